From an optimization exercise on the open Yosys and OpenROAD flow, aimed at small area and a short achievable clock period; shortcuts taken in it are not production practice. Where RTL was checked, it was by simulation tests only, not by an equivalence proof against the original. The runs stand in the order in which they began. Some may have run side by side, so a run need not build on the results above it, and the first need not be the original design. The series may have gaps, and a smaller design here may also do less where the tests do not look. The RTL of runs 1 to 9, 12, 14, 15, 19, 23, 28, 35, 36 and 39 was laid out without a check of its function.

File: flow/design.v
`timescale 1ns / 1ps
module folding_2(Xn,Yn,a,b,clk,switch,rst);
parameter n=16;
input [n-1:0]Xn,a,b;
input clk,switch,rst;
output reg [n-1:0]Yn;
wire signed [n-1:0]w[1:15];
mult_16X16 M(w[14],w[9],w[10]);       
ripplemod add( w[1],w[15], 1'b0, w[2], );  
mux u1(w[12],Xn,w[1],switch);
mux u2(w[13],w[3],w[15],switch);
mux u3(w[5],w[8],w[9],switch);
mux u4(a,b,w[14],switch);
delay d1(w[2],w[3],clk,rst);
delay d2(w[3],w[4],clk,rst);
delay d3(w[4],w[5],clk,rst);
delay d4(w[5],w[6],clk,rst);
delay d5(w[6],w[7],clk,rst);
delay d6(w[7],w[8],clk,rst);
delay d7(w[10],w[11],clk,rst);
delay d8(w[11],w[12],clk,rst); 
delay d9(w[12],w[13],clk,rst);
always@(posedge clk)
if(switch==0)
 Yn<=w[3];
endmodule
module fulladd(a, b, cin, sum, cout);
input a,b,cin;
output sum,cout;
assign sum=(a^b^cin);
assign cout=((a&b)|(b&cin)|(a&cin));
endmodule
module ripplemod(a, b, cin, sum, cout);
input [15:0] a;
input [15:0] b;
input cin;
output [15:0]sum;
output cout;
wire[14:0] c;
fulladd a1(a[0],b[0],cin,sum[0],c[0]);
fulladd aa[15:2](a[14:1],b[14:1],c[13:0],sum[14:1],c[14:1]);
fulladd a16(a[15],b[15],c[14],sum[15],cout);
endmodule
module mux(i0,i1,out,s);
parameter n=16;
input [n-1:0]i0,i1;
input s;
output reg [n-1:0]out;
always@(*)
begin
	out=s?i1:i0;
end
endmodule
module delay(in,out,clk,rst);
parameter n=16;
input [n-1:0]in;
output reg [n-1:0]out;
input clk,rst;
always@(posedge clk)
begin
	out<=rst?0:in;
end
endmodule
module mult_16X16(a,b,y
    );
    input [15:0] a, b;
    output  [15:0] y;
    wire    [15:0] ab0 = a & {16{b[0]}};
    wire    [15:0] ab1 = a & {16{b[1]}};
    wire    [15:0] ab2 = a & {16{b[2]}};
    wire    [15:0] ab3 = a & {16{b[3]}};
    wire    [15:0] ab4 = a & {16{b[4]}};
    wire    [15:0] ab5 = a & {16{b[5]}};
    wire    [15:0] ab6 = a & {16{b[6]}};
    wire    [15:0] ab7 = a & {16{b[7]}};
    wire    [15:0] ab8 = a & {16{b[8]}};
    wire    [15:0] ab9 = a & {16{b[9]}};
    wire    [15:0] ab10 = a & {16{b[10]}};
    wire    [15:0] ab11 = a & {16{b[11]}};
    wire    [15:0] ab12 = a & {16{b[12]}};
    wire    [15:0] ab13 = a & {16{b[13]}};
    wire    [15:0] ab14 = a & {16{b[14]}};
    wire    [15:0] ab15 = a & {16{b[15]}};
    assign y = {~ab0[15], ab0[14:0]}
               + {ab1[14:0], 1'b0}
               + {ab2[13:0], 2'b0}
               + {ab3[12:0], 3'b0}
               + {ab4[11:0], 4'b0}
               + {ab5[10:0], 5'b0}
               + {ab6[9:0], 6'b0}
               + {ab7[8:0], 7'b0}
               + {ab8[7:0], 8'b0}
               + {ab9[6:0], 9'b0}
               + {ab10[5:0], 10'b0}
               + {ab11[4:0], 11'b0}
               + {ab12[3:0], 12'b0}
               + {ab13[2:0], 13'b0}
               + {ab14[1:0], 14'b0}
               + {~ab15[0], 15'b0};
endmodule
File: flow/run.sh
#!/bin/bash
# synth_recipe.tcl (not shown) runs the flow's synth.tcl, then flattens the netlist and writes it again
# the make line also repeats each setting of config.mk as NAME=value (left out here)
make -C /OpenROAD-flow-scripts/flow DESIGN_CONFIG=/design/flow/config.mk WORK_HOME=/design/flow/orfs CLKGATE_MAP_FILE= SYNTH_SCRIPT=/design/flow/synth_recipe.tcl finish
File: flow/config.mk
export PLATFORM = sky130hd
export DESIGN_NAME = folding_2
export DESIGN_NICKNAME = folding_2
export VERILOG_FILES = /design/flow/design.v
export SDC_FILE = /design/flow/constraint.sdc
export NUM_CORES = 4
export LEC_CHECK = 0
export CAP_MARGIN = 20
export CORE_MARGIN = 2
export CORE_UTILIZATION = 40
export SLEW_MARGIN = 20
File: flow/constraint.sdc
create_clock -name core_clock -period 8.0 [get_ports {clk}]
set_input_delay 1.6000 -clock core_clock [delete_from_list [all_inputs] [get_ports {clk}]]
set_output_delay 1.6000 -clock core_clock [all_outputs]
set_load 0.01 [all_outputs]
==> flow_summary.ini, run 1 <==
[status]
status = no timing/DRC/antenna violations

[synthesis]
synth_ff_type = dfxtp_1
synth_commonest_cells = dfxtp_1 (144), nor2b_1 (142), fa_1 (98), nor2_1 (84), inv_1 (76)
avgSynthCellArea_um2 = 11.0
synth_top_cell_area_share = 0.318
synth_cell_types = 34
ys_ff_latch = 160
yosysMostFrequentCell = dfxtp_1
yosysSeqAreaShare = 0.371
synth_cells = 827
async_flop_share = 0
synth_edf_count = 16
yosys-top-cells-area = dfxtp_1 (32%), fa_1 (22%), nor2b_1 (9.8%), ha_1 (5.7%), edfxtp_1 (5.3%)
yosys_warnings = 3
synth_area_um2 = 9060
synth_area_leader_cell = dfxtp_1

[sta]
post-route-period-util = 0.908
max_freq_ghz = 0.138
setup_viol = 0
maxSlewViolCount = 0
worst_pin_slew_ns = 1.02
maxSlewHeadroom = 0.321
fin_crit_ns = 7.26
finalHoldViolCount = 0
fin_skew_ns = 0.0111
rsz0062_at_grt = false
tns_ns = 0

[worst_hold_path]
min-delay-start = d4.out[2]$_SDFF_PP0_
hold_end = d5.out[2]$_SDFF_PP0_
whs_path_depth = 1
min_path_type = register to register

[critical_path]
rrSetupSlack_ns = 2.03
max_stage_delay_ns = 0.55
path_delay_family = adder cells
path_max_fanout = 23
crit_top_cell = fa_1
crit_path_cell_trace = buf_4 -> buf_4 -> mux2i_1 -> nor2_1 -> fa_1 -> inv_1 -> fa_1 -> inv_1 -> fa_1 -> inv_1 -> fa_1 -> fa_1 -> inv_1 -> ha_1 -> xnor2_1 -> xnor2_1 -> xnor2_1 -> xnor2_2 -> xnor3_1 -> xnor2_1 -> xor2_1 -> nor2_1
cp_num_buf_inv = 6
crit_type = primary input to register
start_kind = primary input
r2r_end = d1.out[14]$_SDFF_PP0_
path_depth = 22
arrival_ns = 7.52
critical_path.endpoint_type = register
crit_slowest_cell = fa_1
timing.rr.start = d8.out[0]$_SDFF_PP0_
required_ns = 8.26
r2r_cells = 17

[job]
cap_violations = 0

[placed_design]
port_buffers = 66
dp.final_hpwl_mm = 15.2
place_area_um2 = 10100
gp_congestion = 0.884

[die]
core_um2 = 22400
die_area_um2 = 23900
io_pins = 67
die_x_um = 155
rows = 55
die_h_um = 155
start_util = 0.404

[routing]
wl_per_cell_um = 16.3
drtIter0Drc = 311
route.detailed.drc = 0
routed_wl_mm = 19.6
vias_per_cell = 4.70
ant_nets = 0
dr.pass1.iters = 4
vias = 5640

[cts]
numCtsBuffers = 17
cts_root_buf = clkbuf_16
tritoncts = done
htree_levels = 4
clk_latency_ns = 0.41
clockBufferDepth = 2
ctsResizeCount = 0
cts_hold_buf = 0
cts.sinks = 160
path_clk_slew_ns = 0.07
postCtsSetupBuffers = 0

[grt]
grt_use_total = 0.177
grt_max_degree = 104
grt_pass1_vias = 6022
antenna_found_initial = 0
grt-ovfl-total = 0
grt_pass1_wl_mm = 32.5

[final_layout]
layout.nets = 1092
final_area_um2 = 10800
antennaDiodeCount = 0
syn_to_final_growth_pct = 18.8
drive_above_1_share = 0.144
register_area_um2 = 3360
multi_input_area_um2 = 5290
fillers = 2064
[stage by stage]
step	setup slack, ns	hold WS, ns	std cells	utilization
6_report	0.740	0.434	1200	0.480
5_1_grt	0.435	0.452	1200	0.480
4_1_cts	0.746	0.435	1200	0.480
3_5_place_dp	0.305	0.420	1168	0.451
3_3_place_gp	0.369	0.416	1168	0.451
2_1_floorplan	0.00105	0.414	827	-
[area by class of cell]
type,count,area share
repair buffers,87,0.0767
flip-flops and latches,160,0.312
well taps,285,0.0331
clock inverters,13,0.0156
multi-input cells,560,0.492
clock buffers,19,0.0442
inverters,76,0.0265
[worst max path at each step]
stage,start,end,slack [ns]
after floorplan,switch,d1.out[14]$_SDFF_PP0_,0.001
after global placement,Xn[0],d1.out[15]$_SDFF_PP0_,0.37
after detailed placement,Xn[0],d1.out[14]$_SDFF_PP0_,0.30
after CTS,Xn[0],d1.out[14]$_SDFF_PP0_,0.75
after global routing,switch,d7.out[15]$_SDFF_PP0_,0.43
final,switch,d7.out[15]$_SDFF_PP0_,0.74
[cell usage in the layout (no fill, tap or decap), types with 6 or more instances in the layout]
master             n
mux2_2            40
xnor2_1           28
clkbuf_16         19
xor2_1             7
nand2_1           40
or2_2             13
clkdlybuf4s50_1   64
a21oi_1           12
fa_2              14
buf_4             22
nor2b_1          142
inv_1             76
a21o_1             6
fa_1              84
dfxtp_1          144
mux2i_1           18
ha_1              40
edfxtp_1          16
nor2_1            84
[state kept, by name, summed over array words and instances (netlist names)]
name	cells
d5.out	16
d2.out	16
d3.out	16
d6.out	16
d7.out	16
d8.out	16
Yn	16
d9.out	16
d1.out	16
d4.out	16
[kinds of logic (layout without fill, tap and decap cells)]
logic type	count (synthesis)	in the layout	share of synthesized area
flops	160	160	0.371
buf+inv	107	195	0.0493
compound gates	33	33	0.0258
xor+xnor	37	37	0.0381
simple gates	288	288	0.164
mux	63	63	0.0791
fa+ha+maj	139	139	0.273
[routing by layer]
layer  share of wire  GRT usage
met1            0.47      0.246
met2            0.47      0.282
met3           0.048     0.0350
met4           0.020     0.0511
met5               0          0
Power of run 1 is not shown: the default activity estimate is doubtful for this run.
==> run 2, diff against run 1 <==
==> flow/design.v (replaced) <==
module folding_2(Xn,Yn,a,b,clk,switch,rst);
input [15:0] Xn,a,b;
input clk,switch,rst;
output reg [15:0] Yn;
reg ph;                   
reg rq;                   
reg [15:0] c;             
reg [15:0] h2, h3, h4;    
reg [15:0] as_, ac;       
wire [15:0] y = ph ? h3 : h4;
wire [15:0] as_g = as_ & {16{ph}};
wire [15:0] ac_g = ac & {16{ph}};
wire [15:0] x_g = Xn & {16{ph}};
wire [15:0] ns, nc, ysum;
wire sh = ~ph | rq;        
  wire pp0_0;
  wire pp0_1;
  wire pp0_2;
  wire pp0_3;
  wire pp0_4;
  wire pp0_5;
  wire pp0_6;
  wire pp0_7;
  wire pp0_8;
  wire pp0_9;
  wire pp0_10;
  wire pp0_11;
  wire pp0_12;
  wire pp0_13;
  wire pp0_14;
  wire pp0_15;
  wire pp1_0;
  wire pp1_1;
  wire pp1_2;
  wire pp1_3;
  wire pp1_4;
  wire pp1_5;
  wire pp1_6;
  wire pp1_7;
  wire pp1_8;
  wire pp1_9;
  wire pp1_10;
  wire pp1_11;
  wire pp1_12;
  wire pp1_13;
  wire pp1_14;
  wire pp2_0;
  wire pp2_1;
  wire pp2_2;
  wire pp2_3;
  wire pp2_4;
  wire pp2_5;
  wire pp2_6;
  wire pp2_7;
  wire pp2_8;
  wire pp2_9;
  wire pp2_10;
  wire pp2_11;
  wire pp2_12;
  wire pp2_13;
  wire pp3_0;
  wire pp3_1;
  wire pp3_2;
  wire pp3_3;
  wire pp3_4;
  wire pp3_5;
  wire pp3_6;
  wire pp3_7;
  wire pp3_8;
  wire pp3_9;
  wire pp3_10;
  wire pp3_11;
  wire pp3_12;
  wire pp4_0;
  wire pp4_1;
  wire pp4_2;
  wire pp4_3;
  wire pp4_4;
  wire pp4_5;
  wire pp4_6;
  wire pp4_7;
  wire pp4_8;
  wire pp4_9;
  wire pp4_10;
  wire pp4_11;
  wire pp5_0;
  wire pp5_1;
  wire pp5_2;
  wire pp5_3;
  wire pp5_4;
  wire pp5_5;
  wire pp5_6;
  wire pp5_7;
  wire pp5_8;
  wire pp5_9;
  wire pp5_10;
  wire pp6_0;
  wire pp6_1;
  wire pp6_2;
  wire pp6_3;
  wire pp6_4;
  wire pp6_5;
  wire pp6_6;
  wire pp6_7;
  wire pp6_8;
  wire pp6_9;
  wire pp7_0;
  wire pp7_1;
  wire pp7_2;
  wire pp7_3;
  wire pp7_4;
  wire pp7_5;
  wire pp7_6;
  wire pp7_7;
  wire pp7_8;
  wire pp8_0;
  wire pp8_1;
  wire pp8_2;
  wire pp8_3;
  wire pp8_4;
  wire pp8_5;
  wire pp8_6;
  wire pp8_7;
  wire pp9_0;
  wire pp9_1;
  wire pp9_2;
  wire pp9_3;
  wire pp9_4;
  wire pp9_5;
  wire pp9_6;
  wire pp10_0;
  wire pp10_1;
  wire pp10_2;
  wire pp10_3;
  wire pp10_4;
  wire pp10_5;
  wire pp11_0;
  wire pp11_1;
  wire pp11_2;
  wire pp11_3;
  wire pp11_4;
  wire pp12_0;
  wire pp12_1;
  wire pp12_2;
  wire pp12_3;
  wire pp13_0;
  wire pp13_1;
  wire pp13_2;
  wire pp14_0;
  wire pp14_1;
  wire pp15_0;
  wire s1;
  wire k2;
  wire s3;
  wire k4;
  wire s5;
  wire k6;
  wire s7;
  wire k8;
  wire s9;
  wire k10;
  wire s11;
  wire k12;
  wire s13;
  wire k14;
  wire s15;
  wire k16;
  wire s17;
  wire k18;
  wire s19;
  wire k20;
  wire s21;
  wire k22;
  wire s23;
  wire k24;
  wire s25;
  wire k26;
  wire s27;
  wire k28;
  wire s29;
  wire k30;
  wire s31;
  wire k32;
  wire s33;
  wire k34;
  wire s35;
  wire k36;
  wire s37;
  wire k38;
  wire s39;
  wire k40;
  wire s41;
  wire k42;
  wire s43;
  wire k44;
  wire s45;
  wire k46;
  wire s47;
  wire k48;
  wire s49;
  wire k50;
  wire s51;
  wire k52;
  wire s53;
  wire k54;
  wire s55;
  wire k56;
  wire s57;
  wire k58;
  wire s59;
  wire k60;
  wire s61;
  wire k62;
  wire s63;
  wire k64;
  wire s65;
  wire k66;
  wire s67;
  wire k68;
  wire s69;
  wire k70;
  wire s71;
  wire k72;
  wire s73;
  wire k74;
  wire s75;
  wire k76;
  wire s77;
  wire k78;
  wire s79;
  wire k80;
  wire s81;
  wire k82;
  wire s83;
  wire k84;
  wire s85;
  wire k86;
  wire s87;
  wire k88;
  wire s89;
  wire k90;
  wire s91;
  wire k92;
  wire s93;
  wire k94;
  wire s95;
  wire k96;
  wire s97;
  wire k98;
  wire s99;
  wire k100;
  wire s101;
  wire k102;
  wire s103;
  wire k104;
  wire s105;
  wire k106;
  wire s107;
  wire k108;
  wire s109;
  wire k110;
  wire s111;
  wire k112;
  wire s113;
  wire k114;
  wire s115;
  wire k116;
  wire s117;
  wire k118;
  wire s119;
  wire k120;
  wire s121;
  wire k122;
  wire s123;
  wire k124;
  wire s125;
  wire k126;
  wire s127;
  wire k128;
  wire s129;
  wire k130;
  wire s131;
  wire k132;
  wire s133;
  wire k134;
  wire s135;
  wire k136;
  wire s137;
  wire k138;
  wire s139;
  wire k140;
  wire s141;
  wire k142;
  wire s143;
  wire k144;
  wire s145;
  wire k146;
  wire s147;
  wire k148;
  wire s149;
  wire k150;
  wire s151;
  wire k152;
  wire s153;
  wire k154;
  wire s155;
  wire k156;
  wire s157;
  wire k158;
  wire s159;
  wire k160;
  wire s161;
  wire k162;
  wire s163;
  wire k164;
  wire s165;
  wire k166;
  wire s167;
  wire k168;
  wire s169;
  wire k170;
  wire s171;
  wire k172;
  wire s173;
  wire k174;
  wire s175;
  wire k176;
  wire s177;
  wire k178;
  wire s179;
  wire k180;
  wire s181;
  wire k182;
  wire s183;
  wire k184;
  wire s185;
  wire k186;
  wire s187;
  wire k188;
  wire s189;
  wire k190;
  wire s191;
  wire k192;
  wire s193;
  wire k194;
  wire s195;
  wire k196;
  wire s197;
  wire k198;
  wire s199;
  wire k200;
  wire s201;
  wire k202;
  wire s203;
  wire k204;
  wire s205;
  wire k206;
  wire s207;
  wire k208;
  wire s209;
  wire k210;
  wire s211;
  wire k212;
  wire s213;
  wire k214;
  wire s215;
  wire k216;
  wire s217;
  wire k218;
  wire s219;
  wire k220;
  wire s221;
  wire k222;
  wire s223;
  wire k224;
  wire s225;
  wire k226;
  wire s227;
  wire k228;
  wire s229;
  wire k230;
  wire s231;
  wire k232;
  wire s233;
  wire k234;
  wire s235;
  wire k236;
  wire s237;
  wire k238;
  wire s239;
  wire k240;
  wire s241;
  wire s242;
  wire s243;
  wire s244;
  wire s245;
  wire s246;
  wire s247;
  wire s248;
  wire s249;
  wire s250;
  wire s251;
  wire s252;
  wire s253;
  wire s254;
  wire s255;
  wire s256;
  assign pp0_0 = c[0] & y[0];
  assign pp0_1 = c[0] & y[1];
  assign pp0_2 = c[0] & y[2];
  assign pp0_3 = c[0] & y[3];
  assign pp0_4 = c[0] & y[4];
  assign pp0_5 = c[0] & y[5];
  assign pp0_6 = c[0] & y[6];
  assign pp0_7 = c[0] & y[7];
  assign pp0_8 = c[0] & y[8];
  assign pp0_9 = c[0] & y[9];
  assign pp0_10 = c[0] & y[10];
  assign pp0_11 = c[0] & y[11];
  assign pp0_12 = c[0] & y[12];
  assign pp0_13 = c[0] & y[13];
  assign pp0_14 = c[0] & y[14];
  assign pp0_15 = c[0] & y[15];
  assign pp1_0 = c[1] & y[0];
  assign pp1_1 = c[1] & y[1];
  assign pp1_2 = c[1] & y[2];
  assign pp1_3 = c[1] & y[3];
  assign pp1_4 = c[1] & y[4];
  assign pp1_5 = c[1] & y[5];
  assign pp1_6 = c[1] & y[6];
  assign pp1_7 = c[1] & y[7];
  assign pp1_8 = c[1] & y[8];
  assign pp1_9 = c[1] & y[9];
  assign pp1_10 = c[1] & y[10];
  assign pp1_11 = c[1] & y[11];
  assign pp1_12 = c[1] & y[12];
  assign pp1_13 = c[1] & y[13];
  assign pp1_14 = c[1] & y[14];
  assign pp2_0 = c[2] & y[0];
  assign pp2_1 = c[2] & y[1];
  assign pp2_2 = c[2] & y[2];
  assign pp2_3 = c[2] & y[3];
  assign pp2_4 = c[2] & y[4];
  assign pp2_5 = c[2] & y[5];
  assign pp2_6 = c[2] & y[6];
  assign pp2_7 = c[2] & y[7];
  assign pp2_8 = c[2] & y[8];
  assign pp2_9 = c[2] & y[9];
  assign pp2_10 = c[2] & y[10];
  assign pp2_11 = c[2] & y[11];
  assign pp2_12 = c[2] & y[12];
  assign pp2_13 = c[2] & y[13];
  assign pp3_0 = c[3] & y[0];
  assign pp3_1 = c[3] & y[1];
  assign pp3_2 = c[3] & y[2];
  assign pp3_3 = c[3] & y[3];
  assign pp3_4 = c[3] & y[4];
  assign pp3_5 = c[3] & y[5];
  assign pp3_6 = c[3] & y[6];
  assign pp3_7 = c[3] & y[7];
  assign pp3_8 = c[3] & y[8];
  assign pp3_9 = c[3] & y[9];
  assign pp3_10 = c[3] & y[10];
  assign pp3_11 = c[3] & y[11];
  assign pp3_12 = c[3] & y[12];
  assign pp4_0 = c[4] & y[0];
  assign pp4_1 = c[4] & y[1];
  assign pp4_2 = c[4] & y[2];
  assign pp4_3 = c[4] & y[3];
  assign pp4_4 = c[4] & y[4];
  assign pp4_5 = c[4] & y[5];
  assign pp4_6 = c[4] & y[6];
  assign pp4_7 = c[4] & y[7];
  assign pp4_8 = c[4] & y[8];
  assign pp4_9 = c[4] & y[9];
  assign pp4_10 = c[4] & y[10];
  assign pp4_11 = c[4] & y[11];
  assign pp5_0 = c[5] & y[0];
  assign pp5_1 = c[5] & y[1];
  assign pp5_2 = c[5] & y[2];
  assign pp5_3 = c[5] & y[3];
  assign pp5_4 = c[5] & y[4];
  assign pp5_5 = c[5] & y[5];
  assign pp5_6 = c[5] & y[6];
  assign pp5_7 = c[5] & y[7];
  assign pp5_8 = c[5] & y[8];
  assign pp5_9 = c[5] & y[9];
  assign pp5_10 = c[5] & y[10];
  assign pp6_0 = c[6] & y[0];
  assign pp6_1 = c[6] & y[1];
  assign pp6_2 = c[6] & y[2];
  assign pp6_3 = c[6] & y[3];
  assign pp6_4 = c[6] & y[4];
  assign pp6_5 = c[6] & y[5];
  assign pp6_6 = c[6] & y[6];
  assign pp6_7 = c[6] & y[7];
  assign pp6_8 = c[6] & y[8];
  assign pp6_9 = c[6] & y[9];
  assign pp7_0 = c[7] & y[0];
  assign pp7_1 = c[7] & y[1];
  assign pp7_2 = c[7] & y[2];
  assign pp7_3 = c[7] & y[3];
  assign pp7_4 = c[7] & y[4];
  assign pp7_5 = c[7] & y[5];
  assign pp7_6 = c[7] & y[6];
  assign pp7_7 = c[7] & y[7];
  assign pp7_8 = c[7] & y[8];
  assign pp8_0 = c[8] & y[0];
  assign pp8_1 = c[8] & y[1];
  assign pp8_2 = c[8] & y[2];
  assign pp8_3 = c[8] & y[3];
  assign pp8_4 = c[8] & y[4];
  assign pp8_5 = c[8] & y[5];
  assign pp8_6 = c[8] & y[6];
  assign pp8_7 = c[8] & y[7];
  assign pp9_0 = c[9] & y[0];
  assign pp9_1 = c[9] & y[1];
  assign pp9_2 = c[9] & y[2];
  assign pp9_3 = c[9] & y[3];
  assign pp9_4 = c[9] & y[4];
  assign pp9_5 = c[9] & y[5];
  assign pp9_6 = c[9] & y[6];
  assign pp10_0 = c[10] & y[0];
  assign pp10_1 = c[10] & y[1];
  assign pp10_2 = c[10] & y[2];
  assign pp10_3 = c[10] & y[3];
  assign pp10_4 = c[10] & y[4];
  assign pp10_5 = c[10] & y[5];
  assign pp11_0 = c[11] & y[0];
  assign pp11_1 = c[11] & y[1];
  assign pp11_2 = c[11] & y[2];
  assign pp11_3 = c[11] & y[3];
  assign pp11_4 = c[11] & y[4];
  assign pp12_0 = c[12] & y[0];
  assign pp12_1 = c[12] & y[1];
  assign pp12_2 = c[12] & y[2];
  assign pp12_3 = c[12] & y[3];
  assign pp13_0 = c[13] & y[0];
  assign pp13_1 = c[13] & y[1];
  assign pp13_2 = c[13] & y[2];
  assign pp14_0 = c[14] & y[0];
  assign pp14_1 = c[14] & y[1];
  assign pp15_0 = c[15] & y[0];
  assign s1 = pp0_0 ^ as_g[0] ^ ac_g[0];
  assign k2 = (pp0_0 & as_g[0]) | (pp0_0 & ac_g[0]) | (as_g[0] & ac_g[0]);
  assign s3 = pp0_1 ^ pp1_0 ^ as_g[1];
  assign k4 = (pp0_1 & pp1_0) | (pp0_1 & as_g[1]) | (pp1_0 & as_g[1]);
  assign s5 = ac_g[1] ^ k2 ^ s3;
  assign k6 = (ac_g[1] & k2) | (ac_g[1] & s3) | (k2 & s3);
  assign s7 = pp0_2 ^ pp1_1 ^ pp2_0;
  assign k8 = (pp0_2 & pp1_1) | (pp0_2 & pp2_0) | (pp1_1 & pp2_0);
  assign s9 = as_g[2] ^ ac_g[2] ^ k4;
  assign k10 = (as_g[2] & ac_g[2]) | (as_g[2] & k4) | (ac_g[2] & k4);
  assign s11 = s7 ^ s9 ^ k6;
  assign k12 = (s7 & s9) | (s7 & k6) | (s9 & k6);
  assign s13 = pp0_3 ^ pp1_2 ^ pp2_1;
  assign k14 = (pp0_3 & pp1_2) | (pp0_3 & pp2_1) | (pp1_2 & pp2_1);
  assign s15 = pp3_0 ^ as_g[3] ^ ac_g[3];
  assign k16 = (pp3_0 & as_g[3]) | (pp3_0 & ac_g[3]) | (as_g[3] & ac_g[3]);
  assign s17 = k8 ^ s13 ^ s15;
  assign k18 = (k8 & s13) | (k8 & s15) | (s13 & s15);
  assign s19 = k10 ^ s17 ^ k12;
  assign k20 = (k10 & s17) | (k10 & k12) | (s17 & k12);
  assign s21 = pp0_4 ^ pp1_3 ^ pp2_2;
  assign k22 = (pp0_4 & pp1_3) | (pp0_4 & pp2_2) | (pp1_3 & pp2_2);
  assign s23 = pp3_1 ^ pp4_0 ^ as_g[4];
  assign k24 = (pp3_1 & pp4_0) | (pp3_1 & as_g[4]) | (pp4_0 & as_g[4]);
  assign s25 = ac_g[4] ^ k14 ^ k16;
  assign k26 = (ac_g[4] & k14) | (ac_g[4] & k16) | (k14 & k16);
  assign s27 = s21 ^ s23 ^ s25;
  assign k28 = (s21 & s23) | (s21 & s25) | (s23 & s25);
  assign s29 = k18 ^ x_g[4] ^ s27;
  assign k30 = (k18 & x_g[4]) | (k18 & s27) | (x_g[4] & s27);
  assign s31 = pp0_5 ^ pp1_4 ^ pp2_3;
  assign k32 = (pp0_5 & pp1_4) | (pp0_5 & pp2_3) | (pp1_4 & pp2_3);
  assign s33 = pp3_2 ^ pp4_1 ^ pp5_0;
  assign k34 = (pp3_2 & pp4_1) | (pp3_2 & pp5_0) | (pp4_1 & pp5_0);
  assign s35 = as_g[5] ^ ac_g[5] ^ k22;
  assign k36 = (as_g[5] & ac_g[5]) | (as_g[5] & k22) | (ac_g[5] & k22);
  assign s37 = k24 ^ s31 ^ s33;
  assign k38 = (k24 & s31) | (k24 & s33) | (s31 & s33);
  assign s39 = k26 ^ s35 ^ s37;
  assign k40 = (k26 & s35) | (k26 & s37) | (s35 & s37);
  assign s41 = k28 ^ x_g[5] ^ s39;
  assign k42 = (k28 & x_g[5]) | (k28 & s39) | (x_g[5] & s39);
  assign s43 = pp0_6 ^ pp1_5 ^ pp2_4;
  assign k44 = (pp0_6 & pp1_5) | (pp0_6 & pp2_4) | (pp1_5 & pp2_4);
  assign s45 = pp3_3 ^ pp4_2 ^ pp5_1;
  assign k46 = (pp3_3 & pp4_2) | (pp3_3 & pp5_1) | (pp4_2 & pp5_1);
  assign s47 = pp6_0 ^ as_g[6] ^ ac_g[6];
  assign k48 = (pp6_0 & as_g[6]) | (pp6_0 & ac_g[6]) | (as_g[6] & ac_g[6]);
  assign s49 = k32 ^ k34 ^ s43;
  assign k50 = (k32 & k34) | (k32 & s43) | (k34 & s43);
  assign s51 = s45 ^ s47 ^ k36;
  assign k52 = (s45 & s47) | (s45 & k36) | (s47 & k36);
  assign s53 = k38 ^ s49 ^ s51;
  assign k54 = (k38 & s49) | (k38 & s51) | (s49 & s51);
  assign s55 = x_g[6] ^ k40 ^ s53;
  assign k56 = (x_g[6] & k40) | (x_g[6] & s53) | (k40 & s53);
  assign s57 = pp0_7 ^ pp1_6 ^ pp2_5;
  assign k58 = (pp0_7 & pp1_6) | (pp0_7 & pp2_5) | (pp1_6 & pp2_5);
  assign s59 = pp3_4 ^ pp4_3 ^ pp5_2;
  assign k60 = (pp3_4 & pp4_3) | (pp3_4 & pp5_2) | (pp4_3 & pp5_2);
  assign s61 = pp6_1 ^ pp7_0 ^ as_g[7];
  assign k62 = (pp6_1 & pp7_0) | (pp6_1 & as_g[7]) | (pp7_0 & as_g[7]);
  assign s63 = ac_g[7] ^ k44 ^ k46;
  assign k64 = (ac_g[7] & k44) | (ac_g[7] & k46) | (k44 & k46);
  assign s65 = k48 ^ s57 ^ s59;
  assign k66 = (k48 & s57) | (k48 & s59) | (s57 & s59);
  assign s67 = s61 ^ s63 ^ k50;
  assign k68 = (s61 & s63) | (s61 & k50) | (s63 & k50);
  assign s69 = s65 ^ k52 ^ x_g[7];
  assign k70 = (s65 & k52) | (s65 & x_g[7]) | (k52 & x_g[7]);
  assign s71 = s67 ^ k54 ^ s69;
  assign k72 = (s67 & k54) | (s67 & s69) | (k54 & s69);
  assign s73 = pp0_8 ^ pp1_7 ^ pp2_6;
  assign k74 = (pp0_8 & pp1_7) | (pp0_8 & pp2_6) | (pp1_7 & pp2_6);
  assign s75 = pp3_5 ^ pp4_4 ^ pp5_3;
  assign k76 = (pp3_5 & pp4_4) | (pp3_5 & pp5_3) | (pp4_4 & pp5_3);
  assign s77 = pp6_2 ^ pp7_1 ^ pp8_0;
  assign k78 = (pp6_2 & pp7_1) | (pp6_2 & pp8_0) | (pp7_1 & pp8_0);
  assign s79 = as_g[8] ^ ac_g[8] ^ k58;
  assign k80 = (as_g[8] & ac_g[8]) | (as_g[8] & k58) | (ac_g[8] & k58);
  assign s81 = k60 ^ k62 ^ s73;
  assign k82 = (k60 & k62) | (k60 & s73) | (k62 & s73);
  assign s83 = s75 ^ s77 ^ k64;
  assign k84 = (s75 & s77) | (s75 & k64) | (s77 & k64);
  assign s85 = s79 ^ k66 ^ s81;
  assign k86 = (s79 & k66) | (s79 & s81) | (k66 & s81);
  assign s87 = s83 ^ k68 ^ x_g[8];
  assign k88 = (s83 & k68) | (s83 & x_g[8]) | (k68 & x_g[8]);
  assign s89 = s85 ^ k70 ^ s87;
  assign k90 = (s85 & k70) | (s85 & s87) | (k70 & s87);
  assign s91 = pp0_9 ^ pp1_8 ^ pp2_7;
  assign k92 = (pp0_9 & pp1_8) | (pp0_9 & pp2_7) | (pp1_8 & pp2_7);
  assign s93 = pp3_6 ^ pp4_5 ^ pp5_4;
  assign k94 = (pp3_6 & pp4_5) | (pp3_6 & pp5_4) | (pp4_5 & pp5_4);
  assign s95 = pp6_3 ^ pp7_2 ^ pp8_1;
  assign k96 = (pp6_3 & pp7_2) | (pp6_3 & pp8_1) | (pp7_2 & pp8_1);
  assign s97 = pp9_0 ^ as_g[9] ^ ac_g[9];
  assign k98 = (pp9_0 & as_g[9]) | (pp9_0 & ac_g[9]) | (as_g[9] & ac_g[9]);
  assign s99 = k74 ^ k76 ^ k78;
  assign k100 = (k74 & k76) | (k74 & k78) | (k76 & k78);
  assign s101 = s91 ^ s93 ^ s95;
  assign k102 = (s91 & s93) | (s91 & s95) | (s93 & s95);
  assign s103 = s97 ^ k80 ^ s99;
  assign k104 = (s97 & k80) | (s97 & s99) | (k80 & s99);
  assign s105 = k82 ^ s101 ^ k84;
  assign k106 = (k82 & s101) | (k82 & k84) | (s101 & k84);
  assign s107 = x_g[9] ^ k86 ^ s103;
  assign k108 = (x_g[9] & k86) | (x_g[9] & s103) | (k86 & s103);
  assign s109 = s105 ^ k88 ^ s107;
  assign k110 = (s105 & k88) | (s105 & s107) | (k88 & s107);
  assign s111 = pp0_10 ^ pp1_9 ^ pp2_8;
  assign k112 = (pp0_10 & pp1_9) | (pp0_10 & pp2_8) | (pp1_9 & pp2_8);
  assign s113 = pp3_7 ^ pp4_6 ^ pp5_5;
  assign k114 = (pp3_7 & pp4_6) | (pp3_7 & pp5_5) | (pp4_6 & pp5_5);
  assign s115 = pp6_4 ^ pp7_3 ^ pp8_2;
  assign k116 = (pp6_4 & pp7_3) | (pp6_4 & pp8_2) | (pp7_3 & pp8_2);
  assign s117 = pp9_1 ^ pp10_0 ^ as_g[10];
  assign k118 = (pp9_1 & pp10_0) | (pp9_1 & as_g[10]) | (pp10_0 & as_g[10]);
  assign s119 = ac_g[10] ^ k92 ^ k94;
  assign k120 = (ac_g[10] & k92) | (ac_g[10] & k94) | (k92 & k94);
  assign s121 = k96 ^ k98 ^ s111;
  assign k122 = (k96 & k98) | (k96 & s111) | (k98 & s111);
  assign s123 = s113 ^ s115 ^ s117;
  assign k124 = (s113 & s115) | (s113 & s117) | (s115 & s117);
  assign s125 = k100 ^ s119 ^ k102;
  assign k126 = (k100 & s119) | (k100 & k102) | (s119 & k102);
  assign s127 = s121 ^ s123 ^ k104;
  assign k128 = (s121 & s123) | (s121 & k104) | (s123 & k104);
  assign s129 = x_g[10] ^ s125 ^ k106;
  assign k130 = (x_g[10] & s125) | (x_g[10] & k106) | (s125 & k106);
  assign s131 = k108 ^ s127 ^ s129;
  assign k132 = (k108 & s127) | (k108 & s129) | (s127 & s129);
  assign s133 = pp0_11 ^ pp1_10 ^ pp2_9;
  assign k134 = (pp0_11 & pp1_10) | (pp0_11 & pp2_9) | (pp1_10 & pp2_9);
  assign s135 = pp3_8 ^ pp4_7 ^ pp5_6;
  assign k136 = (pp3_8 & pp4_7) | (pp3_8 & pp5_6) | (pp4_7 & pp5_6);
  assign s137 = pp6_5 ^ pp7_4 ^ pp8_3;
  assign k138 = (pp6_5 & pp7_4) | (pp6_5 & pp8_3) | (pp7_4 & pp8_3);
  assign s139 = pp9_2 ^ pp10_1 ^ pp11_0;
  assign k140 = (pp9_2 & pp10_1) | (pp9_2 & pp11_0) | (pp10_1 & pp11_0);
  assign s141 = as_g[11] ^ ac_g[11] ^ k112;
  assign k142 = (as_g[11] & ac_g[11]) | (as_g[11] & k112) | (ac_g[11] & k112);
  assign s143 = k114 ^ k116 ^ k118;
  assign k144 = (k114 & k116) | (k114 & k118) | (k116 & k118);
  assign s145 = s133 ^ s135 ^ s137;
  assign k146 = (s133 & s135) | (s133 & s137) | (s135 & s137);
  assign s147 = s139 ^ k120 ^ s141;
  assign k148 = (s139 & k120) | (s139 & s141) | (k120 & s141);
  assign s149 = s143 ^ k122 ^ k124;
  assign k150 = (s143 & k122) | (s143 & k124) | (k122 & k124);
  assign s151 = s145 ^ k126 ^ x_g[11];
  assign k152 = (s145 & k126) | (s145 & x_g[11]) | (k126 & x_g[11]);
  assign s153 = s147 ^ s149 ^ k128;
  assign k154 = (s147 & s149) | (s147 & k128) | (s149 & k128);
  assign s155 = s151 ^ k130 ^ s153;
  assign k156 = (s151 & k130) | (s151 & s153) | (k130 & s153);
  assign s157 = pp0_12 ^ pp1_11 ^ pp2_10;
  assign k158 = (pp0_12 & pp1_11) | (pp0_12 & pp2_10) | (pp1_11 & pp2_10);
  assign s159 = pp3_9 ^ pp4_8 ^ pp5_7;
  assign k160 = (pp3_9 & pp4_8) | (pp3_9 & pp5_7) | (pp4_8 & pp5_7);
  assign s161 = pp6_6 ^ pp7_5 ^ pp8_4;
  assign k162 = (pp6_6 & pp7_5) | (pp6_6 & pp8_4) | (pp7_5 & pp8_4);
  assign s163 = pp9_3 ^ pp10_2 ^ pp11_1;
  assign k164 = (pp9_3 & pp10_2) | (pp9_3 & pp11_1) | (pp10_2 & pp11_1);
  assign s165 = pp12_0 ^ as_g[12] ^ ac_g[12];
  assign k166 = (pp12_0 & as_g[12]) | (pp12_0 & ac_g[12]) | (as_g[12] & ac_g[12]);
  assign s167 = k134 ^ k136 ^ k138;
  assign k168 = (k134 & k136) | (k134 & k138) | (k136 & k138);
  assign s169 = k140 ^ s157 ^ s159;
  assign k170 = (k140 & s157) | (k140 & s159) | (s157 & s159);
  assign s171 = s161 ^ s163 ^ s165;
  assign k172 = (s161 & s163) | (s161 & s165) | (s163 & s165);
  assign s173 = k142 ^ k144 ^ s167;
  assign k174 = (k142 & k144) | (k142 & s167) | (k144 & s167);
  assign s175 = k146 ^ s169 ^ s171;
  assign k176 = (k146 & s169) | (k146 & s171) | (s169 & s171);
  assign s177 = k148 ^ k150 ^ x_g[12];
  assign k178 = (k148 & k150) | (k148 & x_g[12]) | (k150 & x_g[12]);
  assign s179 = s173 ^ s175 ^ k152;
  assign k180 = (s173 & s175) | (s173 & k152) | (s175 & k152);
  assign s181 = s177 ^ k154 ^ s179;
  assign k182 = (s177 & k154) | (s177 & s179) | (k154 & s179);
  assign s183 = pp0_13 ^ pp1_12 ^ pp2_11;
  assign k184 = (pp0_13 & pp1_12) | (pp0_13 & pp2_11) | (pp1_12 & pp2_11);
  assign s185 = pp3_10 ^ pp4_9 ^ pp5_8;
  assign k186 = (pp3_10 & pp4_9) | (pp3_10 & pp5_8) | (pp4_9 & pp5_8);
  assign s187 = pp6_7 ^ pp7_6 ^ pp8_5;
  assign k188 = (pp6_7 & pp7_6) | (pp6_7 & pp8_5) | (pp7_6 & pp8_5);
  assign s189 = pp9_4 ^ pp10_3 ^ pp11_2;
  assign k190 = (pp9_4 & pp10_3) | (pp9_4 & pp11_2) | (pp10_3 & pp11_2);
  assign s191 = pp12_1 ^ pp13_0 ^ as_g[13];
  assign k192 = (pp12_1 & pp13_0) | (pp12_1 & as_g[13]) | (pp13_0 & as_g[13]);
  assign s193 = ac_g[13] ^ k158 ^ k160;
  assign k194 = (ac_g[13] & k158) | (ac_g[13] & k160) | (k158 & k160);
  assign s195 = k162 ^ k164 ^ k166;
  assign k196 = (k162 & k164) | (k162 & k166) | (k164 & k166);
  assign s197 = s183 ^ s185 ^ s187;
  assign k198 = (s183 & s185) | (s183 & s187) | (s185 & s187);
  assign s199 = s189 ^ s191 ^ k168;
  assign k200 = (s189 & s191) | (s189 & k168) | (s191 & k168);
  assign s201 = s193 ^ s195 ^ k170;
  assign k202 = (s193 & s195) | (s193 & k170) | (s195 & k170);
  assign s203 = k172 ^ s197 ^ s199;
  assign k204 = (k172 & s197) | (k172 & s199) | (s197 & s199);
  assign s205 = k174 ^ x_g[13] ^ k176;
  assign k206 = (k174 & x_g[13]) | (k174 & k176) | (x_g[13] & k176);
  assign s207 = s201 ^ k178 ^ s203;
  assign k208 = (s201 & k178) | (s201 & s203) | (k178 & s203);
  assign s209 = s205 ^ k180 ^ s207;
  assign k210 = (s205 & k180) | (s205 & s207) | (k180 & s207);
  assign s211 = pp0_14 ^ pp1_13 ^ pp2_12;
  assign k212 = (pp0_14 & pp1_13) | (pp0_14 & pp2_12) | (pp1_13 & pp2_12);
  assign s213 = pp3_11 ^ pp4_10 ^ pp5_9;
  assign k214 = (pp3_11 & pp4_10) | (pp3_11 & pp5_9) | (pp4_10 & pp5_9);
  assign s215 = pp6_8 ^ pp7_7 ^ pp8_6;
  assign k216 = (pp6_8 & pp7_7) | (pp6_8 & pp8_6) | (pp7_7 & pp8_6);
  assign s217 = pp9_5 ^ pp10_4 ^ pp11_3;
  assign k218 = (pp9_5 & pp10_4) | (pp9_5 & pp11_3) | (pp10_4 & pp11_3);
  assign s219 = pp12_2 ^ pp13_1 ^ pp14_0;
  assign k220 = (pp12_2 & pp13_1) | (pp12_2 & pp14_0) | (pp13_1 & pp14_0);
  assign s221 = as_g[14] ^ ac_g[14] ^ k184;
  assign k222 = (as_g[14] & ac_g[14]) | (as_g[14] & k184) | (ac_g[14] & k184);
  assign s223 = k186 ^ k188 ^ k190;
  assign k224 = (k186 & k188) | (k186 & k190) | (k188 & k190);
  assign s225 = k192 ^ s211 ^ s213;
  assign k226 = (k192 & s211) | (k192 & s213) | (s211 & s213);
  assign s227 = s215 ^ s217 ^ s219;
  assign k228 = (s215 & s217) | (s215 & s219) | (s217 & s219);
  assign s229 = k194 ^ k196 ^ s221;
  assign k230 = (k194 & k196) | (k194 & s221) | (k196 & s221);
  assign s231 = s223 ^ k198 ^ s225;
  assign k232 = (s223 & k198) | (s223 & s225) | (k198 & s225);
  assign s233 = s227 ^ k200 ^ k202;
  assign k234 = (s227 & k200) | (s227 & k202) | (k200 & k202);
  assign s235 = x_g[14] ^ s229 ^ s231;
  assign k236 = (x_g[14] & s229) | (x_g[14] & s231) | (s229 & s231);
  assign s237 = k204 ^ k206 ^ s233;
  assign k238 = (k204 & k206) | (k204 & s233) | (k206 & s233);
  assign s239 = s235 ^ k208 ^ s237;
  assign k240 = (s235 & k208) | (s235 & s237) | (k208 & s237);
  assign s241 = pp0_15 ^ pp1_14 ^ pp2_13;
  assign s242 = pp3_12 ^ pp4_11 ^ pp5_10;
  assign s243 = pp6_9 ^ pp7_8 ^ pp8_7;
  assign s244 = pp9_6 ^ pp10_5 ^ pp11_4;
  assign s245 = pp12_3 ^ pp13_2 ^ pp14_1;
  assign s246 = pp15_0 ^ as_g[15] ^ ac_g[15];
  assign s247 = k212 ^ k214 ^ k216;
  assign s248 = k218 ^ k220 ^ s241;
  assign s249 = s242 ^ s243 ^ s244;
  assign s250 = s245 ^ s246 ^ k222;
  assign s251 = k224 ^ s247 ^ k226;
  assign s252 = k228 ^ s248 ^ s249;
  assign s253 = s250 ^ k230 ^ x_g[15];
  assign s254 = k232 ^ s251 ^ s252;
  assign s255 = k234 ^ s253 ^ k236;
  assign s256 = s254 ^ k238 ^ s255;
  assign ns = {k240, k210, k182, k156, k132, k110, k90, k72, k56, k42, k30, k20, x_g[3], x_g[2], x_g[1], x_g[0]};
  assign nc = {s256, s239, s209, s181, s155, s131, s109, s89, s71, s55, s41, s29, s19, s11, s5, s1};
  assign ysum = as_ + ac;
always @(posedge clk) begin
  ph <= ~switch;
  rq <= rst;
  c <= rst ? 16'd0 : (switch ? b : a);
  as_ <= ns;
  ac <= nc;
  if (sh) begin
    Yn <= (rst | rq) ? 16'd0 : ysum;
    h2 <= Yn;
    h3 <= h2;
    h4 <= h3;
  end
end
endmodule
==> flow_summary.ini, run 2 <==
[status]
status = no timing/DRC/antenna violations

[synthesis]
synth_commonest_cells = inv_1 (124), fa_1 (121), and2_1 (93), nand2_1 (83), edfxtp_1 (64)
synth_area_leader_cell = fa_1
yosys_warnings = 1
synth_top_cell_area_share = 0.291
ys_ff_latch = 114
yosys-top-cells-area = fa_1 (29%), edfxtp_1 (23%), dfxtp_1 (12%), and2_1 (7.0%), inv_1 (5.6%)
yosysSeqAreaShare = 0.351
synth_area_um2 = 8320
synth_cell_types = 41
yosysMostFrequentCell = inv_1
synth_ff_type = edfxtp_1
avgSynthCellArea_um2 = 11.1
synth_edf_count = 64
synth_cells = 749
async_flop_share = 0

[placed_design]
place_area_um2 = 9220
gp_congestion = 0.830
dp.final_hpwl_mm = 14.4
port_buffers = 66

[die]
rows = 52
die_h_um = 148
io_pins = 67
core_um2 = 20300
die_area_um2 = 22000
start_util = 0.410
die_x_um = 148

[sta]
rsz0062_at_grt = false
finalHoldViolCount = 0
max_freq_ghz = 0.203
setup_viol = 0
post-route-period-util = 0.614
maxSlewViolCount = 0
fin_skew_ns = 0.00942
worst_pin_slew_ns = 0.987
maxSlewHeadroom = 0.340
tns_ns = 0
fin_crit_ns = 4.91

[critical_path]
crit_type = register to register
startpoint = ph$_DFF_P_
start_kind = register
timing.rr.start = ph$_DFF_P_
path_max_fanout = 65
required_ns = 8.32
r2r_end = ac[15]$_DFF_P_
r2r_cells = 15
rrSetupSlack_ns = 3.09
endpoint = ac[15]$_DFF_P_
arrival_ns = 5.23
critical_path.endpoint_type = register

[cts]
cts_hold_buf = 0
htree_levels = 4
path_clk_slew_ns = 0.06
tritoncts = done
numCtsBuffers = 17
postCtsSetupBuffers = 0
clockBufferDepth = 2
ctsResizeCount = 0
clk_latency_ns = 0.43
cts_root_buf = clkbuf_16
cts.sinks = 114

[final_layout]
final_cell_mix = inv_1 (124), fa_1 (121), and2_1 (93)
syn_to_final_growth_pct = 17.8
final_util = 0.483
layout.nets = 997
antennaDiodeCount = 0
fillers = 1913
final_area_um2 = 9810
layout_commonest_cell = inv_1
drive_above_1_share = 0.0668

[job]
cap_violations = 0

[routing]
wl_per_cell_um = 17.3
met3WireLength_um = 671
dr.max_layer_used = met4
route.detailed.drc = 0
vias_per_cell = 4.70
wl_met1_mm = 8.78
drtIter0Drc = 286
dr_wl_met2_mm = 9.14
ant_nets = 0
routed_wl_mm = 18.9
dr.pass1.iters = 5
vias = 5135

[grt]
grt_pass1_vias = 5724
grt_max_degree = 66
grt_use_total = 0.187
grt-ovfl-total = 0
grt_pass1_wl_mm = 30.9
antenna_found_initial = 0

[worst_hold_path]
min_path_type = register to register
-- run 2: cell count changes after synthesis, moves of 7 or more --
cell	change
fa_1	+23
or2_2	-11
ha_1	-26
and2_1	+92
xnor2_1	+7
mux2_2	-34
edfxtp_1	+48
dfxtp_1	-94
nand2_1	+43
nor2b_1	-131
nor2_1	-56
inv_1	+48
-- run 2: worst min-delay path by stage --
stage / start / to / slack (ns) / cells after the start
2_1_floorplan: h2[0]$_DFFE_PP_ / h3[0]$_DFFE_PP_ / 0.40 / 0
3_3_place_gp: h2[11]$_DFFE_PP_ / h3[11]$_DFFE_PP_ / 0.40 / 0
3_5_place_dp: h2[2]$_DFFE_PP_ / h3[2]$_DFFE_PP_ / 0.40 / 0
4_1_cts: h2[13]$_DFFE_PP_ / h3[13]$_DFFE_PP_ / 0.42 / 0
5_1_grt: h2[10]$_DFFE_PP_ / h3[10]$_DFFE_PP_ / 0.42 / 0
6_report: h2[13]$_DFFE_PP_ / h3[13]$_DFFE_PP_ / 0.41 / 0
-- run 2: logic make-up (layout without fill, tap and decap cells) --
family | count (synthesis) | after routing | synth area share
xor+xnor | 39 | 39 | 0.0410
fa+ha+maj | 136 | 136 | 0.314
mux | 33 | 33 | 0.0440
buf+inv | 150 | 224 | 0.0704
compound gates | 36 | 36 | 0.0293
flops | 114 | 114 | 0.351
simple gates | 241 | 241 | 0.150
-- run 2: metrics by stage --
stage	hold WS [ns]	setup WS [ns]	std cells
final	0.415	3.09	1093
after global routing	0.422	2.81	1093
after CTS	0.416	3.04	1093
after detailed placement	0.405	3.05	1061
after global placement	0.401	3.10	1061
after floorplan	0.400	3.67	749
-- run 2: per-layer routing --
layer | vias to the layer above | GRT usage
met5 | - | 0
met1 | 2599 | 0.252
li1 | 2428 | -
met2 | 88 | 0.310
met4 | 0 | 0.0505
met3 | 20 | 0.0374
-- run 2: worst max-delay path: stages (launching register included) --
cell and delay [ns]:
dfxtp_2 0.31, buf_4 0.55, mux2_2 0.53, and2_1 0.22
fa_1 0.45, fa_1 0.50, fa_1 0.39, inv_1 0.08
fa_1 0.42, fa_1 0.40, xnor2_1 0.20, xnor2_1 0.15
xnor2_1 0.15, xnor2_1 0.15, xnor2_1 0.16, xnor2_1 0.09
-- run 2: area by class of cell --
class	instances	area, um^2	share of cell area
Clock inverter	15	161	0.0165
Multi-Input combinational cell	485	4820	0.491
Clock buffer	17	425	0.0434
Tap cell	270	338	0.0344
Timing Repair Buffer	68	676	0.0689
Inverter	124	465	0.0475
Sequential cell	114	2920	0.298
Power of run 2 is not shown: the default activity estimate is doubtful for this run.
## Run 3: large edit since run 2, in outline
flow/design.v: 816 -> 542 lines; modules unchanged: 0
  folding_2: edited, 816 -> 542 lines, shown in part
==> module folding_2, changes in run 3, first 109 of 893 lines <==
@@ -13,6 +13,7 @@
 wire [15:0] x_g = Xn & {16{ph}};
 wire [15:0] ns, nc, ysum;
 wire sh = ~ph | rq;        
+  wire bo0, bt0, bn0;
   wire pp0_0;
   wire pp0_1;
   wire pp0_2;
@@ -29,6 +30,7 @@
   wire pp0_13;
   wire pp0_14;
   wire pp0_15;
+  wire bo1, bt1, bn1;
   wire pp1_0;
   wire pp1_1;
   wire pp1_2;
@@ -43,7 +45,7 @@
   wire pp1_11;
   wire pp1_12;
   wire pp1_13;
-  wire pp1_14;
+  wire bo2, bt2, bn2;
   wire pp2_0;
   wire pp2_1;
   wire pp2_2;
@@ -56,8 +58,7 @@
   wire pp2_9;
   wire pp2_10;
   wire pp2_11;
-  wire pp2_12;
-  wire pp2_13;
+  wire bo3, bt3, bn3;
   wire pp3_0;
   wire pp3_1;
   wire pp3_2;
@@ -68,9 +69,7 @@
   wire pp3_7;
   wire pp3_8;
   wire pp3_9;
-  wire pp3_10;
-  wire pp3_11;
-  wire pp3_12;
+  wire bo4, bt4, bn4;
   wire pp4_0;
   wire pp4_1;
   wire pp4_2;
@@ -79,76 +78,21 @@
   wire pp4_5;
   wire pp4_6;
   wire pp4_7;
-  wire pp4_8;
-  wire pp4_9;
-  wire pp4_10;
-  wire pp4_11;
+  wire bo5, bt5, bn5;
   wire pp5_0;
   wire pp5_1;
   wire pp5_2;
   wire pp5_3;
   wire pp5_4;
   wire pp5_5;
-  wire pp5_6;
-  wire pp5_7;
-  wire pp5_8;
-  wire pp5_9;
-  wire pp5_10;
+  wire bo6, bt6, bn6;
   wire pp6_0;
   wire pp6_1;
   wire pp6_2;
   wire pp6_3;
-  wire pp6_4;
-  wire pp6_5;
-  wire pp6_6;
-  wire pp6_7;
-  wire pp6_8;
-  wire pp6_9;
+  wire bo7, bt7, bn7;
   wire pp7_0;
   wire pp7_1;
-  wire pp7_2;
-  wire pp7_3;
-  wire pp7_4;
-  wire pp7_5;
-  wire pp7_6;
-  wire pp7_7;
-  wire pp7_8;
-  wire pp8_0;
-  wire pp8_1;
-  wire pp8_2;
-  wire pp8_3;
-  wire pp8_4;
-  wire pp8_5;
-  wire pp8_6;
-  wire pp8_7;
-  wire pp9_0;
-  wire pp9_1;
-  wire pp9_2;
-  wire pp9_3;
-  wire pp9_4;
-  wire pp9_5;
-  wire pp9_6;
-  wire pp10_0;
-  wire pp10_1;
-  wire pp10_2;
-  wire pp10_3;
-  wire pp10_4;
-  wire pp10_5;
-  wire pp11_0;
==> flow_summary.ini, run 3 <==
[status]
status = no timing/DRC/antenna violations

[grt]
grt_pass1_vias = 6622
grt_pass1_wl_mm = 38.3
antenna_found_initial = 2
grt_max_degree = 65
grt_use_total = 0.211
grt-ovfl-total = 0

[routing]
route.detailed.drc = 0
dr.pass1.iters = 8
vias_per_cell = 5.67
wl_per_cell_um = 19.8
vias = 6869
drtIter0Drc = 846
routed_wl_mm = 24.0
ant_nets = 0

[die]
start_util = 0.405
die_area_um2 = 23200
rows = 54
die_h_um = 152
io_pins = 67
core_um2 = 21800
die_x_um = 152

[cts]
postCtsSetupBuffers = 0
numCtsBuffers = 17
ctsResizeCount = 0
htree_levels = 4
cts_hold_buf = 0
path_clk_slew_ns = 0.06
clockBufferDepth = 2
clk_latency_ns = 0.43
cts_root_buf = clkbuf_16
tritoncts = done
cts.sinks = 113

[final_layout]
final_cell_mix = fa_1 (79), nand2_1 (78), clkdlybuf4s50_1 (66)
antennaDiodeCount = 0
drive_above_1_share = 0.0827
layout_commonest_cell = fa_1
layout.nets = 1063
stdcell_count = 1211
syn_to_final_growth_pct = 15.9

[placed_design]
dp.final_hpwl_mm = 17.4
port_buffers = 66
place_inst = 1179
gp_congestion = 0.923

[synthesis]
synth_edf_count = 64
yosys-top-cells-area = edfxtp_1 (22%), fa_1 (18%), dfxtp_1 (11%), mux2i_1 (3.5%), xnor2_1 (3.5%)
avgSynthCellArea_um2 = 9.85
synth_area_um2 = 8810
yosys_warnings = 1
async_flop_share = 0
synth_ff_type = edfxtp_1
synth_cells = 895
synth_area_leader_cell = edfxtp_1
synth_top_cell_area_share = 0.218
yosysMostFrequentCell = fa_1
synth_commonest_cells = fa_1 (79), nand2_1 (78), clkbuf_1 (64), edfxtp_1 (64), inv_1 (62)
yosysSeqAreaShare = 0.329
synth_cell_types = 55
ys_ff_latch = 113

[sta]
max_freq_ghz = 0.189
fin_crit_ns = 5.29
maxSlewHeadroom = 0.319
rsz0062_at_grt = false
maxSlewViolCount = 0
worst_pin_slew_ns = 0.996
finalHoldViolCount = 0
hold-worst-slack_ns = 0.421
setup_viol = 0
fin_skew_ns = 0.0186
tns_ns = 0
post-route-period-util = 0.661

[critical_path]
cp_num_buf_inv = 2
path_max_fanout = 64
arrival_ns = 5.60
crit_type = register to register
crit_slowest_cell = mux2i_1
max_stage_delay_ns = 0.69
r2r_end = ac[15]$_DFF_P_
r2r_cells = 14
critical_path.endpoint_type = register
crit_top_cell = xnor2_1
timing.rr.start = ph$_DFF_P_
path_delay_family = adder cells
required_ns = 8.31
start_kind = register
rrSetupSlack_ns = 2.71
crit_path_cell_trace = buf_4 -> mux2i_1 -> o221ai_1 -> fa_1 -> inv_1 -> fa_1 -> fa_1 -> fa_1 -> xnor2_1 -> xnor2_1 -> xnor2_1 -> xnor2_1 -> xnor2_1 -> xnor3_1

[worst_hold_path]
min_path_type = register to register
min-delay-start = h2[9]$_DFFE_PP_
hold_end = h3[9]$_DFFE_PP_
whs_path_depth = 0

[job]
cap_violations = 0
-- run 3: area by class of cell --
class / instances / area [um^2]
clock buffer: 17 / 425
clock inverter: 15 / 166
fill: 2037 / 11500
inverter: 62 / 233
multi-input combinational: 643 / 5360
sequential: 113 / 2900
tap: 280 / 350
timing repair buffer: 81 / 773
-- run 3: routing by layer --
metal | up-vias | GRT usage | wire [um]
met4 | 0 | 0.0454 | 323
met5 | - | 0 | 0
met3 | 27 | 0.0455 | 1760
met1 | 3359 | 0.312 | 11100
li1 | 3199 | - | -
met2 | 284 | 0.319 | 10800
-- run 3: stage by stage --
stage	utilization	worst slack [ns]	area, um^2
final	0.470	2.71	10200
after global routing	0.470	2.37	10200
after CTS	0.470	2.70	10200
after detailed placement	0.442	2.72	9620
after global placement	0.442	2.83	9620
after floorplan	-	3.47	8810
-- run 3: cell families after synthesis --
kind of cell,count (synthesis),share of synthesized area
buffers and inverters,139,0.0626
xor gates and xnor gates,44,0.0453
adders and majority gates,106,0.214
AOI/OAI and AO/OA,243,0.183
and+or+nand+nor,203,0.106
muxes,47,0.0595
DFF,113,0.329
-- run 3: worst max-delay path by stage --
stage | startpoint | endpoint | slack [ns] | cells after the start
global route | ph$_DFF_P_ | ac[15]$_DFF_P_ | 2.37 | 14
detailed placement | ph$_DFF_P_ | ac[15]$_DFF_P_ | 2.72 | 14
global placement | ph$_DFF_P_ | ac[15]$_DFF_P_ | 2.83 | 14
floorplan | ph$_DFF_P_ | ac[15]$_DFF_P_ | 3.47 | 17
CTS | ph$_DFF_P_ | ac[15]$_DFF_P_ | 2.70 | 14
finish | ph$_DFF_P_ | ac[15]$_DFF_P_ | 2.71 | 14
Power of run 3 is not shown: the default activity estimate is doubtful for this run.
==> run 4, diff against run 3 <==
==> flow/design.v: back to that of run 2 <==
--- a/flow/config.mk
+++ b/flow/config.mk
@@ -5,7 +5,9 @@
 export SDC_FILE = /design/flow/constraint.sdc
 export NUM_CORES = 4
 export LEC_CHECK = 0
+export ABC_CLOCK_PERIOD_IN_PS = 3000
 export CAP_MARGIN = 20
 export CORE_MARGIN = 2
 export CORE_UTILIZATION = 40
+export SETUP_SLACK_MARGIN = 4.5
 export SLEW_MARGIN = 20
==> flow_summary.ini, run 4 <==
[status]
status = no timing/DRC/antenna violations

[placed_design]
dp.final_hpwl_mm = 14.3
gp_congestion = 0.834
post-place-ws_ns = 3.20
place_area_um2 = 9270
port_buffers = 66

[sta]
fin_crit_ns = 4.15
worst_pin_slew_ns = 0.995
maxSlewViolCount = 0
maxSlewHeadroom = 0.335
tns_ns = 0
setup_viol = 0
fin_skew_ns = 0.0135
finalHoldViolCount = 0
setup_ws_ns = 3.85
post-route-period-util = 0.519
max_freq_ghz = 0.241
rsz0062_at_grt = true

[synthesis]
synth_cell_types = 41
yosys-top-cells-area = fa_1 (29%), edfxtp_1 (23%), dfxtp_1 (12%), and2_1 (7.0%), inv_1 (5.6%)
synth_area_leader_cell = fa_1
synth_edf_count = 64
synth_ff_type = edfxtp_1
avgSynthCellArea_um2 = 11.1
synth_area_um2 = 8320
synth_commonest_cells = inv_1 (124), fa_1 (121), and2_1 (93), nand2_1 (83), edfxtp_1 (64)
ys_ff_latch = 114
yosys_warnings = 1
yosysMostFrequentCell = inv_1
async_flop_share = 0
synth_cells = 749
synth_top_cell_area_share = 0.291
yosysSeqAreaShare = 0.351

[critical_path]
crit_type = register to register
path_max_fanout = 8
r2r_cells = 14
arrival_ns = 4.51
rrSetupSlack_ns = 3.85
required_ns = 8.35
start_kind = register
critical_path.endpoint_type = register

[cts]
clockBufferDepth = 2
cts_root_buf = clkbuf_16
tritoncts = done
path_clk_slew_ns = 0.06
clk_latency_ns = 0.43
htree_levels = 4
cts.sinks = 114
numCtsBuffers = 17

[worst_hold_path]
min_path_type = register to register
whs_path_depth = 0

[die]
start_util = 0.410
die_area_um2 = 22000
die_x_um = 148
core_um2 = 20300
die_h_um = 148
rows = 52
io_pins = 67

[routing]
vias_per_cell = 4.71
routed_wl_mm = 20.4
ant_nets = 0
wl_per_cell_um = 18.0
dr.pass1.iters = 4
drtIter0Drc = 311
vias = 5318
route.detailed.drc = 0

[final_layout]
multi_input_area_um2 = 5040
layout.nets = 1032
drive_above_1_share = 0.216
final_area_um2 = 10400
final_cell_mix = inv_1 (93), and2_1 (83), nand2_1 (81)
register_area_um2 = 2930
syn_to_final_growth_pct = 25.3
fillers = 1854
antennaDiodeCount = 0
layout_commonest_cell = inv_1

[grt]
grt_use_total = 0.199
grt_max_degree = 41
grt_pass1_vias = 5952
grt-ovfl-total = 0
antenna_found_initial = 0
grt_pass1_wl_mm = 32.8

[job]
cap_violations = 0
-- run 4: cell families (layout without fill, tap and decap cells) --
| group | count (synthesis) | count (layout) | share of synthesized area |
|---|---|---|---|
| xor gates and xnor gates | 39 | 39 | 0.0410 |
| adders and majority gates | 136 | 136 | 0.314 |
| muxes | 33 | 34 | 0.0440 |
| AOI/OAI and AO/OA | 36 | 36 | 0.0293 |
| DFF | 114 | 114 | 0.351 |
| buffers and inverters | 150 | 258 | 0.0704 |
| and+or+nand+nor | 241 | 241 | 0.150 |
-- run 4: area by class of cell --
cell class                 count  share of cell area
clock buffer                  17              0.0408
clock inverter                15              0.0156
inverter                     124              0.0446
multi-input combinational    486               0.484
sequential                   114               0.281
tap                          270              0.0324
timing repair buffer         102               0.102
-- run 4: per-layer routing --
layer	track usage	vias up	share of wire
li1	-	2495	-
met1	0.268	2674	0.45
met2	0.334	130	0.49
met3	0.0402	19	0.046
met4	0.0462	0	0.0092
met5	0	-	0
-- run 4: timing repair --
| action | 4_1_cts | 5_1_grt |
|---|---|---|
| resized for setup | 62 | 35 |
| pin swaps | 36 | 28 |
| hold buffers | 0 | 0 |
| setup buffers | 25 | 6 |
| cloned | 3 | 1 |
| endpoints found under the setup margin | 25 | 23 |
-- run 4: worst max-delay path: stages, from the launching register on --
cell and delay (ns):
dfxtp_4 0.38, buf_12 0.15, mux2_4 0.28, nand2_1 0.10
fa_1 0.47, fa_1 0.45, fa_1 0.41, fa_1 0.52
fa_2 0.40, xnor2_2 0.15, xnor2_1 0.18, xnor2_1 0.15
xnor2_1 0.15, xnor2_1 0.15, xnor2_1 0.13
-- run 4: worst paths after layout --
check	from	end
max	ph$_DFF_P_	ac[15]$_DFF_P_
min	h2[11]$_DFFE_PP_	h3[11]$_DFFE_PP_
max reg2reg	ph$_DFF_P_	ac[15]$_DFF_P_
min reg2reg	h2[11]$_DFFE_PP_	h3[11]$_DFFE_PP_
-- run 4: stage by stage --
step	util	hold slack (ns)	std cells
5_1_grt	0.514	0.423	1128
3_3_place_gp	0.457	0.403	1061
2_1_floorplan	-	0.400	749
3_5_place_dp	0.457	0.405	1061
6_report	0.514	0.417	1128
4_1_cts	0.508	0.411	1121
Power of run 4 is not shown: the default activity estimate is doubtful for this run.
==> run 5, diff against run 4 <==
==> flow/config.mk (replaced) <==
export PLATFORM = sky130hd
export DESIGN_NAME = folding_2
export DESIGN_NICKNAME = folding_2
export VERILOG_FILES = /design/flow/design.v
export SDC_FILE = /design/flow/constraint.sdc
export NUM_CORES = 4
export LEC_CHECK = 0
export ABC_CLOCK_PERIOD_IN_PS = 2500
export CAP_MARGIN = 20
export CORE_MARGIN = 2
export CORE_UTILIZATION = 40
export SETUP_SLACK_MARGIN = 5
export SLEW_MARGIN = 20
==> flow_summary.ini, run 5 <==
[status]
status = no timing/DRC/antenna violations

[die]
die_area_um2 = 22000
io_pins = 67
start_util = 0.410
rows = 52
core_um2 = 20300
die_h_um = 148
die_x_um = 148

[cts]
clockBufferDepth = 2
numCtsBuffers = 17
cts_hold_buf = 0
htree_levels = 4
cts_root_buf = clkbuf_16
path_clk_slew_ns = 0.06
clk_latency_ns = 0.42
cts.sinks = 114
tritoncts = done

[synthesis]
yosys_warnings = 1
yosysSeqAreaShare = 0.351
synth_edf_count = 64
synth_top_cell_area_share = 0.291
synth_ff_type = edfxtp_1
synth_area_um2 = 8320
synth_cell_types = 41
ys_ff_latch = 114
avgSynthCellArea_um2 = 11.1
yosys-top-cells-area = fa_1 (29%), edfxtp_1 (23%), dfxtp_1 (12%), and2_1 (7.0%), inv_1 (5.6%)
synth_commonest_cells = inv_1 (124), fa_1 (121), and2_1 (93), nand2_1 (83), edfxtp_1 (64)
synth_cells = 749
async_flop_share = 0
yosysMostFrequentCell = inv_1
synth_area_leader_cell = fa_1

[critical_path]
cp_num_buf_inv = 8
rrSetupSlack_ns = 3.80
path_max_fanout = 8
required_ns = 8.36
start_kind = register
max_stage_delay_ns = 0.57
crit_type = register to register
critical_path.endpoint_type = register
arrival_ns = 4.56
crit_slowest_cell = fa_2
path_delay_family = adder cells
crit_top_cell = fa_2
crit_path_cell_trace = buf_12 -> buf_12 -> mux2_4 -> buf_6 -> buf_6 -> and2_4 -> fa_2 -> inv_2 -> fa_2 -> inv_2 -> fa_2 -> inv_2 -> fa_2 -> fa_2 -> inv_2 -> fa_2

[grt]
grt_use_total = 0.196
grt_pass1_vias = 5812
grt-ovfl-total = 0
grt_max_degree = 48
grt_pass1_wl_mm = 32.4
antenna_found_initial = 0

[sta]
fin_skew_ns = 0.00841
setup_viol = 0
fin_crit_ns = 4.20
maxSlewViolCount = 0
post-route-period-util = 0.525
max_freq_ghz = 0.238
rsz0062_at_grt = true
maxSlewHeadroom = 0.348
finalHoldViolCount = 0
worst_pin_slew_ns = 0.975
tns_ns = 0

[routing]
ant_nets = 0
wl_per_cell_um = 17.9
routed_wl_mm = 20.1
dr.pass1.iters = 4
route.detailed.drc = 0
vias = 5352
drtIter0Drc = 254
vias_per_cell = 4.76

[final_layout]
final_cell_mix = inv_1 (84), nand2_1 (79), and2_1 (76)
antennaDiodeCount = 0
syn_to_final_growth_pct = 25.6
drive_above_1_share = 0.247
layout.nets = 1028
layout_commonest_cell = inv_1

[worst_hold_path]
min_path_type = register to register

[job]
cap_violations = 0

[placed_design]
gp_congestion = 0.847
port_buffers = 66
dp.final_hpwl_mm = 14.3
-- run 5: cell counts after synthesis --
No cell type changed its count.
-- run 5: cells by family (layout without fill, tap and decap cells) --
family	after synthesis	after routing	share of synthesized area
adders and majority gates	136	136	0.314
xor gates and xnor gates	39	39	0.0410
DFF	114	114	0.351
AOI/OAI and AO/OA	36	36	0.0293
and+or+nand+nor	241	241	0.150
muxes	33	34	0.0440
buffers and inverters	150	254	0.0704
-- run 5: area by class of cell --
cell class	instances	area (um^2)
multi-input cells	486	5100
fillers	1811	9850
inverters	124	465
well taps	270	338
flip-flops and latches	114	2930
repair buffers	98	1020
clock buffers	17	425
clock inverters	15	175
-- run 5: path summary, 6_finish.rpt --
check | start | to | depth (start not counted)
setup / recovery | ph$_DFF_P_ | ac[13]$_DFF_P_ | 16
hold / removal | h2[10]$_DFFE_PP_ | h3[10]$_DFFE_PP_ | 0
setup reg to reg | ph$_DFF_P_ | ac[13]$_DFF_P_ | 16
hold reg to reg | h2[10]$_DFFE_PP_ | h3[10]$_DFFE_PP_ | 0
-- run 5: worst reg2reg max path, stage by stage, from the launching register on --
cell and delay [ns]:
dfxtp_4 0.37, buf_12 0.14, buf_12 0.15, mux2_4 0.39, buf_6 0.15, buf_6 0.11, and2_4 0.15, fa_2 0.57
inv_2 0.04, fa_2 0.32, inv_2 0.06, fa_2 0.19, inv_2 0.04, fa_2 0.36, fa_2 0.54, inv_2 0.04
fa_2 0.53
-- run 5: layer usage --
| metal | GRT usage | routed length [um] |
|---|---|---|
| met4 | 0.0638 | 525 |
| met5 | 0 | 0 |
| met2 | 0.321 | 9820 |
| met3 | 0.0439 | 980 |
| met1 | 0.262 | 8810 |
-- run 5: metrics by stage --
step | cells | hold WS (ns) | utilization | instance area, um^2 | setup WS, ns
final | 1124 | 0.412 | 0.515 | 10500 | 3.80
after global routing | 1124 | 0.432 | 0.515 | 10500 | 3.63
after CTS | 1120 | 0.413 | 0.510 | 10400 | 3.83
after detailed placement | 1062 | 0.405 | 0.457 | 9280 | 3.45
after global placement | 1062 | 0.401 | 0.457 | 9280 | 3.50
after floorplan | 749 | 0.400 | - | 8440 | 3.96
-- run 5: timing repair --
action / in CTS / in global routing
buffers inserted: 24 / 4
resized for setup: 110 / 26
endpoints found under the hold margin: 0 / 0
endpoints found under the setup margin: 32 / 27
cloned: 2 / 0
pin swaps: 55 / 20
Power of run 5 is not shown: the default activity estimate is doubtful for this run.
==> run 6, diff against run 5 <==
==> flow/design.v (replaced) <==
module folding_2(Xn,Yn,a,b,clk,switch,rst);
input [15:0] Xn,a,b;
input clk,switch,rst;
output reg [15:0] Yn;
reg ph;                   
reg phn;                  
reg rq;                   
reg [15:0] c;             
reg [15:0] yo;            
reg [15:0] h2, h3, h4;    
reg [15:0] asn, acn;      
wire sh = phn | rq;       
wire [255:0] ppn;
genvar gk, gi;
generate for (gk = 0; gk < 16; gk = gk + 1) begin : g_pp
  for (gi = 0; gi < 16 - gk; gi = gi + 1) begin : g_ppi
    assign ppn[gk*16 + gi] = ~(c[gk] & yo[gi]);
  end
end endgenerate
wire [15:0] asg = asn | {16{phn}};
wire [15:0] acg = acn | {16{phn}};
wire [15:0] xg = ~(Xn & {16{ph}});
wire [15:0] tsn, tcn, ysum;
wire s1, k2;
wire s3, k4;
wire s5, k6;
wire s7, k8;
wire s9, k10;
wire s11, k12;
wire s13, k14;
wire s15, k16;
wire s17, k18;
wire s19, k20;
wire s21, k22;
wire s23, k24;
wire s25, k26;
wire s27, k28;
wire s29, k30;
wire s31, k32;
wire s33, k34;
wire s35, k36;
wire s37, k38;
wire s39, k40;
wire s41, k42;
wire s43, k44;
wire s45, k46;
wire s47, k48;
wire s49, k50;
wire s51, k52;
wire s53, k54;
wire s55, k56;
wire s57, k58;
wire s59, k60;
wire s61, k62;
wire s63, k64;
wire s65, k66;
wire s67, k68;
wire s69, k70;
wire s71, k72;
wire s73, k74;
wire s75, k76;
wire s77, k78;
wire s79, k80;
wire s81, k82;
wire s83, k84;
wire s85, k86;
wire s87, k88;
wire s89, k90;
wire s91, k92;
wire s93, k94;
wire s95, k96;
wire s97, k98;
wire s99, k100;
wire s101, k102;
wire s103, k104;
wire s105, k106;
wire s107, k108;
wire s109, k110;
wire s111, k112;
wire s113, k114;
wire s115, k116;
wire s117, k118;
wire s119, k120;
wire s121, k122;
wire s123, k124;
wire s125, k126;
wire s127, k128;
wire s129, k130;
wire s131, k132;
wire s133, k134;
wire s135, k136;
wire s137, k138;
wire s139, k140;
wire s141, k142;
wire s143, k144;
wire s145, k146;
wire s147, k148;
wire s149, k150;
wire s151, k152;
wire s153, k154;
wire s155, k156;
wire s157, k158;
wire s159, k160;
wire s161, k162;
wire s163, k164;
wire s165, k166;
wire s167, k168;
wire s169, k170;
wire s171, k172;
wire s173, k174;
wire s175, k176;
wire s177, k178;
wire s179, k180;
wire s181, k182;
wire s183, k184;
wire s185, k186;
wire s187, k188;
wire s189, k190;
wire s191, k192;
wire s193, k194;
wire s195, k196;
wire s197, k198;
wire s199, k200;
wire s201, k202;
wire s203, k204;
wire s205, k206;
wire s207, k208;
wire s209, k210;
wire s211, k212;
wire s213, k214;
wire s215, k216;
wire s217, k218;
wire s219, k220;
wire s221, k222;
wire s223, k224;
wire s225, k226;
wire s227, k228;
wire s229, k230;
wire s231, k232;
wire s233, k234;
wire s235, k236;
wire s237, k238;
wire s239, k240;
wire s241;
wire s242;
wire s243;
wire s244;
wire s245;
wire s246;
wire s247;
wire s248;
wire s249;
wire s250;
wire s251;
wire s252;
wire s253;
wire s254;
wire s255;
wire s256;
fa u0 (ppn[0], asg[0], acg[0], s1, k2);
fa u1 (ppn[1], ppn[16], asg[1], s3, k4);
fa u2 (acg[1], k2, s3, s5, k6);
fa u3 (ppn[2], ppn[17], ppn[32], s7, k8);
fa u4 (asg[2], acg[2], k4, s9, k10);
fa u5 (s7, s9, k6, s11, k12);
fa u6 (ppn[3], ppn[18], ppn[33], s13, k14);
fa u7 (ppn[48], asg[3], acg[3], s15, k16);
fa u8 (k8, s13, s15, s17, k18);
fa u9 (k10, s17, k12, s19, k20);
fa u10 (ppn[4], ppn[19], ppn[34], s21, k22);
fa u11 (ppn[49], ppn[64], asg[4], s23, k24);
fa u12 (acg[4], k14, k16, s25, k26);
fa u13 (s21, s23, s25, s27, k28);
fa u14 (k18, xg[4], s27, s29, k30);
fa u15 (ppn[5], ppn[20], ppn[35], s31, k32);
fa u16 (ppn[50], ppn[65], ppn[80], s33, k34);
fa u17 (asg[5], acg[5], k22, s35, k36);
fa u18 (k24, s31, s33, s37, k38);
fa u19 (k26, s35, s37, s39, k40);
fa u20 (k28, xg[5], s39, s41, k42);
fa u21 (ppn[6], ppn[21], ppn[36], s43, k44);
fa u22 (ppn[51], ppn[66], ppn[81], s45, k46);
fa u23 (ppn[96], asg[6], acg[6], s47, k48);
fa u24 (k32, k34, s43, s49, k50);
fa u25 (s45, s47, k36, s51, k52);
fa u26 (k38, s49, s51, s53, k54);
fa u27 (xg[6], k40, s53, s55, k56);
fa u28 (ppn[7], ppn[22], ppn[37], s57, k58);
fa u29 (ppn[52], ppn[67], ppn[82], s59, k60);
fa u30 (ppn[97], ppn[112], asg[7], s61, k62);
fa u31 (acg[7], k44, k46, s63, k64);
fa u32 (k48, s57, s59, s65, k66);
fa u33 (s61, s63, k50, s67, k68);
fa u34 (s65, k52, xg[7], s69, k70);
fa u35 (s67, k54, s69, s71, k72);
fa u36 (ppn[8], ppn[23], ppn[38], s73, k74);
fa u37 (ppn[53], ppn[68], ppn[83], s75, k76);
fa u38 (ppn[98], ppn[113], ppn[128], s77, k78);
fa u39 (asg[8], acg[8], k58, s79, k80);
fa u40 (k60, k62, s73, s81, k82);
fa u41 (s75, s77, k64, s83, k84);
fa u42 (s79, k66, s81, s85, k86);
fa u43 (s83, k68, xg[8], s87, k88);
fa u44 (s85, k70, s87, s89, k90);
fa u45 (ppn[9], ppn[24], ppn[39], s91, k92);
fa u46 (ppn[54], ppn[69], ppn[84], s93, k94);
fa u47 (ppn[99], ppn[114], ppn[129], s95, k96);
fa u48 (ppn[144], asg[9], acg[9], s97, k98);
fa u49 (k74, k76, k78, s99, k100);
fa u50 (s91, s93, s95, s101, k102);
fa u51 (s97, k80, s99, s103, k104);
fa u52 (k82, s101, k84, s105, k106);
fa u53 (xg[9], k86, s103, s107, k108);
fa u54 (s105, k88, s107, s109, k110);
fa u55 (ppn[10], ppn[25], ppn[40], s111, k112);
fa u56 (ppn[55], ppn[70], ppn[85], s113, k114);
fa u57 (ppn[100], ppn[115], ppn[130], s115, k116);
fa u58 (ppn[145], ppn[160], asg[10], s117, k118);
fa u59 (acg[10], k92, k94, s119, k120);
fa u60 (k96, k98, s111, s121, k122);
fa u61 (s113, s115, s117, s123, k124);
fa u62 (k100, s119, k102, s125, k126);
fa u63 (s121, s123, k104, s127, k128);
fa u64 (xg[10], s125, k106, s129, k130);
fa u65 (k108, s127, s129, s131, k132);
fa u66 (ppn[11], ppn[26], ppn[41], s133, k134);
fa u67 (ppn[56], ppn[71], ppn[86], s135, k136);
fa u68 (ppn[101], ppn[116], ppn[131], s137, k138);
fa u69 (ppn[146], ppn[161], ppn[176], s139, k140);
fa u70 (asg[11], acg[11], k112, s141, k142);
fa u71 (k114, k116, k118, s143, k144);
fa u72 (s133, s135, s137, s145, k146);
fa u73 (s139, k120, s141, s147, k148);
fa u74 (s143, k122, k124, s149, k150);
fa u75 (s145, k126, xg[11], s151, k152);
fa u76 (s147, s149, k128, s153, k154);
fa u77 (s151, k130, s153, s155, k156);
fa u78 (ppn[12], ppn[27], ppn[42], s157, k158);
fa u79 (ppn[57], ppn[72], ppn[87], s159, k160);
fa u80 (ppn[102], ppn[117], ppn[132], s161, k162);
fa u81 (ppn[147], ppn[162], ppn[177], s163, k164);
fa u82 (ppn[192], asg[12], acg[12], s165, k166);
fa u83 (k134, k136, k138, s167, k168);
fa u84 (k140, s157, s159, s169, k170);
fa u85 (s161, s163, s165, s171, k172);
fa u86 (k142, k144, s167, s173, k174);
fa u87 (k146, s169, s171, s175, k176);
fa u88 (k148, k150, xg[12], s177, k178);
fa u89 (s173, s175, k152, s179, k180);
fa u90 (s177, k154, s179, s181, k182);
fa u91 (ppn[13], ppn[28], ppn[43], s183, k184);
fa u92 (ppn[58], ppn[73], ppn[88], s185, k186);
fa u93 (ppn[103], ppn[118], ppn[133], s187, k188);
fa u94 (ppn[148], ppn[163], ppn[178], s189, k190);
fa u95 (ppn[193], ppn[208], asg[13], s191, k192);
fa u96 (acg[13], k158, k160, s193, k194);
fa u97 (k162, k164, k166, s195, k196);
fa u98 (s183, s185, s187, s197, k198);
fa u99 (s189, s191, k168, s199, k200);
fa u100 (s193, s195, k170, s201, k202);
fa u101 (k172, s197, s199, s203, k204);
fa u102 (k174, xg[13], k176, s205, k206);
fa u103 (s201, k178, s203, s207, k208);
fa u104 (s205, k180, s207, s209, k210);
fa u105 (ppn[14], ppn[29], ppn[44], s211, k212);
fa u106 (ppn[59], ppn[74], ppn[89], s213, k214);
fa u107 (ppn[104], ppn[119], ppn[134], s215, k216);
fa u108 (ppn[149], ppn[164], ppn[179], s217, k218);
fa u109 (ppn[194], ppn[209], ppn[224], s219, k220);
fa u110 (asg[14], acg[14], k184, s221, k222);
fa u111 (k186, k188, k190, s223, k224);
fa u112 (k192, s211, s213, s225, k226);
fa u113 (s215, s217, s219, s227, k228);
fa u114 (k194, k196, s221, s229, k230);
fa u115 (s223, k198, s225, s231, k232);
fa u116 (s227, k200, k202, s233, k234);
fa u117 (xg[14], s229, s231, s235, k236);
fa u118 (k204, k206, s233, s237, k238);
fa u119 (s235, k208, s237, s239, k240);
fa u120 (ppn[15], ppn[30], ppn[45], s241, );
fa u121 (ppn[60], ppn[75], ppn[90], s242, );
fa u122 (ppn[105], ppn[120], ppn[135], s243, );
fa u123 (ppn[150], ppn[165], ppn[180], s244, );
fa u124 (ppn[195], ppn[210], ppn[225], s245, );
fa u125 (ppn[240], asg[15], acg[15], s246, );
fa u126 (k212, k214, k216, s247, );
fa u127 (k218, k220, s241, s248, );
fa u128 (s242, s243, s244, s249, );
fa u129 (s245, s246, k222, s250, );
fa u130 (k224, s247, k226, s251, );
fa u131 (k228, s248, s249, s252, );
fa u132 (s250, k230, xg[15], s253, );
fa u133 (k232, s251, s252, s254, );
fa u134 (k234, s253, k236, s255, );
fa u135 (s254, k238, s255, s256, );
assign tsn = {k240, k210, k182, k156, k132, k110, k90, k72, k56, k42, k30, k20, xg[3], xg[2], xg[1], xg[0]};
assign tcn = {s256, s239, s209, s181, s155, s131, s109, s89, s71, s55, s41, s29, s19, s11, s5, s1};
cpa u_cpa (asn, acn, ysum);
always @(posedge clk) begin
  ph <= ~switch;
  phn <= switch;
  rq <= rst;
  c <= rst ? 16'd0 : (switch ? b : a);
  yo <= sh ? h2 : h4;
  asn <= tsn;
  acn <= tcn;
  if (sh) begin
    Yn <= (rst | rq) ? 16'd0 : ysum;
    h2 <= Yn;
    h3 <= h2;
    h4 <= h3;
  end
end
endmodule
module fa (a, b, c, s, co);
input a, b, c;
output s, co;
assign s = a ^ b ^ c;
assign co = (a & b) | (a & c) | (b & c);
endmodule
module cpa (sn, cn, y);
input [15:0] sn, cn;
output [15:0] y;
wire [15:0] g = ~(sn | cn);
wire [15:0] p = sn ^ cn;
wire G0_1 = g[1] | (p[1] & g[0]);
wire G0_3 = g[3] | (p[3] & g[2]);
wire P0_3 = p[3] & p[2];
wire G0_5 = g[5] | (p[5] & g[4]);
wire P0_5 = p[5] & p[4];
wire G0_7 = g[7] | (p[7] & g[6]);
wire P0_7 = p[7] & p[6];
wire G0_9 = g[9] | (p[9] & g[8]);
wire P0_9 = p[9] & p[8];
wire G0_11 = g[11] | (p[11] & g[10]);
wire P0_11 = p[11] & p[10];
wire G0_13 = g[13] | (p[13] & g[12]);
wire P0_13 = p[13] & p[12];
wire G0_15 = g[15] | (p[15] & g[14]);
wire P0_15 = p[15] & p[14];
wire G1_2 = g[2] | (p[2] & G0_1);
wire G1_3 = G0_3 | (P0_3 & G0_1);
wire G1_6 = g[6] | (p[6] & G0_5);
wire P1_6 = p[6] & P0_5;
wire G1_7 = G0_7 | (P0_7 & G0_5);
wire P1_7 = P0_7 & P0_5;
wire G1_10 = g[10] | (p[10] & G0_9);
wire P1_10 = p[10] & P0_9;
wire G1_11 = G0_11 | (P0_11 & G0_9);
wire P1_11 = P0_11 & P0_9;
wire G1_14 = g[14] | (p[14] & G0_13);
wire P1_14 = p[14] & P0_13;
wire G1_15 = G0_15 | (P0_15 & G0_13);
wire P1_15 = P0_15 & P0_13;
wire G2_4 = g[4] | (p[4] & G1_3);
wire G2_5 = G0_5 | (P0_5 & G1_3);
wire G2_6 = G1_6 | (P1_6 & G1_3);
wire G2_7 = G1_7 | (P1_7 & G1_3);
wire G2_12 = g[12] | (p[12] & G1_11);
wire P2_12 = p[12] & P1_11;
wire G2_13 = G0_13 | (P0_13 & G1_11);
wire P2_13 = P0_13 & P1_11;
wire G2_14 = G1_14 | (P1_14 & G1_11);
wire P2_14 = P1_14 & P1_11;
wire G2_15 = G1_15 | (P1_15 & G1_11);
wire P2_15 = P1_15 & P1_11;
wire G3_8 = g[8] | (p[8] & G2_7);
wire G3_9 = G0_9 | (P0_9 & G2_7);
wire G3_10 = G1_10 | (P1_10 & G2_7);
wire G3_11 = G1_11 | (P1_11 & G2_7);
wire G3_12 = G2_12 | (P2_12 & G2_7);
wire G3_13 = G2_13 | (P2_13 & G2_7);
wire G3_14 = G2_14 | (P2_14 & G2_7);
wire G3_15 = G2_15 | (P2_15 & G2_7);
assign y = p ^ {G3_14, G3_13, G3_12, G3_11, G3_10, G3_9, G3_8, G2_7, G2_6, G2_5, G2_4, G1_3, G1_2, G0_1, g[0], 1'b0};
endmodule
==> flow/config.mk (replaced) <==
export PLATFORM = sky130hd
export DESIGN_NAME = folding_2
export DESIGN_NICKNAME = folding_2
export VERILOG_FILES = /design/flow/design.v
export SDC_FILE = /design/flow/constraint.sdc
export NUM_CORES = 4
export LEC_CHECK = 0
export ABC_CLOCK_PERIOD_IN_PS = 3000
export CAP_MARGIN = 20
export CORE_MARGIN = 2
export CORE_UTILIZATION = 40
export SETUP_SLACK_MARGIN = 4.5
export SLEW_MARGIN = 20
export SYNTH_HIERARCHICAL = 1
export SYNTH_MINIMUM_KEEP_SIZE = 0
==> flow_summary.ini, run 6 <==
[sta]
max_freq_ghz = 0.287
rsz0062_at_grt = true
maxSlewHeadroom = 0.386
setup_ws_ns = 4.52
hold-worst-slack_ns = 0.421
setup_viol = 0
finalHoldViolCount = 0
fin_crit_ns = 3.48
maxSlewViolCount = 0
post-route-period-util = 0.435
tns_ns = 0
fin_skew_ns = 0.0140
worst_pin_slew_ns = 0.918

[synthesis]
yosysSeqAreaShare = 0.398
yosys-top-cells-area = fa_1 (34%), edfxtp_1 (23%), dfxtp_1 (16%), nand2_1 (7.1%), or2_2 (2.4%)
async_flop_share = 0
synth_edf_count = 64
synth_cell_types = 37
synth_top_cell_area_share = 0.342
avgSynthCellArea_um2 = 12.5
synth_commonest_cells = nand2_1 (156), fa_1 (140), dfxtp_1 (67), edfxtp_1 (64), inv_1 (40)
synth_area_leader_cell = fa_1
yosysMostFrequentCell = nand2_1
synth_area_um2 = 8200
ys_ff_latch = 131
synth_ff_type = dfxtp_1
synth_cells = 655
yosys_warnings = 7

[worst_hold_path]
min_path_type = register to register

[grt]
grt_pass1_wl_mm = 29.7
antenna_found_initial = 0
grt_max_degree = 65
grt_use_total = 0.181
grt_pass1_vias = 5538
grt-ovfl-total = 0

[routing]
wl_per_cell_um = 18.2
dr.pass1.iters = 5
drtIter0Drc = 344
ant_nets = 0
vias_per_cell = 4.85
route.detailed.drc = 0
vias = 4891
routed_wl_mm = 18.3

[placed_design]
post-place-ws_ns = 3.99
dp.final_hpwl_mm = 13.3
gp_congestion = 0.833
port_buffers = 66

[critical_path]
crit_path_cell_trace = or2_2 -> fa_2 -> fa_1 -> fa_2 -> fa_2 -> fa_1 -> fa_1
critical_path.endpoint_type = register
start_kind = register
rrSetupSlack_ns = 4.52
required_ns = 8.29
crit_type = register to register
path_max_fanout = 10
path_delay_family = adder cells
max_stage_delay_ns = 0.54
arrival_ns = 3.77
cp_num_buf_inv = 0
crit_slowest_cell = fa_2

[cts]
tritoncts = done
numCtsBuffers = 17
clk_latency_ns = 0.42
path_clk_slew_ns = 0.06
cts.sinks = 131
cts_root_buf = clkbuf_16
clockBufferDepth = 2
htree_levels = 4

[die]
die_h_um = 147
rows = 52
die_area_um2 = 21700
die_x_um = 147
start_util = 0.407
core_um2 = 20200
io_pins = 67

[final_layout]
layout.nets = 930
final_cell_mix = nand2_1 (156), fa_1 (122), clkdlybuf4s50_1 (66)
antennaDiodeCount = 0
layout_commonest_cell = nand2_1
syn_to_final_growth_pct = 20.8
drive_above_1_share = 0.192

[status]
status = no timing/DRC/antenna violations

[job]
cap_violations = 0
## run 6: changes by cell type after synthesis, moves of 6 or more
cell,previous run,this run
and2_1,93,17
and2b_1,6,0
dfxtp_1,50,67
fa_1,121,140
inv_1,124,40
nand2_1,83,156
nor2_1,28,21
nor2b_1,11,1
o21ai_0,9,2
or2_2,2,32
xnor2_1,35,6
## run 6: metrics by stage
stage               utilization  area [um^2]  std cells
detailed placement        0.451         9090        962
finish                    0.491         9910       1008
floorplan                     -         8240        655
global placement          0.451         9090        962
global route              0.491         9910       1008
CTS                       0.486         9810       1002
## run 6: kinds of logic after synthesis
| group | Yosys count | share of synthesized area |
|---|---|---|
| simple gates | 234 | 0.126 |
| fa+ha+maj | 154 | 0.363 |
| flops | 131 | 0.398 |
| buf+inv | 71 | 0.0360 |
| mux | 33 | 0.0468 |
| compound gates | 23 | 0.0209 |
| xor+xnor | 9 | 0.00961 |
## run 6: layout make-up
cell class                      count  area [um^2]
Sequential cell                   131         3340
Timing Repair Buffer               82          797
Inverter                           40          150
Fill cell                        1790        10300
Clock inverter                      9          104
Tap cell                          270          338
Clock buffer                       23          489
Multi-Input combinational cell    453         4690
## run 6: modules after synthesis (local to each module, per instance)
module / area [um^2] / flip-flops and latches / times used / cells
cpa: 738 / 0 / 1 / 105
fa: 20.0 / 0 / 136 / 1
folding_2: 4740 / 131 / 1 / 414
## run 6: repair_timing
action                                  CTS  global route
pin swaps                                 0             2
hold buffers                              0             0
setup buffers                             8             6
gates resized for setup                  38            21
endpoints found under the setup margin   13             7
## run 6: worst paths after layout
kind	cells after the start	to	from
setup / recovery	7	acn[14]$_DFF_P_	phn$_DFF_P_
hold / removal	0	h4[0]$_DFFE_PP_	h3[0]$_DFFE_PP_
setup reg to reg	7	acn[14]$_DFF_P_	phn$_DFF_P_
hold reg to reg	0	h4[0]$_DFFE_PP_	h3[0]$_DFFE_PP_
## run 6: routing by layer
layer | wire length [um] | GRT usage | vias to the layer above
met5 | 0 | 0 | -
met4 | 379 | 0.0620 | 0
met3 | 1010 | 0.0335 | 33
met2 | 8970 | 0.295 | 191
met1 | 7990 | 0.247 | 2476
li1 | - | - | 2191
Power of run 6 is not shown: the default activity estimate is doubtful for this run.
==> run 7, diff against run 6 <==
--- a/flow/config.mk
+++ b/flow/config.mk
@@ -9,7 +9,7 @@
 export CAP_MARGIN = 20
 export CORE_MARGIN = 2
 export CORE_UTILIZATION = 40
-export SETUP_SLACK_MARGIN = 4.5
+export SETUP_SLACK_MARGIN = 5
 export SLEW_MARGIN = 20
 export SYNTH_HIERARCHICAL = 1
 export SYNTH_MINIMUM_KEEP_SIZE = 0
==> flow_summary.ini, run 7 <==
[cts]
cts.sinks = 131
tritoncts = done
clk_latency_ns = 0.44
cts_hold_buf = 0
htree_levels = 4
cts_root_buf = clkbuf_16
path_clk_slew_ns = 0.07
numCtsBuffers = 17
clockBufferDepth = 2

[final_layout]
antennaDiodeCount = 0
layout_commonest_cell = nand2_1
multi_input_area_um2 = 4870
layout.nets = 973
register_area_um2 = 3350
final_cell_mix = nand2_1 (144), fa_1 (76), edfxtp_1 (64), fa_2 (64), clkdlybuf4s50_1 (64)
drive_above_1_share = 0.318
fillers = 1739
syn_to_final_growth_pct = 27.6

[routing]
vias = 5128
drtIter0Drc = 321
route.detailed.drc = 0
vias_per_cell = 4.88
routed_wl_mm = 19.3
ant_nets = 0
wl_per_cell_um = 18.4
dr.pass1.iters = 5

[die]
die_x_um = 147
core_um2 = 20200
io_pins = 67
die_h_um = 147
rows = 52
start_util = 0.407
die_area_um2 = 21700

[synthesis]
synth-simple-area-share = 0.126
synth_cell_types = 37
yosys.area_share.adder = 0.363
synth_xor_area_frac = 0.00961
synth_commonest_cells = nand2_1 (156), fa_1 (140), dfxtp_1 (67), edfxtp_1 (64), inv_1 (40)
synth_top_family_by_area = adder cells
synth_cells = 655
synth_edf_count = 64
synth_mux_area_frac = 0.0468
yosysMostFrequentCell = nand2_1
ys_ff_latch = 131
async_flop_share = 0
synth_area_um2 = 8200
synth_area_leader_cell = fa_1
yosys-top-cells-area = fa_1 (34%), edfxtp_1 (23%), dfxtp_1 (16%), nand2_1 (7.1%), or2_2 (2.4%)
synth_top_cell_area_share = 0.342
yosys_warnings = 7
synth_ff_type = dfxtp_1
synth_compound_area_frac = 0.0209
yosysSeqAreaShare = 0.398
avgSynthCellArea_um2 = 12.5

[worst_hold_path]
whs_path_depth = 0
min_path_type = register to register

[placed_design]
gp_congestion = 0.883
post-place-ws_ns = 4.14
dp.final_hpwl_mm = 13.4
port_buffers = 66

[critical_path]
crit_top_cell = fa_1
critical_path.endpoint_type = register
crit_slowest_cell = fa_1
start_kind = register
cp_num_buf_inv = 0
path_delay_family = adder cells
startpoint = yo[7]$_DFF_P_
endpoint = acn[15]$_DFF_P_
arrival_ns = 3.75
path_max_fanout = 6
crit_path_cell_trace = nand2_1 -> fa_1 -> fa_1 -> fa_1 -> fa_2 -> fa_1 -> fa_1
rrSetupSlack_ns = 4.55
r2r_cells = 7
max_stage_delay_ns = 0.53
path_depth = 7
required_ns = 8.31
r2r_end = acn[15]$_DFF_P_
timing.rr.start = yo[7]$_DFF_P_
crit_type = register to register

[sta]
setup_viol = 0
setup_ws_ns = 4.55
fin_crit_ns = 3.45
maxSlewViolCount = 0
tns_ns = 0
post-route-period-util = 0.431
finalHoldViolCount = 0
worst_pin_slew_ns = 0.889
maxSlewHeadroom = 0.406
fin_skew_ns = 0.0157
max_freq_ghz = 0.290
rsz0062_at_grt = true

[grt]
top_usage_layer = met2
grtUsageMet2 = 0.304
grt_use_total = 0.189
grt_pass1_wl_mm = 30.6
grt_pass1_vias = 5585
antenna_found_initial = 0
gr-usage-met3 = 0.0388
grt-ovfl-total = 0
grt_max_degree = 65
grt_use_met1 = 0.259

[status]
status = no timing/DRC/antenna violations

[job]
cap_violations = 0
[run 7: cell counts after synthesis]
Identical to the previous run, type by type.
[run 7: cell families after synthesis]
logic type | count (synthesis)
xor+xnor | 9
buf+inv | 71
compound gates | 23
fa+ha+maj | 154
simple gates | 234
flops | 131
mux | 33
[run 7: worst reg2reg max path, cell delays in order, from the launching register on]
cell	delay [ns]
dfxtp_4	0.41
nand2_1	0.11
fa_1	0.47
fa_1	0.52
fa_1	0.53
fa_2	0.35
fa_1	0.51
fa_1	0.42
[run 7: through the flow]
step	util	area, um^2	hold slack, ns	cells
final	0.519	10500	0.419	1051
after floorplan	-	8440	0.400	655
after detailed placement	0.455	9170	0.405	961
after CTS	0.508	10300	0.420	1035
after global placement	0.455	9170	0.404	961
after global routing	0.519	10500	0.428	1051
[run 7: layout make-up]
type | count | share of cell area
Clock buffer | 17 | 0.0406
Clock inverter | 15 | 0.0134
Inverter | 40 | 0.0143
Multi-Input combinational cell | 453 | 0.465
Sequential cell | 131 | 0.320
Tap cell | 270 | 0.0323
Timing Repair Buffer | 125 | 0.114
[run 7: worst min-delay path by stage]
stage	from	to	slack (ns)
final	h3[6]$_DFFE_PP_	h4[6]$_DFFE_PP_	0.42
after global routing	h3[2]$_DFFE_PP_	h4[2]$_DFFE_PP_	0.43
after CTS	h3[6]$_DFFE_PP_	h4[6]$_DFFE_PP_	0.42
after detailed placement	h3[6]$_DFFE_PP_	h4[6]$_DFFE_PP_	0.40
after global placement	h3[0]$_DFFE_PP_	h4[0]$_DFFE_PP_	0.40
after floorplan	h3[0]$_DFFE_PP_	h4[0]$_DFFE_PP_	0.40
[run 7: per-module statistics from Yosys, one instance, submodules excluded]
module     cells  copies in the design  area (um^2)
fa             1                   136         20.0
cpa          105                     1          738
folding_2    414                     1         4740
[run 7: repair_timing]
action,4_1_cts,5_1_grt
buffers inserted,42,16
gates resized for setup,72,32
endpoints found under the setup margin,21,24
pin swaps,12,13
[run 7: metal layers]
| layer | routed length (um) | vias up |
|---|---|---|
| li1 | - | 2278 |
| met1 | 8390 | 2628 |
| met2 | 9340 | 192 |
| met3 | 1180 | 30 |
| met4 | 420 | 0 |
| met5 | 0 | - |
Power of run 7 is not shown: the default activity estimate is doubtful for this run.
==> run 8, diff against run 7 <==
==> flow/design.v (replaced) <==
module folding_2(Xn,Yn,a,b,clk,switch,rst);
input [15:0] Xn,a,b;
input clk,switch,rst;
output reg [15:0] Yn;
reg ph;                   
reg phn;                  
reg rq;                   
reg [15:0] c;             
reg [15:0] yo;            
reg [15:0] h2, h3, h4;    
reg [15:0] asn, acn;      
reg [15:0] xrn;           
wire sh = phn | rq;       
genvar gk, gi;
wire [16:0] ce = {c, 1'b0};
wire [7:0] bone, btwo, bneg;
wire [255:0] bpn;         
wire [7:0] negn = ~bneg;
generate for (gk = 0; gk < 8; gk = gk + 1) begin : g_bo
  assign bone[gk] = ce[2*gk+1] ^ ce[2*gk];
  assign btwo[gk] = (ce[2*gk+2] & ~ce[2*gk+1] & ~ce[2*gk]) | (~ce[2*gk+2] & ce[2*gk+1] & ce[2*gk]);
  assign bneg[gk] = ce[2*gk+2];
  bpp0 q0 (yo[0], bone[gk], bneg[gk], bpn[gk*16]);
  for (gi = 1; gi < 16 - 2*gk; gi = gi + 1) begin : g_bpi
    bpp q (yo[gi], yo[gi-1], bone[gk], btwo[gk], bneg[gk], bpn[gk*16 + gi]);
  end
end endgenerate
wire [15:0] asg = asn | {16{phn}};
wire [15:0] acg = acn | {16{phn}};
wire [15:0] tsn, tcn, ysum;
wire s1, k2;
wire s3, k4;
wire s5, k6;
wire s7, k8;
wire s9, k10;
wire s11, k12;
wire s13, k14;
wire s15, k16;
wire s17, k18;
wire s19, k20;
wire s21, k22;
wire s23, k24;
wire s25, k26;
wire s27, k28;
wire s29, k30;
wire s31, k32;
wire s33, k34;
wire s35, k36;
wire s37, k38;
wire s39, k40;
wire s41, k42;
wire s43, k44;
wire s45, k46;
wire s47, k48;
wire s49, k50;
wire s51, k52;
wire s53, k54;
wire s55, k56;
wire s57, k58;
wire s59, k60;
wire s61, k62;
wire s63, k64;
wire s65, k66;
wire s67, k68;
wire s69, k70;
wire s71, k72;
wire s73, k74;
wire s75, k76;
wire s77, k78;
wire s79, k80;
wire s81, k82;
wire s83, k84;
wire s85, k86;
wire s87, k88;
wire s89, k90;
wire s91, k92;
wire s93, k94;
wire s95, k96;
wire s97, k98;
wire s99, k100;
wire s101, k102;
wire s103, k104;
wire s105, k106;
wire s107, k108;
wire s109, k110;
wire s111, k112;
wire s113, k114;
wire s115, k116;
wire s117, k118;
wire s119, k120;
wire s121, k122;
wire s123, k124;
wire s125, k126;
wire s127, k128;
wire s129;
wire s130;
wire s131;
wire s132;
wire s133;
wire s134;
wire s135;
wire s136;
fa u0 (negn[0], asg[0], acg[0], s1, k2);
fa u1 (asg[1], acg[1], bpn[1], s3, k4);
fa u2 (negn[1], asg[2], acg[2], s5, k6);
fa u3 (bpn[2], bpn[16], s5, s7, k8);
fa u4 (asg[3], acg[3], bpn[3], s9, k10);
fa u5 (bpn[17], k6, s9, s11, k12);
fa u6 (negn[2], asg[4], acg[4], s13, k14);
fa u7 (bpn[4], bpn[18], bpn[32], s15, k16);
fa u8 (s13, k10, s15, s17, k18);
fa u9 (asg[5], acg[5], bpn[5], s19, k20);
fa u10 (bpn[19], bpn[33], k14, s21, k22);
fa u11 (k16, s19, s21, s23, k24);
fa u12 (negn[3], asg[6], acg[6], s25, k26);
fa u13 (bpn[6], bpn[20], bpn[34], s27, k28);
fa u14 (bpn[48], s25, k20, s29, k30);
fa u15 (s27, k22, s29, s31, k32);
fa u16 (asg[7], acg[7], bpn[7], s33, k34);
fa u17 (bpn[21], bpn[35], bpn[49], s35, k36);
fa u18 (k26, k28, s33, s37, k38);
fa u19 (s35, k30, s37, s39, k40);
fa u20 (negn[4], asg[8], acg[8], s41, k42);
fa u21 (bpn[8], bpn[22], bpn[36], s43, k44);
fa u22 (bpn[50], bpn[64], s41, s45, k46);
fa u23 (k34, k36, s43, s47, k48);
fa u24 (s45, k38, s47, s49, k50);
fa u25 (asg[9], acg[9], bpn[9], s51, k52);
fa u26 (bpn[23], bpn[37], bpn[51], s53, k54);
fa u27 (bpn[65], k42, k44, s55, k56);
fa u28 (s51, s53, k46, s57, k58);
fa u29 (k48, s55, s57, s59, k60);
fa u30 (negn[5], asg[10], acg[10], s61, k62);
fa u31 (bpn[10], bpn[24], bpn[38], s63, k64);
fa u32 (bpn[52], bpn[66], bpn[80], s65, k66);
fa u33 (s61, k52, k54, s67, k68);
fa u34 (s63, s65, k56, s69, k70);
fa u35 (s67, k58, s69, s71, k72);
fa u36 (asg[11], acg[11], bpn[11], s73, k74);
fa u37 (bpn[25], bpn[39], bpn[53], s75, k76);
fa u38 (bpn[67], bpn[81], k62, s77, k78);
fa u39 (k64, k66, s73, s79, k80);
fa u40 (s75, s77, k68, s81, k82);
fa u41 (s79, k70, s81, s83, k84);
fa u42 (negn[6], asg[12], acg[12], s85, k86);
fa u43 (bpn[12], bpn[26], bpn[40], s87, k88);
fa u44 (bpn[54], bpn[68], bpn[82], s89, k90);
fa u45 (bpn[96], s85, k74, s91, k92);
fa u46 (k76, s87, s89, s93, k94);
fa u47 (k78, k80, s91, s95, k96);
fa u48 (s93, k82, s95, s97, k98);
fa u49 (asg[13], acg[13], bpn[13], s99, k100);
fa u50 (bpn[27], bpn[41], bpn[55], s101, k102);
fa u51 (bpn[69], bpn[83], bpn[97], s103, k104);
fa u52 (k86, k88, k90, s105, k106);
fa u53 (s99, s101, s103, s107, k108);
fa u54 (k92, k94, s105, s109, k110);
fa u55 (s107, k96, s109, s111, k112);
fa u56 (negn[7], asg[14], acg[14], s113, k114);
fa u57 (bpn[14], bpn[28], bpn[42], s115, k116);
fa u58 (bpn[56], bpn[70], bpn[84], s117, k118);
fa u59 (bpn[98], bpn[112], s113, s119, k120);
fa u60 (k100, k102, k104, s121, k122);
fa u61 (s115, s117, s119, s123, k124);
fa u62 (k106, k108, s121, s125, k126);
fa u63 (s123, k110, s125, s127, k128);
fa u64 (asg[15], acg[15], bpn[15], s129, );
fa u65 (bpn[29], bpn[43], bpn[57], s130, );
fa u66 (bpn[71], bpn[85], bpn[99], s131, );
fa u67 (bpn[113], k114, k116, s132, );
fa u68 (k118, s129, s130, s133, );
fa u69 (s131, k120, k122, s134, );
fa u70 (s132, s133, k124, s135, );
fa u71 (k126, s134, s135, s136, );
assign tsn = {k128, k112, k98, k84, k72, k60, k50, k40, k32, k24, k18, k12, k8, k4, k2, bpn[0]};
assign tcn = {s136, s127, s111, s97, s83, s71, s59, s49, s39, s31, s23, s17, s11, s7, s3, s1};
cpa u_cpa (asn, acn, xrn, ysum);
always @(posedge clk) begin
  ph <= ~switch;
  phn <= switch;
  rq <= rst;
  c <= rst ? 16'd0 : (switch ? b : a);
  yo <= sh ? h2 : h4;
  asn <= tsn;
  acn <= tcn;
  xrn <= ~Xn;
  if (sh) begin
    Yn <= (rst | rq) ? 16'd0 : ysum;
    h2 <= Yn;
    h3 <= h2;
    h4 <= h3;
  end
end
endmodule
module fa (a, b, c, s, co);
input a, b, c;
output s, co;
assign s = a ^ b ^ c;
assign co = (a & b) | (a & c) | (b & c);
endmodule
module bpp (y1, y0, one, two, neg, pn);
input y1, y0, one, two, neg;
output pn;
assign pn = ~(((y1 & one) | (y0 & two)) ^ neg);
endmodule
module bpp0 (y1, one, neg, pn);
input y1, one, neg;
output pn;
assign pn = ~((y1 & one) ^ neg);
endmodule
module cpa (sn, cn, xn, y);
input [15:0] sn, cn, xn;
output [15:0] y;
wire [15:0] rs, rc;
fa v0 (sn[0], cn[0], xn[0], rs[0], rc[0]);
fa v1 (sn[1], cn[1], xn[1], rs[1], rc[1]);
fa v2 (sn[2], cn[2], xn[2], rs[2], rc[2]);
fa v3 (sn[3], cn[3], xn[3], rs[3], rc[3]);
fa v4 (sn[4], cn[4], xn[4], rs[4], rc[4]);
fa v5 (sn[5], cn[5], xn[5], rs[5], rc[5]);
fa v6 (sn[6], cn[6], xn[6], rs[6], rc[6]);
fa v7 (sn[7], cn[7], xn[7], rs[7], rc[7]);
fa v8 (sn[8], cn[8], xn[8], rs[8], rc[8]);
fa v9 (sn[9], cn[9], xn[9], rs[9], rc[9]);
fa v10 (sn[10], cn[10], xn[10], rs[10], rc[10]);
fa v11 (sn[11], cn[11], xn[11], rs[11], rc[11]);
fa v12 (sn[12], cn[12], xn[12], rs[12], rc[12]);
fa v13 (sn[13], cn[13], xn[13], rs[13], rc[13]);
fa v14 (sn[14], cn[14], xn[14], rs[14], rc[14]);
fa v15 (sn[15], cn[15], xn[15], rs[15], );
assign rc[15] = 1'b1;
wire g0 = ~(rs[0] | 1'b1);
wire p0 = rs[0] ^ 1'b1;
wire g1 = ~(rs[1] | rc[0]);
wire p1 = rs[1] ^ rc[0];
wire g2 = ~(rs[2] | rc[1]);
wire p2 = rs[2] ^ rc[1];
wire g3 = ~(rs[3] | rc[2]);
wire p3 = rs[3] ^ rc[2];
wire g4 = ~(rs[4] | rc[3]);
wire p4 = rs[4] ^ rc[3];
wire g5 = ~(rs[5] | rc[4]);
wire p5 = rs[5] ^ rc[4];
wire g6 = ~(rs[6] | rc[5]);
wire p6 = rs[6] ^ rc[5];
wire g7 = ~(rs[7] | rc[6]);
wire p7 = rs[7] ^ rc[6];
wire g8 = ~(rs[8] | rc[7]);
wire p8 = rs[8] ^ rc[7];
wire g9 = ~(rs[9] | rc[8]);
wire p9 = rs[9] ^ rc[8];
wire g10 = ~(rs[10] | rc[9]);
wire p10 = rs[10] ^ rc[9];
wire g11 = ~(rs[11] | rc[10]);
wire p11 = rs[11] ^ rc[10];
wire g12 = ~(rs[12] | rc[11]);
wire p12 = rs[12] ^ rc[11];
wire g13 = ~(rs[13] | rc[12]);
wire p13 = rs[13] ^ rc[12];
wire g14 = ~(rs[14] | rc[13]);
wire p14 = rs[14] ^ rc[13];
wire g15 = ~(rs[15] | rc[14]);
wire p15 = rs[15] ^ rc[14];
wire G0_1 = g1 | (p1 & g0);
wire G0_3 = g3 | (p3 & g2);
wire P0_3 = p3 & p2;
wire G0_5 = g5 | (p5 & g4);
wire P0_5 = p5 & p4;
wire G0_7 = g7 | (p7 & g6);
wire P0_7 = p7 & p6;
wire G0_9 = g9 | (p9 & g8);
wire P0_9 = p9 & p8;
wire G0_11 = g11 | (p11 & g10);
wire P0_11 = p11 & p10;
wire G0_13 = g13 | (p13 & g12);
wire P0_13 = p13 & p12;
wire G0_15 = g15 | (p15 & g14);
wire P0_15 = p15 & p14;
wire G1_2 = g2 | (p2 & G0_1);
wire G1_3 = G0_3 | (P0_3 & G0_1);
wire G1_6 = g6 | (p6 & G0_5);
wire P1_6 = p6 & P0_5;
wire G1_7 = G0_7 | (P0_7 & G0_5);
wire P1_7 = P0_7 & P0_5;
wire G1_10 = g10 | (p10 & G0_9);
wire P1_10 = p10 & P0_9;
wire G1_11 = G0_11 | (P0_11 & G0_9);
wire P1_11 = P0_11 & P0_9;
wire G1_14 = g14 | (p14 & G0_13);
wire P1_14 = p14 & P0_13;
wire G1_15 = G0_15 | (P0_15 & G0_13);
wire P1_15 = P0_15 & P0_13;
wire G2_4 = g4 | (p4 & G1_3);
wire G2_5 = G0_5 | (P0_5 & G1_3);
wire G2_6 = G1_6 | (P1_6 & G1_3);
wire G2_7 = G1_7 | (P1_7 & G1_3);
wire G2_12 = g12 | (p12 & G1_11);
wire P2_12 = p12 & P1_11;
wire G2_13 = G0_13 | (P0_13 & G1_11);
wire P2_13 = P0_13 & P1_11;
wire G2_14 = G1_14 | (P1_14 & G1_11);
wire P2_14 = P1_14 & P1_11;
wire G2_15 = G1_15 | (P1_15 & G1_11);
wire P2_15 = P1_15 & P1_11;
wire G3_8 = g8 | (p8 & G2_7);
wire G3_9 = G0_9 | (P0_9 & G2_7);
wire G3_10 = G1_10 | (P1_10 & G2_7);
wire G3_11 = G1_11 | (P1_11 & G2_7);
wire G3_12 = G2_12 | (P2_12 & G2_7);
wire G3_13 = G2_13 | (P2_13 & G2_7);
wire G3_14 = G2_14 | (P2_14 & G2_7);
wire G3_15 = G2_15 | (P2_15 & G2_7);
assign y = {p15, p14, p13, p12, p11, p10, p9, p8, p7, p6, p5, p4, p3, p2, p1, p0} ^ {G3_14, G3_13, G3_12, G3_11, G3_10, G3_9, G3_8, G2_7, G2_6, G2_5, G2_4, G1_3, G1_2, G0_1, g0, 1'b0};
endmodule
==> flow_summary.ini, run 8 <==
[sta]
tns_ns = 0
maxSlewViolCount = 0
worst_pin_slew_ns = 0.997
fin_crit_ns = 3.17
finalHoldViolCount = 0
fin_skew_ns = 0.00887
max_freq_ghz = 0.316
rsz0062_at_grt = true
setup_viol = 0
maxSlewHeadroom = 0.333
post-route-period-util = 0.396

[routing]
wl_per_cell_um = 17.6
routed_wl_mm = 18.9
drtIter0Drc = 179
ant_nets = 0
dr.pass1.iters = 4
route.detailed.drc = 0
vias = 5252
vias_per_cell = 4.89

[grt]
grt_pass1_vias = 5631
antenna_found_initial = 0
grt_max_degree = 65
grt-ovfl-total = 0
grt_pass1_wl_mm = 30.1
grt_use_total = 0.178

[die]
core_um2 = 21100
die_area_um2 = 22700
die_h_um = 151
rows = 53
io_pins = 67
die_x_um = 151
start_util = 0.408

[final_layout]
syn_to_final_growth_pct = 30.8
final_cell_mix = xor2_1 (68), fa_1 (68), clkdlybuf4s50_1 (66)
antennaDiodeCount = 0
drive_above_1_share = 0.378
fillers = 1747
layout.nets = 942

[critical_path]
arrival_ns = 3.47
critical_path.endpoint_type = register
cp_num_buf_inv = 2
required_ns = 8.31
path_delay_family = adder cells
start_kind = register
crit_path_cell_trace = buf_12 -> xor2_4 -> buf_6 -> a22oi_2 -> xor2_2 -> fa_2 -> fa_1 -> fa_1 -> fa_2
crit_slowest_cell = fa_1
path_max_fanout = 7
crit_type = register to register
max_stage_delay_ns = 0.54

[worst_hold_path]
min_path_type = register to register

[placed_design]
port_buffers = 66
dp.final_hpwl_mm = 13.3
gp_congestion = 0.884

[cts]
tritoncts = done
cts.sinks = 146
clk_latency_ns = 0.43
htree_levels = 4
cts_root_buf = clkbuf_16
path_clk_slew_ns = 0.07
numCtsBuffers = 17
clockBufferDepth = 2

[synthesis]
yosys-top-cells-area = edfxtp_1 (22%), fa_1 (21%), dfxtp_1 (19%), a22oi_2 (9.3%), xor2_1 (8.3%)
yosysMostFrequentCell = fa_1
async_flop_share = 0
synth_ff_type = dfxtp_1
synth_area_leader_cell = edfxtp_1
ys_ff_latch = 146
synth_cell_types = 42
synth_edf_count = 64
synth_area_um2 = 8600
yosys_warnings = 7
synth_commonest_cells = fa_1 (91), dfxtp_1 (82), xor2_1 (82), a22oi_2 (64), edfxtp_1 (64)
synth_top_cell_area_share = 0.223
avgSynthCellArea_um2 = 13.4
synth_cells = 644
yosysSeqAreaShare = 0.414

[job]
cap_violations = 0

[status]
status = no timing/DRC/antenna violations
[run 8: changes by cell type in the layout (fill, tap and decap cells not counted), sizes merged, moves of 6 or more]
cell / change
a22oi: +64
buf: +10
dfxtp: +15
fa: -49
inv: +20
nand2: -138
nand2b: +7
o22ai: +6
xor2: +79
[run 8: layer usage]
layer | vias up | share of wire | global-route usage
met5 | - | 0 | 0
met4 | 0 | 0.027 | 0.0780
met3 | 32 | 0.030 | 0.0327
met2 | 104 | 0.50 | 0.295
met1 | 2669 | 0.44 | 0.229
li1 | 2447 | - | -
[run 8: cells by family (layout without fill, tap and decap cells)]
logic type	Yosys count	count (layout)	synth area share
xor+xnor	88	88	0.0896
mux	32	32	0.0435
buf+inv	73	228	0.0358
flops	146	146	0.414
fa+ha+maj	105	105	0.232
compound gates	96	96	0.119
simple gates	104	104	0.0657
[run 8: path summary, 6_finish.rpt]
kind | startpoint | endpoint | slack [ns] | cells after the start
hold / removal | h3[13]$_DFFE_PP_ | h4[13]$_DFFE_PP_ | 0.42 | 0
setup reg to reg | c[5]$_SDFF_PP0_ | acn[14]$_DFF_P_ | 4.83 | 9
setup / recovery | c[5]$_SDFF_PP0_ | acn[14]$_DFF_P_ | 4.83 | 9
hold reg to reg | h3[13]$_DFFE_PP_ | h4[13]$_DFFE_PP_ | 0.42 | 0
[run 8: timing repair]
item,in CTS,in global routing
setup buffers,53,11
pin swaps,34,15
endpoints found under the setup margin,17,14
hold buffers,0,0
resized for setup,49,26
[run 8: modules after synthesis, one instance, submodules excluded]
module | area (um^2) | cells | flops+latches
fa | 20.0 | 1 | 0
folding_2 | 4660 | 307 | 146
bpp | 21.3 | 2 | 0
cpa | 724 | 105 | 0
bpp0 | 12.5 | 2 | 0
[run 8: final cells by class]
cell class | count | area (um^2) | share of cell area
multi-input cells | 425 | 5150 | 0.458
flip-flops and latches | 146 | 3610 | 0.321
repair buffers | 134 | 1340 | 0.119
clock buffers | 17 | 425 | 0.0378
well taps | 275 | 344 | 0.0306
inverters | 62 | 233 | 0.0207
clock inverters | 15 | 148 | 0.0131
[run 8: through the flow]
stage | utilization | instance area, um^2 | worst slack (ns) | hold WS (ns) | instances
final | 0.534 | 11300 | 4.83 | 0.422 | 1074
after global routing | 0.534 | 11300 | 4.77 | 0.427 | 1074
after CTS | 0.525 | 11100 | 4.85 | 0.421 | 1063
after detailed placement | 0.463 | 9760 | 4.50 | 0.405 | 978
after global placement | 0.463 | 9760 | 4.56 | 0.403 | 978
after floorplan | - | 8800 | 4.76 | 0.400 | 644
Power of run 8 is not shown: the default activity estimate is doubtful for this run.
==> run 9, diff against run 8 <==
--- a/flow/config.mk
+++ b/flow/config.mk
@@ -9,7 +9,6 @@
 export CAP_MARGIN = 20
 export CORE_MARGIN = 2
 export CORE_UTILIZATION = 40
-export SETUP_SLACK_MARGIN = 5
 export SLEW_MARGIN = 20
 export SYNTH_HIERARCHICAL = 1
 export SYNTH_MINIMUM_KEEP_SIZE = 0
==> flow_summary.ini, run 9 <==
[status]
status = no timing/DRC/antenna violations

[synthesis]
synth_commonest_cells = fa_1 (91), dfxtp_1 (82), xor2_1 (82), a22oi_2 (64), edfxtp_1 (64)
yosys-top-cells-area = edfxtp_1 (22%), fa_1 (21%), dfxtp_1 (19%), a22oi_2 (9.3%), xor2_1 (8.3%)
synth_area_leader_cell = edfxtp_1
avgSynthCellArea_um2 = 13.4
async_flop_share = 0
synth_area_um2 = 8600
synth_ff_type = dfxtp_1
synth_cell_types = 42
yosysMostFrequentCell = fa_1
synth_edf_count = 64
ys_ff_latch = 146
synth_top_cell_area_share = 0.223
yosysSeqAreaShare = 0.414
synth_cells = 644
yosys_warnings = 7

[die]
start_util = 0.408
core_um2 = 21100
die_area_um2 = 22700
die_h_um = 151
die_x_um = 151
io_pins = 67
rows = 53

[final_layout]
antennaDiodeCount = 0
layout_commonest_cell = fa_1
syn_to_final_growth_pct = 18.6
final_cell_mix = fa_1 (91), xor2_1 (81), dfxtp_1 (81)
drive_above_1_share = 0.218
layout.nets = 882

[sta]
rsz0062_at_grt = false
max_freq_ghz = 0.237
fin_crit_ns = 4.23
fin_skew_ns = 0.0103
setup_viol = 0
tns_ns = 0
maxSlewHeadroom = 0.341
maxSlewViolCount = 0
finalHoldViolCount = 0
worst_pin_slew_ns = 0.989
post-route-period-util = 0.528

[routing]
route.detailed.drc = 0
vias_per_cell = 4.89
wl_per_cell_um = 17.4
ant_nets = 0
routed_wl_mm = 17.7
dr.pass1.iters = 4
drtIter0Drc = 175
vias = 4963

[grt]
grt-ovfl-total = 0
grt_max_degree = 65
grt_use_total = 0.167
grt_pass1_vias = 5424
grt_pass1_wl_mm = 28.7
antenna_found_initial = 0

[cts]
clk_latency_ns = 0.43
ctsResizeCount = 0
cts_root_buf = clkbuf_16
cts.sinks = 146
cts_hold_buf = 0
numCtsBuffers = 17
tritoncts = done
htree_levels = 4
path_clk_slew_ns = 0.06
clockBufferDepth = 2
postCtsSetupBuffers = 0

[critical_path]
endpoint = acn[15]$_DFF_P_
arrival_ns = 4.53
path_max_fanout = 18
timing.rr.start = c[5]$_SDFF_PP0_
rrSetupSlack_ns = 3.77
r2r_end = acn[15]$_DFF_P_
crit_type = register to register
startpoint = c[5]$_SDFF_PP0_
required_ns = 8.30
critical_path.endpoint_type = register
r2r_cells = 7
start_kind = register

[job]
cap_violations = 0

[placed_design]
gp_congestion = 0.843
dp.final_hpwl_mm = 13.0
port_buffers = 66

[worst_hold_path]
min_path_type = register to register
## run 9: cell count changes in the layout (fill, tap and decap cells not counted), sizes merged
cell / before / now
inv: 69 / 70
clkinvlp: 4 / 2
buf: 68 / 8
bufinv: 1 / 2
## run 9: cell type report
cell class / count / area, um^2
clock buffers: 17 / 425
clock inverters: 15 / 169
fillers: 1886 / 10900
inverters: 62 / 233
multi-input cells: 425 / 4750
flip-flops and latches: 146 / 3560
well taps: 275 / 344
repair buffers: 74 / 721
## run 9: worst min path at each step
| stage | from | endpoint | depth (start not counted) |
|---|---|---|---|
| finish | h3[14]$_DFFE_PP_ | h4[14]$_DFFE_PP_ | 0 |
| global route | h3[14]$_DFFE_PP_ | h4[14]$_DFFE_PP_ | 0 |
| CTS | h3[14]$_DFFE_PP_ | h4[14]$_DFFE_PP_ | 0 |
| detailed placement | h3[13]$_DFFE_PP_ | h4[13]$_DFFE_PP_ | 0 |
| global placement | h3[1]$_DFFE_PP_ | h4[1]$_DFFE_PP_ | 0 |
| floorplan | h3[0]$_DFFE_PP_ | h4[0]$_DFFE_PP_ | 0 |
## run 9: worst max-delay path, stage by stage (launching register included)
cell and delay [ns]:
dfxtp_1 0.91, xor2_1 0.83, a22oi_2 0.18, xor2_1 0.22
fa_1 0.49, fa_1 0.51, fa_1 0.54, fa_1 0.42
## run 9: logic make-up after synthesis
| group | Yosys count | share of synthesized area |
|---|---|---|
| AND/OR/NAND/NOR | 104 | 0.0657 |
| flip-flops | 146 | 0.414 |
| adder cells (fa/ha/maj) | 105 | 0.232 |
| XOR/XNOR | 88 | 0.0896 |
| AO/OA/AOI/OAI | 96 | 0.119 |
| buffers and inverters | 73 | 0.0358 |
| multiplexers | 32 | 0.0435 |
## run 9: metrics by stage
stage / setup slack (ns) / cell area, um^2 / std cells / hold WS [ns] / util
floorplan: 3.78 / 8600 / 644 / 0.400 / -
global placement: 3.66 / 9590 / 982 / 0.405 / 0.455
detailed placement: 3.75 / 9610 / 982 / 0.410 / 0.456
CTS: 3.74 / 10200 / 1014 / 0.420 / 0.484
global route: 3.57 / 10200 / 1014 / 0.435 / 0.484
finish: 3.77 / 10200 / 1014 / 0.418 / 0.484
## run 9: per-module statistics from Yosys (local to each module, per instance)
module | copies in the design | area [um^2] | cells
bpp0 | 8 | 12.5 | 2
folding_2 | 1 | 4660 | 307
bpp | 64 | 21.3 | 2
fa | 88 | 20.0 | 1
cpa | 1 | 724 | 105
## run 9: routing by layer
metal	routed length [um]	share of wire	global-route usage	vias to the layer above
met4	288	0.016	0.0537	0
li1	-	-	-	2330
met1	7880	0.45	0.217	2530
met2	8960	0.51	0.279	79
met5	0	0	0	-
met3	522	0.030	0.0361	24
Power of run 9 is not shown: the default activity estimate is doubtful for this run.
==> run 10, diff against run 9 <==
--- a/flow/design.v
+++ b/flow/design.v
@@ -5,21 +5,22 @@
 reg ph;                   
 reg phn;                  
 reg rq;                   
-reg [15:0] c;             
+reg [7:0] bone, btwo, bneg;    
 reg [15:0] yo;            
 reg [15:0] h2, h3, h4;    
 reg [15:0] asn, acn;      
 reg [15:0] xrn;           
 wire sh = phn | rq;       
 genvar gk, gi;
-wire [16:0] ce = {c, 1'b0};
-wire [7:0] bone, btwo, bneg;
 wire [255:0] bpn;         
 wire [7:0] negn = ~bneg;
+wire [15:0] cn = rst ? 16'd0 : (switch ? b : a);    
+wire [16:0] ce = {cn, 1'b0};
+wire [7:0] eone, etwo, eneg;
 generate for (gk = 0; gk < 8; gk = gk + 1) begin : g_bo
-  assign bone[gk] = ce[2*gk+1] ^ ce[2*gk];
-  assign btwo[gk] = (ce[2*gk+2] & ~ce[2*gk+1] & ~ce[2*gk]) | (~ce[2*gk+2] & ce[2*gk+1] & ce[2*gk]);
-  assign bneg[gk] = ce[2*gk+2];
+  assign eone[gk] = ce[2*gk+1] ^ ce[2*gk];
+  assign etwo[gk] = (ce[2*gk+2] & ~ce[2*gk+1] & ~ce[2*gk]) | (~ce[2*gk+2] & ce[2*gk+1] & ce[2*gk]);
+  assign eneg[gk] = ce[2*gk+2];
   bpp0 q0 (yo[0], bone[gk], bneg[gk], bpn[gk*16]);
   for (gi = 1; gi < 16 - 2*gk; gi = gi + 1) begin : g_bpi
     bpp q (yo[gi], yo[gi-1], bone[gk], btwo[gk], bneg[gk], bpn[gk*16 + gi]);
@@ -179,7 +180,9 @@
   ph <= ~switch;
   phn <= switch;
   rq <= rst;
-  c <= rst ? 16'd0 : (switch ? b : a);
+  bone <= eone;
+  btwo <= etwo;
+  bneg <= eneg;
   yo <= sh ? h2 : h4;
   asn <= tsn;
   acn <= tcn;
@@ -229,86 +232,86 @@
 fa v14 (sn[14], cn[14], xn[14], rs[14], rc[14]);
 fa v15 (sn[15], cn[15], xn[15], rs[15], );
 assign rc[15] = 1'b1;
-wire g0 = ~(rs[0] | 1'b1);
 wire p0 = rs[0] ^ 1'b1;
-wire g1 = ~(rs[1] | rc[0]);
+wire k0 = rs[0] | 1'b1;
 wire p1 = rs[1] ^ rc[0];
-wire g2 = ~(rs[2] | rc[1]);
+wire k1 = rs[1] & rc[0];
 wire p2 = rs[2] ^ rc[1];
-wire g3 = ~(rs[3] | rc[2]);
+wire k2 = rs[2] & rc[1];
 wire p3 = rs[3] ^ rc[2];
-wire g4 = ~(rs[4] | rc[3]);
+wire k3 = rs[3] & rc[2];
 wire p4 = rs[4] ^ rc[3];
-wire g5 = ~(rs[5] | rc[4]);
+wire k4 = rs[4] & rc[3];
 wire p5 = rs[5] ^ rc[4];
-wire g6 = ~(rs[6] | rc[5]);
+wire k5 = rs[5] & rc[4];
 wire p6 = rs[6] ^ rc[5];
-wire g7 = ~(rs[7] | rc[6]);
+wire k6 = rs[6] & rc[5];
 wire p7 = rs[7] ^ rc[6];
-wire g8 = ~(rs[8] | rc[7]);
+wire k7 = rs[7] & rc[6];
 wire p8 = rs[8] ^ rc[7];
-wire g9 = ~(rs[9] | rc[8]);
+wire k8 = rs[8] & rc[7];
 wire p9 = rs[9] ^ rc[8];
-wire g10 = ~(rs[10] | rc[9]);
+wire k9 = rs[9] & rc[8];
 wire p10 = rs[10] ^ rc[9];
-wire g11 = ~(rs[11] | rc[10]);
+wire k10 = rs[10] & rc[9];
 wire p11 = rs[11] ^ rc[10];
-wire g12 = ~(rs[12] | rc[11]);
+wire k11 = rs[11] & rc[10];
 wire p12 = rs[12] ^ rc[11];
-wire g13 = ~(rs[13] | rc[12]);
+wire k12 = rs[12] & rc[11];
 wire p13 = rs[13] ^ rc[12];
-wire g14 = ~(rs[14] | rc[13]);
+wire k13 = rs[13] & rc[12];
 wire p14 = rs[14] ^ rc[13];
-wire g15 = ~(rs[15] | rc[14]);
+wire k14 = rs[14] & rc[13];
 wire p15 = rs[15] ^ rc[14];
-wire G0_1 = g1 | (p1 & g0);
-wire G0_3 = g3 | (p3 & g2);
+wire k15 = rs[15] & rc[14];
+wire K0_1 = k1 | (p1 & k0);
+wire K0_3 = k3 | (p3 & k2);
 wire P0_3 = p3 & p2;
-wire G0_5 = g5 | (p5 & g4);
+wire K0_5 = k5 | (p5 & k4);
 wire P0_5 = p5 & p4;
-wire G0_7 = g7 | (p7 & g6);
+wire K0_7 = k7 | (p7 & k6);
 wire P0_7 = p7 & p6;
-wire G0_9 = g9 | (p9 & g8);
+wire K0_9 = k9 | (p9 & k8);
 wire P0_9 = p9 & p8;
-wire G0_11 = g11 | (p11 & g10);
+wire K0_11 = k11 | (p11 & k10);
 wire P0_11 = p11 & p10;
-wire G0_13 = g13 | (p13 & g12);
+wire K0_13 = k13 | (p13 & k12);
 wire P0_13 = p13 & p12;
-wire G0_15 = g15 | (p15 & g14);
+wire K0_15 = k15 | (p15 & k14);
 wire P0_15 = p15 & p14;
-wire G1_2 = g2 | (p2 & G0_1);
-wire G1_3 = G0_3 | (P0_3 & G0_1);
-wire G1_6 = g6 | (p6 & G0_5);
+wire K1_2 = k2 | (p2 & K0_1);
+wire K1_3 = K0_3 | (P0_3 & K0_1);
+wire K1_6 = k6 | (p6 & K0_5);
 wire P1_6 = p6 & P0_5;
-wire G1_7 = G0_7 | (P0_7 & G0_5);
+wire K1_7 = K0_7 | (P0_7 & K0_5);
 wire P1_7 = P0_7 & P0_5;
-wire G1_10 = g10 | (p10 & G0_9);
+wire K1_10 = k10 | (p10 & K0_9);
 wire P1_10 = p10 & P0_9;
-wire G1_11 = G0_11 | (P0_11 & G0_9);
+wire K1_11 = K0_11 | (P0_11 & K0_9);
 wire P1_11 = P0_11 & P0_9;
-wire G1_14 = g14 | (p14 & G0_13);
+wire K1_14 = k14 | (p14 & K0_13);
 wire P1_14 = p14 & P0_13;
-wire G1_15 = G0_15 | (P0_15 & G0_13);
+wire K1_15 = K0_15 | (P0_15 & K0_13);
 wire P1_15 = P0_15 & P0_13;
-wire G2_4 = g4 | (p4 & G1_3);
-wire G2_5 = G0_5 | (P0_5 & G1_3);
-wire G2_6 = G1_6 | (P1_6 & G1_3);
-wire G2_7 = G1_7 | (P1_7 & G1_3);
-wire G2_12 = g12 | (p12 & G1_11);
+wire K2_4 = k4 | (p4 & K1_3);
+wire K2_5 = K0_5 | (P0_5 & K1_3);
+wire K2_6 = K1_6 | (P1_6 & K1_3);
+wire K2_7 = K1_7 | (P1_7 & K1_3);
+wire K2_12 = k12 | (p12 & K1_11);
 wire P2_12 = p12 & P1_11;
-wire G2_13 = G0_13 | (P0_13 & G1_11);
+wire K2_13 = K0_13 | (P0_13 & K1_11);
 wire P2_13 = P0_13 & P1_11;
-wire G2_14 = G1_14 | (P1_14 & G1_11);
+wire K2_14 = K1_14 | (P1_14 & K1_11);
 wire P2_14 = P1_14 & P1_11;
-wire G2_15 = G1_15 | (P1_15 & G1_11);
+wire K2_15 = K1_15 | (P1_15 & K1_11);
 wire P2_15 = P1_15 & P1_11;
-wire G3_8 = g8 | (p8 & G2_7);
-wire G3_9 = G0_9 | (P0_9 & G2_7);
-wire G3_10 = G1_10 | (P1_10 & G2_7);
-wire G3_11 = G1_11 | (P1_11 & G2_7);
-wire G3_12 = G2_12 | (P2_12 & G2_7);
-wire G3_13 = G2_13 | (P2_13 & G2_7);
-wire G3_14 = G2_14 | (P2_14 & G2_7);
-wire G3_15 = G2_15 | (P2_15 & G2_7);
-assign y = {p15, p14, p13, p12, p11, p10, p9, p8, p7, p6, p5, p4, p3, p2, p1, p0} ^ {G3_14, G3_13, G3_12, G3_11, G3_10, G3_9, G3_8, G2_7, G2_6, G2_5, G2_4, G1_3, G1_2, G0_1, g0, 1'b0};
+wire K3_8 = k8 | (p8 & K2_7);
+wire K3_9 = K0_9 | (P0_9 & K2_7);
+wire K3_10 = K1_10 | (P1_10 & K2_7);
+wire K3_11 = K1_11 | (P1_11 & K2_7);
+wire K3_12 = K2_12 | (P2_12 & K2_7);
+wire K3_13 = K2_13 | (P2_13 & K2_7);
+wire K3_14 = K2_14 | (P2_14 & K2_7);
+wire K3_15 = K2_15 | (P2_15 & K2_7);
+assign y = ~({p15, p14, p13, p12, p11, p10, p9, p8, p7, p6, p5, p4, p3, p2, p1, p0} ^ {K3_14, K3_13, K3_12, K3_11, K3_10, K3_9, K3_8, K2_7, K2_6, K2_5, K2_4, K1_3, K1_2, K0_1, k0, 1'b1});
 endmodule
--- a/flow/config.mk
+++ b/flow/config.mk
@@ -9,6 +9,8 @@
 export CAP_MARGIN = 20
 export CORE_MARGIN = 2
 export CORE_UTILIZATION = 40
+export CTS_BUF_LIST = sky130_fd_sc_hd__clkbuf_4 sky130_fd_sc_hd__clkbuf_8
+export SETUP_SLACK_MARGIN = 5
 export SLEW_MARGIN = 20
 export SYNTH_HIERARCHICAL = 1
 export SYNTH_MINIMUM_KEEP_SIZE = 0
==> flow_summary.ini, run 10 <==
[placed_design]
dp.final_hpwl_mm = 13.1
port_buffers = 66
place_area_um2 = 9790
post-place-ws_ns = 4.70
gp_congestion = 0.800

[synthesis]
avgSynthCellArea_um2 = 13.6
synth_top_cell_area_share = 0.218
synth_commonest_cells = fa_1 (91), dfxtp_1 (90), xor2_1 (83), a22oi_2 (64), edfxtp_1 (64)
async_flop_share = 0
synth_cell_types = 43
yosys_warnings = 7
yosys-top-cells-area = edfxtp_1 (22%), fa_1 (21%), dfxtp_1 (20%), a22oi_2 (9.1%), xor2_1 (8.2%)
synth_edf_count = 64
synth_ff_type = dfxtp_1
ys_ff_latch = 154
yosysSeqAreaShare = 0.423
yosysMostFrequentCell = fa_1
synth_area_um2 = 8810
synth_cells = 649
synth_area_leader_cell = edfxtp_1

[final_layout]
final_util = 0.475
layout.nets = 883
syn_to_final_growth_pct = 17.3
final_cell_mix = fa_1 (90), xor2_1 (83), dfxtp_1 (66)
final_area_um2 = 10300
drive_above_1_share = 0.261
antennaDiodeCount = 0
layout_commonest_cell = fa_1

[critical_path]
crit_path_cell_trace = buf_12 -> or2_2 -> fa_1 -> fa_1 -> fa_2 -> fa_1 -> fa_1
rrSetupSlack_ns = 4.82
r2r_end = acn[15]$_DFF_P_
critical_path.endpoint_type = register
path_delay_family = adder cells
r2r_cells = 7
timing.rr.start = phn$_DFF_P_
arrival_ns = 3.51
crit_top_cell = fa_1
crit_type = register to register
path_max_fanout = 33
max_stage_delay_ns = 0.53
required_ns = 8.33
cp_num_buf_inv = 1
start_kind = register
crit_slowest_cell = fa_1

[routing]
wl_met1_mm = 8.57
vias = 5074
dr.pass1.iters = 4
dr_wl_met2_mm = 7.91
wl_per_cell_um = 17.0
dr.max_layer_used = met4
ant_nets = 0
met3WireLength_um = 606
drtIter0Drc = 204
vias_per_cell = 4.97
route.detailed.drc = 0
routed_wl_mm = 17.4

[sta]
fin_skew_ns = 0.0114
setup_viol = 0
post-route-period-util = 0.398
maxSlewHeadroom = 0.394
tns_ns = 0
fin_crit_ns = 3.18
finalHoldViolCount = 0
max_freq_ghz = 0.314
setup_ws_ns = 4.82
rsz0062_at_grt = true
worst_pin_slew_ns = 0.907
maxSlewViolCount = 0

[cts]
clk_latency_ns = 0.45
numCtsBuffers = 17
clockBufferDepth = 2
cts_hold_buf = 0
path_clk_slew_ns = 0.09
cts.sinks = 154
cts_root_buf = clkbuf_8
tritoncts = done
htree_levels = 4

[worst_hold_path]
whs_path_depth = 0
hold_end = h4[4]$_DFFE_PN_
min-delay-start = h3[4]$_DFFE_PN_
min_path_type = register to register

[status]
status = no timing/DRC/antenna violations

[die]
rows = 54
io_pins = 67
die_h_um = 152
start_util = 0.405
die_x_um = 152
core_um2 = 21800
die_area_um2 = 23200

[grt]
grt_use_total = 0.159
grt_pass1_wl_mm = 29.2
grt_pass1_vias = 5467
antenna_found_initial = 0
grt_max_degree = 34
grt-ovfl-total = 0

[job]
cap_violations = 0
## run 10: what timing repair did
| action | in CTS | in global routing |
|---|---|---|
| pin swaps | 0 | 2 |
| setup buffers | 0 | 0 |
| hold endpoints to repair | 0 | 0 |
| endpoints found under the setup margin | 12 | 17 |
| gates resized for setup | 24 | 25 |
## run 10: logic make-up after synthesis
family          Yosys count  share of synthesized area
buf+inv                  49                     0.0237
mux                      39                     0.0473
flops                   154                      0.423
fa+ha+maj               105                      0.227
compound gates           98                      0.120
xor+xnor                 87                     0.0865
simple gates            117                     0.0730
## run 10: worst max-delay path by stage
stage,startpoint,endpoint,slack [ns],cells after the start
floorplan,phn$_DFF_P_,acn[15]$_DFF_P_,4.93,7
global placement,yo[1]$_DFF_P_,acn[14]$_DFF_P_,4.76,6
detailed placement,btwo[0]$_DFF_P_,acn[15]$_DFF_P_,4.70,6
CTS,phn$_DFF_P_,acn[15]$_DFF_P_,4.82,7
global route,phn$_DFF_P_,acn[15]$_DFF_P_,4.73,7
finish,phn$_DFF_P_,acn[15]$_DFF_P_,4.82,7
## run 10: final cells by class
class | count | area (um^2)
Timing Repair Buffer | 71 | 739
Clock buffer | 22 | 272
Sequential cell | 154 | 3780
Tap cell | 280 | 350
Fill cell | 1943 | 11400
Inverter | 37 | 139
Multi-Input combinational cell | 446 | 4890
Clock inverter | 10 | 168
## run 10: layer usage
metal | up-vias | global-route usage
met1 | 2533 | 0.233
met3 | 21 | 0.0273
met2 | 122 | 0.242
met5 | - | 0
li1 | 2398 | -
met4 | 0 | 0.0507
## run 10: Yosys stat by module, one instance, submodules excluded
module     cells inside  copies in the design  flip-flops and latches
folding_2           337                     1                     154
fa                    1                    88                       0
bpp                   2                    64                       0
bpp0                  2                     8                       0
cpa                  80                     1                       0
## run 10: through the flow
step | hold WS (ns) | std cells
final | 0.422 | 1020
after CTS | 0.425 | 1020
after global placement | 0.404 | 988
after global routing | 0.433 | 1020
after floorplan | 0.400 | 649
after detailed placement | 0.406 | 988
Power of run 10 is not shown: the default activity estimate is doubtful for this run.
==> run 11, diff against run 10 <==
--- a/flow/config.mk
+++ b/flow/config.mk
@@ -5,6 +5,7 @@
 export SDC_FILE = /design/flow/constraint.sdc
 export NUM_CORES = 4
 export LEC_CHECK = 0
+export ABC_AREA = 1
 export ABC_CLOCK_PERIOD_IN_PS = 3000
 export CAP_MARGIN = 20
 export CORE_MARGIN = 2
==> flow_summary.ini, run 11 <==
[cts]
cts_hold_buf = 0
cts_root_buf = clkbuf_8
clockBufferDepth = 2
cts.sinks = 154
path_clk_slew_ns = 0.09
numCtsBuffers = 17
clk_latency_ns = 0.48
htree_levels = 4
tritoncts = done

[synthesis]
avgSynthCellArea_um2 = 8.13
synth_top_family_by_area = simple AND/OR/NAND/NOR gates
synth_commonest_cells = nand2_1 (526), inv_1 (160), nand3_1 (94), fa_1 (91), dfxtp_1 (90)
synth_area_um2 = 9450
yosysMostFrequentCell = nand2_1
synth_cells = 1162
yosys.area_share.adder = 0.211
yosys-top-cells-area = nand2_1 (21%), edfxtp_1 (20%), fa_1 (19%), dfxtp_1 (19%), inv_1 (6.4%)
synth_mux_area_frac = 0
synth_ff_type = dfxtp_1
yosys_warnings = 7
synth_compound_area_frac = 0.00463
synth_xor_area_frac = 0.00463
yosysSeqAreaShare = 0.394
synth-simple-area-share = 0.310
ys_ff_latch = 154
async_flop_share = 0
synth_edf_count = 64
synth_area_leader_cell = nand2_1
synth_cell_types = 25
synth_top_cell_area_share = 0.209

[die]
io_pins = 67
start_util = 0.405
die_x_um = 158
die_h_um = 158
rows = 56
core_um2 = 23300
die_area_um2 = 24900

[final_layout]
drive_above_1_share = 0.0893
syn_to_final_growth_pct = 15.2
fillers = 2344
final_cell_mix = nand2_1 (526), inv_1 (160), nand3_1 (94)
layout_commonest_cell = nand2_1
antennaDiodeCount = 0
layout.nets = 1397

[critical_path]
crit_path_cell_trace = or2_2 -> fa_1 -> fa_1 -> fa_2 -> fa_1 -> fa_1
critical_path.endpoint_type = register
crit_slowest_cell = fa_1
crit_top_cell = fa_1
path_max_fanout = 3
rrSetupSlack_ns = 4.99
arrival_ns = 3.37
start_kind = register
max_stage_delay_ns = 0.52
required_ns = 8.36
crit_type = register to register

[status]
status = no timing/DRC/antenna violations

[sta]
setup_viol = 0
post-route-period-util = 0.376
hold-worst-slack_ns = 0.421
fin_crit_ns = 3.01
tns_ns = 0
finalHoldViolCount = 0
rsz0062_at_grt = true
fin_skew_ns = 0.0163
maxSlewHeadroom = 0.453
maxSlewViolCount = 0
max_freq_ghz = 0.332
worst_pin_slew_ns = 0.821

[grt]
grt_use_total = 0.182
grt_pass1_vias = 6949
grt-ovfl-total = 0
grt_pass1_wl_mm = 34.7
grt_max_degree = 71
antenna_found_initial = 0

[routing]
routed_wl_mm = 21.0
vias_per_cell = 4.56
dr.pass1.iters = 5
vias = 7177
ant_nets = 0
route.detailed.drc = 0
drtIter0Drc = 438
wl_per_cell_um = 13.3

[job]
cap_violations = 0

[placed_design]
dp.final_hpwl_mm = 15.2
port_buffers = 66
gp_congestion = 0.787

[worst_hold_path]
min_path_type = register to register
==> run 11: cell types whose count changed after synthesis, sizes merged, moves of 10 or more <==
cell   before  now
mux2       18    0
and2       22    0
nand2      11  536
xor2       83    4
a22oi      64    0
nor2       30   40
mux2i      21    0
nand3       2   94
inv        37  163
==> run 11: per-module statistics from Yosys, one instance, submodules excluded <==
module | area (um^2) | copies in the design
bpp | 27.5 | 64
folding_2 | 5040 | 1
fa | 20.0 | 88
cpa | 724 | 1
bpp0 | 20.0 | 8
==> run 11: worst max-delay path, delay by kind of cell, from the launching register on <==
kind	cells	cell delay (ns)
adders and majority gates	5	2.21
DFF	1	0.37
and+or+nand+nor	1	0.31
==> run 11: what timing repair did <==
item | CTS | global route
gates cloned | 0 | 0
resized for setup | 25 | 24
setup buffers | 3 | 0
hold endpoints to repair | 0 | 0
endpoints found under the setup margin | 39 | 13
==> run 11: layout make-up <==
class	count	area [um^2]	share of cell area
multi-input combinational	829	5010	0.461
sequential	154	3770	0.346
timing repair buffer	75	741	0.0681
inverter	164	617	0.0567
tap	319	399	0.0367
clock buffer	17	234	0.0215
clock inverter	15	115	0.0106
==> run 11: cell families (layout without fill, tap and decap cells) <==
| logic type | after synthesis | after routing |
|---|---|---|
| flops | 154 | 154 |
| fa+ha+maj | 105 | 105 |
| simple gates | 711 | 711 |
| buf+inv | 179 | 271 |
| xor+xnor | 5 | 5 |
| compound gates | 8 | 8 |
==> run 11: routing by layer <==
metal  vias up  wire length [um]  global-route usage  part of all wire
met5         -                 0                   0                 0
met4         0               274              0.0463             0.013
met3        21               812              0.0348             0.039
met2       112             10300               0.304              0.49
met1      3356              9590               0.244              0.46
li1       3688                 -                   -                 -
==> run 11: worst paths after layout <==
kind	startpoint	to	depth (start not counted)
min	h3[1]$_DFFE_PN_	h4[1]$_DFFE_PN_	0
max	phn$_DFF_P_	acn[15]$_DFF_P_	6
min reg2reg	h3[1]$_DFFE_PN_	h4[1]$_DFFE_PN_	0
max reg2reg	phn$_DFF_P_	acn[15]$_DFF_P_	6
==> run 11: stage by stage <==
step | cells | setup slack [ns] | util | instance area, um^2
2_1_floorplan | 1162 | 4.93 | - | 9460
3_3_place_gp | 1538 | 4.27 | 0.448 | 10500
3_5_place_dp | 1538 | 4.23 | 0.448 | 10500
4_1_cts | 1573 | 4.95 | 0.464 | 10800
5_1_grt | 1573 | 4.90 | 0.466 | 10900
6_report | 1573 | 4.99 | 0.466 | 10900
Power of run 11 is not shown: the default activity estimate is doubtful for this run.
==> run 12, diff against run 11 <==
--- a/flow/design.v
+++ b/flow/design.v
@@ -8,8 +8,8 @@
 reg [7:0] bone, btwo, bneg;    
 reg [15:0] yo;            
 reg [15:0] h2, h3, h4;    
-reg [15:0] asn, acn;      
-reg [15:0] xrn;           
+reg [15:0] as_, ac;       
+reg [15:0] xr;            
 wire sh = phn | rq;       
 genvar gk, gi;
 wire [255:0] bpn;         
@@ -26,8 +26,8 @@
     bpp q (yo[gi], yo[gi-1], bone[gk], btwo[gk], bneg[gk], bpn[gk*16 + gi]);
   end
 end endgenerate
-wire [15:0] asg = asn | {16{phn}};
-wire [15:0] acg = acn | {16{phn}};
+wire [15:0] asg = ~(as_ & {16{ph}});    
+wire [15:0] acg = ~(ac & {16{ph}});
 wire [15:0] tsn, tcn, ysum;
 wire s1, k2;
 wire s3, k4;
@@ -175,7 +175,7 @@
 fa u71 (k126, s134, s135, s136, );
 assign tsn = {k128, k112, k98, k84, k72, k60, k50, k40, k32, k24, k18, k12, k8, k4, k2, bpn[0]};
 assign tcn = {s136, s127, s111, s97, s83, s71, s59, s49, s39, s31, s23, s17, s11, s7, s3, s1};
-cpa u_cpa (asn, acn, xrn, ysum);
+cpa u_cpa (as_, ac, xr, ysum);
 always @(posedge clk) begin
   ph <= ~switch;
   phn <= switch;
@@ -184,9 +184,9 @@
   btwo <= etwo;
   bneg <= eneg;
   yo <= sh ? h2 : h4;
-  asn <= tsn;
-  acn <= tcn;
-  xrn <= ~Xn;
+  as_ <= ~tsn;
+  ac <= ~tcn;
+  xr <= Xn;
   if (sh) begin
     Yn <= (rst | rq) ? 16'd0 : ysum;
     h2 <= Yn;
@@ -211,107 +211,107 @@
 output pn;
 assign pn = ~((y1 & one) ^ neg);
 endmodule
-module cpa (sn, cn, xn, y);
-input [15:0] sn, cn, xn;
+module cpa (s, c, x, y);
+input [15:0] s, c, x;
 output [15:0] y;
 wire [15:0] rs, rc;
-fa v0 (sn[0], cn[0], xn[0], rs[0], rc[0]);
-fa v1 (sn[1], cn[1], xn[1], rs[1], rc[1]);
-fa v2 (sn[2], cn[2], xn[2], rs[2], rc[2]);
-fa v3 (sn[3], cn[3], xn[3], rs[3], rc[3]);
-fa v4 (sn[4], cn[4], xn[4], rs[4], rc[4]);
-fa v5 (sn[5], cn[5], xn[5], rs[5], rc[5]);
-fa v6 (sn[6], cn[6], xn[6], rs[6], rc[6]);
-fa v7 (sn[7], cn[7], xn[7], rs[7], rc[7]);
-fa v8 (sn[8], cn[8], xn[8], rs[8], rc[8]);
-fa v9 (sn[9], cn[9], xn[9], rs[9], rc[9]);
-fa v10 (sn[10], cn[10], xn[10], rs[10], rc[10]);
-fa v11 (sn[11], cn[11], xn[11], rs[11], rc[11]);
-fa v12 (sn[12], cn[12], xn[12], rs[12], rc[12]);
-fa v13 (sn[13], cn[13], xn[13], rs[13], rc[13]);
-fa v14 (sn[14], cn[14], xn[14], rs[14], rc[14]);
-fa v15 (sn[15], cn[15], xn[15], rs[15], );
-assign rc[15] = 1'b1;
-wire p0 = rs[0] ^ 1'b1;
-wire k0 = rs[0] | 1'b1;
+fa v0 (s[0], c[0], x[0], rs[0], rc[0]);
+fa v1 (s[1], c[1], x[1], rs[1], rc[1]);
+fa v2 (s[2], c[2], x[2], rs[2], rc[2]);
+fa v3 (s[3], c[3], x[3], rs[3], rc[3]);
+fa v4 (s[4], c[4], x[4], rs[4], rc[4]);
+fa v5 (s[5], c[5], x[5], rs[5], rc[5]);
+fa v6 (s[6], c[6], x[6], rs[6], rc[6]);
+fa v7 (s[7], c[7], x[7], rs[7], rc[7]);
+fa v8 (s[8], c[8], x[8], rs[8], rc[8]);
+fa v9 (s[9], c[9], x[9], rs[9], rc[9]);
+fa v10 (s[10], c[10], x[10], rs[10], rc[10]);
+fa v11 (s[11], c[11], x[11], rs[11], rc[11]);
+fa v12 (s[12], c[12], x[12], rs[12], rc[12]);
+fa v13 (s[13], c[13], x[13], rs[13], rc[13]);
+fa v14 (s[14], c[14], x[14], rs[14], rc[14]);
+fa v15 (s[15], c[15], x[15], rs[15], );
+assign rc[15] = 1'b0;
+wire p0 = rs[0] ^ 1'b0;
+wire g0 = rs[0] & 1'b0;
 wire p1 = rs[1] ^ rc[0];
-wire k1 = rs[1] & rc[0];
+wire g1 = rs[1] & rc[0];
 wire p2 = rs[2] ^ rc[1];
-wire k2 = rs[2] & rc[1];
+wire g2 = rs[2] & rc[1];
 wire p3 = rs[3] ^ rc[2];
-wire k3 = rs[3] & rc[2];
+wire g3 = rs[3] & rc[2];
 wire p4 = rs[4] ^ rc[3];
-wire k4 = rs[4] & rc[3];
+wire g4 = rs[4] & rc[3];
 wire p5 = rs[5] ^ rc[4];
-wire k5 = rs[5] & rc[4];
+wire g5 = rs[5] & rc[4];
 wire p6 = rs[6] ^ rc[5];
-wire k6 = rs[6] & rc[5];
+wire g6 = rs[6] & rc[5];
 wire p7 = rs[7] ^ rc[6];
-wire k7 = rs[7] & rc[6];
+wire g7 = rs[7] & rc[6];
 wire p8 = rs[8] ^ rc[7];
-wire k8 = rs[8] & rc[7];
+wire g8 = rs[8] & rc[7];
 wire p9 = rs[9] ^ rc[8];
-wire k9 = rs[9] & rc[8];
+wire g9 = rs[9] & rc[8];
 wire p10 = rs[10] ^ rc[9];
-wire k10 = rs[10] & rc[9];
+wire g10 = rs[10] & rc[9];
 wire p11 = rs[11] ^ rc[10];
-wire k11 = rs[11] & rc[10];
+wire g11 = rs[11] & rc[10];
 wire p12 = rs[12] ^ rc[11];
-wire k12 = rs[12] & rc[11];
+wire g12 = rs[12] & rc[11];
 wire p13 = rs[13] ^ rc[12];
-wire k13 = rs[13] & rc[12];
+wire g13 = rs[13] & rc[12];
 wire p14 = rs[14] ^ rc[13];
-wire k14 = rs[14] & rc[13];
+wire g14 = rs[14] & rc[13];
 wire p15 = rs[15] ^ rc[14];
-wire k15 = rs[15] & rc[14];
-wire K0_1 = k1 | (p1 & k0);
-wire K0_3 = k3 | (p3 & k2);
+wire g15 = rs[15] & rc[14];
+wire G0_1 = g1 | (p1 & g0);
+wire G0_3 = g3 | (p3 & g2);
 wire P0_3 = p3 & p2;
-wire K0_5 = k5 | (p5 & k4);
+wire G0_5 = g5 | (p5 & g4);
 wire P0_5 = p5 & p4;
-wire K0_7 = k7 | (p7 & k6);
+wire G0_7 = g7 | (p7 & g6);
 wire P0_7 = p7 & p6;
-wire K0_9 = k9 | (p9 & k8);
+wire G0_9 = g9 | (p9 & g8);
 wire P0_9 = p9 & p8;
-wire K0_11 = k11 | (p11 & k10);
+wire G0_11 = g11 | (p11 & g10);
 wire P0_11 = p11 & p10;
-wire K0_13 = k13 | (p13 & k12);
+wire G0_13 = g13 | (p13 & g12);
 wire P0_13 = p13 & p12;
-wire K0_15 = k15 | (p15 & k14);
+wire G0_15 = g15 | (p15 & g14);
 wire P0_15 = p15 & p14;
-wire K1_2 = k2 | (p2 & K0_1);
-wire K1_3 = K0_3 | (P0_3 & K0_1);
-wire K1_6 = k6 | (p6 & K0_5);
+wire G1_2 = g2 | (p2 & G0_1);
+wire G1_3 = G0_3 | (P0_3 & G0_1);
+wire G1_6 = g6 | (p6 & G0_5);
 wire P1_6 = p6 & P0_5;
-wire K1_7 = K0_7 | (P0_7 & K0_5);
+wire G1_7 = G0_7 | (P0_7 & G0_5);
 wire P1_7 = P0_7 & P0_5;
-wire K1_10 = k10 | (p10 & K0_9);
+wire G1_10 = g10 | (p10 & G0_9);
 wire P1_10 = p10 & P0_9;
-wire K1_11 = K0_11 | (P0_11 & K0_9);
+wire G1_11 = G0_11 | (P0_11 & G0_9);
 wire P1_11 = P0_11 & P0_9;
-wire K1_14 = k14 | (p14 & K0_13);
+wire G1_14 = g14 | (p14 & G0_13);
 wire P1_14 = p14 & P0_13;
-wire K1_15 = K0_15 | (P0_15 & K0_13);
+wire G1_15 = G0_15 | (P0_15 & G0_13);
 wire P1_15 = P0_15 & P0_13;
-wire K2_4 = k4 | (p4 & K1_3);
-wire K2_5 = K0_5 | (P0_5 & K1_3);
-wire K2_6 = K1_6 | (P1_6 & K1_3);
-wire K2_7 = K1_7 | (P1_7 & K1_3);
-wire K2_12 = k12 | (p12 & K1_11);
+wire G2_4 = g4 | (p4 & G1_3);
+wire G2_5 = G0_5 | (P0_5 & G1_3);
+wire G2_6 = G1_6 | (P1_6 & G1_3);
+wire G2_7 = G1_7 | (P1_7 & G1_3);
+wire G2_12 = g12 | (p12 & G1_11);
 wire P2_12 = p12 & P1_11;
-wire K2_13 = K0_13 | (P0_13 & K1_11);
+wire G2_13 = G0_13 | (P0_13 & G1_11);
 wire P2_13 = P0_13 & P1_11;
-wire K2_14 = K1_14 | (P1_14 & K1_11);
+wire G2_14 = G1_14 | (P1_14 & G1_11);
 wire P2_14 = P1_14 & P1_11;
-wire K2_15 = K1_15 | (P1_15 & K1_11);
+wire G2_15 = G1_15 | (P1_15 & G1_11);
 wire P2_15 = P1_15 & P1_11;
-wire K3_8 = k8 | (p8 & K2_7);
-wire K3_9 = K0_9 | (P0_9 & K2_7);
-wire K3_10 = K1_10 | (P1_10 & K2_7);
-wire K3_11 = K1_11 | (P1_11 & K2_7);
-wire K3_12 = K2_12 | (P2_12 & K2_7);
-wire K3_13 = K2_13 | (P2_13 & K2_7);
-wire K3_14 = K2_14 | (P2_14 & K2_7);
-wire K3_15 = K2_15 | (P2_15 & K2_7);
-assign y = ~({p15, p14, p13, p12, p11, p10, p9, p8, p7, p6, p5, p4, p3, p2, p1, p0} ^ {K3_14, K3_13, K3_12, K3_11, K3_10, K3_9, K3_8, K2_7, K2_6, K2_5, K2_4, K1_3, K1_2, K0_1, k0, 1'b1});
+wire G3_8 = g8 | (p8 & G2_7);
+wire G3_9 = G0_9 | (P0_9 & G2_7);
+wire G3_10 = G1_10 | (P1_10 & G2_7);
+wire G3_11 = G1_11 | (P1_11 & G2_7);
+wire G3_12 = G2_12 | (P2_12 & G2_7);
+wire G3_13 = G2_13 | (P2_13 & G2_7);
+wire G3_14 = G2_14 | (P2_14 & G2_7);
+wire G3_15 = G2_15 | (P2_15 & G2_7);
+assign y = {p15, p14, p13, p12, p11, p10, p9, p8, p7, p6, p5, p4, p3, p2, p1, p0} ^ {G3_14, G3_13, G3_12, G3_11, G3_10, G3_9, G3_8, G2_7, G2_6, G2_5, G2_4, G1_3, G1_2, G0_1, g0, 1'b0};
 endmodule
==> flow/flow/run.sh (new file) <==
#!/bin/bash
# Own flow: the standard ORFS flow (standard.sh) with two changes:
#  - ports are buffered with sky130_fd_sc_hd__buf_1 (the resizer upsizes them where timing needs it)
#  - CTS uses clkbuf_4/clkbuf_8 and inserts no dummy loads
# Every tool's output goes to standard.log in the work folder (ORFS also keeps its own logs in orfs/logs).
set -euo pipefail
export BUFFER_PORTS_ARGS="-buffer_cell sky130_fd_sc_hd__buf_1"
export CTS_ARGS="-sink_clustering_enable -repair_clock_nets -dont_use_dummy_load -buf_list {sky130_fd_sc_hd__clkbuf_4 sky130_fd_sc_hd__clkbuf_8}"
bash standard.sh > standard.log 2>&1
==> flow/standard.sh (new file) <==
#!/bin/bash
# synth_recipe.tcl (not shown) runs the flow's synth.tcl, then flattens the netlist and writes it again
# the make line also repeats each setting of config.mk as NAME=value (left out here)
make -C /OpenROAD-flow-scripts/flow DESIGN_CONFIG=/design/flow/config.mk WORK_HOME=/design/flow/orfs CLKGATE_MAP_FILE= SYNTH_SCRIPT=/design/flow/synth_recipe.tcl "${@:-finish}"
--- a/flow/config.mk
+++ b/flow/config.mk
@@ -5,7 +5,6 @@
 export SDC_FILE = /design/flow/constraint.sdc
 export NUM_CORES = 4
 export LEC_CHECK = 0
-export ABC_AREA = 1
 export ABC_CLOCK_PERIOD_IN_PS = 3000
 export CAP_MARGIN = 20
 export CORE_MARGIN = 2
removed: flow/run.sh
==> flow_summary.ini, run 12 <==
[status]
status = no timing/DRC/antenna violations

[die]
die_h_um = 152
start_util = 0.405
io_pins = 67
die_area_um2 = 23200
die_x_um = 152
core_um2 = 21700
rows = 54

[critical_path]
r2r_cells = 8
path_max_fanout = 6
required_ns = 8.32
critical_path.endpoint_type = register
timing.rr.start = bone[0]$_DFF_P_
r2r_end = ac[13]$_DFF_P_
start_kind = register
crit_type = register to register
rrSetupSlack_ns = 5.03
arrival_ns = 3.29

[routing]
vias_per_cell = 4.98
dr.pass1.iters = 4
route.detailed.drc = 0
wl_per_cell_um = 17.0
ant_nets = 0
routed_wl_mm = 18.0
drtIter0Drc = 204
vias = 5248

[grt]
grt_use_total = 0.160
grt_max_degree = 63
grt-ovfl-total = 0
antenna_found_initial = 0
grt_pass1_vias = 5636
grt_pass1_wl_mm = 29.3

[cts]
cts.sinks = 155
path_clk_slew_ns = 0.09
clockBufferDepth = 2
clk_latency_ns = 0.46
cts_root_buf = clkbuf_8
tritoncts = done
numCtsBuffers = 17
htree_levels = 4

[synthesis]
synth_edf_count = 64
async_flop_share = 0
synth_top_cell_area_share = 0.219
ys_ff_latch = 155
synth_commonest_cells = dfxtp_1 (91), fa_1 (91), xor2_1 (81), a22oi_2 (64), edfxtp_1 (64)
synth_area_um2 = 8780
synth_cells = 667
synth_cell_types = 41
yosys.area_share.adder = 0.227
yosysSeqAreaShare = 0.426
synth_mux_area_frac = 0.0449
synth_xor_area_frac = 0.0877
yosys-top-cells-area = edfxtp_1 (22%), dfxtp_1 (21%), fa_1 (21%), a22oi_2 (9.1%), xor2_1 (8.1%)
synth-simple-area-share = 0.0620
yosys_warnings = 7
synth_compound_area_frac = 0.121
avgSynthCellArea_um2 = 13.2
synth_ff_type = dfxtp_1
synth_top_family_by_area = adder cells
synth_area_leader_cell = edfxtp_1

[job]
cap_violations = 0

[placed_design]
place_inst = 1003
place_area_um2 = 9340
port_buffers = 66
gp_congestion = 0.813
dp.final_hpwl_mm = 12.9

[final_layout]
drive_above_1_share = 0.246
final_cell_mix = fa_1 (88), xor2_1 (76), buf_1 (65)
layout_commonest_cell = fa_1
final_area_um2 = 10000
syn_to_final_growth_pct = 14.1
antennaDiodeCount = 0
stdcell_count = 1053
layout.nets = 931

[sta]
maxSlewHeadroom = 0.473
post-route-period-util = 0.371
tns_ns = 0
max_freq_ghz = 0.337
worst_pin_slew_ns = 0.790
rsz0062_at_grt = true
setup_viol = 0
fin_crit_ns = 2.97
hold-worst-slack_ns = 0.417
finalHoldViolCount = 0
fin_skew_ns = 0.0363
maxSlewViolCount = 0

[worst_hold_path]
min-delay-start = h3[10]$_DFFE_PN_
hold_end = h4[10]$_DFFE_PN_
whs_path_depth = 0
min_path_type = register to register
run 12: worst max path at each step:
| stage | startpoint | endpoint | slack (ns) |
|---|---|---|---|
| 2_1_floorplan | ph$_DFF_P_ | ac[15]$_DFF_P_ | 5.01 |
| 3_3_place_gp | ph$_DFF_P_ | ac[15]$_DFF_P_ | 4.36 |
| 3_5_place_dp | ph$_DFF_P_ | ac[15]$_DFF_P_ | 4.15 |
| 4_1_cts | bone[4]$_DFF_P_ | ac[15]$_DFF_P_ | 4.99 |
| 5_1_grt | bone[0]$_DFF_P_ | ac[13]$_DFF_P_ | 4.96 |
| 6_report | bone[0]$_DFF_P_ | ac[13]$_DFF_P_ | 5.03 |
run 12: Yosys stat by module (local to each module, per instance):
module | cells | flops+latches
folding_2 | 355 | 155
cpa | 80 | 0
bpp0 | 2 | 0
fa | 1 | 0
bpp | 2 | 0
run 12: metal layers:
metal / track usage / vias up / routed length (um)
met5: 0 / - / 0
li1: - / 2469 / -
met3: 0.0381 / 19 / 699
met2: 0.252 / 107 / 8310
met4: 0.0534 / 0 / 313
met1: 0.219 / 2653 / 8630
run 12: repair_timing:
item	4_1_cts	5_1_grt
hold buffers	0	0
pin swaps	1	11
buffers inserted	10	23
gates resized for setup	33	29
setup endpoints to repair	14	6
run 12: worst max-delay path, stage by stage, from the launching register on:
cell,delay [ns]
dfxtp_4,0.39
buf_12,0.15
a22oi_2,0.22
xor2_2,0.12
fa_1,0.46
fa_1,0.53
fa_1,0.44
fa_1,0.50
inv_1,0.04
run 12: final cells by class:
type	count	area, um^2
sequential	155	3830
clock buffer	17	234
fill	1990	11700
tap	280	350
timing repair buffer	102	548
multi-input combinational	447	4860
inverter	52	195
run 12: cell families (layout without fill, tap and decap cells):
logic type | Yosys count | after routing
XOR/XNOR | 88 | 88
flip-flops | 155 | 155
buffers and inverters | 65 | 171
AND/OR/NAND/NOR | 116 | 116
adder cells (fa/ha/maj) | 105 | 105
multiplexers | 37 | 37
AO/OA/AOI/OAI | 101 | 101
run 12: through the flow:
| step | setup WS [ns] | util |
|---|---|---|
| 3_5_place_dp | 4.15 | 0.430 |
| 2_1_floorplan | 5.01 | - |
| 6_report | 5.03 | 0.462 |
| 4_1_cts | 4.99 | 0.449 |
| 3_3_place_gp | 4.36 | 0.430 |
| 5_1_grt | 4.96 | 0.462 |
Power of run 12 is not shown: the default activity estimate is doubtful for this run.
==> run 13, diff against run 12 <==
==> flow/design.v: back to that of run 10 <==
==> flow_summary.ini, run 13 <==
[status]
status = no timing/DRC/antenna violations

[sta]
fin_skew_ns = 0.0401
fin_crit_ns = 3.16
maxSlewViolCount = 0
worst_pin_slew_ns = 0.983
tns_ns = 0
max_freq_ghz = 0.316
setup_viol = 0
maxSlewHeadroom = 0.344
finalHoldViolCount = 0
post-route-period-util = 0.395
rsz0062_at_grt = true
setup_ws_ns = 4.84

[placed_design]
port_buffers = 66
dp.final_hpwl_mm = 13.4
gp_congestion = 0.841
place_inst = 986
post-place-ws_ns = 4.69

[job]
cap_violations = 0

[cts]
cts_root_buf = clkbuf_8
cts_hold_buf = 0
path_clk_slew_ns = 0.10
tritoncts = done
cts.sinks = 154
numCtsBuffers = 17
htree_levels = 4
clockBufferDepth = 2
clk_latency_ns = 0.46

[final_layout]
layout_commonest_cell = fa_1
final_cell_mix = fa_1 (90), xor2_1 (83), buf_1 (65)
syn_to_final_growth_pct = 9.54
stdcell_count = 1003
layout.nets = 881
final_util = 0.444
register_area_um2 = 3770
fillers = 2019
multi_input_area_um2 = 4880
drive_above_1_share = 0.246
antennaDiodeCount = 0

[synthesis]
yosysSeqAreaShare = 0.423
synth_area_leader_cell = edfxtp_1
ys_ff_latch = 154
yosys-top-cells-area = edfxtp_1 (22%), fa_1 (21%), dfxtp_1 (20%), a22oi_2 (9.1%), xor2_1 (8.2%)
synth_area_um2 = 8810
avgSynthCellArea_um2 = 13.6
synth_ff_type = dfxtp_1
synth_top_cell_area_share = 0.218
synth_cells = 649
async_flop_share = 0
synth_commonest_cells = fa_1 (91), dfxtp_1 (90), xor2_1 (83), a22oi_2 (64), edfxtp_1 (64)
synth_cell_types = 43
synth_edf_count = 64
yosysMostFrequentCell = fa_1
yosys_warnings = 7

[die]
io_pins = 67
die_h_um = 152
start_util = 0.405
core_um2 = 21800
die_area_um2 = 23200
die_x_um = 152
rows = 54

[grt]
grt_pass1_vias = 5314
antenna_found_initial = 0
grt_use_total = 0.155
grt_pass1_wl_mm = 28.4
grt-ovfl-total = 0
grt_max_degree = 38

[critical_path]
crit_slowest_cell = fa_1
required_ns = 8.31
crit_path_cell_trace = buf_8 -> or2_2 -> fa_1 -> fa_1 -> fa_2 -> fa_1 -> fa_1
start_kind = register
arrival_ns = 3.47
cp_num_buf_inv = 1
crit_type = register to register
max_stage_delay_ns = 0.53
critical_path.endpoint_type = register
path_max_fanout = 33
path_delay_family = adder cells
crit_top_cell = fa_1

[routing]
route.detailed.drc = 0
wl_per_cell_um = 17.3
dr.pass1.iters = 6
routed_wl_mm = 17.4
vias = 4995
ant_nets = 0
drtIter0Drc = 194
vias_per_cell = 4.98

[worst_hold_path]
min_path_type = register to register
==> run 13: changes by cell type in the layout (fill, tap and decap cells not counted), moves of 3 or more <==
cell	change
dfxtp_1	+5
inv_1	-15
or2_2	+34
xor2_2	-5
xnor2_1	-3
nand2_1	-33
a21o_1	-4
dfxtp_2	+9
a211o_1	-3
xor2_1	+7
buf_4	-31
dfxtp_4	-15
==> run 13: what timing repair did <==
action                     CTS  global route
setup endpoints to repair   11             6
setup buffers                0             0
pin swaps                    0             0
resized for setup           22            10
==> run 13: Yosys stat by module, one instance, submodules excluded <==
module | times used | cells | flip-flops and latches | area, um^2
bpp | 64 | 2 | 0 | 21.3
cpa | 1 | 80 | 0 | 653
folding_2 | 1 | 337 | 154 | 4940
fa | 88 | 1 | 0 | 20.0
bpp0 | 8 | 2 | 0 | 12.5
==> run 13: path summary, 6_finish.rpt <==
kind,from,endpoint,slack (ns),depth (start not counted)
hold / removal,h3[15]$_DFFE_PN_,h4[15]$_DFFE_PN_,0.39,0
hold reg to reg,h3[15]$_DFFE_PN_,h4[15]$_DFFE_PN_,0.39,0
setup reg to reg,phn$_DFF_P_,acn[15]$_DFF_P_,4.84,7
setup / recovery,phn$_DFF_P_,acn[15]$_DFF_P_,4.84,7
==> run 13: logic make-up after synthesis <==
family	Yosys count	share of synthesized area
DFF	154	0.423
xor gates and xnor gates	87	0.0865
buffers and inverters	49	0.0237
muxes	39	0.0473
and+or+nand+nor	117	0.0730
adders and majority gates	105	0.227
AOI/OAI and AO/OA	98	0.120
==> run 13: final cells by class <==
type / instances / area share
repair buffers: 69 / 0.0289
well taps: 280 / 0.0363
flip-flops and latches: 154 / 0.390
clock buffers: 17 / 0.0242
multi-input cells: 446 / 0.506
inverters: 37 / 0.0144
==> run 13: per-layer routing <==
metal  up-vias  GRT usage  wire length [um]
met3         9     0.0347               738
met2       100      0.234              7800
met1      2514      0.228              8690
met5         -          0                 0
li1       2372          -                 -
met4         0     0.0370               125
==> run 13: stage by stage <==
stage | instance area (um^2) | hold slack (ns)
final | 9650 | 0.392
after global routing | 9650 | 0.403
after global placement | 9370 | 0.406
after detailed placement | 9370 | 0.406
after floorplan | 8820 | 0.400
after CTS | 9630 | 0.390
Power of run 13 is not shown: the default activity estimate is doubtful for this run.
==> run 14, diff against run 13 <==
--- a/flow/design.v
+++ b/flow/design.v
@@ -8,8 +8,8 @@
 reg [7:0] bone, btwo, bneg;    
 reg [15:0] yo;            
 reg [15:0] h2, h3, h4;    
-reg [15:0] asn, acn;      
-reg [15:0] xrn;           
+reg [15:0] as_, ac;       
+reg [15:0] xr;            
 wire sh = phn | rq;       
 genvar gk, gi;
 wire [255:0] bpn;         
@@ -26,8 +26,8 @@
     bpp q (yo[gi], yo[gi-1], bone[gk], btwo[gk], bneg[gk], bpn[gk*16 + gi]);
   end
 end endgenerate
-wire [15:0] asg = asn | {16{phn}};
-wire [15:0] acg = acn | {16{phn}};
+wire [15:0] asg = ~(as_ & {16{ph}});    
+wire [15:0] acg = ~(ac & {16{ph}});
 wire [15:0] tsn, tcn, ysum;
 wire s1, k2;
 wire s3, k4;
@@ -93,14 +93,23 @@
 wire s123, k124;
 wire s125, k126;
 wire s127, k128;
-wire s129;
-wire s130;
-wire s131;
-wire s132;
-wire s133;
-wire s134;
-wire s135;
-wire s136;
+wire x129 = ~(asg[15] ^ acg[15]);
+wire x130 = ~(x129 ^ bpn[15]);
+wire x131 = ~(bpn[29] ^ bpn[43]);
+wire x132 = ~(bpn[57] ^ bpn[71]);
+wire x133 = ~(bpn[85] ^ bpn[99]);
+wire x134 = ~(bpn[113] ^ k114);
+wire x135 = ~(x130 ^ x131);
+wire x136 = ~(x132 ^ x133);
+wire x137 = ~(x134 ^ k116);
+wire x138 = ~(k118 ^ x135);
+wire x139 = ~(x136 ^ x137);
+wire x140 = ~(k120 ^ x138);
+wire x141 = ~(k122 ^ x139);
+wire x142 = ~(x140 ^ x141);
+wire x143 = ~(k124 ^ x142);
+wire x144 = ~(k126 ^ x143);
+wire x145 = ~(x144 ^ k128);
 fa u0 (negn[0], asg[0], acg[0], s1, k2);
 fa u1 (asg[1], acg[1], bpn[1], s3, k4);
 fa u2 (negn[1], asg[2], acg[2], s5, k6);
@@ -165,17 +174,9 @@
 fa u61 (s115, s117, s119, s123, k124);
 fa u62 (k106, k108, s121, s125, k126);
 fa u63 (s123, k110, s125, s127, k128);
-fa u64 (asg[15], acg[15], bpn[15], s129, );
-fa u65 (bpn[29], bpn[43], bpn[57], s130, );
-fa u66 (bpn[71], bpn[85], bpn[99], s131, );
-fa u67 (bpn[113], k114, k116, s132, );
-fa u68 (k118, s129, s130, s133, );
-fa u69 (s131, k120, k122, s134, );
-fa u70 (s132, s133, k124, s135, );
-fa u71 (k126, s134, s135, s136, );
-assign tsn = {k128, k112, k98, k84, k72, k60, k50, k40, k32, k24, k18, k12, k8, k4, k2, bpn[0]};
-assign tcn = {s136, s127, s111, s97, s83, s71, s59, s49, s39, s31, s23, s17, s11, s7, s3, s1};
-cpa u_cpa (asn, acn, xrn, ysum);
+assign tsn = {x145, k112, k98, k84, k72, k60, k50, k40, k32, k24, k18, k12, k8, k4, k2, bpn[0]};
+assign tcn = {1'b1, s127, s111, s97, s83, s71, s59, s49, s39, s31, s23, s17, s11, s7, s3, s1};
+cpa u_cpa (as_, ac, xr, ysum);
 always @(posedge clk) begin
   ph <= ~switch;
   phn <= switch;
@@ -184,9 +185,9 @@
   btwo <= etwo;
   bneg <= eneg;
   yo <= sh ? h2 : h4;
-  asn <= tsn;
-  acn <= tcn;
-  xrn <= ~Xn;
+  as_ <= ~tsn;
+  ac <= ~tcn;
+  xr <= Xn;
   if (sh) begin
     Yn <= (rst | rq) ? 16'd0 : ysum;
     h2 <= Yn;
@@ -211,107 +212,107 @@
 output pn;
 assign pn = ~((y1 & one) ^ neg);
 endmodule
-module cpa (sn, cn, xn, y);
-input [15:0] sn, cn, xn;
+module cpa (s, c, x, y);
+input [15:0] s, c, x;
 output [15:0] y;
 wire [15:0] rs, rc;
-fa v0 (sn[0], cn[0], xn[0], rs[0], rc[0]);
-fa v1 (sn[1], cn[1], xn[1], rs[1], rc[1]);
-fa v2 (sn[2], cn[2], xn[2], rs[2], rc[2]);
-fa v3 (sn[3], cn[3], xn[3], rs[3], rc[3]);
-fa v4 (sn[4], cn[4], xn[4], rs[4], rc[4]);
-fa v5 (sn[5], cn[5], xn[5], rs[5], rc[5]);
-fa v6 (sn[6], cn[6], xn[6], rs[6], rc[6]);
-fa v7 (sn[7], cn[7], xn[7], rs[7], rc[7]);
-fa v8 (sn[8], cn[8], xn[8], rs[8], rc[8]);
-fa v9 (sn[9], cn[9], xn[9], rs[9], rc[9]);
-fa v10 (sn[10], cn[10], xn[10], rs[10], rc[10]);
-fa v11 (sn[11], cn[11], xn[11], rs[11], rc[11]);
-fa v12 (sn[12], cn[12], xn[12], rs[12], rc[12]);
-fa v13 (sn[13], cn[13], xn[13], rs[13], rc[13]);
-fa v14 (sn[14], cn[14], xn[14], rs[14], rc[14]);
-fa v15 (sn[15], cn[15], xn[15], rs[15], );
-assign rc[15] = 1'b1;
-wire p0 = rs[0] ^ 1'b1;
-wire k0 = rs[0] | 1'b1;
+fa v0 (s[0], c[0], x[0], rs[0], rc[0]);
+fa v1 (s[1], c[1], x[1], rs[1], rc[1]);
+fa v2 (s[2], c[2], x[2], rs[2], rc[2]);
+fa v3 (s[3], c[3], x[3], rs[3], rc[3]);
+fa v4 (s[4], c[4], x[4], rs[4], rc[4]);
+fa v5 (s[5], c[5], x[5], rs[5], rc[5]);
+fa v6 (s[6], c[6], x[6], rs[6], rc[6]);
+fa v7 (s[7], c[7], x[7], rs[7], rc[7]);
+fa v8 (s[8], c[8], x[8], rs[8], rc[8]);
+fa v9 (s[9], c[9], x[9], rs[9], rc[9]);
+fa v10 (s[10], c[10], x[10], rs[10], rc[10]);
+fa v11 (s[11], c[11], x[11], rs[11], rc[11]);
+fa v12 (s[12], c[12], x[12], rs[12], rc[12]);
+fa v13 (s[13], c[13], x[13], rs[13], rc[13]);
+fa v14 (s[14], c[14], x[14], rs[14], rc[14]);
+fa v15 (s[15], c[15], x[15], rs[15], );
+assign rc[15] = 1'b0;
+wire p0 = rs[0] ^ 1'b0;
+wire g0 = rs[0] & 1'b0;
 wire p1 = rs[1] ^ rc[0];
-wire k1 = rs[1] & rc[0];
+wire g1 = rs[1] & rc[0];
 wire p2 = rs[2] ^ rc[1];
-wire k2 = rs[2] & rc[1];
+wire g2 = rs[2] & rc[1];
 wire p3 = rs[3] ^ rc[2];
-wire k3 = rs[3] & rc[2];
+wire g3 = rs[3] & rc[2];
 wire p4 = rs[4] ^ rc[3];
-wire k4 = rs[4] & rc[3];
+wire g4 = rs[4] & rc[3];
 wire p5 = rs[5] ^ rc[4];
-wire k5 = rs[5] & rc[4];
+wire g5 = rs[5] & rc[4];
 wire p6 = rs[6] ^ rc[5];
-wire k6 = rs[6] & rc[5];
+wire g6 = rs[6] & rc[5];
 wire p7 = rs[7] ^ rc[6];
-wire k7 = rs[7] & rc[6];
+wire g7 = rs[7] & rc[6];
 wire p8 = rs[8] ^ rc[7];
-wire k8 = rs[8] & rc[7];
+wire g8 = rs[8] & rc[7];
 wire p9 = rs[9] ^ rc[8];
-wire k9 = rs[9] & rc[8];
+wire g9 = rs[9] & rc[8];
 wire p10 = rs[10] ^ rc[9];
-wire k10 = rs[10] & rc[9];
+wire g10 = rs[10] & rc[9];
 wire p11 = rs[11] ^ rc[10];
-wire k11 = rs[11] & rc[10];
+wire g11 = rs[11] & rc[10];
 wire p12 = rs[12] ^ rc[11];
-wire k12 = rs[12] & rc[11];
+wire g12 = rs[12] & rc[11];
 wire p13 = rs[13] ^ rc[12];
-wire k13 = rs[13] & rc[12];
+wire g13 = rs[13] & rc[12];
 wire p14 = rs[14] ^ rc[13];
-wire k14 = rs[14] & rc[13];
+wire g14 = rs[14] & rc[13];
 wire p15 = rs[15] ^ rc[14];
-wire k15 = rs[15] & rc[14];
-wire K0_1 = k1 | (p1 & k0);
-wire K0_3 = k3 | (p3 & k2);
+wire g15 = rs[15] & rc[14];
+wire G0_1 = g1 | (p1 & g0);
+wire G0_3 = g3 | (p3 & g2);
 wire P0_3 = p3 & p2;
-wire K0_5 = k5 | (p5 & k4);
+wire G0_5 = g5 | (p5 & g4);
 wire P0_5 = p5 & p4;
-wire K0_7 = k7 | (p7 & k6);
+wire G0_7 = g7 | (p7 & g6);
 wire P0_7 = p7 & p6;
-wire K0_9 = k9 | (p9 & k8);
+wire G0_9 = g9 | (p9 & g8);
 wire P0_9 = p9 & p8;
-wire K0_11 = k11 | (p11 & k10);
+wire G0_11 = g11 | (p11 & g10);
 wire P0_11 = p11 & p10;
-wire K0_13 = k13 | (p13 & k12);
+wire G0_13 = g13 | (p13 & g12);
 wire P0_13 = p13 & p12;
-wire K0_15 = k15 | (p15 & k14);
+wire G0_15 = g15 | (p15 & g14);
 wire P0_15 = p15 & p14;
-wire K1_2 = k2 | (p2 & K0_1);
-wire K1_3 = K0_3 | (P0_3 & K0_1);
-wire K1_6 = k6 | (p6 & K0_5);
+wire G1_2 = g2 | (p2 & G0_1);
+wire G1_3 = G0_3 | (P0_3 & G0_1);
+wire G1_6 = g6 | (p6 & G0_5);
 wire P1_6 = p6 & P0_5;
-wire K1_7 = K0_7 | (P0_7 & K0_5);
+wire G1_7 = G0_7 | (P0_7 & G0_5);
 wire P1_7 = P0_7 & P0_5;
-wire K1_10 = k10 | (p10 & K0_9);
+wire G1_10 = g10 | (p10 & G0_9);
 wire P1_10 = p10 & P0_9;
-wire K1_11 = K0_11 | (P0_11 & K0_9);
+wire G1_11 = G0_11 | (P0_11 & G0_9);
 wire P1_11 = P0_11 & P0_9;
-wire K1_14 = k14 | (p14 & K0_13);
+wire G1_14 = g14 | (p14 & G0_13);
 wire P1_14 = p14 & P0_13;
-wire K1_15 = K0_15 | (P0_15 & K0_13);
+wire G1_15 = G0_15 | (P0_15 & G0_13);
 wire P1_15 = P0_15 & P0_13;
-wire K2_4 = k4 | (p4 & K1_3);
-wire K2_5 = K0_5 | (P0_5 & K1_3);
-wire K2_6 = K1_6 | (P1_6 & K1_3);
-wire K2_7 = K1_7 | (P1_7 & K1_3);
-wire K2_12 = k12 | (p12 & K1_11);
+wire G2_4 = g4 | (p4 & G1_3);
+wire G2_5 = G0_5 | (P0_5 & G1_3);
+wire G2_6 = G1_6 | (P1_6 & G1_3);
+wire G2_7 = G1_7 | (P1_7 & G1_3);
+wire G2_12 = g12 | (p12 & G1_11);
 wire P2_12 = p12 & P1_11;
-wire K2_13 = K0_13 | (P0_13 & K1_11);
+wire G2_13 = G0_13 | (P0_13 & G1_11);
 wire P2_13 = P0_13 & P1_11;
-wire K2_14 = K1_14 | (P1_14 & K1_11);
+wire G2_14 = G1_14 | (P1_14 & G1_11);
 wire P2_14 = P1_14 & P1_11;
-wire K2_15 = K1_15 | (P1_15 & K1_11);
+wire G2_15 = G1_15 | (P1_15 & G1_11);
 wire P2_15 = P1_15 & P1_11;
-wire K3_8 = k8 | (p8 & K2_7);
-wire K3_9 = K0_9 | (P0_9 & K2_7);
-wire K3_10 = K1_10 | (P1_10 & K2_7);
-wire K3_11 = K1_11 | (P1_11 & K2_7);
-wire K3_12 = K2_12 | (P2_12 & K2_7);
-wire K3_13 = K2_13 | (P2_13 & K2_7);
-wire K3_14 = K2_14 | (P2_14 & K2_7);
-wire K3_15 = K2_15 | (P2_15 & K2_7);
-assign y = ~({p15, p14, p13, p12, p11, p10, p9, p8, p7, p6, p5, p4, p3, p2, p1, p0} ^ {K3_14, K3_13, K3_12, K3_11, K3_10, K3_9, K3_8, K2_7, K2_6, K2_5, K2_4, K1_3, K1_2, K0_1, k0, 1'b1});
+wire G3_8 = g8 | (p8 & G2_7);
+wire G3_9 = G0_9 | (P0_9 & G2_7);
+wire G3_10 = G1_10 | (P1_10 & G2_7);
+wire G3_11 = G1_11 | (P1_11 & G2_7);
+wire G3_12 = G2_12 | (P2_12 & G2_7);
+wire G3_13 = G2_13 | (P2_13 & G2_7);
+wire G3_14 = G2_14 | (P2_14 & G2_7);
+wire G3_15 = G2_15 | (P2_15 & G2_7);
+assign y = {p15, p14, p13, p12, p11, p10, p9, p8, p7, p6, p5, p4, p3, p2, p1, p0} ^ {G3_14, G3_13, G3_12, G3_11, G3_10, G3_9, G3_8, G2_7, G2_6, G2_5, G2_4, G1_3, G1_2, G0_1, g0, 1'b0};
 endmodule
--- a/flow/flow/run.sh
+++ b/flow/flow/run.sh
@@ -5,5 +5,5 @@
 # Every tool's output goes to standard.log in the work folder (ORFS also keeps its own logs in orfs/logs).
 set -euo pipefail
 export BUFFER_PORTS_ARGS="-buffer_cell sky130_fd_sc_hd__buf_1"
-export CTS_ARGS="-sink_clustering_enable -repair_clock_nets -dont_use_dummy_load -buf_list {sky130_fd_sc_hd__clkbuf_4 sky130_fd_sc_hd__clkbuf_8}"
+export CTS_ARGS="-sink_clustering_enable -sink_clustering_size 25 -repair_clock_nets -dont_use_dummy_load -buf_list {sky130_fd_sc_hd__clkbuf_4 sky130_fd_sc_hd__clkbuf_8}"
 bash standard.sh > standard.log 2>&1
--- a/flow/config.mk
+++ b/flow/config.mk
@@ -8,8 +8,7 @@
 export ABC_CLOCK_PERIOD_IN_PS = 3000
 export CAP_MARGIN = 20
 export CORE_MARGIN = 2
-export CORE_UTILIZATION = 40
-export CTS_BUF_LIST = sky130_fd_sc_hd__clkbuf_4 sky130_fd_sc_hd__clkbuf_8
+export CORE_UTILIZATION = 65
 export SETUP_SLACK_MARGIN = 5
 export SLEW_MARGIN = 20
 export SYNTH_HIERARCHICAL = 1
==> flow_summary.ini, run 14 <==
[status]
status = no timing/DRC/antenna violations

[sta]
worst_pin_slew_ns = 0.644
post-route-period-util = 0.423
finalHoldViolCount = 0
maxSlewViolCount = 0
maxSlewHeadroom = 0.570
fin_skew_ns = 0.0295
setup_viol = 0
setup_ws_ns = 4.61
rsz0062_at_grt = true
tns_ns = 0
fin_crit_ns = 3.39
max_freq_ghz = 0.295

[synthesis]
ys_ff_latch = 154
synth_cell_types = 43
async_flop_share = 0
synth_commonest_cells = dfxtp_1 (90), fa_1 (83), xor2_1 (75), a22oi_2 (64), edfxtp_1 (64)
yosys_warnings = 7
synth_cells = 653
yosysMostFrequentCell = dfxtp_1
synth_top_cell_area_share = 0.222
synth_area_leader_cell = edfxtp_1
yosys-top-cells-area = edfxtp_1 (22%), dfxtp_1 (21%), fa_1 (19%), a22oi_2 (9.3%), xor2_1 (7.6%)
synth_edf_count = 64
avgSynthCellArea_um2 = 13.2
yosysSeqAreaShare = 0.431
synth_area_um2 = 8640
synth_ff_type = dfxtp_1

[final_layout]
drive_above_1_share = 0.270
fillers = 915
layout_commonest_cell = fa_1
final_cell_mix = fa_1 (72), xor2_1 (69), buf_1 (66)
register_area_um2 = 3830
layout.nets = 912
antennaDiodeCount = 0
multi_input_area_um2 = 4810
syn_to_final_growth_pct = 13.6

[grt]
antenna_found_initial = 0
grt_pass1_wl_mm = 28.4
grt_use_met1 = 0.348
grt_pass1_vias = 5503
grt-ovfl-total = 0
grtUsageMet2 = 0.439
grt_use_total = 0.267
grt_max_degree = 49
gr-usage-met3 = 0.0642
top_usage_layer = met2

[critical_path]
crit_slowest_cell = fa_1
critical_path.endpoint_type = register
start_kind = register
crit_path_cell_trace = a22oi_2 -> xor2_1 -> fa_2 -> fa_1 -> fa_1 -> fa_2 -> xnor2_2 -> xnor2_1 -> xnor3_1 -> xnor2_1
path_delay_family = adder cells
path_max_fanout = 10
cp_num_buf_inv = 0
max_stage_delay_ns = 0.57
required_ns = 8.31
crit_type = register to register
arrival_ns = 3.70

[die]
rows = 42
die_h_um = 119
core_um2 = 13100
io_pins = 67
die_area_um2 = 14200
die_x_um = 119
start_util = 0.658

[cts]
cts.sinks = 154
clockBufferDepth = 2
path_clk_slew_ns = 0.08
htree_levels = 4
cts_root_buf = clkbuf_8
cts_hold_buf = 0
clk_latency_ns = 0.45
numCtsBuffers = 17
tritoncts = done

[routing]
dr.pass1.iters = 4
route.detailed.drc = 0
wl_per_cell_um = 19.1
vias = 5181
ant_nets = 0
routed_wl_mm = 17.9
vias_per_cell = 5.52
drtIter0Drc = 309

[placed_design]
gp_congestion = 0.898
dp.final_hpwl_mm = 12.4
post-place-ws_ns = 3.96
port_buffers = 66

[job]
cap_violations = 0

[worst_hold_path]
min_path_type = register to register
-- run 14: path summary, 6_finish.rpt --
kind | depth (start not counted) | start | slack [ns] | endpoint
worst min-delay path | 0 | h3[8]$_DFFE_PN_ | 0.42 | h4[8]$_DFFE_PN_
worst max-delay path | 10 | bone[3]$_DFF_P_ | 4.61 | as_[15]$_DFF_P_
worst min register to register | 0 | h3[8]$_DFFE_PN_ | 0.42 | h4[8]$_DFFE_PN_
worst max register to register | 10 | bone[3]$_DFF_P_ | 4.61 | as_[15]$_DFF_P_
-- run 14: metrics by stage --
step / hold slack, ns / cell area (um^2) / util / cells
after floorplan: 0.400 / 8730 / - / 653
after detailed placement: 0.406 / 9150 / 0.697 / 887
final: 0.416 / 9820 / 0.748 / 938
after global placement: 0.401 / 9150 / 0.697 / 887
after CTS: 0.421 / 9690 / 0.738 / 935
after global routing: 0.427 / 9820 / 0.748 / 938
-- run 14: modules after synthesis (local to each module, per instance) --
module     flops+latches  cells inside
fa                     0             1
cpa                    0            80
bpp                    0             2
folding_2            154           349
bpp0                   0             2
-- run 14: cell type report --
cell class                      instances  share of cell area
Clock buffer                           17              0.0238
Inverter                               50              0.0191
Multi-Input combinational cell        437               0.489
Sequential cell                       154               0.390
Tap cell                              176              0.0224
Timing Repair Buffer                  104              0.0554
-- run 14: cell families (layout without fill, tap and decap cells) --
logic type / after synthesis / count (layout) / synth area share
DFF: 154 / 154 / 0.431
and+or+nand+nor: 108 / 108 / 0.0592
xor gates and xnor gates: 103 / 103 / 0.106
adders and majority gates: 97 / 97 / 0.212
AOI/OAI and AO/OA: 95 / 95 / 0.117
buffers and inverters: 62 / 171 / 0.0307
muxes: 33 / 33 / 0.0439
other: 1 / 1 / 0.000434
-- run 14: what timing repair did --
item                       4_1_cts  5_1_grt
setup buffers                   31        3
gates cloned                     0        0
resized for setup               23       23
pin swaps                       11       11
setup endpoints to repair       15        8
-- run 14: metal layers --
| metal | share of wire | vias up |
|---|---|---|
| met1 | 0.43 | 2606 |
| met5 | 0 | - |
| met4 | 0.028 | 0 |
| met3 | 0.047 | 36 |
| met2 | 0.50 | 116 |
| li1 | - | 2423 |
Power of run 14 is not shown: the default activity estimate is doubtful for this run.
==> run 15, diff against run 14 <==
==> flow/flow/run.sh (replaced) <==
#!/bin/bash
# Own flow: the standard ORFS flow (standard.sh) with two changes:
#  - ports are buffered with sky130_fd_sc_hd__buf_1 (the resizer upsizes them where timing needs it)
#  - CTS uses clkbuf_4/clkbuf_8 and inserts no dummy loads
# Every tool's output goes to standard.log in the work folder (ORFS also keeps its own logs in orfs/logs).
set -euo pipefail
export BUFFER_PORTS_ARGS="-buffer_cell sky130_fd_sc_hd__buf_1"
export CTS_ARGS="-sink_clustering_enable -repair_clock_nets -dont_use_dummy_load -buf_list {sky130_fd_sc_hd__clkbuf_4 sky130_fd_sc_hd__clkbuf_8}"
bash standard.sh > standard.log 2>&1
--- a/flow/config.mk
+++ b/flow/config.mk
@@ -8,7 +8,8 @@
 export ABC_CLOCK_PERIOD_IN_PS = 3000
 export CAP_MARGIN = 20
 export CORE_MARGIN = 2
-export CORE_UTILIZATION = 65
+export CORE_UTILIZATION = 40
+export CTS_BUF_LIST = sky130_fd_sc_hd__clkbuf_4 sky130_fd_sc_hd__clkbuf_8
 export SETUP_SLACK_MARGIN = 5
 export SLEW_MARGIN = 20
 export SYNTH_HIERARCHICAL = 1
==> flow_summary.ini, run 15 <==
[synthesis]
yosysSeqAreaShare = 0.431
synth_area_leader_cell = edfxtp_1
avgSynthCellArea_um2 = 13.2
async_flop_share = 0
synth_commonest_cells = dfxtp_1 (90), fa_1 (83), xor2_1 (75), a22oi_2 (64), edfxtp_1 (64)
ys_ff_latch = 154
synth_top_cell_area_share = 0.222
yosysMostFrequentCell = dfxtp_1
synth_cell_types = 43
synth_cells = 653
synth_area_um2 = 8640
yosys-top-cells-area = edfxtp_1 (22%), dfxtp_1 (21%), fa_1 (19%), a22oi_2 (9.3%), xor2_1 (7.6%)
synth_edf_count = 64
synth_ff_type = dfxtp_1
yosys_warnings = 7

[routing]
vias = 5177
ant_nets = 0
routed_wl_mm = 18.4
dr.pass1.iters = 4
route.detailed.drc = 0
drtIter0Drc = 214
vias_per_cell = 4.96
wl_per_cell_um = 17.6

[die]
core_um2 = 21100
rows = 53
io_pins = 67
start_util = 0.410
die_h_um = 151
die_area_um2 = 22800
die_x_um = 151

[critical_path]
max_stage_delay_ns = 0.59
crit_path_cell_trace = a22oi_2 -> xor2_1 -> fa_2 -> fa_1 -> fa_1 -> fa_2 -> xnor2_2 -> xnor2_1 -> xnor3_1 -> xnor2_1
r2r_cells = 10
required_ns = 8.33
start_kind = register
crit_slowest_cell = fa_1
crit_type = register to register
arrival_ns = 3.73
critical_path.endpoint_type = register
path_max_fanout = 12

[final_layout]
layout.nets = 918
syn_to_final_growth_pct = 14.8
final_cell_mix = fa_1 (74), xor2_1 (72), buf_1 (65)
layout_commonest_cell = fa_1
register_area_um2 = 3820
antennaDiodeCount = 0
drive_above_1_share = 0.259
fillers = 1917
multi_input_area_um2 = 4750

[cts]
clockBufferDepth = 2
tritoncts = done
path_clk_slew_ns = 0.10
cts.sinks = 154
htree_levels = 4
numCtsBuffers = 17
cts_root_buf = clkbuf_8
clk_latency_ns = 0.47

[job]
cap_violations = 0

[sta]
tns_ns = 0
fin_skew_ns = 0.0428
fin_crit_ns = 3.40
rsz0062_at_grt = true
finalHoldViolCount = 0
maxSlewHeadroom = 0.668
max_freq_ghz = 0.294
maxSlewViolCount = 0
post-route-period-util = 0.425
worst_pin_slew_ns = 0.484
setup_viol = 0

[grt]
grtUsageMet2 = 0.270
grt-ovfl-total = 0
top_usage_layer = met2
grt_pass1_vias = 5533
grt_use_met1 = 0.236
gr-usage-met3 = 0.0419
grt_use_total = 0.172
antenna_found_initial = 0
grt_max_degree = 41
grt_pass1_wl_mm = 29.4

[status]
status = no timing/DRC/antenna violations

[worst_hold_path]
min_path_type = register to register
whs_path_depth = 0

[placed_design]
gp_congestion = 0.818
port_buffers = 66
dp.final_hpwl_mm = 12.8
[run 15: worst paths after layout]
| check | from | to | slack, ns |
|---|---|---|---|
| worst max register to register | bone[2]$_DFF_P_ | as_[15]$_DFF_P_ | 4.60 |
| worst min-delay path | h3[3]$_DFFE_PN_ | h4[3]$_DFFE_PN_ | 0.41 |
| worst min register to register | h3[3]$_DFFE_PN_ | h4[3]$_DFFE_PN_ | 0.41 |
| worst max-delay path | bone[2]$_DFF_P_ | as_[15]$_DFF_P_ | 4.60 |
[run 15: cells by family (layout without fill, tap and decap cells)]
kind of cell,after synthesis,in the layout,share of synthesized area
compound gates,95,95,0.117
flops,154,154,0.431
xor+xnor,103,103,0.106
simple gates,108,108,0.0592
other cells,1,1,0.000434
mux,33,33,0.0439
buf+inv,62,177,0.0307
fa+ha+maj,97,97,0.212
[run 15: cell type report]
type                       instances  share of cell area
sequential                       154               0.385
timing repair buffer             110              0.0588
tap                              275              0.0347
clock buffer                      17              0.0236
multi-input combinational        437               0.479
inverter                          50              0.0189
[run 15: critical path: cells and delay by family, from the launching register on]
| kind | cells | cell delay, ns |
|---|---|---|
| DFF | 1 | 0.48 |
| AOI/OAI and AO/OA | 1 | 0.11 |
| xor gates and xnor gates | 5 | 0.88 |
| adders and majority gates | 4 | 1.80 |
[run 15: timing repair]
action	CTS	global route
gates resized for setup	19	11
gates cloned	0	0
pin swaps	1	7
hold endpoints to repair	0	0
endpoints found under the setup margin	15	8
hold buffers	0	0
buffers inserted	24	15
[run 15: layer usage]
metal	vias to the layer above	wire length (um)
met5	-	0
met4	0	377
met3	23	712
met2	115	8770
met1	2600	8530
li1	2439	-
[run 15: modules after synthesis, one instance, submodules excluded]
module / copies in the design / flops+latches / cells
cpa: 1 / 0 / 80
fa: 80 / 0 / 1
bpp: 64 / 0 / 2
bpp0: 8 / 0 / 2
folding_2: 1 / 154 / 349
[run 15: stage by stage]
| step | util | setup slack (ns) | cell area, um^2 | hold WS, ns | std cells |
|---|---|---|---|---|---|
| 5_1_grt | 0.470 | 4.46 | 9920 | 0.411 | 1043 |
| 2_1_floorplan | - | 4.75 | 8730 | 0.400 | 653 |
| 3_5_place_dp | 0.440 | 3.93 | 9280 | 0.405 | 987 |
| 6_report | 0.470 | 4.60 | 9920 | 0.406 | 1043 |
| 3_3_place_gp | 0.440 | 4.10 | 9280 | 0.407 | 986 |
| 4_1_cts | 0.462 | 4.55 | 9750 | 0.409 | 1028 |
Power of run 15 is not shown: the default activity estimate is doubtful for this run.
==> run 16, diff against run 15 <==
--- a/flow/design.v
+++ b/flow/design.v
@@ -93,23 +93,23 @@
 wire s123, k124;
 wire s125, k126;
 wire s127, k128;
-wire x129 = ~(asg[15] ^ acg[15]);
-wire x130 = ~(x129 ^ bpn[15]);
-wire x131 = ~(bpn[29] ^ bpn[43]);
-wire x132 = ~(bpn[57] ^ bpn[71]);
-wire x133 = ~(bpn[85] ^ bpn[99]);
-wire x134 = ~(bpn[113] ^ k114);
-wire x135 = ~(x130 ^ x131);
-wire x136 = ~(x132 ^ x133);
-wire x137 = ~(x134 ^ k116);
-wire x138 = ~(k118 ^ x135);
-wire x139 = ~(x136 ^ x137);
-wire x140 = ~(k120 ^ x138);
-wire x141 = ~(k122 ^ x139);
-wire x142 = ~(x140 ^ x141);
-wire x143 = ~(k124 ^ x142);
-wire x144 = ~(k126 ^ x143);
-wire x145 = ~(x144 ^ k128);
+wire x129;
+wire x130;
+wire x131;
+wire x132;
+wire x133;
+wire x134;
+wire x135;
+wire x136;
+wire x137;
+wire x138;
+wire x139;
+wire x140;
+wire x141;
+wire x142;
+wire x143;
+wire x144;
+wire x145;
 fa u0 (negn[0], asg[0], acg[0], s1, k2);
 fa u1 (asg[1], acg[1], bpn[1], s3, k4);
 fa u2 (negn[1], asg[2], acg[2], s5, k6);
@@ -174,6 +174,23 @@
 fa u61 (s115, s117, s119, s123, k124);
 fa u62 (k106, k108, s121, s125, k126);
 fa u63 (s123, k110, s125, s127, k128);
+xnr z0 (asg[15], acg[15], x129);
+xnr z1 (x129, bpn[15], x130);
+xnr z2 (bpn[29], bpn[43], x131);
+xnr z3 (bpn[57], bpn[71], x132);
+xnr z4 (bpn[85], bpn[99], x133);
+xnr z5 (bpn[113], k114, x134);
+xnr z6 (x130, x131, x135);
+xnr z7 (x132, x133, x136);
+xnr z8 (x134, k116, x137);
+xnr z9 (k118, x135, x138);
+xnr z10 (x136, x137, x139);
+xnr z11 (k120, x138, x140);
+xnr z12 (k122, x139, x141);
+xnr z13 (x140, x141, x142);
+xnr z14 (k124, x142, x143);
+xnr z15 (k126, x143, x144);
+xnr z16 (x144, k128, x145);
 assign tsn = {x145, k112, k98, k84, k72, k60, k50, k40, k32, k24, k18, k12, k8, k4, k2, bpn[0]};
 assign tcn = {1'b1, s127, s111, s97, s83, s71, s59, s49, s39, s31, s23, s17, s11, s7, s3, s1};
 cpa u_cpa (as_, ac, xr, ysum);
@@ -202,6 +219,11 @@
 assign s = a ^ b ^ c;
 assign co = (a & b) | (a & c) | (b & c);
 endmodule
+module xnr (an, bn, sn);
+input an, bn;
+output sn;
+assign sn = ~(an ^ bn);
+endmodule
 module bpp (y1, y0, one, two, neg, pn);
 input y1, y0, one, two, neg;
 output pn;
==> flow/flow/run.sh (replaced) <==
#!/bin/bash
# Own flow: the standard ORFS flow (standard.sh) with two changes:
#  - ports are buffered with sky130_fd_sc_hd__buf_1 (the resizer upsizes them where timing needs it)
#  - timing repair aims at 5.3 ns of setup slack (a 2.7 ns period)
#  - CTS uses clkbuf_4/clkbuf_8 and inserts no dummy loads
# Every tool's output goes to standard.log in the work folder (ORFS also keeps its own logs in orfs/logs).
set -euo pipefail
export BUFFER_PORTS_ARGS="-buffer_cell sky130_fd_sc_hd__buf_1"
export SETUP_SLACK_MARGIN=5.3
export CTS_ARGS="-sink_clustering_enable -repair_clock_nets -dont_use_dummy_load -buf_list {sky130_fd_sc_hd__clkbuf_4 sky130_fd_sc_hd__clkbuf_8}"
bash standard.sh > standard.log 2>&1
--- a/flow/config.mk
+++ b/flow/config.mk
@@ -9,8 +9,6 @@
 export CAP_MARGIN = 20
 export CORE_MARGIN = 2
 export CORE_UTILIZATION = 40
-export CTS_BUF_LIST = sky130_fd_sc_hd__clkbuf_4 sky130_fd_sc_hd__clkbuf_8
-export SETUP_SLACK_MARGIN = 5
 export SLEW_MARGIN = 20
 export SYNTH_HIERARCHICAL = 1
 export SYNTH_MINIMUM_KEEP_SIZE = 0
==> flow_summary.ini, run 16 <==
[sta]
setup_viol = 0
worst_pin_slew_ns = 0.818
maxSlewViolCount = 0
rsz0062_at_grt = true
fin_skew_ns = 0.0248
max_freq_ghz = 0.346
finalHoldViolCount = 0
fin_crit_ns = 2.89
post-route-period-util = 0.361
maxSlewHeadroom = 0.455
tns_ns = 0

[synthesis]
synth_top_cell_area_share = 0.220
synth_mux_area_frac = 0.0450
yosys-top-cells-area = edfxtp_1 (22%), dfxtp_1 (21%), fa_1 (19%), a22oi_2 (9.1%), xor2_1 (8.1%)
synth_area_leader_cell = edfxtp_1
yosysSeqAreaShare = 0.425
synth_cell_types = 42
synth_commonest_cells = dfxtp_1 (90), fa_1 (83), xor2_1 (81), a22oi_2 (64), edfxtp_1 (64)
synth_top_family_by_area = adder cells
synth_cells = 675
synth_edf_count = 64
yosysMostFrequentCell = dfxtp_1
synth_area_um2 = 8750
synth-simple-area-share = 0.0618
synth_xor_area_frac = 0.105
async_flop_share = 0
synth_compound_area_frac = 0.122
avgSynthCellArea_um2 = 13.0
yosys_warnings = 7
ys_ff_latch = 154
yosys.area_share.adder = 0.210
synth_ff_type = dfxtp_1

[cts]
numCtsBuffers = 17
clk_latency_ns = 0.45
path_clk_slew_ns = 0.08
cts_root_buf = clkbuf_8
cts_hold_buf = 0
cts.sinks = 154
htree_levels = 4
clockBufferDepth = 2
tritoncts = done

[routing]
dr.pass1.iters = 5
vias = 5620
wl_per_cell_um = 18.3
vias_per_cell = 5.10
route.detailed.drc = 0
drtIter0Drc = 258
routed_wl_mm = 20.1
ant_nets = 0

[critical_path]
crit_top_cell = fa_2
arrival_ns = 3.22
endpoint = ac[14]$_DFF_P_
r2r_end = ac[14]$_DFF_P_
path_depth = 7
crit_slowest_cell = fa_2
timing.rr.start = bone[0]$_DFF_P_
path_max_fanout = 6
path_delay_family = adder cells
rrSetupSlack_ns = 5.11
cp_num_buf_inv = 1
startpoint = bone[0]$_DFF_P_
max_stage_delay_ns = 0.55
critical_path.endpoint_type = register
r2r_cells = 7
start_kind = register
crit_type = register to register
required_ns = 8.33
crit_path_cell_trace = a22oi_2 -> xor2_2 -> fa_2 -> fa_2 -> fa_1 -> fa_2 -> inv_2

[placed_design]
place_inst = 1011
port_buffers = 66
gp_congestion = 0.806
dp.final_hpwl_mm = 13.3

[final_layout]
layout.nets = 973
final_cell_mix = xor2_1 (71), buf_4 (70), buf_1 (65)
fillers = 1945
syn_to_final_growth_pct = 20.3
layout_commonest_cell = xor2_1
stdcell_count = 1103
antennaDiodeCount = 0
drive_above_1_share = 0.339

[die]
die_area_um2 = 23100
io_pins = 67
start_util = 0.405
die_x_um = 152
core_um2 = 21600
die_h_um = 152
rows = 54

[grt]
top_usage_layer = met2
antenna_found_initial = 0
grt-ovfl-total = 0
grt_pass1_wl_mm = 31.8
grtUsageMet2 = 0.299
grt_pass1_vias = 5992
grt_use_met1 = 0.229
gr-usage-met3 = 0.0436
grt_use_total = 0.179
grt_max_degree = 65

[worst_hold_path]
min_path_type = register to register

[status]
status = no timing/DRC/antenna violations

[job]
cap_violations = 0
run 16: cell count changes after synthesis, moves of 3 or more:
| cell | before | now |
|---|---|---|
| xnor2_1 | 27 | 24 |
| xor2_1 | 75 | 81 |
| nand3b_1 | 6 | 1 |
| nor3_1 | 3 | 9 |
| and2_1 | 17 | 22 |
| or3b_1 | 4 | 1 |
| a32oi_1 | 0 | 5 |
| mux2i_1 | 12 | 20 |
| nor2_2 | 0 | 6 |
run 16: worst min-delay path by stage:
| stage | startpoint | to | slack, ns | cells past startpoint |
|---|---|---|---|---|
| 6_report | h3[2]$_DFFE_PN_ | h4[2]$_DFFE_PN_ | 0.43 | 0 |
| 5_1_grt | h3[2]$_DFFE_PN_ | h4[2]$_DFFE_PN_ | 0.44 | 0 |
| 4_1_cts | h3[13]$_DFFE_PN_ | h4[13]$_DFFE_PN_ | 0.42 | 0 |
| 3_5_place_dp | h3[10]$_DFFE_PN_ | h4[10]$_DFFE_PN_ | 0.41 | 0 |
| 3_3_place_gp | h3[13]$_DFFE_PN_ | h4[13]$_DFFE_PN_ | 0.41 | 0 |
| 2_1_floorplan | h3[0]$_DFFE_PN_ | h4[0]$_DFFE_PN_ | 0.40 | 0 |
run 16: cell type report:
class,instances,area (um^2),share of cell area
sequential,154,3840,0.364
timing repair buffer,144,902,0.0857
inverter,51,191,0.0182
clock buffer,17,234,0.0222
tap,280,350,0.0333
multi-input combinational,457,5010,0.476
run 16: layer usage:
| layer | share of wire | up-vias |
|---|---|---|
| met3 | 0.055 | 35 |
| met4 | 0.023 | 0 |
| met1 | 0.43 | 2831 |
| li1 | - | 2582 |
| met2 | 0.50 | 172 |
| met5 | 0 | - |
run 16: what timing repair did:
action | 4_1_cts | 5_1_grt
hold endpoints to repair | 0 | 0
pin swaps | 32 | 23
gates resized for setup | 49 | 24
buffers inserted | 64 | 11
gates cloned | 0 | 0
endpoints found under the setup margin | 26 | 18
run 16: stage by stage:
step	instance area, um^2	utilization	worst slack (ns)	hold slack (ns)
2_1_floorplan	8850	-	5.26	0.400
3_3_place_gp	9400	0.435	4.59	0.406
3_5_place_dp	9400	0.435	4.51	0.407
4_1_cts	10400	0.480	5.11	0.424
5_1_grt	10500	0.487	5.05	0.436
6_report	10500	0.487	5.11	0.425
run 16: cells by family after synthesis:
logic type / after synthesis
XOR/XNOR: 105
AO/OA/AOI/OAI: 101
other: 2
adder cells (fa/ha/maj): 97
flip-flops: 154
buffers and inverters: 64
AND/OR/NAND/NOR: 115
multiplexers: 37
run 16: modules after synthesis, one instance, submodules excluded:
module	flops+latches	cell area [um^2]
fa	0	20.0
bpp	0	21.3
cpa	0	626
xnr	0	8.76
folding_2	154	4910
bpp0	0	12.5
Power of run 16 is not shown: the default activity estimate is doubtful for this run.
==> run 17, diff against run 16 <==
==> flow/flow/run.sh (replaced) <==
#!/bin/bash
# Own flow: the standard ORFS flow (standard.sh) with two changes:
#  - ports are buffered with sky130_fd_sc_hd__buf_1 (the resizer upsizes them where timing needs it)
#  - CTS uses clkbuf_4/clkbuf_8 and inserts no dummy loads
# Every tool's output goes to standard.log in the work folder (ORFS also keeps its own logs in orfs/logs).
set -euo pipefail
export BUFFER_PORTS_ARGS="-buffer_cell sky130_fd_sc_hd__buf_1"
export CTS_ARGS="-sink_clustering_enable -repair_clock_nets -dont_use_dummy_load -buf_list {sky130_fd_sc_hd__clkbuf_4 sky130_fd_sc_hd__clkbuf_8}"
bash standard.sh > standard.log 2>&1
--- a/flow/config.mk
+++ b/flow/config.mk
@@ -9,6 +9,8 @@
 export CAP_MARGIN = 20
 export CORE_MARGIN = 2
 export CORE_UTILIZATION = 40
+export CTS_BUF_LIST = sky130_fd_sc_hd__clkbuf_4 sky130_fd_sc_hd__clkbuf_8
+export SETUP_SLACK_MARGIN = 5
 export SLEW_MARGIN = 20
 export SYNTH_HIERARCHICAL = 1
 export SYNTH_MINIMUM_KEEP_SIZE = 0
==> flow_summary.ini, run 17 <==
[cts]
cts.sinks = 154
path_clk_slew_ns = 0.08
tritoncts = done
cts_hold_buf = 0
clockBufferDepth = 2
clk_latency_ns = 0.45
cts_root_buf = clkbuf_8
htree_levels = 4
numCtsBuffers = 17

[final_layout]
layout_commonest_cell = fa_1
drive_above_1_share = 0.217
final_cell_mix = fa_1 (81), xor2_1 (78), buf_1 (65)
layout.nets = 916
antennaDiodeCount = 0
syn_to_final_growth_pct = 12.1

[synthesis]
synth_area_um2 = 8750
synth-simple-area-share = 0.0618
synth_compound_area_frac = 0.122
yosys.area_share.adder = 0.210
yosys-top-cells-area = edfxtp_1 (22%), dfxtp_1 (21%), fa_1 (19%), a22oi_2 (9.1%), xor2_1 (8.1%)
synth_top_cell_area_share = 0.220
yosysSeqAreaShare = 0.425
synth_commonest_cells = dfxtp_1 (90), fa_1 (83), xor2_1 (81), a22oi_2 (64), edfxtp_1 (64)
synth_cell_types = 42
yosysMostFrequentCell = dfxtp_1
yosys_warnings = 7
synth_edf_count = 64
synth_cells = 675
synth_top_family_by_area = adder cells
synth_mux_area_frac = 0.0450
avgSynthCellArea_um2 = 13.0
synth_ff_type = dfxtp_1
synth_xor_area_frac = 0.105
async_flop_share = 0
synth_area_leader_cell = edfxtp_1
ys_ff_latch = 154

[critical_path]
crit_path_cell_trace = a22oi_2 -> xor2_1 -> fa_1 -> fa_1 -> fa_1 -> fa_1 -> xnor2_1 -> inv_1
critical_path.endpoint_type = register
crit_type = register to register
required_ns = 8.33
arrival_ns = 3.30
path_max_fanout = 15
start_kind = register
crit_slowest_cell = dfxtp_4
rrSetupSlack_ns = 5.03
crit_top_cell = fa_1
max_stage_delay_ns = 0.56

[routing]
ant_nets = 0
routed_wl_mm = 18.3
vias = 5214
vias_per_cell = 4.98
drtIter0Drc = 241
route.detailed.drc = 0
wl_per_cell_um = 17.5
dr.pass1.iters = 4

[sta]
fin_skew_ns = 0.0268
finalHoldViolCount = 0
max_freq_ghz = 0.336
maxSlewViolCount = 0
post-route-period-util = 0.372
setup_viol = 0
rsz0062_at_grt = true
fin_crit_ns = 2.97
worst_pin_slew_ns = 0.788
tns_ns = 0
maxSlewHeadroom = 0.475

[die]
die_area_um2 = 23100
die_x_um = 152
die_h_um = 152
io_pins = 67
rows = 54
start_util = 0.405
core_um2 = 21600

[grt]
grt_use_total = 0.162
grt-ovfl-total = 0
grt_max_degree = 65
grt_pass1_vias = 5634
antenna_found_initial = 0
grt_pass1_wl_mm = 29.2

[job]
cap_violations = 0

[placed_design]
port_buffers = 66
gp_congestion = 0.826
dp.final_hpwl_mm = 13.5

[worst_hold_path]
min_path_type = register to register

[status]
status = no timing/DRC/antenna violations
[run 17: cell counts after synthesis]
Identical to the previous run, type by type.
[run 17: area by class of cell]
cell class | instances | area [um^2]
Sequential cell | 154 | 3800
Timing Repair Buffer | 87 | 414
Multi-Input combinational cell | 457 | 4820
Fill cell | 1997 | 11800
Inverter | 51 | 191
Clock buffer | 17 | 234
Tap cell | 280 | 350
[run 17: metrics by stage]
stage	hold slack [ns]	setup WS (ns)	cells	util	instance area [um^2]
2_1_floorplan	0.400	5.00	675	-	8760
3_3_place_gp	0.406	4.53	1013	0.431	9320
3_5_place_dp	0.407	4.49	1013	0.431	9330
4_1_cts	0.415	5.00	1040	0.449	9720
5_1_grt	0.436	4.96	1046	0.454	9810
6_report	0.413	5.03	1046	0.454	9810
[run 17: cell families after synthesis]
| family | Yosys count |
|---|---|
| flip-flops | 154 |
| AND/OR/NAND/NOR | 115 |
| XOR/XNOR | 105 |
| AO/OA/AOI/OAI | 101 |
| adder cells (fa/ha/maj) | 97 |
| buffers and inverters | 64 |
| multiplexers | 37 |
| other | 2 |
[run 17: per-module statistics from Yosys, one instance, submodules excluded]
module | copies in the design | flip-flops and latches
bpp | 64 | 0
bpp0 | 8 | 0
cpa | 1 | 0
fa | 80 | 0
folding_2 | 1 | 154
xnr | 17 | 0
[run 17: worst max-delay path, delay by kind of cell, from the launching register on]
| kind | cells | cell delay (ns) |
|---|---|---|
| compound gates | 1 | 0.14 |
| xor+xnor | 2 | 0.32 |
| flops | 1 | 0.56 |
| buf+inv | 1 | 0.05 |
| fa+ha+maj | 4 | 1.76 |
[run 17: timing repair]
action,4_1_cts,5_1_grt
endpoints found under the setup margin,15,4
resized for setup,37,14
pin swaps,1,4
endpoints found under the hold margin,0,0
setup buffers,10,6
[run 17: routing by layer]
metal	vias up	global-route usage	share of wire
met1	2606	0.219	0.45
met4	0	0.0436	0.011
met5	-	0	0
met2	127	0.264	0.49
li1	2471	-	-
met3	10	0.0359	0.048
[run 17: worst paths after layout]
kind	from	endpoint	depth (start not counted)
worst max-delay path	yo[1]$_DFF_P_	as_[15]$_DFF_P_	8
worst min-delay path	h3[14]$_DFFE_PN_	h4[14]$_DFFE_PN_	0
worst max register to register	yo[1]$_DFF_P_	as_[15]$_DFF_P_	8
worst min register to register	h3[14]$_DFFE_PN_	h4[14]$_DFFE_PN_	0
Power of run 17 is not shown: the default activity estimate is doubtful for this run.
==> run 18, diff against run 17 <==
--- a/flow/flow/run.sh
+++ b/flow/flow/run.sh
@@ -5,5 +5,5 @@
 # Every tool's output goes to standard.log in the work folder (ORFS also keeps its own logs in orfs/logs).
 set -euo pipefail
 export BUFFER_PORTS_ARGS="-buffer_cell sky130_fd_sc_hd__buf_1"
-export CTS_ARGS="-sink_clustering_enable -repair_clock_nets -dont_use_dummy_load -buf_list {sky130_fd_sc_hd__clkbuf_4 sky130_fd_sc_hd__clkbuf_8}"
+export CTS_ARGS="-sink_clustering_enable -sink_clustering_size 40 -sink_clustering_max_diameter 150 -repair_clock_nets -dont_use_dummy_load -buf_list {sky130_fd_sc_hd__clkbuf_4 sky130_fd_sc_hd__clkbuf_8}"
 bash standard.sh > standard.log 2>&1
==> flow_summary.ini, run 18 <==
[synthesis]
yosysSeqAreaShare = 0.425
synth_top_cell_area_share = 0.220
synth_area_um2 = 8750
synth_ff_type = dfxtp_1
yosys-top-cells-area = edfxtp_1 (22%), dfxtp_1 (21%), fa_1 (19%), a22oi_2 (9.1%), xor2_1 (8.1%)
synth_area_leader_cell = edfxtp_1
synth_commonest_cells = dfxtp_1 (90), fa_1 (83), xor2_1 (81), a22oi_2 (64), edfxtp_1 (64)
async_flop_share = 0
ys_ff_latch = 154
synth_cell_types = 42
synth_edf_count = 64
avgSynthCellArea_um2 = 13.0
yosysMostFrequentCell = dfxtp_1
synth_cells = 675
yosys_warnings = 7

[final_layout]
final_cell_mix = fa_1 (81), xor2_1 (78), buf_1 (65)
stdcell_count = 1046
fillers = 1997
layout.nets = 916
layout_commonest_cell = fa_1
syn_to_final_growth_pct = 12.1
antennaDiodeCount = 0
drive_above_1_share = 0.217
final_area_um2 = 9810

[critical_path]
r2r_cells = 8
r2r_end = as_[15]$_DFF_P_
timing.rr.start = yo[1]$_DFF_P_
path_max_fanout = 15
endpoint = as_[15]$_DFF_P_
crit_type = register to register
required_ns = 8.33
startpoint = yo[1]$_DFF_P_
critical_path.endpoint_type = register
rrSetupSlack_ns = 5.03
start_kind = register
arrival_ns = 3.30

[grt]
grt_use_total = 0.162
grt_pass1_vias = 5634
grt_max_degree = 65
grt_pass1_wl_mm = 29.2
grt-ovfl-total = 0
antenna_found_initial = 0

[routing]
vias_per_cell = 4.98
dr.pass1.iters = 4
drtIter0Drc = 241
routed_wl_mm = 18.3
vias = 5214
route.detailed.drc = 0
ant_nets = 0
wl_per_cell_um = 17.5

[job]
cap_violations = 0

[sta]
post-route-period-util = 0.372
fin_crit_ns = 2.97
rsz0062_at_grt = true
fin_skew_ns = 0.0268
worst_pin_slew_ns = 0.788
finalHoldViolCount = 0
tns_ns = 0
setup_viol = 0
maxSlewHeadroom = 0.475
maxSlewViolCount = 0
max_freq_ghz = 0.336

[placed_design]
port_buffers = 66
place_area_um2 = 9330
place_inst = 1013
dp.final_hpwl_mm = 13.5
gp_congestion = 0.826

[status]
status = no timing/DRC/antenna violations

[cts]
clockBufferDepth = 2
cts_hold_buf = 0
htree_levels = 4
cts_root_buf = clkbuf_8
clk_latency_ns = 0.45
cts.sinks = 154
path_clk_slew_ns = 0.08
numCtsBuffers = 17
tritoncts = done

[worst_hold_path]
min_path_type = register to register

[die]
die_h_um = 152
start_util = 0.405
core_um2 = 21600
die_x_um = 152
die_area_um2 = 23100
rows = 54
io_pins = 67
==> run 18: per-layer routing <==
layer / share of wire / global-route usage / up-vias
met4: 0.011 / 0.0436 / 0
met2: 0.49 / 0.264 / 127
met5: 0 / 0 / -
li1: - / - / 2471
met3: 0.048 / 0.0359 / 10
met1: 0.45 / 0.219 / 2606
==> run 18: how the worst min path moves through the flow <==
stage | from | endpoint | slack, ns | depth (start not counted)
3_3_place_gp | h3[11]$_DFFE_PN_ | h4[11]$_DFFE_PN_ | 0.41 | 0
2_1_floorplan | h3[0]$_DFFE_PN_ | h4[0]$_DFFE_PN_ | 0.40 | 0
5_1_grt | h3[14]$_DFFE_PN_ | h4[14]$_DFFE_PN_ | 0.44 | 0
3_5_place_dp | h3[4]$_DFFE_PN_ | h4[4]$_DFFE_PN_ | 0.41 | 0
4_1_cts | h3[14]$_DFFE_PN_ | h4[14]$_DFFE_PN_ | 0.42 | 0
6_report | h3[14]$_DFFE_PN_ | h4[14]$_DFFE_PN_ | 0.41 | 0
==> run 18: final cells by class <==
class / instances / area, um^2 / area share
inverter: 51 / 191 / 0.0195
multi-input combinational: 457 / 4820 / 0.491
timing repair buffer: 87 / 414 / 0.0422
clock buffer: 17 / 234 / 0.0238
sequential: 154 / 3800 / 0.388
tap: 280 / 350 / 0.0357
==> run 18: cell families (layout without fill, tap and decap cells) <==
| logic type | Yosys count | count (layout) | synth area share |
|---|---|---|---|
| buffers and inverters | 64 | 155 | 0.0304 |
| other | 2 | 2 | 0.000858 |
| DFF | 154 | 154 | 0.425 |
| muxes | 37 | 37 | 0.0450 |
| xor gates and xnor gates | 105 | 105 | 0.105 |
| AOI/OAI and AO/OA | 101 | 101 | 0.122 |
| and+or+nand+nor | 115 | 115 | 0.0618 |
| adders and majority gates | 97 | 97 | 0.210 |
==> run 18: repair_timing <==
action                     4_1_cts  5_1_grt
setup endpoints to repair       15        4
pin swaps                        1        4
resized for setup               37       14
buffers inserted                10        6
==> run 18: critical path: stages, from the launching register on <==
cell and delay [ns]:
dfxtp_4 0.56, a22oi_2 0.14, xor2_1 0.16, fa_1 0.41, fa_1 0.52, fa_1 0.44
fa_1 0.39, xnor2_1 0.16, inv_1 0.05
==> run 18: per-stage QoR <==
step | utilization | hold slack (ns) | worst slack, ns
finish | 0.454 | 0.413 | 5.03
global route | 0.454 | 0.436 | 4.96
CTS | 0.449 | 0.415 | 5.00
detailed placement | 0.431 | 0.407 | 4.49
global placement | 0.431 | 0.406 | 4.53
floorplan | - | 0.400 | 5.00
==> run 18: per-module statistics from Yosys (local to each module, per instance) <==
module	flip-flops and latches	copies in the design	area [um^2]	cells
folding_2	154	1	4910	354
xnr	0	17	8.76	1
cpa	0	1	626	80
bpp0	0	8	12.5	2
fa	0	80	20.0	1
bpp	0	64	21.3	2
Power of run 18 is not shown: the default activity estimate is doubtful for this run.
==> run 19, diff against run 18 <==
--- a/flow/design.v
+++ b/flow/design.v
@@ -7,9 +7,9 @@
 reg rq;                   
 reg [7:0] bone, btwo, bneg;    
 reg [15:0] yo;            
-reg [15:0] h2, h3, h4;    
+reg [15:0] h2, h3;        
+reg [15:0] h4;            
 reg [15:0] as_, ac;       
-reg [15:0] xr;            
 wire sh = phn | rq;       
 genvar gk, gi;
 wire [255:0] bpn;         
@@ -193,7 +193,7 @@
 xnr z16 (x144, k128, x145);
 assign tsn = {x145, k112, k98, k84, k72, k60, k50, k40, k32, k24, k18, k12, k8, k4, k2, bpn[0]};
 assign tcn = {1'b1, s127, s111, s97, s83, s71, s59, s49, s39, s31, s23, s17, s11, s7, s3, s1};
-cpa u_cpa (as_, ac, xr, ysum);
+cpa u_cpa (as_, ac, h4, ysum);
 always @(posedge clk) begin
   ph <= ~switch;
   phn <= switch;
@@ -204,12 +204,11 @@
   yo <= sh ? h2 : h4;
   as_ <= ~tsn;
   ac <= ~tcn;
-  xr <= Xn;
+  h4 <= phn ? h3 : Xn;
   if (sh) begin
     Yn <= (rst | rq) ? 16'd0 : ysum;
     h2 <= Yn;
     h3 <= h2;
-    h4 <= h3;
   end
 end
 endmodule
==> flow/flow/run.sh (replaced) <==
#!/bin/bash
# Own flow: the standard ORFS flow (standard.sh) with two changes:
#  - ports are buffered with sky130_fd_sc_hd__buf_1 (the resizer upsizes them where timing needs it)
#  - CTS uses clkbuf_4/clkbuf_8 and inserts no dummy loads
# Every tool's output goes to standard.log in the work folder (ORFS also keeps its own logs in orfs/logs).
set -euo pipefail
export BUFFER_PORTS_ARGS="-buffer_cell sky130_fd_sc_hd__buf_1"
export CTS_ARGS="-sink_clustering_enable -repair_clock_nets -dont_use_dummy_load -buf_list {sky130_fd_sc_hd__clkbuf_4 sky130_fd_sc_hd__clkbuf_8}"
bash standard.sh > standard.log 2>&1
==> flow_summary.ini, run 19 <==
[status]
status = no timing/DRC/antenna violations

[sta]
finalHoldViolCount = 0
setup_viol = 0
worst_pin_slew_ns = 1.00
max_freq_ghz = 0.342
rsz0062_at_grt = true
post-route-period-util = 0.365
maxSlewViolCount = 0
tns_ns = 0
fin_skew_ns = 0.0301
maxSlewHeadroom = 0.333
fin_crit_ns = 2.92

[critical_path]
max_stage_delay_ns = 0.49
critical_path.endpoint_type = register
crit_slowest_cell = fa_1
crit_top_cell = fa_1
crit_type = register to register
rrSetupSlack_ns = 5.08
crit_path_cell_trace = buf_4 -> a22oi_2 -> xor2_1 -> fa_1 -> fa_1 -> fa_1 -> fa_1 -> inv_1
cp_num_buf_inv = 2
arrival_ns = 3.26
path_max_fanout = 10
path_delay_family = adder cells
required_ns = 8.34
start_kind = register

[synthesis]
avgSynthCellArea_um2 = 12.5
yosysSeqAreaShare = 0.383
synth_cell_types = 43
synth_edf_count = 48
synth_top_cell_area_share = 0.213
synth_ff_type = dfxtp_1
synth_commonest_cells = dfxtp_1 (90), fa_1 (83), xor2_1 (81), a22oi_2 (64), inv_1 (51)
ys_ff_latch = 138
synth_area_leader_cell = dfxtp_1
synth_area_um2 = 8470
yosys-top-cells-area = dfxtp_1 (21%), fa_1 (20%), edfxtp_1 (17%), a22oi_2 (9.5%), xor2_1 (8.4%)
yosysMostFrequentCell = dfxtp_1
synth_cells = 677
async_flop_share = 0
yosys_warnings = 7

[grt]
grt-ovfl-total = 0
grt_use_total = 0.174
grt_pass1_wl_mm = 29.7
grt_max_degree = 34
antenna_found_initial = 0
grt_pass1_vias = 5645

[placed_design]
gp_congestion = 0.833
dp.final_hpwl_mm = 13.6
place_inst = 1006
port_buffers = 66

[cts]
htree_levels = 4
clockBufferDepth = 2
numCtsBuffers = 17
cts_hold_buf = 0
clk_latency_ns = 0.45
cts_root_buf = clkbuf_8
path_clk_slew_ns = 0.08
tritoncts = done
cts.sinks = 138

[final_layout]
fillers = 1896
final_cell_mix = fa_1 (79), xor2_1 (74), buf_4 (72)
antennaDiodeCount = 0
drive_above_1_share = 0.303
syn_to_final_growth_pct = 17.9
layout.nets = 969
layout_commonest_cell = fa_1
register_area_um2 = 3330
multi_input_area_um2 = 5060
stdcell_count = 1094

[die]
rows = 53
die_h_um = 150
die_x_um = 150
die_area_um2 = 22400
start_util = 0.405
core_um2 = 20900
io_pins = 67

[worst_hold_path]
min_path_type = register to register

[routing]
drtIter0Drc = 225
wl_per_cell_um = 17.3
vias_per_cell = 4.96
route.detailed.drc = 0
ant_nets = 0
routed_wl_mm = 19.0
dr.pass1.iters = 4
vias = 5422

[job]
cap_violations = 0
## run 19: cell types whose count changed after synthesis, sizes merged
| cell | delta |
|---|---|
| edfxtp | -16 |
| mux2 | +16 |
| buf | +2 |
## run 19: area by class of cell
| cell class | count | share of cell area |
|---|---|---|
| clock buffer | 17 | 0.0234 |
| tap | 275 | 0.0345 |
| sequential | 138 | 0.334 |
| timing repair buffer | 140 | 0.0824 |
| inverter | 51 | 0.0193 |
| multi-input combinational | 473 | 0.507 |
## run 19: kinds of logic after synthesis
logic type	synth area share
other cells	0.000887
compound gates	0.126
fa+ha+maj	0.217
flops	0.383
simple gates	0.0644
buf+inv	0.0329
mux	0.0678
xor+xnor	0.109
## run 19: routing by layer
metal | vias to the layer above | share of wire | track usage
li1 | 2571 | - | -
met3 | 25 | 0.040 | 0.0415
met2 | 108 | 0.50 | 0.289
met1 | 2718 | 0.44 | 0.227
met4 | 0 | 0.016 | 0.0481
met5 | - | 0 | 0
## run 19: worst paths after layout
check                                          from         endpoint  cells after the start
worst max register to register      bone[0]$_DFF_P_   ac[12]$_DFF_P_                      8
worst min-delay path            Yn[3]$_SDFFCE_PP0N_  h2[3]$_DFFE_PN_                      0
worst max-delay path                bone[0]$_DFF_P_   ac[12]$_DFF_P_                      8
worst min register to register  Yn[3]$_SDFFCE_PP0N_  h2[3]$_DFFE_PN_                      0
## run 19: per-module statistics from Yosys, one instance, submodules excluded
module	cells inside	flip-flops and latches
fa	1	0
cpa	80	0
folding_2	356	138
xnr	1	0
bpp	2	0
bpp0	2	0
## run 19: repair_timing
action	in CTS	in global routing
gates resized for setup	30	36
buffers inserted	0	71
gates cloned	0	0
pin swaps	1	14
setup endpoints to repair	41	6
## run 19: metrics by stage
stage | setup WS, ns | area (um^2) | utilization | hold WS, ns
4_1_cts | 4.94 | 9300 | 0.445 | 0.435
6_report | 5.08 | 9980 | 0.478 | 0.437
5_1_grt | 4.97 | 9980 | 0.478 | 0.457
3_5_place_dp | 4.48 | 9010 | 0.431 | 0.441
3_3_place_gp | 4.61 | 9010 | 0.431 | 0.435
2_1_floorplan | 5.00 | 8480 | - | 0.422
Power of run 19 is not shown: the default activity estimate is doubtful for this run.
==> run 20, diff against run 19 <==
--- a/flow/design.v
+++ b/flow/design.v
@@ -13,7 +13,6 @@
 wire sh = phn | rq;       
 genvar gk, gi;
 wire [255:0] bpn;         
-wire [7:0] negn = ~bneg;
 wire [15:0] cn = rst ? 16'd0 : (switch ? b : a);    
 wire [16:0] ce = {cn, 1'b0};
 wire [7:0] eone, etwo, eneg;
@@ -26,9 +25,9 @@
     bpp q (yo[gi], yo[gi-1], bone[gk], btwo[gk], bneg[gk], bpn[gk*16 + gi]);
   end
 end endgenerate
-wire [15:0] asg = ~(as_ & {16{ph}});    
-wire [15:0] acg = ~(ac & {16{ph}});
-wire [15:0] tsn, tcn, ysum;
+wire [15:0] asg = as_ & {16{ph}};       
+wire [15:0] acg = ac & {16{ph}};
+wire [15:0] tsn, tcn, ysum;    
 wire s1, k2;
 wire s3, k4;
 wire s5, k6;
@@ -110,19 +109,19 @@
 wire x143;
 wire x144;
 wire x145;
-fa u0 (negn[0], asg[0], acg[0], s1, k2);
+fa u0 (bneg[0], asg[0], acg[0], s1, k2);
 fa u1 (asg[1], acg[1], bpn[1], s3, k4);
-fa u2 (negn[1], asg[2], acg[2], s5, k6);
+fa u2 (bneg[1], asg[2], acg[2], s5, k6);
 fa u3 (bpn[2], bpn[16], s5, s7, k8);
 fa u4 (asg[3], acg[3], bpn[3], s9, k10);
 fa u5 (bpn[17], k6, s9, s11, k12);
-fa u6 (negn[2], asg[4], acg[4], s13, k14);
+fa u6 (bneg[2], asg[4], acg[4], s13, k14);
 fa u7 (bpn[4], bpn[18], bpn[32], s15, k16);
 fa u8 (s13, k10, s15, s17, k18);
 fa u9 (asg[5], acg[5], bpn[5], s19, k20);
 fa u10 (bpn[19], bpn[33], k14, s21, k22);
 fa u11 (k16, s19, s21, s23, k24);
-fa u12 (negn[3], asg[6], acg[6], s25, k26);
+fa u12 (bneg[3], asg[6], acg[6], s25, k26);
 fa u13 (bpn[6], bpn[20], bpn[34], s27, k28);
 fa u14 (bpn[48], s25, k20, s29, k30);
 fa u15 (s27, k22, s29, s31, k32);
@@ -130,7 +129,7 @@
 fa u17 (bpn[21], bpn[35], bpn[49], s35, k36);
 fa u18 (k26, k28, s33, s37, k38);
 fa u19 (s35, k30, s37, s39, k40);
-fa u20 (negn[4], asg[8], acg[8], s41, k42);
+fa u20 (bneg[4], asg[8], acg[8], s41, k42);
 fa u21 (bpn[8], bpn[22], bpn[36], s43, k44);
 fa u22 (bpn[50], bpn[64], s41, s45, k46);
 fa u23 (k34, k36, s43, s47, k48);
@@ -140,7 +139,7 @@
 fa u27 (bpn[65], k42, k44, s55, k56);
 fa u28 (s51, s53, k46, s57, k58);
 fa u29 (k48, s55, s57, s59, k60);
-fa u30 (negn[5], asg[10], acg[10], s61, k62);
+fa u30 (bneg[5], asg[10], acg[10], s61, k62);
 fa u31 (bpn[10], bpn[24], bpn[38], s63, k64);
 fa u32 (bpn[52], bpn[66], bpn[80], s65, k66);
 fa u33 (s61, k52, k54, s67, k68);
@@ -152,7 +151,7 @@
 fa u39 (k64, k66, s73, s79, k80);
 fa u40 (s75, s77, k68, s81, k82);
 fa u41 (s79, k70, s81, s83, k84);
-fa u42 (negn[6], asg[12], acg[12], s85, k86);
+fa u42 (bneg[6], asg[12], acg[12], s85, k86);
 fa u43 (bpn[12], bpn[26], bpn[40], s87, k88);
 fa u44 (bpn[54], bpn[68], bpn[82], s89, k90);
 fa u45 (bpn[96], s85, k74, s91, k92);
@@ -166,7 +165,7 @@
 fa u53 (s99, s101, s103, s107, k108);
 fa u54 (k92, k94, s105, s109, k110);
 fa u55 (s107, k96, s109, s111, k112);
-fa u56 (negn[7], asg[14], acg[14], s113, k114);
+fa u56 (bneg[7], asg[14], acg[14], s113, k114);
 fa u57 (bpn[14], bpn[28], bpn[42], s115, k116);
 fa u58 (bpn[56], bpn[70], bpn[84], s117, k118);
 fa u59 (bpn[98], bpn[112], s113, s119, k120);
@@ -192,7 +191,7 @@
 xnr z15 (k126, x143, x144);
 xnr z16 (x144, k128, x145);
 assign tsn = {x145, k112, k98, k84, k72, k60, k50, k40, k32, k24, k18, k12, k8, k4, k2, bpn[0]};
-assign tcn = {1'b1, s127, s111, s97, s83, s71, s59, s49, s39, s31, s23, s17, s11, s7, s3, s1};
+assign tcn = {1'b0, s127, s111, s97, s83, s71, s59, s49, s39, s31, s23, s17, s11, s7, s3, s1};
 cpa u_cpa (as_, ac, h4, ysum);
 always @(posedge clk) begin
   ph <= ~switch;
@@ -202,8 +201,8 @@
   btwo <= etwo;
   bneg <= eneg;
   yo <= sh ? h2 : h4;
-  as_ <= ~tsn;
-  ac <= ~tcn;
+  as_ <= tsn;
+  ac <= tcn;
   h4 <= phn ? h3 : Xn;
   if (sh) begin
     Yn <= (rst | rq) ? 16'd0 : ysum;
@@ -221,17 +220,17 @@
 module xnr (an, bn, sn);
 input an, bn;
 output sn;
-assign sn = ~(an ^ bn);
+assign sn = an ^ bn;
 endmodule
 module bpp (y1, y0, one, two, neg, pn);
 input y1, y0, one, two, neg;
 output pn;
-assign pn = ~(((y1 & one) | (y0 & two)) ^ neg);
+assign pn = ((y1 & one) | (y0 & two)) ^ neg;
 endmodule
 module bpp0 (y1, one, neg, pn);
 input y1, one, neg;
 output pn;
-assign pn = ~((y1 & one) ^ neg);
+assign pn = (y1 & one) ^ neg;
 endmodule
 module cpa (s, c, x, y);
 input [15:0] s, c, x;
--- a/flow/config.mk
+++ b/flow/config.mk
@@ -9,8 +9,8 @@
 export CAP_MARGIN = 20
 export CORE_MARGIN = 2
 export CORE_UTILIZATION = 40
-export CTS_BUF_LIST = sky130_fd_sc_hd__clkbuf_4 sky130_fd_sc_hd__clkbuf_8
 export SETUP_SLACK_MARGIN = 5
 export SLEW_MARGIN = 20
 export SYNTH_HIERARCHICAL = 1
 export SYNTH_MINIMUM_KEEP_SIZE = 0
+export TNS_END_PERCENT = 0
==> flow_summary.ini, run 20 <==
[placed_design]
port_buffers = 66
dp.final_hpwl_mm = 12.9
gp_congestion = 0.866
place_inst = 971

[critical_path]
start_kind = register
r2r_cells = 7
crit_type = register to register
required_ns = 8.32
arrival_ns = 3.22
critical_path.endpoint_type = register
path_max_fanout = 9

[synthesis]
ys_ff_latch = 138
yosysMostFrequentCell = dfxtp_1
yosys-top-cells-area = dfxtp_1 (21%), fa_1 (20%), edfxtp_1 (17%), a22oi_2 (9.5%), xnor2_1 (7.8%)
synth_top_cell_area_share = 0.214
yosysSeqAreaShare = 0.385
avgSynthCellArea_um2 = 13.1
yosys_warnings = 7
synth_cells = 641
synth_commonest_cells = dfxtp_1 (90), fa_1 (83), xnor2_1 (75), a22oi_2 (64), and2_1 (52)
async_flop_share = 0
synth_area_leader_cell = dfxtp_1
synth_ff_type = dfxtp_1
synth_cell_types = 44
synth_area_um2 = 8430
synth_edf_count = 48

[grt]
grt_use_met1 = 0.226
grt_pass1_vias = 5309
gr-usage-met3 = 0.0385
antenna_found_initial = 0
grtUsageMet2 = 0.253
grt_max_degree = 49
grt_pass1_wl_mm = 28.0
grt_use_total = 0.164
top_usage_layer = met2
grt-ovfl-total = 0

[die]
core_um2 = 20800
io_pins = 67
die_area_um2 = 22200
rows = 53
die_h_um = 149
die_x_um = 149
start_util = 0.405

[final_layout]
layout_commonest_cell = fa_1
final_cell_mix = fa_1 (83), xnor2_1 (75), buf_1 (65)
layout.nets = 884
antennaDiodeCount = 0
fillers = 1921
drive_above_1_share = 0.247
syn_to_final_growth_pct = 12.1
stdcell_count = 1009

[cts]
numCtsBuffers = 17
htree_levels = 4
cts_root_buf = clkbuf_8
clk_latency_ns = 0.44
path_clk_slew_ns = 0.07
tritoncts = done
cts.sinks = 138
clockBufferDepth = 2

[status]
status = no timing/DRC/antenna violations

[sta]
maxSlewHeadroom = 0.312
finalHoldViolCount = 0
post-route-period-util = 0.364
fin_skew_ns = 0.0298
rsz0062_at_grt = true
setup_viol = 0
maxSlewViolCount = 0
fin_crit_ns = 2.91
max_freq_ghz = 0.344
worst_pin_slew_ns = 1.03
tns_ns = 0

[routing]
vias = 5039
vias_per_cell = 4.99
ant_nets = 0
dr.pass1.iters = 4
route.detailed.drc = 0
routed_wl_mm = 17.2
drtIter0Drc = 308
wl_per_cell_um = 17.0

[worst_hold_path]
whs_path_depth = 0
min_path_type = register to register

[job]
cap_violations = 0
## run 20: cell types whose count changed in the layout (fill, tap and decap cells not counted), moves of 5 or more
cell,previous run,this run
and2_1,22,52
buf_4,72,25
o21ai_0,1,6
xnor2_1,24,75
xor2_2,7,0
xor2_1,74,30
inv_1,50,7
nand2_1,43,12
## run 20: repair_timing
| action | CTS | global route |
|---|---|---|
| gates resized for setup | 25 | 19 |
| hold buffers | 0 | 0 |
| buffers inserted | 0 | 21 |
| endpoints found under the setup margin | 12 | 7 |
| pin swaps | 0 | 3 |
## run 20: logic make-up (layout without fill, tap and decap cells)
kind of cell,after synthesis,in the layout,share of synthesized area
buffers and inverters,24,116,0.0146
and+or+nand+nor,117,117,0.0760
DFF,138,138,0.385
muxes,53,53,0.0682
AOI/OAI and AO/OA,106,106,0.129
other,1,2,0.000445
xor gates and xnor gates,105,105,0.109
adders and majority gates,97,97,0.218
## run 20: area by class of cell
| type | instances | area, um^2 | area share |
|---|---|---|---|
| timing repair buffer | 91 | 437 | 0.0462 |
| multi-input combinational | 480 | 5070 | 0.537 |
| sequential | 138 | 3330 | 0.352 |
| tap | 275 | 344 | 0.0364 |
| inverter | 8 | 30.0 | 0.00318 |
| clock buffer | 17 | 234 | 0.0248 |
## run 20: final timing paths
path / startpoint / endpoint / slack, ns
max: btwo[3]$_DFF_P_ / as_[15]$_DFF_P_ / 5.09
min: Yn[9]$_SDFFCE_PP0N_ / h2[9]$_DFFE_PN_ / 0.45
max reg2reg: btwo[3]$_DFF_P_ / as_[15]$_DFF_P_ / 5.09
min reg2reg: Yn[9]$_SDFFCE_PP0N_ / h2[9]$_DFFE_PN_ / 0.45
## run 20: per-layer routing
metal / up-vias / wire [um]
met5: - / 0
met2: 99 / 7850
met4: 0 / 346
met3: 18 / 708
li1: 2415 / -
met1: 2507 / 8270
## run 20: worst max-delay path: stages (launching register included)
cell     delay (ns)
dfxtp_2        0.51
a22oi_2        0.09
xnor2_1        0.24
fa_1           0.48
fa_1           0.42
fa_1           0.48
fa_1           0.38
xor2_1         0.17
## run 20: through the flow
| stage | hold WS, ns | worst slack (ns) | util | area [um^2] |
|---|---|---|---|---|
| 2_1_floorplan | 0.422 | 5.00 | - | 8440 |
| 3_3_place_gp | 0.426 | 4.75 | 0.431 | 8970 |
| 3_5_place_dp | 0.434 | 4.64 | 0.431 | 8970 |
| 4_1_cts | 0.450 | 4.99 | 0.444 | 9250 |
| 5_1_grt | 0.461 | 4.99 | 0.453 | 9440 |
| 6_report | 0.451 | 5.09 | 0.453 | 9440 |
## run 20: modules after synthesis, one instance, submodules excluded
module	cells	times used	area, um^2	flops+latches
folding_2	316	1	4560	138
cpa	84	1	656	0
bpp	2	64	21.3	0
fa	1	80	20.0	0
bpp0	2	8	12.5	0
xnr	1	17	8.76	0
Power of run 20 is not shown: the default activity estimate is doubtful for this run.
==> run 21, diff against run 20 <==
--- a/flow/config.mk
+++ b/flow/config.mk
@@ -5,6 +5,7 @@
 export SDC_FILE = /design/flow/constraint.sdc
 export NUM_CORES = 4
 export LEC_CHECK = 0
+export ABC_AREA = 1
 export ABC_CLOCK_PERIOD_IN_PS = 3000
 export CAP_MARGIN = 20
 export CORE_MARGIN = 2
@@ -13,4 +14,3 @@
 export SLEW_MARGIN = 20
 export SYNTH_HIERARCHICAL = 1
 export SYNTH_MINIMUM_KEEP_SIZE = 0
-export TNS_END_PERCENT = 0
==> flow_summary.ini, run 21 <==
[cts]
path_clk_slew_ns = 0.07
htree_levels = 4
numCtsBuffers = 17
cts_root_buf = clkbuf_8
postCtsSetupBuffers = 0
cts.sinks = 138
ctsResizeCount = 16
clockBufferDepth = 2
cts_hold_buf = 0
clk_latency_ns = 0.45
tritoncts = done

[routing]
wl_per_cell_um = 12.9
drtIter0Drc = 370
dr.pass1.iters = 5
route.detailed.drc = 0
vias = 7498
routed_wl_mm = 21.1
ant_nets = 0
vias_per_cell = 4.59

[critical_path]
arrival_ns = 3.25
critical_path.endpoint_type = register
start_kind = register
r2r_end = as_[15]$_DFF_P_
rrSetupSlack_ns = 5.10
r2r_cells = 9
timing.rr.start = ph$_DFF_P_
required_ns = 8.34
path_max_fanout = 31
crit_type = register to register

[synthesis]
synth_cells = 1276
async_flop_share = 0
yosysSeqAreaShare = 0.350
synth_mux_area_frac = 0
avgSynthCellArea_um2 = 7.26
yosys-top-cells-area = nand2_1 (27%), dfxtp_1 (19%), fa_1 (18%), edfxtp_1 (16%), inv_1 (7.8%)
synth_ff_type = dfxtp_1
synth_xor_area_frac = 0.00473
synth-simple-area-share = 0.349
synth_cell_types = 30
yosysMostFrequentCell = nand2_1
synth_area_leader_cell = nand2_1
synth_edf_count = 48
synth_compound_area_frac = 0.00757
synth_top_cell_area_share = 0.265
synth_area_um2 = 9260
yosys_warnings = 7
yosys.area_share.adder = 0.198
synth_top_family_by_area = simple AND/OR/NAND/NOR gates
ys_ff_latch = 138
synth_commonest_cells = nand2_1 (654), inv_1 (192), nand3_1 (92), dfxtp_1 (90), fa_1 (83)

[sta]
fin_crit_ns = 2.90
tns_ns = 0
maxSlewViolCount = 0
fin_skew_ns = 0.0371
maxSlewHeadroom = 0.475
worst_pin_slew_ns = 0.782
hold-worst-slack_ns = 0.428
post-route-period-util = 0.363
finalHoldViolCount = 0
rsz0062_at_grt = true
max_freq_ghz = 0.344
setup_viol = 0
setup_ws_ns = 5.10

[grt]
grt_pass1_vias = 7044
grt_use_met1 = 0.240
grt_use_total = 0.182
grtUsageMet2 = 0.315
grt-ovfl-total = 0
grt_max_degree = 52
gr-usage-met3 = 0.0300
grt_pass1_wl_mm = 34.5
antenna_found_initial = 0
top_usage_layer = met2

[worst_hold_path]
min_path_type = register to register
hold_end = h4[13]$_DFF_P_
min-delay-start = h3[13]$_DFFE_PN_
whs_path_depth = 2

[final_layout]
final_util = 0.445
layout.nets = 1497
drive_above_1_share = 0.0475
antennaDiodeCount = 0
final_cell_mix = nand2_1 (654), inv_1 (192), nand3_1 (92)
syn_to_final_growth_pct = 9.01
layout_commonest_cell = nand2_1

[die]
die_h_um = 156
rows = 55
core_um2 = 22700
die_area_um2 = 24400
io_pins = 67
die_x_um = 156
start_util = 0.408

[placed_design]
dp.final_hpwl_mm = 15.9
gp_congestion = 0.827
port_buffers = 66
post-place-ws_ns = 4.67

[job]
cap_violations = 0

[status]
status = no timing/DRC/antenna violations
[run 21: layout make-up]
type | instances | area, um^2
tap | 285 | 357
inverter | 196 | 736
clock buffer | 17 | 234
timing repair buffer | 71 | 293
sequential | 138 | 3280
multi-input combinational | 925 | 5190
fill | 2302 | 12600
[run 21: modules after synthesis (local to each module, per instance)]
module     times used  cells
fa                 80      1
xnr                17      5
bpp0                8      5
folding_2           1    501
cpa                 1    122
bpp                64      7
[run 21: logic make-up after synthesis]
logic type / Yosys count
AO/OA/AOI/OAI: 11
XOR/XNOR: 5
adder cells (fa/ha/maj): 97
buffers and inverters: 215
flip-flops: 138
other: 1
AND/OR/NAND/NOR: 809
[run 21: metrics by stage]
step                      cells  cell area [um^2]
after floorplan            1278              9270
after global placement     1615              9810
after detailed placement   1615              9810
after CTS                  1632             10100
after global routing       1632             10100
final                      1632             10100
[run 21: how the worst max path moves through the flow]
| stage | depth (start not counted) | slack [ns] | startpoint | to |
|---|---|---|---|---|
| 3_5_place_dp | 9 | 4.67 | bneg[1]$_DFF_P_ | as_[15]$_DFF_P_ |
| 2_1_floorplan | 9 | 5.03 | bneg[1]$_DFF_P_ | as_[15]$_DFF_P_ |
| 6_report | 9 | 5.10 | ph$_DFF_P_ | as_[15]$_DFF_P_ |
| 5_1_grt | 11 | 5.00 | yo[0]$_DFF_P_ | as_[15]$_DFF_P_ |
| 4_1_cts | 7 | 5.02 | yo[6]$_DFF_P_ | ac[13]$_DFF_P_ |
| 3_3_place_gp | 9 | 4.75 | bneg[1]$_DFF_P_ | as_[15]$_DFF_P_ |
[run 21: layer usage]
metal | vias up | share of wire | wire length (um)
li1 | 3950 | - | -
met1 | 3397 | 0.48 | 10000
met2 | 131 | 0.48 | 10000
met3 | 20 | 0.031 | 660
met4 | 0 | 0.015 | 320
met5 | - | 0 | 0
[run 21: critical path, stage by stage, from the launching register on]
cell	delay [ns]
dfxtp_1	0.35
buf_8	0.24
nand2_1	0.12
inv_1	0.10
fa_1	0.44
fa_1	0.51
fa_1	0.45
fa_1	0.45
nand2_1	0.08
nand2_1	0.05
Power of run 21 is not shown: the default activity estimate is doubtful for this run.
==> run 22, diff against run 21 <==
--- a/flow/config.mk
+++ b/flow/config.mk
@@ -5,11 +5,11 @@
 export SDC_FILE = /design/flow/constraint.sdc
 export NUM_CORES = 4
 export LEC_CHECK = 0
-export ABC_AREA = 1
 export ABC_CLOCK_PERIOD_IN_PS = 3000
 export CAP_MARGIN = 20
 export CORE_MARGIN = 2
 export CORE_UTILIZATION = 40
+export CTS_BUF_LIST = sky130_fd_sc_hd__clkbuf_4 sky130_fd_sc_hd__clkbuf_8
 export SETUP_SLACK_MARGIN = 5
 export SLEW_MARGIN = 20
 export SYNTH_HIERARCHICAL = 1
==> flow_summary.ini, run 22 <==
[die]
rows = 53
die_x_um = 149
start_util = 0.405
core_um2 = 20800
die_h_um = 149
die_area_um2 = 22200
io_pins = 67

[critical_path]
path_delay_family = adder cells
crit_top_cell = fa_1
path_max_fanout = 9
crit_slowest_cell = dfxtp_2
arrival_ns = 3.22
critical_path.endpoint_type = register
required_ns = 8.32
crit_path_cell_trace = a22oi_2 -> xnor2_1 -> fa_1 -> fa_1 -> fa_1 -> fa_1 -> xor2_1
max_stage_delay_ns = 0.51
crit_type = register to register
cp_num_buf_inv = 0
start_kind = register

[synthesis]
async_flop_share = 0
yosys_warnings = 7
yosysSeqAreaShare = 0.385
avgSynthCellArea_um2 = 13.1
synth_top_cell_area_share = 0.214
synth_commonest_cells = dfxtp_1 (90), fa_1 (83), xnor2_1 (75), a22oi_2 (64), and2_1 (52)
synth_cell_types = 44
yosysMostFrequentCell = dfxtp_1
synth_edf_count = 48
ys_ff_latch = 138
synth_ff_type = dfxtp_1
yosys-top-cells-area = dfxtp_1 (21%), fa_1 (20%), edfxtp_1 (17%), a22oi_2 (9.5%), xnor2_1 (7.8%)
synth_area_leader_cell = dfxtp_1
synth_cells = 641
synth_area_um2 = 8430

[cts]
cts.sinks = 138
path_clk_slew_ns = 0.07
numCtsBuffers = 17
htree_levels = 4
clockBufferDepth = 2
tritoncts = done
clk_latency_ns = 0.44
cts_root_buf = clkbuf_8
cts_hold_buf = 0

[sta]
maxSlewViolCount = 0
finalHoldViolCount = 0
setup_viol = 0
rsz0062_at_grt = true
post-route-period-util = 0.364
tns_ns = 0
maxSlewHeadroom = 0.312
fin_skew_ns = 0.0298
fin_crit_ns = 2.91
worst_pin_slew_ns = 1.03
hold-worst-slack_ns = 0.451
max_freq_ghz = 0.344

[grt]
grt_use_total = 0.164
grt_max_degree = 49
grt_pass1_wl_mm = 28.0
grt-ovfl-total = 0
grt_pass1_vias = 5309
antenna_found_initial = 0

[routing]
dr.pass1.iters = 4
vias = 5039
routed_wl_mm = 17.2
route.detailed.drc = 0
drtIter0Drc = 308
wl_per_cell_um = 17.0
vias_per_cell = 4.99
ant_nets = 0

[final_layout]
antennaDiodeCount = 0
fillers = 1921
layout_commonest_cell = fa_1
register_area_um2 = 3330
stdcell_count = 1009
multi_input_area_um2 = 5070
drive_above_1_share = 0.247
final_cell_mix = fa_1 (83), xnor2_1 (75), buf_1 (65)
syn_to_final_growth_pct = 12.1
layout.nets = 884
final_area_um2 = 9440

[placed_design]
place_area_um2 = 8970
dp.final_hpwl_mm = 12.9
port_buffers = 66
place_inst = 971
gp_congestion = 0.866

[job]
cap_violations = 0

[status]
status = no timing/DRC/antenna violations

[worst_hold_path]
min_path_type = register to register
==> run 22: cell count changes after synthesis, sizes merged, moves of 14 or more <==
| cell | before | now |
|---|---|---|
| mux2i | 0 | 21 |
| nand2 | 662 | 12 |
| and2 | 1 | 53 |
| mux2 | 0 | 32 |
| xor2 | 3 | 30 |
| nor2 | 43 | 29 |
| xnor2 | 2 | 75 |
| a22oi | 0 | 64 |
| inv | 195 | 8 |
| nand3 | 93 | 4 |
==> run 22: worst register-to-register path: cells and delay by family (launching register included) <==
kind	cells	cell delay [ns]
AO/OA/AOI/OAI	1	0.09
XOR/XNOR	2	0.41
adder cells (fa/ha/maj)	4	1.77
flip-flops	1	0.51
==> run 22: worst paths after layout <==
kind                                           from               to  slack [ns]  cells past startpoint
worst min register to register  Yn[9]$_SDFFCE_PP0N_  h2[9]$_DFFE_PN_        0.45                      0
worst min-delay path            Yn[9]$_SDFFCE_PP0N_  h2[9]$_DFFE_PN_        0.45                      0
worst max-delay path                btwo[3]$_DFF_P_  as_[15]$_DFF_P_        5.09                      7
worst max register to register      btwo[3]$_DFF_P_  as_[15]$_DFF_P_        5.09                      7
==> run 22: per-stage QoR <==
step                      setup WS, ns  utilization
after floorplan                   5.00            -
after global placement            4.75        0.431
after detailed placement          4.64        0.431
after CTS                         4.99        0.444
after global routing              4.99        0.453
final                             5.09        0.453
==> run 22: final cells by class <==
type / count / area share
Sequential cell: 138 / 0.352
Tap cell: 275 / 0.0364
Inverter: 8 / 0.00318
Multi-Input combinational cell: 480 / 0.537
Timing Repair Buffer: 91 / 0.0462
Clock buffer: 17 / 0.0248
==> run 22: layer usage <==
layer	up-vias	routed length, um	track usage
met3	18	708	0.0385
met4	0	346	0.0590
met1	2507	8270	0.226
li1	2415	-	-
met5	-	0	0
met2	99	7850	0.253
==> run 22: kinds of logic after synthesis <==
logic type      synth area share
flops                      0.385
simple gates              0.0760
compound gates             0.129
xor+xnor                   0.109
fa+ha+maj                  0.218
mux                       0.0682
buf+inv                   0.0146
other cells             0.000445
==> run 22: repair_timing <==
action,4_1_cts,5_1_grt
setup buffers,0,21
pin swaps,0,3
endpoints found under the setup margin,12,7
gates resized for setup,25,19
==> run 22: Yosys stat by module, one instance, submodules excluded <==
module | flip-flops and latches | cells | times used
folding_2 | 138 | 316 | 1
bpp0 | 0 | 2 | 8
fa | 0 | 1 | 80
xnr | 0 | 1 | 17
cpa | 0 | 84 | 1
bpp | 0 | 2 | 64
Power of run 22 is not shown: the default activity estimate is doubtful for this run.
==> run 23, diff against run 22 <==
--- a/flow/design.v
+++ b/flow/design.v
@@ -285,54 +285,42 @@
 wire g14 = rs[14] & rc[13];
 wire p15 = rs[15] ^ rc[14];
 wire g15 = rs[15] & rc[14];
-wire G0_1 = g1 | (p1 & g0);
-wire G0_3 = g3 | (p3 & g2);
-wire P0_3 = p3 & p2;
-wire G0_5 = g5 | (p5 & g4);
-wire P0_5 = p5 & p4;
-wire G0_7 = g7 | (p7 & g6);
-wire P0_7 = p7 & p6;
-wire G0_9 = g9 | (p9 & g8);
-wire P0_9 = p9 & p8;
-wire G0_11 = g11 | (p11 & g10);
-wire P0_11 = p11 & p10;
-wire G0_13 = g13 | (p13 & g12);
-wire P0_13 = p13 & p12;
-wire G0_15 = g15 | (p15 & g14);
-wire P0_15 = p15 & p14;
-wire G1_2 = g2 | (p2 & G0_1);
-wire G1_3 = G0_3 | (P0_3 & G0_1);
-wire G1_6 = g6 | (p6 & G0_5);
-wire P1_6 = p6 & P0_5;
-wire G1_7 = G0_7 | (P0_7 & G0_5);
-wire P1_7 = P0_7 & P0_5;
-wire G1_10 = g10 | (p10 & G0_9);
-wire P1_10 = p10 & P0_9;
-wire G1_11 = G0_11 | (P0_11 & G0_9);
-wire P1_11 = P0_11 & P0_9;
-wire G1_14 = g14 | (p14 & G0_13);
-wire P1_14 = p14 & P0_13;
-wire G1_15 = G0_15 | (P0_15 & G0_13);
-wire P1_15 = P0_15 & P0_13;
-wire G2_4 = g4 | (p4 & G1_3);
-wire G2_5 = G0_5 | (P0_5 & G1_3);
-wire G2_6 = G1_6 | (P1_6 & G1_3);
-wire G2_7 = G1_7 | (P1_7 & G1_3);
-wire G2_12 = g12 | (p12 & G1_11);
-wire P2_12 = p12 & P1_11;
-wire G2_13 = G0_13 | (P0_13 & G1_11);
-wire P2_13 = P0_13 & P1_11;
-wire G2_14 = G1_14 | (P1_14 & G1_11);
-wire P2_14 = P1_14 & P1_11;
-wire G2_15 = G1_15 | (P1_15 & G1_11);
-wire P2_15 = P1_15 & P1_11;
-wire G3_8 = g8 | (p8 & G2_7);
-wire G3_9 = G0_9 | (P0_9 & G2_7);
-wire G3_10 = G1_10 | (P1_10 & G2_7);
-wire G3_11 = G1_11 | (P1_11 & G2_7);
-wire G3_12 = G2_12 | (P2_12 & G2_7);
-wire G3_13 = G2_13 | (P2_13 & G2_7);
-wire G3_14 = G2_14 | (P2_14 & G2_7);
-wire G3_15 = G2_15 | (P2_15 & G2_7);
-assign y = {p15, p14, p13, p12, p11, p10, p9, p8, p7, p6, p5, p4, p3, p2, p1, p0} ^ {G3_14, G3_13, G3_12, G3_11, G3_10, G3_9, G3_8, G2_7, G2_6, G2_5, G2_4, G1_3, G1_2, G0_1, g0, 1'b0};
+wire G1 = g1 | (p1 & g0);
+wire G2 = g3 | (p3 & g2);
+wire P2 = p3 & p2;
+wire G3 = g5 | (p5 & g4);
+wire P3 = p5 & p4;
+wire G4 = g7 | (p7 & g6);
+wire P4 = p7 & p6;
+wire G5 = g9 | (p9 & g8);
+wire P5 = p9 & p8;
+wire G6 = g11 | (p11 & g10);
+wire P6 = p11 & p10;
+wire G7 = g13 | (p13 & g12);
+wire P7 = p13 & p12;
+wire G8 = g15 | (p15 & g14);
+wire P8 = p15 & p14;
+wire G9 = G2 | (P2 & G1);
+wire G10 = G4 | (P4 & G3);
+wire P10 = P4 & P3;
+wire G11 = G6 | (P6 & G5);
+wire P11 = P6 & P5;
+wire G12 = G8 | (P8 & G7);
+wire P12 = P8 & P7;
+wire G13 = G10 | (P10 & G9);
+wire G14 = G12 | (P12 & G11);
+wire P14 = P12 & P11;
+wire G15 = G14 | (P14 & G13);
+wire G16 = G11 | (P11 & G13);
+wire G17 = G3 | (P3 & G9);
+wire G18 = G5 | (P5 & G13);
+wire G19 = G7 | (P7 & G16);
+wire G20 = g2 | (p2 & G1);
+wire G21 = g4 | (p4 & G9);
+wire G22 = g6 | (p6 & G17);
+wire G23 = g8 | (p8 & G13);
+wire G24 = g10 | (p10 & G18);
+wire G25 = g12 | (p12 & G16);
+wire G26 = g14 | (p14 & G19);
+assign y = {p15, p14, p13, p12, p11, p10, p9, p8, p7, p6, p5, p4, p3, p2, p1, p0} ^ {G26, G19, G25, G16, G24, G18, G23, G13, G22, G17, G21, G9, G20, G1, g0, 1'b0};
 endmodule
==> flow_summary.ini, run 23 <==
[sta]
finalHoldViolCount = 0
max_freq_ghz = 0.337
hold-worst-slack_ns = 0.438
worst_pin_slew_ns = 1.01
rsz0062_at_grt = true
maxSlewViolCount = 0
tns_ns = 0
setup_viol = 0
fin_crit_ns = 2.97
maxSlewHeadroom = 0.325
post-route-period-util = 0.371
fin_skew_ns = 0.0224

[status]
status = no timing/DRC/antenna violations

[synthesis]
synth_cells = 620
synth_area_um2 = 8340
yosys_warnings = 7
ys_ff_latch = 138
yosys-top-cells-area = dfxtp_1 (22%), fa_1 (21%), edfxtp_1 (17%), a22oi_2 (9.6%), xnor2_1 (8.2%)
yosysSeqAreaShare = 0.389
synth_top_cell_area_share = 0.216
synth_area_leader_cell = dfxtp_1
synth_edf_count = 48
async_flop_share = 0
synth_ff_type = dfxtp_1
synth_cell_types = 36
yosysMostFrequentCell = dfxtp_1
synth_commonest_cells = dfxtp_1 (90), fa_1 (87), xnor2_1 (78), a22oi_2 (64), and2_1 (52)
avgSynthCellArea_um2 = 13.5

[die]
io_pins = 67
rows = 52
start_util = 0.410
die_h_um = 148
core_um2 = 20400
die_area_um2 = 22000
die_x_um = 148

[routing]
drtIter0Drc = 210
wl_per_cell_um = 17.8
routed_wl_mm = 17.4
wl_met1_mm = 8.66
dr_wl_met2_mm = 7.63
ant_nets = 0
route.detailed.drc = 0
met3WireLength_um = 663
vias = 4898
vias_per_cell = 5.01
dr.pass1.iters = 4
dr.max_layer_used = met4

[final_layout]
layout.nets = 860
drive_above_1_share = 0.248
final_util = 0.458
register_area_um2 = 3310
multi_input_area_um2 = 5000
fillers = 1861
layout_commonest_cell = fa_1
final_cell_mix = fa_1 (86), xnor2_1 (78), buf_1 (65)
syn_to_final_growth_pct = 11.7
antennaDiodeCount = 0

[grt]
grt_use_total = 0.168
grt_max_degree = 49
grt_pass1_vias = 5188
grt-ovfl-total = 0
grt_pass1_wl_mm = 28.1
antenna_found_initial = 0

[critical_path]
path_delay_family = adder cells
critical_path.endpoint_type = register
max_stage_delay_ns = 0.50
crit_top_cell = fa_1
r2r_cells = 7
path_max_fanout = 3
cp_num_buf_inv = 0
crit_slowest_cell = fa_1
crit_type = register to register
arrival_ns = 3.29
crit_path_cell_trace = a22oi_2 -> xnor2_1 -> fa_1 -> fa_1 -> fa_1 -> fa_1 -> xor2_1
required_ns = 8.33
start_kind = register
path_depth = 7

[cts]
cts.sinks = 138
numCtsBuffers = 17
tritoncts = done
cts_root_buf = clkbuf_8
path_clk_slew_ns = 0.07
cts_hold_buf = 0
htree_levels = 4
clockBufferDepth = 2
clk_latency_ns = 0.46

[worst_hold_path]
whs_path_depth = 0
min_path_type = register to register

[placed_design]
port_buffers = 66
dp.final_hpwl_mm = 12.6
gp_congestion = 0.808

[job]
cap_violations = 0
==> run 23: worst reg2reg max path, cell delays in order, from the launching register on <==
cell and delay, ns:
dfxtp_1 0.48, a22oi_2 0.14, xnor2_1 0.25, fa_1 0.50, fa_1 0.46, fa_1 0.48, fa_1 0.39, xor2_1 0.17
==> run 23: cells by family after synthesis <==
| group | share of synthesized area |
|---|---|
| compound gates | 0.121 |
| xor+xnor | 0.109 |
| fa+ha+maj | 0.228 |
| buf+inv | 0.0164 |
| flops | 0.389 |
| mux | 0.0688 |
| other cells | 0.000450 |
| simple gates | 0.0666 |
==> run 23: final cells by class <==
type | instances | share of cell area
well taps | 270 | 0.0363
repair buffers | 84 | 0.0412
clock buffers | 17 | 0.0251
flip-flops and latches | 138 | 0.356
multi-input cells | 455 | 0.536
inverters | 13 | 0.00524
==> run 23: modules after synthesis (local to each module, per instance) <==
module     times used  area, um^2  flops+latches
fa                 80        20.0              0
bpp0                8        12.5              0
bpp                64        21.3              0
xnr                17        8.76              0
cpa                 1         571              0
folding_2           1        4560            138
==> run 23: layer usage <==
| metal | global-route usage | vias up |
|---|---|---|
| met2 | 0.252 | 113 |
| met5 | 0 | - |
| met3 | 0.0374 | 25 |
| li1 | - | 2326 |
| met1 | 0.239 | 2434 |
| met4 | 0.0605 | 0 |
==> run 23: path summary, 6_finish.rpt <==
check | start | endpoint | slack, ns
hold / removal | h2[1]$_DFFE_PN_ | h3[1]$_DFFE_PN_ | 0.44
hold reg to reg | h2[1]$_DFFE_PN_ | h3[1]$_DFFE_PN_ | 0.44
setup reg to reg | yo[13]$_DFF_P_ | as_[15]$_DFF_P_ | 5.03
setup / recovery | yo[13]$_DFF_P_ | as_[15]$_DFF_P_ | 5.03
==> run 23: metrics by stage <==
step | instances | setup WS [ns] | instance area, um^2
2_1_floorplan | 621 | 5.00 | 8350
3_3_place_gp | 945 | 4.76 | 8870
3_5_place_dp | 945 | 4.64 | 8870
4_1_cts | 967 | 5.00 | 9230
5_1_grt | 977 | 4.96 | 9320
6_report | 977 | 5.03 | 9320
==> run 23: timing repair <==
| item | CTS | global route |
|---|---|---|
| resized for setup | 34 | 8 |
| endpoints found under the hold margin | 0 | 0 |
| gates cloned | 0 | 0 |
| buffers inserted | 5 | 10 |
| pin swaps | 7 | 2 |
| setup endpoints to repair | 13 | 5 |
Power of run 23 is not shown: the default activity estimate is doubtful for this run.
==> run 24, diff against run 23 <==
==> flow/design.v: back to that of run 20 <==
==> flow/flow/run.sh (replaced) <==
#!/bin/bash
# Own flow: the standard ORFS flow (standard.sh), with these changes:
#  - ports are buffered with sky130_fd_sc_hd__buf_1 (the resizer upsizes them where timing needs it)
#  - CTS uses clkbuf_4/clkbuf_8, no sink clustering, and inserts no dummy loads
# Each step's output goes to its own log in the work folder (ORFS also keeps its logs in orfs/logs).
set -euo pipefail
export BUFFER_PORTS_ARGS="-buffer_cell sky130_fd_sc_hd__buf_1"
export CTS_ARGS="-repair_clock_nets -dont_use_dummy_load -buf_list {sky130_fd_sc_hd__clkbuf_4 sky130_fd_sc_hd__clkbuf_8}"
net="$PWD/orfs/results/sky130hd/folding_2/base/1_2_yosys.v"
bash standard.sh "$net" > synth.log 2>&1
n=$(grep -c 'sky130_fd_sc_hd__a22oi_2 ' "$net" || true)
sed -i 's/sky130_fd_sc_hd__a22oi_2 /sky130_fd_sc_hd__a22oi_1 /' "$net"
echo "swapped $n a22oi_2 for a22oi_1" > swap.log
bash standard.sh > standard.log 2>&1
==> flow_summary.ini, run 24 <==
[sta]
finalHoldViolCount = 0
fin_crit_ns = 2.90
rsz0062_at_grt = false
maxSlewViolCount = 0
setup_ws_ns = 5.10
maxSlewHeadroom = 0.422
worst_pin_slew_ns = 0.866
tns_ns = 0
fin_skew_ns = 0.0312
post-route-period-util = 0.362
setup_viol = 0
max_freq_ghz = 0.345

[grt]
grt_pass1_wl_mm = 27.8
grt_use_total = 0.164
grt-ovfl-total = 0
antenna_found_initial = 0
grt_max_degree = 49
grt_pass1_vias = 5292

[final_layout]
stdcell_count = 994
syn_to_final_growth_pct = 12.0
final_cell_mix = fa_1 (83), xnor2_1 (75), buf_1 (65)
layout.nets = 874
antennaDiodeCount = 0
fillers = 1857
layout_commonest_cell = fa_1
drive_above_1_share = 0.148

[critical_path]
rrSetupSlack_ns = 5.10
arrival_ns = 3.20
required_ns = 8.30
path_max_fanout = 5
critical_path.endpoint_type = register
r2r_end = as_[15]$_DFF_P_
r2r_cells = 7
crit_type = register to register
endpoint = as_[15]$_DFF_P_
start_kind = register
timing.rr.start = yo[11]$_DFF_P_
startpoint = yo[11]$_DFF_P_

[worst_hold_path]
min_path_type = register to register
whs_path_depth = 0

[die]
die_area_um2 = 21400
start_util = 0.405
die_h_um = 146
core_um2 = 20000
io_pins = 67
rows = 52
die_x_um = 146

[routing]
routed_wl_mm = 16.8
dr.pass1.iters = 5
route.detailed.drc = 0
drtIter0Drc = 300
wl_per_cell_um = 16.9
vias = 5039
ant_nets = 0
vias_per_cell = 5.07

[job]
cap_violations = 0

[placed_design]
dp.final_hpwl_mm = 12.3
place_inst = 965
gp_congestion = 0.843
post-place-ws_ns = 4.68
port_buffers = 66

[cts]
cts.sinks = 138
path_clk_slew_ns = 0.06
tritoncts = done
numCtsBuffers = 17
clockBufferDepth = 2
htree_levels = 4
cts_root_buf = clkbuf_8
clk_latency_ns = 0.44

[synthesis]
synth_area_um2 = 8110
yosys_warnings = 7
avgSynthCellArea_um2 = 12.6
synth_cells = 641

[status]
status = no timing/DRC/antenna violations
run 24: layout make-up:
class | instances | area [um^2] | area share
multi-input cells | 480 | 4770 | 0.525
flip-flops and latches | 138 | 3320 | 0.366
repair buffers | 81 | 387 | 0.0426
well taps | 270 | 338 | 0.0372
clock buffers | 17 | 234 | 0.0258
inverters | 8 | 31.3 | 0.00345
run 24: timing repair:
action,4_1_cts,5_1_grt
pin swaps,1,5
setup endpoints to repair,13,6
hold buffers,0,0
gates resized for setup,23,23
setup buffers,1,11
endpoints found under the hold margin,0,0
run 24: critical path, stage by stage (launching register included):
cell and delay [ns]:
dfxtp_1 0.48, a22oi_1 0.16, xnor2_1 0.17, fa_1 0.51, fa_1 0.43, fa_1 0.48, fa_1 0.39, xor2_1 0.17
run 24: metal layers:
layer / vias to the layer above / wire [um] / track usage
li1: 2404 / - / -
met1: 2485 / 8040 / 0.230
met2: 138 / 7890 / 0.258
met3: 12 / 642 / 0.0309
met4: 0 / 253 / 0.0573
met5: - / 0 / 0
run 24: worst min path at each step:
| stage | from | endpoint | slack (ns) |
|---|---|---|---|
| after floorplan | h2[0]$_DFFE_PN_ | h3[0]$_DFFE_PN_ | 0.42 |
| after global placement | Yn[3]$_SDFFCE_PP0N_ | h2[3]$_DFFE_PN_ | 0.43 |
| after detailed placement | Yn[2]$_SDFFCE_PP0N_ | h2[2]$_DFFE_PN_ | 0.43 |
| after CTS | Yn[9]$_SDFFCE_PP0N_ | h2[9]$_DFFE_PN_ | 0.45 |
| after global routing | Yn[9]$_SDFFCE_PP0N_ | h2[9]$_DFFE_PN_ | 0.46 |
| final | Yn[9]$_SDFFCE_PP0N_ | h2[9]$_DFFE_PN_ | 0.45 |
run 24: stage by stage:
stage | hold WS (ns) | cell area, um^2 | util
2_1_floorplan | 0.422 | 8110 | -
3_3_place_gp | 0.430 | 8630 | 0.431
3_5_place_dp | 0.435 | 8630 | 0.431
4_1_cts | 0.446 | 8910 | 0.445
5_1_grt | 0.465 | 9080 | 0.453
6_report | 0.445 | 9080 | 0.453
Power of run 24 is not shown: the default activity estimate is doubtful for this run.
==> run 25, diff against run 24 <==
==> flow/flow/run.sh (replaced) <==
#!/bin/bash
# Own flow: the standard ORFS flow (standard.sh), with these changes:
#  - ports are buffered with sky130_fd_sc_hd__buf_1 (the resizer upsizes them where timing needs it)
#  - CTS uses clkbuf_4/clkbuf_8 and inserts no dummy loads
# Each step's output goes to its own log in the work folder (ORFS also keeps its logs in orfs/logs).
set -euo pipefail
export BUFFER_PORTS_ARGS="-buffer_cell sky130_fd_sc_hd__buf_1"
export CTS_ARGS="-sink_clustering_enable -repair_clock_nets -dont_use_dummy_load -buf_list {sky130_fd_sc_hd__clkbuf_4 sky130_fd_sc_hd__clkbuf_8}"
net="$PWD/orfs/results/sky130hd/folding_2/base/1_2_yosys.v"
bash standard.sh "$net" > synth.log 2>&1
n=$(grep -c 'sky130_fd_sc_hd__a22oi_2 ' "$net" || true)
sed -i 's/sky130_fd_sc_hd__a22oi_2 /sky130_fd_sc_hd__a22oi_1 /' "$net"
echo "swapped $n a22oi_2 for a22oi_1" > swap.log
bash standard.sh > standard.log 2>&1
==> flow_summary.ini, run 25 <==
[sta]
finalHoldViolCount = 0
setup_viol = 0
post-route-period-util = 0.362
max_freq_ghz = 0.345
setup_ws_ns = 5.10
worst_pin_slew_ns = 0.866
rsz0062_at_grt = false
maxSlewHeadroom = 0.422
tns_ns = 0
maxSlewViolCount = 0
fin_skew_ns = 0.0312
fin_crit_ns = 2.90

[critical_path]
arrival_ns = 3.20
required_ns = 8.30
start_kind = register
r2r_cells = 7
endpoint = as_[15]$_DFF_P_
timing.rr.start = yo[11]$_DFF_P_
critical_path.endpoint_type = register
rrSetupSlack_ns = 5.10
crit_type = register to register
startpoint = yo[11]$_DFF_P_
r2r_end = as_[15]$_DFF_P_
path_max_fanout = 5

[cts]
clockBufferDepth = 2
path_clk_slew_ns = 0.06
tritoncts = done
cts_hold_buf = 0
htree_levels = 4
clk_latency_ns = 0.44
numCtsBuffers = 17
cts_root_buf = clkbuf_8
cts.sinks = 138

[final_layout]
final_util = 0.453
drive_above_1_share = 0.148
syn_to_final_growth_pct = 12.0
layout_commonest_cell = fa_1
register_area_um2 = 3320
multi_input_area_um2 = 4770
antennaDiodeCount = 0
fillers = 1857
layout.nets = 874
final_cell_mix = fa_1 (83), xnor2_1 (75), buf_1 (65)

[placed_design]
port_buffers = 66
post-place-ws_ns = 4.68
gp_congestion = 0.843
dp.final_hpwl_mm = 12.3

[routing]
route.detailed.drc = 0
vias_per_cell = 5.07
dr.pass1.iters = 5
ant_nets = 0
vias = 5039
drtIter0Drc = 300
routed_wl_mm = 16.8
wl_per_cell_um = 16.9

[synthesis]
avgSynthCellArea_um2 = 12.6
yosys_warnings = 7
synth_area_um2 = 8110
synth_cells = 641

[die]
start_util = 0.405
die_h_um = 146
core_um2 = 20000
rows = 52
io_pins = 67
die_area_um2 = 21400
die_x_um = 146

[status]
status = no timing/DRC/antenna violations

[grt]
grt_use_total = 0.164
antenna_found_initial = 0
grt_pass1_vias = 5292
grt_max_degree = 49
grt-ovfl-total = 0
grt_pass1_wl_mm = 27.8

[job]
cap_violations = 0

[worst_hold_path]
min_path_type = register to register
[run 25: worst min path at each step]
| stage | depth (start not counted) | from | slack (ns) | to |
|---|---|---|---|---|
| after floorplan | 0 | h2[0]$_DFFE_PN_ | 0.42 | h3[0]$_DFFE_PN_ |
| after global placement | 0 | Yn[3]$_SDFFCE_PP0N_ | 0.43 | h2[3]$_DFFE_PN_ |
| after detailed placement | 0 | Yn[2]$_SDFFCE_PP0N_ | 0.43 | h2[2]$_DFFE_PN_ |
| after CTS | 0 | Yn[9]$_SDFFCE_PP0N_ | 0.45 | h2[9]$_DFFE_PN_ |
| after global routing | 0 | Yn[9]$_SDFFCE_PP0N_ | 0.46 | h2[9]$_DFFE_PN_ |
| final | 0 | Yn[9]$_SDFFCE_PP0N_ | 0.45 | h2[9]$_DFFE_PN_ |
[run 25: timing repair]
action | 4_1_cts | 5_1_grt
resized for setup | 23 | 23
buffers inserted | 1 | 11
endpoints found under the setup margin | 13 | 6
pin swaps | 1 | 5
[run 25: metal layers]
metal	vias up	track usage	wire length, um
li1	2404	-	-
met1	2485	0.230	8040
met2	138	0.258	7890
met3	12	0.0309	642
met4	0	0.0573	253
met5	-	0	0
[run 25: worst max-delay path, stage by stage (launching register included)]
cell	delay [ns]
dfxtp_1	0.48
a22oi_1	0.16
xnor2_1	0.17
fa_1	0.51
fa_1	0.43
fa_1	0.48
fa_1	0.39
xor2_1	0.17
[run 25: layout make-up]
cell class / instances / area share
multi-input combinational: 480 / 0.525
tap: 270 / 0.0372
sequential: 138 / 0.366
inverter: 8 / 0.00345
clock buffer: 17 / 0.0258
timing repair buffer: 81 / 0.0426
[run 25: per-stage QoR]
step                area, um^2  hold WS (ns)  std cells
global placement          8630         0.430        965
CTS                       8910         0.446        983
global route              9080         0.465        994
finish                    9080         0.445        994
detailed placement        8630         0.435        965
floorplan                 8110         0.422        642
Power of run 25 is not shown: the default activity estimate is doubtful for this run.
==> run 26, diff against run 25 <==
--- a/flow/config.mk
+++ b/flow/config.mk
@@ -9,7 +9,7 @@
 export CAP_MARGIN = 20
 export CORE_MARGIN = 2
 export CORE_UTILIZATION = 40
-export CTS_BUF_LIST = sky130_fd_sc_hd__clkbuf_4 sky130_fd_sc_hd__clkbuf_8
+export PLACE_DENSITY = 0.75
 export SETUP_SLACK_MARGIN = 5
 export SLEW_MARGIN = 20
 export SYNTH_HIERARCHICAL = 1
==> flow_summary.ini, run 26 <==
[status]
status = no timing/DRC/antenna violations

[routing]
route.detailed.drc = 0
routed_wl_mm = 16.5
vias = 5058
ant_nets = 0
drtIter0Drc = 300
dr.pass1.iters = 5
vias_per_cell = 5.16
wl_per_cell_um = 16.8

[grt]
grt_pass1_wl_mm = 26.6
grt_use_total = 0.160
grt_pass1_vias = 5161
antenna_found_initial = 0
grt_max_degree = 49
grt-ovfl-total = 0

[synthesis]
synth_area_um2 = 8110
synth_cells = 641
yosys_warnings = 7
avgSynthCellArea_um2 = 12.6

[die]
die_h_um = 146
io_pins = 67
rows = 52
die_area_um2 = 21400
start_util = 0.405
die_x_um = 146
core_um2 = 20000

[sta]
worst_pin_slew_ns = 1.07
finalHoldViolCount = 0
fin_skew_ns = 0.0145
setup_viol = 0
maxSlewHeadroom = 0.284
post-route-period-util = 0.369
tns_ns = 0
maxSlewViolCount = 0
rsz0062_at_grt = true
fin_crit_ns = 2.95
max_freq_ghz = 0.339

[cts]
clk_latency_ns = 0.45
numCtsBuffers = 17
cts_root_buf = clkbuf_8
tritoncts = done
path_clk_slew_ns = 0.07
clockBufferDepth = 2
htree_levels = 4
cts.sinks = 138

[final_layout]
layout_commonest_cell = fa_1
final_cell_mix = fa_1 (83), xnor2_1 (74), buf_1 (65)
layout.nets = 861
drive_above_1_share = 0.136
antennaDiodeCount = 0
syn_to_final_growth_pct = 10.3

[placed_design]
port_buffers = 66
dp.final_hpwl_mm = 12.3
gp_congestion = 0.881

[critical_path]
path_max_fanout = 5
critical_path.endpoint_type = register
start_kind = register
required_ns = 8.33
crit_type = register to register
arrival_ns = 3.28

[worst_hold_path]
min_path_type = register to register

[job]
cap_violations = 0
-- run 26: repair_timing --
item / CTS / global route
setup endpoints to repair: 10 / 7
hold buffers: 0 / 0
setup buffers: 0 / 1
pin swaps: 0 / 5
cloned: 0 / 0
gates resized for setup: 12 / 30
-- run 26: metal layers --
metal / GRT usage / wire length (um) / vias up
met1: 0.212 / 7270 / 2503
met5: 0 / 0 / -
li1: - / - / 2372
met3: 0.0463 / 873 / 26
met2: 0.259 / 8030 / 157
met4: 0.0427 / 278 / 0
-- run 26: final cells by class --
type	instances	area, um^2
inverters	8	30.0
flip-flops and latches	138	3310
repair buffers	68	264
fillers	1881	11100
clock buffers	17	234
multi-input cells	480	4770
well taps	270	338
-- run 26: final timing paths --
| check | from | end | slack [ns] | depth (start not counted) |
|---|---|---|---|---|
| max | yo[11]$_DFF_P_ | as_[15]$_DFF_P_ | 5.05 | 7 |
| min | Yn[11]$_SDFFCE_PP0N_ | h2[11]$_DFFE_PN_ | 0.44 | 0 |
| max reg2reg | yo[11]$_DFF_P_ | as_[15]$_DFF_P_ | 5.05 | 7 |
| min reg2reg | Yn[11]$_SDFFCE_PP0N_ | h2[11]$_DFFE_PN_ | 0.44 | 0 |
-- run 26: per-stage QoR --
step | utilization | hold WS [ns] | instance area (um^2) | setup WS [ns] | instances
2_1_floorplan | - | 0.422 | 8110 | 5.09 | 642
3_3_place_gp | 0.430 | 0.429 | 8610 | 4.87 | 963
3_5_place_dp | 0.430 | 0.431 | 8610 | 4.72 | 963
4_1_cts | 0.442 | 0.441 | 8870 | 4.94 | 980
5_1_grt | 0.446 | 0.447 | 8940 | 4.98 | 981
6_report | 0.446 | 0.440 | 8940 | 5.05 | 981
-- run 26: critical path: stages (launching register included) --
cell,delay (ns)
dfxtp_1,0.49
a22oi_1,0.16
xnor2_1,0.16
fa_1,0.55
fa_1,0.43
fa_1,0.48
fa_1,0.39
xor2_1,0.16
Power of run 26 is not shown: the default activity estimate is doubtful for this run.
==> run 27, diff against run 26 <==
--- a/flow/config.mk
+++ b/flow/config.mk
@@ -9,8 +9,7 @@
 export CAP_MARGIN = 20
 export CORE_MARGIN = 2
 export CORE_UTILIZATION = 40
-export PLACE_DENSITY = 0.75
-export SETUP_SLACK_MARGIN = 5
+export SETUP_SLACK_MARGIN = 4.8
 export SLEW_MARGIN = 20
 export SYNTH_HIERARCHICAL = 1
 export SYNTH_MINIMUM_KEEP_SIZE = 0
==> flow_summary.ini, run 27 <==
[die]
die_h_um = 146
core_um2 = 20000
die_x_um = 146
start_util = 0.405
rows = 52
die_area_um2 = 21400
io_pins = 67

[sta]
rsz0062_at_grt = true
tns_ns = 0
maxSlewViolCount = 0
fin_skew_ns = 0.0406
worst_pin_slew_ns = 0.778
hold-worst-slack_ns = 0.446
fin_crit_ns = 3.08
setup_viol = 0
finalHoldViolCount = 0
max_freq_ghz = 0.325
post-route-period-util = 0.385
maxSlewHeadroom = 0.481

[final_layout]
antennaDiodeCount = 0
drive_above_1_share = 0.119
fillers = 1916
final_area_um2 = 8910
layout.nets = 864
syn_to_final_growth_pct = 9.96
final_cell_mix = fa_1 (83), xnor2_1 (75), dfxtp_1 (74)
register_area_um2 = 3260
multi_input_area_um2 = 4750
stdcell_count = 984
layout_commonest_cell = fa_1

[grt]
grt_use_total = 0.169
grt-ovfl-total = 0
grt_pass1_vias = 5246
grt_max_degree = 49
antenna_found_initial = 0
grt_pass1_wl_mm = 28.2

[status]
status = no timing/DRC/antenna violations

[routing]
vias_per_cell = 5.11
vias = 5031
drtIter0Drc = 248
wl_per_cell_um = 17.2
ant_nets = 0
dr.pass1.iters = 5
routed_wl_mm = 16.9
route.detailed.drc = 0

[placed_design]
port_buffers = 66
place_inst = 966
place_area_um2 = 8630
gp_congestion = 0.850
dp.final_hpwl_mm = 12.5

[cts]
cts_root_buf = clkbuf_8
numCtsBuffers = 17
clockBufferDepth = 2
path_clk_slew_ns = 0.06
clk_latency_ns = 0.47
postCtsSetupBuffers = 0
htree_levels = 4
tritoncts = done
cts.sinks = 138

[critical_path]
required_ns = 8.33
arrival_ns = 3.41
start_kind = register
path_max_fanout = 12
timing.rr.start = yo[4]$_DFF_P_
rrSetupSlack_ns = 4.92
r2r_cells = 7
r2r_end = as_[15]$_DFF_P_
crit_type = register to register
critical_path.endpoint_type = register

[worst_hold_path]
min_path_type = register to register
whs_path_depth = 0
min-delay-start = h2[5]$_DFFE_PN_
hold_end = h3[5]$_DFFE_PN_

[synthesis]
yosys_warnings = 7
synth_area_um2 = 8110
synth_cells = 641
avgSynthCellArea_um2 = 12.6

[job]
cap_violations = 0
run 27: cell type report:
type,count,area share
timing repair buffer,71,0.0335
sequential,138,0.366
clock buffer,17,0.0262
tap,270,0.0379
inverter,8,0.00337
multi-input combinational,480,0.533
run 27: how the worst max path moves through the flow:
stage	from	end	slack [ns]	depth (start not counted)
after floorplan	bneg[0]$_DFF_P_	as_[15]$_DFF_P_	4.95	6
after global placement	ph$_DFF_P_	as_[15]$_DFF_P_	4.73	6
after detailed placement	ph$_DFF_P_	as_[15]$_DFF_P_	4.65	6
after CTS	bone[1]$_DFF_P_	as_[15]$_DFF_P_	4.83	7
after global routing	yo[4]$_DFF_P_	as_[15]$_DFF_P_	4.80	7
final	yo[4]$_DFF_P_	as_[15]$_DFF_P_	4.92	7
run 27: critical path, cell delays in order (launching register included):
cell and delay [ns]:
dfxtp_1 0.63, a22oi_1 0.19, xnor2_1 0.22, fa_1 0.49
fa_1 0.42, fa_1 0.43, fa_1 0.41, xor2_1 0.17
run 27: routing by layer:
layer | up-vias | GRT usage | share of wire
li1 | 2378 | - | -
met1 | 2479 | 0.235 | 0.47
met2 | 154 | 0.267 | 0.47
met3 | 20 | 0.0353 | 0.049
met4 | 0 | 0.0544 | 0.014
met5 | - | 0 | 0
run 27: timing repair:
| item | 4_1_cts | 5_1_grt |
|---|---|---|
| endpoints found under the setup margin | 3 | 4 |
| hold buffers | 0 | 0 |
| resized for setup | 5 | 12 |
run 27: per-stage QoR:
stage                      util  worst slack, ns
after floorplan               -             4.95
final                     0.445             4.92
after detailed placement  0.431             4.65
after global placement    0.431             4.73
after global routing      0.445             4.80
after CTS                 0.443             4.83
Power of run 27 is not shown: the default activity estimate is doubtful for this run.
==> run 28, diff against run 27 <==
==> flow/design.v: back to that of run 23 <==
--- a/flow/config.mk
+++ b/flow/config.mk
@@ -9,7 +9,8 @@
 export CAP_MARGIN = 20
 export CORE_MARGIN = 2
 export CORE_UTILIZATION = 40
-export SETUP_SLACK_MARGIN = 4.8
+export CTS_BUF_LIST = sky130_fd_sc_hd__clkbuf_4 sky130_fd_sc_hd__clkbuf_8
+export SETUP_SLACK_MARGIN = 5
 export SLEW_MARGIN = 20
 export SYNTH_HIERARCHICAL = 1
 export SYNTH_MINIMUM_KEEP_SIZE = 0
==> flow_summary.ini, run 28 <==
[status]
status = no timing/DRC/antenna violations

[grt]
grt_pass1_wl_mm = 26.7
antenna_found_initial = 0
grt_use_total = 0.162
grt-ovfl-total = 0
grt_max_degree = 49
grt_pass1_vias = 5115

[critical_path]
crit_path_cell_trace = fa_1 -> ha_4 -> o211ai_1 -> o21a_2 -> a211o_1 -> a32oi_2 -> fa_1 -> and2_1
max_stage_delay_ns = 0.54
crit_top_cell = fa_1
start_kind = register
path_delay_family = adder cells
cp_num_buf_inv = 0
crit_type = register to register
path_max_fanout = 3
arrival_ns = 3.15
critical_path.endpoint_type = register
crit_slowest_cell = fa_1
required_ns = 8.21

[cts]
tritoncts = done
cts_hold_buf = 0
clockBufferDepth = 2
cts_root_buf = clkbuf_8
htree_levels = 4
path_clk_slew_ns = 0.07
clk_latency_ns = 0.45
numCtsBuffers = 17
cts.sinks = 138

[worst_hold_path]
min_path_type = register to register

[final_layout]
final_cell_mix = fa_1 (86), xnor2_1 (78), buf_1 (65)
antennaDiodeCount = 0
drive_above_1_share = 0.153
layout_commonest_cell = fa_1
syn_to_final_growth_pct = 12.1
layout.nets = 854
fillers = 1827

[routing]
dr.pass1.iters = 5
vias_per_cell = 5.04
drtIter0Drc = 272
route.detailed.drc = 0
wl_per_cell_um = 17.4
ant_nets = 0
vias = 4872
routed_wl_mm = 16.8

[placed_design]
port_buffers = 66
gp_congestion = 0.871
dp.final_hpwl_mm = 12.1

[sta]
fin_crit_ns = 2.94
maxSlewHeadroom = 0.301
rsz0062_at_grt = true
worst_pin_slew_ns = 1.05
finalHoldViolCount = 0
maxSlewViolCount = 0
post-route-period-util = 0.368
fin_skew_ns = 0.0244
tns_ns = 0
max_freq_ghz = 0.340
setup_viol = 0

[die]
start_util = 0.409
die_area_um2 = 21200
die_h_um = 146
die_x_um = 146
rows = 51
core_um2 = 19600
io_pins = 67

[synthesis]
avgSynthCellArea_um2 = 12.9
synth_area_um2 = 8020
yosys_warnings = 7
synth_cells = 620

[job]
cap_violations = 0
==> run 28: final cells by class <==
| cell class | instances | area (um^2) | share of cell area |
|---|---|---|---|
| inverter | 13 | 50.0 | 0.00556 |
| clock buffer | 17 | 234 | 0.0260 |
| sequential | 138 | 3330 | 0.370 |
| timing repair buffer | 78 | 349 | 0.0388 |
| tap | 265 | 332 | 0.0369 |
| multi-input combinational | 455 | 4700 | 0.522 |
==> run 28: per-stage QoR <==
stage               area (um^2)  std cells  hold slack, ns   util  worst slack (ns)
floorplan                  8030        621           0.422      -              5.09
global placement           8540        939           0.428  0.436              4.79
detailed placement         8540        939           0.436  0.436              4.62
CTS                        8860        957           0.445  0.452              4.99
global route               8990        966           0.458  0.459              5.00
finish                     8990        966           0.442  0.459              5.06
==> run 28: timing repair <==
action                     CTS  global route
resized for setup           36            19
pin swaps                    7             8
setup endpoints to repair   14             3
buffers inserted             1             9
==> run 28: final timing paths <==
kind                          from                    to  slack, ns  cells after the start
hold / removal    h2[11]$_DFFE_PN_      h3[11]$_DFFE_PN_       0.44                      0
setup / recovery     ac[3]$_DFF_P_  Yn[14]$_SDFFCE_PP0N_       5.06                      8
setup reg to reg     ac[3]$_DFF_P_  Yn[14]$_SDFFCE_PP0N_       5.06                      8
hold reg to reg   h2[11]$_DFFE_PN_      h3[11]$_DFFE_PN_       0.44                      0
==> run 28: routing by layer <==
metal / wire [um] / global-route usage / vias to the layer above
met5: 0 / 0 / -
met4: 255 / 0.0544 / 0
met3: 788 / 0.0376 / 20
met2: 7910 / 0.259 / 125
met1: 7820 / 0.218 / 2418
li1: - / - / 2309
Power of run 28 is not shown: the default activity estimate is doubtful for this run.
==> run 29, diff against run 28 <==
==> flow/design.v: back to that of run 20 <==
--- a/flow/config.mk
+++ b/flow/config.mk
@@ -8,8 +8,8 @@
 export ABC_CLOCK_PERIOD_IN_PS = 3000
 export CAP_MARGIN = 20
 export CORE_MARGIN = 2
-export CORE_UTILIZATION = 40
-export CTS_BUF_LIST = sky130_fd_sc_hd__clkbuf_4 sky130_fd_sc_hd__clkbuf_8
+export CORE_UTILIZATION = 55
+export PLACE_DENSITY = 0.75
 export SETUP_SLACK_MARGIN = 5
 export SLEW_MARGIN = 20
 export SYNTH_HIERARCHICAL = 1
==> flow_summary.ini, run 29 <==
[cts]
htree_levels = 4
numCtsBuffers = 17
clk_latency_ns = 0.46
clockBufferDepth = 2
path_clk_slew_ns = 0.07
tritoncts = done
cts.sinks = 138
cts_root_buf = clkbuf_8

[sta]
maxSlewViolCount = 0
maxSlewHeadroom = 0.342
fin_crit_ns = 2.93
post-route-period-util = 0.367
fin_skew_ns = 0.0226
rsz0062_at_grt = false
finalHoldViolCount = 0
max_freq_ghz = 0.341
tns_ns = 0
worst_pin_slew_ns = 0.985
setup_viol = 0

[die]
die_x_um = 125
core_um2 = 14500
die_area_um2 = 15700
start_util = 0.560
io_pins = 67
rows = 44
die_h_um = 125

[grt]
grt_pass1_wl_mm = 27.7
grt_max_degree = 49
grt-ovfl-total = 0
grt_use_total = 0.226
grt_pass1_vias = 5567
antenna_found_initial = 0

[synthesis]
synth_cells = 641
avgSynthCellArea_um2 = 12.6
yosys_warnings = 7
synth_area_um2 = 8110

[final_layout]
drive_above_1_share = 0.145
layout.nets = 867
antennaDiodeCount = 0
layout_commonest_cell = fa_1
multi_input_area_um2 = 4810
final_cell_mix = fa_1 (83), xnor2_1 (74), buf_1 (65)
syn_to_final_growth_pct = 10.0
fillers = 1158
register_area_um2 = 3310

[routing]
vias = 5136
dr.pass1.iters = 6
drtIter0Drc = 334
route.detailed.drc = 0
vias_per_cell = 5.70
wl_per_cell_um = 18.6
routed_wl_mm = 16.8
ant_nets = 0

[placed_design]
dp.final_hpwl_mm = 11.9
gp_congestion = 0.866
port_buffers = 66

[critical_path]
crit_path_cell_trace = a22oi_1 -> xnor2_1 -> fa_1 -> fa_1 -> fa_1 -> fa_1 -> xor2_1
path_max_fanout = 9
start_kind = register
crit_type = register to register
max_stage_delay_ns = 0.50
arrival_ns = 3.28
crit_top_cell = fa_1
crit_slowest_cell = fa_1
required_ns = 8.35
startpoint = yo[7]$_DFF_P_
timing.rr.start = yo[7]$_DFF_P_
critical_path.endpoint_type = register

[job]
cap_violations = 0

[status]
status = no timing/DRC/antenna violations

[worst_hold_path]
min-delay-start = Yn[5]$_SDFFCE_PP0N_
min_path_type = register to register
-- run 29: repair_timing --
item                                    4_1_cts  5_1_grt
cloned                                        0        0
endpoints found under the setup margin       13        4
pin swaps                                     0        6
endpoints found under the hold margin         0        0
gates resized for setup                      21       24
buffers inserted                              0        7
hold buffers                                  0        0
-- run 29: routing by layer --
layer,up-vias,wire (um),GRT usage
li1,2383,-,-
met1,2568,7200,0.291
met2,146,8340,0.365
met3,39,780,0.0565
met4,0,433,0.0993
met5,-,0,0
-- run 29: stage by stage --
| stage | area (um^2) | cells | setup WS (ns) | hold slack (ns) | utilization |
|---|---|---|---|---|---|
| after floorplan | 8110 | 642 | 5.09 | 0.422 | - |
| after global placement | 8510 | 877 | 4.77 | 0.430 | 0.588 |
| after detailed placement | 8510 | 877 | 4.63 | 0.434 | 0.588 |
| after CTS | 8770 | 894 | 4.97 | 0.449 | 0.606 |
| after global routing | 8920 | 901 | 4.98 | 0.442 | 0.616 |
| final | 8920 | 901 | 5.07 | 0.447 | 0.616 |
-- run 29: layout make-up --
cell class	count	share of cell area
multi-input cells	480	0.539
flip-flops and latches	138	0.371
repair buffers	74	0.0347
clock buffers	17	0.0262
well taps	184	0.0258
inverters	8	0.00337
-- run 29: worst paths after layout --
path	end	slack (ns)	depth (start not counted)
hold / removal	h2[5]$_DFFE_PN_	0.45	0
hold reg to reg	h2[5]$_DFFE_PN_	0.45	0
setup / recovery	as_[15]$_DFF_P_	5.07	7
setup reg to reg	as_[15]$_DFF_P_	5.07	7
-- run 29: critical path: cells and delay by family, from the launching register on --
family	cells	cell delay, ns
flops	1	0.45
compound gates	1	0.14
fa+ha+maj	4	1.83
xor+xnor	2	0.40
Power of run 29 is not shown: the default activity estimate is doubtful for this run.
==> run 30, diff against run 29 <==
--- a/flow/design.v
+++ b/flow/design.v
@@ -235,7 +235,7 @@
 module cpa (s, c, x, y);
 input [15:0] s, c, x;
 output [15:0] y;
-wire [15:0] rs, rc;
+wire [15:0] rs, rc, g, p, cy;
 fa v0 (s[0], c[0], x[0], rs[0], rc[0]);
 fa v1 (s[1], c[1], x[1], rs[1], rc[1]);
 fa v2 (s[2], c[2], x[2], rs[2], rc[2]);
@@ -252,87 +252,55 @@
 fa v13 (s[13], c[13], x[13], rs[13], rc[13]);
 fa v14 (s[14], c[14], x[14], rs[14], rc[14]);
 fa v15 (s[15], c[15], x[15], rs[15], );
-assign rc[15] = 1'b0;
-wire p0 = rs[0] ^ 1'b0;
-wire g0 = rs[0] & 1'b0;
-wire p1 = rs[1] ^ rc[0];
-wire g1 = rs[1] & rc[0];
-wire p2 = rs[2] ^ rc[1];
-wire g2 = rs[2] & rc[1];
-wire p3 = rs[3] ^ rc[2];
-wire g3 = rs[3] & rc[2];
-wire p4 = rs[4] ^ rc[3];
-wire g4 = rs[4] & rc[3];
-wire p5 = rs[5] ^ rc[4];
-wire g5 = rs[5] & rc[4];
-wire p6 = rs[6] ^ rc[5];
-wire g6 = rs[6] & rc[5];
-wire p7 = rs[7] ^ rc[6];
-wire g7 = rs[7] & rc[6];
-wire p8 = rs[8] ^ rc[7];
-wire g8 = rs[8] & rc[7];
-wire p9 = rs[9] ^ rc[8];
-wire g9 = rs[9] & rc[8];
-wire p10 = rs[10] ^ rc[9];
-wire g10 = rs[10] & rc[9];
-wire p11 = rs[11] ^ rc[10];
-wire g11 = rs[11] & rc[10];
-wire p12 = rs[12] ^ rc[11];
-wire g12 = rs[12] & rc[11];
-wire p13 = rs[13] ^ rc[12];
-wire g13 = rs[13] & rc[12];
-wire p14 = rs[14] ^ rc[13];
-wire g14 = rs[14] & rc[13];
-wire p15 = rs[15] ^ rc[14];
-wire g15 = rs[15] & rc[14];
-wire G0_1 = g1 | (p1 & g0);
-wire G0_3 = g3 | (p3 & g2);
-wire P0_3 = p3 & p2;
-wire G0_5 = g5 | (p5 & g4);
-wire P0_5 = p5 & p4;
-wire G0_7 = g7 | (p7 & g6);
-wire P0_7 = p7 & p6;
-wire G0_9 = g9 | (p9 & g8);
-wire P0_9 = p9 & p8;
-wire G0_11 = g11 | (p11 & g10);
-wire P0_11 = p11 & p10;
-wire G0_13 = g13 | (p13 & g12);
-wire P0_13 = p13 & p12;
-wire G0_15 = g15 | (p15 & g14);
-wire P0_15 = p15 & p14;
-wire G1_2 = g2 | (p2 & G0_1);
+assign g = rs & {rc[14:0], 1'b0};
+assign p = rs ^ {rc[14:0], 1'b0};
+pfx u_pfx (g, p, cy);
+assign y = p ^ cy;
+endmodule
+module pfx (g, p, cy);
+input [15:0] g, p;
+output [15:0] cy;
+wire G0_1 = g[1] | (p[1] & g[0]);
+wire G0_3 = g[3] | (p[3] & g[2]);
+wire P0_3 = p[3] & p[2];
+wire G0_5 = g[5] | (p[5] & g[4]);
+wire P0_5 = p[5] & p[4];
+wire G0_7 = g[7] | (p[7] & g[6]);
+wire P0_7 = p[7] & p[6];
+wire G0_9 = g[9] | (p[9] & g[8]);
+wire P0_9 = p[9] & p[8];
+wire G0_11 = g[11] | (p[11] & g[10]);
+wire P0_11 = p[11] & p[10];
+wire G0_13 = g[13] | (p[13] & g[12]);
+wire P0_13 = p[13] & p[12];
+wire G1_2 = g[2] | (p[2] & G0_1);
 wire G1_3 = G0_3 | (P0_3 & G0_1);
-wire G1_6 = g6 | (p6 & G0_5);
-wire P1_6 = p6 & P0_5;
+wire G1_6 = g[6] | (p[6] & G0_5);
+wire P1_6 = p[6] & P0_5;
 wire G1_7 = G0_7 | (P0_7 & G0_5);
 wire P1_7 = P0_7 & P0_5;
-wire G1_10 = g10 | (p10 & G0_9);
-wire P1_10 = p10 & P0_9;
+wire G1_10 = g[10] | (p[10] & G0_9);
+wire P1_10 = p[10] & P0_9;
 wire G1_11 = G0_11 | (P0_11 & G0_9);
 wire P1_11 = P0_11 & P0_9;
-wire G1_14 = g14 | (p14 & G0_13);
-wire P1_14 = p14 & P0_13;
-wire G1_15 = G0_15 | (P0_15 & G0_13);
-wire P1_15 = P0_15 & P0_13;
-wire G2_4 = g4 | (p4 & G1_3);
+wire G1_14 = g[14] | (p[14] & G0_13);
+wire P1_14 = p[14] & P0_13;
+wire G2_4 = g[4] | (p[4] & G1_3);
 wire G2_5 = G0_5 | (P0_5 & G1_3);
 wire G2_6 = G1_6 | (P1_6 & G1_3);
 wire G2_7 = G1_7 | (P1_7 & G1_3);
-wire G2_12 = g12 | (p12 & G1_11);
-wire P2_12 = p12 & P1_11;
+wire G2_12 = g[12] | (p[12] & G1_11);
+wire P2_12 = p[12] & P1_11;
 wire G2_13 = G0_13 | (P0_13 & G1_11);
 wire P2_13 = P0_13 & P1_11;
 wire G2_14 = G1_14 | (P1_14 & G1_11);
 wire P2_14 = P1_14 & P1_11;
-wire G2_15 = G1_15 | (P1_15 & G1_11);
-wire P2_15 = P1_15 & P1_11;
-wire G3_8 = g8 | (p8 & G2_7);
+wire G3_8 = g[8] | (p[8] & G2_7);
 wire G3_9 = G0_9 | (P0_9 & G2_7);
 wire G3_10 = G1_10 | (P1_10 & G2_7);
 wire G3_11 = G1_11 | (P1_11 & G2_7);
 wire G3_12 = G2_12 | (P2_12 & G2_7);
 wire G3_13 = G2_13 | (P2_13 & G2_7);
 wire G3_14 = G2_14 | (P2_14 & G2_7);
-wire G3_15 = G2_15 | (P2_15 & G2_7);
-assign y = {p15, p14, p13, p12, p11, p10, p9, p8, p7, p6, p5, p4, p3, p2, p1, p0} ^ {G3_14, G3_13, G3_12, G3_11, G3_10, G3_9, G3_8, G2_7, G2_6, G2_5, G2_4, G1_3, G1_2, G0_1, g0, 1'b0};
+assign cy = {G3_14, G3_13, G3_12, G3_11, G3_10, G3_9, G3_8, G2_7, G2_6, G2_5, G2_4, G1_3, G1_2, G0_1, g[0], 1'b0};
 endmodule
--- a/flow/config.mk
+++ b/flow/config.mk
@@ -8,8 +8,8 @@
 export ABC_CLOCK_PERIOD_IN_PS = 3000
 export CAP_MARGIN = 20
 export CORE_MARGIN = 2
-export CORE_UTILIZATION = 55
-export PLACE_DENSITY = 0.75
+export CORE_UTILIZATION = 40
+export CTS_BUF_LIST = sky130_fd_sc_hd__clkbuf_4 sky130_fd_sc_hd__clkbuf_8
 export SETUP_SLACK_MARGIN = 5
 export SLEW_MARGIN = 20
 export SYNTH_HIERARCHICAL = 1
==> flow_summary.ini, run 30 <==
[final_layout]
register_area_um2 = 3320
drive_above_1_share = 0.139
final_cell_mix = fa_1 (80), xnor2_1 (72), buf_1 (65)
final_util = 0.444
syn_to_final_growth_pct = 9.52
multi_input_area_um2 = 4730
layout_commonest_cell = fa_1
antennaDiodeCount = 0
fillers = 1886
final_area_um2 = 8930
stdcell_count = 973
layout.nets = 851

[cts]
path_clk_slew_ns = 0.06
cts.sinks = 138
cts_root_buf = clkbuf_8
htree_levels = 4
clk_latency_ns = 0.44
cts_hold_buf = 0
clockBufferDepth = 2
tritoncts = done
numCtsBuffers = 17

[sta]
post-route-period-util = 0.364
finalHoldViolCount = 0
setup_viol = 0
maxSlewViolCount = 0
rsz0062_at_grt = false
max_freq_ghz = 0.344
maxSlewHeadroom = 0.471
fin_crit_ns = 2.91
worst_pin_slew_ns = 0.794
tns_ns = 0
fin_skew_ns = 0.0244

[placed_design]
dp.final_hpwl_mm = 13.0
place_area_um2 = 8580
port_buffers = 66
gp_congestion = 0.864
place_inst = 954

[die]
die_h_um = 147
io_pins = 67
rows = 52
die_x_um = 147
start_util = 0.406
die_area_um2 = 21500
core_um2 = 20100

[job]
cap_violations = 0

[grt]
antenna_found_initial = 0
grt_use_total = 0.171
grt-ovfl-total = 0
grt_pass1_wl_mm = 28.6
grt_pass1_vias = 5399
grt_max_degree = 49

[synthesis]
avgSynthCellArea_um2 = 12.7
synth_cells = 642
yosys_warnings = 7
synth_area_um2 = 8150

[critical_path]
max_stage_delay_ns = 0.49
crit_path_cell_trace = a22oi_1 -> xnor2_1 -> fa_1 -> fa_1 -> fa_1 -> fa_1 -> xor2_1
path_max_fanout = 12
required_ns = 8.32
cp_num_buf_inv = 0
rrSetupSlack_ns = 5.09
path_depth = 7
timing.rr.start = yo[4]$_DFF_P_
critical_path.endpoint_type = register
r2r_end = as_[15]$_DFF_P_
start_kind = register
crit_type = register to register
arrival_ns = 3.22
crit_slowest_cell = fa_1
path_delay_family = adder cells
r2r_cells = 7
crit_top_cell = fa_1

[routing]
ant_nets = 0
dr.pass1.iters = 7
routed_wl_mm = 17.4
route.detailed.drc = 0
vias_per_cell = 5.03
vias = 4895
drtIter0Drc = 260
wl_per_cell_um = 17.9

[worst_hold_path]
hold_end = h3[15]$_DFFE_PN_
min-delay-start = h2[15]$_DFFE_PN_
min_path_type = register to register
whs_path_depth = 0

[status]
status = no timing/DRC/antenna violations
-- run 30: repair_timing --
| action | 4_1_cts | 5_1_grt |
|---|---|---|
| gates resized for setup | 28 | 16 |
| buffers inserted | 0 | 1 |
| setup endpoints to repair | 12 | 3 |
| pin swaps | 1 | 3 |
| hold endpoints to repair | 0 | 0 |
-- run 30: layout make-up --
class,count,area share
Clock buffer,17,0.0262
Tap cell,270,0.0378
Multi-Input combinational cell,473,0.529
Inverter,4,0.00168
Timing Repair Buffer,71,0.0335
Sequential cell,138,0.371
-- run 30: routing by layer --
metal / vias to the layer above / track usage / routed length (um)
met5: - / 0 / 0
met4: 0 / 0.0621 / 334
met3: 18 / 0.0307 / 738
met2: 135 / 0.281 / 8350
met1: 2410 / 0.229 / 7950
li1: 2332 / - / -
-- run 30: worst max-delay path by stage --
stage	from	endpoint	slack, ns
floorplan	bone[0]$_DFF_P_	as_[15]$_DFF_P_	5.09
global placement	ph$_DFF_P_	as_[15]$_DFF_P_	4.82
detailed placement	ph$_DFF_P_	as_[15]$_DFF_P_	4.63
CTS	bone[0]$_DFF_P_	as_[15]$_DFF_P_	5.00
global route	bone[2]$_DFF_P_	as_[15]$_DFF_P_	5.00
finish	yo[4]$_DFF_P_	as_[15]$_DFF_P_	5.09
-- run 30: stage by stage --
stage               hold slack [ns]  setup WS [ns]
global route                  0.466           5.00
global placement              0.436           4.82
CTS                           0.455           5.00
finish                        0.451           5.09
floorplan                     0.422           5.09
detailed placement            0.432           4.63
-- run 30: worst register-to-register path: cells and delay by family, from the launching register on --
kind / cells / cell delay (ns)
fa+ha+maj: 4 / 1.78
xor+xnor: 2 / 0.45
flops: 1 / 0.45
compound gates: 1 / 0.11
Power of run 30 is not shown: the default activity estimate is doubtful for this run.
==> run 31, diff against run 30 <==
--- a/flow/design.v
+++ b/flow/design.v
@@ -108,7 +108,6 @@
 wire x142;
 wire x143;
 wire x144;
-wire x145;
 fa u0 (bneg[0], asg[0], acg[0], s1, k2);
 fa u1 (asg[1], acg[1], bpn[1], s3, k4);
 fa u2 (bneg[1], asg[2], acg[2], s5, k6);
@@ -189,9 +188,8 @@
 xnr z13 (x140, x141, x142);
 xnr z14 (k124, x142, x143);
 xnr z15 (k126, x143, x144);
-xnr z16 (x144, k128, x145);
-assign tsn = {x145, k112, k98, k84, k72, k60, k50, k40, k32, k24, k18, k12, k8, k4, k2, bpn[0]};
-assign tcn = {1'b0, s127, s111, s97, s83, s71, s59, s49, s39, s31, s23, s17, s11, s7, s3, s1};
+assign tsn = {k128, k112, k98, k84, k72, k60, k50, k40, k32, k24, k18, k12, k8, k4, k2, bpn[0]};
+assign tcn = {x144, s127, s111, s97, s83, s71, s59, s49, s39, s31, s23, s17, s11, s7, s3, s1};
 cpa u_cpa (as_, ac, h4, ysum);
 always @(posedge clk) begin
   ph <= ~switch;
==> flow_summary.ini, run 31 <==
[final_layout]
stdcell_count = 969
layout.nets = 847
drive_above_1_share = 0.129
antennaDiodeCount = 0
register_area_um2 = 3310
final_util = 0.441
syn_to_final_growth_pct = 8.61
final_cell_mix = fa_1 (80), xnor2_1 (72), dfxtp_1 (66)
multi_input_area_um2 = 4710
layout_commonest_cell = fa_1
fillers = 1878

[cts]
tritoncts = done
htree_levels = 4
cts.sinks = 139
postCtsSetupBuffers = 0
clk_latency_ns = 0.44
cts_root_buf = clkbuf_8
numCtsBuffers = 17
clockBufferDepth = 2
path_clk_slew_ns = 0.08

[sta]
tns_ns = 0
maxSlewViolCount = 0
hold-worst-slack_ns = 0.433
fin_skew_ns = 0.0265
post-route-period-util = 0.364
maxSlewHeadroom = 0.330
worst_pin_slew_ns = 1.00
max_freq_ghz = 0.343
finalHoldViolCount = 0
fin_crit_ns = 2.92
setup_viol = 0
rsz0062_at_grt = true

[worst_hold_path]
min_path_type = register to register

[grt]
gr-usage-met3 = 0.0339
grt_max_degree = 49
grtUsageMet2 = 0.283
top_usage_layer = met2
antenna_found_initial = 0
grt_pass1_vias = 5301
grt_use_met1 = 0.220
grt_pass1_wl_mm = 27.8
grt_use_total = 0.167
grt-ovfl-total = 0

[critical_path]
timing.rr.start = yo[2]$_DFF_P_
crit_path_cell_trace = a22oi_1 -> xnor2_1 -> fa_1 -> fa_1 -> fa_1 -> fa_1
startpoint = yo[2]$_DFF_P_
max_stage_delay_ns = 0.56
rrSetupSlack_ns = 5.08
crit_slowest_cell = dfxtp_2
r2r_end = ac[14]$_DFF_P_
path_max_fanout = 14
crit_type = register to register
required_ns = 8.30
arrival_ns = 3.22
endpoint = ac[14]$_DFF_P_
r2r_cells = 6
start_kind = register
critical_path.endpoint_type = register
crit_top_cell = fa_1

[status]
status = no timing/DRC/antenna violations

[routing]
dr.pass1.iters = 5
drtIter0Drc = 359
wl_per_cell_um = 17.9
ant_nets = 0
vias = 4971
vias_per_cell = 5.13
routed_wl_mm = 17.3
route.detailed.drc = 0

[die]
io_pins = 67
die_h_um = 147
die_x_um = 147
rows = 52
start_util = 0.406
die_area_um2 = 21600
core_um2 = 20100

[synthesis]
synth_cells = 642
synth_area_um2 = 8170
yosys_warnings = 7
avgSynthCellArea_um2 = 12.7

[placed_design]
place_inst = 952
port_buffers = 66
gp_congestion = 0.844
dp.final_hpwl_mm = 12.8

[job]
cap_violations = 0
==> run 31: timing repair <==
item	4_1_cts	5_1_grt
endpoints found under the hold margin	0	0
gates resized for setup	21	11
hold buffers	0	0
setup endpoints to repair	11	5
==> run 31: worst min-delay path by stage <==
stage                              start                to  slack (ns)  cells past startpoint
floorplan                h2[0]$_DFFE_PN_   h3[0]$_DFFE_PN_        0.42                      0
global placement     Yn[5]$_SDFFCE_PP0N_   h2[5]$_DFFE_PN_        0.44                      0
detailed placement  Yn[11]$_SDFFCE_PP0N_  h2[11]$_DFFE_PN_        0.43                      0
finish                   h2[0]$_DFFE_PN_   h3[0]$_DFFE_PN_        0.43                      0
CTS                      h2[0]$_DFFE_PN_   h3[0]$_DFFE_PN_        0.44                      0
global route         Yn[5]$_SDFFCE_PP0N_   h2[5]$_DFFE_PN_        0.46                      0
==> run 31: per-layer routing <==
| metal | wire (um) | up-vias |
|---|---|---|
| met3 | 732 | 13 |
| met5 | 0 | - |
| li1 | - | 2323 |
| met1 | 7810 | 2502 |
| met4 | 174 | 0 |
| met2 | 8620 | 133 |
==> run 31: layout make-up <==
cell class | count | share of cell area
multi-input cells | 471 | 0.531
flip-flops and latches | 139 | 0.373
well taps | 270 | 0.0381
repair buffers | 68 | 0.0298
clock buffers | 17 | 0.0264
inverters | 4 | 0.00169
==> run 31: stage by stage <==
stage	worst slack, ns	cell area, um^2
after floorplan	5.01	8170
after global placement	4.74	8580
after detailed placement	4.69	8580
after CTS	5.01	8840
after global routing	5.00	8870
final	5.08	8870
==> run 31: worst max-delay path: cells and delay by family (launching register included) <==
| family | cells | cell delay [ns] |
|---|---|---|
| AO/OA/AOI/OAI | 1 | 0.14 |
| XOR/XNOR | 1 | 0.22 |
| adder cells (fa/ha/maj) | 4 | 1.84 |
| flip-flops | 1 | 0.56 |
Power of run 31 is not shown: the default activity estimate is doubtful for this run.
==> run 32, diff against run 31 <==
--- a/flow/flow/run.sh
+++ b/flow/flow/run.sh
@@ -1,10 +1,12 @@
 #!/bin/bash
 # Own flow: the standard ORFS flow (standard.sh), with these changes:
 #  - ports are buffered with sky130_fd_sc_hd__buf_1 (the resizer upsizes them where timing needs it)
+#  - timing repair aims at 5.4 ns of setup slack
 #  - CTS uses clkbuf_4/clkbuf_8 and inserts no dummy loads
 # Each step's output goes to its own log in the work folder (ORFS also keeps its logs in orfs/logs).
 set -euo pipefail
 export BUFFER_PORTS_ARGS="-buffer_cell sky130_fd_sc_hd__buf_1"
+export SETUP_SLACK_MARGIN=5.4
 export CTS_ARGS="-sink_clustering_enable -repair_clock_nets -dont_use_dummy_load -buf_list {sky130_fd_sc_hd__clkbuf_4 sky130_fd_sc_hd__clkbuf_8}"
 net="$PWD/orfs/results/sky130hd/folding_2/base/1_2_yosys.v"
 bash standard.sh "$net" > synth.log 2>&1
--- a/flow/config.mk
+++ b/flow/config.mk
@@ -9,8 +9,6 @@
 export CAP_MARGIN = 20
 export CORE_MARGIN = 2
 export CORE_UTILIZATION = 40
-export CTS_BUF_LIST = sky130_fd_sc_hd__clkbuf_4 sky130_fd_sc_hd__clkbuf_8
-export SETUP_SLACK_MARGIN = 5
 export SLEW_MARGIN = 20
 export SYNTH_HIERARCHICAL = 1
 export SYNTH_MINIMUM_KEEP_SIZE = 0
==> flow_summary.ini, run 32 <==
[critical_path]
r2r_cells = 6
start_kind = register
timing.rr.start = yo[8]$_DFF_P_
crit_path_cell_trace = a22oi_2 -> xnor2_1 -> fa_2 -> fa_2 -> fa_1 -> fa_1
max_stage_delay_ns = 0.52
arrival_ns = 3.03
rrSetupSlack_ns = 5.28
required_ns = 8.31
critical_path.endpoint_type = register
crit_type = register to register
crit_slowest_cell = fa_1
path_max_fanout = 8
r2r_end = ac[13]$_DFF_P_

[final_layout]
antennaDiodeCount = 0
layout_commonest_cell = xnor2_1
final_util = 0.486
final_cell_mix = xnor2_1 (65), fa_1 (58), dfxtp_1 (57)
drive_above_1_share = 0.309
stdcell_count = 1031
syn_to_final_growth_pct = 19.6
layout.nets = 909

[grt]
grt-ovfl-total = 0
grt_use_total = 0.182
grt_max_degree = 49
antenna_found_initial = 0
grt_pass1_vias = 5733
grt_pass1_wl_mm = 30.2

[die]
die_area_um2 = 21600
die_x_um = 147
core_um2 = 20100
rows = 52
start_util = 0.406
die_h_um = 147
io_pins = 67

[worst_hold_path]
hold_end = h3[4]$_DFFE_PN_
min-delay-start = h2[4]$_DFFE_PN_
whs_path_depth = 0
min_path_type = register to register

[routing]
drtIter0Drc = 276
vias_per_cell = 5.11
ant_nets = 0
vias = 5267
route.detailed.drc = 0
routed_wl_mm = 18.9
wl_per_cell_um = 18.3
dr.pass1.iters = 6

[sta]
maxSlewHeadroom = 0.485
max_freq_ghz = 0.367
maxSlewViolCount = 0
tns_ns = 0
post-route-period-util = 0.341
fin_skew_ns = 0.0252
rsz0062_at_grt = true
fin_crit_ns = 2.72
setup_viol = 0
finalHoldViolCount = 0
setup_ws_ns = 5.28
worst_pin_slew_ns = 0.770

[cts]
tritoncts = done
cts_root_buf = clkbuf_8
numCtsBuffers = 17
clk_latency_ns = 0.45
htree_levels = 4
clockBufferDepth = 2
cts_hold_buf = 0
cts.sinks = 139
path_clk_slew_ns = 0.07

[placed_design]
post-place-ws_ns = 4.82
place_inst = 953
port_buffers = 66
gp_congestion = 0.823
dp.final_hpwl_mm = 12.8

[synthesis]
synth_cells = 642
avgSynthCellArea_um2 = 12.7
yosys_warnings = 7
synth_area_um2 = 8170

[status]
status = no timing/DRC/antenna violations

[job]
cap_violations = 0
[run 32: metrics by stage]
step | area [um^2] | hold WS, ns
after detailed placement | 8700 | 0.432
after global routing | 9770 | 0.467
after floorplan | 8280 | 0.422
after CTS | 9520 | 0.446
final | 9770 | 0.451
after global placement | 8700 | 0.435
[run 32: routing by layer]
layer | global-route usage | share of wire
met5 | 0 | 0
met3 | 0.0484 | 0.053
met4 | 0.0563 | 0.024
met1 | 0.233 | 0.43
met2 | 0.304 | 0.49
[run 32: how the worst max path moves through the flow]
stage / slack [ns] / endpoint / depth (start not counted) / from
2_1_floorplan: 5.40 / ac[14]$_DFF_P_ / 6 / yo[5]$_DFF_P_
3_3_place_gp: 4.94 / ac[14]$_DFF_P_ / 5 / ph$_DFF_P_
3_5_place_dp: 4.82 / ac[13]$_DFF_P_ / 5 / ph$_DFF_P_
4_1_cts: 5.28 / ac[14]$_DFF_P_ / 6 / bone[3]$_DFF_P_
5_1_grt: 5.21 / ac[13]$_DFF_P_ / 6 / bone[0]$_DFF_P_
6_report: 5.28 / ac[13]$_DFF_P_ / 6 / yo[8]$_DFF_P_
[run 32: worst max-delay path, delay by kind of cell, from the launching register on]
kind	cells	cell delay [ns]
flip-flops	1	0.44
AO/OA/AOI/OAI	1	0.11
XOR/XNOR	1	0.25
adder cells (fa/ha/maj)	4	1.81
[run 32: final cells by class]
| class | instances | area [um^2] |
|---|---|---|
| Multi-Input combinational cell | 471 | 5010 |
| Sequential cell | 139 | 3360 |
| Fill cell | 1767 | 10300 |
| Timing Repair Buffer | 130 | 808 |
| Tap cell | 270 | 338 |
| Clock buffer | 17 | 234 |
| Inverter | 4 | 15.0 |
[run 32: timing repair]
item / in CTS / in global routing
resized for setup: 64 / 35
pin swaps: 33 / 18
setup buffers: 46 / 14
endpoints found under the setup margin: 38 / 36
Power of run 32 is not shown: the default activity estimate is doubtful for this run.
==> run 33, diff against run 32 <==
--- a/flow/flow/run.sh
+++ b/flow/flow/run.sh
@@ -1,12 +1,12 @@
 #!/bin/bash
 # Own flow: the standard ORFS flow (standard.sh), with these changes:
 #  - ports are buffered with sky130_fd_sc_hd__buf_1 (the resizer upsizes them where timing needs it)
-#  - timing repair aims at 5.4 ns of setup slack
+#  - timing repair aims at 5.3 ns of setup slack
 #  - CTS uses clkbuf_4/clkbuf_8 and inserts no dummy loads
 # Each step's output goes to its own log in the work folder (ORFS also keeps its logs in orfs/logs).
 set -euo pipefail
 export BUFFER_PORTS_ARGS="-buffer_cell sky130_fd_sc_hd__buf_1"
-export SETUP_SLACK_MARGIN=5.4
+export SETUP_SLACK_MARGIN=5.3
 export CTS_ARGS="-sink_clustering_enable -repair_clock_nets -dont_use_dummy_load -buf_list {sky130_fd_sc_hd__clkbuf_4 sky130_fd_sc_hd__clkbuf_8}"
 net="$PWD/orfs/results/sky130hd/folding_2/base/1_2_yosys.v"
 bash standard.sh "$net" > synth.log 2>&1
==> flow_summary.ini, run 33 <==
[cts]
tritoncts = done
cts_root_buf = clkbuf_8
clockBufferDepth = 2
path_clk_slew_ns = 0.08
htree_levels = 4
clk_latency_ns = 0.46
numCtsBuffers = 17
cts.sinks = 139

[sta]
tns_ns = 0
worst_pin_slew_ns = 1.02
finalHoldViolCount = 0
maxSlewHeadroom = 0.321
maxSlewViolCount = 0
fin_skew_ns = 0.0292
max_freq_ghz = 0.368
fin_crit_ns = 2.72
setup_viol = 0
post-route-period-util = 0.340
rsz0062_at_grt = true

[grt]
grt-ovfl-total = 0
antenna_found_initial = 0
grt_pass1_wl_mm = 29.4
grt_pass1_vias = 5524
grt_max_degree = 49
grt_use_total = 0.177

[critical_path]
path_delay_family = adder cells
max_stage_delay_ns = 0.53
required_ns = 8.31
cp_num_buf_inv = 0
critical_path.endpoint_type = register
crit_path_cell_trace = a22oi_2 -> xnor2_2 -> fa_2 -> fa_2 -> fa_1 -> fa_1
crit_type = register to register
arrival_ns = 3.02
crit_slowest_cell = fa_1
path_max_fanout = 12
start_kind = register

[synthesis]
synth_cells = 642
yosys_warnings = 7
synth_area_um2 = 8170
avgSynthCellArea_um2 = 12.7

[die]
core_um2 = 20100
rows = 52
die_h_um = 147
start_util = 0.406
die_x_um = 147
die_area_um2 = 21600
io_pins = 67

[routing]
routed_wl_mm = 18.7
dr.pass1.iters = 6
vias = 5191
vias_per_cell = 5.11
drtIter0Drc = 361
ant_nets = 0
wl_per_cell_um = 18.4
route.detailed.drc = 0

[final_layout]
syn_to_final_growth_pct = 16.4
fillers = 1822
drive_above_1_share = 0.258
antennaDiodeCount = 0
final_cell_mix = fa_1 (65), buf_1 (65), xnor2_1 (63)
layout.nets = 893
final_area_um2 = 9510

[placed_design]
dp.final_hpwl_mm = 12.4
port_buffers = 66
place_area_um2 = 8600
gp_congestion = 0.819

[job]
cap_violations = 0

[status]
status = no timing/DRC/antenna violations

[worst_hold_path]
min_path_type = register to register
## run 33: final timing paths
check	cells after the start	startpoint	to	slack, ns
hold reg to reg	0	Yn[4]$_SDFFCE_PP0N_	h2[4]$_DFFE_PN_	0.44
setup / recovery	6	yo[4]$_DFF_P_	ac[13]$_DFF_P_	5.28
setup reg to reg	6	yo[4]$_DFF_P_	ac[13]$_DFF_P_	5.28
hold / removal	0	Yn[4]$_SDFFCE_PP0N_	h2[4]$_DFFE_PN_	0.44
## run 33: metal layers
layer  up-vias  track usage  wire (um)  share of wire
met5         -            0          0              0
met4         0       0.0558        344          0.018
met3        22       0.0444       1100          0.059
met2       167        0.278       8820           0.47
met1      2583        0.242       8390           0.45
li1       2419            -          -              -
## run 33: worst register-to-register path: stages (launching register included)
cell	delay (ns)
dfxtp_4	0.41
a22oi_2	0.23
xnor2_2	0.15
fa_2	0.47
fa_2	0.39
fa_1	0.53
fa_1	0.42
## run 33: metrics by stage
| stage | hold slack (ns) | worst slack (ns) | std cells | utilization |
|---|---|---|---|---|
| final | 0.438 | 5.28 | 1015 | 0.473 |
| after global routing | 0.447 | 5.24 | 1015 | 0.473 |
| after CTS | 0.443 | 5.25 | 992 | 0.456 |
| after detailed placement | 0.439 | 4.80 | 953 | 0.428 |
| after global placement | 0.435 | 4.94 | 953 | 0.428 |
| after floorplan | 0.422 | 5.29 | 643 | - |
## run 33: final cells by class
type / instances / area, um^2 / share of cell area
multi-input combinational: 471 / 4950 / 0.521
inverter: 4 / 15.0 / 0.00158
tap: 270 / 338 / 0.0355
clock buffer: 17 / 234 / 0.0246
timing repair buffer: 114 / 604 / 0.0636
sequential: 139 / 3370 / 0.354
## run 33: what timing repair did
action | CTS | global route
endpoints found under the hold margin | 0 | 0
resized for setup | 56 | 42
setup endpoints to repair | 20 | 16
hold buffers | 0 | 0
buffers inserted | 22 | 23
gates cloned | 0 | 0
pin swaps | 12 | 34
Power of run 33 is not shown: the default activity estimate is doubtful for this run.
==> run 34, diff against run 33 <==
--- a/flow/flow/run.sh
+++ b/flow/flow/run.sh
@@ -1,12 +1,12 @@
 #!/bin/bash
 # Own flow: the standard ORFS flow (standard.sh), with these changes:
 #  - ports are buffered with sky130_fd_sc_hd__buf_1 (the resizer upsizes them where timing needs it)
-#  - timing repair aims at 5.3 ns of setup slack
+#  - timing repair aims at 5.1 ns of setup slack
 #  - CTS uses clkbuf_4/clkbuf_8 and inserts no dummy loads
 # Each step's output goes to its own log in the work folder (ORFS also keeps its logs in orfs/logs).
 set -euo pipefail
 export BUFFER_PORTS_ARGS="-buffer_cell sky130_fd_sc_hd__buf_1"
-export SETUP_SLACK_MARGIN=5.3
+export SETUP_SLACK_MARGIN=5.1
 export CTS_ARGS="-sink_clustering_enable -repair_clock_nets -dont_use_dummy_load -buf_list {sky130_fd_sc_hd__clkbuf_4 sky130_fd_sc_hd__clkbuf_8}"
 net="$PWD/orfs/results/sky130hd/folding_2/base/1_2_yosys.v"
 bash standard.sh "$net" > synth.log 2>&1
==> flow_summary.ini, run 34 <==
[status]
status = no timing/DRC/antenna violations

[job]
cap_violations = 0

[die]
die_h_um = 147
die_area_um2 = 21600
core_um2 = 20100
die_x_um = 147
io_pins = 67
rows = 52
start_util = 0.406

[final_layout]
layout.nets = 851
drive_above_1_share = 0.145
layout_commonest_cell = fa_1
syn_to_final_growth_pct = 9.97
register_area_um2 = 3340
fillers = 1870
multi_input_area_um2 = 4760
antennaDiodeCount = 0
final_cell_mix = fa_1 (80), xnor2_1 (70), buf_1 (65)

[routing]
route.detailed.drc = 0
wl_per_cell_um = 17.8
drtIter0Drc = 284
dr.pass1.iters = 5
routed_wl_mm = 17.3
ant_nets = 0
vias_per_cell = 5.16
vias = 5017

[cts]
clk_latency_ns = 0.45
htree_levels = 4
path_clk_slew_ns = 0.08
numCtsBuffers = 17
tritoncts = done
cts_hold_buf = 0
cts_root_buf = clkbuf_8
cts.sinks = 139
clockBufferDepth = 2

[critical_path]
crit_slowest_cell = fa_1
max_stage_delay_ns = 0.53
path_max_fanout = 11
start_kind = register
crit_top_cell = fa_1
critical_path.endpoint_type = register
crit_type = register to register
required_ns = 8.31
crit_path_cell_trace = a22oi_1 -> xnor2_2 -> fa_1 -> fa_1 -> fa_1 -> fa_1
arrival_ns = 3.17

[sta]
rsz0062_at_grt = true
fin_crit_ns = 2.85
tns_ns = 0
maxSlewHeadroom = 0.426
max_freq_ghz = 0.351
setup_viol = 0
finalHoldViolCount = 0
post-route-period-util = 0.356
worst_pin_slew_ns = 0.861
maxSlewViolCount = 0
fin_skew_ns = 0.0247

[grt]
grt_pass1_wl_mm = 28.3
grt_use_total = 0.169
grt_max_degree = 49
grt_pass1_vias = 5437
antenna_found_initial = 1
grt-ovfl-total = 0

[placed_design]
dp.final_hpwl_mm = 12.7
port_buffers = 66
gp_congestion = 0.840

[synthesis]
yosys_warnings = 7
avgSynthCellArea_um2 = 12.7
synth_area_um2 = 8170
synth_cells = 642

[worst_hold_path]
min_path_type = register to register
==> run 34: per-layer routing <==
metal,wire (um),GRT usage
met1,7760,0.224
met2,8550,0.280
met3,709,0.0354
met4,289,0.0534
met5,0,0
==> run 34: final timing paths <==
kind                   startpoint          endpoint  slack (ns)  depth (start not counted)
min          Yn[11]$_SDFFCE_PP0N_  h2[11]$_DFFE_PN_        0.45                          0
min reg2reg  Yn[11]$_SDFFCE_PP0N_  h2[11]$_DFFE_PN_        0.45                          0
max                 yo[5]$_DFF_P_    ac[14]$_DFF_P_        5.15                          6
max reg2reg         yo[5]$_DFF_P_    ac[14]$_DFF_P_        5.15                          6
==> run 34: layout make-up <==
cell class                      instances  area share
Clock buffer                           17      0.0261
Multi-Input combinational cell        471       0.530
Tap cell                              270      0.0376
Inverter                                4     0.00181
Sequential cell                       139       0.372
Timing Repair Buffer                   72      0.0327
==> run 34: what timing repair did <==
action	in CTS	in global routing
setup buffers	0	2
gates resized for setup	34	17
pin swaps	1	6
setup endpoints to repair	13	7
==> run 34: critical path, delay by kind of cell (launching register included) <==
kind                     cells  cell delay [ns]
adder cells (fa/ha/maj)      4             1.89
AO/OA/AOI/OAI                1             0.29
flip-flops                   1             0.40
XOR/XNOR                     1             0.13
==> run 34: per-stage QoR <==
step | std cells | hold WS (ns) | setup WS (ns) | util | instance area, um^2
2_1_floorplan | 643 | 0.422 | 5.17 | - | 8170
3_3_place_gp | 954 | 0.434 | 4.87 | 0.428 | 8600
3_5_place_dp | 954 | 0.434 | 4.79 | 0.428 | 8600
4_1_cts | 971 | 0.446 | 5.10 | 0.442 | 8890
5_1_grt | 973 | 0.462 | 5.07 | 0.447 | 8980
6_report | 973 | 0.446 | 5.15 | 0.447 | 8980
Power of run 34 is not shown: the default activity estimate is doubtful for this run.
==> run 35, diff against run 34 <==
--- a/flow/design.v
+++ b/flow/design.v
@@ -13,7 +13,7 @@
 wire sh = phn | rq;       
 genvar gk, gi;
 wire [255:0] bpn;         
-wire [15:0] cn = rst ? 16'd0 : (switch ? b : a);    
+wire [15:0] cn = rst ? 16'd0 : (ph ? b : a);    
 wire [16:0] ce = {cn, 1'b0};
 wire [7:0] eone, etwo, eneg;
 generate for (gk = 0; gk < 8; gk = gk + 1) begin : g_bo
--- a/flow/flow/run.sh
+++ b/flow/flow/run.sh
@@ -1,12 +1,12 @@
 #!/bin/bash
 # Own flow: the standard ORFS flow (standard.sh), with these changes:
 #  - ports are buffered with sky130_fd_sc_hd__buf_1 (the resizer upsizes them where timing needs it)
-#  - timing repair aims at 5.1 ns of setup slack
+#  - timing repair aims at 5.2 ns of setup slack
 #  - CTS uses clkbuf_4/clkbuf_8 and inserts no dummy loads
 # Each step's output goes to its own log in the work folder (ORFS also keeps its logs in orfs/logs).
 set -euo pipefail
 export BUFFER_PORTS_ARGS="-buffer_cell sky130_fd_sc_hd__buf_1"
-export SETUP_SLACK_MARGIN=5.1
+export SETUP_SLACK_MARGIN=5.2
 export CTS_ARGS="-sink_clustering_enable -repair_clock_nets -dont_use_dummy_load -buf_list {sky130_fd_sc_hd__clkbuf_4 sky130_fd_sc_hd__clkbuf_8}"
 net="$PWD/orfs/results/sky130hd/folding_2/base/1_2_yosys.v"
 bash standard.sh "$net" > synth.log 2>&1
==> flow_summary.ini, run 35 <==
[status]
status = no timing/DRC/antenna violations

[routing]
ant_nets = 0
vias_per_cell = 5.14
vias = 5137
dr.pass1.iters = 4
drtIter0Drc = 289
wl_per_cell_um = 18.2
routed_wl_mm = 18.2
route.detailed.drc = 0

[sta]
hold-worst-slack_ns = 0.436
max_freq_ghz = 0.360
finalHoldViolCount = 0
fin_skew_ns = 0.0211
rsz0062_at_grt = true
maxSlewHeadroom = 0.355
tns_ns = 0
maxSlewViolCount = 0
setup_ws_ns = 5.22
fin_crit_ns = 2.78
worst_pin_slew_ns = 0.967
setup_viol = 0
post-route-period-util = 0.347

[grt]
grt_pass1_wl_mm = 28.4
antenna_found_initial = 0
grt_pass1_vias = 5444
grt_max_degree = 49
grt-ovfl-total = 0
grt_use_total = 0.171

[final_layout]
multi_input_area_um2 = 4830
drive_above_1_share = 0.201
syn_to_final_growth_pct = 14.5
final_cell_mix = fa_1 (74), xnor2_1 (71), buf_1 (65)
layout_commonest_cell = fa_1
layout.nets = 878
stdcell_count = 1000
antennaDiodeCount = 0
register_area_um2 = 3360
fillers = 1831

[placed_design]
dp.final_hpwl_mm = 12.4
post-place-ws_ns = 4.54
place_inst = 951
gp_congestion = 0.878
port_buffers = 66

[cts]
cts_root_buf = clkbuf_8
path_clk_slew_ns = 0.08
htree_levels = 4
cts.sinks = 139
clk_latency_ns = 0.45
cts_hold_buf = 0
tritoncts = done
clockBufferDepth = 2
numCtsBuffers = 17

[die]
die_x_um = 147
core_um2 = 20100
die_area_um2 = 21500
io_pins = 67
die_h_um = 147
start_util = 0.405
rows = 52

[critical_path]
critical_path.endpoint_type = register
crit_slowest_cell = fa_1
crit_type = register to register
crit_path_cell_trace = a22oi_1 -> xnor2_1 -> fa_1 -> fa_2 -> fa_1 -> fa_1
start_kind = register
max_stage_delay_ns = 0.54
required_ns = 8.30
arrival_ns = 3.08
path_max_fanout = 11
crit_top_cell = fa_1

[synthesis]
avgSynthCellArea_um2 = 12.7
synth_area_um2 = 8150
yosys_warnings = 7
synth_cells = 642

[worst_hold_path]
min_path_type = register to register

[job]
cap_violations = 0
run 35: worst paths after layout:
kind	endpoint	start	depth (start not counted)	slack, ns
worst min register to register	h3[12]$_DFFE_PN_	h2[12]$_DFFE_PN_	0	0.44
worst max register to register	ac[14]$_DFF_P_	yo[5]$_DFF_P_	6	5.22
worst max-delay path	ac[14]$_DFF_P_	yo[5]$_DFF_P_	6	5.22
worst min-delay path	h3[12]$_DFFE_PN_	h2[12]$_DFFE_PN_	0	0.44
run 35: cell type report:
type                            count  share of cell area
Clock buffer                       17              0.0251
Timing Repair Buffer               99              0.0603
Multi-Input combinational cell    471               0.517
Inverter                            4             0.00161
Tap cell                          270              0.0362
Sequential cell                   139               0.360
run 35: worst max-delay path, delay by kind of cell, from the launching register on:
kind	cells	cell delay [ns]
AO/OA/AOI/OAI	1	0.24
XOR/XNOR	1	0.15
adder cells (fa/ha/maj)	4	1.83
flip-flops	1	0.40
run 35: timing repair:
item / in CTS / in global routing
gates cloned: 0 / 0
resized for setup: 42 / 36
pin swaps: 2 / 17
buffers inserted: 5 / 26
endpoints found under the setup margin: 35 / 14
run 35: metrics by stage:
step,instance area (um^2),utilization
floorplan,8190,-
global route,9330,0.464
detailed placement,8570,0.426
CTS,8940,0.445
finish,9330,0.464
global placement,8570,0.426
run 35: metal layers:
| metal | share of wire | GRT usage | vias up |
|---|---|---|---|
| met3 | 0.048 | 0.0385 | 19 |
| met2 | 0.50 | 0.281 | 135 |
| li1 | - | - | 2390 |
| met5 | 0 | 0 | - |
| met1 | 0.44 | 0.226 | 2593 |
| met4 | 0.018 | 0.0563 | 0 |
Power of run 35 is not shown: the default activity estimate is doubtful for this run.
==> run 36, diff against run 35 <==
--- a/flow/config.mk
+++ b/flow/config.mk
@@ -5,7 +5,7 @@
 export SDC_FILE = /design/flow/constraint.sdc
 export NUM_CORES = 4
 export LEC_CHECK = 0
-export ABC_CLOCK_PERIOD_IN_PS = 3000
+export ABC_CLOCK_PERIOD_IN_PS = 2500
 export CAP_MARGIN = 20
 export CORE_MARGIN = 2
 export CORE_UTILIZATION = 40
==> flow_summary.ini, run 36 <==
[status]
status = no timing/DRC/antenna violations

[critical_path]
crit_path_cell_trace = a22oi_1 -> xnor2_1 -> fa_1 -> fa_2 -> fa_1 -> fa_1
crit_type = register to register
arrival_ns = 3.08
cp_num_buf_inv = 0
critical_path.endpoint_type = register
start_kind = register
path_max_fanout = 11
required_ns = 8.30
max_stage_delay_ns = 0.54
crit_slowest_cell = fa_1
crit_top_cell = fa_1
path_delay_family = adder cells

[cts]
path_clk_slew_ns = 0.08
htree_levels = 4
clockBufferDepth = 2
numCtsBuffers = 17
tritoncts = done
clk_latency_ns = 0.45
cts_root_buf = clkbuf_8
cts.sinks = 139

[sta]
fin_crit_ns = 2.78
post-route-period-util = 0.347
rsz0062_at_grt = true
hold-worst-slack_ns = 0.436
setup_viol = 0
maxSlewViolCount = 0
setup_ws_ns = 5.22
max_freq_ghz = 0.360
maxSlewHeadroom = 0.355
worst_pin_slew_ns = 0.967
finalHoldViolCount = 0
fin_skew_ns = 0.0211
tns_ns = 0

[placed_design]
place_area_um2 = 8570
gp_congestion = 0.878
dp.final_hpwl_mm = 12.4
post-place-ws_ns = 4.54
port_buffers = 66

[die]
die_area_um2 = 21500
rows = 52
start_util = 0.405
die_h_um = 147
core_um2 = 20100
io_pins = 67
die_x_um = 147

[grt]
grt_max_degree = 49
grt_pass1_wl_mm = 28.4
grt-ovfl-total = 0
antenna_found_initial = 0
grt_pass1_vias = 5444
grt_use_total = 0.171

[final_layout]
final_cell_mix = fa_1 (74), xnor2_1 (71), buf_1 (65)
syn_to_final_growth_pct = 14.5
multi_input_area_um2 = 4830
antennaDiodeCount = 0
drive_above_1_share = 0.201
layout.nets = 878
final_area_um2 = 9330
fillers = 1831
layout_commonest_cell = fa_1
register_area_um2 = 3360

[routing]
vias = 5137
ant_nets = 0
routed_wl_mm = 18.2
vias_per_cell = 5.14
drtIter0Drc = 289
wl_per_cell_um = 18.2
dr.pass1.iters = 4
route.detailed.drc = 0

[synthesis]
synth_area_um2 = 8150
yosys_warnings = 7
avgSynthCellArea_um2 = 12.7
synth_cells = 642

[worst_hold_path]
min_path_type = register to register

[job]
cap_violations = 0
## run 36: layout make-up
class	instances	share of cell area
Sequential cell	139	0.360
Timing Repair Buffer	99	0.0603
Inverter	4	0.00161
Clock buffer	17	0.0251
Multi-Input combinational cell	471	0.517
Tap cell	270	0.0362
## run 36: path summary, 6_finish.rpt
check	start	endpoint	slack, ns	cells after the start
setup reg to reg	yo[5]$_DFF_P_	ac[14]$_DFF_P_	5.22	6
setup / recovery	yo[5]$_DFF_P_	ac[14]$_DFF_P_	5.22	6
hold reg to reg	h2[12]$_DFFE_PN_	h3[12]$_DFFE_PN_	0.44	0
hold / removal	h2[12]$_DFFE_PN_	h3[12]$_DFFE_PN_	0.44	0
## run 36: stage by stage
step / util / std cells
floorplan: - / 643
global placement: 0.426 / 951
detailed placement: 0.426 / 951
CTS: 0.445 / 973
global route: 0.464 / 1000
finish: 0.464 / 1000
## run 36: timing repair
action | CTS | global route
setup buffers | 5 | 26
hold buffers | 0 | 0
endpoints found under the setup margin | 35 | 14
gates resized for setup | 42 | 36
pin swaps | 2 | 17
## run 36: per-layer routing
layer | up-vias | track usage | share of wire | wire [um]
met1 | 2593 | 0.226 | 0.44 | 8000
met4 | 0 | 0.0563 | 0.018 | 329
met5 | - | 0 | 0 | 0
met2 | 135 | 0.281 | 0.50 | 9030
met3 | 19 | 0.0385 | 0.048 | 878
li1 | 2390 | - | - | -
Power of run 36 is not shown: the default activity estimate is doubtful for this run.
==> run 37, diff against run 36 <==
--- a/flow/design.v
+++ b/flow/design.v
@@ -13,7 +13,7 @@
 wire sh = phn | rq;       
 genvar gk, gi;
 wire [255:0] bpn;         
-wire [15:0] cn = rst ? 16'd0 : (ph ? b : a);    
+wire [15:0] cn = rst ? 16'd0 : (switch ? b : a);    
 wire [16:0] ce = {cn, 1'b0};
 wire [7:0] eone, etwo, eneg;
 generate for (gk = 0; gk < 8; gk = gk + 1) begin : g_bo
--- a/flow/config.mk
+++ b/flow/config.mk
@@ -5,7 +5,7 @@
 export SDC_FILE = /design/flow/constraint.sdc
 export NUM_CORES = 4
 export LEC_CHECK = 0
-export ABC_CLOCK_PERIOD_IN_PS = 2500
+export ABC_CLOCK_PERIOD_IN_PS = 3000
 export CAP_MARGIN = 20
 export CORE_MARGIN = 2
 export CORE_UTILIZATION = 40
==> flow_summary.ini, run 37 <==
[routing]
route.detailed.drc = 0
wl_per_cell_um = 17.9
vias_per_cell = 5.13
ant_nets = 0
vias = 5073
routed_wl_mm = 17.7
dr.pass1.iters = 5
drtIter0Drc = 376

[grt]
top_usage_layer = met2
grt_use_total = 0.170
grtUsageMet2 = 0.271
grt_pass1_vias = 5312
grt_pass1_wl_mm = 28.1
grt-ovfl-total = 0
gr-usage-met3 = 0.0457
grt_use_met1 = 0.225
antenna_found_initial = 0
grt_max_degree = 49

[die]
die_area_um2 = 21600
rows = 52
start_util = 0.406
die_x_um = 147
io_pins = 67
die_h_um = 147
core_um2 = 20100

[critical_path]
max_stage_delay_ns = 0.51
required_ns = 8.31
crit_type = register to register
path_depth = 7
r2r_cells = 7
path_delay_family = adder cells
arrival_ns = 3.06
crit_path_cell_trace = buf_4 -> a22oi_1 -> xnor2_1 -> fa_2 -> fa_2 -> fa_1 -> fa_1
path_max_fanout = 6
cp_num_buf_inv = 1
critical_path.endpoint_type = register
start_kind = register
crit_slowest_cell = fa_1

[sta]
rsz0062_at_grt = true
fin_skew_ns = 0.0286
tns_ns = 0
maxSlewViolCount = 0
max_freq_ghz = 0.364
fin_crit_ns = 2.75
maxSlewHeadroom = 0.281
setup_viol = 0
worst_pin_slew_ns = 1.08
finalHoldViolCount = 0
post-route-period-util = 0.344

[final_layout]
drive_above_1_share = 0.203
multi_input_area_um2 = 4850
syn_to_final_growth_pct = 13.0
layout.nets = 867
fillers = 1851
antennaDiodeCount = 0
layout_commonest_cell = xnor2_1
final_cell_mix = xnor2_1 (71), fa_1 (68), buf_1 (65)
register_area_um2 = 3360

[worst_hold_path]
min_path_type = register to register
whs_path_depth = 0

[synthesis]
avgSynthCellArea_um2 = 12.7
yosys_warnings = 7
synth_cells = 642
synth_area_um2 = 8170

[cts]
numCtsBuffers = 17
path_clk_slew_ns = 0.08
clockBufferDepth = 2
cts_root_buf = clkbuf_8
tritoncts = done
cts.sinks = 139
htree_levels = 4
clk_latency_ns = 0.44

[placed_design]
dp.final_hpwl_mm = 12.7
gp_congestion = 0.879
port_buffers = 66

[job]
cap_violations = 0

[status]
status = no timing/DRC/antenna violations
[run 37: per-layer routing]
layer	part of all wire	wire length, um
met2	0.47	8400
met1	0.45	8020
met3	0.052	927
met4	0.022	383
met5	0	0
[run 37: per-stage QoR]
step                worst slack, ns  cell area [um^2]  hold WS (ns)  utilization  std cells
finish                         5.25              9230         0.427        0.459        989
CTS                            5.20              9040         0.436        0.450        985
floorplan                      5.21              8180         0.422            -        643
global placement               4.89              8590         0.437        0.427        953
detailed placement             4.84              8590         0.438        0.427        953
global route                   5.19              9230         0.453        0.459        989
[run 37: layout make-up]
cell class,count,share of cell area
multi-input combinational,471,0.525
sequential,139,0.365
timing repair buffer,88,0.0462
tap,270,0.0366
clock buffer,17,0.0254
inverter,4,0.00176
[run 37: what timing repair did]
item / 4_1_cts / 5_1_grt
gates cloned: 0 / 0
pin swaps: 5 / 14
setup buffers: 15 / 4
hold buffers: 0 / 0
gates resized for setup: 48 / 34
setup endpoints to repair: 14 / 10
endpoints found under the hold margin: 0 / 0
[run 37: path summary, 6_finish.rpt]
kind / slack, ns / end / startpoint
setup / recovery: 5.25 / ac[10]$_DFF_P_ / yo[7]$_DFF_P_
hold / removal: 0.43 / h2[0]$_DFFE_PN_ / Yn[0]$_SDFFCE_PP0N_
setup reg to reg: 5.25 / ac[10]$_DFF_P_ / yo[7]$_DFF_P_
hold reg to reg: 0.43 / h2[0]$_DFFE_PN_ / Yn[0]$_SDFFCE_PP0N_
Power of run 37 is not shown: the default activity estimate is doubtful for this run.
==> run 38, diff against run 37 <==
--- a/flow/config.mk
+++ b/flow/config.mk
@@ -6,9 +6,9 @@
 export NUM_CORES = 4
 export LEC_CHECK = 0
 export ABC_CLOCK_PERIOD_IN_PS = 3000
-export CAP_MARGIN = 20
+export CAP_MARGIN = 5
 export CORE_MARGIN = 2
 export CORE_UTILIZATION = 40
-export SLEW_MARGIN = 20
+export SLEW_MARGIN = 5
 export SYNTH_HIERARCHICAL = 1
 export SYNTH_MINIMUM_KEEP_SIZE = 0
==> flow_summary.ini, run 38 <==
[grt]
grt_max_degree = 49
grt_use_total = 0.170
antenna_found_initial = 0
grt_pass1_wl_mm = 28.1
grt-ovfl-total = 0
grt_pass1_vias = 5312

[critical_path]
start_kind = register
path_max_fanout = 11
crit_path_cell_trace = a22oi_2 -> xnor2_2 -> fa_1 -> fa_2 -> fa_1 -> fa_1
crit_type = register to register
crit_slowest_cell = fa_1
required_ns = 8.31
crit_top_cell = fa_1
max_stage_delay_ns = 0.52
critical_path.endpoint_type = register
arrival_ns = 3.05

[sta]
worst_pin_slew_ns = 1.08
maxSlewViolCount = 0
post-route-period-util = 0.342
setup_viol = 0
fin_skew_ns = 0.0274
finalHoldViolCount = 0
max_freq_ghz = 0.365
maxSlewHeadroom = 0.281
fin_crit_ns = 2.74
rsz0062_at_grt = true
tns_ns = 0

[die]
io_pins = 67
start_util = 0.406
die_h_um = 147
die_x_um = 147
core_um2 = 20100
die_area_um2 = 21600
rows = 52

[placed_design]
dp.final_hpwl_mm = 12.7
port_buffers = 66
place_area_um2 = 8590
place_inst = 953
gp_congestion = 0.879

[final_layout]
fillers = 1850
antennaDiodeCount = 0
final_cell_mix = xnor2_1 (71), fa_1 (68), buf_1 (65)
stdcell_count = 989
final_area_um2 = 9230
layout_commonest_cell = xnor2_1
drive_above_1_share = 0.203
layout.nets = 867
syn_to_final_growth_pct = 13.0

[cts]
cts.sinks = 139
htree_levels = 4
cts_root_buf = clkbuf_8
tritoncts = done
clockBufferDepth = 2
numCtsBuffers = 17
clk_latency_ns = 0.44
path_clk_slew_ns = 0.08
cts_hold_buf = 0

[status]
status = no timing/DRC/antenna violations

[routing]
vias = 5054
vias_per_cell = 5.11
dr.pass1.iters = 5
ant_nets = 0
routed_wl_mm = 17.7
route.detailed.drc = 0
drtIter0Drc = 387
wl_per_cell_um = 17.9

[synthesis]
yosys_warnings = 7
synth_cells = 642
synth_area_um2 = 8170
avgSynthCellArea_um2 = 12.7

[job]
cap_violations = 0

[worst_hold_path]
min_path_type = register to register
[run 38: layout make-up]
type                    instances  area [um^2]  area share
clock buffers                  17          234      0.0254
inverters                       4         15.0     0.00163
multi-input cells             471         4850       0.526
flip-flops and latches        139         3360       0.365
well taps                     270          338      0.0366
repair buffers                 88          427      0.0462
[run 38: repair_timing]
action | 4_1_cts | 5_1_grt
gates cloned | 0 | 0
setup endpoints to repair | 14 | 10
gates resized for setup | 48 | 34
buffers inserted | 15 | 4
pin swaps | 5 | 14
[run 38: worst paths after layout]
| check | startpoint | endpoint | slack, ns | cells past startpoint |
|---|---|---|---|---|
| worst min-delay path | Yn[0]$_SDFFCE_PP0N_ | h2[0]$_DFFE_PN_ | 0.43 | 0 |
| worst max-delay path | yo[5]$_DFF_P_ | ac[14]$_DFF_P_ | 5.26 | 6 |
| worst max register to register | yo[5]$_DFF_P_ | ac[14]$_DFF_P_ | 5.26 | 6 |
| worst min register to register | Yn[0]$_SDFFCE_PP0N_ | h2[0]$_DFFE_PN_ | 0.43 | 0 |
[run 38: per-layer routing]
| metal | GRT usage | part of all wire |
|---|---|---|
| met1 | 0.225 | 0.45 |
| met3 | 0.0457 | 0.051 |
| met5 | 0 | 0 |
| met4 | 0.0558 | 0.021 |
| met2 | 0.271 | 0.48 |
[run 38: per-stage QoR]
stage | worst slack, ns | hold WS (ns) | utilization
finish | 5.26 | 0.432 | 0.459
global placement | 4.89 | 0.437 | 0.427
global route | 5.19 | 0.453 | 0.459
floorplan | 5.21 | 0.422 | -
detailed placement | 4.84 | 0.438 | 0.427
CTS | 5.20 | 0.436 | 0.450
[run 38: worst max-delay path, delay by kind of cell (launching register included)]
| family | cells | cell delay [ns] |
|---|---|---|
| adder cells (fa/ha/maj) | 4 | 1.78 |
| XOR/XNOR | 1 | 0.16 |
| AO/OA/AOI/OAI | 1 | 0.24 |
| flip-flops | 1 | 0.41 |
Power of run 38 is not shown: the default activity estimate is doubtful for this run.
==> run 39, diff against run 38 <==
--- a/flow/design.v
+++ b/flow/design.v
@@ -13,7 +13,7 @@
 wire sh = phn | rq;       
 genvar gk, gi;
 wire [255:0] bpn;         
-wire [15:0] cn = rst ? 16'd0 : (switch ? b : a);    
+wire [15:0] cn = rst ? 16'd0 : (ph ? b : a);    
 wire [16:0] ce = {cn, 1'b0};
 wire [7:0] eone, etwo, eneg;
 generate for (gk = 0; gk < 8; gk = gk + 1) begin : g_bo
--- a/flow/flow/run.sh
+++ b/flow/flow/run.sh
@@ -1,12 +1,12 @@
 #!/bin/bash
 # Own flow: the standard ORFS flow (standard.sh), with these changes:
 #  - ports are buffered with sky130_fd_sc_hd__buf_1 (the resizer upsizes them where timing needs it)
-#  - timing repair aims at 5.2 ns of setup slack
+#  - timing repair aims at 5.25 ns of setup slack
 #  - CTS uses clkbuf_4/clkbuf_8 and inserts no dummy loads
 # Each step's output goes to its own log in the work folder (ORFS also keeps its logs in orfs/logs).
 set -euo pipefail
 export BUFFER_PORTS_ARGS="-buffer_cell sky130_fd_sc_hd__buf_1"
-export SETUP_SLACK_MARGIN=5.2
+export SETUP_SLACK_MARGIN=5.25
 export CTS_ARGS="-sink_clustering_enable -repair_clock_nets -dont_use_dummy_load -buf_list {sky130_fd_sc_hd__clkbuf_4 sky130_fd_sc_hd__clkbuf_8}"
 net="$PWD/orfs/results/sky130hd/folding_2/base/1_2_yosys.v"
 bash standard.sh "$net" > synth.log 2>&1
--- a/flow/config.mk
+++ b/flow/config.mk
@@ -6,9 +6,9 @@
 export NUM_CORES = 4
 export LEC_CHECK = 0
 export ABC_CLOCK_PERIOD_IN_PS = 3000
-export CAP_MARGIN = 5
+export CAP_MARGIN = 20
 export CORE_MARGIN = 2
 export CORE_UTILIZATION = 40
-export SLEW_MARGIN = 5
+export SLEW_MARGIN = 20
 export SYNTH_HIERARCHICAL = 1
 export SYNTH_MINIMUM_KEEP_SIZE = 0
==> flow_summary.ini, run 39 <==
[grt]
grt-ovfl-total = 0
grt_use_total = 0.168
grt_pass1_vias = 5363
antenna_found_initial = 0
grt_pass1_wl_mm = 28.2
grt_max_degree = 49

[routing]
vias_per_cell = 5.15
ant_nets = 0
wl_per_cell_um = 17.9
vias = 5100
route.detailed.drc = 0
dr.pass1.iters = 5
drtIter0Drc = 268
routed_wl_mm = 17.7

[sta]
worst_pin_slew_ns = 1.02
finalHoldViolCount = 0
post-route-period-util = 0.348
rsz0062_at_grt = true
max_freq_ghz = 0.360
setup_viol = 0
fin_crit_ns = 2.78
setup_ws_ns = 5.22
tns_ns = 0
maxSlewViolCount = 0
maxSlewHeadroom = 0.317
fin_skew_ns = 0.0349

[cts]
clk_latency_ns = 0.46
cts.sinks = 139
cts_hold_buf = 0
path_clk_slew_ns = 0.07
clockBufferDepth = 2
cts_root_buf = clkbuf_8
tritoncts = done
numCtsBuffers = 17
htree_levels = 4

[worst_hold_path]
min-delay-start = Yn[5]$_SDFFCE_PP0N_
min_path_type = register to register

[die]
die_h_um = 147
rows = 52
io_pins = 67
start_util = 0.405
die_x_um = 147
core_um2 = 20100
die_area_um2 = 21500

[final_layout]
final_cell_mix = fa_1 (72), xnor2_1 (71), buf_1 (65)
layout_commonest_cell = fa_1
fillers = 1815
drive_above_1_share = 0.192
layout.nets = 868
final_util = 0.459
antennaDiodeCount = 0
syn_to_final_growth_pct = 13.3
stdcell_count = 990

[placed_design]
port_buffers = 66
post-place-ws_ns = 4.57
place_inst = 951
dp.final_hpwl_mm = 12.1
gp_congestion = 0.879

[critical_path]
arrival_ns = 3.09
critical_path.endpoint_type = register
path_max_fanout = 15
cp_num_buf_inv = 0
required_ns = 8.31
startpoint = yo[1]$_DFF_P_
max_stage_delay_ns = 0.54
crit_path_cell_trace = a22oi_1 -> xnor2_1 -> fa_1 -> fa_2 -> fa_1 -> fa_1
crit_slowest_cell = fa_1
crit_type = register to register
start_kind = register
crit_top_cell = fa_1
timing.rr.start = yo[1]$_DFF_P_
path_delay_family = adder cells

[synthesis]
yosys_warnings = 7
synth_cells = 642
avgSynthCellArea_um2 = 12.7
synth_area_um2 = 8150

[status]
status = no timing/DRC/antenna violations

[job]
cap_violations = 0
## run 39: cell types whose count changed in the layout (fill, tap and decap cells not counted), moves of 2 or more
cell     previous run  this run
buf_4              20        16
fa_1               68        72
fa_2               12         8
dfxtp_1            57        60
nor2_1             20        23
nor2_2              5         2
a22oi_1            53        55
a22oi_2            11         9
buf_2               0         2
dfxtp_2            11         9
## run 39: timing repair
item,CTS,global route
gates resized for setup,47,31
endpoints found under the setup margin,35,26
pin swaps,2,20
setup buffers,9,13
## run 39: cell type report
type / count / area (um^2) / area share
multi-input cells: 471 / 4840 / 0.524
flip-flops and latches: 139 / 3360 / 0.363
repair buffers: 89 / 458 / 0.0496
well taps: 270 / 338 / 0.0366
clock buffers: 17 / 234 / 0.0253
inverters: 4 / 15.0 / 0.00163
## run 39: layer usage
metal	up-vias	track usage	share of wire
met2	112	0.282	0.50
met5	-	0	0
met3	19	0.0382	0.044
met1	2599	0.223	0.45
met4	0	0.0427	0.013
li1	2370	-	-
## run 39: worst paths after layout
kind | slack [ns] | end | depth (start not counted)
setup / recovery | 5.22 | ac[14]$_DFF_P_ | 6
hold / removal | 0.44 | h2[5]$_DFFE_PN_ | 0
setup reg to reg | 5.22 | ac[14]$_DFF_P_ | 6
hold reg to reg | 0.44 | h2[5]$_DFFE_PN_ | 0
## run 39: stage by stage
stage | hold slack, ns | area [um^2]
2_1_floorplan | 0.422 | 8190
3_3_place_gp | 0.434 | 8570
3_5_place_dp | 0.433 | 8570
4_1_cts | 0.439 | 9000
5_1_grt | 0.460 | 9240
6_report | 0.437 | 9240
Power of run 39 is not shown: the default activity estimate is doubtful for this run.
==> run 40, diff against run 39 <==
--- a/flow/design.v
+++ b/flow/design.v
@@ -13,7 +13,7 @@
 wire sh = phn | rq;       
 genvar gk, gi;
 wire [255:0] bpn;         
-wire [15:0] cn = rst ? 16'd0 : (ph ? b : a);    
+wire [15:0] cn = rst ? 16'd0 : (switch ? b : a);    
 wire [16:0] ce = {cn, 1'b0};
 wire [7:0] eone, etwo, eneg;
 generate for (gk = 0; gk < 8; gk = gk + 1) begin : g_bo
==> flow_summary.ini, run 40 <==
[sta]
maxSlewHeadroom = 0.427
finalHoldViolCount = 0
fin_crit_ns = 2.74
tns_ns = 0
setup_viol = 0
max_freq_ghz = 0.365
fin_skew_ns = 0.0191
post-route-period-util = 0.342
maxSlewViolCount = 0
rsz0062_at_grt = true
worst_pin_slew_ns = 0.860

[routing]
ant_nets = 0
route.detailed.drc = 0
drtIter0Drc = 238
dr_wl_met2_mm = 8.65
vias = 5132
vias_per_cell = 5.05
wl_met1_mm = 8.15
routed_wl_mm = 18.1
wl_per_cell_um = 17.8
dr.max_layer_used = met4
met3WireLength_um = 864
dr.pass1.iters = 5

[placed_design]
dp.final_hpwl_mm = 12.6
gp_congestion = 0.830
port_buffers = 66
place_inst = 954

[grt]
grt_pass1_vias = 5575
grt_pass1_wl_mm = 29.6
antenna_found_initial = 0
grt_max_degree = 49
grt-ovfl-total = 0
grt_use_total = 0.177

[cts]
clk_latency_ns = 0.44
numCtsBuffers = 17
cts_root_buf = clkbuf_8
cts_hold_buf = 0
cts.sinks = 139
tritoncts = done
path_clk_slew_ns = 0.07
clockBufferDepth = 2
htree_levels = 4

[synthesis]
avgSynthCellArea_um2 = 12.7
synth_cells = 642
yosys_warnings = 7
synth_area_um2 = 8170

[final_layout]
layout.nets = 895
syn_to_final_growth_pct = 16.4
antennaDiodeCount = 0
final_util = 0.473
layout_commonest_cell = fa_1
final_cell_mix = fa_1 (68), xnor2_1 (66), buf_1 (65)
stdcell_count = 1017
fillers = 1812
drive_above_1_share = 0.250

[critical_path]
required_ns = 8.32
path_max_fanout = 6
timing.rr.start = yo[7]$_DFF_P_
r2r_cells = 7
start_kind = register
rrSetupSlack_ns = 5.26
crit_type = register to register
r2r_end = ac[12]$_DFF_P_
arrival_ns = 3.06
critical_path.endpoint_type = register

[status]
status = no timing/DRC/antenna violations

[worst_hold_path]
whs_path_depth = 0
min-delay-start = Yn[2]$_SDFFCE_PP0N_
min_path_type = register to register
hold_end = h2[2]$_DFFE_PN_

[die]
core_um2 = 20100
io_pins = 67
start_util = 0.406
die_h_um = 147
die_x_um = 147
die_area_um2 = 21600
rows = 52

[job]
cap_violations = 0
## run 40: how the worst max path moves through the flow
stage                          end  cells past startpoint       startpoint  slack (ns)
CTS                 ac[14]$_DFF_P_                      6   yo[12]$_DFF_P_        5.22
global placement    ac[14]$_DFF_P_                      5       ph$_DFF_P_        4.93
finish              ac[12]$_DFF_P_                      7    yo[7]$_DFF_P_        5.26
floorplan           ac[14]$_DFF_P_                      6  btwo[1]$_DFF_P_        5.26
detailed placement  ac[14]$_DFF_P_                      5       ph$_DFF_P_        4.82
global route        ac[13]$_DFF_P_                      6  bone[2]$_DFF_P_        5.19
## run 40: metal layers
layer	GRT usage	vias up
met4	0.0670	0
met3	0.0339	21
met2	0.284	145
li1	-	2422
met1	0.240	2544
met5	0	-
## run 40: final cells by class
cell class	instances	area, um^2	area share
sequential	139	3370	0.354
clock buffer	17	234	0.0246
multi-input combinational	471	4920	0.518
tap	270	338	0.0355
inverter	4	16.3	0.00171
timing repair buffer	116	628	0.0661
## run 40: what timing repair did
item                                    CTS  global route
endpoints found under the setup margin   16            10
gates resized for setup                  70            26
pin swaps                                15            24
buffers inserted                         37             9
## run 40: worst max-delay path: stages (launching register included)
cell,delay [ns]
dfxtp_4,0.38
buf_4,0.15
a22oi_1,0.19
xnor2_1,0.12
fa_2,0.39
fa_1,0.45
fa_1,0.53
fa_1,0.41
## run 40: stage by stage
stage / setup slack (ns) / area (um^2) / hold WS (ns)
after floorplan: 5.26 / 8180 / 0.422
after global placement: 4.93 / 8600 / 0.435
after detailed placement: 4.82 / 8600 / 0.435
after CTS: 5.22 / 9330 / 0.450
after global routing: 5.19 / 9510 / 0.465
final: 5.26 / 9510 / 0.449
Power of run 40 is not shown: the default activity estimate is doubtful for this run.
==> run 41, diff against run 40 <==
==> flow/flow/run.sh (replaced) <==
#!/bin/bash
# Own flow: the standard ORFS flow (standard.sh), with these changes:
#  - ports are buffered with sky130_fd_sc_hd__buf_1 (the resizer upsizes them where timing needs it)
#  - timing repair aims at 5.2 ns of setup slack
#  - CTS uses clkbuf_8/clkbuf_16 and inserts no dummy loads
# Each step's output goes to its own log in the work folder (ORFS also keeps its logs in orfs/logs).
set -euo pipefail
export BUFFER_PORTS_ARGS="-buffer_cell sky130_fd_sc_hd__buf_1"
export SETUP_SLACK_MARGIN=5.2
export CTS_ARGS="-sink_clustering_enable -repair_clock_nets -dont_use_dummy_load -buf_list {sky130_fd_sc_hd__clkbuf_8 sky130_fd_sc_hd__clkbuf_16}"
net="$PWD/orfs/results/sky130hd/folding_2/base/1_2_yosys.v"
bash standard.sh "$net" > synth.log 2>&1
n=$(grep -c 'sky130_fd_sc_hd__a22oi_2 ' "$net" || true)
sed -i 's/sky130_fd_sc_hd__a22oi_2 /sky130_fd_sc_hd__a22oi_1 /' "$net"
echo "swapped $n a22oi_2 for a22oi_1" > swap.log
bash standard.sh > standard.log 2>&1
==> flow_summary.ini, run 41 <==
[status]
status = no timing/DRC/antenna violations

[sta]
setup_viol = 0
worst_pin_slew_ns = 1.06
rsz0062_at_grt = true
fin_skew_ns = 0.0224
setup_ws_ns = 5.25
finalHoldViolCount = 0
max_freq_ghz = 0.364
post-route-period-util = 0.343
tns_ns = 0
maxSlewHeadroom = 0.292
maxSlewViolCount = 0
fin_crit_ns = 2.75

[grt]
grt_use_total = 0.172
grt_pass1_vias = 5301
grt_max_degree = 49
grt_pass1_wl_mm = 28.4
antenna_found_initial = 0
grt-ovfl-total = 0

[cts]
path_clk_slew_ns = 0.06
numCtsBuffers = 17
cts_root_buf = clkbuf_16
clockBufferDepth = 2
tritoncts = done
htree_levels = 4
clk_latency_ns = 0.42
cts_hold_buf = 0
cts.sinks = 139

[critical_path]
arrival_ns = 3.03
r2r_end = ac[14]$_DFF_P_
crit_type = register to register
path_max_fanout = 6
rrSetupSlack_ns = 5.25
required_ns = 8.28
critical_path.endpoint_type = register
timing.rr.start = yo[7]$_DFF_P_
r2r_cells = 6
start_kind = register

[routing]
wl_per_cell_um = 18.2
dr_wl_met2_mm = 8.52
routed_wl_mm = 17.9
ant_nets = 0
vias_per_cell = 5.13
met3WireLength_um = 896
wl_met1_mm = 8.02
dr.max_layer_used = met4
vias = 5054
route.detailed.drc = 0
drtIter0Drc = 363
dr.pass1.iters = 4

[final_layout]
multi_input_area_um2 = 4830
fillers = 1816
drive_above_1_share = 0.193
syn_to_final_growth_pct = 14.9
layout.nets = 864
stdcell_count = 986
antennaDiodeCount = 0
final_cell_mix = xnor2_1 (71), fa_1 (71), buf_1 (65)
final_area_um2 = 9380
register_area_um2 = 3360

[die]
die_x_um = 147
io_pins = 67
core_um2 = 20100
die_h_um = 147
rows = 52
start_util = 0.406
die_area_um2 = 21600

[placed_design]
place_inst = 953
gp_congestion = 0.879
place_area_um2 = 8590
port_buffers = 66
dp.final_hpwl_mm = 12.7
post-place-ws_ns = 4.84

[synthesis]
synth_cells = 642
yosys_warnings = 7
avgSynthCellArea_um2 = 12.7
synth_area_um2 = 8170

[worst_hold_path]
min-delay-start = Yn[2]$_SDFFCE_PP0N_
hold_end = h2[2]$_DFFE_PN_
min_path_type = register to register
whs_path_depth = 0

[job]
cap_violations = 0
[run 41: area by class of cell]
| class | count | share of cell area |
|---|---|---|
| Multi-Input combinational cell | 471 | 0.515 |
| Sequential cell | 139 | 0.358 |
| Clock buffer | 17 | 0.0453 |
| Timing Repair Buffer | 85 | 0.0437 |
| Tap cell | 270 | 0.0360 |
| Inverter | 4 | 0.00173 |
[run 41: timing repair]
item | CTS | global route
setup buffers | 13 | 3
setup endpoints to repair | 14 | 12
cloned | 0 | 0
resized for setup | 45 | 32
pin swaps | 5 | 11
[run 41: worst max-delay path, stage by stage, from the launching register on]
cell     delay, ns
dfxtp_4       0.38
a22oi_2       0.24
xnor2_2       0.17
fa_2          0.51
fa_2          0.38
fa_1          0.52
fa_1          0.41
[run 41: how the worst max path moves through the flow]
stage                               start        endpoint  slack [ns]  cells past startpoint
after floorplan           bone[1]$_DFF_P_  ac[14]$_DFF_P_        5.21                      6
after global placement      yo[2]$_DFF_P_  ac[14]$_DFF_P_        4.89                      6
after detailed placement       ph$_DFF_P_  ac[14]$_DFF_P_        4.84                      5
after CTS                  yo[10]$_DFF_P_  ac[13]$_DFF_P_        5.19                      6
after global routing      bone[0]$_DFF_P_  ac[13]$_DFF_P_        5.18                      6
final                       yo[7]$_DFF_P_  ac[14]$_DFF_P_        5.25                      6
[run 41: layer usage]
| metal | global-route usage | vias up |
|---|---|---|
| met5 | 0 | - |
| met4 | 0.0617 | 0 |
| met3 | 0.0457 | 30 |
| met2 | 0.274 | 150 |
| met1 | 0.228 | 2503 |
| li1 | - | 2371 |
[run 41: through the flow]
step	hold slack, ns	utilization
detailed placement	0.438	0.427
floorplan	0.422	-
global route	0.459	0.467
CTS	0.442	0.458
finish	0.443	0.467
global placement	0.437	0.427
Power of run 41 is not shown: the default activity estimate is doubtful for this run.
==> run 42, diff against run 41 <==
==> flow/flow/run.sh (replaced) <==
#!/bin/bash
# Own flow: the standard ORFS flow (standard.sh), with these changes:
#  - ports are buffered with sky130_fd_sc_hd__buf_1 (the resizer upsizes them where timing needs it)
#  - timing repair aims at 5.2 ns of setup slack
#  - CTS uses clkbuf_16 and inserts no dummy loads
# Each step's output goes to its own log in the work folder (ORFS also keeps its logs in orfs/logs).
set -euo pipefail
export BUFFER_PORTS_ARGS="-buffer_cell sky130_fd_sc_hd__buf_1"
export SETUP_SLACK_MARGIN=5.2
export CTS_ARGS="-sink_clustering_enable -repair_clock_nets -dont_use_dummy_load -buf_list {sky130_fd_sc_hd__clkbuf_16}"
net="$PWD/orfs/results/sky130hd/folding_2/base/1_2_yosys.v"
bash standard.sh "$net" > synth.log 2>&1
n=$(grep -c 'sky130_fd_sc_hd__a22oi_2 ' "$net" || true)
sed -i 's/sky130_fd_sc_hd__a22oi_2 /sky130_fd_sc_hd__a22oi_1 /' "$net"
echo "swapped $n a22oi_2 for a22oi_1" > swap.log
bash standard.sh > standard.log 2>&1
==> flow_summary.ini, run 42 <==
[status]
status = no timing/DRC/antenna violations

[grt]
grt_pass1_wl_mm = 28.4
grt_pass1_vias = 5301
antenna_found_initial = 0
grt_max_degree = 49
grt_use_total = 0.172
grt-ovfl-total = 0

[worst_hold_path]
min_path_type = register to register

[cts]
cts_root_buf = clkbuf_16
clockBufferDepth = 2
htree_levels = 4
clk_latency_ns = 0.42
cts.sinks = 139
tritoncts = done
numCtsBuffers = 17
path_clk_slew_ns = 0.06

[critical_path]
max_stage_delay_ns = 0.52
arrival_ns = 3.03
crit_type = register to register
crit_path_cell_trace = a22oi_2 -> xnor2_2 -> fa_2 -> fa_2 -> fa_1 -> fa_1
start_kind = register
required_ns = 8.28
path_delay_family = adder cells
critical_path.endpoint_type = register
cp_num_buf_inv = 0
path_max_fanout = 6
crit_slowest_cell = fa_1

[job]
cap_violations = 0

[die]
start_util = 0.406
rows = 52
io_pins = 67
die_h_um = 147
core_um2 = 20100
die_area_um2 = 21600
die_x_um = 147

[final_layout]
layout.nets = 864
drive_above_1_share = 0.193
register_area_um2 = 3360
fillers = 1816
final_cell_mix = xnor2_1 (71), fa_1 (71), buf_1 (65)
antennaDiodeCount = 0
multi_input_area_um2 = 4830
syn_to_final_growth_pct = 14.9

[sta]
fin_skew_ns = 0.0224
setup_viol = 0
max_freq_ghz = 0.364
rsz0062_at_grt = true
worst_pin_slew_ns = 1.06
post-route-period-util = 0.343
maxSlewViolCount = 0
tns_ns = 0
finalHoldViolCount = 0
fin_crit_ns = 2.75
maxSlewHeadroom = 0.292

[routing]
route.detailed.drc = 0
dr.pass1.iters = 4
wl_per_cell_um = 18.2
routed_wl_mm = 17.9
ant_nets = 0
drtIter0Drc = 363
vias = 5054
vias_per_cell = 5.13

[placed_design]
gp_congestion = 0.879
dp.final_hpwl_mm = 12.7
port_buffers = 66

[synthesis]
avgSynthCellArea_um2 = 12.7
synth_area_um2 = 8170
synth_cells = 642
yosys_warnings = 7
-- run 42: layer usage --
layer	track usage	share of wire	wire, um
met3	0.0457	0.050	896
met2	0.274	0.48	8520
met1	0.228	0.45	8020
met5	0	0	0
met4	0.0617	0.026	471
-- run 42: path summary, 6_finish.rpt --
kind	startpoint	to	slack, ns	cells after the start
setup / recovery	yo[7]$_DFF_P_	ac[14]$_DFF_P_	5.25	6
hold / removal	Yn[2]$_SDFFCE_PP0N_	h2[2]$_DFFE_PN_	0.44	0
setup reg to reg	yo[7]$_DFF_P_	ac[14]$_DFF_P_	5.25	6
hold reg to reg	Yn[2]$_SDFFCE_PP0N_	h2[2]$_DFFE_PN_	0.44	0
-- run 42: timing repair --
item	in CTS	in global routing
setup buffers	13	3
pin swaps	5	11
gates resized for setup	45	32
setup endpoints to repair	14	12
hold buffers	0	0
-- run 42: layout make-up --
type,count,share of cell area
clock buffers,17,0.0453
inverters,4,0.00173
multi-input cells,471,0.515
flip-flops and latches,139,0.358
well taps,270,0.0360
repair buffers,85,0.0437
-- run 42: metrics by stage --
stage | instance area [um^2] | util | setup slack (ns) | hold WS, ns | cells
global placement | 8590 | 0.427 | 4.89 | 0.437 | 953
floorplan | 8180 | - | 5.21 | 0.422 | 643
detailed placement | 8590 | 0.427 | 4.84 | 0.438 | 953
global route | 9380 | 0.467 | 5.18 | 0.459 | 986
finish | 9380 | 0.467 | 5.25 | 0.443 | 986
CTS | 9220 | 0.458 | 5.19 | 0.442 | 983
Power of run 42 is not shown: the default activity estimate is doubtful for this run.

[static timing again, ports no longer ideal]
No port has a modelled driver above. Below, the same layouts with a new extraction and two added sets of constraints. Step 1 sets driving cells, clkbuf_16 on the clock port and buf_2 on the other inputs (assumed; they add their load-dependent delay and slew). Step 2 moves the port delays by t, midway between the first and last clock arrival at a register: inputs arrive t later, outputs are due t later. That takes back most of the time a late clock gives input paths. Slacks: ideal ports / drivers / drivers and shift; pairs: ideal ports / drivers.
| run | shift t [ns] | slack for setup (ns) | hold slack, ns | worst setup path after step 2 |
|---|---|---|---|---|
| run 1 | 0.445 | 0.740 / 0.745 / 0.300 | 0.434 / 0.434 / 0.434 | input to register |
| run 2 | 0.465 | 3.086 / 3.086 / 3.086 | 0.415 / 0.415 / 0.415 | register to register |
| run 3 | 0.463 | 2.708 / 2.708 / 2.708 | 0.421 / 0.421 / 0.421 | register to register |
| run 4 | 0.466 | 3.845 / 3.845 / 3.845 | 0.417 / 0.417 / 0.417 | register to register |
| run 5 | 0.461 | 3.803 / 3.803 / 3.803 | 0.412 / 0.412 / 0.412 | register to register |
| run 6 | 0.462 | 4.520 / 4.520 / 4.243 | 0.421 / 0.421 / 0.421 | input to register |
| run 7 | 0.473 | 4.554 / 4.554 / 4.256 | 0.419 / 0.419 / 0.419 | input to register |
| run 8 | 0.473 | 4.834 / 4.834 / 4.737 | 0.422 / 0.422 / 0.422 | input to register |
| run 9 | 0.474 | 3.773 / 3.773 / 3.773 | 0.418 / 0.418 / 0.418 | register to register |
| run 10 | 0.479 | 4.820 / 4.820 / 4.693 | 0.422 / 0.422 / 0.422 | input to register |
| run 11 | 0.513 | 4.988 / 4.988 / 4.872 | 0.421 / 0.421 / 0.421 | input to register |
| run 12 | 0.481 | 5.033 / 5.033 / 4.891 | 0.417 / 0.417 / 0.417 | input to register |
| run 13 | 0.480 | 4.840 / 4.840 / 4.840 | 0.392 / 0.392 / 0.392 | register to register |
| run 14 | 0.475 | 4.613 / 4.613 / 4.613 | 0.416 / 0.416 / 0.416 | register to register |
| run 15 | 0.491 | 4.598 / 4.598 / 4.598 | 0.406 / 0.406 / 0.406 | register to register |
| run 16 | 0.481 | 5.110 / 5.110 / 5.095 | 0.425 / 0.425 / 0.425 | input to register |
| run 17 | 0.481 | 5.026 / 5.026 / 4.865 | 0.413 / 0.413 / 0.413 | input to register |
| run 18 | 0.481 | 5.026 / 5.026 / 4.865 | 0.413 / 0.413 / 0.413 | input to register |
| run 19 | 0.482 | 5.080 / 5.080 / 4.847 | 0.437 / 0.437 / 0.437 | input to register |
| run 20 | 0.466 | 5.091 / 5.091 / 4.873 | 0.451 / 0.451 / 0.451 | input to register |
| run 21 | 0.476 | 5.095 / 5.095 / 4.896 | 0.428 / 0.428 / 0.428 | input to register |
| run 22 | 0.466 | 5.091 / 5.091 / 4.873 | 0.451 / 0.451 / 0.451 | input to register |
| run 23 | 0.489 | 5.033 / 5.033 / 4.832 | 0.438 / 0.438 / 0.438 | input to register |
| run 24 | 0.463 | 5.100 / 5.100 / 4.821 | 0.445 / 0.445 / 0.445 | input to register |
| run 25 | 0.463 | 5.100 / 5.100 / 4.821 | 0.445 / 0.445 / 0.445 | input to register |
| run 26 | 0.480 | 5.051 / 5.051 / 4.874 | 0.440 / 0.440 / 0.440 | input to register |
| run 27 | 0.485 | 4.920 / 4.920 / 4.829 | 0.446 / 0.446 / 0.446 | input to register |
| run 28 | 0.482 | 5.056 / 5.056 / 4.824 | 0.442 / 0.442 / 0.442 | input to register |
| run 29 | 0.488 | 5.067 / 5.067 / 4.854 | 0.447 / 0.447 / 0.447 | input to register |
| run 30 | 0.471 | 5.092 / 5.092 / 4.853 | 0.451 / 0.451 / 0.451 | input to register |
| run 31 | 0.469 | 5.084 / 5.084 / 4.875 | 0.433 / 0.433 / 0.433 | input to register |
| run 32 | 0.472 | 5.276 / 5.276 / 5.039 | 0.451 / 0.451 / 0.451 | input to register |
| run 33 | 0.485 | 5.284 / 5.284 / 4.946 | 0.438 / 0.438 / 0.438 | input to register |
| run 34 | 0.471 | 5.149 / 5.149 / 4.876 | 0.446 / 0.446 / 0.446 | input to register |
| run 35 | 0.474 | 5.224 / 5.224 / 4.902 | 0.436 / 0.436 / 0.436 | input to register |
| run 36 | 0.474 | 5.224 / 5.224 / 4.902 | 0.436 / 0.436 / 0.436 | input to register |
| run 37 | 0.472 | 5.250 / 5.250 / 4.853 | 0.427 / 0.427 / 0.427 | input to register |
| run 38 | 0.474 | 5.262 / 5.262 / 4.854 | 0.432 / 0.432 / 0.432 | input to register |
| run 39 | 0.478 | 5.219 / 5.219 / 4.928 | 0.437 / 0.437 / 0.437 | input to register |
| run 40 | 0.469 | 5.261 / 5.261 / 4.944 | 0.449 / 0.449 / 0.449 | input to register |
| run 41 | 0.458 | 5.252 / 5.252 / 4.906 | 0.443 / 0.443 / 0.443 | input to register |
| run 42 | 0.458 | 5.252 / 5.252 / 4.906 | 0.443 / 0.443 / 0.443 | input to register |
After both steps setup and hold are still met in every run listed. For run 1, which loses most, drivers alone change the setup slack by +0.005 ns; drivers and shift together by -0.440 ns.
